From an optimization exercise on the open Yosys and OpenROAD flow, aimed at small area and a short achievable clock period; shortcuts taken in it are not production practice.
At most, simulation tests tie the RTL to the original design; equivalence was not proved.
The runs stand in the order in which they began. Some may have run side by side, so a run need not build on the results above it, and the first need not be the original design.
Not every run is shown, and edits may drop behaviour that the tests do not exercise.
Function not checked in runs 5 to 18, 23, 24, 27 to 30, 33, 42, 45, 52, 53 and 59: the RTL went through the layout flow alone.
Power and IR drop assume default switching activity.

`flow/constraint.sdc`:
```
create_clock -name core_clock -period 11.0 [get_ports {clk}]
set_input_delay 2.2000 -clock core_clock [delete_from_list [all_inputs] [get_ports {clk}]]
set_output_delay 2.2000 -clock core_clock [all_outputs]
set_load 0.01 [all_outputs]
```
`flow/run.sh`:
```
#!/bin/bash
# synth_recipe.tcl (not shown) runs the flow's synth.tcl, then flattens the netlist and writes it again
# the make line also repeats each setting of config.mk as NAME=value (left out here)
make -C /OpenROAD-flow-scripts/flow DESIGN_CONFIG=/design/flow/config.mk WORK_HOME=/design/flow/orfs CLKGATE_MAP_FILE= SYNTH_SCRIPT=/design/flow/synth_recipe.tcl finish
```
`flow/config.mk`:
```
export PLATFORM = sky130hd
export DESIGN_NAME = alu
export DESIGN_NICKNAME = alu
export VERILOG_FILES = /design/flow/design.v
export SDC_FILE = /design/flow/constraint.sdc
export NUM_CORES = 4
export LEC_CHECK = 0
export CAP_MARGIN = 20
export CORE_MARGIN = 2
export CORE_UTILIZATION = 40
export SLEW_MARGIN = 20
```
`flow/design.v`:
```
`timescale 1ns/1ps
module alu_top(
			   src1,        
               src2,        
               less,        
               A_invert,    
               B_invert,    
               cin,         
               operation,   
               result,      
               cout         
               );
input         src1;
input         src2;
input         less;
input         A_invert;
input         B_invert;
input         cin;
input [3-1:0] operation;                                                     
output        result;
output        cout;
reg           result, cout;
parameter AND = 3'b001, 
          OR  = 3'b010,
          ADD = 3'b011,
		  SUB = 3'b100,
		  NOR = 3'b101,
		  SLT = 3'b110;
always@(*)																	 
begin
	case(operation)
		AND: 
			begin
				result = src1 & src2;
				cout = 1'b0;
			end
		OR: 
			begin
				result = src1 | src2;
				cout = 1'b0;
			end
		ADD: 
			begin
				result = src1 ^ src2 ^ cin;
				cout = (src1 & src2) | (cin & (src1 | src2));
			end
		SUB:  																 
			begin
				result = src1 ^ B_invert ^ cin;
				cout = (src1 & B_invert) | (cin & (src1 | B_invert));
			end
		NOR:																 
			begin
				result = A_invert & B_invert;
				cout = 1'b0;
			end
		SLT:																 
			begin
				result = less;
				cout = (src1 & B_invert) | (cin & (src1 | B_invert));
			end
		default:
			begin
				result = 1'b0;
				cout = 1'b0;
			end
	endcase
end
endmodule
`timescale 1ns/1ps
module alu_bottom(
			   src1,        
               src2,        
               less,        
               A_invert,    
               B_invert,    
               cin,         
               operation,   
               result,      
               cout,        
			   set,         
			   overflow     
               );
input         src1;
input         src2;
input         less;
input         A_invert;
input         B_invert;
input         cin;
input [3-1:0] operation;
output        result;
output        cout;
output        set;
output        overflow;
reg           result, cout, set, overflow;
parameter AND = 3'b001, 
          OR  = 3'b010,
          ADD = 3'b011,
		  SUB = 3'b100,
		  NOR = 3'b101,
		  SLT = 3'b110;
always@(*)
begin
	case(operation)
		AND: 
			begin
				result = src1 & src2;
				cout = 1'b0;
				set = 1'b0;
				overflow = 1'b0;
			end
		OR: 
			begin
				result = src1 | src2;
				cout = 1'b0;
				set = 1'b0;
				overflow = 1'b0;
			end
		ADD: 
			begin
				result = src1 ^ src2 ^ cin;
				cout = (src1 & src2) | (cin & (src1 | src2));
				set = 1'b0;
				overflow = (src1 ^ src2)? 1'b0:                             
				           (src1 ^ src2 ^ cin == src1)? 1'b0:               
						   1'b1;
			end
		SUB:                                                                
			begin
				result = src1 ^ B_invert ^ cin;
				cout = (src1 & B_invert) | (cin & (src1 | B_invert));
				set = 1'b0;
				overflow = (src1 ^ B_invert)? 1'b0:
				           (src1 ^ B_invert ^ cin == src1)? 1'b0:
						   1'b1;
			end
		NOR:
			begin
				result = A_invert & B_invert;
				cout = 1'b0;
				set = 1'b0;
				overflow = 1'b0;
			end
		SLT:
			begin
				result = less;
				cout = 1'b0;
				set = (src1 ^ src2)? ~(src1 < src2):                        
									 src1 ^ B_invert ^ cin;                 
				overflow = 1'b0;
			end
		default:
			begin
				result = 1'b0;
				cout = 1'b0;
				set = 1'b0;
				overflow = 1'b0;
			end
	endcase
end
endmodule
`timescale 1ns/1ps
module alu(
           clk,            
           rst_n,          
           src1,           
           src2,           
           ALU_control,    
           result,         
           zero,           
           cout,           
           overflow        
           );
input           clk;
input           rst_n;
input  [32-1:0] src1;
input  [32-1:0] src2;
input   [4-1:0] ALU_control;
output [32-1:0] result;
output          zero;
output          cout;
output          overflow;
wire    [32-1:0] result;
wire             zero;
wire             cout;
wire             overflow;
parameter And = 4'b0000, Or  = 4'b0001, Add = 4'b0010,
          Sub = 4'b0110, Nor = 4'b1100, Slt = 4'b0111;
wire [31-1:0] t_cout;                                  
wire [32-1:0] cin;									   
wire          set;									   
reg   [3-1:0] operation;
reg  [32-1:0] r_src1, r_src2;                          
reg           cin0;                                    
assign cin = t_cout << 1;							   
assign zero = ~(| result);							   
always@( posedge clk or negedge rst_n ) 
begin
	if(!rst_n) begin								   
		operation = 3'b000;
		r_src1 = 0;
		r_src2 = 0;
		cin0 = 0;
	end
	else begin
		case(ALU_control)
			And: 
			begin
				operation = 3'b001;
				cin0 = 0;
			end
			Or:  
			begin
				operation = 3'b010;
				cin0 = 0;
			end
			Add: 
			begin
				operation = 3'b011;
				cin0 = 0;
			end
			Sub: 
			begin
				operation = 3'b100;
				cin0 = 1;							   
			end
			Nor: 
			begin
				operation = 3'b101;
				cin0 = 0;
			end
			Slt: 
			begin
				operation = 3'b110;
				cin0 = 1;
			end
			default: operation = 3'b111;
		endcase
		r_src1 = src1;
		r_src2 = src2;
	end
end
genvar idx;
generate
	for (idx = 0; idx < 32; idx = idx + 1)
	begin: BLOCK
		if(idx == 0)								  
			begin
				alu_top alu_topI(				
					.src1(r_src1[idx]),
					.src2(r_src2[idx]),
					.less(set),
					.A_invert(~r_src1[idx]),
					.B_invert(~r_src2[idx]),
					.cin(cin0),
					.operation(operation),
					.result(result[idx]),
					.cout(t_cout[idx])
				);
			end
		else if(idx == 31)							  
			begin
				alu_bottom alu_bottomI(
					.src1(r_src1[idx]),
					.src2(r_src2[idx]),
					.less(1'b0),
					.A_invert(~r_src1[idx]),
					.B_invert(~r_src2[idx]),
					.cin(cin[idx]),
					.operation(operation),
					.result(result[idx]),
					.cout(cout),
					.set(set),
					.overflow(overflow)
				);
			end
		else										  
			begin
				alu_top alu_topI(
					.src1(r_src1[idx]),
					.src2(r_src2[idx]),
					.less(1'b0),
					.A_invert(~r_src1[idx]),
					.B_invert(~r_src2[idx]),
					.cin(cin[idx]),
					.operation(operation),
					.result(result[idx]),
					.cout(t_cout[idx])
				);
			end
	end
endgenerate
endmodule
```
==> results of run 1 <==
path summary, 6_finish.rpt:
kind / to / slack, ns / cells past startpoint
worst max-delay path: zero / 0.32 / 34
max in group asynchronous: operation[2]$_DFF_PN0_ / 8.51 / 1
worst min-delay path: cin0$_DFFE_PN0P_ / 0.66 / 2
worst min register to register: cin0$_DFFE_PN0P_ / 0.66 / 2
min in group asynchronous: r_src1[19]$_DFF_PN0_ / 1.95 / 1
worst max register to register: cin0$_DFFE_PN0P_ / 10.20 / 2
stage by stage:
stage	total power, W	cells
finish	0.0009144	1216
global placement	0.0005616	1195
CTS	0.0009103	1212
detailed placement	0.0005607	1195
floorplan	0.0004597	914
global route	0.0009608	1216
tightest hold or removal path, stage by stage, from the launching register on:
cell and delay [ns]:
dfrtp_1 0.45, nor2_1 0.13, nor3_1 0.05
logic make-up (layout without fill, tap and decap cells):
logic type	Yosys count	count (layout)	share of synthesized area (%)
AOI/OAI and AO/OA	356	356	35.95
xor gates and xnor gates	6	6	0.7616
adders and majority gates	25	25	4.242
buffers and inverters	136	213	9.500
DFF	68	68	24.66
muxes	32	32	4.659
and+or+nand+nor	291	291	20.23
power by group through the flow:
stage | Combinational [W] | Clock, W | Sequential (W)
3_3_place_gp | 0.000269 | 0 | 0.000293
4_1_cts | 0.000272 | 0.000349 | 0.000288
6_report | 0.000282 | 0.000343 | 0.000289
5_1_grt | 0.000305 | 0.000364 | 0.000292
3_5_place_dp | 0.000268 | 0 | 0.000293
2_1_floorplan | 0.000182 | 0 | 0.000278
cell usage after synthesis, drive strengths merged (9+ instances only):
cell type	n
nor2	91
nand2	85
o21ai	80
a21oi	77
dfrtp	68
buf	51
clkbuf	44
inv	40
mux2i	31
nand3	22
maj3	20
nor3	18
o211ai	15
o31ai	15
a211oi	14
o21a	14
and3	13
o221ai	13
a21o	12
a31oi	11
a221oi	10
o22ai	9
area by class of cell:
| type | instances | area share [%] |
|---|---|---|
| multi-input combinational | 710 | 54.27 |
| clock buffer | 10 | 2.791 |
| clock inverter | 6 | 1.301 |
| inverter | 41 | 1.797 |
| sequential | 68 | 19.87 |
| tap | 225 | 3.288 |
| timing repair buffer | 156 | 16.67 |
registers in the layout, summed over array words and instances, names as in the netlist:
signal     cells
operation      3
r_src2        32
cin0           1
r_src1        32
what timing repair did:
| action | in CTS | in global routing |
|---|---|---|
| gates resized for setup | 7 | 22 |
| pin swaps | 1 | 12 |
| setup endpoints to repair | 1 | 1 |
| setup buffers | 1 | 4 |
| gates cloned | 0 | 0 |
routing by layer:
metal | vias up | share of wire (%) | GRT usage [%]
li1 | 3533 | - | -
met1 | 3500 | 43 | 34.68
met2 | 376 | 45 | 41.23
met3 | 63 | 8.5 | 5.649
met4 | 0 | 3.4 | 10.42
met5 | - | 0 | 0
==> summary.txt, run 1 <==
Floorplan
  • Die width: 135.4 µm
  • Die ar.: 18320 µm²
  • Core box area: 17060 µm²
  • I/O pins: 105
  • Core Rows: 48
  • Initial core utilization: 40.46%
  • Die Ht: 135.4 µm

Global routing
  • First-pass GRT wire length: 37.15 mm
  • Largest net degree at the start of global routing: 69
  • Vias in the first global route: 6880
  • Gr usage total: 26.05%
  • Grt total ovfl: 0
  • Initial antenna violation count: 0

Power
  • Cell Pwr Density: 106.8 nW/µm²
  • Sw frac: 32.44%
  • Flop pwr share: 31.6%
  • Net Sw Power: 0.0002966 W
  • Combinational share of power: 30.9%
  • Clock Power Share: 37.5%
  • Leakage dissipation: 3.389 nW
  • Internal: 0.0006178 W
  • Maximum vdd drop: 95.54 µV

Place
  • Final HPWL DP: 16.67 mm
  • Post-DP Area: 8075 µm²
  • Port bufs: 104
  • GP Congestion: 0.9011
  • Dpl ws: -0.03879 ns

Worst setup path
  • Worst Setup End Kind: primary output
  • Worst setup path startpoint: operation[0]$_DFF_PN0_
  • CP max FO: 10
  • Buf/Inv on CP: 6
  • Delay-heaviest family, CP: simple AND/OR/NAND/NOR gates
  • Setup CP Type: reg2out
  • Worst Path Arrival: 8.48 ns
  • CP required: 8.80 ns
  • Most frequent CP cell: buf_4
  • Startpoint types: flop
  • Worst r2r src: cin0$_DFFE_PN0P_
  • Crit-path slowest cell: or4b_4
  • Critical Path Max Stage Delay: 0.51 ns

Status
  • Status: complete, no violations

STA
  • Final Hold Vio Count: 0
  • Worst-margin pin slew: 1.054 ns
  • Hold slack: 0.6588 ns
  • Setup WS post-layout: 0.3217 ns
  • Final Cycle Share: 97.08%
  • Setup violators final: 0
  • Relative slew slack: 29.46%
  • Final Slew Violations: 0
  • Clock skew: 0 ns
  • TNS Setup: 0 ns
  • Final min period: 10.68 ns
  • Max Clock Freq: 93.65 MHz

Run
  • Max-cap viol count: 0

Yosys
  • Synth area leader: dfrtp_1
  • Synthesized netlist cell count: 914
  • Post-Syn Nets: 989
  • Sequential area share after synthesis: 24.66%
  • Count of different cell masters after synthesis: 93
  • Post-synth top area share: 24.66%
  • Synth top area cells: dfrtp_1, a21oi_1, o21ai_0, nor2_1, nand2_1
  • Top_reg_cell synth: dfrtp_1
  • Syn Area/Cell: 7.551 µm²
  • EDFF count, synth: 0
  • Ys async rst share: 100.0%
  • Post-Syn Area: 6902 µm²
  • YS warnings: 3
  • Register bit total from synthesis: 68

Clocking
  • CTS clk-pin slew, worst paths: 0.05 ns
  • CTS tree: built
  • Num CTS Buffers: 9
  • Bufs on Longest Clock Path: 2
  • Root Driver: clkbuf_16
  • Hold buffers post-CTS: 0
  • # H-tree levels: 3
  • Worst-Skew Late Latency: 0.35 ns
  • Clock sink total: 68

Worst hold path
  • Hold path start: cin0$_DFFE_PN0P_
  • Class of the worst hold path: reg2reg

Routing
  • Wire length per cell: 19.69 µm
  • 1st-iter DRT viols: 647
  • Vias per cell: 6.145
  • Antenna Nets Post-Route: 0
  • Final WL: 23.94 mm
  • Pre-antenna DRT Iters: 5
  • Via Count: 7472
  • Residual DRC: 0

Finish
  • Post-layout util: 50.20%
  • Commonest non-fill, non-tap cells in the layout: clkdlybuf4s50_1, nor2_1, nand2_1, a21oi_1, o21ai_0
  • Final Cell Area: 8562 µm²
  • Fraction of layout cells with a size suffix above 1: 12.31%
  • Storage cell area: 1702 µm²
  • Area grow syn2layout: 24.06%
  • Most common cell after layout, fill and taps aside: clkdlybuf4s50_1
  • Final-layout fill cell count: 1676
  • Antenna cell count: 0
  • Fin nets: 1061
  • Multi-input logic area: 4647 µm²
==> run 2: changes to the inputs <==
==> flow/design.v (replaced) <==
`timescale 1ns/1ps
module alu(
           clk,
           rst_n,
           src1,
           src2,
           ALU_control,
           result,
           zero,
           cout,
           overflow
           );
input           clk;
input           rst_n;
input  [32-1:0] src1;
input  [32-1:0] src2;
input   [4-1:0] ALU_control;
output [32-1:0] result;
output          zero;
output          cout;
output          overflow;
wire is_and = (ALU_control == 4'b0000);
wire is_or  = (ALU_control == 4'b0001);
wire is_add = (ALU_control == 4'b0010);
wire is_sub = (ALU_control == 4'b0110);
wire is_slt = (ALU_control == 4'b0111);
wire is_nor = (ALU_control == 4'b1100);
wire        inv  = is_sub | is_slt;
wire [31:0] b    = src2 ^ {32{inv}};
wire [32:0] sum  = {1'b0, src1} + {1'b0, b} + {32'b0, inv};
wire        ovf  = (src1[31] == b[31]) & (sum[31] != src1[31]);
wire        lt   = sum[31] ^ ovf;
wire [31:0] orv  = src1 | src2;
wire [31:0] res  = ({32{is_and}} & (src1 & src2))
                 | ({32{is_or}}  & orv)
                 | ({32{is_nor}} & ~orv)
                 | ({32{is_add | is_sub}} & sum[31:0])
                 | {31'b0, is_slt & lt};
reg  [31:0] r_result;
reg         r_cout;
reg         r_ovf;
always @(posedge clk or negedge rst_n) begin
	if (!rst_n) begin
		r_result <= 32'b0;
		r_cout   <= 1'b0;
		r_ovf    <= 1'b0;
	end else begin
		r_result <= res;
		r_cout   <= (is_add | is_sub) & sum[32];
		r_ovf    <= (is_add | is_sub) & ovf;
	end
end
assign result   = r_result;
assign zero     = ~(|r_result);
assign cout     = r_cout;
assign overflow = r_ovf;
endmodule
==> run 2 against run 1 <==
  * Hold slack better by 1.7 ns
  * Flip-flop and latch count shrank 34
  * Synthesized cell count shrank 41%
  * Fmax up 76%
  * Critical path depth decreased by 21
  * Sequential power down about 50%
  * Via count is 39% lower
  * Global-route usage decreased by 1.7 points
  * Setup slack better by 4.6 ns
  * Utilization increased by 3.1 points
  * Critical path type is now in2reg
  * Critical endpoint is now r_result[28]$_DFF_PN0_
==> summary.txt, run 2 <==
Power
  • Cell Pwr Density: 99.63 nW/µm² (-6.7%)
  • Maximum vdd drop: 50.96 µV (-47%)
  • Tot Pwr: 0.0005526 W (-40%)

Yosys
  • Synth top area cells: dfrtp_1, ha_1, o211ai_1, xnor2_1, a21oi_1
  • Synth Area in XOR/XNOR: 10.56% (+9.8 points)
  • YS warnings: 1 (-2)
  • Synth area leader: dfrtp_1
  • EDFF count, synth: 0 (unchanged)
  • Top_reg_cell synth: dfrtp_1
  • Sequential area share after synthesis: 19.72% (-4.9 points)
  • Count of different cell masters after synthesis: 68 (-27%)
  • Post-synth top area share: 19.72% (-4.9 points)
  • Post-Syn Nets: 645 (-35%)
  • Main combinational cell family by area after synthesis: compound AO/OA/AOI/OAI gates
  • Post-Syn Area: 4314 µm² (-37%)
  • Most frequent cells after synthesis: o211ai_1, a21oi_1, xnor2_1
  • Ys async rst share: 100.0% (unchanged)
  • Synthesized netlist cell count: 540 (-41%)
  • Compound-Gate Fraction of Synth Area: 36.14% (+0.19 points)
  • Synth Area in Adders: 10.56% (+6.3 points)

Floorplan
  • Core Rows: 37 (-23%)
  • Die ar.: 11630 µm² (-37%)
  • Die Ht: 107.9 µm (-20%)
  • Core box area: 10420 µm² (-39%)
  • Initial core utilization: 41.42% (+0.95 points)

Global routing
  • Gr usage total: 24.32% (-1.7 points)
  • First-pass GRT wire length: 22.67 mm (-39%)
  • Grt total ovfl: 0 (unchanged)
  • Largest net degree at the start of global routing: 37 (-46%)
  • Initial antenna violation count: 0 (unchanged)

Status
  • Status: complete, no violations

Routing
  • Final WL: 13.99 mm (-42%)
  • 1st-iter DRT viols: 224 (-65%)
  • Wire length per cell: 18.34 µm (-6.9%)
  • Via Count: 4552 (-39%)

STA
  • Final Hold Vio Count: 0 (unchanged)
  • Max Clock Freq: 164.8 MHz (+76%)
  • Setup violators final: 0 (unchanged)
  • Worst-margin pin slew: 0.9985 ns (-0.05566 ns)
  • Final Slew Violations: 0 (unchanged)
  • Final Cycle Share: 55.15% (-42 points)
  • Final min period: 6.067 ns (-4.612 ns)
  • Relative slew slack: 33.20% (+3.7 points)

Worst setup path
  • Setup CP Type: in2reg
  • Worst Path Arrival: 6.25 ns (-2.23 ns)
  • Crit-path slowest cell: nand2_2
  • CP required: 11.18 ns (+2.38 ns)
  • Startpoint types: input pin
  • Delay-heaviest family, CP: simple AND/OR/NAND/NOR gates
  • Critical Path Max Stage Delay: 0.62 ns (+0.11 ns)
  • Buf/Inv on CP: 2 (-4)
  • CP max FO: 32 (+22)

Place
  • Post-DP Area: 5438 µm² (-33%)
  • Final HPWL DP: 10.42 mm (-37%)
  • Port bufs: 104 (unchanged)
  • Dpl ws: 4.604 ns (+4.643 ns)

Clocking
  • CTS tree: built
  • Hold buffers post-CTS: 0 (unchanged)
  • Bufs on Longest Clock Path: 2 (unchanged)
  • CTS clk-pin slew, worst paths: 0.09 ns (+0.04 ns)
  • Post-CTS sizing: 0 (-7)
  • Num CTS Buffers: 5 (-4)
  • Setup bufs post-CTS: 0 (-1)

Finish
  • Final Cell Area: 5547 µm² (-35%)
  • Fin nets: 731 (-31%)
  • Most flops, register: r_result
  • Commonest non-fill, non-tap cells in the layout: clkdlybuf4s50_1, o211ai_1, a21oi_1, xnor2_1, nand2_1
  • Most common cell after layout, fill and taps aside: clkdlybuf4s50_1
  • Fraction of layout cells with a size suffix above 1: 5.423% (-6.9 points)

Worst hold path
  • Class of the worst hold path: in2async

Run
  • Max-cap viol count: 0 (unchanged)
-- run 2: changes by cell type in the layout (fill, tap and decap cells not counted), sizes merged, moves of 30 or more --
cell,change
nand2,-47
buf,-48
mux2i,-30
nor2,-67
xnor2,+38
ha,+32
o211ai,+38
o21ai,-58
dfrtp,-34
-- run 2: area by class of cell --
type	count	area (µm²)	area share [%]
clock buffers	5	68.82	1.241
clock inverters	3	40.04	0.7219
inverters	18	67.56	1.218
multi-input cells	457	3263	58.83
flip-flops and latches	34	850.8	15.34
well taps	136	170.2	3.068
repair buffers	110	1086	19.58
-- run 2: cells by family after synthesis --
logic type | after synthesis
AOI/OAI and AO/OA | 214
and+or+nand+nor | 154
DFF | 34
buffers and inverters | 49
adders and majority gates | 36
muxes | 1
xor gates and xnor gates | 52
-- run 2: final timing paths --
check | slack [ns] | cells past startpoint | to | startpoint
min | 2.33 | 2 | r_result[14]$_DFF_PN0_ | rst_n
max in group asynchronous | 8.34 | 2 | r_result[20]$_DFF_PN0_ | rst_n
min in group core_clock | 2.59 | 3 | r_result[4]$_DFF_PN0_ | src2[4]
max | 4.93 | 13 | r_result[28]$_DFF_PN0_ | ALU_control[1]
-- run 2: metrics by stage --
| step | utilization, % | instances | hold WS (ns) |
|---|---|---|---|
| after CTS | 53.25 | 763 | 2.334 |
| after detailed placement | 52.20 | 755 | 2.658 |
| after floorplan | - | 540 | 1.904 |
| after global routing | 53.25 | 763 | 2.352 |
| final | 53.25 | 763 | 2.326 |
| after global placement | 52.20 | 755 | 2.662 |
-- run 2: per-layer routing --
layer | up-vias | global-route usage [%] | wire, µm
li1 | 2254 | - | -
met1 | 2159 | 33.43 | 6371
met2 | 134 | 42.14 | 6844
met3 | 5 | 2.179 | 708
met4 | 0 | 3.663 | 65
met5 | - | 0 | 0
-- run 2: power by group --
| part | total [W] | internal (W) | switching (W) |
|---|---|---|---|
| Combinational | 0.000288 | 0.000129 | 0.000160 |
| Sequential | 0.000144 | 0.000136 | 0.00000736 |
| Clock | 0.000121 | 0.0000668 | 0.0000538 |
| Total | 0.000553 | 0.000332 | 0.000221 |
==> run 3: changes to the inputs <==
==> flow/flow/run.sh (new file) <==
#!/bin/bash
set -euo pipefail
export BUFFER_PORTS_ARGS="-buffer_cell sky130_fd_sc_hd__buf_1"
bash standard.sh > standard_flow.log 2>&1
==> flow/standard.sh (new file) <==
#!/bin/bash
# synth_recipe.tcl (not shown) runs the flow's synth.tcl, then flattens the netlist and writes it again
# the make line also repeats each setting of config.mk as NAME=value (left out here)
make -C /OpenROAD-flow-scripts/flow DESIGN_CONFIG=/design/flow/config.mk WORK_HOME=/design/flow/orfs CLKGATE_MAP_FILE= SYNTH_SCRIPT=/design/flow/synth_recipe.tcl "${@:-finish}"
removed: flow/run.sh
==> run 3 against run 2 <==
  * Setup slack better by 0.35 ns
  * Routed wire length decreased by 3.7%
  * Utilization decreased by 6.3 points
  * Final area is 12% lower
  * Count of clock-buffer cells in the layout is the same
  * Synthesized cell count is the same
  * Final cell count is 0.13% lower
  * Largest cell class unchanged
  * Largest power group unchanged
  * Highest routed layer unchanged
==> summary.txt, run 3 <==
Place
  • Placed Cells: 754 (-0.13%)
  • Final HPWL DP: 10.17 mm (-2.4%)
  • Port bufs: 104 (unchanged)

Yosys
  • Synth area leader: dfrtp_1
  • Sequential area share after synthesis: 19.72% (unchanged)
  • EDFF count, synth: 0 (unchanged)
  • Most frequent cells after synthesis: o211ai_1, a21oi_1, xnor2_1
  • Register bit total from synthesis: 34
  • Count of different cell masters after synthesis: 68 (unchanged)
  • Top_reg_cell synth: dfrtp_1
  • Post-synth top area share: 19.72% (unchanged)
  • Synth top area cells: dfrtp_1, ha_1, o211ai_1, xnor2_1, a21oi_1
  • YS warnings: 1 (unchanged)
  • Synthesized netlist cell count: 540 (unchanged)

Power
  • Net Sw Power: 0.0002207 W (about the same)
  • Cell Pwr Density: 106.7 nW/µm² (+7.1%)
  • Internal: 0.0003008 W (-9.4%)
  • Maximum vdd drop: 47.58 µV (-6.6%)
  • Clock Power Share: 23.4% (+1.6 points)
  • Sw frac: 42.32% (+2.4 points)
  • Flop pwr share: 27.5% (+1.5 points)

Worst setup path
  • CP max FO: 32 (unchanged)
  • Startpoint types: input pin
  • Buf/Inv on CP: 1 (-1)
  • Critical Path Max Stage Delay: 0.64 ns (+0.02 ns)
  • Worst Path Arrival: 5.92 ns (-0.33 ns)
  • CP required: 11.21 ns (+0.03 ns)
  • Crit-path slowest cell: nand2_2

STA
  • Hold slack: 2.006 ns (-0.3198 ns)
  • Relative slew slack: 30.09% (-3.1 points)
  • Worst-margin pin slew: 1.045 ns (+0.04638 ns)
  • Final Hold Vio Count: 0 (unchanged)
  • Max Clock Freq: 175.0 MHz (+6.1%)
  • Final min period: 5.716 ns (-0.3510 ns)
  • Final Cycle Share: 51.96% (-3.2 points)
  • Final Slew Violations: 0 (unchanged)
  • Setup violators final: 0 (unchanged)

Clocking
  • Bufs on Longest Clock Path: 2 (unchanged)
  • CTS clk-pin slew, worst paths: 0.08 ns (about the same)
  • CTS tree: built
  • Setup bufs post-CTS: 0 (unchanged)
  • Num CTS Buffers: 5 (unchanged)
  • Hold buffers post-CTS: 0 (unchanged)
  • Post-CTS sizing: 0 (unchanged)

Floorplan
  • Die ar.: 11630 µm² (unchanged)
  • Core box area: 10420 µm² (unchanged)
  • Initial core utilization: 41.42% (unchanged)
  • Die Ht: 107.9 µm (unchanged)
  • Core Rows: 37 (unchanged)
  • I/O pins: 105

Routing
  • Via Count: 4576 (+0.53%)
  • Wire length per cell: 17.67 µm (-3.6%)
  • Final WL: 13.47 mm (-3.7%)
  • 1st-iter DRT viols: 191 (-15%)

Worst hold path
  • Class of the worst hold path: in2async

Global routing
  • Initial antenna violation count: 0 (unchanged)
  • Largest net degree at the start of global routing: 37 (unchanged)
  • First-pass GRT wire length: 21.74 mm (-4.1%)
  • Grt total ovfl: 0 (unchanged)
  • Gr usage total: 23.59% (-0.74 points)

Finish
  • Fraction of layout cells with a size suffix above 1: 5.431% (+0.0087 points)
  • Fin nets: 730 (-0.14%)
  • Most common cell after layout, fill and taps aside: buf_1
  • Multi-input logic area: 3263 µm² (unchanged)
  • Post-layout util: 46.94% (-6.3 points)
  • Storage cell area: 850.8 µm² (unchanged)
  • Most flops, register: r_result
  • Commonest non-fill, non-tap cells in the layout: buf_1, o211ai_1, a21oi_1, xnor2_1, nand2_1
  • Fin cells: 762 (-0.13%)

Status
  • Status: complete, no violations

Run
  • Max-cap viol count: 0 (unchanged)
## run 3: cell counts after synthesis
Identical to the previous run, type by type.
## run 3: power by group through the flow
stage	logic [W]	clock network, W	registers (W)
floorplan	0.000174	0	0.000150
global placement	0.000251	0	0.000146
detailed placement	0.000254	0	0.000146
CTS	0.000255	0.000123	0.000143
global route	0.000284	0.000130	0.000145
finish	0.000256	0.000122	0.000143
## run 3: worst paths after layout
kind,start,end,slack (ns),cells after the start
max,ALU_control[1],r_result[0]$_DFF_PN0_,5.28,12
min,rst_n,r_result[5]$_DFF_PN0_,2.01,1
max in group asynchronous,rst_n,r_result[29]$_DFF_PN0_,8.45,1
min in group core_clock,src2[25],r_result[25]$_DFF_PN0_,2.21,3
## run 3: final cells by class
class / instances / area share (%)
clock buffer: 5 / 1.407
clock inverter: 3 / 0.8188
inverter: 18 / 1.382
multi-input combinational: 457 / 66.73
sequential: 34 / 17.40
tap: 136 / 3.480
timing repair buffer: 109 / 8.777
## run 3: per-layer routing
layer | up-vias | part of all wire [%] | track usage (%) | routed length, µm
li1 | 2246 | - | - | -
met1 | 2176 | 44 | 30.50 | 5925
met2 | 143 | 50 | 40.70 | 6747
met3 | 11 | 4.9 | 3.632 | 664
met4 | 0 | 0.97 | 6.319 | 131
met5 | - | 0 | 0 | 0
## run 3: cell families (layout without fill, tap and decap cells)
logic type | Yosys count | in the layout | share of synthesized area (%)
compound gates | 214 | 214 | 36.14
xor+xnor | 52 | 52 | 10.56
fa+ha+maj | 36 | 36 | 10.56
buf+inv | 49 | 135 | 4.814
flops | 34 | 34 | 19.72
mux | 1 | 1 | 0.2320
simple gates | 154 | 154 | 17.98
## run 3: stage by stage
stage	setup WS, ns	area (µm²)	power [W]
global route	5.000	4890	0.0005588
finish	5.284	4890	0.0005215
CTS	5.307	4890	0.0005212
floorplan	6.000	4314	0.0003248
detailed placement	4.973	4781	0.0003996
global placement	5.150	4781	0.0003965
==> run 4: changes to the inputs <==
==> flow/flow/run.sh (replaced) <==
#!/bin/bash
set -euo pipefail
export BUFFER_PORTS_ARGS="-buffer_cell sky130_fd_sc_hd__buf_1"
export SETUP_SLACK_MARGIN=6
bash standard.sh > standard_flow.log 2>&1
==> run 4 against run 3 <==
  * Power rose by 1.6%
  * Via count rose by 0.94%
  * Synthesized cell count did not move
  * Combinational power rose by 4%
  * Final area rose by 2.6%
  * Flip-flop and latch count did not move
  * Utilization rose by 1.2 points
  * Routed wire length rose by 3.4%
  * Global-route usage rose by 0.51 points
  * Largest power group unchanged
==> summary.txt, run 4 <==
Routing
  • Final WL: 13.92 mm (+3.4%)
  • Via Count: 4619 (+0.94%)
  • Wire length per cell: 18.22 µm (+3.1%)
  • 1st-iter DRT viols: 245 (+28%)

Global routing
  • Initial antenna violation count: 0 (unchanged)
  • Gr usage total: 24.10% (+0.51 points)
  • Largest net degree at the start of global routing: 37 (unchanged)

Yosys
  • Sequential area share after synthesis: 19.72% (unchanged)
  • Synthesized netlist cell count: 540 (unchanged)
  • Top_reg_cell synth: dfrtp_1
  • Synth area leader: dfrtp_1
  • YS warnings: 1 (unchanged)
  • Post-synth top area share: 19.72% (unchanged)
  • Synth top area cells: dfrtp_1, ha_1, o211ai_1, xnor2_1, a21oi_1
  • EDFF count, synth: 0 (unchanged)
  • Count of different cell masters after synthesis: 68 (unchanged)
  • Register bit total from synthesis: 34 (unchanged)
  • Most frequent cells after synthesis: o211ai_1, a21oi_1, xnor2_1

STA
  • Setup violators final: 0 (unchanged)
  • Setup WS post-layout: 6.163 ns (+0.8793 ns)
  • Worst-margin pin slew: 0.9033 ns (-0.1416 ns)
  • Max Clock Freq: 206.8 MHz (+18%)
  • TNS Setup: 0 ns
  • Final min period: 4.837 ns (-0.8793 ns)
  • Final Cycle Share: 43.97% (-8.0 points)
  • Relative slew slack: 39.78% (+9.7 points)
  • Hold slack: 2.005 ns (-0.0008700 ns)
  • Final Hold Vio Count: 0 (unchanged)

Worst setup path
  • Startpoint types: input pin
  • Worst Path Arrival: 5.03 ns (-0.89 ns)
  • Crit-path slowest cell: or3_1
  • CP max FO: 16 (-50%)
  • Worst Setup End Kind: flop
  • Critical Path Max Stage Delay: 0.38 ns (-0.26 ns)
  • CP required: 11.19 ns (-0.02 ns)
  • Worst setup path startpoint: ALU_control[3]

Place
  • Dpl ws: 4.915 ns (-0.05771 ns)
  • Port bufs: 104 (unchanged)
  • Final HPWL DP: 10.19 mm (+0.21%)
  • Post-DP Area: 4781 µm² (unchanged)
  • Placed Cells: 754 (unchanged)

Floorplan
  • Die ar.: 11630 µm² (unchanged)
  • Core box area: 10420 µm² (unchanged)
  • Initial core utilization: 41.42% (unchanged)
  • Core Rows: 37 (unchanged)
  • I/O pins: 105 (unchanged)
  • Die Ht: 107.9 µm (unchanged)

Finish
  • Most common cell after layout, fill and taps aside: buf_1
  • Commonest non-fill, non-tap cells in the layout: buf_1, o211ai_1, a21oi_1, xnor2_1, nand2_1
  • Most flops, register: r_result
  • Post-layout util: 48.14% (+1.2 points)
  • Fin nets: 732 (+0.27%)
  • Final Cell Area: 5015 µm² (+2.6%)
  • Fin cells: 764 (+0.26%)
  • Fraction of layout cells with a size suffix above 1: 7.484% (+2.1 points)

Clocking
  • CTS tree: built
  • CTS clk-pin slew, worst paths: 0.09 ns (about the same)
  • Root Driver: clkbuf_8
  • Num CTS Buffers: 5 (unchanged)
  • Bufs on Longest Clock Path: 2 (unchanged)

Power
  • Cell Pwr Density: 105.7 nW/µm² (-0.93%)
  • Sw frac: 42.46% (+0.14 points)
  • Clock Power Share: 22.9% (-0.5 points)
  • Internal: 0.0003049 W (+1.4%)
  • Net Sw Power: 0.0002250 W (+1.9%)
  • Maximum vdd drop: 44.17 µV (-7.2%)
  • Flop pwr share: 27.1% (-0.4 points)
  • Tot Pwr: 0.0005299 W (+1.6%)

Worst hold path
  • Class of the worst hold path: in2async

Run
  • Max-cap viol count: 0 (unchanged)

Status
  • Status: complete, no violations
## run 4: cell families (layout without fill, tap and decap cells)
kind of cell | Yosys count | in the layout | share of synthesized area, %
AOI/OAI and AO/OA | 214 | 214 | 36.14
adders and majority gates | 36 | 36 | 10.56
buffers and inverters | 49 | 136 | 4.814
DFF | 34 | 34 | 19.72
muxes | 1 | 1 | 0.2320
xor gates and xnor gates | 52 | 52 | 10.56
and+or+nand+nor | 154 | 155 | 17.98
## run 4: what timing repair did
action                                  4_1_cts  5_1_grt
buffers inserted                              1        0
pin swaps                                     0        2
endpoints found under the setup margin       27       21
gates cloned                                  1        0
endpoints found under the hold margin         0        0
hold buffers                                  0        0
gates resized for setup                       7       14
## run 4: power by group through the flow
| stage | clock network, W | registers [W] | logic, W |
|---|---|---|---|
| 4_1_cts | 0.000124 | 0.000144 | 0.000258 |
| 6_report | 0.000121 | 0.000144 | 0.000265 |
| 2_1_floorplan | 0 | 0.000150 | 0.000174 |
| 3_3_place_gp | 0 | 0.000146 | 0.000251 |
| 3_5_place_dp | 0 | 0.000146 | 0.000253 |
| 5_1_grt | 0.000129 | 0.000145 | 0.000293 |
## run 4: layout make-up
| cell class | count | area (µm²) |
|---|---|---|
| fillers | 1056 | 5401 |
| multi-input cells | 458 | 3366 |
| flip-flops and latches | 34 | 850.8 |
| repair buffers | 110 | 451.7 |
| well taps | 136 | 170.2 |
| clock buffers | 5 | 68.82 |
| inverters | 18 | 67.56 |
| clock inverters | 3 | 40.04 |
## run 4: final timing paths
| check | to | slack [ns] | depth (start not counted) |
|---|---|---|---|
| worst max-delay path | r_ovf$_DFF_PN0_ | 6.16 | 12 |
| worst min-delay path | r_result[1]$_DFF_PN0_ | 2.01 | 1 |
| max in group asynchronous | r_result[24]$_DFF_PN0_ | 8.43 | 1 |
| min in group core_clock | r_result[15]$_DFF_PN0_ | 2.21 | 3 |
## run 4: per-layer routing
metal,global-route usage [%],wire length [µm],part of all wire (%),vias up
met5,0,0,0,-
met4,5.861,136,0.98,0
met3,2.966,620,4.5,8
met2,41.96,6967,50,123
met1,31.55,6200,45,2232
li1,-,-,-,2256
==> run 5: changes to the inputs <==
==> flow/design.v (replaced) <==
`timescale 1ns/1ps
module alu(
           clk,
           rst_n,
           src1,
           src2,
           ALU_control,
           result,
           zero,
           cout,
           overflow
           );
input           clk;
input           rst_n;
input  [32-1:0] src1;
input  [32-1:0] src2;
input   [4-1:0] ALU_control;
output [32-1:0] result;
output          zero;
output          cout;
output          overflow;
  wire is_and = (ALU_control == 4'b0000);
  wire is_or  = (ALU_control == 4'b0001);
  wire is_add = (ALU_control == 4'b0010);
  wire is_sub = (ALU_control == 4'b0110);
  wire is_slt = (ALU_control == 4'b0111);
  wire is_nor = (ALU_control == 4'b1100);
  wire arith  = is_add | is_sub;
  wire        inv = is_sub | is_slt;
  wire [31:0] b   = src2 ^ {32{inv}};
  wire [31:0] p   = src1 ^ b;
  wire [31:0] g   = src1 & b;
  wire [31:0] g0 = {g[31:1], g[0] | (p[0] & inv)};
  wire [31:0] p0 = p;
  wire G0_1 = g0[1] | (p0[1] & g0[0]);
  wire G0_3 = g0[3] | (p0[3] & g0[2]);
  wire P0_3 = p0[3] & p0[2];
  wire G0_5 = g0[5] | (p0[5] & g0[4]);
  wire P0_5 = p0[5] & p0[4];
  wire G0_7 = g0[7] | (p0[7] & g0[6]);
  wire P0_7 = p0[7] & p0[6];
  wire G0_9 = g0[9] | (p0[9] & g0[8]);
  wire P0_9 = p0[9] & p0[8];
  wire G0_11 = g0[11] | (p0[11] & g0[10]);
  wire P0_11 = p0[11] & p0[10];
  wire G0_13 = g0[13] | (p0[13] & g0[12]);
  wire P0_13 = p0[13] & p0[12];
  wire G0_15 = g0[15] | (p0[15] & g0[14]);
  wire P0_15 = p0[15] & p0[14];
  wire G0_17 = g0[17] | (p0[17] & g0[16]);
  wire P0_17 = p0[17] & p0[16];
  wire G0_19 = g0[19] | (p0[19] & g0[18]);
  wire P0_19 = p0[19] & p0[18];
  wire G0_21 = g0[21] | (p0[21] & g0[20]);
  wire P0_21 = p0[21] & p0[20];
  wire G0_23 = g0[23] | (p0[23] & g0[22]);
  wire P0_23 = p0[23] & p0[22];
  wire G0_25 = g0[25] | (p0[25] & g0[24]);
  wire P0_25 = p0[25] & p0[24];
  wire G0_27 = g0[27] | (p0[27] & g0[26]);
  wire P0_27 = p0[27] & p0[26];
  wire G0_29 = g0[29] | (p0[29] & g0[28]);
  wire P0_29 = p0[29] & p0[28];
  wire G0_31 = g0[31] | (p0[31] & g0[30]);
  wire P0_31 = p0[31] & p0[30];
  wire G1_2 = g0[2] | (p0[2] & G0_1);
  wire G1_3 = G0_3 | (P0_3 & G0_1);
  wire G1_6 = g0[6] | (p0[6] & G0_5);
  wire P1_6 = p0[6] & P0_5;
  wire G1_7 = G0_7 | (P0_7 & G0_5);
  wire P1_7 = P0_7 & P0_5;
  wire G1_10 = g0[10] | (p0[10] & G0_9);
  wire P1_10 = p0[10] & P0_9;
  wire G1_11 = G0_11 | (P0_11 & G0_9);
  wire P1_11 = P0_11 & P0_9;
  wire G1_14 = g0[14] | (p0[14] & G0_13);
  wire P1_14 = p0[14] & P0_13;
  wire G1_15 = G0_15 | (P0_15 & G0_13);
  wire P1_15 = P0_15 & P0_13;
  wire G1_18 = g0[18] | (p0[18] & G0_17);
  wire P1_18 = p0[18] & P0_17;
  wire G1_19 = G0_19 | (P0_19 & G0_17);
  wire P1_19 = P0_19 & P0_17;
  wire G1_22 = g0[22] | (p0[22] & G0_21);
  wire P1_22 = p0[22] & P0_21;
  wire G1_23 = G0_23 | (P0_23 & G0_21);
  wire P1_23 = P0_23 & P0_21;
  wire G1_26 = g0[26] | (p0[26] & G0_25);
  wire P1_26 = p0[26] & P0_25;
  wire G1_27 = G0_27 | (P0_27 & G0_25);
  wire P1_27 = P0_27 & P0_25;
  wire G1_30 = g0[30] | (p0[30] & G0_29);
  wire P1_30 = p0[30] & P0_29;
  wire G1_31 = G0_31 | (P0_31 & G0_29);
  wire P1_31 = P0_31 & P0_29;
  wire G2_4 = g0[4] | (p0[4] & G1_3);
  wire G2_5 = G0_5 | (P0_5 & G1_3);
  wire G2_6 = G1_6 | (P1_6 & G1_3);
  wire G2_7 = G1_7 | (P1_7 & G1_3);
  wire G2_12 = g0[12] | (p0[12] & G1_11);
  wire P2_12 = p0[12] & P1_11;
  wire G2_13 = G0_13 | (P0_13 & G1_11);
  wire P2_13 = P0_13 & P1_11;
  wire G2_14 = G1_14 | (P1_14 & G1_11);
  wire P2_14 = P1_14 & P1_11;
  wire G2_15 = G1_15 | (P1_15 & G1_11);
  wire P2_15 = P1_15 & P1_11;
  wire G2_20 = g0[20] | (p0[20] & G1_19);
  wire P2_20 = p0[20] & P1_19;
  wire G2_21 = G0_21 | (P0_21 & G1_19);
  wire P2_21 = P0_21 & P1_19;
  wire G2_22 = G1_22 | (P1_22 & G1_19);
  wire P2_22 = P1_22 & P1_19;
  wire G2_23 = G1_23 | (P1_23 & G1_19);
  wire P2_23 = P1_23 & P1_19;
  wire G2_28 = g0[28] | (p0[28] & G1_27);
  wire P2_28 = p0[28] & P1_27;
  wire G2_29 = G0_29 | (P0_29 & G1_27);
  wire P2_29 = P0_29 & P1_27;
  wire G2_30 = G1_30 | (P1_30 & G1_27);
  wire P2_30 = P1_30 & P1_27;
  wire G2_31 = G1_31 | (P1_31 & G1_27);
  wire P2_31 = P1_31 & P1_27;
  wire G3_8 = g0[8] | (p0[8] & G2_7);
  wire G3_9 = G0_9 | (P0_9 & G2_7);
  wire G3_10 = G1_10 | (P1_10 & G2_7);
  wire G3_11 = G1_11 | (P1_11 & G2_7);
  wire G3_12 = G2_12 | (P2_12 & G2_7);
  wire G3_13 = G2_13 | (P2_13 & G2_7);
  wire G3_14 = G2_14 | (P2_14 & G2_7);
  wire G3_15 = G2_15 | (P2_15 & G2_7);
  wire G3_24 = g0[24] | (p0[24] & G2_23);
  wire P3_24 = p0[24] & P2_23;
  wire G3_25 = G0_25 | (P0_25 & G2_23);
  wire P3_25 = P0_25 & P2_23;
  wire G3_26 = G1_26 | (P1_26 & G2_23);
  wire P3_26 = P1_26 & P2_23;
  wire G3_27 = G1_27 | (P1_27 & G2_23);
  wire P3_27 = P1_27 & P2_23;
  wire G3_28 = G2_28 | (P2_28 & G2_23);
  wire P3_28 = P2_28 & P2_23;
  wire G3_29 = G2_29 | (P2_29 & G2_23);
  wire P3_29 = P2_29 & P2_23;
  wire G3_30 = G2_30 | (P2_30 & G2_23);
  wire P3_30 = P2_30 & P2_23;
  wire G3_31 = G2_31 | (P2_31 & G2_23);
  wire P3_31 = P2_31 & P2_23;
  wire G4_16 = g0[16] | (p0[16] & G3_15);
  wire G4_17 = G0_17 | (P0_17 & G3_15);
  wire G4_18 = G1_18 | (P1_18 & G3_15);
  wire G4_19 = G1_19 | (P1_19 & G3_15);
  wire G4_20 = G2_20 | (P2_20 & G3_15);
  wire G4_21 = G2_21 | (P2_21 & G3_15);
  wire G4_22 = G2_22 | (P2_22 & G3_15);
  wire G4_23 = G2_23 | (P2_23 & G3_15);
  wire G4_24 = G3_24 | (P3_24 & G3_15);
  wire G4_25 = G3_25 | (P3_25 & G3_15);
  wire G4_26 = G3_26 | (P3_26 & G3_15);
  wire G4_27 = G3_27 | (P3_27 & G3_15);
  wire G4_28 = G3_28 | (P3_28 & G3_15);
  wire G4_29 = G3_29 | (P3_29 & G3_15);
  wire G4_30 = G3_30 | (P3_30 & G3_15);
  wire G4_31 = G3_31 | (P3_31 & G3_15);
  wire [32:0] c;
  assign c[0] = inv;
  assign c[1] = g0[0];
  assign c[2] = G0_1;
  assign c[3] = G1_2;
  assign c[4] = G1_3;
  assign c[5] = G2_4;
  assign c[6] = G2_5;
  assign c[7] = G2_6;
  assign c[8] = G2_7;
  assign c[9] = G3_8;
  assign c[10] = G3_9;
  assign c[11] = G3_10;
  assign c[12] = G3_11;
  assign c[13] = G3_12;
  assign c[14] = G3_13;
  assign c[15] = G3_14;
  assign c[16] = G3_15;
  assign c[17] = G4_16;
  assign c[18] = G4_17;
  assign c[19] = G4_18;
  assign c[20] = G4_19;
  assign c[21] = G4_20;
  assign c[22] = G4_21;
  assign c[23] = G4_22;
  assign c[24] = G4_23;
  assign c[25] = G4_24;
  assign c[26] = G4_25;
  assign c[27] = G4_26;
  assign c[28] = G4_27;
  assign c[29] = G4_28;
  assign c[30] = G4_29;
  assign c[31] = G4_30;
  assign c[32] = G4_31;
  wire [31:0] sum = p ^ c[31:0];
  wire        ovf = c[31] ^ c[32];
  wire        lt  = sum[31] ^ ovf;
  wire [31:0] orv = src1 | src2;
  wire [31:0] res = ({32{is_and}} & (src1 & src2))
                  | ({32{is_or}}  & orv)
                  | ({32{is_nor}} & ~orv)
                  | ({32{arith}}  & sum)
                  | {31'b0, is_slt & lt};
  reg  [31:0] r_result;
  reg         r_cout;
  reg         r_ovf;
  always @(posedge clk or negedge rst_n) begin
    if (!rst_n) begin
      r_result <= 32'b0;
      r_cout   <= 1'b0;
      r_ovf    <= 1'b0;
    end else begin
      r_result <= res;
      r_cout   <= arith & c[32];
      r_ovf    <= arith & ovf;
    end
  end
  assign result   = r_result;
  assign zero     = ~(|r_result);
  assign cout     = r_cout;
  assign overflow = r_ovf;
endmodule
==> run 5 against run 4 <==
  * Global-route usage fell by 1.8 points
  * Routed wire length fell by 21%
  * Count of clock-buffer cells in the layout rose by 2
  * Critical path depth rose by 1
  * Fmax fell by 1.1%
  * Critical endpoint is now r_result[26]$_DFF_PN0_
==> summary.txt, run 5 <==
Yosys
  • Top_reg_cell synth: dfrtp_1
  • Post-synth top area share: 23.34% (+3.6 points)
  • Register bit total from synthesis: 34 (unchanged)
  • Synthesized netlist cell count: 431 (-20%)
  • Count of different cell masters after synthesis: 52 (-24%)
  • YS warnings: 1 (unchanged)
  • EDFF count, synth: 0 (unchanged)

Worst setup path
  • Startpoint types: input pin
  • CP required: 11.14 ns (-0.05 ns)
  • Worst Setup End Kind: flop
  • Worst Path Arrival: 5.03 ns (about the same)
  • CP max FO: 17 (+1)
  • Worst setup path startpoint: ALU_control[3]
  • Setup crit end: r_result[26]$_DFF_PN0_

Finish
  • Most common cell after layout, fill and taps aside: buf_1
  • Fin cells: 645 (-16%)
  • Fin nets: 643 (-12%)
  • Post-layout util: 50.26% (+2.1 points)
  • Most flops, register: r_result
  • Final Cell Area: 4404 µm² (-12%)
  • Commonest non-fill, non-tap cells in the layout: buf_1, o211ai_1, xnor2_1, dfrtp_1, ha_1
  • Fraction of layout cells with a size suffix above 1: 10.43% (+2.9 points)

STA
  • Setup violators final: 0 (unchanged)
  • Relative slew slack: 33.21% (-6.6 points)
  • Max Clock Freq: 204.5 MHz (-1.1%)
  • Worst-margin pin slew: 1.001 ns (+0.09753 ns)
  • Final Hold Vio Count: 0 (unchanged)
  • TNS Setup: 0 ns (unchanged)
  • Final Cycle Share: 44.45% (+0.48 points)
  • Hold slack: 2.041 ns (+0.03624 ns)

Routing
  • Wire length per cell: 17.10 µm (-6.2%)
  • Metal3 WL: 516 µm (-17%)
  • Routed wl met2: 5.440 mm (-22%)
  • Final WL: 11.03 mm (-21%)
  • 1st-iter DRT viols: 157 (-36%)
  • WL met1: 4.948 mm (-20%)
  • Highest Signal Layer: met4
  • Via Count: 3729 (-19%)

Worst hold path
  • Class of the worst hold path: in2async

Floorplan
  • Die ar.: 9894 µm² (-15%)
  • I/O pins: 105 (unchanged)
  • Initial core utilization: 41.60% (+0.19 points)
  • Core box area: 8763 µm² (-16%)
  • Core Rows: 34 (-8.1%)

Power
  • Internal: 0.0002742 W (-10%)
  • Cell Pwr Density: 101.6 nW/µm² (-3.8%)
  • Sw frac: 38.73% (-3.7 points)
  • Maximum vdd drop: 40.17 µV (-9.1%)
  • Tot Pwr: 0.0004476 W (-16%)
  • Clock Power Share: 22.0% (-0.9 points)
  • Net Sw Power: 0.0001733 W (-23%)
  • Flop pwr share: 32.0% (+4.9 points)

Clocking
  • Bufs on Longest Clock Path: 2 (unchanged)
  • CTS clk-pin slew, worst paths: 0.07 ns (-0.02 ns)
  • Hold buffers post-CTS: 0 (unchanged)
  • Root Driver: clkbuf_8
  • CTS tree: built
  • Post-CTS sizing: 5 (-2)
  • Num CTS Buffers: 5 (unchanged)

Global routing
  • Gr usage total: 22.28% (-1.8 points)
  • Grt peak-use layer: met2
  • GRT met1 Usage: 28.66% (-2.9 points)
  • Met3 Resource Use GR: 2.670% (-0.30 points)
  • Grt met2 use: 39.45% (-2.5 points)
  • Largest net degree at the start of global routing: 36 (-2.7%)

Place
  • Dpl ws: 5.304 ns (+0.3888 ns)
  • Placed Cells: 627 (-17%)
  • Post-DP Area: 4151 µm² (-13%)
  • Port bufs: 104 (unchanged)

Status
  • Status: complete, no violations

Run
  • Max-cap viol count: 0 (unchanged)
-- run 5: cell types whose count changed after synthesis, sizes merged, moves of 7 or more --
cell | before | now
a221oi | 1 | 9
xor2 | 11 | 3
a21oi | 55 | 32
nand2 | 38 | 27
a21o | 15 | 4
nand4 | 13 | 6
buf | 10 | 2
nor3 | 34 | 27
o211ai | 53 | 45
-- run 5: final cells by class --
type                       count  area [µm²]
fill                         906        4359
multi-input combinational    356        2705
sequential                    34       850.8
timing repair buffer         120       550.5
tap                          108       135.1
clock buffer                   7       86.33
inverter                      19       71.32
clock inverter                 1       5.005
-- run 5: how the worst min path moves through the flow --
stage	startpoint	endpoint	cells past startpoint	slack (ns)
6_report	rst_n	r_result[3]$_DFF_PN0_	1	2.04
3_5_place_dp	rst_n	r_result[3]$_DFF_PN0_	1	2.38
3_3_place_gp	rst_n	r_result[4]$_DFF_PN0_	1	2.38
2_1_floorplan	rst_n	r_cout$_DFF_PN0_	0	1.90
5_1_grt	rst_n	r_result[7]$_DFF_PN0_	1	2.11
4_1_cts	rst_n	r_result[3]$_DFF_PN0_	1	2.07
-- run 5: power by group through the flow --
stage	clock (W)	sequential (W)	combinational, W
final	0.0000983	0.000143	0.000206
after floorplan	0	0.000150	0.000127
after CTS	0.000102	0.000143	0.000196
after global placement	0	0.000146	0.000187
after detailed placement	0	0.000146	0.000191
after global routing	0.000108	0.000145	0.000229
-- run 5: critical path: stages --
cell and delay, ns:
buf_2 0.14, nand3b_1 0.23, buf_12 0.21, xnor2_1 0.15
fa_2 0.39, a211oi_2 0.27, o211ai_2 0.19, a32o_2 0.30
a21boi_0 0.24, o21ai_1 0.18, o21ai_1 0.19, mux2i_1 0.19
o21ai_0 0.14
-- run 5: cells by family (layout without fill, tap and decap cells) --
family	Yosys count	count (layout)	share of synthesized area [%]
AO/OA/AOI/OAI	145	145	28.83
AND/OR/NAND/NOR	121	121	16.71
XOR/XNOR	44	44	10.57
buffers and inverters	41	147	4.221
adder cells (fa/ha/maj)	37	37	13.73
flip-flops	34	34	23.34
multiplexers	9	9	2.608
==> run 6: changes to the inputs <==
==> flow/flow/run.sh (replaced) <==
#!/bin/bash
set -euo pipefail
export BUFFER_PORTS_ARGS="-buffer_cell sky130_fd_sc_hd__buf_1"
export SETUP_SLACK_MARGIN=0
bash standard.sh > standard_flow.log 2>&1
==> run 6 against run 5 <==
  * Still clean
  * Area after synthesis unchanged
  * Die area is the same
  * Hold slack worse by 0.0012 ns
  * Via count hardly changed
  * Clock power grew 14%
  * First-iteration DRC count grew 11%
  * Sequential share of layout area grew 0.64 points
  * Routed wire length decreased by 3.2%
  * Count of clock-buffer cells in the layout is 1 higher
  * Final area is 3.2% lower
  * Global-route usage is 0.42 points lower
  * Power is 0.45% lower
  * Largest cell class unchanged
  * Largest power group unchanged
==> summary.txt, run 6 <==
Clocking
  • Num CTS Buffers: 5 (unchanged)
  • CTS clk-pin slew, worst paths: 0.07 ns (about the same)
  • Hold buffers post-CTS: 0 (unchanged)
  • CTS tree: built
  • Setup bufs post-CTS: 0
  • Bufs on Longest Clock Path: 2 (unchanged)
  • Post-CTS sizing: 0 (-5)

Status
  • Status: complete, no violations

Routing
  • Wire length per cell: 16.78 µm (-1.8%)
  • 1st-iter DRT viols: 174 (+11%)
  • Final WL: 10.67 mm (-3.2%)
  • Via Count: 3726 (-0.080%)

Worst setup path
  • Critical Path Max Stage Delay: 0.49 ns (+0.10 ns)
  • Crit-path slowest cell: buf_4
  • CP required: 11.17 ns (+0.03 ns)
  • Worst Setup End Kind: flop
  • CP max FO: 34 (+17)
  • Worst Path Arrival: 5.49 ns (+0.46 ns)
  • Delay-heaviest family, CP: compound AO/OA/AOI/OAI gates
  • Buf/Inv on CP: 2 (unchanged)
  • Startpoint types: input pin
  • Crit path cell chain: buf_1 -> nand3b_1 -> buf_4 -> o21ai_0 -> fa_1 -> a211oi_2 -> o21ai_0 -> a21oi_1 -> o21bai_1 -> fa_1 -> xnor2_1 -> o32ai_1 -> a21oi_1 -> nand2_1

Global routing
  • Gr usage total: 21.86% (-0.42 points)
  • Largest net degree at the start of global routing: 36 (unchanged)
  • First-pass GRT wire length: 17.66 mm

Finish
  • Fin cells: 636 (-1.4%)
  • Fraction of layout cells with a size suffix above 1: 7.386% (-3.0 points)
  • Antenna cell count: 0
  • Most common cell after layout, fill and taps aside: buf_1
  • Fin nets: 634 (-1.4%)
  • Most flops, register: r_result
  • Final-layout fill cell count: 871 (-3.9%)
  • Area grow syn2layout: 16.92%
  • Post-layout util: 48.64% (-1.6 points)
  • Commonest non-fill, non-tap cells in the layout: buf_1, o211ai_1, xnor2_1, dfrtp_1, ha_1

Yosys
  • Syn Area/Cell: 8.459 µm²
  • Most frequent cells after synthesis: o211ai_1, xnor2_1, dfrtp_1
  • Synthesized netlist cell count: 431 (unchanged)
  • Top_reg_cell synth: dfrtp_1
  • YS warnings: 1 (unchanged)
  • EDFF count, synth: 0 (unchanged)
  • Post-synth top area share: 23.34% (unchanged)
  • Register bit total from synthesis: 34 (unchanged)
  • Synth top area cells: dfrtp_1, ha_1, xnor2_1, o211ai_1, a21oi_1
  • Count of different cell masters after synthesis: 52 (unchanged)

Place
  • Placed Cells: 628 (+0.16%)
  • Port bufs: 104 (unchanged)
  • Dpl ws: 5.396 ns (+0.09205 ns)
  • GP Congestion: 0.8342

Run
  • Max-cap viol count: 0 (unchanged)

STA
  • Max Clock Freq: 188.1 MHz (-8.0%)
  • Worst-margin pin slew: 0.9213 ns (-0.07950 ns)
  • Hold slack: 2.040 ns (-0.001200 ns)
  • TNS Setup: 0 ns (unchanged)
  • Final Hold Vio Count: 0 (unchanged)
  • Final Cycle Share: 48.32% (+3.9 points)
  • Relative slew slack: 38.58% (+5.4 points)
  • Setup violators final: 0 (unchanged)

Worst hold path
  • Class of the worst hold path: in2async

Floorplan
  • Core box area: 8763 µm² (unchanged)
  • I/O pins: 105 (unchanged)
  • Die ar.: 9894 µm² (unchanged)
  • Core Rows: 34 (unchanged)
  • Initial core utilization: 41.60% (unchanged)

Power
  • Net Sw Power: 0.0001674 W (-3.4%)
  • Sw frac: 37.57% (-1.2 points)
  • Maximum vdd drop: 47.68 µV (+19%)
  • Internal: 0.0002782 W (+1.4%)
  • Flop pwr share: 32.1% (about the same)
  • Clock Power Share: 25.1% (+3.1 points)
  • Cell Pwr Density: 104.5 nW/µm² (+2.9%)
==> run 6: final cells by class <==
type,count,area (µm²),area share (%)
tap,108,135.1,3.170
timing repair buffer,111,444.2,10.42
multi-input combinational,356,2651,62.20
sequential,34,850.8,19.96
inverter,19,71.32,1.673
clock buffer,8,110.1,2.583
==> run 6: worst max path at each step <==
stage | startpoint | to | slack [ns] | depth (start not counted)
6_report | ALU_control[3] | r_result[9]$_DFF_PN0_ | 5.69 | 14
5_1_grt | ALU_control[3] | r_result[9]$_DFF_PN0_ | 5.40 | 14
4_1_cts | ALU_control[3] | r_result[9]$_DFF_PN0_ | 5.67 | 14
3_5_place_dp | ALU_control[3] | r_result[9]$_DFF_PN0_ | 5.40 | 14
3_3_place_gp | ALU_control[3] | r_result[9]$_DFF_PN0_ | 5.47 | 14
2_1_floorplan | ALU_control[3] | r_result[9]$_DFF_PN0_ | 5.70 | 14
==> run 6: layer usage <==
metal	vias up	part of all wire [%]	global-route usage, %
met5	-	0	0
met4	0	0.68	5.479
met3	4	5.1	2.389
met2	101	49	36.28
li1	1838	-	-
met1	1783	46	30.47
==> run 6: kinds of logic (layout without fill, tap and decap cells) <==
family | Yosys count | in the layout | share of synthesized area, %
AOI/OAI and AO/OA | 145 | 145 | 28.83
xor gates and xnor gates | 44 | 44 | 10.57
adders and majority gates | 37 | 37 | 13.73
buffers and inverters | 41 | 138 | 4.221
DFF | 34 | 34 | 23.34
muxes | 9 | 9 | 2.608
and+or+nand+nor | 121 | 121 | 16.71
==> run 6: through the flow <==
step                      total power, W  instance area [µm²]
after detailed placement       0.0003362                 4153
final                          0.0004455                 4263
after CTS                      0.0004510                 4263
after global placement         0.0003327                 4153
after floorplan                0.0002764                 3646
after global routing           0.0004813                 4263
==> run 6: power by group through the flow <==
stage / Combinational, W / Sequential (W) / Clock [W]
final: 0.000191 / 0.000143 / 0.000112
after detailed placement: 0.000190 / 0.000146 / 0
after global placement: 0.000187 / 0.000146 / 0
after floorplan: 0.000126 / 0.000150 / 0
after global routing: 0.000215 / 0.000145 / 0.000121
after CTS: 0.000192 / 0.000143 / 0.000116
==> run 7: changes to the inputs <==
==> flow/design.v (replaced) <==
`timescale 1ns/1ps
module alu(
           clk,
           rst_n,
           src1,
           src2,
           ALU_control,
           result,
           zero,
           cout,
           overflow
           );
input           clk;
input           rst_n;
input  [32-1:0] src1;
input  [32-1:0] src2;
input   [4-1:0] ALU_control;
output [32-1:0] result;
output          zero;
output          cout;
output          overflow;
  wire is_and = (ALU_control == 4'b0000);
  wire is_or  = (ALU_control == 4'b0001);
  wire is_add = (ALU_control == 4'b0010);
  wire is_sub = (ALU_control == 4'b0110);
  wire is_slt = (ALU_control == 4'b0111);
  wire is_nor = (ALU_control == 4'b1100);
  wire arith  = is_add | is_sub;
  wire        inv = is_sub | is_slt;
  wire [31:0] b   = src2 ^ {32{inv}};
  wire [31:0] p   = src1 ^ b;
  wire [31:0] g   = src1 & b;
  wire [31:0] g0 = {g[31:1], g[0] | (p[0] & inv)};
  wire [31:0] p0 = p;
  wire G0_1 = g0[1] | (p0[1] & g0[0]);
  wire G0_3 = g0[3] | (p0[3] & g0[2]);
  wire P0_3 = p0[3] & p0[2];
  wire G0_5 = g0[5] | (p0[5] & g0[4]);
  wire P0_5 = p0[5] & p0[4];
  wire G0_7 = g0[7] | (p0[7] & g0[6]);
  wire P0_7 = p0[7] & p0[6];
  wire G0_9 = g0[9] | (p0[9] & g0[8]);
  wire P0_9 = p0[9] & p0[8];
  wire G0_11 = g0[11] | (p0[11] & g0[10]);
  wire P0_11 = p0[11] & p0[10];
  wire G0_13 = g0[13] | (p0[13] & g0[12]);
  wire P0_13 = p0[13] & p0[12];
  wire G0_15 = g0[15] | (p0[15] & g0[14]);
  wire P0_15 = p0[15] & p0[14];
  wire G0_17 = g0[17] | (p0[17] & g0[16]);
  wire P0_17 = p0[17] & p0[16];
  wire G0_19 = g0[19] | (p0[19] & g0[18]);
  wire P0_19 = p0[19] & p0[18];
  wire G0_21 = g0[21] | (p0[21] & g0[20]);
  wire P0_21 = p0[21] & p0[20];
  wire G0_23 = g0[23] | (p0[23] & g0[22]);
  wire P0_23 = p0[23] & p0[22];
  wire G0_25 = g0[25] | (p0[25] & g0[24]);
  wire P0_25 = p0[25] & p0[24];
  wire G0_27 = g0[27] | (p0[27] & g0[26]);
  wire P0_27 = p0[27] & p0[26];
  wire G0_29 = g0[29] | (p0[29] & g0[28]);
  wire P0_29 = p0[29] & p0[28];
  wire G0_31 = g0[31] | (p0[31] & g0[30]);
  wire P0_31 = p0[31] & p0[30];
  wire G1_3 = G0_3 | (P0_3 & G0_1);
  wire G1_5 = G0_5 | (P0_5 & G0_3);
  wire P1_5 = P0_5 & P0_3;
  wire G1_7 = G0_7 | (P0_7 & G0_5);
  wire P1_7 = P0_7 & P0_5;
  wire G1_9 = G0_9 | (P0_9 & G0_7);
  wire P1_9 = P0_9 & P0_7;
  wire G1_11 = G0_11 | (P0_11 & G0_9);
  wire P1_11 = P0_11 & P0_9;
  wire G1_13 = G0_13 | (P0_13 & G0_11);
  wire P1_13 = P0_13 & P0_11;
  wire G1_15 = G0_15 | (P0_15 & G0_13);
  wire P1_15 = P0_15 & P0_13;
  wire G1_17 = G0_17 | (P0_17 & G0_15);
  wire P1_17 = P0_17 & P0_15;
  wire G1_19 = G0_19 | (P0_19 & G0_17);
  wire P1_19 = P0_19 & P0_17;
  wire G1_21 = G0_21 | (P0_21 & G0_19);
  wire P1_21 = P0_21 & P0_19;
  wire G1_23 = G0_23 | (P0_23 & G0_21);
  wire P1_23 = P0_23 & P0_21;
  wire G1_25 = G0_25 | (P0_25 & G0_23);
  wire P1_25 = P0_25 & P0_23;
  wire G1_27 = G0_27 | (P0_27 & G0_25);
  wire P1_27 = P0_27 & P0_25;
  wire G1_29 = G0_29 | (P0_29 & G0_27);
  wire P1_29 = P0_29 & P0_27;
  wire G1_31 = G0_31 | (P0_31 & G0_29);
  wire P1_31 = P0_31 & P0_29;
  wire G2_5 = G1_5 | (P1_5 & G0_1);
  wire G2_7 = G1_7 | (P1_7 & G1_3);
  wire G2_9 = G1_9 | (P1_9 & G1_5);
  wire P2_9 = P1_9 & P1_5;
  wire G2_11 = G1_11 | (P1_11 & G1_7);
  wire P2_11 = P1_11 & P1_7;
  wire G2_13 = G1_13 | (P1_13 & G1_9);
  wire P2_13 = P1_13 & P1_9;
  wire G2_15 = G1_15 | (P1_15 & G1_11);
  wire P2_15 = P1_15 & P1_11;
  wire G2_17 = G1_17 | (P1_17 & G1_13);
  wire P2_17 = P1_17 & P1_13;
  wire G2_19 = G1_19 | (P1_19 & G1_15);
  wire P2_19 = P1_19 & P1_15;
  wire G2_21 = G1_21 | (P1_21 & G1_17);
  wire P2_21 = P1_21 & P1_17;
  wire G2_23 = G1_23 | (P1_23 & G1_19);
  wire P2_23 = P1_23 & P1_19;
  wire G2_25 = G1_25 | (P1_25 & G1_21);
  wire P2_25 = P1_25 & P1_21;
  wire G2_27 = G1_27 | (P1_27 & G1_23);
  wire P2_27 = P1_27 & P1_23;
  wire G2_29 = G1_29 | (P1_29 & G1_25);
  wire P2_29 = P1_29 & P1_25;
  wire G2_31 = G1_31 | (P1_31 & G1_27);
  wire P2_31 = P1_31 & P1_27;
  wire G3_9 = G2_9 | (P2_9 & G0_1);
  wire G3_11 = G2_11 | (P2_11 & G1_3);
  wire G3_13 = G2_13 | (P2_13 & G2_5);
  wire G3_15 = G2_15 | (P2_15 & G2_7);
  wire G3_17 = G2_17 | (P2_17 & G2_9);
  wire P3_17 = P2_17 & P2_9;
  wire G3_19 = G2_19 | (P2_19 & G2_11);
  wire P3_19 = P2_19 & P2_11;
  wire G3_21 = G2_21 | (P2_21 & G2_13);
  wire P3_21 = P2_21 & P2_13;
  wire G3_23 = G2_23 | (P2_23 & G2_15);
  wire P3_23 = P2_23 & P2_15;
  wire G3_25 = G2_25 | (P2_25 & G2_17);
  wire P3_25 = P2_25 & P2_17;
  wire G3_27 = G2_27 | (P2_27 & G2_19);
  wire P3_27 = P2_27 & P2_19;
  wire G3_29 = G2_29 | (P2_29 & G2_21);
  wire P3_29 = P2_29 & P2_21;
  wire G3_31 = G2_31 | (P2_31 & G2_23);
  wire P3_31 = P2_31 & P2_23;
  wire G4_17 = G3_17 | (P3_17 & G0_1);
  wire G4_19 = G3_19 | (P3_19 & G1_3);
  wire G4_21 = G3_21 | (P3_21 & G2_5);
  wire G4_23 = G3_23 | (P3_23 & G2_7);
  wire G4_25 = G3_25 | (P3_25 & G3_9);
  wire G4_27 = G3_27 | (P3_27 & G3_11);
  wire G4_29 = G3_29 | (P3_29 & G3_13);
  wire G4_31 = G3_31 | (P3_31 & G3_15);
  wire G5_2 = g0[2] | (p0[2] & G0_1);
  wire G5_4 = g0[4] | (p0[4] & G1_3);
  wire G5_6 = g0[6] | (p0[6] & G2_5);
  wire G5_8 = g0[8] | (p0[8] & G2_7);
  wire G5_10 = g0[10] | (p0[10] & G3_9);
  wire G5_12 = g0[12] | (p0[12] & G3_11);
  wire G5_14 = g0[14] | (p0[14] & G3_13);
  wire G5_16 = g0[16] | (p0[16] & G3_15);
  wire G5_18 = g0[18] | (p0[18] & G4_17);
  wire G5_20 = g0[20] | (p0[20] & G4_19);
  wire G5_22 = g0[22] | (p0[22] & G4_21);
  wire G5_24 = g0[24] | (p0[24] & G4_23);
  wire G5_26 = g0[26] | (p0[26] & G4_25);
  wire G5_28 = g0[28] | (p0[28] & G4_27);
  wire G5_30 = g0[30] | (p0[30] & G4_29);
  wire [32:0] c;
  assign c[0] = inv;
  assign c[1] = g0[0];
  assign c[2] = G0_1;
  assign c[3] = G5_2;
  assign c[4] = G1_3;
  assign c[5] = G5_4;
  assign c[6] = G2_5;
  assign c[7] = G5_6;
  assign c[8] = G2_7;
  assign c[9] = G5_8;
  assign c[10] = G3_9;
  assign c[11] = G5_10;
  assign c[12] = G3_11;
  assign c[13] = G5_12;
  assign c[14] = G3_13;
  assign c[15] = G5_14;
  assign c[16] = G3_15;
  assign c[17] = G5_16;
  assign c[18] = G4_17;
  assign c[19] = G5_18;
  assign c[20] = G4_19;
  assign c[21] = G5_20;
  assign c[22] = G4_21;
  assign c[23] = G5_22;
  assign c[24] = G4_23;
  assign c[25] = G5_24;
  assign c[26] = G4_25;
  assign c[27] = G5_26;
  assign c[28] = G4_27;
  assign c[29] = G5_28;
  assign c[30] = G4_29;
  assign c[31] = G5_30;
  assign c[32] = G4_31;
  wire [31:0] sum = p ^ c[31:0];
  wire        ovf = c[31] ^ c[32];
  wire        lt  = sum[31] ^ ovf;
  wire [31:0] orv = src1 | src2;
  wire [31:0] res = ({32{is_and}} & (src1 & src2))
                  | ({32{is_or}}  & orv)
                  | ({32{is_nor}} & ~orv)
                  | ({32{arith}}  & sum)
                  | {31'b0, is_slt & lt};
  reg  [31:0] r_result;
  reg         r_cout;
  reg         r_ovf;
  always @(posedge clk or negedge rst_n) begin
    if (!rst_n) begin
      r_result <= 32'b0;
      r_cout   <= 1'b0;
      r_ovf    <= 1'b0;
    end else begin
      r_result <= res;
      r_cout   <= arith & c[32];
      r_ovf    <= arith & ovf;
    end
  end
  assign result   = r_result;
  assign zero     = ~(|r_result);
  assign cout     = r_cout;
  assign overflow = r_ovf;
endmodule
==> flow/flow/run.sh (replaced) <==
#!/bin/bash
set -euo pipefail
export BUFFER_PORTS_ARGS="-buffer_cell sky130_fd_sc_hd__buf_1"
export SETUP_SLACK_MARGIN=6
bash standard.sh > standard_flow.log 2>&1
==> run 7 against run 6 <==
  * Global-route usage increased by 1.1 points
  * Highest routed layer unchanged
  * Synthesized cell count down 5.6%
  * Power grew 9.2%
  * Setup slack better by 0.16 ns
  * Flip-flop and latch count unchanged
  * Area after synthesis down 1.7%
  * Final area rose by 15%
  * Clock power is 12% lower
  * Combinational power up 28%
  * Hold slack lost 0.022 ns
  * Sequential share of layout area shrank 2.6 points
  * Final cell count grew 2.2%
==> summary.txt, run 7 <==
Finish
  • Commonest non-fill, non-tap cells in the layout: buf_1, nand2_1, buf_4, dfrtp_1, o211ai_1
  • Antenna cell count: 0 (unchanged)
  • Fraction of layout cells with a size suffix above 1: 20.66% (+13 points)
  • Area grow syn2layout: 36.80%
  • Most flops, register: r_result
  • Fin nets: 659 (+3.9%)
  • Most common cell after layout, fill and taps aside: buf_1

Routing
  • 1st-iter DRT viols: 123 (-29%)
  • Pre-antenna DRT Iters: 4
  • Wire length per cell: 17.49 µm (+4.2%)
  • Via Count: 3751 (+0.67%)
  • Antenna Nets Post-Route: 0

Worst hold path
  • Class of the worst hold path: in2async

Worst setup path
  • Worst setup path startpoint: ALU_control[3]
  • CP max FO: 8 (-76%)
  • Worst Path Arrival: 5.34 ns (-0.15 ns)
  • Worst Setup End Kind: flop
  • Delay-heaviest family, CP: compound AO/OA/AOI/OAI gates
  • Startpoint types: input pin
  • Crit-path slowest cell: fa_2
  • Critical Path Max Stage Delay: 0.39 ns (-0.10 ns)
  • Crit path depth: 18 (+4)
  • Crit path cell chain: buf_8 -> nor2b_4 -> buf_12 -> nand2_8 -> buf_6 -> xnor2_4 -> ha_4 -> o211ai_1 -> a21oi_2 -> o2111ai_2 -> o2111ai_2 -> a31o_1 -> a221o_1 -> fa_2 -> xnor2_2 -> o32ai_2 -> a21oi_1 -> nand2_1
  • Buf/Inv on CP: 3 (+1)
  • CP required: 11.18 ns (about the same)
  • Setup crit end: r_result[27]$_DFF_PN0_

STA
  • Final Cycle Share: 46.88% (-1.4 points)
  • Setup violators final: 0 (unchanged)
  • TNS Setup: 0 ns (unchanged)
  • Worst-margin pin slew: 0.9462 ns (+0.02490 ns)
  • Setup WS post-layout: 5.843 ns
  • Final Hold Vio Count: 0 (unchanged)
  • Max Clock Freq: 193.9 MHz (+3.1%)

Yosys
  • Synth Area in XOR/XNOR: 11.24% (+0.67 points)
  • Synth Area in Adders: 20.11% (+6.4 points)
  • Most frequent cells after synthesis: nand2_1, xnor2_1, a21oi_1, dfrtp_1
  • Top_reg_cell synth: dfrtp_1
  • Syn Area/Cell: 8.805 µm² (+4.1%)
  • Post-synth top area share: 23.74% (+0.41 points)
  • Count of different cell masters after synthesis: 40 (-23%)
  • Synth top area cells: dfrtp_1, ha_1, xnor2_1, fa_1, o211ai_1
  • Ys async rst share: 100.0%
  • EDFF count, synth: 0 (unchanged)
  • Synthesized netlist cell count: 407 (-5.6%)
  • Main combinational cell family by area after synthesis: compound AO/OA/AOI/OAI gates
  • Compound-Gate Fraction of Synth Area: 26.78% (-2.0 points)
  • Multiplexer share of the synthesized area: 0% (-2.6 points)
  • Synth Area in Simple Gates: 14.32% (-2.4 points)
  • Register bit total from synthesis: 34 (unchanged)
  • YS warnings: 1 (unchanged)

Clocking
  • Bufs on Longest Clock Path: 2 (unchanged)
  • Num CTS Buffers: 5 (unchanged)
  • Root Driver: clkbuf_8
  • CTS tree: built
  • CTS clk-pin slew, worst paths: 0.07 ns (about the same)

Floorplan
  • Core box area: 8721 µm² (-0.49%)
  • Core Rows: 34 (unchanged)
  • Die ar.: 9732 µm² (-1.6%)
  • I/O pins: 105 (unchanged)

Power
  • Cell Pwr Density: 99.28 nW/µm² (-5.0%)
  • Maximum vdd drop: 47.89 µV (+0.43%)
  • Leakage dissipation: 2.077 nW

Global routing
  • Gr usage total: 22.92% (+1.1 points)
  • First-pass GRT wire length: 17.96 mm (+1.7%)
  • Initial antenna violation count: 0
  • Largest net degree at the start of global routing: 39 (+8.3%)

Place
  • GP Congestion: 0.8352 (+0.12%)
  • Port bufs: 104 (unchanged)
  • Dpl ws: 5.112 ns (-0.2839 ns)

Status
  • Status: complete, no violations

Run
  • Max-cap viol count: 0 (unchanged)
==> run 7: stage by stage <==
stage               utilization (%)  total power [W]  instance area, µm²  std cells  hold WS [ns]
detailed placement            47.12        0.0003370                4109        604         2.361
floorplan                         -        0.0002761                3642        407         1.904
global route                  56.21        0.0005214                4902        650         2.086
global placement              47.12        0.0003351                4109        604         2.350
CTS                           53.31        0.0004617                4649        641         2.046
finish                        56.21        0.0004867                4902        650         2.018
==> run 7: layer usage <==
metal / share of wire [%] / track usage (%) / up-vias
met5: 0 / 0 / -
met4: 1.3 / 5.479 / 0
met3: 4.8 / 2.624 / 11
met2: 50 / 38.83 / 113
met1: 44 / 31.52 / 1810
li1: - / - / 1817
==> run 7: logic make-up (layout without fill, tap and decap cells) <==
kind of cell / Yosys count / count (layout)
AOI/OAI and AO/OA: 135 / 135
xor gates and xnor gates: 46 / 46
adders and majority gates: 48 / 48
buffers and inverters: 34 / 166
DFF: 34 / 34
and+or+nand+nor: 110 / 113
==> run 7: what timing repair did <==
| action | 4_1_cts | 5_1_grt |
|---|---|---|
| endpoints found under the setup margin | 24 | 19 |
| pin swaps | 32 | 33 |
| endpoints found under the hold margin | 0 | 0 |
| cloned | 3 | 0 |
| hold buffers | 0 | 0 |
| setup buffers | 26 | 9 |
| gates resized for setup | 37 | 34 |
==> run 7: power breakdown <==
group / internal (W) / switching [W] / leakage [nW] / total [W]
combinational: 0.000112 / 0.000133 / 1.57 / 0.000245
clock: 0.0000506 / 0.0000483 / 0.0482 / 0.0000988
sequential: 0.000136 / 0.00000643 / 0.454 / 0.000143
total: 0.000299 / 0.000188 / 2.08 / 0.000487
==> run 7: layout make-up <==
cell class / instances / area [µm²]
Clock buffer: 7 / 86.33
Clock inverter: 1 / 5.005
Fill cell: 809 / 3819
Inverter: 14 / 52.55
Multi-Input combinational cell: 342 / 3005
Sequential cell: 34 / 850.8
Tap cell: 108 / 135.1
Timing Repair Buffer: 144 / 767.0
==> run 8: changes to the inputs <==
==> flow/design.v: back to that of run 5 <==
==> flow/flow/run.sh (replaced) <==
#!/bin/bash
set -euo pipefail
export BUFFER_PORTS_ARGS="-buffer_cell sky130_fd_sc_hd__buf_1"
export SETUP_SLACK_MARGIN=7
bash standard.sh > standard_flow.log 2>&1
==> run 8 against run 7 <==
  * Count of clock-buffer cells in the layout unchanged
  * Global-route usage increased by 1.1 points
  * Combinational power increased by 8.6%
  * Critical path type unchanged
  * Largest power group unchanged
  * Highest routed layer unchanged
==> summary.txt, run 8 <==
Worst setup path
  • Crit path cell chain: buf_8 -> nand3b_1 -> buf_6 -> buf_8 -> buf_16 -> xnor2_1 -> ha_1 -> nand3_2 -> nor2_2 -> and3_4 -> a211oi_4 -> a21oi_4 -> o21ai_4 -> a211oi_2 -> mux2_1
  • Startpoint types: input pin
  • Delay-heaviest family, CP: simple AND/OR/NAND/NOR gates
  • CP required: 11.18 ns (about the same)
  • CP max FO: 6 (-2)
  • Worst Setup End Kind: flop
  • Critical Path Max Stage Delay: 0.40 ns (about the same)
  • Crit-path slowest cell: ha_1
  • Worst Path Arrival: 4.87 ns (-0.47 ns)

STA
  • Setup WS post-layout: 6.308 ns (+0.4653 ns)
  • TNS Setup: 0 ns (unchanged)
  • Max Clock Freq: 213.1 MHz (+9.9%)
  • Hold slack: 2.033 ns (+0.01449 ns)
  • Final Hold Vio Count: 0 (unchanged)
  • Setup violators final: 0 (unchanged)
  • Worst-margin pin slew: 0.9545 ns (+0.008346 ns)
  • Final Cycle Share: 42.65% (-4.2 points)

Global routing
  • Gr usage total: 24.00% (+1.1 points)
  • First-pass GRT wire length: 19.27 mm (+7.3%)
  • Initial antenna violation count: 0 (unchanged)

Floorplan
  • I/O pins: 105 (unchanged)
  • Core box area: 8763 µm² (+0.49%)
  • Core Rows: 34 (unchanged)
  • Die ar.: 9894 µm² (+1.7%)

Finish
  • Storage cell area: 850.8 µm² (unchanged)
  • Area grow syn2layout: 40.63%
  • Fin nets: 671 (+1.8%)
  • Commonest non-fill, non-tap cells in the layout: buf_1, o211ai_1, buf_4, dfrtp_1
  • Final Cell Area: 5127 µm² (+4.6%)
  • Most common cell after layout, fill and taps aside: buf_1
  • Fraction of layout cells with a size suffix above 1: 25.13% (+4.5 points)
  • Antenna cell count: 0 (unchanged)
  • Fin cells: 673 (+3.5%)
  • Final-layout fill cell count: 807 (-0.25%)
  • Multi-input logic area: 3138 µm² (+4.4%)

Routing
  • Via Count: 4010 (+6.9%)
  • 1st-iter DRT viols: 147 (+20%)
  • Pre-antenna DRT Iters: 5 (+1)
  • Wire length per cell: 18.60 µm (+6.4%)

Yosys
  • Syn Area/Cell: 8.459 µm² (-3.9%)
  • Synth Area in Simple Gates: 16.71% (+2.4 points)
  • Ys async rst share: 100.0% (unchanged)
  • Top_reg_cell synth: dfrtp_1
  • Compound-Gate Fraction of Synth Area: 28.83% (+2.0 points)
  • Register bit total from synthesis: 34 (unchanged)
  • Main combinational cell family by area after synthesis: compound AO/OA/AOI/OAI gates
  • Count of different cell masters after synthesis: 52 (+30%)
  • Synth Area in XOR/XNOR: 10.57% (-0.67 points)
  • EDFF count, synth: 0 (unchanged)
  • Synthesized netlist cell count: 431 (+5.9%)
  • Post-synth top area share: 23.34% (-0.41 points)
  • Synth top area cells: dfrtp_1, ha_1, xnor2_1, o211ai_1, a21oi_1
  • Most frequent cells after synthesis: o211ai_1, xnor2_1, dfrtp_1
  • Synth Area in Adders: 13.73% (-6.4 points)

Worst hold path
  • Class of the worst hold path: in2async

Clocking
  • Num CTS Buffers: 5 (unchanged)
  • Bufs on Longest Clock Path: 2 (unchanged)
  • Hold buffers post-CTS: 0 (unchanged)
  • Root Driver: clkbuf_8
  • CTS tree: built
  • CTS clk-pin slew, worst paths: 0.08 ns (about the same)

Power
  • Cell Pwr Density: 99.86 nW/µm² (+0.58%)
  • Leakage dissipation: 2.067 nW (-0.47%)
  • Maximum vdd drop: 39.74 µV (-17%)

Place
  • Placed Cells: 628 (+4.0%)
  • GP Congestion: 0.7996 (-4.3%)
  • Port bufs: 104 (unchanged)
  • Post-DP Area: 4209 µm² (+2.4%)
  • Dpl ws: 5.538 ns (+0.4266 ns)

Status
  • Status: complete, no violations

Run
  • Max-cap viol count: 0 (unchanged)
run 8: cell types whose count changed after synthesis, sizes merged, moves of 6 or more:
cell,delta
nor3,+9
clkbuf,+7
o32ai,-12
nand2,-18
nor2,+6
o311ai,+7
fa,-11
nand3,+6
a221oi,-7
o21ai,+7
o211ai,+13
run 8: worst paths after layout:
check | from | endpoint | slack (ns) | depth (start not counted)
max | ALU_control[3] | r_ovf$_DFF_PN0_ | 6.31 | 15
min | rst_n | r_result[1]$_DFF_PN0_ | 2.03 | 1
max in group asynchronous | rst_n | r_result[13]$_DFF_PN0_ | 8.37 | 1
min in group core_clock | src2[3] | r_result[3]$_DFF_PN0_ | 2.22 | 3
run 8: layout make-up:
class                   instances  share of cell area [%]
clock buffers                   7                   1.684
inverters                      19                   1.391
repair buffers                148                   16.40
well taps                     108                   2.635
clock inverters                 1                 0.09761
multi-input cells             356                   61.20
flip-flops and latches         34                   16.59
run 8: timing repair:
action / 4_1_cts / 5_1_grt
setup buffers: 24 / 9
endpoints found under the setup margin: 34 / 32
gates cloned: 3 / 1
resized for setup: 49 / 39
pin swaps: 26 / 35
run 8: logic make-up after synthesis:
group,after synthesis
flops,34
fa+ha+maj,37
xor+xnor,44
simple gates,121
compound gates,145
buf+inv,41
mux,9
run 8: routing by layer:
layer / GRT usage (%) / share of wire [%] / routed length, µm
met1: 31.33 / 43 / 5421
met2: 41.11 / 49 / 6170
met3: 2.811 / 5.0 / 622
met4: 8.325 / 2.4 / 304
met5: 0 / 0 / 0
run 8: stage by stage:
step	util [%]	power (W)
after global routing	58.51	0.0005423
after detailed placement	48.03	0.0003411
after floorplan	-	0.0002825
final	58.51	0.0005120
after global placement	48.03	0.0003378
after CTS	54.43	0.0004760
run 8: power by group:
group	switching (W)	internal [W]
Combinational	0.000144	0.000123
Clock	0.0000516	0.0000506
Sequential	0.00000704	0.000136
Total	0.000202	0.000310
==> run 9: changes to the inputs <==
==> flow/design.v (replaced) <==
`timescale 1ns/1ps
module alu(
           clk,
           rst_n,
           src1,
           src2,
           ALU_control,
           result,
           zero,
           cout,
           overflow
           );
input           clk;
input           rst_n;
input  [32-1:0] src1;
input  [32-1:0] src2;
input   [4-1:0] ALU_control;
output [32-1:0] result;
output          zero;
output          cout;
output          overflow;
  wire is_and = (ALU_control == 4'b0000);
  wire is_or  = (ALU_control == 4'b0001);
  wire is_add = (ALU_control == 4'b0010);
  wire is_sub = (ALU_control == 4'b0110);
  wire is_slt = (ALU_control == 4'b0111);
  wire is_nor = (ALU_control == 4'b1100);
  wire arith  = is_add | is_sub;
  wire        inv = is_sub | is_slt;
  wire [31:0] b   = src2 ^ {32{inv}};
  wire [31:0] p   = src1 ^ b;
  wire [31:0] g   = src1 & b;
  wire [31:0] g0 = {g[31:1], g[0] | (p[0] & inv)};
  wire [31:0] p0 = p;
  wire G0_1 = g0[1] | (p0[1] & g0[0]);
  wire G0_3 = g0[3] | (p0[3] & g0[2]);
  wire P0_3 = p0[3] & p0[2];
  wire G0_5 = g0[5] | (p0[5] & g0[4]);
  wire P0_5 = p0[5] & p0[4];
  wire G0_7 = g0[7] | (p0[7] & g0[6]);
  wire P0_7 = p0[7] & p0[6];
  wire G0_9 = g0[9] | (p0[9] & g0[8]);
  wire P0_9 = p0[9] & p0[8];
  wire G0_11 = g0[11] | (p0[11] & g0[10]);
  wire P0_11 = p0[11] & p0[10];
  wire G0_13 = g0[13] | (p0[13] & g0[12]);
  wire P0_13 = p0[13] & p0[12];
  wire G0_15 = g0[15] | (p0[15] & g0[14]);
  wire P0_15 = p0[15] & p0[14];
  wire G0_17 = g0[17] | (p0[17] & g0[16]);
  wire P0_17 = p0[17] & p0[16];
  wire G0_19 = g0[19] | (p0[19] & g0[18]);
  wire P0_19 = p0[19] & p0[18];
  wire G0_21 = g0[21] | (p0[21] & g0[20]);
  wire P0_21 = p0[21] & p0[20];
  wire G0_23 = g0[23] | (p0[23] & g0[22]);
  wire P0_23 = p0[23] & p0[22];
  wire G0_25 = g0[25] | (p0[25] & g0[24]);
  wire P0_25 = p0[25] & p0[24];
  wire G0_27 = g0[27] | (p0[27] & g0[26]);
  wire P0_27 = p0[27] & p0[26];
  wire G0_29 = g0[29] | (p0[29] & g0[28]);
  wire P0_29 = p0[29] & p0[28];
  wire G0_31 = g0[31] | (p0[31] & g0[30]);
  wire P0_31 = p0[31] & p0[30];
  wire G1_3 = G0_3 | (P0_3 & G0_1);
  wire G1_7 = G0_7 | (P0_7 & G0_5);
  wire P1_7 = P0_7 & P0_5;
  wire G1_11 = G0_11 | (P0_11 & G0_9);
  wire P1_11 = P0_11 & P0_9;
  wire G1_15 = G0_15 | (P0_15 & G0_13);
  wire P1_15 = P0_15 & P0_13;
  wire G1_19 = G0_19 | (P0_19 & G0_17);
  wire P1_19 = P0_19 & P0_17;
  wire G1_23 = G0_23 | (P0_23 & G0_21);
  wire P1_23 = P0_23 & P0_21;
  wire G1_27 = G0_27 | (P0_27 & G0_25);
  wire P1_27 = P0_27 & P0_25;
  wire G1_31 = G0_31 | (P0_31 & G0_29);
  wire P1_31 = P0_31 & P0_29;
  wire G2_7 = G1_7 | (P1_7 & G1_3);
  wire G2_15 = G1_15 | (P1_15 & G1_11);
  wire P2_15 = P1_15 & P1_11;
  wire G2_23 = G1_23 | (P1_23 & G1_19);
  wire P2_23 = P1_23 & P1_19;
  wire G2_31 = G1_31 | (P1_31 & G1_27);
  wire P2_31 = P1_31 & P1_27;
  wire G3_15 = G2_15 | (P2_15 & G2_7);
  wire G3_31 = G2_31 | (P2_31 & G2_23);
  wire P3_31 = P2_31 & P2_23;
  wire G4_31 = G3_31 | (P3_31 & G3_15);
  wire G5_23 = G2_23 | (P2_23 & G3_15);
  wire G6_11 = G1_11 | (P1_11 & G2_7);
  wire G6_19 = G1_19 | (P1_19 & G3_15);
  wire G6_27 = G1_27 | (P1_27 & G5_23);
  wire G7_5 = G0_5 | (P0_5 & G1_3);
  wire G7_9 = G0_9 | (P0_9 & G2_7);
  wire G7_13 = G0_13 | (P0_13 & G6_11);
  wire G7_17 = G0_17 | (P0_17 & G3_15);
  wire G7_21 = G0_21 | (P0_21 & G6_19);
  wire G7_25 = G0_25 | (P0_25 & G5_23);
  wire G7_29 = G0_29 | (P0_29 & G6_27);
  wire G8_2 = g0[2] | (p0[2] & G0_1);
  wire G8_4 = g0[4] | (p0[4] & G1_3);
  wire G8_6 = g0[6] | (p0[6] & G7_5);
  wire G8_8 = g0[8] | (p0[8] & G2_7);
  wire G8_10 = g0[10] | (p0[10] & G7_9);
  wire G8_12 = g0[12] | (p0[12] & G6_11);
  wire G8_14 = g0[14] | (p0[14] & G7_13);
  wire G8_16 = g0[16] | (p0[16] & G3_15);
  wire G8_18 = g0[18] | (p0[18] & G7_17);
  wire G8_20 = g0[20] | (p0[20] & G6_19);
  wire G8_22 = g0[22] | (p0[22] & G7_21);
  wire G8_24 = g0[24] | (p0[24] & G5_23);
  wire G8_26 = g0[26] | (p0[26] & G7_25);
  wire G8_28 = g0[28] | (p0[28] & G6_27);
  wire G8_30 = g0[30] | (p0[30] & G7_29);
  wire [32:0] c;
  assign c[0] = inv;
  assign c[1] = g0[0];
  assign c[2] = G0_1;
  assign c[3] = G8_2;
  assign c[4] = G1_3;
  assign c[5] = G8_4;
  assign c[6] = G7_5;
  assign c[7] = G8_6;
  assign c[8] = G2_7;
  assign c[9] = G8_8;
  assign c[10] = G7_9;
  assign c[11] = G8_10;
  assign c[12] = G6_11;
  assign c[13] = G8_12;
  assign c[14] = G7_13;
  assign c[15] = G8_14;
  assign c[16] = G3_15;
  assign c[17] = G8_16;
  assign c[18] = G7_17;
  assign c[19] = G8_18;
  assign c[20] = G6_19;
  assign c[21] = G8_20;
  assign c[22] = G7_21;
  assign c[23] = G8_22;
  assign c[24] = G5_23;
  assign c[25] = G8_24;
  assign c[26] = G7_25;
  assign c[27] = G8_26;
  assign c[28] = G6_27;
  assign c[29] = G8_28;
  assign c[30] = G7_29;
  assign c[31] = G8_30;
  assign c[32] = G4_31;
  wire [31:0] sum = p ^ c[31:0];
  wire        ovf = c[31] ^ c[32];
  wire        lt  = sum[31] ^ ovf;
  wire [31:0] orv = src1 | src2;
  wire [31:0] res = ({32{is_and}} & (src1 & src2))
                  | ({32{is_or}}  & orv)
                  | ({32{is_nor}} & ~orv)
                  | ({32{arith}}  & sum)
                  | {31'b0, is_slt & lt};
  reg  [31:0] r_result;
  reg         r_cout;
  reg         r_ovf;
  always @(posedge clk or negedge rst_n) begin
    if (!rst_n) begin
      r_result <= 32'b0;
      r_cout   <= 1'b0;
      r_ovf    <= 1'b0;
    end else begin
      r_result <= res;
      r_cout   <= arith & c[32];
      r_ovf    <= arith & ovf;
    end
  end
  assign result   = r_result;
  assign zero     = ~(|r_result);
  assign cout     = r_cout;
  assign overflow = r_ovf;
endmodule
==> flow/flow/run.sh (replaced) <==
#!/bin/bash
set -euo pipefail
export BUFFER_PORTS_ARGS="-buffer_cell sky130_fd_sc_hd__buf_1"
export SETUP_SLACK_MARGIN=6
bash standard.sh > standard_flow.log 2>&1
==> run 9 against run 8 <==
  * Largest cell class unchanged
  * Via count down 11%
  * Fmax decreased by 7.8%
  * Critical path type unchanged
  * Highest routed layer unchanged
  * Final area is 7.7% lower
  * Routed wire length decreased by 12%
  * Still clean
  * Critical endpoint is now r_result[15]$_DFF_PN0_
  * Global-route usage fell by 1.2 points
  * Combinational power decreased by 13%
  * Clock power grew 14%
  * Final cell count down 8.6%
  * Critical path depth rose by 1
  * Synthesized cell count is 10% lower
==> summary.txt, run 9 <==
Finish
  • Area grow syn2layout: 32.92%
  • Commonest non-fill, non-tap cells in the layout: buf_1, nand2_1, dfrtp_1, ha_1, a21oi_1
  • Most flops, register: r_result
  • Fraction of layout cells with a size suffix above 1: 21.10% (-4.0 points)
  • Most common cell after layout, fill and taps aside: buf_1
  • Fin nets: 624 (-7.0%)
  • Max FFs per register: 32
  • Antenna cell count: 0 (unchanged)

Worst setup path
  • Worst Path Arrival: 5.27 ns (+0.40 ns)
  • CP required: 11.18 ns (about the same)
  • Setup crit end: r_result[15]$_DFF_PN0_
  • Crit path depth: 16 (+1)
  • Crit path cell chain: buf_8 -> nand3b_1 -> buf_12 -> xnor2_4 -> fa_2 -> a211oi_4 -> o21ai_4 -> o211ai_1 -> a31oi_2 -> a21o_1 -> a21o_1 -> fa_2 -> xnor2_2 -> o32ai_1 -> a21oi_1 -> nand2_1
  • Crit-path slowest cell: fa_2
  • CP max FO: 7 (+1)
  • Worst Setup End Kind: flop
  • Delay-heaviest family, CP: compound AO/OA/AOI/OAI gates
  • Startpoint types: input pin
  • Critical Path Max Stage Delay: 0.40 ns (about the same)
  • Worst setup path startpoint: ALU_control[3]

Floorplan
  • I/O pins: 105 (unchanged)
  • Initial core utilization: 41.03%
  • Core box area: 8678 µm² (-0.97%)
  • Core Rows: 34 (unchanged)
  • Die ar.: 9673 µm² (-2.2%)

Routing
  • Antenna Nets Post-Route: 0
  • Via Count: 3550 (-11%)
  • Pre-antenna DRT Iters: 6 (+1)
  • Wire length per cell: 17.83 µm (-4.1%)
  • 1st-iter DRT viols: 126 (-14%)

Yosys
  • Top_reg_cell synth: dfrtp_1
  • Most frequent cells after synthesis: xnor2_1, nand2_1, a21oi_1
  • Synth top area cells: dfrtp_1, ha_1, xnor2_1, fa_1, o211ai_1
  • EDFF count, synth: 0 (unchanged)
  • Register bit total from synthesis: 34 (unchanged)
  • Sequential area share after synthesis: 23.89%
  • Syn Area/Cell: 9.178 µm² (+8.5%)
  • Ys async rst share: 100.0% (unchanged)
  • Synthesized netlist cell count: 388 (-10%)
  • Count of different cell masters after synthesis: 45 (-13%)
  • Post-synth top area share: 23.89% (+0.56 points)

Power
  • Net Sw Power: 0.0001855 W (-8.3%)
  • Cell Pwr Density: 103.7 nW/µm² (+3.9%)
  • Sw frac: 37.79% (-1.7 points)
  • Maximum vdd drop: 41.73 µV (+5.0%)
  • Internal: 0.0003054 W (-1.4%)
  • Flop pwr share: 29.2% (+1.2 points)
  • Clock Power Share: 23.6% (+3.6 points)
  • Leakage dissipation: 1.994 nW (-3.6%)

Global routing
  • Initial antenna violation count: 0 (unchanged)
  • First-pass GRT wire length: 17.98 mm (-6.7%)
  • Gr usage total: 22.81% (-1.2 points)

Clocking
  • CTS tree: built
  • Num CTS Buffers: 5 (unchanged)
  • Clock sink total: 34
  • CTS clk-pin slew, worst paths: 0.08 ns (about the same)
  • Root Driver: clkbuf_8
  • Bufs on Longest Clock Path: 2 (unchanged)

STA
  • Final Hold Vio Count: 0 (unchanged)
  • TNS Setup: 0 ns (unchanged)
  • Worst-margin pin slew: 1.079 ns (+0.1244 ns)
  • Hold slack: 2.024 ns (-0.008910 ns)
  • Max Clock Freq: 196.6 MHz (-7.8%)
  • Setup violators final: 0 (unchanged)
  • Final Cycle Share: 46.25% (+3.6 points)

Run
  • Max-cap viol count: 0 (unchanged)

Place
  • Port bufs: 104 (unchanged)
  • Dpl ws: 5.047 ns (-0.4910 ns)
  • GP Congestion: 0.8199 (+2.5%)

Status
  • Status: complete, no violations

Worst hold path
  • Class of the worst hold path: in2async
[run 9: per-layer routing]
metal | share of wire, % | routed length [µm] | global-route usage (%)
met3 | 3.3 | 367 | 2.792
met5 | 0 | 0 | 0
met1 | 44 | 4803 | 29.33
met2 | 51 | 5593 | 39.93
met4 | 1.8 | 202 | 7.165
[run 9: how the worst min path moves through the flow]
| stage | endpoint | cells past startpoint | start |
|---|---|---|---|
| finish | r_result[2]$_DFF_PN0_ | 1 | rst_n |
| global route | r_result[2]$_DFF_PN0_ | 1 | rst_n |
| CTS | r_result[30]$_DFF_PN0_ | 1 | rst_n |
| detailed placement | r_result[2]$_DFF_PN0_ | 1 | rst_n |
| global placement | r_result[2]$_DFF_PN0_ | 1 | rst_n |
| floorplan | r_cout$_DFF_PN0_ | 0 | rst_n |
[run 9: power groups by stage]
stage,Sequential (W),Clock (W),Combinational (W)
after global routing,0.000144,0.000122,0.000256
after detailed placement,0.000146,0,0.000191
after CTS,0.000143,0.000118,0.000214
final,0.000143,0.000116,0.000232
after floorplan,0.000150,0,0.000127
after global placement,0.000145,0,0.000188
[run 9: through the flow]
stage	std cells	utilization [%]	area, µm²	power [W]
2_1_floorplan	388	-	3662	0.0002768
3_3_place_gp	585	47.53	4125	0.0003333
3_5_place_dp	585	47.53	4125	0.0003368
4_1_cts	611	52.49	4556	0.0004755
5_1_grt	615	54.54	4733	0.0005222
6_report	615	54.54	4733	0.0004909
[run 9: logic make-up after synthesis]
kind of cell / synth area share [%]
AOI/OAI and AO/OA: 28.36
and+or+nand+nor: 12.26
adders and majority gates: 20.24
xor gates and xnor gates: 11.31
buffers and inverters: 3.935
DFF: 23.89
[run 9: what timing repair did]
item                                    CTS  global route
endpoints found under the setup margin   25            21
hold buffers                              0             0
setup buffers                            16             4
gates cloned                              2             0
gates resized for setup                  34            29
pin swaps                                26            30
[run 9: final cells by class]
cell class	instances	area [µm²]
inverter	14	52.55
timing repair buffer	132	678.2
sequential	34	850.8
multi-input combinational	319	2907
fill	809	3945
clock buffer	8	110.1
tap	108	135.1
==> run 10: changes to the inputs <==
==> flow/design.v: back to that of run 5 <==
==> flow/flow/run.sh (replaced) <==
#!/bin/bash
set -euo pipefail
export BUFFER_PORTS_ARGS="-buffer_cell sky130_fd_sc_hd__buf_1"
export SETUP_SLACK_MARGIN=0
export ABC_AREA=1
bash standard.sh > standard_flow.log 2>&1
==> run 10 against run 9 <==
  * Still clean
  * Final cell count rose by 35%
  * Global-route usage fell by 0.50 points
  * Hold slack improved by 0.026 ns
  * Combinational power fell by 19%
  * Clock power fell by 9%
  * Die area rose by 10%
  * Power fell by 11%
  * Critical endpoint is now r_result[17]$_DFF_PN0_
  * Largest cell class unchanged
==> summary.txt, run 10 <==
Floorplan
  • Core Rows: 36 (+5.9%)
  • Initial core utilization: 40.82% (-0.21 points)
  • Die Ht: 103.2 µm
  • Die width: 103.2 µm
  • Die ar.: 10650 µm² (+10%)
  • Core box area: 9639 µm² (+11%)
  • I/O pins: 105 (unchanged)

Finish
  • Fraction of layout cells with a size suffix above 1: 3.309% (-18 points)
  • Max FFs per register: 32 (unchanged)
  • Final-layout fill cell count: 1017 (+26%)
  • Fin cells: 828 (+35%)
  • Most common cell after layout, fill and taps aside: nand2_1
  • Antenna cell count: 0 (unchanged)
  • Most flops, register: r_result
  • Area grow syn2layout: 16.34%
  • Fin nets: 801 (+28%)
  • Commonest non-fill, non-tap cells in the layout: nand2_1, buf_1, inv_1, nand3_1, nor2_1

STA
  • Final min period: 5.428 ns
  • Setup WS post-layout: 5.572 ns
  • Final Hold Vio Count: 0 (unchanged)
  • RSZ-0062 raised after global routing: false
  • Setup violators final: 0 (unchanged)
  • Worst-margin pin slew: 0.9788 ns (-0.1002 ns)
  • TNS Setup: 0 ns (unchanged)
  • Final Slew Violations: 0
  • Final Cycle Share: 49.35% (+3.1 points)
  • Hold slack: 2.050 ns (+0.02576 ns)
  • Relative slew slack: 34.75%
  • Max Clock Freq: 184.2 MHz (-6.3%)

Yosys
  • Sequential area share after synthesis: 21.62% (-2.3 points)
  • Most frequent cells after synthesis: nand2_1, inv_1, nand3_1
  • Top_reg_cell synth: dfrtp_1
  • EDFF count, synth: 0 (unchanged)
  • Syn Area/Cell: 6.602 µm² (-28%)
  • Count of different cell masters after synthesis: 34 (-24%)
  • Post-Syn Nets: 703
  • Synth top area cells: dfrtp_1, nand2_1, ha_1, nand3_1, inv_1
  • Post-synth top area share: 21.62% (-2.3 points)
  • YS warnings: 1
  • Count leader, synth: nand2_1
  • Synthesized netlist cell count: 596 (+54%)
  • Synth area leader: dfrtp_1
  • Post-Syn Area: 3935 µm²
  • Register bit total from synthesis: 34 (unchanged)
  • Ys async rst share: 100.0% (unchanged)

Clocking
  • Root Driver: clkbuf_8
  • Bufs on Longest Clock Path: 2 (unchanged)
  • CTS tree: built
  • # H-tree levels: 2
  • Hold buffers post-CTS: 0 (unchanged)
  • Num CTS Buffers: 5 (unchanged)
  • Clock sink total: 34 (unchanged)
  • CTS clk-pin slew, worst paths: 0.08 ns (about the same)
  • Setup bufs post-CTS: 0 (-16)
  • Post-CTS sizing: 0 (-100%)

Place
  • GP Congestion: 0.8783 (+7.1%)
  • Final HPWL DP: 8.533 mm
  • Placed Cells: 818 (+40%)
  • Dpl ws: 4.787 ns (-0.2607 ns)
  • Port bufs: 104 (unchanged)

Worst setup path
  • Setup CP Type: in2reg
  • Worst setup path startpoint: ALU_control[3]
  • Setup crit end: r_result[17]$_DFF_PN0_
  • Worst Path Arrival: 5.58 ns (+0.31 ns)
  • Worst Setup End Kind: flop
  • CP required: 11.15 ns (-0.03 ns)
  • Startpoint types: input pin
  • CP max FO: 19 (+12)

Routing
  • Via Count: 4283 (+21%)
  • Pre-antenna DRT Iters: 4 (-2)
  • Wire length per cell: 13.90 µm (-22%)
  • Antenna Nets Post-Route: 0 (unchanged)
  • Final WL: 11.51 mm
  • Vias per cell: 5.173
  • Residual DRC: 0
  • 1st-iter DRT viols: 138 (+9.5%)

Run
  • Max-cap viol count: 0 (unchanged)

Global routing
  • Initial antenna violation count: 0 (unchanged)
  • Largest net degree at the start of global routing: 35
  • Gr usage total: 22.31% (-0.50 points)
  • First-pass GRT wire length: 18.69 mm (+4.0%)
  • Grt total ovfl: 0
  • Vias in the first global route: 4032

Status
  • Status: complete, no violations

Worst hold path
  • Class of the worst hold path: in2async

Power
  • Maximum vdd drop: 39.44 µV (-5.5%)
  • Cell Pwr Density: 94.95 nW/µm² (-8.4%)
  • Leakage dissipation: 2.239 nW (+12%)
run 10: critical path: stages:
cell and delay (ns):
buf_1 0.13, inv_2 0.10, nand3_2 0.43, buf_16 0.37, o21ai_0 0.23, fa_1 0.27, nand2_1 0.06, nand2_1 0.11
nand3_1 0.09, nand2_1 0.17, nand2_1 0.09, nand2_2 0.25, inv_1 0.15, fa_1 0.42, or2_2 0.30, nand3_1 0.08
o2111ai_1 0.11
run 10: layer usage:
layer,GRT usage (%),part of all wire [%]
met1,28.89,46
met5,0,0
met4,5.162,1.2
met3,3.159,5.0
met2,39.41,47
run 10: logic make-up (layout without fill, tap and decap cells):
| group | Yosys count | count (layout) | share of synthesized area [%] |
|---|---|---|---|
| flip-flops | 34 | 34 | 21.62 |
| adder cells (fa/ha/maj) | 37 | 37 | 12.72 |
| buffers and inverters | 93 | 192 | 9.221 |
| AO/OA/AOI/OAI | 96 | 96 | 15.80 |
| AND/OR/NAND/NOR | 305 | 305 | 33.74 |
| XOR/XNOR | 31 | 31 | 6.900 |
run 10: final cells by class:
type | count | area (µm²) | share of cell area [%]
flip-flops and latches | 34 | 850.8 | 18.58
multi-input cells | 469 | 2726 | 59.55
clock inverters | 1 | 5.005 | 0.1093
inverters | 77 | 289.0 | 6.313
clock buffers | 7 | 86.33 | 1.886
well taps | 133 | 166.4 | 3.635
repair buffers | 107 | 454.2 | 9.921
run 10: where the power goes:
part           total (W)  leakage (nW)  switching, W  internal, W
Combinational   0.000189          1.73      0.000121    0.0000685
Clock           0.000105        0.0482     0.0000538    0.0000507
Sequential      0.000141         0.456    0.00000609     0.000135
Total           0.000435          2.24      0.000180     0.000254
run 10: stage by stage:
stage	cell area [µm²]	utilization, %	power, W
detailed placement	4432	45.98	0.0003297
floorplan	3935	-	0.0002722
global route	4578	47.49	0.0004721
finish	4578	47.49	0.0004347
CTS	4523	46.92	0.0004361
global placement	4432	45.98	0.0003256
==> run 11: changes to the inputs <==
==> flow/flow/run.sh (replaced) <==
#!/bin/bash
set -euo pipefail
export BUFFER_PORTS_ARGS="-buffer_cell sky130_fd_sc_hd__buf_1"
export SETUP_SLACK_MARGIN=6.5
export ABC_AREA=1
bash standard.sh > standard_flow.log 2>&1
==> run 11 against run 10 <==
  * Still clean on timing, DRC and antenna
  * Flip-flop and latch count unchanged
  * Clock power is 15% higher
  * Utilization is 2.8 points higher
  * Synthesized cell count stayed put
  * Routed wire length increased by 2.4%
  * Critical path depth fell by 2
  * Fmax rose by 22%
  * Combinational power increased by 11%
  * Hold slack worse by 0.025 ns
  * Critical path type unchanged
==> summary.txt, run 11 <==
Worst setup path
  • Worst setup path startpoint: ALU_control[3]
  • Crit path cell chain: buf_4 -> inv_8 -> nand3_4 -> clkbuf_16 -> xnor2_1 -> ha_1 -> nand2_2 -> inv_1 -> a21oi_2 -> nand2_2 -> buf_4 -> fa_2 -> or2_2 -> nand3_1 -> o2111ai_1
  • Critical Path Max Stage Delay: 0.34 ns (-0.09 ns)
  • Crit-path slowest cell: ha_1
  • CP required: 11.16 ns (about the same)
  • Worst Setup End Kind: flop
  • Delay-heaviest family, CP: simple AND/OR/NAND/NOR gates
  • Setup CP Type: in2reg
  • Worst Path Arrival: 4.62 ns (-0.96 ns)
  • Startpoint types: input pin
  • CP max FO: 8 (-11)

Clocking
  • CTS clk-pin slew, worst paths: 0.08 ns (about the same)
  • CTS tree: built
  • Clock sink total: 34 (unchanged)
  • Hold buffers post-CTS: 0 (unchanged)

Finish
  • Nonclk inv count: 77 (unchanged)
  • Fraction of area in registers: 17.55% (-1.0 points)
  • Layout non-clock buf frac: 11.66% (+1.7 points)
  • Top class by area: multi-input gates
  • Area grow syn2layout: 23.21%
  • Storage cell area: 850.8 µm² (unchanged)
  • Antenna cell count: 0 (unchanged)
  • Final-layout fill cell count: 1061 (+4.3%)
  • Most flops, register: r_result
  • Seq cells: 34 (unchanged)
  • Bufs w/o clock: 120 (+12%)
  • ClkCell Share: 2.194% (+0.20 points)
  • Commonest non-fill, non-tap cells in the layout: nand2_1, buf_1, inv_1, nand3_1, nor2_1
  • Fraction of area in multi-input gates: 58.99% (-0.56 points)
  • Fin nets: 815 (+1.7%)

Place
  • Final HPWL DP: 8.392 mm (-1.7%)
  • GP Congestion: 0.8360 (-4.8%)
  • Port bufs: 104 (unchanged)
  • Placed Cells: 818 (unchanged)

Floorplan
  • Tap cell count: 133 (unchanged)
  • Die Ht: 103.2 µm (unchanged)
  • Die width: 103.2 µm (unchanged)
  • Core box area: 9639 µm² (unchanged)
  • I/O pins: 105 (unchanged)

Yosys
  • Synth area leader: dfrtp_1
  • Count leader, synth: nand2_1
  • Most frequent cells after synthesis: nand2_1, inv_1, nand3_1
  • EDFF count, synth: 0 (unchanged)
  • Ys async rst share: 100.0% (unchanged)
  • Post-Syn Area: 3935 µm² (unchanged)
  • Post-Syn Nets: 703 (unchanged)
  • Synthesized netlist cell count: 596 (unchanged)
  • YS warnings: 1 (unchanged)
  • Top_reg_cell synth: dfrtp_1
  • Post-synth top area share: 21.62% (unchanged)
  • Count of different cell masters after synthesis: 34 (unchanged)

STA
  • Worst-margin pin slew: 0.9396 ns (-0.03914 ns)
  • Final Cycle Share: 40.55% (-8.8 points)
  • Final Hold Vio Count: 0 (unchanged)
  • Relative slew slack: 37.36% (+2.6 points)
  • RSZ-0062 raised after global routing: true
  • TNS Setup: 0 ns (unchanged)

Power
  • Maximum vdd drop: 53.74 µV (+36%)

Global routing
  • First-pass GRT wire length: 18.11 mm (-3.1%)
  • Grt total ovfl: 0 (unchanged)
  • Gr usage total: 21.87% (-0.44 points)
  • Largest net degree at the start of global routing: 35 (unchanged)
  • Initial antenna violation count: 0 (unchanged)

Routing
  • 1st-iter DRT viols: 149 (+8.0%)
  • Final WL: 11.78 mm (+2.4%)
  • Pre-antenna DRT Iters: 5 (+1)
  • Antenna Nets Post-Route: 0 (unchanged)
  • Vias per cell: 5.190 (+0.33%)

Worst hold path
  • Class of the worst hold path: in2async

Run
  • Max-cap viol count: 0 (unchanged)

Status
  • Status: complete, no violations
==> run 11: cell counts after synthesis <==
No cell type changed its count.
==> run 11: cell families (layout without fill, tap and decap cells) <==
| group | Yosys count | count (layout) | share of synthesized area [%] |
|---|---|---|---|
| buffers and inverters | 93 | 205 | 9.221 |
| and+or+nand+nor | 305 | 306 | 33.74 |
| xor gates and xnor gates | 31 | 31 | 6.900 |
| adders and majority gates | 37 | 37 | 12.72 |
| DFF | 34 | 34 | 21.62 |
| AOI/OAI and AO/OA | 96 | 96 | 15.80 |
==> run 11: through the flow <==
step | setup slack (ns) | hold slack (ns) | area (µm²) | total power, W | util (%)
after floorplan | 6.527 | 1.904 | 3971 | 0.0002737 | -
after global placement | 5.646 | 2.377 | 4447 | 0.0003251 | 46.13
after detailed placement | 5.515 | 2.386 | 4447 | 0.0003296 | 46.13
after CTS | 6.377 | 2.058 | 4606 | 0.0004547 | 47.78
after global routing | 6.455 | 2.106 | 4848 | 0.0005066 | 50.30
final | 6.539 | 2.025 | 4848 | 0.0004722 | 50.30
==> run 11: final timing paths <==
| check | end | slack, ns | depth (start not counted) |
|---|---|---|---|
| min in group core_clock | r_result[3]$_DFF_PN0_ | 2.23 | 3 |
| max in group asynchronous | r_result[21]$_DFF_PN0_ | 8.38 | 1 |
| worst max-delay path | r_result[9]$_DFF_PN0_ | 6.54 | 15 |
| worst min-delay path | r_result[2]$_DFF_PN0_ | 2.02 | 1 |
==> run 11: metal layers <==
metal  vias to the layer above  wire, µm  part of all wire, %  track usage [%]
met2                       110      5652                   48            38.26
met4                         0       122                  1.0            4.150
li1                       2229         -                    -                -
met3                        10       604                  5.1            2.554
met5                         -         0                    0                0
met1                      2021      5404                   46            29.33
==> run 11: timing repair <==
item	in CTS	in global routing
pin swaps	1	13
endpoints found under the setup margin	23	12
resized for setup	6	31
setup buffers	1	13
cloned	1	1
==> run 11: power breakdown <==
| group | switching [W] | leakage (nW) | internal (W) |
|---|---|---|---|
| combinational | 0.000129 | 1.87 | 0.0000814 |
| sequential | 0.00000594 | 0.456 | 0.000135 |
| clock | 0.0000533 | 0.0524 | 0.0000680 |
==> run 12: changes to the inputs <==
==> flow/flow/run.sh (replaced) <==
#!/bin/bash
set -euo pipefail
export BUFFER_PORTS_ARGS="-buffer_cell sky130_fd_sc_hd__buf_1"
export SETUP_SLACK_MARGIN=6.25

bash standard.sh > standard_flow.log 2>&1
==> run 12 against run 11 <==
  * Count of clock-buffer cells in the layout increased by 1
  * Final area decreased by 6.7%
  * Highest routed layer unchanged
  * Final cell count decreased by 23%
  * Die area decreased by 7.1%
  * Sequential power about the same
  * Utilization increased by 1.3 points
  * Largest power group unchanged
  * Synthesized cell count decreased by 28%
  * Sequential share of layout area increased by 1.3 points
  * Non-clock buffer count increased by 6
  * Power decreased by 0.61%
  * Combinational power about the same
  * Critical path depth decreased by 1
==> summary.txt, run 12 <==
Place
  • GP Congestion: 0.8521 (+1.9%)
  • Port bufs: 104 (unchanged)
  • Dpl ws: 5.586 ns (+0.07124 ns)
  • Placed Cells: 628 (-23%)
  • Final HPWL DP: 7.680 mm (-8.5%)

Power
  • Maximum vdd drop: 43.70 µV (-19%)
  • Tot Pwr: 0.0004693 W (-0.61%)

Finish
  • Storage cell area: 850.8 µm² (unchanged)
  • Multi-input logic area: 2751 µm²
  • Commonest non-fill, non-tap cells in the layout: buf_1, o211ai_1, xnor2_1, dfrtp_1, ha_1
  • Most flops, register: r_result
  • Post-layout util: 51.61% (+1.3 points)
  • Area grow syn2layout: 24.06%
  • Final Cell Area: 4523 µm² (-6.7%)
  • Final-layout fill cell count: 861 (-19%)
  • Antenna cell count: 0 (unchanged)
  • Fin nets: 649 (-20%)

Worst setup path
  • Startpoint types: input pin
  • CP max FO: 17 (+9)
  • Crit-path slowest cell: ha_2
  • CP required: 11.18 ns (+0.02 ns)
  • Worst setup path startpoint: ALU_control[3]
  • Setup CP Type: in2reg
  • Worst Setup End Kind: flop
  • Crit path cell chain: buf_2 -> nand3b_1 -> buf_4 -> buf_16 -> xnor2_2 -> ha_2 -> nand4_1 -> nor2_1 -> and3_1 -> a211oi_2 -> a21oi_2 -> o21ai_2 -> a211oi_2 -> mux2_1
  • Critical Path Max Stage Delay: 0.37 ns (+0.03 ns)
  • Worst Path Arrival: 4.97 ns (+0.35 ns)

Yosys
  • Post-Syn Area: 3646 µm² (-7.3%)
  • Synthesized netlist cell count: 431 (-28%)
  • Top_reg_cell synth: dfrtp_1
  • Post-synth top area share: 23.34% (+1.7 points)
  • Synth area leader: dfrtp_1
  • Post-Syn Nets: 538 (-23%)
  • YS warnings: 1 (unchanged)
  • Ys async rst share: 100.0% (unchanged)
  • Count of different cell masters after synthesis: 52 (+53%)
  • EDFF count, synth: 0 (unchanged)
  • Most frequent cells after synthesis: o211ai_1, xnor2_1, dfrtp_1
  • Count leader, synth: o211ai_1

Floorplan
  • Die width: 99.47 µm (-3.6%)
  • Core box area: 8763 µm² (-9.1%)
  • I/O pins: 105 (unchanged)
  • Die Ht: 99.47 µm (-3.6%)

Status
  • Status: complete, no violations

STA
  • Final Hold Vio Count: 0 (unchanged)
  • Final min period: 4.796 ns
  • RSZ-0062 raised after global routing: true
  • Worst-margin pin slew: 0.9481 ns (+0.008448 ns)
  • Setup WS post-layout: 6.204 ns (-0.3347 ns)
  • TNS Setup: 0 ns (unchanged)
  • Final Cycle Share: 43.60% (+3.0 points)
  • Setup violators final: 0
  • Hold slack: 2.036 ns (+0.01163 ns)

Clocking
  • CTS clk-pin slew, worst paths: 0.08 ns (about the same)
  • Clock sink total: 34 (unchanged)
  • Hold buffers post-CTS: 0 (unchanged)
  • CTS tree: built

Routing
  • Final WL: 11.16 mm (-5.3%)
  • Vias per cell: 5.869 (+13%)
  • Antenna Nets Post-Route: 0 (unchanged)
  • 1st-iter DRT viols: 153 (+2.7%)
  • Pre-antenna DRT Iters: 4 (-1)

Global routing
  • GRT met1 Usage: 29.56% (+0.23 points)
  • Largest net degree at the start of global routing: 36 (+2.9%)
  • Met3 Resource Use GR: 2.600% (+0.046 points)
  • Grt peak-use layer: met2
  • First-pass GRT wire length: 17.66 mm (-2.5%)
  • Gr usage total: 22.01% (+0.15 points)
  • Grt met2 use: 36.80% (-1.5 points)

Worst hold path
  • Class of the worst hold path: in2async

Run
  • Max-cap viol count: 0 (unchanged)
## run 12: cell count changes in the layout (fill, tap and decap cells not counted), sizes merged, moves of 13 or more
cell / change
nand2: -132
nor2: -25
inv: -58
xnor2: +26
xor2: -13
nor3: +16
o311a: -17
nand3: -56
o211ai: +45
## run 12: how the worst max path moves through the flow
stage                             endpoint  slack [ns]  cells after the start
floorplan           r_result[17]$_DFF_PN0_        6.25                     15
global placement    r_result[17]$_DFF_PN0_        5.69                     15
detailed placement  r_result[19]$_DFF_PN0_        5.59                     13
CTS                 r_result[19]$_DFF_PN0_        6.24                     13
global route        r_result[31]$_DFF_PN0_        6.03                     13
finish                     r_ovf$_DFF_PN0_        6.20                     14
## run 12: cell type report
cell class | count | area share, %
inverter | 19 | 1.577
tap | 108 | 2.988
sequential | 34 | 18.81
clock buffer | 8 | 2.434
multi-input combinational | 356 | 60.83
timing repair buffer | 126 | 13.36
## run 12: report_power, final
group / internal (W) / leakage (nW) / switching [W]
clock network: 0.0000633 / 0.0575 / 0.0000500
registers: 0.000136 / 0.454 / 0.00000694
logic: 0.0000918 / 1.30 / 0.000121
total: 0.000291 / 1.81 / 0.000178
## run 12: layer usage
metal	wire (µm)	share of wire, %
met1	4958	44
met4	198	1.8
met3	691	6.2
met2	5310	48
met5	0	0
## run 12: critical path: cells and delay by family
kind / cells / cell delay [ns]
and+or+nand+nor: 4 / 0.72
muxes: 1 / 0.36
AOI/OAI and AO/OA: 4 / 0.69
adders and majority gates: 1 / 0.37
buffers and inverters: 3 / 0.50
xor gates and xnor gates: 1 / 0.15
## run 12: kinds of logic (layout without fill, tap and decap cells)
group	after synthesis	count (layout)	share of synthesized area [%]
compound gates	145	145	28.83
simple gates	121	121	16.71
xor+xnor	44	44	10.57
buf+inv	41	153	4.221
fa+ha+maj	37	37	13.73
flops	34	34	23.34
mux	9	9	2.608
## run 12: repair_timing
item,4_1_cts,5_1_grt
pin swaps,8,14
gates cloned,1,0
resized for setup,12,13
endpoints found under the hold margin,0,0
endpoints found under the setup margin,22,20
setup buffers,6,8
==> run 13: changes to the inputs <==
==> flow/flow/run.sh (replaced) <==
#!/bin/bash
set -euo pipefail
export BUFFER_PORTS_ARGS="-buffer_cell sky130_fd_sc_hd__buf_1"
export SETUP_SLACK_MARGIN=6

bash standard.sh > standard_flow.log 2>&1
--- a/flow/config.mk
+++ b/flow/config.mk
@@ -8,4 +8,4 @@
 export CAP_MARGIN = 20
 export CORE_MARGIN = 2
-export CORE_UTILIZATION = 40
+export CORE_UTILIZATION = 60
 export SLEW_MARGIN = 20
==> run 13 against run 12 <==
  * Combinational power shrank 4%
  * Critical endpoint unchanged
  * Via count grew 0.52%
  * Still clean
  * Count of clock-buffer cells in the layout shrank 1
  * Critical path type unchanged
==> summary.txt, run 13 <==
Status
  • Status: complete, no violations

STA
  • Final Hold Vio Count: 0 (unchanged)
  • Final min period: 4.850 ns (+0.05410 ns)
  • RSZ-0062 raised after global routing: false
  • Setup violators final: 0 (unchanged)
  • Final Cycle Share: 44.09% (+0.49 points)
  • TNS Setup: 0 ns (unchanged)
  • Worst-margin pin slew: 0.9208 ns (-0.02725 ns)

Worst setup path
  • Delay-heaviest family, CP: compound AO/OA/AOI/OAI gates
  • Crit path cell chain: clkbuf_2 -> nand3b_1 -> buf_4 -> buf_16 -> xnor2_1 -> ha_1 -> nand2_1 -> o21a_1 -> o21ai_1 -> a211oi_2 -> a21oi_2 -> o21ai_2 -> a211oi_2 -> mux2_4
  • Worst Setup End Kind: flop
  • Buf/Inv on CP: 3 (unchanged)
  • CP max FO: 17 (unchanged)
  • Setup CP Type: in2reg
  • Worst Path Arrival: 5.03 ns (+0.06 ns)
  • CP required: 11.18 ns (about the same)
  • Crit-path slowest cell: ha_1
  • Startpoint types: input pin

Global routing
  • Grt peak-use layer: met2
  • GRT met1 Usage: 41.59% (+12 points)
  • First-pass GRT wire length: 16.48 mm (-6.6%)
  • Largest net degree at the start of global routing: 36 (unchanged)
  • Gr usage total: 31.88% (+9.9 points)
  • Grt met2 use: 53.82% (+17 points)

Yosys
  • Post-Syn Area: 3646 µm² (unchanged)
  • Syn Area/Cell: 8.459 µm²
  • Synth Area in XOR/XNOR: 10.57% (unchanged)
  • Most frequent cells after synthesis: o211ai_1, xnor2_1, dfrtp_1
  • Top_reg_cell synth: dfrtp_1
  • Synth area leader: dfrtp_1
  • Compound-Gate Fraction of Synth Area: 28.83% (unchanged)
  • Multiplexer share of the synthesized area: 2.608% (unchanged)
  • Count of different cell masters after synthesis: 52 (unchanged)
  • Synth Area in Simple Gates: 16.71% (unchanged)
  • EDFF count, synth: 0 (unchanged)
  • YS warnings: 1 (unchanged)
  • Main combinational cell family by area after synthesis: compound AO/OA/AOI/OAI gates
  • Post-synth top area share: 23.34% (unchanged)
  • Count leader, synth: o211ai_1
  • Synth Area in Adders: 13.73% (unchanged)
  • Synthesized netlist cell count: 431 (unchanged)
  • Post-Syn Nets: 538 (unchanged)
  • Ys async rst share: 100.0% (unchanged)

Floorplan
  • Die width: 81.95 µm (-18%)
  • Die ar.: 6716 µm²
  • Die Ht: 81.95 µm (-18%)
  • Core box area: 5886 µm² (-33%)
  • I/O pins: 105 (unchanged)
  • Core Rows: 28

Clocking
  • CTS tree: built
  • Hold buffers post-CTS: 0 (unchanged)
  • CTS clk-pin slew, worst paths: 0.08 ns (about the same)
  • Clock sink total: 34 (unchanged)

Run
  • Max-cap viol count: 0 (unchanged)

Power
  • Maximum vdd drop: 60.32 µV (+38%)
  • Cell Pwr Density: 102.8 nW/µm²

Finish
  • Final Cell Area: 4348 µm² (-3.9%)
  • Antenna cell count: 0 (unchanged)
  • Fin nets: 645 (-0.62%)
  • Most flops, register: r_result
  • Post-layout util: 73.87% (+22 points)
  • Commonest non-fill, non-tap cells in the layout: buf_1, o211ai_1, xnor2_1, dfrtp_1, ha_1
  • Area grow syn2layout: 19.25%

Routing
  • Vias per cell: 6.256 (+6.6%)
  • Pre-antenna DRT Iters: 4 (unchanged)
  • 1st-iter DRT viols: 175 (+14%)
  • Final WL: 10.71 mm (-4.0%)

Place
  • Placed Cells: 595 (-5.3%)
  • Final HPWL DP: 7.201 mm (-6.2%)
  • Port bufs: 104 (unchanged)

Worst hold path
  • Class of the worst hold path: in2async
[run 13: cell counts after synthesis]
No cell type changed its count.
[run 13: final timing paths]
kind | slack [ns] | startpoint | depth (start not counted) | to
worst max-delay path | 6.15 | ALU_control[3] | 14 | r_ovf$_DFF_PN0_
worst min-delay path | 2.03 | rst_n | 1 | r_result[3]$_DFF_PN0_
max in group asynchronous | 8.40 | rst_n | 1 | r_result[16]$_DFF_PN0_
min in group core_clock | 2.19 | src2[4] | 3 | r_result[4]$_DFF_PN0_
[run 13: what timing repair did]
action | CTS | global route
gates resized for setup | 3 | 15
pin swaps | 1 | 17
cloned | 1 | 0
hold endpoints to repair | 0 | 0
setup endpoints to repair | 19 | 15
setup buffers | 0 | 10
[run 13: metal layers]
metal | wire [µm] | vias up | share of wire [%]
met3 | 922 | 15 | 8.6
li1 | - | 1867 | -
met4 | 191 | 0 | 1.8
met5 | 0 | - | 0
met1 | 4358 | 1801 | 41
met2 | 5241 | 158 | 49
[run 13: layout make-up]
| type | instances | area, µm² |
|---|---|---|
| Clock buffer | 7 | 86.33 |
| Clock inverter | 1 | 5.005 |
| Fill cell | 485 | 1538 |
| Inverter | 19 | 71.32 |
| Multi-Input combinational cell | 356 | 2679 |
| Sequential cell | 34 | 850.8 |
| Tap cell | 75 | 93.84 |
| Timing Repair Buffer | 122 | 561.8 |
[run 13: metrics by stage]
stage / hold WS, ns / total power [W] / setup slack, ns
2_1_floorplan: 1.904 / 0.0002769 / 5.986
3_3_place_gp: 2.359 / 0.0003292 / 5.496
3_5_place_dp: 2.373 / 0.0003348 / 5.410
4_1_cts: 2.058 / 0.0004361 / 6.010
5_1_grt: 2.098 / 0.0004773 / 5.987
6_report: 2.030 / 0.0004471 / 6.150
[run 13: report_power, final]
part	switching, W	internal, W	total (W)
registers	0.00000692	0.000136	0.000143
clock network	0.0000494	0.0000506	0.000100
logic	0.000117	0.0000867	0.000204
total	0.000173	0.000274	0.000447
==> run 14: changes to the inputs <==
--- a/flow/config.mk
+++ b/flow/config.mk
@@ -8,4 +8,5 @@
 export CAP_MARGIN = 20
 export CORE_MARGIN = 2
-export CORE_UTILIZATION = 60
+export CORE_UTILIZATION = 75
+export PLACE_DENSITY = 0.8
 export SLEW_MARGIN = 20
==> run 14 against run 13 <==
  * Setup slack worse by 0.31 ns
  * Combinational power rose by about 20%
  * Final area is 2.4% higher
  * Hold slack improved by 0.0086 ns
  * Clock power about the same
  * Final cell count fell by 2.9%
  * Power is 9.9% higher
  * Via count up 27%
  * Non-clock buffer count rose by 3
  * Die area fell by 19%
  * Sequential share of layout area is 0.46 points lower
  * Critical path type unchanged
  * Largest cell class unchanged
==> summary.txt, run 14 <==
Status
  • Status: complete, no violations

Run
  • Max-cap viol count: 0 (unchanged)

Worst setup path
  • Worst setup path startpoint: ALU_control[3]
  • Setup CP Type: in2reg
  • Startpoint types: input pin
  • Worst Setup End Kind: flop
  • Worst Path Arrival: 5.33 ns (+0.30 ns)
  • CP required: 11.17 ns (about the same)
  • CP max FO: 17 (unchanged)

Yosys
  • Count leader, synth: o211ai_1
  • Register bit total from synthesis: 34
  • Synth top area cells: dfrtp_1, ha_1, xnor2_1, o211ai_1, a21oi_1
  • Synthesized netlist cell count: 431 (unchanged)
  • Top_reg_cell synth: dfrtp_1
  • YS warnings: 1 (unchanged)
  • Post-synth top area share: 23.34% (unchanged)
  • EDFF count, synth: 0 (unchanged)
  • Count of different cell masters after synthesis: 52 (unchanged)
  • Ys async rst share: 100.0% (unchanged)
  • Sequential area share after synthesis: 23.34%
  • Synth area leader: dfrtp_1
  • Most frequent cells after synthesis: o211ai_1, xnor2_1, dfrtp_1
  • Post-Syn Nets: 538 (unchanged)
  • Syn Area/Cell: 8.459 µm² (unchanged)
  • Post-Syn Area: 3646 µm² (unchanged)

Routing
  • Via Count: 4887
  • 1st-iter DRT viols: 1008 (+480%)
  • Antenna Nets Post-Route: 0
  • Wire length per cell: 26.37 µm
  • Final WL: 15.72 mm (+47%)
  • Residual DRC: 0
  • Pre-antenna DRT Iters: 12 (+8)
  • Vias per cell: 8.200 (+31%)

Place
  • Port bufs: 104 (unchanged)
  • Post-DP Area: 4078 µm²
  • GP Congestion: 0.8718
  • Final HPWL DP: 7.701 mm (+6.9%)

Global routing
  • Grt total ovfl: 0
  • Gr usage total: 45.25% (+13 points)
  • Vias in the first global route: 4041
  • Initial antenna violation count: 2
  • Largest net degree at the start of global routing: 36 (unchanged)
  • First-pass GRT wire length: 18.98 mm (+15%)

Floorplan
  • Core box area: 4692 µm² (-20%)
  • Core Rows: 25 (-11%)
  • Die Ht: 73.73 µm (-10%)
  • Die ar.: 5435 µm² (-19%)
  • Die width: 73.73 µm (-10%)
  • I/O pins: 105 (unchanged)
  • Initial core utilization: 77.71%

Finish
  • Fraction of layout cells with a size suffix above 1: 13.33%
  • Commonest non-fill, non-tap cells in the layout: buf_1, o211ai_1, xnor2_1, dfrtp_1, ha_1
  • Post-layout util: 94.88% (+21 points)
  • Final-layout fill cell count: 140 (-71%)
  • Storage cell area: 850.8 µm² (unchanged)
  • Fin nets: 648 (+0.47%)
  • Multi-input logic area: 2765 µm² (+3.2%)
  • Area grow syn2layout: 22.10%
  • Most common cell after layout, fill and taps aside: buf_1
  • Most flops, register: r_result
  • Max FFs per register: 32
  • Final Cell Area: 4452 µm² (+2.4%)

Clocking
  • Setup bufs post-CTS: 0 (unchanged)
  • Root Driver: clkbuf_8
  • Hold buffers post-CTS: 0 (unchanged)
  • Bufs on Longest Clock Path: 2
  • Clock sink total: 34 (unchanged)
  • CTS tree: built
  • Num CTS Buffers: 5
  • Post-CTS sizing: 5 (+2)
  • # H-tree levels: 2
  • CTS clk-pin slew, worst paths: 0.08 ns (about the same)

STA
  • Setup violators final: 0 (unchanged)
  • Worst-margin pin slew: 0.9798 ns (+0.05894 ns)
  • Final Cycle Share: 46.89% (+2.8 points)
  • Final Hold Vio Count: 0 (unchanged)
  • Max Clock Freq: 193.9 MHz
  • TNS Setup: 0 ns (unchanged)
  • RSZ-0062 raised after global routing: true
  • Final Slew Violations: 0
  • Hold slack: 2.038 ns (+0.008630 ns)
  • Relative slew slack: 34.68%
  • Final min period: 5.158 ns (+0.3085 ns)

Power
  • Maximum vdd drop: 78.89 µV (+31%)
  • Leakage dissipation: 1.794 nW
  • Tot Pwr: 0.0004913 W (+9.9%)
  • Cell Pwr Density: 110.4 nW/µm² (+7.3%)

Worst hold path
  • Class of the worst hold path: in2async
[run 14: cell families after synthesis]
family | Yosys count | share of synthesized area (%)
xor+xnor | 44 | 10.57
flops | 34 | 23.34
fa+ha+maj | 37 | 13.73
compound gates | 145 | 28.83
simple gates | 121 | 16.71
mux | 9 | 2.608
buf+inv | 41 | 4.221
[run 14: area by class of cell]
class	instances	area share (%)
tap	54	1.518
multi-input combinational	356	62.11
clock buffer	6	1.855
timing repair buffer	125	13.69
antenna	2	0.1124
inverter	19	1.602
sequential	34	19.11
[run 14: per-stage QoR]
step                      cells  worst slack, ns
after floorplan             431            5.986
after global placement      573            5.460
after detailed placement    573            5.318
after CTS                   580            6.028
after global routing        596            5.718
final                       596            5.842
[run 14: report_power, final]
part,switching (W),internal (W),total [W]
logic,0.000151,0.0000938,0.000245
registers,0.00000980,0.000136,0.000146
clock network,0.0000520,0.0000485,0.000101
total,0.000213,0.000279,0.000491
[run 14: metal layers]
layer | part of all wire [%] | global-route usage (%) | wire (µm) | vias to the layer above
met3 | 16 | 9.328 | 2548 | 271
li1 | - | - | - | 1864
met1 | 30 | 54.50 | 4751 | 2097
met5 | 0 | 0 | 0 | -
met4 | 11 | 22.42 | 1735 | 0
met2 | 43 | 76.19 | 6681 | 655
[run 14: how the worst max path moves through the flow]
| stage | endpoint | slack, ns |
|---|---|---|
| after floorplan | r_result[9]$_DFF_PN0_ | 5.99 |
| after global placement | r_result[9]$_DFF_PN0_ | 5.46 |
| after detailed placement | r_result[9]$_DFF_PN0_ | 5.32 |
| after CTS | r_result[9]$_DFF_PN0_ | 6.03 |
| after global routing | r_cout$_DFF_PN0_ | 5.72 |
| final | r_result[16]$_DFF_PN0_ | 5.84 |
[run 14: worst max-delay path, stage by stage]
cell,delay (ns)
clkbuf_2,0.14
nand3b_1,0.27
buf_6,0.20
buf_16,0.17
xnor2_1,0.15
ha_1,0.27
o21ai_0,0.15
nor2_1,0.25
a32oi_2,0.22
o21bai_1,0.29
inv_1,0.12
fa_1,0.54
o32ai_1,0.08
a21oi_1,0.13
o21ai_0,0.14
==> run 15: changes to the inputs <==
==> flow/flow/run.sh (replaced) <==
#!/bin/bash
# Layout flow: the standard layout, with two changes.
# 1. Synthesis is the standard synthesis (synth_recipe.tcl, so -nofsm -noshare,
#    flatten and the same renames) except that Yosys does not extract full and
#    half adder cells, and ABC maps the logic with flow/abc.script instead of
#    the ORFS speed script. The registers are the standard synthesis's.
# 2. The port buffers are the small plain buffer instead of the default
#    delay-buffer cell, and the resizer's setup repair aims for a slack margin.
# Each tool's output goes to a log of its own in the work folder.
set -euo pipefail
here=$(pwd)
{ head -n 1 synth_recipe.tcl
  cat <<'EOT'
# ABC with this flow's own script
proc abc {args} {
  set i [lsearch -exact $args -script]
  if {$i >= 0} { lset args [expr {$i + 1}] $::env(OWN_ABC_SCRIPT) }
  yosys abc {*}$args
}
EOT
  tail -n +2 synth_recipe.tcl
} > own_synth.tcl
sed -e "s#SYNTH_SCRIPT=[^ ]*#SYNTH_SCRIPT=$here/own_synth.tcl ADDER_MAP_FILE=#" standard.sh > own_synth.sh
export OWN_ABC_SCRIPT=$here/flow/abc.script
bash own_synth.sh synth > synth.log 2>&1
export BUFFER_PORTS_ARGS="-buffer_cell sky130_fd_sc_hd__buf_1"
export SETUP_SLACK_MARGIN=6
bash standard.sh > layout.log 2>&1
==> flow/flow/abc.script (new file) <==
strash
&get -n
&dch -f
&nf -R 1000
&put
topo
buffer -c
upsize -c
dnsize -c
stime -c
--- a/flow/config.mk
+++ b/flow/config.mk
@@ -8,5 +8,4 @@
 export CAP_MARGIN = 20
 export CORE_MARGIN = 2
-export CORE_UTILIZATION = 75
-export PLACE_DENSITY = 0.8
+export CORE_UTILIZATION = 40
 export SLEW_MARGIN = 20
==> run 15 against run 14 <==
  * Hold slack improved by 0.0063 ns
  * Setup slack improved by 0.16 ns
  * Fmax increased by 3.2%
  * Combinational power decreased by 13%
  * Sequential power decreased by 3%
  * First-iteration DRC count decreased by 83%
  * Critical endpoint is now r_result[22]$_DFF_PN0_
  * Largest cell class unchanged
  * Largest power group unchanged
==> summary.txt, run 15 <==
Finish
  • Commonest non-fill, non-tap cells in the layout: buf_1, o21ai_0, xnor2_1
  • Fraction of layout cells with a size suffix above 1: 12.01% (-1.3 points)
  • Area grow syn2layout: 24.89%
  • Fin nets: 627 (-3.2%)
  • Fin cells: 666 (+12%)
  • Most flops, register: r_result
  • Most common cell after layout, fill and taps aside: buf_1

Yosys
  • Syn Area/Cell: 8.008 µm² (-5.3%)
  • Register bit total from synthesis: 34 (unchanged)
  • Most frequent cells after synthesis: o21ai_0, xnor2_1, xor2_1
  • Post-Syn Nets: 515 (-4.3%)
  • Synth area leader: dfrtp_1
  • Ys async rst share: 100.0% (unchanged)
  • Synthesized netlist cell count: 445 (+3.2%)
  • Sequential area share after synthesis: 23.88% (+0.54 points)
  • Count leader, synth: o21ai_0

Floorplan
  • I/O pins: 105 (unchanged)
  • Core box area: 8678 µm² (+85%)
  • Core Rows: 34 (+36%)
  • Die ar.: 9680 µm² (+78%)
  • Die Ht: 98.39 µm (+33%)
  • Initial core utilization: 41.06% (-37 points)
  • Die width: 98.39 µm (+33%)

Routing
  • Antenna Nets Post-Route: 0 (unchanged)
  • Via Count: 3787 (-23%)
  • Final WL: 10.73 mm (-32%)
  • Residual DRC: 0 (unchanged)
  • 1st-iter DRT viols: 169 (-83%)
  • Vias per cell: 5.686 (-31%)
  • Wire length per cell: 16.11 µm (-39%)
  • Pre-antenna DRT Iters: 4 (-8)

Global routing
  • Largest net degree at the start of global routing: 35 (-2.8%)
  • Vias in the first global route: 3588 (-11%)
  • Grt total ovfl: 0 (unchanged)
  • Gr usage total: 21.50% (-24 points)
  • Grt met2 use: 37.31% (-39 points)
  • Grt peak-use layer: met2
  • Met3 Resource Use GR: 3.865% (-5.5 points)

Worst setup path
  • CP max FO: 7 (-10)
  • Worst setup path startpoint: ALU_control[3]
  • Critical Path Max Stage Delay: 0.51 ns (-0.03 ns)
  • Setup CP Type: in2reg
  • Worst Path Arrival: 5.14 ns (-0.19 ns)
  • Crit-path slowest cell: a2111o_4
  • Crit path cell chain: buf_12 -> nand3b_4 -> buf_6 -> xor2_2 -> xnor2_2 -> nor2b_4 -> a221o_1 -> a31oi_4 -> and3b_2 -> a2111o_4 -> a311oi_2 -> xnor2_1 -> o21ai_1
  • CP required: 11.15 ns (-0.02 ns)

STA
  • Worst-margin pin slew: 0.9431 ns (-0.03673 ns)
  • RSZ-0062 raised after global routing: true
  • Final Slew Violations: 0 (unchanged)
  • Setup WS post-layout: 6.001 ns (+0.1596 ns)
  • Max Clock Freq: 200.1 MHz (+3.2%)
  • Relative slew slack: 37.13% (+2.4 points)
  • Setup violators final: 0 (unchanged)
  • TNS Setup: 0 ns (unchanged)

Power
  • Combinational share of power: 45.4% (-4.4 points)
  • Flop pwr share: 30.4% (+0.6 points)
  • Net Sw Power: 0.0001801 W (-15%)
  • Leakage dissipation: 1.699 nW (-5.3%)
  • Maximum vdd drop: 47.72 µV (-40%)

Clocking
  • Clock sink total: 34 (unchanged)
  • Root Driver: clkbuf_8
  • Bufs on Longest Clock Path: 2 (unchanged)
  • CTS tree: built
  • # H-tree levels: 2 (unchanged)

Worst hold path
  • Class of the worst hold path: in2async

Status
  • Status: complete, no violations

Place
  • Port bufs: 104 (unchanged)
  • Dpl ws: 4.913 ns (-0.4053 ns)
  • Placed Cells: 642 (+12%)
  • GP Congestion: 0.7758 (-11%)

Run
  • Max-cap viol count: 0 (unchanged)
-- run 15: power by group through the flow --
| stage | Sequential [W] | Clock (W) | Combinational [W] |
|---|---|---|---|
| after floorplan | 0.000149 | 0 | 0.000128 |
| after global placement | 0.000144 | 0 | 0.000183 |
| after detailed placement | 0.000144 | 0 | 0.000187 |
| after CTS | 0.000142 | 0.000116 | 0.000197 |
| after global routing | 0.000143 | 0.000119 | 0.000233 |
| final | 0.000142 | 0.000113 | 0.000212 |
-- run 15: area by class of cell --
type                       instances  area [µm²]
clock buffer                       8       110.1
fill                             874        4228
inverter                          17       63.81
multi-input combinational        379        2731
sequential                        34       850.8
tap                              108       135.1
timing repair buffer             120       559.3
-- run 15: cells by family after synthesis --
family / after synthesis / share of synthesized area, %
XOR/XNOR: 90 / 23.38
buffers and inverters: 35 / 4.564
adder cells (fa/ha/maj): 9 / 2.563
flip-flops: 34 / 23.88
AND/OR/NAND/NOR: 110 / 15.13
AO/OA/AOI/OAI: 167 / 30.48
-- run 15: worst max-delay path by stage --
stage,to
detailed placement,r_result[23]$_DFF_PN0_
global route,r_result[23]$_DFF_PN0_
floorplan,r_result[29]$_DFF_PN0_
CTS,r_result[23]$_DFF_PN0_
global placement,r_result[23]$_DFF_PN0_
finish,r_result[22]$_DFF_PN0_
-- run 15: repair_timing --
item / in CTS / in global routing
gates resized for setup: 11 / 27
pin swaps: 3 / 11
setup buffers: 5 / 8
setup endpoints to repair: 25 / 18
gates cloned: 2 / 1
-- run 15: routing by layer --
metal	wire length [µm]	vias to the layer above
met1	4665	1790
met2	5285	113
met5	0	-
li1	-	1861
met4	233	0
met3	542	23
-- run 15: critical path: cells and delay by family --
family | cells | cell delay, ns
AO/OA/AOI/OAI | 5 | 1.50
AND/OR/NAND/NOR | 3 | 0.69
buffers and inverters | 2 | 0.28
XOR/XNOR | 3 | 0.47
-- run 15: per-stage QoR --
stage	area [µm²]	hold slack, ns
after floorplan	3563	1.904
after global placement	4026	2.367
after detailed placement	4026	2.377
after CTS	4265	2.065
after global routing	4451	2.118
final	4451	2.045
==> run 16: changes to the inputs <==
==> flow/flow/abc.script (replaced) <==
strash
&get -n
&dch -f
&nf -R 1000
&put
topo
upsize -c
dnsize -c
stime -c
==> run 16 against run 15 <==
  * Via count shrank 0.26%
  * Fmax grew 2.0%
  * Critical path type unchanged
  * Synthesized cell count shrank 4.0%
  * Area after synthesis shrank 2.8%
  * Count of clock-buffer cells in the layout shrank 1
  * Routed wire length grew 0.30%
  * Combinational power is essentially flat
  * Non-clock buffer count is the same
==> summary.txt, run 16 <==
Global routing
  • Largest net degree at the start of global routing: 35 (unchanged)
  • Gr usage total: 21.19% (-0.31 points)
  • Vias in the first global route: 3425 (-4.5%)
  • Grt total ovfl: 0 (unchanged)

Floorplan
  • Die ar.: 9422 µm² (-2.7%)
  • Die width: 97.07 µm (-1.3%)
  • Die Ht: 97.07 µm (-1.3%)
  • I/O pins: 105 (unchanged)
  • Initial core utilization: 41.75% (+0.68 points)
  • Core box area: 8299 µm² (-4.4%)

STA
  • Worst-margin pin slew: 0.9029 ns (-0.04018 ns)
  • Setup violators final: 0 (unchanged)
  • Relative slew slack: 39.81% (+2.7 points)
  • RSZ-0062 raised after global routing: true
  • Max Clock Freq: 204.0 MHz (+2.0%)
  • TNS Setup: 0 ns (unchanged)

Routing
  • WL met1: 4.763 mm (+2.1%)
  • Antenna Nets Post-Route: 0 (unchanged)
  • Final WL: 10.76 mm (+0.30%)
  • 1st-iter DRT viols: 162 (-4.1%)
  • Metal3 WL: 732 µm (+35%)
  • Wire length per cell: 16.20 µm (+0.60%)
  • Routed wl met2: 5.127 mm (-3.0%)
  • Vias per cell: 5.688 (about the same)
  • Residual DRC: 0 (unchanged)
  • Via Count: 3777 (-0.26%)

Run
  • Max-cap viol count: 0 (unchanged)

Yosys
  • EDFF count, synth: 0
  • Synth area leader: dfrtp_1
  • Syn Area/Cell: 8.114 µm² (+1.3%)
  • Count leader, synth: o21ai_0
  • Ys async rst share: 100.0% (unchanged)
  • Post-Syn Nets: 497 (-3.5%)
  • Sequential area share after synthesis: 24.56% (+0.68 points)
  • Most frequent cells after synthesis: o21ai_0, xnor2_1, a31oi_1
  • Synthesized netlist cell count: 427 (-4.0%)
  • Register bit total from synthesis: 34 (unchanged)

Worst setup path
  • Crit path cell chain: buf_12 -> nand3b_4 -> buf_12 -> xor2_4 -> xnor2_2 -> nor2b_4 -> a221o_1 -> a31oi_4 -> and3b_2 -> a2111o_4 -> a221oi_4 -> xor2_1 -> o21ai_1
  • Critical Path Max Stage Delay: 0.54 ns (+0.03 ns)
  • Worst Path Arrival: 5.04 ns (-0.10 ns)
  • CP required: 11.14 ns (about the same)
  • Worst setup path startpoint: ALU_control[3]
  • Crit path depth: 13 (unchanged)
  • CP max FO: 6 (-1)
  • Crit-path slowest cell: a2111o_4
  • Setup CP Type: in2reg
  • Delay-heaviest family, CP: compound AO/OA/AOI/OAI gates
  • Buf/Inv on CP: 2 (unchanged)
  • Setup crit end: r_result[21]$_DFF_PN0_

Power
  • Maximum vdd drop: 49.61 µV (+4.0%)
  • Leakage dissipation: 1.653 nW (-2.7%)
  • Flop pwr share: 31.6% (+1.2 points)
  • Net Sw Power: 0.0001770 W (-1.7%)
  • Combinational share of power: 46.7% (+1.3 points)

Status
  • Status: complete, no violations

Worst hold path
  • Class of the worst hold path: in2async

Finish
  • Most flops, register: r_result
  • Final Cell Area: 4484 µm² (+0.76%)
  • Commonest non-fill, non-tap cells in the layout: buf_1, o21ai_0, xnor2_1, a31oi_1
  • Area grow syn2layout: 29.43%
  • Most common cell after layout, fill and taps aside: buf_1
  • Fraction of layout cells with a size suffix above 1: 11.99% (-0.021 points)
  • Fin nets: 628 (+0.16%)

Place
  • Port bufs: 104 (unchanged)
  • GP Congestion: 0.8228 (+6.1%)
  • Post-DP Area: 4030 µm² (about the same)

Clocking
  • Root Driver: clkbuf_8
  • Clock sink total: 34 (unchanged)
  • CTS tree: built
  • # H-tree levels: 2 (unchanged)
  • Bufs on Longest Clock Path: 2 (unchanged)
==> run 16: cell count changes after synthesis, sizes merged <==
cell,delta
buf,-7
clkinv,+16
inv,-16
clkbuf,-11
nor2b,+1
and2b,-1
==> run 16: power by group through the flow <==
stage,logic [W],clock network (W),registers (W)
after floorplan,0.000124,0,0.000149
after global placement,0.000182,0,0.000145
after detailed placement,0.000185,0,0.000145
after CTS,0.000192,0.000100,0.000142
after global routing,0.000232,0.000106,0.000144
final,0.000210,0.0000978,0.000142
==> run 16: per-layer routing <==
metal / vias up / track usage (%)
met5: - / 0
met4: 0 / 4.009
met3: 16 / 4.245
met2: 140 / 35.74
met1: 1742 / 28.42
li1: 1879 / -
==> run 16: per-stage QoR <==
stage	hold WS [ns]	utilization [%]	setup WS, ns	instances	total power, W
final	2.028	54.03	6.097	664	0.0004507
after global routing	2.097	54.03	5.993	664	0.0004818
after CTS	2.053	51.09	5.967	652	0.0004345
after detailed placement	2.364	48.56	5.014	639	0.0003295
after global placement	2.357	48.56	5.117	639	0.0003267
after floorplan	1.904	-	5.778	427	0.0002732
==> run 16: layout make-up <==
cell class                      instances  area [µm²]
Inverter                               17       63.81
Tap cell                              105       131.4
Clock buffer                            7       86.33
Sequential cell                        34       850.8
Fill cell                             799        3815
Clock inverter                          1       5.005
Timing Repair Buffer                  120       568.0
Multi-Input combinational cell        380        2779
==> run 16: kinds of logic (layout without fill, tap and decap cells) <==
group | after synthesis | count (layout) | synth area share (%)
XOR/XNOR | 90 | 90 | 24.16
AO/OA/AOI/OAI | 167 | 169 | 31.13
adder cells (fa/ha/maj) | 9 | 9 | 2.709
flip-flops | 34 | 34 | 24.56
AND/OR/NAND/NOR | 110 | 112 | 15.60
buffers and inverters | 17 | 145 | 1.842
==> run 16: what timing repair did <==
| action | CTS | global route |
|---|---|---|
| pin swaps | 1 | 11 |
| gates cloned | 2 | 2 |
| setup endpoints to repair | 24 | 18 |
| resized for setup | 13 | 27 |
| buffers inserted | 3 | 10 |
==> run 17: changes to the inputs <==
--- a/flow/flow/run.sh
+++ b/flow/flow/run.sh
@@ -25,4 +25,4 @@
 bash own_synth.sh synth > synth.log 2>&1
 export BUFFER_PORTS_ARGS="-buffer_cell sky130_fd_sc_hd__buf_1"
-export SETUP_SLACK_MARGIN=6
+export SETUP_SLACK_MARGIN=0
 bash standard.sh > layout.log 2>&1
==> run 17 against run 16 <==
  * Final cell count fell by 2.6%
  * Flip-flop and latch count did not move
  * Highest routed layer unchanged
  * Power rose by 4.6%
  * Clock power rose by 46%
==> summary.txt, run 17 <==
Floorplan
  • Die Ht: 97.07 µm (unchanged)
  • Core box area: 8299 µm² (unchanged)
  • Die ar.: 9422 µm² (unchanged)
  • Core Rows: 33
  • Initial core utilization: 41.75% (unchanged)
  • Die width: 97.07 µm (unchanged)
  • I/O pins: 105 (unchanged)

STA
  • Worst-margin pin slew: 0.8777 ns (-0.02517 ns)
  • Final Hold Vio Count: 0
  • Final min period: 5.740 ns
  • Final Cycle Share: 52.18%
  • Setup violators final: 0 (unchanged)
  • Final Slew Violations: 0
  • RSZ-0062 raised after global routing: false
  • TNS Setup: 0 ns (unchanged)
  • Relative slew slack: 41.49% (+1.7 points)
  • Max Clock Freq: 174.2 MHz (-15%)

Finish
  • Most flops, register: r_result
  • Commonest non-fill, non-tap cells in the layout: buf_1, o21ai_0, xnor2_1, a31oi_1, xor2_1
  • Most common cell after layout, fill and taps aside: buf_1
  • Area grow syn2layout: 20.08%
  • Post-layout util: 50.13% (-3.9 points)
  • Max FFs per register: 32
  • Fin nets: 611 (-2.7%)
  • Fraction of layout cells with a size suffix above 1: 6.458% (-5.5 points)
  • Antenna cell count: 0

Global routing
  • First-pass GRT wire length: 16.10 mm
  • Vias in the first global route: 3496 (+2.1%)
  • Largest net degree at the start of global routing: 35 (unchanged)
  • Gr usage total: 20.36% (-0.83 points)
  • Initial antenna violation count: 0
  • Grt total ovfl: 0 (unchanged)

Place
  • GP Congestion: 0.8822 (+7.2%)
  • Port bufs: 104 (unchanged)
  • Final HPWL DP: 6.917 mm

Yosys
  • Post-Syn Area: 3465 µm²
  • Multiplexer share of the synthesized area: 0% (unchanged)
  • Sequential area share after synthesis: 24.56% (unchanged)
  • Synthesized netlist cell count: 427 (unchanged)
  • Syn Area/Cell: 8.114 µm² (unchanged)
  • Count of different cell masters after synthesis: 45
  • YS warnings: 1
  • Compound-Gate Fraction of Synth Area: 31.13% (unchanged)
  • Register bit total from synthesis: 34 (unchanged)
  • EDFF count, synth: 0 (unchanged)
  • Top_reg_cell synth: dfrtp_1
  • Synth Area in Adders: 2.709% (unchanged)
  • Post-Syn Nets: 497 (unchanged)
  • Synth top area cells: dfrtp_1, xnor2_1, o21ai_0, xor2_1, o31ai_1
  • Synth area leader: dfrtp_1
  • Count leader, synth: o21ai_0
  • Synth Area in XOR/XNOR: 24.16% (unchanged)
  • Ys async rst share: 100.0% (unchanged)
  • Main combinational cell family by area after synthesis: compound AO/OA/AOI/OAI gates
  • Synth Area in Simple Gates: 15.60% (unchanged)
  • Most frequent cells after synthesis: o21ai_0, xnor2_1, a31oi_1
  • Post-synth top area share: 24.56%

Routing
  • Final WL: 9.689 mm (-9.9%)
  • Antenna Nets Post-Route: 0 (unchanged)
  • Vias per cell: 5.564 (-2.2%)
  • Pre-antenna DRT Iters: 4
  • Residual DRC: 0 (unchanged)
  • Via Count: 3600 (-4.7%)
  • Wire length per cell: 14.98 µm (-7.6%)
  • 1st-iter DRT viols: 151 (-6.8%)

Worst setup path
  • CP required: 11.15 ns (about the same)
  • Startpoint types: input pin
  • Setup CP Type: in2reg
  • Worst Setup End Kind: flop
  • CP max FO: 32 (+26)
  • Worst Path Arrival: 5.89 ns (+0.85 ns)

Clocking
  • CTS tree: built
  • Post-CTS sizing: 0 (-13)
  • CTS clk-pin slew, worst paths: 0.08 ns
  • Hold buffers post-CTS: 0
  • Bufs on Longest Clock Path: 2 (unchanged)
  • # H-tree levels: 2 (unchanged)
  • Clock sink total: 34 (unchanged)
  • Root Driver: clkbuf_8
  • Setup bufs post-CTS: 0 (-3)
  • Num CTS Buffers: 5

Run
  • Max-cap viol count: 0 (unchanged)

Status
  • Status: complete, no violations

Power
  • Maximum vdd drop: 54.89 µV (+11%)
  • Leakage dissipation: 1.501 nW (-9.2%)
  • Cell Pwr Density: 113.3 nW/µm²

Worst hold path
  • Class of the worst hold path: in2async
[run 17: cell counts after synthesis]
No cell type changed its count.
[run 17: worst paths after layout]
check,to,cells after the start,startpoint
max in group asynchronous,r_result[3]$_DFF_PN0_,1,rst_n
max,r_result[21]$_DFF_PN0_,12,ALU_control[1]
min in group core_clock,r_result[16]$_DFF_PN0_,3,src1[16]
min,r_result[23]$_DFF_PN0_,1,rst_n
[run 17: through the flow]
stage | std cells | total power (W) | setup slack, ns | area (µm²) | hold slack [ns]
after floorplan | 427 | 0.0002730 | 5.667 | 3465 | 1.904
after global placement | 639 | 0.0003260 | 5.081 | 4023 | 2.354
after detailed placement | 639 | 0.0003295 | 4.926 | 4023 | 2.360
after CTS | 647 | 0.0004732 | 5.217 | 4160 | 2.040
after global routing | 647 | 0.0005026 | 4.882 | 4160 | 2.091
final | 647 | 0.0004713 | 5.260 | 4160 | 2.014
[run 17: kinds of logic after synthesis]
family | after synthesis
compound gates | 167
simple gates | 110
xor+xnor | 90
flops | 34
buf+inv | 17
fa+ha+maj | 9
[run 17: routing by layer]
metal,vias to the layer above,global-route usage [%],routed length [µm]
met5,-,0,0
met4,0,5.200,93
met3,11,4.748,630
met2,101,33.87,4557
met1,1666,26.73,4407
li1,1822,-,-
[run 17: area by class of cell]
type / count / area, µm²
clock inverters: 3 / 68.82
multi-input cells: 376 / 2562
fillers: 860 / 4139
flip-flops and latches: 34 / 850.8
well taps: 105 / 131.4
clock buffers: 5 / 68.82
repair buffers: 107 / 414.1
inverters: 17 / 63.81
[run 17: power by group]
part	internal, W	switching (W)
Combinational	0.0000747	0.000111
Clock	0.0000909	0.0000524
Sequential	0.000136	0.00000653
[run 17: critical path: stages]
cell and delay (ns):
buf_1 0.28, nand3b_4 0.55, xnor2_1 0.65, xnor2_4 0.20, nor2b_4 0.07, a221o_1 0.31, a31oi_2 0.30, and3b_1 0.23
a2111o_4 0.56, a221oi_2 0.28, xor2_1 0.16, o21ai_0 0.08
==> run 18: changes to the inputs <==
==> flow/flow/abc.script (replaced) <==
strash
&get -n
&st
&dch -f
&nf -R 1000
&dch -f
&nf -R 1000
&put
topo
buffer -c
upsize -c
dnsize -c
stime -c
==> run 18 against run 17 <==
  * Hold slack improved by 0.019 ns
  * Largest cell class unchanged
  * Still clean
  * Critical path type unchanged
  * Utilization decreased by 2.7 points
  * Final cell count increased by 7.7%
  * Count of clock-buffer cells in the layout increased by 2
  * Critical path depth increased by 2
  * Routed wire length increased by 4.4%
  * Synthesized cell count increased by 15%
  * First-iteration DRC count increased by 21%
  * Fmax decreased by 1.4%
  * Final area decreased by 1.0%
  * Via count increased by 7.0%
==> summary.txt, run 18 <==
Status
  • Status: complete, no violations

Place
  • Placed Cells: 690 (+8.0%)
  • GP Congestion: 0.8290 (-6.0%)
  • Dpl ws: 4.858 ns (-0.06780 ns)

STA
  • Final Hold Vio Count: 0 (unchanged)
  • Setup WS post-layout: 5.178 ns (-0.08181 ns)
  • Worst-margin pin slew: 0.9259 ns (+0.04817 ns)
  • Setup violators final: 0 (unchanged)
  • Max Clock Freq: 171.8 MHz (-1.4%)
  • TNS Setup: 0 ns (unchanged)
  • Final Slew Violations: 0 (unchanged)
  • Final Cycle Share: 52.92% (+0.74 points)

Yosys
  • Register bit total from synthesis: 34 (unchanged)
  • Post-synth top area share: 23.90% (-0.66 points)
  • EDFF count, synth: 0 (unchanged)
  • Post-Syn Nets: 561 (+13%)
  • Sequential area share after synthesis: 23.90% (-0.66 points)
  • Synth top area cells: dfrtp_1, xor2_1, o21ai_0, a31oi_1, xnor2_1
  • Ys async rst share: 100.0% (unchanged)
  • Count leader, synth: o21ai_0
  • Synth area leader: dfrtp_1
  • Syn Area/Cell: 7.250 µm² (-11%)
  • Most frequent cells after synthesis: o21ai_0, nand2_1, xor2_1
  • Synthesized netlist cell count: 491 (+15%)
  • YS warnings: 1 (unchanged)
  • Post-Syn Area: 3560 µm² (+2.7%)
  • Count of different cell masters after synthesis: 51 (+13%)

Clocking
  • Bufs on Longest Clock Path: 2 (unchanged)
  • CTS tree: built
  • Setup bufs post-CTS: 0 (unchanged)
  • Root Driver: clkbuf_8
  • Hold buffers post-CTS: 0 (unchanged)
  • Clock sink total: 34 (unchanged)
  • Num CTS Buffers: 5 (unchanged)

Finish
  • Most flops, register: r_result
  • Commonest non-fill, non-tap cells in the layout: buf_1, o21ai_0, xor2_1, nand2_1
  • Area grow syn2layout: 15.68%
  • Final-layout fill cell count: 948 (+10%)
  • Fraction of layout cells with a size suffix above 1: 5.433% (-1.0 points)
  • Multi-input logic area: 2502 µm² (-2.3%)
  • Fin nets: 659 (+7.9%)
  • Storage cell area: 850.8 µm² (unchanged)
  • Most common cell after layout, fill and taps aside: buf_1

Worst setup path
  • CP required: 11.18 ns (+0.03 ns)
  • Setup CP Type: in2reg
  • CP max FO: 33 (+3.1%)
  • Startpoint types: input pin
  • Worst Path Arrival: 6.00 ns (+0.11 ns)
  • Worst Setup End Kind: flop

Worst hold path
  • Class of the worst hold path: in2async

Global routing
  • Vias in the first global route: 3599 (+2.9%)
  • Initial antenna violation count: 0 (unchanged)
  • First-pass GRT wire length: 16.89 mm (+4.9%)
  • Gr usage total: 21.18% (+0.82 points)
  • Largest net degree at the start of global routing: 35 (unchanged)
  • Grt total ovfl: 0 (unchanged)

Routing
  • Vias per cell: 5.527 (-0.68%)
  • Pre-antenna DRT Iters: 4 (unchanged)
  • Antenna Nets Post-Route: 0 (unchanged)
  • Via Count: 3852 (+7.0%)
  • Wire length per cell: 14.52 µm (-3.0%)

Power
  • Cell Pwr Density: 96.95 nW/µm² (-14%)
  • Maximum vdd drop: 38.65 µV (-30%)
  • Tot Pwr: 0.0003992 W (-15%)
  • Leakage dissipation: 1.681 nW (+12%)

Floorplan
  • Core box area: 8678 µm² (+4.6%)
  • I/O pins: 105 (unchanged)
  • Core Rows: 34 (+3.0%)
  • Initial core utilization: 41.02% (-0.73 points)
  • Die ar.: 9670 µm² (+2.6%)

Run
  • Max-cap viol count: 0 (unchanged)
[run 18: cell type report]
cell class,count,share of cell area (%)
Tap cell,108,3.282
Multi-Input combinational cell,405,60.77
Inverter,35,3.191
Clock buffer,7,1.854
Timing Repair Buffer,108,10.24
Sequential cell,34,20.66
[run 18: cell families (layout without fill, tap and decap cells)]
family | Yosys count | in the layout | share of synthesized area (%)
AND/OR/NAND/NOR | 171 | 171 | 23.52
multiplexers | 1 | 1 | 0.2812
AO/OA/AOI/OAI | 159 | 159 | 26.50
buffers and inverters | 52 | 150 | 6.397
flip-flops | 34 | 34 | 23.90
XOR/XNOR | 64 | 64 | 16.38
adder cells (fa/ha/maj) | 10 | 10 | 3.023
[run 18: metrics by stage]
step	area, µm²	hold slack (ns)	utilization [%]
after CTS	4118	2.064	47.45
after global routing	4118	2.104	47.45
after detailed placement	4041	2.381	46.57
after floorplan	3560	1.904	-
final	4118	2.033	47.45
after global placement	4041	2.374	46.57
[run 18: worst paths after layout]
kind | endpoint | cells past startpoint | startpoint
worst max-delay path | r_result[0]$_DFF_PN0_ | 14 | ALU_control[1]
worst min-delay path | r_result[5]$_DFF_PN0_ | 1 | rst_n
max in group asynchronous | r_result[28]$_DFF_PN0_ | 1 | rst_n
min in group core_clock | r_result[13]$_DFF_PN0_ | 3 | src1[13]
[run 18: report_power, final]
group	total (W)	switching (W)	internal [W]
combinational	0.000165	0.000105	0.0000603
clock	0.0000930	0.0000493	0.0000437
sequential	0.000141	0.00000624	0.000135
total	0.000399	0.000160	0.000239
[run 18: critical path, stage by stage]
cell	delay [ns]
buf_1	0.31
nand3b_4	0.54
xor2_1	0.35
xnor2_1	0.20
nor2_1	0.13
o211ai_1	0.18
a31oi_1	0.29
a31oi_1	0.22
o221ai_2	0.68
inv_2	0.13
nor4b_2	0.40
o21ai_0	0.18
nand3_1	0.11
nand3_1	0.07
[run 18: routing by layer]
layer	routed length (µm)	vias to the layer above	part of all wire [%]	GRT usage [%]
li1	-	1956	-	-
met1	4756	1781	47	29.03
met2	4609	102	46	34.85
met3	522	13	5.2	2.434
met4	231	0	2.3	6.955
met5	0	-	0	0
==> run 19: changes to the inputs <==
--- a/flow/design.v
+++ b/flow/design.v
@@ -27,5 +27,5 @@
   wire is_nor = (ALU_control == 4'b1100);
   wire arith  = is_add | is_sub;
-  wire        inv = is_sub | is_slt;
+  wire        inv = ALU_control[2];
   wire [31:0] b   = src2 ^ {32{inv}};
   wire [31:0] p   = src1 ^ b;
==> flow/flow/run.sh (replaced) <==
#!/bin/bash
set -euo pipefail
export BUFFER_PORTS_ARGS="-buffer_cell sky130_fd_sc_hd__buf_1"
export SETUP_SLACK_MARGIN=6

bash standard.sh > standard_flow.log 2>&1
--- a/flow/config.mk
+++ b/flow/config.mk
@@ -8,4 +8,4 @@
 export CAP_MARGIN = 20
 export CORE_MARGIN = 2
-export CORE_UTILIZATION = 40
+export CORE_UTILIZATION = 60
 export SLEW_MARGIN = 20
removed: flow/flow/abc.script
==> run 19 against run 18 <==
  * Fmax increased by 21%
  * First-iteration DRC count decreased by 1.6%
  * Combinational power increased by 25%
  * Synthesized cell count decreased by 12%
  * Critical path type unchanged
  * Utilization increased by 25 points
  * Die area decreased by 29%
  * Critical endpoint is now r_result[27]$_DFF_PN0_
==> summary.txt, run 19 <==
Worst setup path
  • Setup CP Type: in2reg
  • Delay-heaviest family, CP: compound AO/OA/AOI/OAI gates
  • CP max FO: 36 (+9.1%)
  • Worst Path Arrival: 4.92 ns (-1.08 ns)
  • Crit path cell chain: clkbuf_2 -> buf_12 -> mux2_2 -> fa_1 -> a211oi_2 -> nor3_1 -> o21ba_2 -> o21bai_2 -> nand2_1 -> a311oi_1 -> xor2_1 -> o21ai_0
  • Startpoint types: input pin
  • CP required: 11.11 ns (-0.07 ns)
  • Worst Setup End Kind: flop
  • Critical Path Max Stage Delay: 0.46 ns (-0.22 ns)
  • Crit-path slowest cell: fa_1

Status
  • Status: complete, no violations

Finish
  • Storage cell area: 850.8 µm² (unchanged)
  • Fraction of layout cells with a size suffix above 1: 6.226% (+0.79 points)
  • Final Cell Area: 4288 µm² (+4.1%)
  • Area grow syn2layout: 15.43%
  • Post-layout util: 72.00% (+25 points)
  • Multi-input logic area: 2760 µm² (+10%)
  • Commonest non-fill, non-tap cells in the layout: buf_1, xor2_1, nor3_1, dfrtp_1, o21ai_0
  • Most common cell after layout, fill and taps aside: buf_1
  • Fin nets: 637 (-3.3%)
  • Most flops, register: r_result
  • Final-layout fill cell count: 501 (-47%)

Floorplan
  • Core Rows: 28 (-18%)
  • I/O pins: 105 (unchanged)
  • Die ar.: 6837 µm² (-29%)
  • Initial core utilization: 62.37% (+21 points)
  • Core box area: 5956 µm² (-31%)

STA
  • Setup WS post-layout: 6.196 ns (+1.018 ns)
  • Setup violators final: 0 (unchanged)
  • Hold slack: 2.037 ns (+0.003680 ns)
  • Max Clock Freq: 208.2 MHz (+21%)
  • Worst-margin pin slew: 1.117 ns (+0.1908 ns)
  • Final Hold Vio Count: 0 (unchanged)
  • Final min period: 4.804 ns
  • TNS Setup: 0 ns (unchanged)

Global routing
  • Largest net degree at the start of global routing: 37 (+5.7%)
  • Gr usage total: 30.18% (+9.0 points)
  • Vias in the first global route: 3387 (-5.9%)
  • Initial antenna violation count: 0 (unchanged)
  • First-pass GRT wire length: 15.87 mm (-6.0%)

Yosys
  • Post-Syn Nets: 541 (-3.6%)
  • Ys async rst share: 100.0% (unchanged)
  • Top_reg_cell synth: dfrtp_1
  • YS warnings: 1 (unchanged)
  • Register bit total from synthesis: 34 (unchanged)
  • Syn Area/Cell: 8.559 µm² (+18%)
  • Count of different cell masters after synthesis: 54 (+5.9%)
  • EDFF count, synth: 0 (unchanged)
  • Synth area leader: dfrtp_1
  • Count leader, synth: xor2_1
  • Sequential area share after synthesis: 22.90% (-1.0 points)
  • Synthesized netlist cell count: 434 (-12%)
  • Synth top area cells: dfrtp_1, ha_1, xor2_1, a221oi_1, a21o_1
  • Post-Syn Area: 3715 µm² (+4.4%)

Routing
  • Via Count: 3805 (-1.2%)
  • Pre-antenna DRT Iters: 5 (+1)
  • Antenna Nets Post-Route: 0 (unchanged)
  • Vias per cell: 6.289 (+14%)

Place
  • Placed Cells: 598 (-13%)
  • Post-DP Area: 4184 µm² (+3.5%)

Power
  • Maximum vdd drop: 65.23 µV (+69%)
  • Tot Pwr: 0.0004398 W (+10%)
  • Cell Pwr Density: 102.6 nW/µm² (+5.8%)
  • Leakage dissipation: 1.964 nW (+17%)

Clocking
  • Hold buffers post-CTS: 0 (unchanged)
  • Clock sink total: 34 (unchanged)
  • Num CTS Buffers: 5 (unchanged)
  • Bufs on Longest Clock Path: 2 (unchanged)
  • CTS tree: built

Worst hold path
  • Class of the worst hold path: in2async

Run
  • Max-cap viol count: 0 (unchanged)
[run 19: power by group]
group	total [W]	internal (W)	switching (W)	leakage (nW)
Combinational	0.000206	0.0000870	0.000119	1.47
Clock	0.0000890	0.0000436	0.0000454	0.0383
Sequential	0.000144	0.000137	0.00000741	0.454
Total	0.000440	0.000268	0.000172	1.96
[run 19: cell type report]
cell class                 instances  share of cell area (%)
inverter                          17                   1.488
multi-input combinational        363                   64.37
sequential                        34                   19.84
tap                               75                   2.189
clock buffer                       7                   1.780
timing repair buffer             109                   10.33
[run 19: logic make-up after synthesis]
| kind of cell | Yosys count | share of synthesized area, % |
|---|---|---|
| AOI/OAI and AO/OA | 154 | 29.10 |
| xor gates and xnor gates | 46 | 10.85 |
| adders and majority gates | 37 | 13.47 |
| buffers and inverters | 37 | 3.739 |
| DFF | 34 | 22.90 |
| muxes | 9 | 2.627 |
| and+or+nand+nor | 117 | 17.31 |
[run 19: worst max-delay path by stage]
stage	startpoint	endpoint	slack [ns]	depth (start not counted)
global placement	ALU_control[2]	r_result[23]$_DFF_PN0_	5.65	12
global route	ALU_control[2]	r_result[30]$_DFF_PN0_	6.05	12
finish	ALU_control[2]	r_result[27]$_DFF_PN0_	6.20	12
detailed placement	ALU_control[2]	r_result[23]$_DFF_PN0_	5.61	12
floorplan	ALU_control[2]	r_result[31]$_DFF_PN0_	5.98	12
CTS	ALU_control[2]	r_result[23]$_DFF_PN0_	6.00	12
[run 19: per-layer routing]
metal / vias to the layer above / GRT usage, % / share of wire (%)
li1: 1847 / - / -
met3: 18 / 3.804 / 5.9
met5: - / 0 / 0
met1: 1802 / 41.34 / 45
met2: 138 / 48.95 / 47
met4: 0 / 10.49 / 2.1
[run 19: repair_timing]
item | in CTS | in global routing
buffers inserted | 0 | 0
hold endpoints to repair | 0 | 0
setup endpoints to repair | 6 | 16
pin swaps | 0 | 1
resized for setup | 1 | 5
==> run 20: changes to the inputs <==
==> flow/flow/run.sh (replaced) <==
#!/bin/bash
set -euo pipefail
export BUFFER_PORTS_ARGS="-buffer_cell sky130_fd_sc_hd__buf_1"
export SETUP_SLACK_MARGIN=0

bash standard.sh > standard_flow.log 2>&1
==> run 20 against run 19 <==
  * Setup slack worse by 0.34 ns
  * Count of clock-buffer cells in the layout stayed put
  * Final area is 0.17% lower
  * First-iteration DRC count is 22% higher
  * Sequential share of layout area hardly changed
  * Via count is 0.21% lower
  * Die area stayed put
==> summary.txt, run 20 <==
Yosys
  • Ys async rst share: 100.0% (unchanged)
  • Sequential area share after synthesis: 22.90% (unchanged)
  • YS warnings: 1 (unchanged)
  • Synth area leader: dfrtp_1
  • Synth Area in XOR/XNOR: 10.85% (unchanged)
  • Post-Syn Area: 3715 µm² (unchanged)
  • EDFF count, synth: 0 (unchanged)
  • Register bit total from synthesis: 34 (unchanged)
  • Syn Area/Cell: 8.559 µm² (unchanged)
  • Synth Area in Adders: 13.47% (unchanged)
  • Synth top area cells: dfrtp_1, ha_1, xor2_1, a221oi_1, a21o_1
  • Count leader, synth: xor2_1
  • Count of different cell masters after synthesis: 54 (unchanged)
  • Synth Area in Simple Gates: 17.31% (unchanged)
  • Multiplexer share of the synthesized area: 2.627% (unchanged)
  • Synthesized netlist cell count: 434 (unchanged)
  • Top_reg_cell synth: dfrtp_1
  • Post-Syn Nets: 541 (unchanged)
  • Compound-Gate Fraction of Synth Area: 29.10% (unchanged)

Finish
  • Final-layout fill cell count: 535 (+6.8%)
  • Most common cell after layout, fill and taps aside: buf_1
  • Fin nets: 638 (+0.16%)
  • Final Cell Area: 4280 µm² (-0.17%)
  • Commonest non-fill, non-tap cells in the layout: buf_1, xor2_1, nor3_1, dfrtp_1, o21ai_0
  • Area grow syn2layout: 15.22%
  • Most flops, register: r_result
  • Fraction of layout cells with a size suffix above 1: 6.026% (-0.20 points)
  • Storage cell area: 850.8 µm² (unchanged)
  • Multi-input logic area: 2751 µm² (-0.32%)

Worst setup path
  • Delay-heaviest family, CP: compound AO/OA/AOI/OAI gates
  • Worst Setup End Kind: flop
  • CP max FO: 36 (unchanged)
  • Critical Path Max Stage Delay: 0.47 ns (about the same)
  • Worst Path Arrival: 5.31 ns (+0.39 ns)
  • CP required: 11.16 ns (+0.05 ns)
  • Startpoint types: input pin
  • Crit path cell chain: clkbuf_2 -> buf_4 -> mux2_2 -> fa_1 -> a211oi_1 -> o21ai_0 -> a21oi_1 -> o21bai_1 -> fa_1 -> a221oi_1 -> o21ai_0

Global routing
  • Gr usage total: 29.36% (-0.82 points)
  • First-pass GRT wire length: 15.28 mm (-3.7%)
  • Largest net degree at the start of global routing: 42 (+14%)
  • Initial antenna violation count: 0 (unchanged)
  • Vias in the first global route: 3269 (-3.5%)

Routing
  • Antenna Nets Post-Route: 0 (unchanged)
  • Pre-antenna DRT Iters: 4 (-1)
  • Vias per cell: 6.266 (-0.37%)
  • Via Count: 3797 (-0.21%)

Clocking
  • CTS tree: built
  • Bufs on Longest Clock Path: 2 (unchanged)
  • Setup bufs post-CTS: 0 (unchanged)
  • Clock sink total: 34 (unchanged)
  • Num CTS Buffers: 5 (unchanged)
  • Post-CTS sizing: 0 (-1)
  • # H-tree levels: 2
  • Hold buffers post-CTS: 0 (unchanged)

Floorplan
  • I/O pins: 105 (unchanged)
  • Initial core utilization: 62.37% (unchanged)
  • Die ar.: 6837 µm² (unchanged)
  • Core Rows: 28 (unchanged)
  • Core box area: 5956 µm² (unchanged)

STA
  • Worst-margin pin slew: 0.9001 ns (-0.2166 ns)
  • Final Hold Vio Count: 0 (unchanged)
  • TNS Setup: 0 ns (unchanged)
  • Final Slew Violations: 0
  • Max Clock Freq: 194.3 MHz (-6.7%)
  • Setup violators final: 0 (unchanged)

Worst hold path
  • Class of the worst hold path: in2async

Power
  • Maximum vdd drop: 55.76 µV (-15%)
  • Leakage dissipation: 1.970 nW (+0.31%)

Place
  • Port bufs: 104

Status
  • Status: complete, no violations

Run
  • Max-cap viol count: 0 (unchanged)
==> run 20: area by class of cell <==
class | count | share of cell area, %
multi-input cells | 363 | 64.28
inverters | 17 | 1.491
clock buffers | 7 | 1.783
well taps | 75 | 2.192
flip-flops and latches | 34 | 19.88
repair buffers | 110 | 10.38
==> run 20: stage by stage <==
stage	setup slack [ns]	utilization [%]	instances	hold WS, ns	total power, W
4_1_cts	5.934	71.53	605	2.056	0.0004356
6_report	5.853	71.87	606	2.028	0.0004366
3_3_place_gp	5.657	70.25	598	2.346	0.0003411
2_1_floorplan	5.817	-	434	1.904	0.0002867
5_1_grt	5.722	71.87	606	2.084	0.0004675
3_5_place_dp	5.631	70.25	598	2.363	0.0003471
==> run 20: routing by layer <==
metal / vias to the layer above / track usage [%] / wire length [µm]
li1: 1851 / - / -
met4: 0 / 8.197 / 144
met1: 1813 / 39.27 / 4516
met2: 123 / 49.52 / 4808
met3: 10 / 4.022 / 586
met5: - / 0 / 0
==> run 20: kinds of logic after synthesis <==
| family | Yosys count |
|---|---|
| AOI/OAI and AO/OA | 154 |
| xor gates and xnor gates | 46 |
| adders and majority gates | 37 |
| buffers and inverters | 37 |
| DFF | 34 |
| muxes | 9 |
| and+or+nand+nor | 117 |
==> run 20: worst max-delay path by stage <==
stage | depth (start not counted) | start | endpoint | slack [ns]
after floorplan | 12 | ALU_control[2] | r_result[31]$_DFF_PN0_ | 5.82
after global placement | 12 | ALU_control[2] | r_result[23]$_DFF_PN0_ | 5.66
after detailed placement | 12 | ALU_control[2] | r_result[23]$_DFF_PN0_ | 5.63
after CTS | 12 | ALU_control[2] | r_result[23]$_DFF_PN0_ | 5.93
after global routing | 12 | ALU_control[2] | r_result[23]$_DFF_PN0_ | 5.72
final | 11 | ALU_control[2] | r_result[8]$_DFF_PN0_ | 5.85
==> run 20: power by group <==
part,total [W],internal [W],switching [W]
Clock,0.0000884,0.0000436,0.0000448
Sequential,0.000144,0.000137,0.00000716
Combinational,0.000204,0.0000860,0.000118
Total,0.000437,0.000267,0.000170
==> run 21: changes to the inputs <==
==> flow/flow/run.sh (replaced) <==
#!/bin/bash
set -euo pipefail
export BUFFER_PORTS_ARGS="-buffer_cell sky130_fd_sc_hd__buf_1"
export SETUP_SLACK_MARGIN=5.5

bash standard.sh > standard_flow.log 2>&1
==> run 21 against run 20 <==
  * Still clean
  * Synthesized cell count is the same
  * Count of clock-buffer cells in the layout unchanged
  * Final area stayed put
  * Combinational power hardly changed
  * Global-route usage did not move
  * Hold slack did not move
  * Sequential share of layout area unchanged
  * Utilization did not move
  * Clock power about the same
  * Largest cell class unchanged
==> summary.txt, run 21 <==
Status
  • Status: complete, no violations

Power
  • Flop pwr share: 33.0% (about the same)
  • Net Sw Power: 0.0001700 W (unchanged)
  • Sw frac: 38.93% (unchanged)
  • Maximum vdd drop: 55.76 µV (unchanged)
  • Clock Power Share: 20.2% (about the same)
  • Combinational share of power: 46.7% (about the same)
  • Internal: 0.0002666 W (unchanged)

Place
  • Port bufs: 104 (unchanged)

Worst setup path
  • CP max FO: 36 (unchanged)
  • Worst Path Arrival: 5.31 ns (about the same)
  • CP required: 11.16 ns (about the same)
  • Worst Setup End Kind: flop
  • Crit path cell chain: clkbuf_2 -> buf_4 -> mux2_2 -> fa_1 -> a211oi_1 -> o21ai_0 -> a21oi_1 -> o21bai_1 -> fa_1 -> a221oi_1 -> o21ai_0
  • Startpoint types: input pin
  • Critical Path Max Stage Delay: 0.47 ns (about the same)

Yosys
  • Ys async rst share: 100.0% (unchanged)
  • Count of different cell masters after synthesis: 54 (unchanged)
  • Post-Syn Nets: 541 (unchanged)
  • Synthesized netlist cell count: 434 (unchanged)
  • Syn Area/Cell: 8.559 µm² (unchanged)
  • Register bit total from synthesis: 34 (unchanged)
  • Synth area leader: dfrtp_1
  • EDFF count, synth: 0 (unchanged)
  • Top_reg_cell synth: dfrtp_1
  • Post-Syn Area: 3715 µm² (unchanged)
  • Count leader, synth: xor2_1
  • Sequential area share after synthesis: 22.90% (unchanged)
  • Synth top area cells: dfrtp_1, ha_1, xor2_1, a221oi_1, a21o_1

Routing
  • Antenna Nets Post-Route: 0 (unchanged)
  • Routed wl met2: 4.808 mm (unchanged)
  • Pre-antenna DRT Iters: 4 (unchanged)
  • WL met1: 4.516 mm (unchanged)
  • Residual DRC: 0
  • Highest Signal Layer: met4
  • Wire length per cell: 16.59 µm
  • Via Count: 3797 (unchanged)

Finish
  • Antenna cell count: 0
  • Final Cell Area: 4280 µm² (unchanged)
  • Area grow syn2layout: 15.22% (unchanged)
  • Most flops, register: r_result
  • Fraction of layout cells with a size suffix above 1: 6.026% (unchanged)
  • Post-layout util: 71.87% (unchanged)
  • Commonest non-fill, non-tap cells in the layout: buf_1, xor2_1, nor3_1, dfrtp_1, o21ai_0
  • Fin nets: 638 (unchanged)

Global routing
  • Vias in the first global route: 3269 (unchanged)
  • First-pass GRT wire length: 15.28 mm (unchanged)
  • Gr usage total: 29.36% (unchanged)
  • Grt total ovfl: 0
  • Largest net degree at the start of global routing: 42 (unchanged)
  • Initial antenna violation count: 0 (unchanged)

Floorplan
  • I/O pins: 105 (unchanged)
  • Core box area: 5956 µm² (unchanged)
  • Initial core utilization: 62.37% (unchanged)

Clocking
  • Hold buffers post-CTS: 0 (unchanged)
  • Post-CTS sizing: 0 (unchanged)
  • Clock sink total: 34 (unchanged)
  • CTS tree: built
  • # H-tree levels: 2 (unchanged)
  • Bufs on Longest Clock Path: 2 (unchanged)
  • Setup bufs post-CTS: 0 (unchanged)
  • Num CTS Buffers: 5 (unchanged)

STA
  • Setup violators final: 0 (unchanged)
  • Final Cycle Share: 46.79%
  • TNS Setup: 0 ns (unchanged)
  • Final Hold Vio Count: 0 (unchanged)
  • Max Clock Freq: 194.3 MHz (unchanged)
  • Final Slew Violations: 0 (unchanged)
  • Worst-margin pin slew: 0.9001 ns (unchanged)

Run
  • Max-cap viol count: 0 (unchanged)

Worst hold path
  • Class of the worst hold path: in2async
[run 21: cell counts after synthesis]
No cell type changed its count.
[run 21: power groups by stage]
stage               registers [W]  logic, W  clock network [W]
global placement         0.000146  0.000195                  0
CTS                      0.000144  0.000202          0.0000897
global route             0.000146  0.000226          0.0000955
floorplan                0.000151  0.000135                  0
finish                   0.000144  0.000204          0.0000884
detailed placement       0.000147  0.000201                  0
[run 21: layer usage]
metal	up-vias	GRT usage, %
li1	1851	-
met1	1813	39.27
met2	123	49.52
met3	10	4.022
met4	0	8.197
met5	-	0
[run 21: final timing paths]
kind	depth (start not counted)	from	slack, ns	end
setup / recovery	11	ALU_control[2]	5.85	r_result[8]$_DFF_PN0_
hold / removal	1	rst_n	2.03	r_result[27]$_DFF_PN0_
max in group asynchronous	1	rst_n	8.41	r_result[6]$_DFF_PN0_
min in group core_clock	3	src2[4]	2.19	r_result[4]$_DFF_PN0_
[run 21: kinds of logic after synthesis]
family	count (synthesis)	synth area share, %
flip-flops	34	22.90
adder cells (fa/ha/maj)	37	13.47
buffers and inverters	37	3.739
XOR/XNOR	46	10.85
AO/OA/AOI/OAI	154	29.10
AND/OR/NAND/NOR	117	17.31
multiplexers	9	2.627
[run 21: final cells by class]
type	count	area (µm²)
multi-input combinational	363	2751
fill	535	1675
sequential	34	850.8
timing repair buffer	110	444.2
tap	75	93.84
clock buffer	7	76.32
inverter	17	63.81
[run 21: critical path, delay by kind of cell]
kind,cells,cell delay (ns)
mux,1,0.35
fa+ha+maj,2,0.92
compound gates,6,1.43
buf+inv,2,0.38
[run 21: metrics by stage]
stage | std cells | worst slack (ns) | total power, W | hold WS (ns)
final | 606 | 5.853 | 0.0004366 | 2.028
after global routing | 606 | 5.722 | 0.0004675 | 2.084
after CTS | 605 | 5.934 | 0.0004356 | 2.056
after detailed placement | 598 | 5.631 | 0.0003471 | 2.363
after global placement | 598 | 5.657 | 0.0003411 | 2.346
after floorplan | 434 | 5.817 | 0.0002867 | 1.904
==> run 22: changes to the inputs <==
==> flow/flow/run.sh (replaced) <==
#!/bin/bash
# Layout flow: the standard layout, with two changes.
# 1. Synthesis is the standard synthesis (synth_recipe.tcl, so -nofsm -noshare,
#    flatten and the same renames) except that Yosys does not extract full and
#    half adder cells, and ABC maps the logic with flow/abc.script instead of
#    the ORFS speed script. The registers are the standard synthesis's.
# 2. The port buffers are the small plain buffer instead of the default
#    delay-buffer cell, and the resizer's setup repair aims for a slack margin.
# Each tool's output goes to a log of its own in the work folder.
set -euo pipefail
here=$(pwd)
{ head -n 1 synth_recipe.tcl
  cat <<'EOT'
# ABC with this flow's own script
proc abc {args} {
  set i [lsearch -exact $args -script]
  if {$i >= 0} { lset args [expr {$i + 1}] $::env(OWN_ABC_SCRIPT) }
  yosys abc {*}$args
}
EOT
  tail -n +2 synth_recipe.tcl
} > own_synth.tcl
sed -e "s#SYNTH_SCRIPT=[^ ]*#SYNTH_SCRIPT=$here/own_synth.tcl ADDER_MAP_FILE=#" standard.sh > own_synth.sh
export OWN_ABC_SCRIPT=$here/flow/abc.script
bash own_synth.sh synth > synth.log 2>&1
export BUFFER_PORTS_ARGS="-buffer_cell sky130_fd_sc_hd__buf_1"
export SETUP_SLACK_MARGIN=6
bash standard.sh > layout.log 2>&1
==> flow/flow/abc.script (new file) <==
strash
&get -n
&dch -f
&nf -R 1000
&put
topo
buffer -c
upsize -c
dnsize -c
stime -c
==> run 22 against run 21 <==
  * Hold slack got worse by 0.0033 ns
  * Power increased by 1.1%
  * Final area decreased by 2.0%
  * Clock power increased by 1%
  * Critical path depth grew 3
  * Flip-flop and latch count stayed put
  * Count of clock-buffer cells in the layout is the same
==> summary.txt, run 22 <==
Yosys
  • EDFF count, synth: 0 (unchanged)
  • Count leader, synth: o21ai_0
  • Syn Area/Cell: 7.994 µm² (-6.6%)
  • Synthesized netlist cell count: 445 (+2.5%)
  • Top_reg_cell synth: dfrtp_1
  • Register bit total from synthesis: 34 (unchanged)
  • Sequential area share after synthesis: 23.92% (+1.0 points)
  • Synth area leader: dfrtp_1
  • Post-Syn Area: 3557 µm² (-4.2%)
  • Post-Syn Nets: 515 (-4.8%)
  • Ys async rst share: 100.0% (unchanged)
  • Synth top area cells: dfrtp_1, xor2_1, o21ai_0, xnor2_1, a31oi_1

Global routing
  • GRT met1 Usage: 34.69% (-4.6 points)
  • Grt peak-use layer: met2
  • Largest net degree at the start of global routing: 37 (-12%)
  • Grt met2 use: 50.91% (+1.4 points)
  • Initial antenna violation count: 0 (unchanged)
  • Grt total ovfl: 0 (unchanged)
  • Met3 Resource Use GR: 5.667% (+1.6 points)
  • First-pass GRT wire length: 14.79 mm (-3.2%)
  • Vias in the first global route: 3273 (+0.12%)
  • Gr usage total: 28.85% (-0.51 points)

Floorplan
  • Core box area: 5816 µm² (-2.4%)
  • Initial core utilization: 61.17% (-1.2 points)
  • I/O pins: 105 (unchanged)

Power
  • Comb group: 0.000209 W (+2%)
  • Sw frac: 40.21% (+1.3 points)
  • Seq group: 0.000143 W (about the same)
  • Net Sw Power: 0.0001775 W (+4.4%)
  • Combinational share of power: 47.4% (+0.7 points)
  • Internal: 0.0002639 W (-1.0%)
  • Max power group: combinational cells
  • Tot Pwr: 0.0004414 W (+1.1%)
  • Clock Power Share: 20.2% (about the same)
  • Clock-net power: 0.0000893 W (+1%)

STA
  • Max Clock Freq: 206.0 MHz (+6.0%)
  • Worst-margin pin slew: 0.9018 ns (+0.001693 ns)
  • Setup violators final: 0 (unchanged)
  • Final Slew Violations: 0 (unchanged)
  • TNS Setup: 0 ns (unchanged)
  • Final Cycle Share: 44.13% (-2.7 points)
  • Final Hold Vio Count: 0 (unchanged)

Finish
  • Multi-input logic area: 2609 µm² (-5.2%)
  • Fraction of layout cells with a size suffix above 1: 8.696% (+2.7 points)
  • Post-layout util: 72.14% (+0.27 points)
  • Fin nets: 622 (-2.5%)
  • Final-layout fill cell count: 495 (-7.5%)
  • Area grow syn2layout: 17.94%
  • Storage cell area: 850.8 µm² (unchanged)
  • Commonest non-fill, non-tap cells in the layout: buf_1, o21ai_0, xor2_1, a31oi_1, nand2_1
  • Antenna cell count: 0 (unchanged)

Worst setup path
  • Worst Path Arrival: 5.00 ns (-0.31 ns)
  • CP max FO: 16 (-56%)
  • Startpoint types: input pin
  • CP required: 11.14 ns (-0.02 ns)
  • Worst Setup End Kind: flop

Routing
  • Residual DRC: 0 (unchanged)
  • Pre-antenna DRT Iters: 4 (unchanged)
  • Wire length per cell: 15.59 µm (-6.0%)
  • Vias per cell: 6.049
  • Antenna Nets Post-Route: 0 (unchanged)
  • Via Count: 3793 (-0.11%)

Clocking
  • CTS tree: built
  • # H-tree levels: 2 (unchanged)
  • Num CTS Buffers: 5 (unchanged)
  • Bufs on Longest Clock Path: 2 (unchanged)
  • Clock sink total: 34 (unchanged)

Place
  • Port bufs: 104 (unchanged)

Worst hold path
  • Class of the worst hold path: in2async

Run
  • Max-cap viol count: 0 (unchanged)

Status
  • Status: complete, no violations
## run 22: worst paths after layout
kind | start | endpoint | slack [ns] | depth (start not counted)
min in group core_clock | src2[20] | r_result[20]$_DFF_PN0_ | 2.24 | 3
setup / recovery | ALU_control[2] | r_result[29]$_DFF_PN0_ | 6.15 | 14
hold / removal | rst_n | r_result[4]$_DFF_PN0_ | 2.02 | 1
max in group asynchronous | rst_n | r_result[12]$_DFF_PN0_ | 8.41 | 1
## run 22: what timing repair did
item	in CTS	in global routing
buffers inserted	0	10
pin swaps	0	1
gates cloned	0	2
endpoints found under the setup margin	18	10
resized for setup	3	2
## run 22: critical path: stages
cell       delay, ns
clkbuf_2        0.16
buf_12          0.21
xor2_4          0.19
xor2_2          0.23
nand2_1         0.13
o211ai_4        0.26
nand3_2         0.11
and4_4          0.20
or4_4           0.57
o211ai_4        0.18
nand4_1         0.15
o2111ai_1       0.15
xor2_1          0.17
o21ai_0         0.08
## run 22: per-stage QoR
step           instance area [µm²]  hold WS [ns]  setup WS, ns  instances
2_1_floorplan                 3557         1.904         6.298        445
6_report                      4195         2.025         6.146        627
3_5_place_dp                  3970         2.363         5.422        608
4_1_cts                       4059         2.053         6.025        615
3_3_place_gp                  3970         2.358         5.544        608
5_1_grt                       4195         2.085         5.982        627
## run 22: logic make-up after synthesis
| family | share of synthesized area, % |
|---|---|
| buffers and inverters | 4.115 |
| XOR/XNOR | 24.06 |
| AND/OR/NAND/NOR | 16.46 |
| adder cells (fa/ha/maj) | 1.161 |
| AO/OA/AOI/OAI | 29.97 |
| multiplexers | 0.3165 |
| flip-flops | 23.92 |
## run 22: layout make-up
type	count	share of cell area [%]
repair buffers	120	12.94
clock buffers	7	1.819
flip-flops and latches	34	20.28
multi-input cells	385	62.18
inverters	6	0.5368
well taps	75	2.237
## run 22: routing by layer
metal,vias up,part of all wire (%)
li1,1869,-
met1,1768,41
met2,135,50
met3,21,6.3
met4,0,2.1
met5,-,0
==> run 23: too many edits to list; what changed since run 22 <==
flow/design.v: 225 -> 323 lines; modules unchanged: 0
  alu: edited, 224 -> 322 lines, shown in part
==> module alu, changes in run 23, first 49 of 302 lines <==
@@ -33,131 +33,229 @@
   wire [31:0] p0 = p;
   wire G0_1 = g0[1] | (p0[1] & g0[0]);
+  wire G0_2 = g0[2] | (p0[2] & g0[1]);
+  wire P0_2 = p0[2] & p0[1];
   wire G0_3 = g0[3] | (p0[3] & g0[2]);
   wire P0_3 = p0[3] & p0[2];
+  wire G0_4 = g0[4] | (p0[4] & g0[3]);
+  wire P0_4 = p0[4] & p0[3];
   wire G0_5 = g0[5] | (p0[5] & g0[4]);
   wire P0_5 = p0[5] & p0[4];
+  wire G0_6 = g0[6] | (p0[6] & g0[5]);
+  wire P0_6 = p0[6] & p0[5];
   wire G0_7 = g0[7] | (p0[7] & g0[6]);
   wire P0_7 = p0[7] & p0[6];
+  wire G0_8 = g0[8] | (p0[8] & g0[7]);
+  wire P0_8 = p0[8] & p0[7];
   wire G0_9 = g0[9] | (p0[9] & g0[8]);
   wire P0_9 = p0[9] & p0[8];
+  wire G0_10 = g0[10] | (p0[10] & g0[9]);
+  wire P0_10 = p0[10] & p0[9];
   wire G0_11 = g0[11] | (p0[11] & g0[10]);
   wire P0_11 = p0[11] & p0[10];
+  wire G0_12 = g0[12] | (p0[12] & g0[11]);
+  wire P0_12 = p0[12] & p0[11];
   wire G0_13 = g0[13] | (p0[13] & g0[12]);
   wire P0_13 = p0[13] & p0[12];
+  wire G0_14 = g0[14] | (p0[14] & g0[13]);
+  wire P0_14 = p0[14] & p0[13];
   wire G0_15 = g0[15] | (p0[15] & g0[14]);
   wire P0_15 = p0[15] & p0[14];
+  wire G0_16 = g0[16] | (p0[16] & g0[15]);
+  wire P0_16 = p0[16] & p0[15];
   wire G0_17 = g0[17] | (p0[17] & g0[16]);
   wire P0_17 = p0[17] & p0[16];
+  wire G0_18 = g0[18] | (p0[18] & g0[17]);
+  wire P0_18 = p0[18] & p0[17];
   wire G0_19 = g0[19] | (p0[19] & g0[18]);
   wire P0_19 = p0[19] & p0[18];
+  wire G0_20 = g0[20] | (p0[20] & g0[19]);
+  wire P0_20 = p0[20] & p0[19];
   wire G0_21 = g0[21] | (p0[21] & g0[20]);
   wire P0_21 = p0[21] & p0[20];
+  wire G0_22 = g0[22] | (p0[22] & g0[21]);
+  wire P0_22 = p0[22] & p0[21];
   wire G0_23 = g0[23] | (p0[23] & g0[22]);
   wire P0_23 = p0[23] & p0[22];
+  wire G0_24 = g0[24] | (p0[24] & g0[23]);
+  wire P0_24 = p0[24] & p0[23];
removed: flow/flow/abc.script
==> flow/flow/run.sh (replaced) <==
#!/bin/bash
set -euo pipefail
export BUFFER_PORTS_ARGS="-buffer_cell sky130_fd_sc_hd__buf_1"
export SETUP_SLACK_MARGIN=6

bash standard.sh > standard_flow.log 2>&1
==> run 23 against run 22 <==
  * Still clean on timing, DRC and antenna
  * Setup slack improved by 0.035 ns
  * Routed wire length grew 16%
  * First-iteration DRC count decreased by 8.6%
  * Final area grew 5.7%
  * Critical path type unchanged
  * Largest power group unchanged
  * Highest routed layer unchanged
==> summary.txt, run 23 <==
Yosys
  • Ys async rst share: 100.0% (unchanged)
  • Multiplexer share of the synthesized area: 0.6163% (+0.30 points)
  • Synth Area in Adders: 11.55% (+10 points)
  • Synth Area in XOR/XNOR: 13.40% (-11 points)
  • Count leader, synth: a21oi_1
  • Synth Area in Simple Gates: 16.74% (+0.28 points)
  • Main combinational cell family by area after synthesis: compound AO/OA/AOI/OAI gates
  • Post-Syn Area: 3857 µm² (+8.4%)
  • Synth top area cells: dfrtp_1, xor2_1, o211ai_1, ha_1, a21oi_1
  • Syn Area/Cell: 7.970 µm² (-0.30%)
  • Synthesized netlist cell count: 484 (+8.8%)
  • Sequential area share after synthesis: 22.06% (-1.9 points)
  • Synth area leader: dfrtp_1
  • Top_reg_cell synth: dfrtp_1
  • Post-Syn Nets: 589 (+14%)
  • Compound-Gate Fraction of Synth Area: 32.01% (+2.0 points)

Finish
  • Final-layout fill cell count: 536 (+8.3%)
  • Top class by area: multi-input gates
  • ClkCell Share: 2.060% (+0.24 points)
  • Final Cell Area: 4433 µm² (+5.7%)
  • Storage cell area: 850.8 µm² (unchanged)
  • Multi-input logic area: 2893 µm² (+11%)
  • Antenna cell count: 0 (unchanged)
  • Fraction of area in multi-input gates: 65.26% (+3.1 points)
  • Seq cells: 34 (unchanged)
  • Fin nets: 678 (+9.0%)
  • Nonclk inv count: 7 (+1)
  • Fin cells: 651 (+3.8%)
  • Bufs w/o clock: 111 (-7.5%)
  • Post-layout util: 70.62% (-1.5 points)
  • Area grow syn2layout: 14.92%
  • #MultiIn Comb: 414 (+7.5%)

Place
  • Dpl ws: 5.596 ns (+0.1738 ns)
  • Post-DP Area: 4283 µm² (+7.9%)
  • Placed Cells: 642 (+5.6%)

Worst setup path
  • Worst Path Arrival: 4.97 ns (-0.03 ns)
  • Buf/Inv on CP: 3 (+1)
  • Critical Path Max Stage Delay: 0.40 ns (-0.17 ns)
  • Most frequent CP cell: o21ai_1
  • Crit path cell chain: clkbuf_2 -> buf_12 -> xor2_1 -> inv_1 -> fa_1 -> nand3b_1 -> a21oi_1 -> o21ai_1 -> a211o_1 -> a31oi_1 -> o31ai_1 -> o21ai_1 -> xnor2_1 -> o211ai_1
  • CP required: 11.15 ns (about the same)
  • Crit-path slowest cell: fa_1
  • Setup crit end: r_result[30]$_DFF_PN0_
  • Worst setup path startpoint: ALU_control[2]

STA
  • Max Clock Freq: 207.5 MHz (+0.72%)
  • Final Cycle Share: 43.81% (-0.32 points)
  • Hold slack: 2.038 ns (+0.01357 ns)
  • Final Hold Vio Count: 0 (unchanged)
  • Worst-margin pin slew: 0.9077 ns (+0.005911 ns)
  • Setup WS post-layout: 6.181 ns (+0.03469 ns)
  • TNS Setup: 0 ns (unchanged)
  • Setup violators final: 0 (unchanged)

Floorplan
  • Core box area: 6277 µm² (+7.9%)
  • Initial core utilization: 61.45% (+0.28 points)
  • I/O pins: 105 (unchanged)

Clocking
  • Bufs on Longest Clock Path: 2 (unchanged)
  • Clock sink total: 34 (unchanged)
  • Num CTS Buffers: 5 (unchanged)

Run
  • Max-cap viol count: 0 (unchanged)

Routing
  • Pre-antenna DRT Iters: 4 (unchanged)
  • Wire length per cell: 17.40 µm (+12%)
  • Antenna Nets Post-Route: 0 (unchanged)
  • Via Count: 4204 (+11%)

Power
  • Sw frac: 41.29% (+1.1 points)
  • Internal: 0.0002826 W (+7.1%)
  • Net Sw Power: 0.0001988 W (+12%)
  • Clock Power Share: 20.2% (about the same)

Global routing
  • Initial antenna violation count: 0 (unchanged)
  • Largest net degree at the start of global routing: 38 (+2.7%)
  • First-pass GRT wire length: 18.02 mm (+22%)

Status
  • Status: complete, no violations
[run 23: changes by cell type in the layout (fill, tap and decap cells not counted), moves of 5 or more]
cell      delta
a21o_1      +15
a21oi_1     +52
a31oi_1     -28
buf_4        -9
ha_1        +34
nand2_1      -7
nand4_1      +5
nor2_1      -14
nor2b_1      +5
nor3_1      +24
o211ai_1    +56
o21ai_0     -54
o31ai_1     -29
xnor2_1     -25
[run 23: cell families after synthesis]
kind of cell	after synthesis
AO/OA/AOI/OAI	192
adder cells (fa/ha/maj)	35
XOR/XNOR	59
buffers and inverters	36
multiplexers	2
AND/OR/NAND/NOR	126
flip-flops	34
[run 23: metal layers]
layer | wire length [µm] | track usage, % | vias up | share of wire (%)
met5 | 0 | 0 | - | 0
met3 | 663 | 3.147 | 8 | 5.9
met1 | 5170 | 43.73 | 2021 | 46
li1 | - | - | 2019 | -
met4 | 89 | 7.771 | 0 | 0.79
met2 | 5406 | 50.22 | 156 | 48
[run 23: power groups by stage]
stage | sequential (W) | clock [W] | combinational (W)
5_1_grt | 0.000146 | 0.000106 | 0.000263
2_1_floorplan | 0.000151 | 0 | 0.000158
3_3_place_gp | 0.000147 | 0 | 0.000227
3_5_place_dp | 0.000147 | 0 | 0.000230
4_1_cts | 0.000145 | 0.0000987 | 0.000232
6_report | 0.000145 | 0.0000971 | 0.000239
[run 23: how the worst min path moves through the flow]
stage	slack (ns)	end	cells after the start	from
5_1_grt	2.09	r_result[3]$_DFF_PN0_	1	rst_n
2_1_floorplan	1.90	r_cout$_DFF_PN0_	0	rst_n
6_report	2.04	r_result[3]$_DFF_PN0_	1	rst_n
3_3_place_gp	2.35	r_result[2]$_DFF_PN0_	1	rst_n
3_5_place_dp	2.36	r_result[3]$_DFF_PN0_	1	rst_n
4_1_cts	2.06	r_result[3]$_DFF_PN0_	1	rst_n
[run 23: what timing repair did]
item / in CTS / in global routing
endpoints found under the setup margin: 5 / 11
hold buffers: 0 / 0
resized for setup: 1 / 10
cloned: 0 / 1
endpoints found under the hold margin: 0 / 0
==> run 24: changes to the inputs <==
==> flow/design.v (replaced) <==
`timescale 1ns/1ps
module alu(
           clk,
           rst_n,
           src1,
           src2,
           ALU_control,
           result,
           zero,
           cout,
           overflow
           );
input           clk;
input           rst_n;
input  [32-1:0] src1;
input  [32-1:0] src2;
input   [4-1:0] ALU_control;
output [32-1:0] result;
output          zero;
output          cout;
output          overflow;
  wire is_and = (ALU_control == 4'b0000);
  wire is_or  = (ALU_control == 4'b0001);
  wire is_add = (ALU_control == 4'b0010);
  wire is_sub = (ALU_control == 4'b0110);
  wire is_slt = (ALU_control == 4'b0111);
  wire is_nor = (ALU_control == 4'b1100);
  wire arith  = is_add | is_sub;
  wire        inv = ALU_control[2];
  wire [31:0] b   = src2 ^ {32{inv}};
  wire [31:0] p   = src1 ^ b;
  wire [31:0] g   = src1 & b;
  wire [31:0] g0 = {g[31:1], g[0] | (p[0] & inv)};
  wire [31:0] p0 = p;
  wire G0_1 = g0[1] | (p0[1] & g0[0]);
  wire G0_3 = g0[3] | (p0[3] & g0[2]);
  wire P0_3 = p0[3] & p0[2];
  wire G0_5 = g0[5] | (p0[5] & g0[4]);
  wire P0_5 = p0[5] & p0[4];
  wire G0_7 = g0[7] | (p0[7] & g0[6]);
  wire P0_7 = p0[7] & p0[6];
  wire G0_9 = g0[9] | (p0[9] & g0[8]);
  wire P0_9 = p0[9] & p0[8];
  wire G0_11 = g0[11] | (p0[11] & g0[10]);
  wire P0_11 = p0[11] & p0[10];
  wire G0_13 = g0[13] | (p0[13] & g0[12]);
  wire P0_13 = p0[13] & p0[12];
  wire G0_15 = g0[15] | (p0[15] & g0[14]);
  wire P0_15 = p0[15] & p0[14];
  wire G0_17 = g0[17] | (p0[17] & g0[16]);
  wire P0_17 = p0[17] & p0[16];
  wire G0_19 = g0[19] | (p0[19] & g0[18]);
  wire P0_19 = p0[19] & p0[18];
  wire G0_21 = g0[21] | (p0[21] & g0[20]);
  wire P0_21 = p0[21] & p0[20];
  wire G0_23 = g0[23] | (p0[23] & g0[22]);
  wire P0_23 = p0[23] & p0[22];
  wire G0_25 = g0[25] | (p0[25] & g0[24]);
  wire P0_25 = p0[25] & p0[24];
  wire G0_27 = g0[27] | (p0[27] & g0[26]);
  wire P0_27 = p0[27] & p0[26];
  wire G0_29 = g0[29] | (p0[29] & g0[28]);
  wire P0_29 = p0[29] & p0[28];
  wire G0_31 = g0[31] | (p0[31] & g0[30]);
  wire P0_31 = p0[31] & p0[30];
  wire G1_3 = G0_3 | (P0_3 & G0_1);
  wire G1_5 = G0_5 | (P0_5 & G0_3);
  wire P1_5 = P0_5 & P0_3;
  wire G1_7 = G0_7 | (P0_7 & G0_5);
  wire P1_7 = P0_7 & P0_5;
  wire G1_9 = G0_9 | (P0_9 & G0_7);
  wire P1_9 = P0_9 & P0_7;
  wire G1_11 = G0_11 | (P0_11 & G0_9);
  wire P1_11 = P0_11 & P0_9;
  wire G1_13 = G0_13 | (P0_13 & G0_11);
  wire P1_13 = P0_13 & P0_11;
  wire G1_15 = G0_15 | (P0_15 & G0_13);
  wire P1_15 = P0_15 & P0_13;
  wire G1_17 = G0_17 | (P0_17 & G0_15);
  wire P1_17 = P0_17 & P0_15;
  wire G1_19 = G0_19 | (P0_19 & G0_17);
  wire P1_19 = P0_19 & P0_17;
  wire G1_21 = G0_21 | (P0_21 & G0_19);
  wire P1_21 = P0_21 & P0_19;
  wire G1_23 = G0_23 | (P0_23 & G0_21);
  wire P1_23 = P0_23 & P0_21;
  wire G1_25 = G0_25 | (P0_25 & G0_23);
  wire P1_25 = P0_25 & P0_23;
  wire G1_27 = G0_27 | (P0_27 & G0_25);
  wire P1_27 = P0_27 & P0_25;
  wire G1_29 = G0_29 | (P0_29 & G0_27);
  wire P1_29 = P0_29 & P0_27;
  wire G1_31 = G0_31 | (P0_31 & G0_29);
  wire P1_31 = P0_31 & P0_29;
  wire G2_5 = G1_5 | (P1_5 & G0_1);
  wire G2_7 = G1_7 | (P1_7 & G1_3);
  wire G2_9 = G1_9 | (P1_9 & G1_5);
  wire P2_9 = P1_9 & P1_5;
  wire G2_11 = G1_11 | (P1_11 & G1_7);
  wire P2_11 = P1_11 & P1_7;
  wire G2_13 = G1_13 | (P1_13 & G1_9);
  wire P2_13 = P1_13 & P1_9;
  wire G2_15 = G1_15 | (P1_15 & G1_11);
  wire P2_15 = P1_15 & P1_11;
  wire G2_17 = G1_17 | (P1_17 & G1_13);
  wire P2_17 = P1_17 & P1_13;
  wire G2_19 = G1_19 | (P1_19 & G1_15);
  wire P2_19 = P1_19 & P1_15;
  wire G2_21 = G1_21 | (P1_21 & G1_17);
  wire P2_21 = P1_21 & P1_17;
  wire G2_23 = G1_23 | (P1_23 & G1_19);
  wire P2_23 = P1_23 & P1_19;
  wire G2_25 = G1_25 | (P1_25 & G1_21);
  wire P2_25 = P1_25 & P1_21;
  wire G2_27 = G1_27 | (P1_27 & G1_23);
  wire P2_27 = P1_27 & P1_23;
  wire G2_29 = G1_29 | (P1_29 & G1_25);
  wire P2_29 = P1_29 & P1_25;
  wire G2_31 = G1_31 | (P1_31 & G1_27);
  wire P2_31 = P1_31 & P1_27;
  wire G3_9 = G2_9 | (P2_9 & G0_1);
  wire G3_11 = G2_11 | (P2_11 & G1_3);
  wire G3_13 = G2_13 | (P2_13 & G2_5);
  wire G3_15 = G2_15 | (P2_15 & G2_7);
  wire G3_17 = G2_17 | (P2_17 & G2_9);
  wire P3_17 = P2_17 & P2_9;
  wire G3_19 = G2_19 | (P2_19 & G2_11);
  wire P3_19 = P2_19 & P2_11;
  wire G3_21 = G2_21 | (P2_21 & G2_13);
  wire P3_21 = P2_21 & P2_13;
  wire G3_23 = G2_23 | (P2_23 & G2_15);
  wire P3_23 = P2_23 & P2_15;
  wire G3_25 = G2_25 | (P2_25 & G2_17);
  wire P3_25 = P2_25 & P2_17;
  wire G3_27 = G2_27 | (P2_27 & G2_19);
  wire P3_27 = P2_27 & P2_19;
  wire G3_29 = G2_29 | (P2_29 & G2_21);
  wire P3_29 = P2_29 & P2_21;
  wire G3_31 = G2_31 | (P2_31 & G2_23);
  wire P3_31 = P2_31 & P2_23;
  wire G4_17 = G3_17 | (P3_17 & G0_1);
  wire G4_19 = G3_19 | (P3_19 & G1_3);
  wire G4_21 = G3_21 | (P3_21 & G2_5);
  wire G4_23 = G3_23 | (P3_23 & G2_7);
  wire G4_25 = G3_25 | (P3_25 & G3_9);
  wire G4_27 = G3_27 | (P3_27 & G3_11);
  wire G4_29 = G3_29 | (P3_29 & G3_13);
  wire G4_31 = G3_31 | (P3_31 & G3_15);
  wire G5_2 = g0[2] | (p0[2] & G0_1);
  wire G5_4 = g0[4] | (p0[4] & G1_3);
  wire G5_6 = g0[6] | (p0[6] & G2_5);
  wire G5_8 = g0[8] | (p0[8] & G2_7);
  wire G5_10 = g0[10] | (p0[10] & G3_9);
  wire G5_12 = g0[12] | (p0[12] & G3_11);
  wire G5_14 = g0[14] | (p0[14] & G3_13);
  wire G5_16 = g0[16] | (p0[16] & G3_15);
  wire G5_18 = g0[18] | (p0[18] & G4_17);
  wire G5_20 = g0[20] | (p0[20] & G4_19);
  wire G5_22 = g0[22] | (p0[22] & G4_21);
  wire G5_24 = g0[24] | (p0[24] & G4_23);
  wire G5_26 = g0[26] | (p0[26] & G4_25);
  wire G5_28 = g0[28] | (p0[28] & G4_27);
  wire G5_30 = g0[30] | (p0[30] & G4_29);
  wire [32:0] c;
  assign c[0] = inv;
  assign c[1] = g0[0];
  assign c[2] = G0_1;
  assign c[3] = G5_2;
  assign c[4] = G1_3;
  assign c[5] = G5_4;
  assign c[6] = G2_5;
  assign c[7] = G5_6;
  assign c[8] = G2_7;
  assign c[9] = G5_8;
  assign c[10] = G3_9;
  assign c[11] = G5_10;
  assign c[12] = G3_11;
  assign c[13] = G5_12;
  assign c[14] = G3_13;
  assign c[15] = G5_14;
  assign c[16] = G3_15;
  assign c[17] = G5_16;
  assign c[18] = G4_17;
  assign c[19] = G5_18;
  assign c[20] = G4_19;
  assign c[21] = G5_20;
  assign c[22] = G4_21;
  assign c[23] = G5_22;
  assign c[24] = G4_23;
  assign c[25] = G5_24;
  assign c[26] = G4_25;
  assign c[27] = G5_26;
  assign c[28] = G4_27;
  assign c[29] = G5_28;
  assign c[30] = G4_29;
  assign c[31] = G5_30;
  assign c[32] = G4_31;
  wire [31:0] sum = p ^ c[31:0];
  wire        ovf = c[31] ^ c[32];
  wire        lt  = sum[31] ^ ovf;
  wire [31:0] orv = src1 | src2;
  wire [31:0] res = ({32{is_and}} & (src1 & src2))
                  | ({32{is_or}}  & orv)
                  | ({32{is_nor}} & ~orv)
                  | ({32{arith}}  & sum)
                  | {31'b0, is_slt & lt};
  reg  [31:0] r_result;
  reg         r_cout;
  reg         r_ovf;
  always @(posedge clk or negedge rst_n) begin
    if (!rst_n) begin
      r_result <= 32'b0;
      r_cout   <= 1'b0;
      r_ovf    <= 1'b0;
    end else begin
      r_result <= res;
      r_cout   <= arith & c[32];
      r_ovf    <= arith & ovf;
    end
  end
  assign result   = r_result;
  assign zero     = ~(|r_result);
  assign cout     = r_cout;
  assign overflow = r_ovf;
endmodule
==> run 24 against run 23 <==
  * Flip-flop and latch count stayed put
  * Sequential power hardly changed
  * Final cell count is 8.0% lower
  * Critical endpoint is now r_result[24]$_DFF_PN0_
  * Area after synthesis is 3.8% lower
  * Power is 6.5% higher
  * Routed wire length is 6.7% lower
  * Clock power is 48% higher
  * Via count is 11% lower
==> summary.txt, run 24 <==
Place
  • Final HPWL DP: 7.412 mm
  • Port bufs: 104
  • Placed Cells: 577 (-10%)
  • GP Congestion: 0.8617

Finish
  • Fraction of layout cells with a size suffix above 1: 11.07%
  • Most flops, register: r_result
  • Antenna cell count: 0 (unchanged)
  • Post-layout util: 76.62% (+6.0 points)
  • Most common cell after layout, fill and taps aside: buf_1
  • Commonest non-fill, non-tap cells in the layout: buf_1, dfrtp_1, nor3_1, ha_1
  • Max FFs per register: 32
  • Fin nets: 641 (-5.5%)
  • Fin cells: 599 (-8.0%)
  • Area grow syn2layout: 22.96%

Power
  • Cell Pwr Density: 112.3 nW/µm²
  • Maximum vdd drop: 63.62 µV
  • Tot Pwr: 0.0005125 W
  • Leakage dissipation: 1.982 nW

Yosys
  • Register bit total from synthesis: 34
  • Synth area leader: dfrtp_1
  • Post-synth top area share: 22.93%
  • Synth top area cells: dfrtp_1, ha_1, fa_1, xor2_1, a221oi_1
  • Post-Syn Area: 3711 µm² (-3.8%)
  • EDFF count, synth: 0
  • Count leader, synth: dfrtp_1
  • Count of different cell masters after synthesis: 51
  • Ys async rst share: 100.0% (unchanged)
  • Most frequent cells after synthesis: dfrtp_1, nor3_1, ha_1
  • Sequential area share after synthesis: 22.93% (+0.87 points)
  • Post-Syn Nets: 531 (-9.8%)
  • YS warnings: 1
  • Top_reg_cell synth: dfrtp_1
  • Synthesized netlist cell count: 413 (-15%)
  • Syn Area/Cell: 8.986 µm² (+13%)

Floorplan
  • Die ar.: 6830 µm²
  • Die width: 82.65 µm
  • I/O pins: 105 (unchanged)
  • Die Ht: 82.65 µm
  • Core box area: 5956 µm² (-5.1%)
  • Core Rows: 28
  • Initial core utilization: 62.31% (+0.86 points)

Worst setup path
  • Startpoint types: input pin
  • Buf/Inv on CP: 4 (+1)
  • Crit-path slowest cell: fa_1
  • Critical Path Max Stage Delay: 0.49 ns (+0.09 ns)
  • Most frequent CP cell: buf_12
  • Delay-heaviest family, CP: adder cells
  • CP required: 11.17 ns (+0.02 ns)
  • Worst Path Arrival: 5.17 ns (+0.20 ns)
  • Setup CP Type: in2reg
  • Crit path cell chain: buf_12 -> buf_12 -> xor2_2 -> ha_1 -> nor3_2 -> or3_4 -> a21oi_2 -> nor2_2 -> clkinv_2 -> a311oi_4 -> buf_6 -> o21ai_4 -> fa_1 -> a221oi_2 -> o21ai_1
  • CP max FO: 5
  • Worst Setup End Kind: flop

Run
  • Max-cap viol count: 0 (unchanged)

Clocking
  • Clock sink total: 34 (unchanged)
  • Num CTS Buffers: 5 (unchanged)
  • # H-tree levels: 2
  • Root Driver: clkbuf_8
  • Bufs on Longest Clock Path: 2 (unchanged)
  • CTS clk-pin slew, worst paths: 0.08 ns
  • CTS tree: built

Routing
  • Via Count: 3744 (-11%)
  • Wire length per cell: 17.65 µm (+1.4%)
  • Residual DRC: 0
  • Final WL: 10.57 mm
  • 1st-iter DRT viols: 249
  • Vias per cell: 6.250
  • Antenna Nets Post-Route: 0 (unchanged)
  • Pre-antenna DRT Iters: 4 (unchanged)

Global routing
  • Grt total ovfl: 0
  • First-pass GRT wire length: 15.81 mm (-12%)
  • Gr usage total: 30.54%
  • Largest net degree at the start of global routing: 41 (+7.9%)
  • Initial antenna violation count: 0 (unchanged)
  • Vias in the first global route: 3303

STA
  • Hold slack: 1.992 ns (-0.04627 ns)
  • Final Hold Vio Count: 0 (unchanged)
  • Final Slew Violations: 0
  • RSZ-0062 raised after global routing: true
  • Worst-margin pin slew: 0.8793 ns (-0.02837 ns)
  • Max Clock Freq: 200.0 MHz (-3.6%)
  • Final min period: 5.000 ns
  • TNS Setup: 0 ns (unchanged)
  • Final Cycle Share: 45.46% (+1.6 points)
  • Relative slew slack: 41.38%
  • Setup violators final: 0 (unchanged)

Worst hold path
  • Class of the worst hold path: in2async

Status
  • Status: complete, no violations
-- run 24: what timing repair did --
| item | in CTS | in global routing |
|---|---|---|
| resized for setup | 5 | 24 |
| hold endpoints to repair | 0 | 0 |
| setup buffers | 0 | 10 |
| endpoints found under the setup margin | 18 | 16 |
| gates cloned | 1 | 2 |
| pin swaps | 0 | 13 |
| hold buffers | 0 | 0 |
-- run 24: final cells by class --
class | instances | area [µm²]
Clock buffer | 5 | 68.82
Clock inverter | 3 | 68.82
Fill cell | 448 | 1393
Inverter | 22 | 83.83
Multi-Input combinational cell | 338 | 2771
Sequential cell | 34 | 850.8
Tap cell | 75 | 93.84
Timing Repair Buffer | 122 | 625.6
-- run 24: report_power, final --
group / internal, W / leakage, nW / switching [W]
clock: 0.0000909 / 0.0683 / 0.0000533
combinational: 0.0000969 / 1.46 / 0.000128
sequential: 0.000137 / 0.454 / 0.00000680
-- run 24: cell families after synthesis --
kind of cell | count (synthesis) | share of synthesized area (%)
AOI/OAI and AO/OA | 146 | 27.11
xor gates and xnor gates | 47 | 11.09
adders and majority gates | 48 | 19.42
buffers and inverters | 41 | 4.754
DFF | 34 | 22.93
muxes | 1 | 0.2697
and+or+nand+nor | 96 | 14.43
-- run 24: stage by stage --
step	cell area [µm²]	worst slack, ns
final	4563	6.000
after global placement	4141	5.507
after global routing	4563	5.881
after CTS	4324	6.000
after floorplan	3735	5.989
after detailed placement	4141	5.374
-- run 24: routing by layer --
metal / GRT usage, % / share of wire, %
met5: 0 / 0
met4: 6.885 / 1.4
met3: 4.565 / 8.3
met2: 50.24 / 48
met1: 42.49 / 42
-- run 24: worst paths after layout --
kind                                           to  slack [ns]  depth (start not counted)           start
max                        r_result[24]$_DFF_PN0_        6.00                         15  ALU_control[2]
max in group asynchronous   r_result[4]$_DFF_PN0_        8.47                          1           rst_n
min                        r_result[19]$_DFF_PN0_        1.99                          1           rst_n
min in group core_clock    r_result[18]$_DFF_PN0_        2.16                          3        src2[18]
==> run 25: changes to the inputs <==
==> flow/design.v: back to that of run 19 <==
==> flow/flow/run.sh (replaced) <==
#!/bin/bash
# Layout flow: the standard layout, with two changes.
# 1. Synthesis is the standard synthesis (synth_recipe.tcl, so -nofsm -noshare,
#    flatten and the same renames) except that Yosys does not extract full and
#    half adder cells, and ABC maps the logic with flow/abc.script instead of
#    the ORFS speed script. The registers are the standard synthesis's.
# 2. The port buffers are the small plain buffer instead of the default
#    delay-buffer cell, and the resizer's setup repair aims for a slack margin.
# Each tool's output goes to a log of its own in the work folder.
set -euo pipefail
here=$(pwd)
{ head -n 1 synth_recipe.tcl
  cat <<'EOT'
# ABC with this flow's own script
proc abc {args} {
  set i [lsearch -exact $args -script]
  if {$i >= 0} { lset args [expr {$i + 1}] $::env(OWN_ABC_SCRIPT) }
  yosys abc {*}$args
}
EOT
  tail -n +2 synth_recipe.tcl
} > own_synth.tcl
sed -e "s#SYNTH_SCRIPT=[^ ]*#SYNTH_SCRIPT=$here/own_synth.tcl ADDER_MAP_FILE=#" standard.sh > own_synth.sh
export OWN_ABC_SCRIPT=$here/flow/abc.script
bash own_synth.sh synth > synth.log 2>&1
export BUFFER_PORTS_ARGS="-buffer_cell sky130_fd_sc_hd__buf_1"
export SETUP_SLACK_MARGIN=6
bash standard.sh > layout.log 2>&1
==> flow/flow/abc.script (new file) <==
strash
&get -n
&dch -f
&nf -R 1000
&put
topo
upsize -c
dnsize -c
stime -c
==> run 25 against run 24 <==
  * Still clean
  * Synthesized cell count up 2.7%
  * Power is 15% lower
  * Critical path depth increased by 1
  * Setup slack improved by 0.16 ns
  * Fmax is 3.2% higher
  * First-iteration DRC count is 27% lower
  * Routed wire length shrank 12%
  * Utilization down 1.2 points
  * Die area decreased by 8.7%
  * Combinational power down 8.9%
  * Sequential power hardly changed
  * Critical path type unchanged
  * Largest cell class unchanged
==> summary.txt, run 25 <==
Clocking
  • Setup bufs post-CTS: 3 (+3)
  • CTS tree: built
  • Clock sink total: 34 (unchanged)
  • Post-CTS sizing: 3 (-2)
  • Num CTS Buffers: 5 (unchanged)
  • # H-tree levels: 2 (unchanged)
  • CTS clk-pin slew, worst paths: 0.07 ns (about the same)
  • Root Driver: clkbuf_8

Worst setup path
  • Worst setup path startpoint: ALU_control[2]
  • Setup CP Type: in2reg
  • CP required: 11.14 ns (-0.03 ns)
  • Crit-path slowest cell: or4_4
  • Crit path cell chain: clkbuf_2 -> buf_12 -> xor2_1 -> and2_1 -> nor2_2 -> a21oi_2 -> o211ai_2 -> nand3_2 -> and4_4 -> or4_4 -> o211ai_4 -> buf_4 -> nand3_1 -> nand3_1 -> xnor2_1 -> o21ai_1
  • Worst Setup End Kind: flop
  • CP max FO: 18 (+13)
  • Most frequent CP cell: nand3_1
  • Delay-heaviest family, CP: simple AND/OR/NAND/NOR gates
  • Buf/Inv on CP: 3 (-1)

Place
  • Final HPWL DP: 6.624 mm (-11%)
  • Port bufs: 104 (unchanged)
  • Placed Cells: 604 (+4.7%)
  • Post-DP Area: 3905 µm² (-5.7%)

Finish
  • Fin cells: 615 (+2.7%)
  • Area grow syn2layout: 22.46%
  • Final Cell Area: 4128 µm² (-9.5%)
  • Most common cell after layout, fill and taps aside: buf_1
  • Fraction of layout cells with a size suffix above 1: 6.630% (-4.4 points)
  • Max FFs per register: 32 (unchanged)
  • Fin nets: 614 (-4.2%)
  • Most flops, register: r_result

Routing
  • Via Count: 3723 (-0.56%)
  • Antenna Nets Post-Route: 0 (unchanged)
  • Final WL: 9.263 mm (-12%)
  • Pre-antenna DRT Iters: 5 (+1)
  • Wire length per cell: 15.06 µm (-15%)
  • 1st-iter DRT viols: 181 (-27%)

Yosys
  • Sequential area share after synthesis: 25.24% (+2.3 points)
  • Synth top area cells: dfrtp_1, xor2_1, o21ai_0, xnor2_1, a31oi_1
  • Most frequent cells after synthesis: o21ai_0, xor2_1, a31oi_1
  • Top_reg_cell synth: dfrtp_1
  • EDFF count, synth: 0 (unchanged)
  • Synthesized netlist cell count: 424 (+2.7%)
  • Post-Syn Area: 3371 µm² (-9.2%)
  • Syn Area/Cell: 7.950 µm² (-12%)
  • Ys async rst share: 100.0% (unchanged)
  • Post-synth top area share: 25.24% (+2.3 points)

Global routing
  • First-pass GRT wire length: 14.78 mm (-6.5%)
  • Vias in the first global route: 3359 (+1.7%)
  • Initial antenna violation count: 0 (unchanged)

STA
  • Setup violators final: 0 (unchanged)
  • Final Hold Vio Count: 0 (unchanged)
  • Final min period: 4.844 ns (-0.1566 ns)
  • RSZ-0062 raised after global routing: false
  • Relative slew slack: 29.69% (-12 points)
  • TNS Setup: 0 ns (unchanged)
  • Worst-margin pin slew: 1.055 ns (+0.1754 ns)
  • Final Cycle Share: 44.03% (-1.4 points)

Power
  • Flop pwr share: 32.7% (+4.7 points)
  • Maximum vdd drop: 52.08 µV (-18%)
  • Net Sw Power: 0.0001714 W (-8.7%)
  • Sw frac: 39.13% (+2.5 points)
  • Cell Pwr Density: 106.1 nW/µm² (-5.5%)
  • Combinational share of power: 46.7% (+2.9 points)
  • Leakage dissipation: 1.520 nW (-23%)

Floorplan
  • Core box area: 5473 µm² (-8.1%)
  • Initial core utilization: 61.59% (-0.72 points)
  • I/O pins: 105 (unchanged)
  • Die Ht: 78.95 µm (-4.5%)

Worst hold path
  • Class of the worst hold path: in2async

Status
  • Status: complete, no violations

Run
  • Max-cap viol count: 0 (unchanged)
## run 25: logic make-up (layout without fill, tap and decap cells)
logic type | count (synthesis) | in the layout | share of synthesized area (%)
muxes | 1 | 1 | 0.3341
adders and majority gates | 4 | 4 | 1.188
xor gates and xnor gates | 90 | 90 | 24.05
AOI/OAI and AO/OA | 174 | 174 | 31.52
and+or+nand+nor | 115 | 115 | 17.00
DFF | 34 | 34 | 25.24
buffers and inverters | 6 | 125 | 0.6681
## run 25: power groups by stage
| stage | logic, W | clock network (W) | registers, W |
|---|---|---|---|
| 3_5_place_dp | 0.000189 | 0 | 0.000145 |
| 6_report | 0.000205 | 0.0000904 | 0.000143 |
| 2_1_floorplan | 0.000124 | 0 | 0.000150 |
| 5_1_grt | 0.000227 | 0.0000959 | 0.000144 |
| 4_1_cts | 0.000195 | 0.0000910 | 0.000143 |
| 3_3_place_gp | 0.000183 | 0 | 0.000145 |
## run 25: final cells by class
class	instances	area (µm²)
multi-input combinational	384	2575
fill	443	1345
sequential	34	850.8
timing repair buffer	113	506.7
tap	72	90.09
clock buffer	6	82.58
inverter	6	22.52
## run 25: path summary, 6_finish.rpt
path	endpoint	depth (start not counted)
worst max-delay path	r_result[25]$_DFF_PN0_	16
worst min-delay path	r_result[17]$_DFF_PN0_	1
max in group asynchronous	r_result[24]$_DFF_PN0_	1
min in group core_clock	r_result[26]$_DFF_PN0_	3
## run 25: metrics by stage
stage          worst slack [ns]  power (W)  util, %  hold slack, ns
3_5_place_dp              5.398  0.0003342    71.35           2.350
4_1_cts                   6.034  0.0004291    73.73           2.051
6_report                  6.156  0.0004380    75.42           2.020
5_1_grt                   5.978  0.0004668    75.42           2.094
3_3_place_gp              5.527  0.0003281    71.35           2.350
2_1_floorplan             6.323  0.0002741        -           1.904
## run 25: per-layer routing
metal  GRT usage, %  wire (µm)
met1          35.57       3924
met2          55.73       4778
met3          4.091        469
met4          5.345         90
met5              0          0
==> run 26: changes to the inputs <==
==> flow/flow/abc.script (replaced) <==
strash
dch -f
map -D 1500
topo
buffer -c
upsize -c
dnsize -c
stime -c
==> run 26 against run 25 <==
  * Power is 2.5% lower
  * Clock power is 2.5% higher
  * Sequential power hardly changed
  * Non-clock buffer count is 6 lower
  * Synthesized cell count is 44% higher
  * Flip-flop and latch count stayed put
  * Global-route usage is 1.1 points higher
  * Sequential share of layout area is 1.2 points lower
  * Highest routed layer unchanged
==> summary.txt, run 26 <==
Status
  • Status: complete, no violations

Yosys
  • Top_reg_cell synth: dfrtp_1
  • Post-Syn Area: 3865 µm² (+15%)
  • Sequential area share after synthesis: 22.01% (-3.2 points)
  • Syn Area/Cell: 6.336 µm² (-20%)
  • Synth top area cells: dfrtp_1, nand2_1, nor2_1, inv_1, xnor2_1
  • Synth Area in Simple Gates: 32.37% (+15 points)
  • Post-synth top area share: 22.01% (-3.2 points)
  • Synth Area in Adders: 0% (-1.2 points)
  • Multiplexer share of the synthesized area: 0% (-0.33 points)
  • Synthesized netlist cell count: 610 (+44%)
  • Ys async rst share: 100.0% (unchanged)
  • Most frequent cells after synthesis: nand2_1, nor2_1, inv_1
  • EDFF count, synth: 0 (unchanged)
  • Main combinational cell family by area after synthesis: simple AND/OR/NAND/NOR gates
  • Synth Area in XOR/XNOR: 9.518% (-15 points)

Routing
  • Via Count: 4439 (+19%)
  • Wire length per cell: 13.78 µm (-8.5%)
  • Metal3 WL: 630 µm (+34%)
  • Antenna Nets Post-Route: 0 (unchanged)
  • 1st-iter DRT viols: 241 (+33%)
  • WL met1: 4.801 mm (+22%)
  • Final WL: 10.82 mm (+17%)
  • Routed wl met2: 5.191 mm (+8.6%)
  • Highest Signal Layer: met4

Finish
  • Fraction of layout cells with a size suffix above 1: 6.073% (-0.56 points)
  • Fin nets: 778 (+27%)
  • Most common cell after layout, fill and taps aside: nand2_1
  • Area grow syn2layout: 13.27%
  • Most flops, register: r_result

Clocking
  • CTS clk-pin slew, worst paths: 0.08 ns (about the same)
  • Setup bufs post-CTS: 0 (-3)
  • Root Driver: clkbuf_8
  • CTS tree: built
  • Clock sink total: 34 (unchanged)
  • # H-tree levels: 2 (unchanged)
  • Hold buffers post-CTS: 0

Floorplan
  • Core box area: 6277 µm² (+15%)
  • Initial core utilization: 61.57% (about the same)
  • Die Ht: 84.26 µm (+6.7%)
  • I/O pins: 105 (unchanged)

Global routing
  • First-pass GRT wire length: 17.78 mm (+20%)
  • Initial antenna violation count: 0 (unchanged)
  • Grt met2 use: 52.24% (-3.5 points)
  • Grt peak-use layer: met2
  • GRT met1 Usage: 40.05% (+4.5 points)
  • Met3 Resource Use GR: 4.130% (+0.039 points)
  • Gr usage total: 30.48%
  • Vias in the first global route: 3996 (+19%)

Place
  • Final HPWL DP: 8.057 mm (+22%)
  • GP Congestion: 0.8771
  • Port bufs: 104 (unchanged)

Run
  • Max-cap viol count: 0 (unchanged)

STA
  • Relative slew slack: 34.90% (+5.2 points)
  • Setup violators final: 0 (unchanged)
  • Final Slew Violations: 0
  • Final Cycle Share: 42.70% (-1.3 points)
  • Worst-margin pin slew: 0.9738 ns (-0.08092 ns)
  • RSZ-0062 raised after global routing: false
  • Final Hold Vio Count: 0 (unchanged)
  • Final min period: 4.697 ns (-0.1461 ns)

Worst setup path
  • CP max FO: 37 (+19)
  • Worst Setup End Kind: flop
  • Setup CP Type: in2reg

Power
  • Flop pwr share: 33.0% (+0.3 points)
  • Tot Pwr: 0.0004271 W (-2.5%)
  • Cell Pwr Density: 97.55 nW/µm² (-8.1%)
  • Sw frac: 42.88% (+3.7 points)
  • Combinational share of power: 45.3% (-1.4 points)
  • Net Sw Power: 0.0001831 W (+6.8%)
  • Maximum vdd drop: 72.93 µV (+40%)
## run 26: cell count changes in the layout (fill, tap and decap cells not counted), sizes merged, moves of 13 or more
cell and change:
inv +73, nand2 +70, nor2 +66, xor2 -46, nand3 +33, a21oi +21
a31oi -18, o31ai -15, o21ai -13
## run 26: layout make-up
type	count	area, µm²
clock inverters	2	10.01
well taps	77	96.34
repair buffers	107	435.4
clock buffers	5	68.82
inverters	75	281.5
multi-input cells	485	2635
flip-flops and latches	34	850.8
fillers	574	1899
## run 26: what timing repair did
action | CTS | global route
gates resized for setup | 0 | 1
endpoints found under the setup margin | 0 | 18
endpoints found under the hold margin | 0 | 0
## run 26: critical path: stages
cell	delay [ns]
clkbuf_2	0.07
buf_4	0.52
xnor2_1	0.19
or2_1	0.25
and2_1	0.15
nand2_1	0.08
nor2_1	0.04
a211oi_1	0.32
a21boi_2	0.31
o21bai_4	0.22
a21oi_2	0.29
nand3_1	0.10
nand2_1	0.07
nor2_1	0.04
## run 26: final timing paths
| kind | slack, ns | from | cells past startpoint | end |
|---|---|---|---|---|
| max | 6.30 | ALU_control[2] | 14 | r_ovf$_DFF_PN0_ |
| min | 2.03 | rst_n | 1 | r_result[19]$_DFF_PN0_ |
| max in group asynchronous | 8.40 | rst_n | 1 | r_result[8]$_DFF_PN0_ |
| min in group core_clock | 2.22 | ALU_control[0] | 3 | r_result[0]$_DFF_PN0_ |
## run 26: power groups by stage
stage	Combinational, W	Clock, W	Sequential [W]
after global routing	0.000218	0.0000956	0.000142
final	0.000193	0.0000927	0.000141
after CTS	0.000190	0.0000926	0.000141
after global placement	0.000183	0	0.000143
after floorplan	0.000133	0	0.000147
after detailed placement	0.000189	0	0.000143
## run 26: stage by stage
stage	util, %	hold slack (ns)	cell area, µm²	worst slack, ns	std cells
3_3_place_gp	67.93	2.369	4264	5.819	777
6_report	69.74	2.035	4378	6.303	785
5_1_grt	69.74	2.105	4378	6.014	785
4_1_cts	69.18	2.059	4343	6.034	784
2_1_floorplan	-	1.904	3865	6.896	610
3_5_place_dp	67.93	2.372	4264	5.731	777
==> run 27: changes to the inputs <==
==> flow/design.v: back to that of run 23 <==
==> flow/flow/abc.script (replaced) <==
strash
&get -n
&st
&dch -f
&nf -R 1000
&dch -f
&nf -R 1000
&put
topo
buffer -c
upsize -c
dnsize -c
stime -c
==> run 27 against run 26 <==
  * Still clean
  * Critical path depth decreased by 2
  * Sequential share of layout area decreased by 0.89 points
  * Die area increased by 4.4%
  * Final area increased by 4.8%
  * Non-clock buffer count increased by 2
  * Flip-flop and latch count unchanged
  * Final cell count decreased by 7.1%
  * Synthesized cell count decreased by 9.3%
  * Via count increased by 2.1%
  * Count of clock-buffer cells in the layout increased by 1
  * Largest power group unchanged
  * Highest routed layer unchanged
==> summary.txt, run 27 <==
Yosys
  • Most frequent cells after synthesis: nor2_1, o21ai_0, nand2_1
  • Post-Syn Area: 4044 µm² (+4.6%)
  • Syn Area/Cell: 7.313 µm² (+15%)
  • Synth Area in Adders: 0% (unchanged)
  • Sequential area share after synthesis: 21.04% (-0.97 points)
  • Top_reg_cell synth: dfrtp_1
  • Synthesized netlist cell count: 553 (-9.3%)
  • EDFF count, synth: 0 (unchanged)
  • Multiplexer share of the synthesized area: 0.2475% (+0.25 points)
  • Post-synth top area share: 21.04% (-0.97 points)
  • Main combinational cell family by area after synthesis: compound AO/OA/AOI/OAI gates
  • Ys async rst share: 100.0% (unchanged)
  • Synth Area in XOR/XNOR: 21.16% (+12 points)

Clocking
  • Root Driver: clkbuf_8
  • CTS tree: built
  • CTS clk-pin slew, worst paths: 0.08 ns (about the same)
  • Clock sink total: 34 (unchanged)
  • # H-tree levels: 2 (unchanged)
  • Setup bufs post-CTS: 0 (unchanged)

Finish
  • Commonest non-fill, non-tap cells in the layout: buf_1, nor2_1, o21ai_0, nand2_1
  • Most common cell after layout, fill and taps aside: buf_1
  • Fin nets: 721 (-7.3%)
  • Area grow syn2layout: 13.43%
  • Fraction of layout cells with a size suffix above 1: 7.055% (+0.98 points)
  • Most flops, register: r_result

Routing
  • Metal3 WL: 903 µm (+43%)
  • Routed wl met2: 5.787 mm (+11%)
  • WL met1: 5.444 mm (+13%)
  • 1st-iter DRT viols: 340 (+41%)
  • Antenna Nets Post-Route: 0 (unchanged)
  • Wire length per cell: 17.00 µm (+23%)
  • Final WL: 12.39 mm (+15%)
  • Highest Signal Layer: met4
  • Via Count: 4533 (+2.1%)

Global routing
  • Initial antenna violation count: 0 (unchanged)
  • Gr usage total: 33.51% (+3.0 points)
  • First-pass GRT wire length: 19.89 mm (+12%)
  • Vias in the first global route: 4279 (+7.1%)

STA
  • Final min period: 4.828 ns (+0.1305 ns)
  • Setup WS post-layout: 6.172 ns (-0.1305 ns)
  • Final Cycle Share: 43.89% (+1.2 points)
  • Relative slew slack: 37.30% (+2.4 points)
  • Setup violators final: 0 (unchanged)
  • RSZ-0062 raised after global routing: false
  • Final Hold Vio Count: 0 (unchanged)
  • Hold slack: 2.034 ns (-0.0009800 ns)
  • Worst-margin pin slew: 0.9404 ns (-0.03331 ns)
  • Final Slew Violations: 0 (unchanged)

Floorplan
  • Initial core utilization: 62.97% (+1.4 points)
  • I/O pins: 105 (unchanged)
  • Die Ht: 86.10 µm (+2.2%)
  • Core box area: 6422 µm² (+2.3%)

Worst setup path
  • Worst Setup End Kind: flop
  • Critical Path Max Stage Delay: 0.41 ns (-0.11 ns)
  • Delay-heaviest family, CP: compound AO/OA/AOI/OAI gates
  • Setup CP Type: in2reg
  • Crit-path slowest cell: or3_4
  • Worst Path Arrival: 5.00 ns
  • Buf/Inv on CP: 2 (unchanged)
  • CP max FO: 36 (-2.7%)
  • Crit path cell chain: clkbuf_2 -> clkbuf_8 -> xor2_1 -> and2_4 -> or3_4 -> a31oi_4 -> a31oi_2 -> o31ai_2 -> nor3b_2 -> a21oi_2 -> o211ai_1 -> nand3_1
  • CP required: 11.18 ns

Power
  • Tot Pwr: 0.0004987 W (+17%)
  • Cell Pwr Density: 108.7 nW/µm² (+11%)
  • Maximum vdd drop: 57.97 µV (-21%)

Place
  • Port bufs: 104 (unchanged)
  • Dpl ws: 5.713 ns (-0.01859 ns)
  • Final HPWL DP: 9.633 mm (+20%)
  • GP Congestion: 0.9627 (+9.8%)

Status
  • Status: complete, no violations

Run
  • Max-cap viol count: 0 (unchanged)
[run 27: cell count changes after synthesis, moves of 8 or more]
cell       delta
inv_1        -62
nand2_1      -47
xor2_1       +46
nand3_1      -34
a21oi_1      +24
o21ai_0      +22
nor2_1       -19
a31oi_1      +14
o31ai_1      +13
o2111ai_1     -9
xor2_2        +9
nor2_2        -8
[run 27: area by class of cell]
| cell class | instances | area, µm² |
|---|---|---|
| well taps | 77 | 96.34 |
| multi-input cells | 496 | 3089 |
| inverters | 5 | 18.77 |
| repair buffers | 109 | 436.7 |
| flip-flops and latches | 34 | 850.8 |
| fillers | 584 | 1836 |
| clock inverters | 2 | 12.51 |
| clock buffers | 6 | 82.58 |
[run 27: routing by layer]
metal	up-vias	track usage [%]
li1	2213	-
met1	2073	44.24
met2	219	55.88
met3	28	5.679
met4	0	10.53
met5	-	0
[run 27: worst paths after layout]
| path | from | end | depth (start not counted) |
|---|---|---|---|
| min in group core_clock | src2[2] | r_result[2]$_DFF_PN0_ | 3 |
| max in group asynchronous | rst_n | r_result[25]$_DFF_PN0_ | 1 |
| setup / recovery | ALU_control[2] | r_result[0]$_DFF_PN0_ | 12 |
| hold / removal | rst_n | r_result[2]$_DFF_PN0_ | 1 |
[run 27: report_power, final]
part / leakage [nW] / internal, W / switching, W
clock: 0.0472 / 0.0000504 / 0.0000531
combinational: 1.18 / 0.0000869 / 0.000165
sequential: 0.456 / 0.000136 / 0.00000701
[run 27: through the flow]
step | std cells | area (µm²)
floorplan | 553 | 4044
global placement | 721 | 4486
detailed placement | 721 | 4486
CTS | 729 | 4581
global route | 729 | 4587
finish | 729 | 4587
[run 27: timing repair]
action,in CTS,in global routing
endpoints found under the setup margin,0,13
resized for setup,0,2
hold buffers,0,0
[run 27: logic make-up after synthesis]
kind of cell / after synthesis
AO/OA/AOI/OAI: 218
flip-flops: 34
buffers and inverters: 23
AND/OR/NAND/NOR: 187
XOR/XNOR: 90
multiplexers: 1
==> run 28: changes to the inputs <==
==> flow/design.v (replaced) <==
`timescale 1ns/1ps
module alu(
           clk,
           rst_n,
           src1,
           src2,
           ALU_control,
           result,
           zero,
           cout,
           overflow
           );
input           clk;
input           rst_n;
input  [32-1:0] src1;
input  [32-1:0] src2;
input   [4-1:0] ALU_control;
output [32-1:0] result;
output          zero;
output          cout;
output          overflow;
  wire is_and = (ALU_control == 4'b0000);
  wire is_or  = (ALU_control == 4'b0001);
  wire is_add = (ALU_control == 4'b0010);
  wire is_sub = (ALU_control == 4'b0110);
  wire is_slt = (ALU_control == 4'b0111);
  wire is_nor = (ALU_control == 4'b1100);
  wire arith  = is_add | is_sub;
  wire        inv = ALU_control[2];
  wire [31:0] b   = src2 ^ {32{inv}};
  wire [31:0] p   = src1 ^ b;
  wire [31:0] g   = src1 & b;
  wire [31:0] g0 = {g[31:1], g[0] | (p[0] & inv)};
  wire [31:0] p0 = p;
  wire G0_1 = g0[1] | (p0[1] & g0[0]);
  wire G0_3 = g0[3] | (p0[3] & g0[2]);
  wire P0_3 = p0[3] & p0[2];
  wire G0_5 = g0[5] | (p0[5] & g0[4]);
  wire P0_5 = p0[5] & p0[4];
  wire G0_7 = g0[7] | (p0[7] & g0[6]);
  wire P0_7 = p0[7] & p0[6];
  wire G0_9 = g0[9] | (p0[9] & g0[8]);
  wire P0_9 = p0[9] & p0[8];
  wire G0_11 = g0[11] | (p0[11] & g0[10]);
  wire P0_11 = p0[11] & p0[10];
  wire G0_13 = g0[13] | (p0[13] & g0[12]);
  wire P0_13 = p0[13] & p0[12];
  wire G0_15 = g0[15] | (p0[15] & g0[14]);
  wire P0_15 = p0[15] & p0[14];
  wire G0_17 = g0[17] | (p0[17] & g0[16]);
  wire P0_17 = p0[17] & p0[16];
  wire G0_19 = g0[19] | (p0[19] & g0[18]);
  wire P0_19 = p0[19] & p0[18];
  wire G0_21 = g0[21] | (p0[21] & g0[20]);
  wire P0_21 = p0[21] & p0[20];
  wire G0_23 = g0[23] | (p0[23] & g0[22]);
  wire P0_23 = p0[23] & p0[22];
  wire G0_25 = g0[25] | (p0[25] & g0[24]);
  wire P0_25 = p0[25] & p0[24];
  wire G0_27 = g0[27] | (p0[27] & g0[26]);
  wire P0_27 = p0[27] & p0[26];
  wire G0_29 = g0[29] | (p0[29] & g0[28]);
  wire P0_29 = p0[29] & p0[28];
  wire G0_31 = g0[31] | (p0[31] & g0[30]);
  wire P0_31 = p0[31] & p0[30];
  wire G1_3 = G0_3 | (P0_3 & G0_1);
  wire G1_7 = G0_7 | (P0_7 & G0_5);
  wire P1_7 = P0_7 & P0_5;
  wire G1_11 = G0_11 | (P0_11 & G0_9);
  wire P1_11 = P0_11 & P0_9;
  wire G1_15 = G0_15 | (P0_15 & G0_13);
  wire P1_15 = P0_15 & P0_13;
  wire G1_19 = G0_19 | (P0_19 & G0_17);
  wire P1_19 = P0_19 & P0_17;
  wire G1_23 = G0_23 | (P0_23 & G0_21);
  wire P1_23 = P0_23 & P0_21;
  wire G1_27 = G0_27 | (P0_27 & G0_25);
  wire P1_27 = P0_27 & P0_25;
  wire G1_31 = G0_31 | (P0_31 & G0_29);
  wire P1_31 = P0_31 & P0_29;
  wire G2_7 = G1_7 | (P1_7 & G1_3);
  wire G2_15 = G1_15 | (P1_15 & G1_11);
  wire P2_15 = P1_15 & P1_11;
  wire G2_23 = G1_23 | (P1_23 & G1_19);
  wire P2_23 = P1_23 & P1_19;
  wire G2_31 = G1_31 | (P1_31 & G1_27);
  wire P2_31 = P1_31 & P1_27;
  wire G3_15 = G2_15 | (P2_15 & G2_7);
  wire G3_31 = G2_31 | (P2_31 & G2_23);
  wire P3_31 = P2_31 & P2_23;
  wire G4_31 = G3_31 | (P3_31 & G3_15);
  wire G5_23 = G2_23 | (P2_23 & G3_15);
  wire G6_11 = G1_11 | (P1_11 & G2_7);
  wire G6_19 = G1_19 | (P1_19 & G3_15);
  wire G6_27 = G1_27 | (P1_27 & G5_23);
  wire G7_5 = G0_5 | (P0_5 & G1_3);
  wire G7_9 = G0_9 | (P0_9 & G2_7);
  wire G7_13 = G0_13 | (P0_13 & G6_11);
  wire G7_17 = G0_17 | (P0_17 & G3_15);
  wire G7_21 = G0_21 | (P0_21 & G6_19);
  wire G7_25 = G0_25 | (P0_25 & G5_23);
  wire G7_29 = G0_29 | (P0_29 & G6_27);
  wire G8_2 = g0[2] | (p0[2] & G0_1);
  wire G8_4 = g0[4] | (p0[4] & G1_3);
  wire G8_6 = g0[6] | (p0[6] & G7_5);
  wire G8_8 = g0[8] | (p0[8] & G2_7);
  wire G8_10 = g0[10] | (p0[10] & G7_9);
  wire G8_12 = g0[12] | (p0[12] & G6_11);
  wire G8_14 = g0[14] | (p0[14] & G7_13);
  wire G8_16 = g0[16] | (p0[16] & G3_15);
  wire G8_18 = g0[18] | (p0[18] & G7_17);
  wire G8_20 = g0[20] | (p0[20] & G6_19);
  wire G8_22 = g0[22] | (p0[22] & G7_21);
  wire G8_24 = g0[24] | (p0[24] & G5_23);
  wire G8_26 = g0[26] | (p0[26] & G7_25);
  wire G8_28 = g0[28] | (p0[28] & G6_27);
  wire G8_30 = g0[30] | (p0[30] & G7_29);
  wire [32:0] c;
  assign c[0] = inv;
  assign c[1] = g0[0];
  assign c[2] = G0_1;
  assign c[3] = G8_2;
  assign c[4] = G1_3;
  assign c[5] = G8_4;
  assign c[6] = G7_5;
  assign c[7] = G8_6;
  assign c[8] = G2_7;
  assign c[9] = G8_8;
  assign c[10] = G7_9;
  assign c[11] = G8_10;
  assign c[12] = G6_11;
  assign c[13] = G8_12;
  assign c[14] = G7_13;
  assign c[15] = G8_14;
  assign c[16] = G3_15;
  assign c[17] = G8_16;
  assign c[18] = G7_17;
  assign c[19] = G8_18;
  assign c[20] = G6_19;
  assign c[21] = G8_20;
  assign c[22] = G7_21;
  assign c[23] = G8_22;
  assign c[24] = G5_23;
  assign c[25] = G8_24;
  assign c[26] = G7_25;
  assign c[27] = G8_26;
  assign c[28] = G6_27;
  assign c[29] = G8_28;
  assign c[30] = G7_29;
  assign c[31] = G8_30;
  assign c[32] = G4_31;
  wire [31:0] sum = p ^ c[31:0];
  wire        ovf = c[31] ^ c[32];
  wire        lt  = sum[31] ^ ovf;
  wire [31:0] orv = src1 | src2;
  wire [31:0] res = ({32{is_and}} & (src1 & src2))
                  | ({32{is_or}}  & orv)
                  | ({32{is_nor}} & ~orv)
                  | ({32{arith}}  & sum)
                  | {31'b0, is_slt & lt};
  reg  [31:0] r_result;
  reg         r_cout;
  reg         r_ovf;
  always @(posedge clk or negedge rst_n) begin
    if (!rst_n) begin
      r_result <= 32'b0;
      r_cout   <= 1'b0;
      r_ovf    <= 1'b0;
    end else begin
      r_result <= res;
      r_cout   <= arith & c[32];
      r_ovf    <= arith & ovf;
    end
  end
  assign result   = r_result;
  assign zero     = ~(|r_result);
  assign cout     = r_cout;
  assign overflow = r_ovf;
endmodule
==> run 28 against run 27 <==
  * Final area decreased by 10%
  * Clock power increased by 6%
  * Still clean
  * Utilization increased by 4.4 points
  * Sequential power about the same
  * Power decreased by 10%
  * Critical path type unchanged
  * Combinational power decreased by 23%
  * Flip-flop and latch count unchanged
  * Largest cell class unchanged
  * Synthesized cell count decreased by 26%
  * Via count decreased by 22%
==> summary.txt, run 28 <==
STA
  • Setup violators final: 0 (unchanged)
  • Final Hold Vio Count: 0 (unchanged)
  • Final min period: 4.886 ns (+0.05830 ns)
  • Worst-margin pin slew: 0.8772 ns (-0.06326 ns)
  • Final Slew Violations: 0 (unchanged)
  • RSZ-0062 raised after global routing: false
  • Final Cycle Share: 44.42% (+0.53 points)
  • Relative slew slack: 41.03% (+3.7 points)

Worst setup path
  • Worst Path Arrival: 5.05 ns (+0.05 ns)
  • CP max FO: 12 (-67%)
  • CP required: 11.17 ns (about the same)
  • Critical Path Max Stage Delay: 0.35 ns (-0.06 ns)
  • Crit-path slowest cell: maj3_1
  • Delay-heaviest family, CP: compound AO/OA/AOI/OAI gates
  • Crit path cell chain: clkbuf_2 -> buf_12 -> buf_4 -> buf_4 -> xor2_1 -> and2_1 -> maj3_1 -> a31o_2 -> a21oi_1 -> nand3_4 -> a31oi_4 -> nor3_2 -> nor2_1 -> o21a_1 -> o21ai_0 -> nand3_1 -> nand3_1
  • Buf/Inv on CP: 4 (+2)
  • Setup CP Type: in2reg
  • Worst Setup End Kind: flop

Place
  • Post-DP Area: 3760 µm² (-16%)
  • Port bufs: 104 (unchanged)
  • Final HPWL DP: 6.425 mm (-33%)
  • Placed Cells: 574 (-20%)
  • GP Congestion: 0.9021 (-6.3%)

Finish
  • Final Cell Area: 4123 µm² (-10%)
  • Storage cell area: 850.8 µm² (unchanged)
  • Commonest non-fill, non-tap cells in the layout: buf_1, o21ai_0, xor2_1, nand2_1, dfrtp_1
  • Most common cell after layout, fill and taps aside: buf_1
  • Area grow syn2layout: 24.06%
  • Fin nets: 590 (-18%)
  • Fin cells: 593 (-19%)
  • Most flops, register: r_result
  • Multi-input logic area: 2509 µm² (-19%)
  • Final-layout fill cell count: 466 (-20%)
  • Fraction of layout cells with a size suffix above 1: 11.32% (+4.3 points)

Yosys
  • Sequential area share after synthesis: 25.60% (+4.6 points)
  • Post-Syn Area: 3323 µm² (-18%)
  • Count of different cell masters after synthesis: 46
  • Synthesized netlist cell count: 410 (-26%)
  • YS warnings: 1
  • Ys async rst share: 100.0% (unchanged)
  • Most frequent cells after synthesis: o21ai_0, xor2_1, nand2_1
  • Count leader, synth: o21ai_0
  • Post-synth top area share: 25.60% (+4.6 points)
  • EDFF count, synth: 0 (unchanged)
  • Top_reg_cell synth: dfrtp_1
  • Syn Area/Cell: 8.105 µm² (+11%)

Power
  • Cell Pwr Density: 108.4 nW/µm² (-0.26%)
  • Tot Pwr: 0.0004470 W (-10%)
  • Maximum vdd drop: 58.96 µV (+1.7%)

Floorplan
  • Die width: 78.42 µm
  • I/O pins: 105 (unchanged)
  • Die Ht: 78.42 µm (-8.9%)
  • Core box area: 5439 µm² (-15%)
  • Initial core utilization: 61.10% (-1.9 points)

Routing
  • Via Count: 3555 (-22%)
  • Wire length per cell: 15.35 µm (-9.7%)
  • 1st-iter DRT viols: 258 (-24%)
  • Final WL: 9.100 mm (-27%)
  • Antenna Nets Post-Route: 0 (unchanged)

Global routing
  • Initial antenna violation count: 0 (unchanged)
  • First-pass GRT wire length: 14.52 mm (-27%)
  • Vias in the first global route: 3280 (-23%)
  • Gr usage total: 29.24% (-4.3 points)

Status
  • Status: complete, no violations

Clocking
  • # H-tree levels: 2 (unchanged)
  • Num CTS Buffers: 5
  • Clock sink total: 34 (unchanged)
  • CTS tree: built
  • Root Driver: clkbuf_8
  • CTS clk-pin slew, worst paths: 0.07 ns (about the same)

Run
  • Max-cap viol count: 0 (unchanged)
## run 28: cell types whose count changed after synthesis, moves of 8 or more
| cell | delta |
|---|---|
| a21oi_1 | -45 |
| nor2_1 | -39 |
| xor2_2 | -8 |
| o21ai_1 | -16 |
| nand2_1 | -23 |
## run 28: cell type report
type / instances / share of cell area [%]
multi-input cells: 358 / 60.85
clock buffers: 8 / 2.671
flip-flops and latches: 34 / 20.64
repair buffers: 119 / 13.47
well taps: 72 / 2.185
inverters: 2 / 0.1821
## run 28: cell families (layout without fill, tap and decap cells)
kind of cell | count (synthesis) | after routing | share of synthesized area, %
buffers and inverters | 18 | 129 | 2.899
adder cells (fa/ha/maj) | 6 | 6 | 1.807
AO/OA/AOI/OAI | 159 | 159 | 29.86
multiplexers | 1 | 1 | 0.3388
AND/OR/NAND/NOR | 107 | 107 | 15.74
flip-flops | 34 | 34 | 25.60
XOR/XNOR | 85 | 85 | 23.76
## run 28: where the power goes
part	total (W)	internal, W	leakage (nW)	switching [W]
Sequential	0.000142	0.000136	0.456	0.00000619
Clock	0.000110	0.0000632	0.0575	0.0000464
Combinational	0.000195	0.0000793	1.05	0.000116
Total	0.000447	0.000278	1.56	0.000169
## run 28: worst paths after layout
check,cells past startpoint,slack [ns],from,end
max,17,6.11,ALU_control[2],r_result[31]$_DFF_PN0_
min,1,2.02,rst_n,r_result[3]$_DFF_PN0_
max in group asynchronous,1,8.44,rst_n,r_result[23]$_DFF_PN0_
min in group core_clock,3,2.25,src2[23],r_result[23]$_DFF_PN0_
## run 28: metal layers
layer,global-route usage (%),share of wire (%)
met5,0,0
met4,7.193,0.65
met3,3.908,5.2
met2,54.40,52
met1,35.52,42
## run 28: what timing repair did
action / CTS / global route
resized for setup: 7 / 14
hold buffers: 0 / 0
endpoints found under the setup margin: 12 / 6
cloned: 1 / 0
endpoints found under the hold margin: 0 / 0
setup buffers: 3 / 7
pin swaps: 1 / 10
## run 28: metrics by stage
step / setup slack, ns / hold WS (ns)
floorplan: 6.164 / 1.904
global placement: 5.504 / 2.349
detailed placement: 5.289 / 2.355
CTS: 6.028 / 2.047
global route: 5.986 / 2.096
finish: 6.114 / 2.017
==> run 29: changes to the inputs <==
==> flow/design.v: back to that of run 24 <==
==> run 29 against run 28 <==
  * Final cell count is 7.1% higher
  * Fmax is 2.8% higher
  * Routed wire length is 7.5% higher
  * First-iteration DRC count is 12% lower
  * Sequential power hardly changed
  * Still clean on timing, DRC and antenna
  * Critical path depth is 3 lower
==> summary.txt, run 29 <==
Routing
  • Routed wl met2: 4.735 mm (+0.19%)
  • Antenna Nets Post-Route: 0 (unchanged)
  • Wire length per cell: 15.41 µm (+0.44%)
  • Metal3 WL: 635 µm (+34%)
  • Highest Signal Layer: met4
  • Final WL: 9.787 mm (+7.5%)
  • WL met1: 4.309 mm (+12%)
  • Via Count: 3858 (+8.5%)
  • 1st-iter DRT viols: 228 (-12%)

Global routing
  • Gr usage total: 31.10% (+1.9 points)
  • Initial antenna violation count: 0 (unchanged)
  • First-pass GRT wire length: 15.77 mm (+8.6%)
  • Vias in the first global route: 3460 (+5.5%)

Place
  • Placed Cells: 627 (+9.2%)
  • Dpl ws: 5.832 ns (+0.5425 ns)
  • Final HPWL DP: 7.357 mm (+15%)
  • Port bufs: 104 (unchanged)
  • GP Congestion: 0.8910 (-1.2%)

Floorplan
  • Initial core utilization: 63.01% (+1.9 points)
  • Core box area: 5608 µm² (+3.1%)
  • I/O pins: 105 (unchanged)
  • Die width: 80.74 µm (+3.0%)
  • Die Ht: 80.74 µm (+3.0%)

Clocking
  • CTS clk-pin slew, worst paths: 0.08 ns (about the same)
  • # H-tree levels: 2 (unchanged)
  • CTS tree: built
  • Hold buffers post-CTS: 0 (unchanged)
  • Root Driver: clkbuf_8
  • Clock sink total: 34 (unchanged)

Worst setup path
  • Worst setup path startpoint: ALU_control[2]
  • Setup CP Type: in2reg
  • CP required: 11.15 ns (-0.02 ns)
  • Worst Setup End Kind: flop
  • Crit-path slowest cell: buf_6
  • Crit path cell chain: clkbuf_2 -> buf_6 -> xor2_1 -> and2_1 -> nor2_1 -> and3_4 -> or2_4 -> nand3_2 -> and3_1 -> a21oi_1 -> a31oi_1 -> o21ai_1 -> xor2_1 -> o21ai_0
  • Critical Path Max Stage Delay: 0.37 ns (+0.02 ns)
  • Worst Path Arrival: 4.90 ns (-0.15 ns)
  • Buf/Inv on CP: 2 (-2)
  • CP max FO: 36 (+24)

STA
  • Setup WS post-layout: 6.249 ns (+0.1352 ns)
  • Setup violators final: 0 (unchanged)
  • Worst-margin pin slew: 0.9120 ns (+0.03486 ns)
  • Final Slew Violations: 0 (unchanged)
  • RSZ-0062 raised after global routing: false
  • Final Hold Vio Count: 0 (unchanged)
  • Final Cycle Share: 43.19% (-1.2 points)
  • Relative slew slack: 39.20% (-1.8 points)

Yosys
  • Count leader, synth: o21ai_0
  • EDFF count, synth: 0 (unchanged)
  • Post-synth top area share: 24.08% (-1.5 points)
  • Synthesized netlist cell count: 463 (+13%)
  • Top_reg_cell synth: dfrtp_1
  • Sequential area share after synthesis: 24.08% (-1.5 points)
  • Ys async rst share: 100.0% (unchanged)
  • Syn Area/Cell: 7.632 µm² (-5.8%)
  • Post-Syn Area: 3533 µm² (+6.3%)
  • Most frequent cells after synthesis: o21ai_0, nand2_1, xor2_1

Finish
  • Most flops, register: r_result
  • Fin nets: 632 (+7.1%)
  • Commonest non-fill, non-tap cells in the layout: buf_1, o21ai_0, xor2_1, nand2_1, dfrtp_1
  • Post-layout util: 72.51%
  • Fraction of layout cells with a size suffix above 1: 6.394% (-4.9 points)
  • Storage cell area: 850.8 µm² (unchanged)
  • Most common cell after layout, fill and taps aside: buf_1
  • Multi-input logic area: 2589 µm² (+3.2%)
  • Area grow syn2layout: 15.08%

Power
  • Maximum vdd drop: 61.03 µV (+3.5%)
  • Cell Pwr Density: 108.9 nW/µm² (+0.44%)
  • Tot Pwr: 0.0004429 W (-0.94%)

Run
  • Max-cap viol count: 0 (unchanged)

Status
  • Status: complete, no violations
[run 29: cell types whose count changed after synthesis, sizes merged, moves of 3 or more]
cell	delta
nand2	+18
a21oi	+15
o21ai	+7
nor2b	+5
o211ai	+5
inv	+3
nand3	-3
or2	+3
or3	+3
[run 29: kinds of logic after synthesis]
family,synth area share [%]
AOI/OAI and AO/OA,30.49
xor gates and xnor gates,21.99
adders and majority gates,1.771
buffers and inverters,3.258
DFF,24.08
muxes,0.3187
and+or+nand+nor,18.09
[run 29: layout make-up]
class,instances,area share [%]
multi-input combinational,408,63.66
sequential,34,20.92
timing repair buffer,108,10.49
tap,72,2.215
clock buffer,7,2.123
inverter,5,0.4615
clock inverter,1,0.1231
[run 29: final timing paths]
| kind | endpoint | slack (ns) | cells after the start |
|---|---|---|---|
| min | r_result[2]$_DFF_PN0_ | 2.03 | 1 |
| min in group core_clock | r_result[16]$_DFF_PN0_ | 2.24 | 3 |
| max | r_result[29]$_DFF_PN0_ | 6.25 | 14 |
| max in group asynchronous | r_result[24]$_DFF_PN0_ | 8.41 | 1 |
[run 29: routing by layer]
layer,track usage [%],vias up
met5,0,-
met2,55.00,130
met3,5.222,10
met4,7.627,0
met1,39.60,1818
li1,-,1900
[run 29: repair_timing]
item | CTS | global route
gates resized for setup | 0 | 1
setup buffers | 0 | 0
endpoints found under the hold margin | 0 | 0
setup endpoints to repair | 0 | 5
[run 29: through the flow]
stage | hold slack (ns) | cell area, µm²
final | 2.025 | 4066
after global routing | 2.102 | 4066
after CTS | 2.060 | 4063
after detailed placement | 2.378 | 3971
after global placement | 2.369 | 3963
after floorplan | 1.904 | 3533
[run 29: power breakdown]
part,switching (W),internal (W)
clock,0.0000489,0.0000506
sequential,0.00000654,0.000136
combinational,0.000125,0.0000759
==> run 30: changes to the inputs <==
==> flow/design.v (replaced) <==
`timescale 1ns/1ps
module alu(
           clk,
           rst_n,
           src1,
           src2,
           ALU_control,
           result,
           zero,
           cout,
           overflow
           );
input           clk;
input           rst_n;
input  [32-1:0] src1;
input  [32-1:0] src2;
input   [4-1:0] ALU_control;
output [32-1:0] result;
output          zero;
output          cout;
output          overflow;
  wire is_and = (ALU_control == 4'b0000);
  wire is_or  = (ALU_control == 4'b0001);
  wire is_add = (ALU_control == 4'b0010);
  wire is_sub = (ALU_control == 4'b0110);
  wire is_slt = (ALU_control == 4'b0111);
  wire is_nor = (ALU_control == 4'b1100);
  wire arith  = is_add | is_sub;
  wire        inv = ALU_control[2];
  wire [31:0] b   = src2 ^ {32{inv}};
  wire [31:0] p   = src1 ^ b;
  wire [31:0] g   = src1 & b;
  wire [31:0] g0 = {g[31:1], g[0] | (p[0] & inv)};
  wire [31:0] p0 = p;
  wire G0_1 = g0[1] | (p0[1] & g0[0]);
  wire G0_3 = g0[3] | (p0[3] & g0[2]);
  wire P0_3 = p0[3] & p0[2];
  wire G0_5 = g0[5] | (p0[5] & g0[4]);
  wire P0_5 = p0[5] & p0[4];
  wire G0_7 = g0[7] | (p0[7] & g0[6]);
  wire P0_7 = p0[7] & p0[6];
  wire G0_9 = g0[9] | (p0[9] & g0[8]);
  wire P0_9 = p0[9] & p0[8];
  wire G0_11 = g0[11] | (p0[11] & g0[10]);
  wire P0_11 = p0[11] & p0[10];
  wire G0_13 = g0[13] | (p0[13] & g0[12]);
  wire P0_13 = p0[13] & p0[12];
  wire G0_15 = g0[15] | (p0[15] & g0[14]);
  wire P0_15 = p0[15] & p0[14];
  wire G0_17 = g0[17] | (p0[17] & g0[16]);
  wire P0_17 = p0[17] & p0[16];
  wire G0_19 = g0[19] | (p0[19] & g0[18]);
  wire P0_19 = p0[19] & p0[18];
  wire G0_21 = g0[21] | (p0[21] & g0[20]);
  wire P0_21 = p0[21] & p0[20];
  wire G0_23 = g0[23] | (p0[23] & g0[22]);
  wire P0_23 = p0[23] & p0[22];
  wire G0_25 = g0[25] | (p0[25] & g0[24]);
  wire P0_25 = p0[25] & p0[24];
  wire G0_27 = g0[27] | (p0[27] & g0[26]);
  wire P0_27 = p0[27] & p0[26];
  wire G0_29 = g0[29] | (p0[29] & g0[28]);
  wire P0_29 = p0[29] & p0[28];
  wire G0_31 = g0[31] | (p0[31] & g0[30]);
  wire P0_31 = p0[31] & p0[30];
  wire G1_2 = g0[2] | (p0[2] & G0_1);
  wire G1_3 = G0_3 | (P0_3 & G0_1);
  wire G1_6 = g0[6] | (p0[6] & G0_5);
  wire P1_6 = p0[6] & P0_5;
  wire G1_7 = G0_7 | (P0_7 & G0_5);
  wire P1_7 = P0_7 & P0_5;
  wire G1_10 = g0[10] | (p0[10] & G0_9);
  wire P1_10 = p0[10] & P0_9;
  wire G1_11 = G0_11 | (P0_11 & G0_9);
  wire P1_11 = P0_11 & P0_9;
  wire G1_14 = g0[14] | (p0[14] & G0_13);
  wire P1_14 = p0[14] & P0_13;
  wire G1_15 = G0_15 | (P0_15 & G0_13);
  wire P1_15 = P0_15 & P0_13;
  wire G1_18 = g0[18] | (p0[18] & G0_17);
  wire P1_18 = p0[18] & P0_17;
  wire G1_19 = G0_19 | (P0_19 & G0_17);
  wire P1_19 = P0_19 & P0_17;
  wire G1_22 = g0[22] | (p0[22] & G0_21);
  wire P1_22 = p0[22] & P0_21;
  wire G1_23 = G0_23 | (P0_23 & G0_21);
  wire P1_23 = P0_23 & P0_21;
  wire G1_26 = g0[26] | (p0[26] & G0_25);
  wire P1_26 = p0[26] & P0_25;
  wire G1_27 = G0_27 | (P0_27 & G0_25);
  wire P1_27 = P0_27 & P0_25;
  wire G1_30 = g0[30] | (p0[30] & G0_29);
  wire P1_30 = p0[30] & P0_29;
  wire G1_31 = G0_31 | (P0_31 & G0_29);
  wire P1_31 = P0_31 & P0_29;
  wire G2_4 = g0[4] | (p0[4] & G1_3);
  wire G2_5 = G0_5 | (P0_5 & G1_3);
  wire G2_6 = G1_6 | (P1_6 & G1_3);
  wire G2_7 = G1_7 | (P1_7 & G1_3);
  wire G2_12 = g0[12] | (p0[12] & G1_11);
  wire P2_12 = p0[12] & P1_11;
  wire G2_13 = G0_13 | (P0_13 & G1_11);
  wire P2_13 = P0_13 & P1_11;
  wire G2_14 = G1_14 | (P1_14 & G1_11);
  wire P2_14 = P1_14 & P1_11;
  wire G2_15 = G1_15 | (P1_15 & G1_11);
  wire P2_15 = P1_15 & P1_11;
  wire G2_20 = g0[20] | (p0[20] & G1_19);
  wire P2_20 = p0[20] & P1_19;
  wire G2_21 = G0_21 | (P0_21 & G1_19);
  wire P2_21 = P0_21 & P1_19;
  wire G2_22 = G1_22 | (P1_22 & G1_19);
  wire P2_22 = P1_22 & P1_19;
  wire G2_23 = G1_23 | (P1_23 & G1_19);
  wire P2_23 = P1_23 & P1_19;
  wire G2_28 = g0[28] | (p0[28] & G1_27);
  wire P2_28 = p0[28] & P1_27;
  wire G2_29 = G0_29 | (P0_29 & G1_27);
  wire P2_29 = P0_29 & P1_27;
  wire G2_30 = G1_30 | (P1_30 & G1_27);
  wire P2_30 = P1_30 & P1_27;
  wire G2_31 = G1_31 | (P1_31 & G1_27);
  wire P2_31 = P1_31 & P1_27;
  wire G3_8 = g0[8] | (p0[8] & G2_7);
  wire G3_9 = G0_9 | (P0_9 & G2_7);
  wire G3_10 = G1_10 | (P1_10 & G2_7);
  wire G3_11 = G1_11 | (P1_11 & G2_7);
  wire G3_12 = G2_12 | (P2_12 & G2_7);
  wire G3_13 = G2_13 | (P2_13 & G2_7);
  wire G3_14 = G2_14 | (P2_14 & G2_7);
  wire G3_15 = G2_15 | (P2_15 & G2_7);
  wire G3_24 = g0[24] | (p0[24] & G2_23);
  wire P3_24 = p0[24] & P2_23;
  wire G3_25 = G0_25 | (P0_25 & G2_23);
  wire P3_25 = P0_25 & P2_23;
  wire G3_26 = G1_26 | (P1_26 & G2_23);
  wire P3_26 = P1_26 & P2_23;
  wire G3_27 = G1_27 | (P1_27 & G2_23);
  wire P3_27 = P1_27 & P2_23;
  wire G3_28 = G2_28 | (P2_28 & G2_23);
  wire P3_28 = P2_28 & P2_23;
  wire G3_29 = G2_29 | (P2_29 & G2_23);
  wire P3_29 = P2_29 & P2_23;
  wire G3_30 = G2_30 | (P2_30 & G2_23);
  wire P3_30 = P2_30 & P2_23;
  wire G3_31 = G2_31 | (P2_31 & G2_23);
  wire P3_31 = P2_31 & P2_23;
  wire G4_16 = g0[16] | (p0[16] & G3_15);
  wire G4_17 = G0_17 | (P0_17 & G3_15);
  wire G4_18 = G1_18 | (P1_18 & G3_15);
  wire G4_19 = G1_19 | (P1_19 & G3_15);
  wire G4_20 = G2_20 | (P2_20 & G3_15);
  wire G4_21 = G2_21 | (P2_21 & G3_15);
  wire G4_22 = G2_22 | (P2_22 & G3_15);
  wire G4_23 = G2_23 | (P2_23 & G3_15);
  wire G4_24 = G3_24 | (P3_24 & G3_15);
  wire G4_25 = G3_25 | (P3_25 & G3_15);
  wire G4_26 = G3_26 | (P3_26 & G3_15);
  wire G4_27 = G3_27 | (P3_27 & G3_15);
  wire G4_28 = G3_28 | (P3_28 & G3_15);
  wire G4_29 = G3_29 | (P3_29 & G3_15);
  wire G4_30 = G3_30 | (P3_30 & G3_15);
  wire G4_31 = G3_31 | (P3_31 & G3_15);
  wire [32:0] c;
  assign c[0] = inv;
  assign c[1] = g0[0];
  assign c[2] = G0_1;
  assign c[3] = G1_2;
  assign c[4] = G1_3;
  assign c[5] = G2_4;
  assign c[6] = G2_5;
  assign c[7] = G2_6;
  assign c[8] = G2_7;
  assign c[9] = G3_8;
  assign c[10] = G3_9;
  assign c[11] = G3_10;
  assign c[12] = G3_11;
  assign c[13] = G3_12;
  assign c[14] = G3_13;
  assign c[15] = G3_14;
  assign c[16] = G3_15;
  assign c[17] = G4_16;
  assign c[18] = G4_17;
  assign c[19] = G4_18;
  assign c[20] = G4_19;
  assign c[21] = G4_20;
  assign c[22] = G4_21;
  assign c[23] = G4_22;
  assign c[24] = G4_23;
  assign c[25] = G4_24;
  assign c[26] = G4_25;
  assign c[27] = G4_26;
  assign c[28] = G4_27;
  assign c[29] = G4_28;
  assign c[30] = G4_29;
  assign c[31] = G4_30;
  assign c[32] = G4_31;
  wire [31:0] sum = p ^ c[31:0];
  wire        ovf = c[31] ^ c[32];
  wire        lt  = sum[31] ^ ovf;
  wire [31:0] res = ({32{is_and}} & g)
                  | ({32{is_or}}  & (p | g))
                  | ({32{is_nor}} & ~(src1 | src2))
                  | ({32{arith}}  & sum)
                  | {31'b0, is_slt & lt};
  reg  [31:0] r_result;
  reg         r_cout;
  reg         r_ovf;
  always @(posedge clk or negedge rst_n) begin
    if (!rst_n) begin
      r_result <= 32'b0;
      r_cout   <= 1'b0;
      r_ovf    <= 1'b0;
    end else begin
      r_result <= res;
      r_cout   <= arith & c[32];
      r_ovf    <= arith & ovf;
    end
  end
  assign result   = r_result;
  assign zero     = ~(|r_result);
  assign cout     = r_cout;
  assign overflow = r_ovf;
endmodule
--- a/flow/flow/run.sh
+++ b/flow/flow/run.sh
@@ -25,4 +25,4 @@
 bash own_synth.sh synth > synth.log 2>&1
 export BUFFER_PORTS_ARGS="-buffer_cell sky130_fd_sc_hd__buf_1"
-export SETUP_SLACK_MARGIN=6
+export SETUP_SLACK_MARGIN=6.25
 bash standard.sh > layout.log 2>&1
==> run 30 against run 29 <==
  * Still clean
  * Synthesized cell count grew 2.2%
  * Sequential power is essentially flat
  * Combinational power grew 9%
  * Power grew 4.2%
  * Critical endpoint is now r_result[26]$_DFF_PN0_
  * Largest power group unchanged
==> summary.txt, run 30 <==
STA
  • Final Hold Vio Count: 0 (unchanged)
  • Final Cycle Share: 43.34% (+0.14 points)
  • Setup violators final: 0 (unchanged)
  • Worst-margin pin slew: 1.055 ns (+0.1430 ns)
  • RSZ-0062 raised after global routing: true
  • Final min period: 4.767 ns
  • Relative slew slack: 29.08% (-10 points)

Power
  • Seq group: 0.000142 W (about the same)
  • Clock-net power: 0.000101 W (about the same)
  • Sw frac: 39.86% (-0.86 points)
  • Internal: 0.0002775 W (+5.7%)
  • Flop pwr share: 30.8% (-1.4 points)
  • Net Sw Power: 0.0001839 W (+2.0%)
  • Max power group: combinational cells
  • Cell Pwr Density: 105.8 nW/µm² (-2.9%)
  • Comb group: 0.000219 W (+9%)
  • Combinational share of power: 47.4% (+2.0 points)

Finish
  • Most common cell after layout, fill and taps aside: buf_1
  • Final Cell Area: 4363 µm² (+7.3%)
  • Fin nets: 666 (+5.4%)
  • Area grow syn2layout: 26.39%
  • Most flops, register: r_result
  • Fraction of layout cells with a size suffix above 1: 12.90% (+6.5 points)
  • Commonest non-fill, non-tap cells in the layout: buf_1, nand2_1, nor2_1, a21oi_1, dfrtp_1
  • Max FFs per register: 32

Yosys
  • Synthesized netlist cell count: 473 (+2.2%)
  • Post-Syn Area: 3452 µm² (-2.3%)
  • EDFF count, synth: 0 (unchanged)
  • Post-synth top area share: 24.65% (+0.57 points)
  • YS warnings: 1
  • Count leader, synth: nand2_1
  • Sequential area share after synthesis: 24.65% (+0.57 points)
  • Top_reg_cell synth: dfrtp_1
  • Syn Area/Cell: 7.298 µm² (-4.4%)
  • Ys async rst share: 100.0% (unchanged)

Clocking
  • Hold buffers post-CTS: 0 (unchanged)
  • # H-tree levels: 2 (unchanged)
  • CTS clk-pin slew, worst paths: 0.07 ns (about the same)
  • Setup bufs post-CTS: 12 (+12)
  • Clock sink total: 34 (unchanged)
  • Post-CTS sizing: 5 (+5)
  • CTS tree: built

Place
  • GP Congestion: 0.8910 (unchanged)
  • Post-DP Area: 3880 µm² (-2.3%)
  • Final HPWL DP: 7.015 mm (-4.7%)
  • Port bufs: 104 (unchanged)

Worst setup path
  • CP max FO: 5 (-86%)
  • CP required: 11.17 ns (+0.02 ns)
  • Worst setup path startpoint: ALU_control[2]
  • Setup CP Type: in2reg
  • Setup crit end: r_result[26]$_DFF_PN0_
  • Worst Setup End Kind: flop
  • Startpoint types: input pin

Routing
  • Antenna Nets Post-Route: 0 (unchanged)
  • Final WL: 10.73 mm (+9.6%)
  • Via Count: 4069 (+5.5%)
  • 1st-iter DRT viols: 360 (+58%)
  • Vias per cell: 6.082

Global routing
  • Vias in the first global route: 3631 (+4.9%)
  • GRT met1 Usage: 41.36% (+1.8 points)
  • Initial antenna violation count: 0 (unchanged)
  • Met3 Resource Use GR: 3.620% (-1.6 points)
  • Grt total ovfl: 0
  • Gr usage total: 32.80% (+1.7 points)
  • First-pass GRT wire length: 16.52 mm (+4.8%)
  • Grt peak-use layer: met2

Run
  • Max-cap viol count: 0 (unchanged)

Floorplan
  • Die Ht: 79.85 µm (-1.1%)
  • Initial core utilization: 62.31% (-0.70 points)
  • I/O pins: 105 (unchanged)

Status
  • Status: complete, no violations
-- run 30: cell count changes after synthesis, moves of 10 or more --
cell     change
nor2_1      +20
o31ai_1     -25
o21ai_0     -23
a31oi_1     -27
xnor2_1     -10
nor3_1      +13
o22ai_1     +12
a21oi_1     +19
xor2_1      -19
-- run 30: cell families (layout without fill, tap and decap cells) --
logic type                 count (synthesis)  count (layout)  share of synthesized area, %
and+or+nand+nor                          206             206                         28.71
AOI/OAI and AO/OA                        144             144                         26.50
xor gates and xnor gates                  57              57                         15.01
DFF                                       34              34                         24.65
buffers and inverters                     28             152                         3.950
adders and majority gates                  3               3                        0.8699
muxes                                      1               1                        0.3262
-- run 30: final cells by class --
type | instances | area [µm²]
multi-input cells | 411 | 2570
well taps | 72 | 90.09
fillers | 437 | 1177
inverters | 12 | 45.04
clock inverters | 1 | 5.005
clock buffers | 7 | 86.33
repair buffers | 132 | 715.7
flip-flops and latches | 34 | 850.8
-- run 30: layer usage --
metal / wire length (µm) / up-vias
met4: 275 / 0
met1: 4341 / 1871
li1: - / 1961
met5: 0 / -
met3: 829 / 29
met2: 5284 / 208
-- run 30: worst max-delay path: stages --
cell and delay [ns]:
buf_8 0.11, buf_12 0.13, buf_4 0.13, xor2_2 0.20, nand2_1 0.15, a21oi_1 0.23
nor2_2 0.08, nor4_2 0.30, a211oi_2 0.05, buf_4 0.15, o311ai_4 0.32, buf_6 0.17
buf_16 0.11, inv_1 0.07, o21ai_2 0.17, a21oi_1 0.13, o21ai_1 0.14, nand4_1 0.09
-- run 30: stage by stage --
| step | util (%) | setup WS, ns | cells | power (W) | hold slack (ns) |
|---|---|---|---|---|---|
| 2_1_floorplan | - | 6.295 | 473 | 0.0002731 | 1.904 |
| 3_3_place_gp | 70.03 | 5.401 | 637 | 0.0003172 | 2.358 |
| 3_5_place_dp | 70.03 | 5.307 | 637 | 0.0003222 | 2.366 |
| 4_1_cts | 74.98 | 6.260 | 659 | 0.0004391 | 2.044 |
| 5_1_grt | 78.75 | 6.105 | 669 | 0.0004867 | 2.118 |
| 6_report | 78.75 | 6.233 | 669 | 0.0004614 | 2.033 |
==> run 31: changes to the inputs <==
--- a/flow/design.v
+++ b/flow/design.v
@@ -199,7 +199,8 @@
   wire        ovf = c[31] ^ c[32];
   wire        lt  = sum[31] ^ ovf;
-  wire [31:0] res = ({32{is_and}} & g)
-                  | ({32{is_or}}  & (p | g))
-                  | ({32{is_nor}} & ~(src1 | src2))
+  wire [31:0] orv = src1 | src2;
+  wire [31:0] res = ({32{is_and}} & (src1 & src2))
+                  | ({32{is_or}}  & orv)
+                  | ({32{is_nor}} & ~orv)
                   | ({32{arith}}  & sum)
                   | {31'b0, is_slt & lt};
--- a/flow/flow/run.sh
+++ b/flow/flow/run.sh
@@ -25,4 +25,4 @@
 bash own_synth.sh synth > synth.log 2>&1
 export BUFFER_PORTS_ARGS="-buffer_cell sky130_fd_sc_hd__buf_1"
-export SETUP_SLACK_MARGIN=6.25
+export SETUP_SLACK_MARGIN=6.5
 bash standard.sh > layout.log 2>&1
==> run 31 against run 30 <==
  * Still clean on timing, DRC and antenna
  * Flip-flop and latch count unchanged
  * Highest routed layer unchanged
  * Sequential share of layout area down 0.64 points
  * Via count down 3.8%
  * Fmax up 7.5%
  * Sequential power about the same
  * Synthesized cell count down 7.4%
  * Largest cell class unchanged
  * Routed wire length about the same
==> summary.txt, run 31 <==
Status
  • Status: complete, no violations

Place
  • Final HPWL DP: 7.055 mm (+0.58%)
  • Port bufs: 104 (unchanged)
  • Post-DP Area: 3988 µm² (+2.8%)
  • GP Congestion: 0.8262 (-7.3%)

Global routing
  • First-pass GRT wire length: 15.97 mm (-3.3%)
  • Vias in the first global route: 3505 (-3.5%)
  • Grt total ovfl: 0 (unchanged)
  • Gr usage total: 31.31% (-1.5 points)

Worst setup path
  • CP required: 11.15 ns (-0.02 ns)
  • Startpoint types: input pin
  • Delay-heaviest family, CP: simple AND/OR/NAND/NOR gates
  • Crit path cell chain: buf_12 -> buf_12 -> buf_8 -> xor2_4 -> xnor2_1 -> inv_1 -> nand2_2 -> or2_1 -> or3_4 -> o221ai_4 -> nand4_1 -> nor3b_4 -> xnor2_2 -> o21ai_1
  • Critical Path Max Stage Delay: 0.38 ns (+0.06 ns)
  • Worst Setup End Kind: flop
  • Buf/Inv on CP: 4 (-3)
  • Crit-path slowest cell: or3_4
  • Setup CP Type: in2reg
  • CP max FO: 5 (unchanged)
  • Most frequent CP cell: buf_12

STA
  • Hold slack: 2.019 ns (-0.01417 ns)
  • Final Hold Vio Count: 0 (unchanged)
  • Setup violators final: 0 (unchanged)
  • Relative slew slack: 41.15% (+12 points)
  • Final min period: 4.435 ns (-0.3319 ns)
  • Final Cycle Share: 40.32% (-3.0 points)
  • RSZ-0062 raised after global routing: true
  • Worst-margin pin slew: 0.8828 ns (-0.1723 ns)

Clocking
  • Clock sink total: 34 (unchanged)
  • CTS clk-pin slew, worst paths: 0.08 ns (about the same)
  • # H-tree levels: 2 (unchanged)

Finish
  • Commonest non-fill, non-tap cells in the layout: buf_1, o21ai_0, xor2_1, dfrtp_1, nor2_1
  • #MultiIn Comb: 381 (-7.3%)
  • Fraction of area in multi-input gates: 62.51% (+3.6 points)
  • # clk buffers: 7 (unchanged)
  • Area grow syn2layout: 26.70%
  • Multi-input logic area: 2820 µm² (+9.7%)
  • Most common cell after layout, fill and taps aside: buf_1
  • Most flops, register: r_result
  • Bufs w/o clock: 126 (-4.5%)
  • Post-layout util: 77.58% (-1.2 points)
  • Fraction of area in registers: 18.86% (-0.64 points)
  • Top class by area: multi-input gates
  • Seq cells: 34 (unchanged)
  • Max FFs per register: 32 (unchanged)
  • Nonclk inv count: 5 (-7)
  • ClkCell Share: 1.692% (-0.40 points)
  • Final Cell Area: 4512 µm² (+3.4%)
  • Layout non-clock buf frac: 14.45% (-2.0 points)
  • Fraction of layout cells with a size suffix above 1: 16.27% (+3.4 points)

Power
  • Combinational share of power: 50.1% (+2.7 points)
  • Net Sw Power: 0.0001910 W (+3.9%)
  • Tot Pwr: 0.0004674 W (+1.3%)
  • Cell Pwr Density: 103.6 nW/µm² (-2.0%)
  • Internal: 0.0002764 W (-0.39%)
  • Sw frac: 40.87% (+1.0 points)

Floorplan
  • Initial core utilization: 61.23% (-1.1 points)
  • I/O pins: 105 (unchanged)
  • Tap cell count: 75 (+4.2%)

Yosys
  • YS warnings: 1 (unchanged)
  • Sequential area share after synthesis: 23.89% (-0.75 points)
  • Synthesized netlist cell count: 438 (-7.4%)
  • Top_reg_cell synth: dfrtp_1
  • EDFF count, synth: 0 (unchanged)
  • Post-Syn Area: 3561 µm² (+3.2%)
  • Count leader, synth: o21ai_0

Routing
  • Antenna Nets Post-Route: 0 (unchanged)
  • Via Count: 3914 (-3.8%)
  • Final WL: 10.73 mm (about the same)
  • Vias per cell: 6.232 (+2.5%)

Run
  • Max-cap viol count: 0 (unchanged)
## run 31: changes by cell type after synthesis, moves of 10 or more
cell / delta
nor3_1: -10
a21oi_1: -30
nor2_1: -18
o21ai_0: +21
xnor2_1: +15
a31oi_1: +30
o22ai_1: -12
o31ai_1: +26
xor2_1: +12
nand2_1: -32
## run 31: kinds of logic (layout without fill, tap and decap cells)
| kind of cell | after synthesis | after routing | synth area share, % |
|---|---|---|---|
| compound gates | 169 | 169 | 30.46 |
| mux | 1 | 1 | 0.3162 |
| fa+ha+maj | 11 | 11 | 3.303 |
| simple gates | 111 | 111 | 15.25 |
| buf+inv | 23 | 138 | 3.619 |
| flops | 34 | 34 | 23.89 |
| xor+xnor | 89 | 89 | 23.16 |
## run 31: timing repair
action,in CTS,in global routing
gates cloned,1,2
gates resized for setup,8,45
pin swaps,3,14
hold buffers,0,0
setup endpoints to repair,23,22
setup buffers,5,9
## run 31: power by group through the flow
stage	logic (W)	registers [W]	clock network, W
2_1_floorplan	0.000135	0.000149	0
3_3_place_gp	0.000191	0.000145	0
3_5_place_dp	0.000196	0.000145	0
4_1_cts	0.000206	0.000143	0.0000903
5_1_grt	0.000255	0.000144	0.0000933
6_report	0.000234	0.000143	0.0000903
## run 31: worst max path at each step
stage                     cells after the start                      to            from  slack (ns)
after global routing                         14  r_result[31]$_DFF_PN0_  ALU_control[2]        6.41
after detailed placement                     12  r_result[31]$_DFF_PN0_  ALU_control[2]        5.77
after floorplan                              13         r_ovf$_DFF_PN0_  ALU_control[2]        6.50
final                                        14  r_result[31]$_DFF_PN0_  ALU_control[2]        6.56
after CTS                                    11  r_result[31]$_DFF_PN0_  ALU_control[2]        6.50
after global placement                       12   r_result[0]$_DFF_PN0_  ALU_control[2]        5.88
## run 31: routing by layer
metal  vias to the layer above  track usage, %  routed length (µm)
met4                         0           10.85                 208
met3                        18           5.000                 745
met2                       194           54.88                5422
met1                      1852           38.96                4358
li1                       1850               -                   -
met5                         -               0                   0
## run 31: metrics by stage
stage	setup WS (ns)	instances
floorplan	6.503	438
CTS	6.502	617
global route	6.412	628
global placement	5.878	604
finish	6.565	628
detailed placement	5.765	604
==> run 32: changes to the inputs <==
--- a/flow/flow/run.sh
+++ b/flow/flow/run.sh
@@ -25,4 +25,4 @@
 bash own_synth.sh synth > synth.log 2>&1
 export BUFFER_PORTS_ARGS="-buffer_cell sky130_fd_sc_hd__buf_1"
-export SETUP_SLACK_MARGIN=6.5
+export SETUP_SLACK_MARGIN=6.75
 bash standard.sh > layout.log 2>&1
==> run 32 against run 31 <==
  * Still clean
  * Sequential power about the same
  * Combinational power up 6%
  * Power up 3.1%
  * Count of clock-buffer cells in the layout down 1
  * Critical path type unchanged
  * Critical endpoint is now r_result[20]$_DFF_PN0_
  * Largest cell class unchanged
  * Highest routed layer unchanged
==> summary.txt, run 32 <==
Status
  • Status: complete, no violations

Place
  • Final HPWL DP: 6.945 mm (-1.6%)
  • Placed Cells: 604 (unchanged)
  • GP Congestion: 0.8666 (+4.9%)
  • Port bufs: 104 (unchanged)
  • Post-DP Area: 4011 µm² (+0.60%)

Yosys
  • YS warnings: 1 (unchanged)
  • Top_reg_cell synth: dfrtp_1
  • Count leader, synth: o21ai_0
  • Post-Syn Area: 3561 µm² (unchanged)
  • Synth Area in Simple Gates: 15.25% (unchanged)
  • EDFF count, synth: 0 (unchanged)
  • Synth Area in Adders: 3.303% (unchanged)
  • Synth Area in XOR/XNOR: 23.16% (unchanged)
  • Sequential area share after synthesis: 23.89% (unchanged)
  • Main combinational cell family by area after synthesis: compound AO/OA/AOI/OAI gates
  • Compound-Gate Fraction of Synth Area: 30.46% (unchanged)
  • Synthesized netlist cell count: 438 (unchanged)
  • Multiplexer share of the synthesized area: 0.3162% (unchanged)

Finish
  • Max FFs per register: 32 (unchanged)
  • Area grow syn2layout: 29.62%
  • Fraction of layout cells with a size suffix above 1: 18.62% (+2.3 points)
  • Commonest non-fill, non-tap cells in the layout: buf_1, o21ai_0, xor2_1, dfrtp_1
  • Most common cell after layout, fill and taps aside: buf_1
  • Fin cells: 639 (+1.8%)
  • Final Cell Area: 4616 µm² (+2.3%)
  • Most flops, register: r_result
  • Multi-input logic area: 2838 µm² (+0.62%)
  • Storage cell area: 850.8 µm²

Clocking
  • # H-tree levels: 2 (unchanged)
  • CTS clk-pin slew, worst paths: 0.07 ns (about the same)
  • Hold buffers post-CTS: 0 (unchanged)
  • Clock sink total: 34 (unchanged)

STA
  • Setup violators final: 0 (unchanged)
  • Hold slack: 2.031 ns (+0.01168 ns)
  • RSZ-0062 raised after global routing: true
  • TNS Setup: 0 ns
  • Final min period: 4.517 ns (+0.08150 ns)
  • Relative slew slack: 33.11% (-8.0 points)
  • Final Hold Vio Count: 0 (unchanged)
  • Final Cycle Share: 41.06% (+0.74 points)

Power
  • Net Sw Power: 0.0001920 W (+0.52%)
  • Sw frac: 39.83% (-1.0 points)
  • Combinational share of power: 51.5% (+1.4 points)
  • Leakage dissipation: 1.736 nW
  • Internal: 0.0002901 W (+4.9%)

Worst setup path
  • Crit path cell chain: clkbuf_16 -> buf_12 -> buf_4 -> xor2_2 -> xnor2_1 -> inv_1 -> nand2_2 -> or2_1 -> or3_4 -> o221ai_4 -> buf_4 -> buf_6 -> a21oi_2 -> xor2_1 -> o21ai_0
  • Buf/Inv on CP: 6 (+2)
  • Crit-path slowest cell: or3_4
  • Worst setup path startpoint: ALU_control[2]
  • Delay-heaviest family, CP: buffers and inverters
  • Critical Path Max Stage Delay: 0.35 ns (-0.03 ns)
  • CP max FO: 8 (+3)
  • Worst Setup End Kind: flop
  • CP required: 11.19 ns (+0.04 ns)
  • Setup CP Type: in2reg
  • Most frequent CP cell: buf_4
  • Startpoint types: input pin

Global routing
  • Grt total ovfl: 0 (unchanged)
  • Initial antenna violation count: 0
  • Vias in the first global route: 3565 (+1.7%)
  • First-pass GRT wire length: 16.55 mm (+3.7%)

Floorplan
  • I/O pins: 105 (unchanged)
  • Initial core utilization: 61.23% (unchanged)

Routing
  • Vias per cell: 6.110 (-2.0%)
  • Residual DRC: 0
  • Final WL: 10.71 mm (-0.25%)
  • Via Count: 3904 (-0.26%)
  • Antenna Nets Post-Route: 0 (unchanged)
  • Wire length per cell: 16.76 µm

Run
  • Max-cap viol count: 0 (unchanged)
[run 32: routing by layer]
layer	share of wire, %	track usage (%)	vias to the layer above	wire, µm
met5	0	0	-	0
met4	2.9	14.07	0	307
met3	6.3	4.889	27	678
met2	47	54.55	168	5076
met1	43	41.78	1826	4644
li1	-	-	1883	-
[run 32: worst max-delay path by stage]
stage               cells past startpoint                endpoint  slack, ns
floorplan                              13         r_ovf$_DFF_PN0_       6.56
global placement                       12   r_result[0]$_DFF_PN0_       5.86
detailed placement                     12   r_result[0]$_DFF_PN0_       5.76
CTS                                    12  r_result[31]$_DFF_PN0_       6.57
global route                           14  r_result[31]$_DFF_PN0_       6.37
finish                                 15  r_result[20]$_DFF_PN0_       6.48
[run 32: power groups by stage]
stage / Sequential, W / Clock, W / Combinational, W
floorplan: 0.000149 / 0 / 0.000137
global placement: 0.000145 / 0 / 0.000192
detailed placement: 0.000145 / 0 / 0.000198
CTS: 0.000143 / 0.0000933 / 0.000230
global route: 0.000144 / 0.0000972 / 0.000270
finish: 0.000143 / 0.0000911 / 0.000248
[run 32: layout make-up]
type,count,area share (%)
clock buffer,6,1.789
inverter,5,0.4066
multi-input combinational,381,61.48
sequential,34,18.43
tap,75,2.033
timing repair buffer,138,15.86
[run 32: cells by family after synthesis]
group / Yosys count
xor gates and xnor gates: 89
muxes: 1
buffers and inverters: 23
AOI/OAI and AO/OA: 169
adders and majority gates: 11
DFF: 34
and+or+nand+nor: 111
[run 32: through the flow]
step	worst slack [ns]	total power (W)	util, %
2_1_floorplan	6.559	0.0002865	-
3_3_place_gp	5.863	0.0003368	68.98
3_5_place_dp	5.758	0.0003427	68.98
4_1_cts	6.567	0.0004660	77.04
5_1_grt	6.374	0.0005107	79.37
6_report	6.483	0.0004821	79.37
[run 32: repair_timing]
| action | 4_1_cts | 5_1_grt |
|---|---|---|
| gates cloned | 2 | 0 |
| resized for setup | 35 | 15 |
| setup buffers | 21 | 6 |
| setup endpoints to repair | 26 | 26 |
| pin swaps | 19 | 4 |
| endpoints found under the hold margin | 0 | 0 |
==> run 33: changes to the inputs <==
==> flow/design.v: back to that of run 24 <==
--- a/flow/flow/run.sh
+++ b/flow/flow/run.sh
@@ -25,4 +25,4 @@
 bash own_synth.sh synth > synth.log 2>&1
 export BUFFER_PORTS_ARGS="-buffer_cell sky130_fd_sc_hd__buf_1"
-export SETUP_SLACK_MARGIN=6.75
+export SETUP_SLACK_MARGIN=6.25
 bash standard.sh > layout.log 2>&1
==> run 33 against run 32 <==
  * Critical endpoint is now r_result[31]$_DFF_PN0_
  * Sequential share of layout area increased by 2.2 points
  * Flip-flop and latch count unchanged
  * Count of clock-buffer cells in the layout increased by 1
  * Die area decreased by 0.74%
  * Still clean on timing, DRC and antenna
  * Clock power increased by 9.7%
  * Fmax decreased by 2.4%
  * Utilization decreased by 6.0 points
  * Largest cell class unchanged
  * Global-route usage decreased by 1.4 points
==> summary.txt, run 33 <==
Yosys
  • Synth Area in XOR/XNOR: 21.99% (-1.2 points)
  • EDFF count, synth: 0 (unchanged)
  • YS warnings: 1 (unchanged)
  • Post-Syn Area: 3533 µm² (-0.77%)
  • Main combinational cell family by area after synthesis: compound AO/OA/AOI/OAI gates
  • Synth Area in Adders: 1.771% (-1.5 points)
  • Sequential area share after synthesis: 24.08% (+0.19 points)
  • Register bit total from synthesis: 34
  • Synth Area in Simple Gates: 18.09% (+2.8 points)
  • Synth area leader: dfrtp_1
  • Multiplexer share of the synthesized area: 0.3187% (+0.0025 points)
  • Compound-Gate Fraction of Synth Area: 30.49% (about the same)
  • Top_reg_cell synth: dfrtp_1
  • Synthesized netlist cell count: 463 (+5.7%)
  • Post-Syn Nets: 533
  • Count leader, synth: o21ai_0

Worst setup path
  • CP required: 11.20 ns (about the same)
  • Critical Path Max Stage Delay: 0.36 ns (about the same)
  • Crit path depth: 13 (-2)
  • CP max FO: 18 (+10)
  • Delay-heaviest family, CP: compound AO/OA/AOI/OAI gates
  • Buf/Inv on CP: 2 (-4)
  • Worst Setup End Kind: flop
  • Crit path cell chain: clkbuf_2 -> buf_12 -> mux2_2 -> maj3_2 -> and3_4 -> or3_1 -> o21ai_2 -> or3_1 -> o211ai_2 -> a21oi_2 -> o21ai_2 -> xor2_1 -> o21ai_1
  • Setup CP Type: in2reg
  • Startpoint types: input pin
  • Crit-path slowest cell: or3_1

Floorplan
  • I/O pins: 105 (unchanged)
  • Initial core utilization: 63.01% (+1.8 points)

Routing
  • Wire length per cell: 15.90 µm (-5.1%)
  • Residual DRC: 0 (unchanged)
  • Final WL: 10.11 mm (-5.6%)
  • Antenna Nets Post-Route: 0 (unchanged)
  • 1st-iter DRT viols: 304
  • Via Count: 3938 (+0.87%)
  • Vias per cell: 6.192 (+1.3%)
  • Pre-antenna DRT Iters: 5

Clocking
  • Clock sink total: 34 (unchanged)
  • Setup bufs post-CTS: 0 (-100%)
  • # H-tree levels: 2 (unchanged)
  • Post-CTS sizing: 1 (-97%)
  • Hold buffers post-CTS: 0 (unchanged)
  • CTS clk-pin slew, worst paths: 0.08 ns (about the same)

Place
  • GP Congestion: 0.8910 (+2.8%)
  • Port bufs: 104 (unchanged)
  • Dpl ws: 5.832 ns (+0.07382 ns)
  • Final HPWL DP: 7.357 mm (+5.9%)

STA
  • Setup WS post-layout: 6.374 ns (-0.1099 ns)
  • Final Hold Vio Count: 0 (unchanged)
  • RSZ-0062 raised after global routing: false
  • Setup violators final: 0 (unchanged)
  • Worst-margin pin slew: 0.9108 ns
  • Final min period: 4.627 ns (+0.1099 ns)
  • Final Cycle Share: 42.06% (+1.0 points)
  • Relative slew slack: 38.78% (+5.7 points)
  • TNS Setup: 0 ns (unchanged)

Finish
  • Most flops, register: r_result
  • Max FFs per register: 32 (unchanged)
  • Fraction of layout cells with a size suffix above 1: 7.270% (-11 points)
  • Area grow syn2layout: 16.50%
  • Commonest non-fill, non-tap cells in the layout: buf_1, o21ai_0, xor2_1, nand2_1, dfrtp_1
  • Post-layout util: 73.40% (-6.0 points)
  • Most common cell after layout, fill and taps aside: buf_1

Global routing
  • Grt total ovfl: 0 (unchanged)
  • Vias in the first global route: 3459 (-3.0%)
  • First-pass GRT wire length: 15.79 mm (-4.6%)
  • Initial antenna violation count: 0 (unchanged)

Power
  • Leakage dissipation: 1.546 nW (-11%)

Worst hold path
  • Class of the worst hold path: in2async

Run
  • Max-cap viol count: 0 (unchanged)

Status
  • Status: complete, no violations
## run 33: cell types whose count changed in the layout (fill, tap and decap cells not counted), sizes merged, moves of 6 or more
cell,delta
o21ai,+6
xnor2,-6
nand2,+25
a21oi,+9
buf,-30
## run 33: power by group
group          leakage, nW  switching, W  internal (W)   total, W
Clock               0.0482     0.0000493     0.0000506  0.0000999
Sequential           0.456    0.00000652      0.000136   0.000143
Combinational         1.04      0.000127     0.0000779   0.000205
Total                 1.55      0.000183      0.000264   0.000448
## run 33: final cells by class
cell class	count	area, µm²	share of cell area [%]
Tap cell	72	90.09	2.188
Sequential cell	34	850.8	20.67
Clock buffer	7	86.33	2.097
Inverter	5	18.77	0.4559
Timing Repair Buffer	109	460.4	11.19
Multi-Input combinational cell	408	2605	63.28
Clock inverter	1	5.005	0.1216
## run 33: per-stage QoR
step                std cells  area (µm²)  total power, W  hold slack (ns)
global route              636        4116       0.0004748            2.102
finish                    636        4116       0.0004476            2.026
floorplan                 463        3533       0.0002815            1.904
CTS                       635        4066       0.0004430            2.060
global placement          627        3963       0.0003380            2.369
detailed placement        627        3971       0.0003434            2.378
## run 33: worst max-delay path by stage
stage	startpoint	endpoint	slack, ns
floorplan	ALU_control[2]	r_result[25]$_DFF_PN0_	6.52
global placement	ALU_control[2]	r_result[29]$_DFF_PN0_	5.95
detailed placement	ALU_control[2]	r_result[29]$_DFF_PN0_	5.83
CTS	ALU_control[2]	r_result[29]$_DFF_PN0_	6.28
global route	ALU_control[2]	r_result[23]$_DFF_PN0_	6.26
finish	ALU_control[2]	r_result[31]$_DFF_PN0_	6.37
## run 33: metal layers
layer / routed length (µm) / vias up / global-route usage [%]
li1: - / 1907 / -
met5: 0 / - / 0
met1: 4414 / 1870 / 39.67
met4: 101 / 0 / 7.627
met3: 684 / 8 / 5.222
met2: 4913 / 153 / 55.08
## run 33: cell families after synthesis
family,after synthesis
fa+ha+maj,6
xor+xnor,87
buf+inv,21
compound gates,179
simple gates,135
flops,34
mux,1
==> run 34: changes to the inputs <==
==> flow/design.v: back to that of run 19 <==
==> run 34 against run 33 <==
  * Fmax rose by 0.62%
  * Hold slack better by 0.00054 ns
  * Utilization decreased by 2.5 points
  * Final cell count fell by 3.3%
  * Routed wire length is 5.5% lower
  * Clock power down about 10%
  * Die area grew 0.74%
  * Via count shrank 6.0%
  * Setup slack better by 0.029 ns
  * Non-clock buffer count up 4
  * Global-route usage shrank 1.2 points
  * Sequential power about the same
  * Critical path type unchanged
  * Largest power group unchanged
==> summary.txt, run 34 <==
Routing
  • 1st-iter DRT viols: 193 (-37%)
  • Metal3 WL: 537 µm (-21%)
  • Residual DRC: 0 (unchanged)
  • Vias per cell: 6.020 (-2.8%)
  • WL met1: 4.152 mm (-5.9%)
  • Pre-antenna DRT Iters: 4 (-1)
  • Antenna Nets Post-Route: 0 (unchanged)
  • Highest Signal Layer: met4
  • Routed wl met2: 4.745 mm (-3.4%)
  • Via Count: 3702 (-6.0%)
  • Final WL: 9.551 mm (-5.5%)
  • Wire length per cell: 15.53 µm (-2.3%)

Worst setup path
  • CP max FO: 36 (+18)
  • Worst Setup End Kind: flop
  • CP required: 11.15 ns (-0.05 ns)
  • Startpoint types: input pin
  • Setup CP Type: in2reg

Yosys
  • Most frequent cells after synthesis: o21ai_0, xor2_1, xnor2_1
  • Sequential area share after synthesis: 23.89% (-0.19 points)
  • Synthesized netlist cell count: 438 (-5.4%)
  • Top_reg_cell synth: dfrtp_1
  • YS warnings: 1 (unchanged)
  • Count leader, synth: o21ai_0
  • Post-Syn Area: 3561 µm² (+0.78%)
  • EDFF count, synth: 0 (unchanged)
  • Register bit total from synthesis: 34 (unchanged)
  • Post-Syn Nets: 508 (-4.7%)
  • Synth area leader: dfrtp_1

Floorplan
  • Core box area: 5816 µm²
  • I/O pins: 105 (unchanged)
  • Die Ht: 81.04 µm
  • Initial core utilization: 61.23% (-1.8 points)

Worst hold path
  • Class of the worst hold path: in2async

Global routing
  • Initial antenna violation count: 0 (unchanged)
  • Grt peak-use layer: met2
  • Grt met2 use: 51.98% (-3.1 points)
  • GRT met1 Usage: 38.54% (-1.1 points)
  • Vias in the first global route: 3366 (-2.7%)
  • Grt total ovfl: 0 (unchanged)
  • First-pass GRT wire length: 15.38 mm (-2.6%)
  • Met3 Resource Use GR: 3.778% (-1.4 points)

Place
  • Port bufs: 104 (unchanged)
  • Dpl ws: 5.765 ns (-0.06677 ns)
  • Final HPWL DP: 7.055 mm (-4.1%)
  • GP Congestion: 0.8262 (-7.3%)
  • Placed Cells: 604 (-3.7%)

Finish
  • Commonest non-fill, non-tap cells in the layout: buf_1, o21ai_0, xor2_1, xnor2_1, a31oi_1
  • Area grow syn2layout: 15.74%
  • Fraction of layout cells with a size suffix above 1: 8.889% (+1.6 points)
  • Max FFs per register: 32 (unchanged)
  • Fin cells: 615 (-3.3%)
  • Most flops, register: r_result
  • Post-layout util: 70.87% (-2.5 points)
  • Most common cell after layout, fill and taps aside: buf_1

STA
  • Setup violators final: 0 (unchanged)
  • Final min period: 4.598 ns (-0.02861 ns)
  • Final Slew Violations: 0
  • RSZ-0062 raised after global routing: false
  • Setup WS post-layout: 6.402 ns (+0.02861 ns)
  • TNS Setup: 0 ns (unchanged)
  • Relative slew slack: 40.61% (+1.8 points)
  • Final Cycle Share: 41.80% (-0.26 points)

Clocking
  • Clock sink total: 34 (unchanged)
  • Hold buffers post-CTS: 0 (unchanged)
  • # H-tree levels: 2 (unchanged)
  • CTS clk-pin slew, worst paths: 0.07 ns (about the same)
  • Setup bufs post-CTS: 0 (unchanged)
  • Post-CTS sizing: 2 (+1)

Power
  • Leakage dissipation: 1.520 nW (-1.7%)

Status
  • Status: complete, no violations

Run
  • Max-cap viol count: 0 (unchanged)
==> run 34: changes by cell type in the layout (fill, tap and decap cells not counted), sizes merged, moves of 5 or more <==
cell	delta
nand2	-25
maj3	+5
buf	+5
a31oi	+5
a21oi	-9
o21ai	-6
o211ai	-5
xnor2	+6
==> run 34: cell type report <==
cell class / count / area [µm²]
repair buffers: 113 / 473.0
inverters: 5 / 18.77
fillers: 522 / 1694
multi-input cells: 381 / 2609
clock buffers: 7 / 76.32
flip-flops and latches: 34 / 850.8
well taps: 75 / 93.84
==> run 34: final timing paths <==
kind / from / endpoint / cells past startpoint
worst max-delay path: ALU_control[2] / r_result[27]$_DFF_PN0_ / 13
worst min-delay path: rst_n / r_result[6]$_DFF_PN0_ / 1
max in group asynchronous: rst_n / r_result[11]$_DFF_PN0_ / 1
min in group core_clock: src2[20] / r_result[20]$_DFF_PN0_ / 3
==> run 34: report_power, final <==
| part | switching, W | internal (W) |
|---|---|---|
| Clock | 0.0000461 | 0.0000436 |
| Sequential | 0.00000673 | 0.000136 |
| Combinational | 0.000123 | 0.0000809 |
| Total | 0.000175 | 0.000261 |
==> run 34: critical path: stages <==
cell and delay, ns:
clkbuf_2 0.10, buf_12 0.27, xor2_1 0.30, xnor2_1 0.20, nor2_1 0.12, a221o_1 0.34, a31oi_4 0.27, o221ai_4 0.17
buf_4 0.18, buf_4 0.13, a31oi_1 0.23, xor2_1 0.16, o21ai_1 0.07
==> run 34: cells by family (layout without fill, tap and decap cells) <==
group / count (synthesis) / in the layout / share of synthesized area [%]
XOR/XNOR: 89 / 89 / 23.16
AND/OR/NAND/NOR: 111 / 111 / 15.25
buffers and inverters: 23 / 125 / 3.619
flip-flops: 34 / 34 / 23.89
adder cells (fa/ha/maj): 11 / 11 / 3.303
multiplexers: 1 / 1 / 0.3162
AO/OA/AOI/OAI: 169 / 169 / 30.46
==> run 34: metrics by stage <==
stage	cell area (µm²)	hold slack [ns]	total power, W
finish	4121	2.027	0.0004361
global route	4121	2.098	0.0004633
CTS	4071	2.056	0.0004306
detailed placement	3988	2.364	0.0003414
global placement	3988	2.348	0.0003353
floorplan	3561	1.904	0.0002848
==> run 35: changes to the inputs <==
--- a/flow/config.mk
+++ b/flow/config.mk
@@ -9,3 +9,4 @@
 export CORE_MARGIN = 2
 export CORE_UTILIZATION = 60
+export CTS_BUF_LIST = sky130_fd_sc_hd__clkbuf_4
 export SLEW_MARGIN = 20
==> run 35 against run 34 <==
  * Final area shrank 1.0%
  * Area after synthesis is the same
  * Hold slack lost 0.062 ns
  * Highest routed layer unchanged
  * First-iteration DRC count grew 9.3%
  * Global-route usage shrank 0.28 points
==> summary.txt, run 35 <==
Status
  • Status: complete, no violations

Yosys
  • Register bit total from synthesis: 34 (unchanged)
  • Count leader, synth: o21ai_0
  • Synth area leader: dfrtp_1
  • Post-Syn Area: 3561 µm² (unchanged)
  • Post-Syn Nets: 508 (unchanged)
  • EDFF count, synth: 0 (unchanged)
  • Most frequent cells after synthesis: o21ai_0, xor2_1, xnor2_1
  • YS warnings: 1 (unchanged)
  • Sequential area share after synthesis: 23.89% (unchanged)
  • Top_reg_cell synth: dfrtp_1

Finish
  • Layout non-clock buf frac: 11.47% (about the same)
  • Fraction of layout cells with a size suffix above 1: 8.889% (unchanged)
  • Nonclk inv count: 5 (unchanged)
  • Fin cells: 615 (unchanged)
  • Top class by area: multi-input gates
  • Most flops, register: r_result
  • Fraction of area in registers: 20.85% (+0.21 points)
  • # clk buffers: 7 (unchanged)
  • #MultiIn Comb: 381 (unchanged)
  • Final-layout fill cell count: 528 (+1.1%)
  • Seq cells: 34 (unchanged)
  • ClkCell Share: 1.288% (-0.56 points)
  • Bufs w/o clock: 113 (unchanged)
  • Most common cell after layout, fill and taps aside: buf_1
  • Commonest non-fill, non-tap cells in the layout: buf_1, o21ai_0, xor2_1, xnor2_1, a31oi_1

Power
  • Leakage dissipation: 1.505 nW (-0.97%)
  • Maximum vdd drop: 54.85 µV
  • Tot Pwr: 0.0004160 W (-4.6%)

Routing
  • Final WL: 9.412 mm (-1.5%)
  • Antenna Nets Post-Route: 0 (unchanged)
  • Wire length per cell: 15.30 µm (-1.5%)
  • Residual DRC: 0 (unchanged)
  • Vias per cell: 5.974 (-0.76%)
  • 1st-iter DRT viols: 211 (+9.3%)
  • Via Count: 3674 (-0.76%)

STA
  • TNS Setup: 0 ns (unchanged)
  • Final Cycle Share: 41.91% (+0.11 points)
  • Setup violators final: 0 (unchanged)
  • Setup WS post-layout: 6.390 ns (-0.01232 ns)
  • RSZ-0062 raised after global routing: false
  • Final Slew Violations: 0 (unchanged)
  • Relative slew slack: 41.52% (+0.91 points)

Global routing
  • Initial antenna violation count: 0 (unchanged)
  • Grt total ovfl: 0 (unchanged)
  • First-pass GRT wire length: 15.32 mm (-0.40%)
  • Vias in the first global route: 3404 (+1.1%)

Place
  • Final HPWL DP: 7.055 mm (unchanged)
  • Dpl ws: 5.765 ns (unchanged)
  • Placed Cells: 604 (unchanged)
  • GP Congestion: 0.8262 (unchanged)

Worst setup path
  • Critical Path Max Stage Delay: 0.34 ns (about the same)
  • Buf/Inv on CP: 4 (unchanged)
  • Crit path cell chain: clkbuf_2 -> buf_8 -> xor2_1 -> xnor2_1 -> nor2_1 -> a221o_1 -> a31oi_4 -> o221ai_4 -> buf_4 -> buf_4 -> a31oi_1 -> xor2_1 -> o21ai_1
  • CP required: 11.21 ns (+0.06 ns)
  • Startpoint types: input pin
  • Crit-path slowest cell: a221o_1
  • Delay-heaviest family, CP: compound AO/OA/AOI/OAI gates
  • CP max FO: 36 (unchanged)
  • Worst Setup End Kind: flop

Floorplan
  • Tap cell count: 75 (unchanged)
  • Die Ht: 81.04 µm (unchanged)
  • Initial core utilization: 61.23% (unchanged)
  • Core box area: 5816 µm² (unchanged)
  • I/O pins: 105 (unchanged)

Clocking
  • Hold buffers post-CTS: 0 (unchanged)
  • Clock sink total: 34 (unchanged)
  • CTS clk-pin slew, worst paths: 0.11 ns (+0.04 ns)
  • # H-tree levels: 2 (unchanged)

Worst hold path
  • Class of the worst hold path: in2async

Run
  • Max-cap viol count: 0 (unchanged)
## run 35: cell counts after synthesis
Identical to the previous run, type by type.
## run 35: routing by layer
metal / share of wire [%] / GRT usage (%) / wire (µm) / vias to the layer above
li1: - / - / - / 1837
met1: 44 / 38.06 / 4116 / 1711
met2: 51 / 52.89 / 4761 / 116
met3: 4.7 / 2.778 / 444 / 10
met4: 0.96 / 8.305 / 90 / 0
met5: 0 / 0 / 0 / -
## run 35: cells by family (layout without fill, tap and decap cells)
kind of cell               count (synthesis)  in the layout  share of synthesized area [%]
AOI/OAI and AO/OA                        169            169                          30.46
xor gates and xnor gates                  89             89                          23.16
adders and majority gates                 11             11                          3.303
buffers and inverters                     23            125                          3.619
DFF                                       34             34                          23.89
muxes                                      1              1                         0.3162
and+or+nand+nor                          111            111                          15.25
## run 35: worst max-delay path by stage
stage | startpoint | to | slack, ns | cells past startpoint
global placement | ALU_control[2] | r_result[0]$_DFF_PN0_ | 5.88 | 12
CTS | ALU_control[2] | r_result[31]$_DFF_PN0_ | 6.28 | 12
finish | ALU_control[2] | r_result[27]$_DFF_PN0_ | 6.39 | 13
floorplan | ALU_control[2] | r_ovf$_DFF_PN0_ | 6.50 | 13
global route | ALU_control[2] | r_result[31]$_DFF_PN0_ | 6.27 | 15
detailed placement | ALU_control[2] | r_result[31]$_DFF_PN0_ | 5.77 | 12
## run 35: metrics by stage
stage | util, % | cell area (µm²)
after floorplan | - | 3561
after global placement | 68.57 | 3988
after detailed placement | 68.57 | 3988
after CTS | 69.54 | 4044
after global routing | 70.16 | 4080
final | 70.16 | 4080
## run 35: power breakdown
part / internal (W) / total (W) / switching [W] / leakage, nW
Sequential: 0.000136 / 0.000143 / 0.00000690 / 0.456
Combinational: 0.0000802 / 0.000202 / 0.000122 / 1.02
Clock: 0.0000291 / 0.0000712 / 0.0000421 / 0.0322
## run 35: repair_timing
action                                  CTS  global route
pin swaps                                 0             1
setup buffers                             0             4
endpoints found under the setup margin    8            12
cloned                                    0             0
gates resized for setup                   1             3
==> run 36: changes to the inputs <==
--- a/flow/flow/run.sh
+++ b/flow/flow/run.sh
@@ -25,4 +25,4 @@
 bash own_synth.sh synth > synth.log 2>&1
 export BUFFER_PORTS_ARGS="-buffer_cell sky130_fd_sc_hd__buf_1"
-export SETUP_SLACK_MARGIN=6.25
+export SETUP_SLACK_MARGIN=6.35
 bash standard.sh > layout.log 2>&1
--- a/flow/config.mk
+++ b/flow/config.mk
@@ -9,4 +9,3 @@
 export CORE_MARGIN = 2
 export CORE_UTILIZATION = 60
-export CTS_BUF_LIST = sky130_fd_sc_hd__clkbuf_4
 export SLEW_MARGIN = 20
==> run 36 against run 35 <==
  * Hold slack better by 0.056 ns
  * Count of clock-buffer cells in the layout stayed put
  * Critical endpoint is now r_ovf$_DFF_PN0_
  * Setup slack better by 0.045 ns
  * Utilization is 2.7 points higher
  * Die area stayed put
  * Area after synthesis stayed put
  * Via count is 2.3% higher
  * Routed wire length is 7.5% higher
  * Global-route usage is 0.49 points higher
  * Highest routed layer unchanged
  * Combinational power is 5% higher
  * Non-clock buffer count is 4 higher
==> summary.txt, run 36 <==
Status
  • Status: complete, no violations

STA
  • Setup WS post-layout: 6.435 ns (+0.04480 ns)
  • Final Slew Violations: 0 (unchanged)
  • Max Clock Freq: 219.0 MHz
  • Relative slew slack: 41.30% (-0.22 points)
  • Setup violators final: 0 (unchanged)
  • RSZ-0062 raised after global routing: true
  • TNS Setup: 0 ns (unchanged)
  • Final Cycle Share: 41.50% (-0.41 points)

Worst setup path
  • CP required: 11.14 ns (-0.07 ns)
  • Crit-path slowest cell: maj3_2
  • Startpoint types: input pin
  • Buf/Inv on CP: 3 (-1)
  • Delay-heaviest family, CP: XOR/XNOR gates
  • Worst Path Arrival: 4.71 ns
  • Critical Path Max Stage Delay: 0.34 ns (about the same)
  • CP max FO: 9 (-75%)
  • Worst Setup End Kind: flop
  • Crit path cell chain: buf_2 -> buf_12 -> buf_4 -> xor2_1 -> xnor2_1 -> nand2b_1 -> o221ai_2 -> maj3_2 -> maj3_2 -> a21oi_2 -> o21ai_1 -> xor2_1 -> nor2_1

Yosys
  • Synth area leader: dfrtp_1
  • EDFF count, synth: 0 (unchanged)
  • Count of different cell masters after synthesis: 57
  • YS warnings: 1 (unchanged)
  • Post-Syn Nets: 508 (unchanged)
  • Top_reg_cell synth: dfrtp_1
  • Sequential area share after synthesis: 23.89% (unchanged)
  • Register bit total from synthesis: 34 (unchanged)
  • Post-Syn Area: 3561 µm² (unchanged)
  • Count leader, synth: o21ai_0
  • Most frequent cells after synthesis: o21ai_0, xor2_1, xnor2_1
  • Post-synth top area share: 23.89%

Routing
  • Vias per cell: 6.074 (+1.7%)
  • Antenna Nets Post-Route: 0 (unchanged)
  • Wire length per cell: 16.35 µm (+6.8%)
  • Residual DRC: 0 (unchanged)
  • Final WL: 10.12 mm (+7.5%)
  • Pre-antenna DRT Iters: 5
  • 1st-iter DRT viols: 244 (+16%)
  • Via Count: 3760 (+2.3%)

Global routing
  • Initial antenna violation count: 0 (unchanged)
  • Grt total ovfl: 0 (unchanged)
  • Vias in the first global route: 3388 (-0.47%)
  • First-pass GRT wire length: 15.46 mm (+0.90%)

Power
  • Maximum vdd drop: 63.53 µV (+16%)
  • Leakage dissipation: 1.563 nW (+3.8%)

Floorplan
  • Initial core utilization: 61.23% (unchanged)
  • Die Ht: 81.04 µm (unchanged)
  • I/O pins: 105 (unchanged)
  • Core box area: 5816 µm² (unchanged)
  • Core Rows: 28

Finish
  • Most common cell after layout, fill and taps aside: buf_1
  • Post-layout util: 72.85% (+2.7 points)
  • Antenna cell count: 0
  • Fin cells: 619 (+0.65%)
  • Most flops, register: r_result
  • Commonest non-fill, non-tap cells in the layout: buf_1, o21ai_0, xor2_1, xnor2_1
  • Fin nets: 614
  • Fraction of layout cells with a size suffix above 1: 10.85% (+2.0 points)

Place
  • Port bufs: 104
  • GP Congestion: 0.8262 (unchanged)
  • Final HPWL DP: 7.055 mm (unchanged)
  • Dpl ws: 5.765 ns (unchanged)
  • Placed Cells: 604 (unchanged)

Clocking
  • CTS tree: built
  • Hold buffers post-CTS: 0 (unchanged)
  • # H-tree levels: 2 (unchanged)
  • Clock sink total: 34 (unchanged)
  • Root Driver: clkbuf_8
  • CTS clk-pin slew, worst paths: 0.06 ns (-0.05 ns)

Worst hold path
  • Class of the worst hold path: in2async

Run
  • Max-cap viol count: 0 (unchanged)
[run 36: cell count changes in the layout (fill, tap and decap cells not counted), sizes merged]
cell | previous run | this run
clkbuf | 9 | 10
buf | 111 | 114
[run 36: logic make-up after synthesis]
kind of cell,synth area share (%)
compound gates,30.46
xor+xnor,23.16
fa+ha+maj,3.303
buf+inv,3.619
flops,23.89
mux,0.3162
simple gates,15.25
[run 36: per-stage QoR]
| step | instance area [µm²] | total power (W) |
|---|---|---|
| floorplan | 3561 | 0.0002848 |
| global placement | 3988 | 0.0003353 |
| detailed placement | 3988 | 0.0003414 |
| CTS | 4089 | 0.0004326 |
| global route | 4237 | 0.0004710 |
| finish | 4237 | 0.0004437 |
[run 36: what timing repair did]
action	CTS	global route
endpoints found under the setup margin	21	19
pin swaps	1	4
endpoints found under the hold margin	0	0
gates resized for setup	3	14
gates cloned	0	2
setup buffers	2	4
[run 36: final timing paths]
check	from	to	slack [ns]	cells after the start
worst min-delay path	rst_n	r_result[6]$_DFF_PN0_	2.02	1
worst max-delay path	ALU_control[2]	r_ovf$_DFF_PN0_	6.43	13
min in group core_clock	src2[20]	r_result[20]$_DFF_PN0_	2.25	3
max in group asynchronous	rst_n	r_result[9]$_DFF_PN0_	8.43	1
[run 36: cell type report]
type,instances,area [µm²]
Fill cell,493,1579
Clock buffer,7,76.32
Multi-Input combinational cell,381,2655
Sequential cell,34,850.8
Inverter,5,18.77
Timing Repair Buffer,117,541.8
Tap cell,75,93.84
[run 36: where the power goes]
group          leakage [nW]  total (W)  internal (W)  switching (W)
sequential            0.456   0.000143      0.000136     0.00000676
clock                0.0383  0.0000891     0.0000436      0.0000455
combinational          1.07   0.000212     0.0000840       0.000128
total                  1.56   0.000444      0.000264       0.000180
[run 36: layer usage]
metal,GRT usage [%],up-vias,routed length [µm]
met4,9.322,0,200
met2,52.56,150,5013
met1,38.75,1757,4269
met5,0,-,0
li1,-,1833,-
met3,3.778,20,636
==> run 37: changes to the inputs <==
--- a/flow/flow/run.sh
+++ b/flow/flow/run.sh
@@ -25,4 +25,4 @@
 bash own_synth.sh synth > synth.log 2>&1
 export BUFFER_PORTS_ARGS="-buffer_cell sky130_fd_sc_hd__buf_1"
-export SETUP_SLACK_MARGIN=6.35
+export SETUP_SLACK_MARGIN=6.15
 bash standard.sh > layout.log 2>&1
==> run 37 against run 36 <==
  * Critical path depth is the same
  * Sequential share of layout area grew 0.62 points
  * Sequential power is essentially flat
  * Die area is the same
==> summary.txt, run 37 <==
Status
  • Status: complete, no violations

Routing
  • Residual DRC: 0 (unchanged)
  • Final WL: 9.526 mm (-5.9%)
  • Vias per cell: 6.037 (-0.61%)
  • 1st-iter DRT viols: 199 (-18%)
  • Via Count: 3713 (-1.3%)
  • Antenna Nets Post-Route: 0 (unchanged)
  • Pre-antenna DRT Iters: 4 (-1)

Floorplan
  • I/O pins: 105 (unchanged)
  • Initial core utilization: 61.23% (unchanged)
  • Core Rows: 28 (unchanged)
  • Die Ht: 81.04 µm (unchanged)

Worst setup path
  • Worst Path Arrival: 4.82 ns (+0.11 ns)
  • Startpoint types: input pin
  • Worst Setup End Kind: flop
  • CP max FO: 36 (+27)
  • CP required: 11.15 ns (about the same)
  • Setup crit end: r_result[27]$_DFF_PN0_

Power
  • Clock Power Share: 20.6% (+0.5 points)
  • Maximum vdd drop: 73.24 µV (+15%)
  • Leakage dissipation: 1.513 nW (-3.2%)
  • Combinational share of power: 46.6% (-1.1 points)
  • Tot Pwr: 0.0004357 W (-1.8%)
  • Flop pwr share: 32.8% (+0.6 points)
  • Sw frac: 40.31% (-0.24 points)

Yosys
  • EDFF count, synth: 0 (unchanged)
  • Synth Area in XOR/XNOR: 23.16% (unchanged)
  • Synth area leader: dfrtp_1
  • Post-synth top area share: 23.89% (unchanged)
  • YS warnings: 1 (unchanged)
  • Post-Syn Nets: 508 (unchanged)
  • Main combinational cell family by area after synthesis: compound AO/OA/AOI/OAI gates
  • Most frequent cells after synthesis: o21ai_0, xor2_1, xnor2_1
  • Count of different cell masters after synthesis: 57 (unchanged)
  • Compound-Gate Fraction of Synth Area: 30.46% (unchanged)
  • Sequential area share after synthesis: 23.89% (unchanged)
  • Register bit total from synthesis: 34 (unchanged)

Place
  • Post-DP Area: 3988 µm² (unchanged)
  • Placed Cells: 604 (unchanged)
  • GP Congestion: 0.8262 (unchanged)
  • Final HPWL DP: 7.055 mm (unchanged)
  • Dpl ws: 5.765 ns (unchanged)
  • Port bufs: 104 (unchanged)

Finish
  • Most flops, register: r_result
  • Fin cells: 615 (-0.65%)
  • Final Cell Area: 4109 µm² (-3.0%)
  • Most common cell after layout, fill and taps aside: buf_1
  • Commonest non-fill, non-tap cells in the layout: buf_1, o21ai_0, xor2_1, xnor2_1, a31oi_1
  • Fraction of layout cells with a size suffix above 1: 8.704% (-2.1 points)
  • Antenna cell count: 0 (unchanged)
  • Final-layout fill cell count: 524 (+6.3%)

Clocking
  • Post-CTS sizing: 1 (-2)
  • CTS clk-pin slew, worst paths: 0.07 ns (about the same)
  • Clock sink total: 34 (unchanged)
  • Setup bufs post-CTS: 0 (-2)
  • CTS tree: built
  • # H-tree levels: 2 (unchanged)
  • Root Driver: clkbuf_8
  • Hold buffers post-CTS: 0 (unchanged)

STA
  • Setup violators final: 0 (unchanged)
  • Final Cycle Share: 42.38% (+0.88 points)
  • RSZ-0062 raised after global routing: false
  • Final Slew Violations: 0 (unchanged)
  • Setup WS post-layout: 6.338 ns (-0.09654 ns)
  • Relative slew slack: 40.76% (-0.54 points)

Global routing
  • Initial antenna violation count: 0 (unchanged)
  • Grt total ovfl: 0 (unchanged)
  • First-pass GRT wire length: 15.38 mm (-0.49%)
  • Vias in the first global route: 3366 (-0.65%)

Worst hold path
  • Class of the worst hold path: in2async

Run
  • Max-cap viol count: 0 (unchanged)
==> run 37: cell counts after synthesis <==
Identical to the previous run, type by type.
==> run 37: layer usage <==
| metal | GRT usage, % | part of all wire (%) | vias to the layer above |
|---|---|---|---|
| met4 | 9.492 | 1.2 | 0 |
| met2 | 51.98 | 50 | 105 |
| met5 | 0 | 0 | - |
| met3 | 3.778 | 4.3 | 11 |
| li1 | - | - | 1835 |
| met1 | 38.54 | 45 | 1762 |
==> run 37: worst max-delay path: stages <==
cell and delay [ns]:
clkbuf_2 0.09, buf_8 0.33, xor2_1 0.30, xnor2_1 0.20, nor2_1 0.12, a221o_1 0.34
a31oi_4 0.27, o221ai_4 0.17, buf_4 0.18, buf_4 0.13, a31oi_1 0.23, xor2_1 0.16
o21ai_1 0.07
==> run 37: final cells by class <==
type	instances	area (µm²)	share of cell area [%]
multi-input cells	381	2601	63.31
flip-flops and latches	34	850.8	20.71
repair buffers	113	467.9	11.39
well taps	75	93.84	2.284
clock buffers	7	76.32	1.857
inverters	5	18.77	0.4568
==> run 37: worst min path at each step <==
stage | startpoint | to | slack [ns] | depth (start not counted)
global route | rst_n | r_result[31]$_DFF_PN0_ | 2.10 | 1
global placement | rst_n | r_result[5]$_DFF_PN0_ | 2.35 | 1
floorplan | rst_n | r_cout$_DFF_PN0_ | 1.90 | 0
CTS | rst_n | r_result[31]$_DFF_PN0_ | 2.06 | 1
detailed placement | rst_n | r_result[6]$_DFF_PN0_ | 2.36 | 1
finish | rst_n | r_result[6]$_DFF_PN0_ | 2.02 | 1
==> run 37: power groups by stage <==
stage | Clock, W | Combinational, W | Sequential (W)
after floorplan | 0 | 0.000135 | 0.000149
after global placement | 0 | 0.000191 | 0.000145
after detailed placement | 0 | 0.000196 | 0.000145
after CTS | 0.0000903 | 0.000197 | 0.000143
after global routing | 0.0000937 | 0.000225 | 0.000144
final | 0.0000900 | 0.000203 | 0.000143
==> run 37: logic make-up after synthesis <==
group | after synthesis
buf+inv | 23
simple gates | 111
compound gates | 169
mux | 1
xor+xnor | 89
flops | 34
fa+ha+maj | 11
==> run 38: changes to the inputs <==
--- a/flow/design.v
+++ b/flow/design.v
@@ -29,5 +29,6 @@
   wire        inv = ALU_control[2];
   wire [31:0] b   = src2 ^ {32{inv}};
-  wire [31:0] p   = src1 ^ b;
+  wire [31:0] x   = src1 ^ src2;
+  wire [31:0] p   = x ^ {32{inv}};
   wire [31:0] g   = src1 & b;
   wire [31:0] g0 = {g[31:1], g[0] | (p[0] & inv)};
--- a/flow/flow/run.sh
+++ b/flow/flow/run.sh
@@ -25,4 +25,4 @@
 bash own_synth.sh synth > synth.log 2>&1
 export BUFFER_PORTS_ARGS="-buffer_cell sky130_fd_sc_hd__buf_1"
-export SETUP_SLACK_MARGIN=6.15
+export SETUP_SLACK_MARGIN=6.25
 bash standard.sh > layout.log 2>&1
==> flow/flow/abc.script (replaced) <==
strash
&get -n
&st
&dch -f
&nf -R 1000
&dch -f
&nf -R 1000
&put
topo
upsize -c
dnsize -c
stime -c
--- a/flow/config.mk
+++ b/flow/config.mk
@@ -9,3 +9,4 @@
 export CORE_MARGIN = 2
 export CORE_UTILIZATION = 60
+export CTS_BUF_LIST = sky130_fd_sc_hd__clkbuf_4
 export SLEW_MARGIN = 20
==> run 38 against run 37 <==
  * Setup slack improved by 0.012 ns
  * Still clean on timing, DRC and antenna
  * Largest power group unchanged
  * Sequential power barely moved
  * Highest routed layer unchanged
  * First-iteration DRC count rose by 4.5%
  * Via count rose by 1.7%
  * Hold slack got worse by 0.088 ns
  * Fmax rose by 0.25%
  * Flip-flop and latch count did not move
  * Global-route usage fell by 0.46 points
  * Area after synthesis fell by 4.7%
==> summary.txt, run 38 <==
Worst setup path
  • Worst Path Arrival: 4.87 ns (+0.05 ns)
  • CP max FO: 16 (-56%)
  • CP required: 11.22 ns (+0.07 ns)
  • Buf/Inv on CP: 3 (-1)
  • Critical Path Max Stage Delay: 0.44 ns (+0.10 ns)
  • Crit-path slowest cell: maj3_1
  • Startpoint types: input pin
  • Worst Setup End Kind: flop
  • Crit path cell chain: clkbuf_2 -> buf_12 -> mux2_1 -> maj3_1 -> nand3_1 -> o21ai_2 -> a31oi_4 -> o211ai_4 -> buf_12 -> maj3_1 -> xnor2_1 -> nand2_1 -> nand3_1

Routing
  • Residual DRC: 0 (unchanged)
  • 1st-iter DRT viols: 208 (+4.5%)
  • Final WL: 9.685 mm (+1.7%)
  • Vias per cell: 6.108 (+1.2%)
  • Via Count: 3775 (+1.7%)
  • Pre-antenna DRT Iters: 5 (+1)
  • Antenna Nets Post-Route: 0 (unchanged)
  • Wire length per cell: 15.67 µm

Finish
  • Final Cell Area: 4128 µm² (+0.46%)
  • Fin cells: 618 (+0.49%)
  • Fin nets: 615
  • Antenna cell count: 0 (unchanged)
  • Most flops, register: r_result
  • Commonest non-fill, non-tap cells in the layout: buf_1, o21ai_0, xor2_1, xnor2_1, dfrtp_1
  • Fraction of layout cells with a size suffix above 1: 6.777% (-1.9 points)
  • Most common cell after layout, fill and taps aside: buf_1

STA
  • RSZ-0062 raised after global routing: true
  • Setup violators final: 0 (unchanged)
  • Hold slack: 1.937 ns
  • Setup WS post-layout: 6.350 ns (+0.01179 ns)
  • Final Slew Violations: 0 (unchanged)
  • Relative slew slack: 32.94% (-7.8 points)
  • Final Cycle Share: 42.27% (-0.11 points)

Clocking
  • CTS tree: built
  • Num CTS Buffers: 5
  • CTS clk-pin slew, worst paths: 0.12 ns (+0.05 ns)
  • Hold buffers post-CTS: 0 (unchanged)
  • # H-tree levels: 2 (unchanged)
  • Root Driver: clkbuf_4
  • Clock sink total: 34 (unchanged)

Power
  • Tot Pwr: 0.0004164 W (-4.4%)
  • Maximum vdd drop: 52.23 µV (-29%)
  • Leakage dissipation: 1.537 nW (+1.6%)

Floorplan
  • Die Ht: 79.20 µm (-2.3%)
  • I/O pins: 105 (unchanged)
  • Core Rows: 27 (-3.6%)
  • Core box area: 5473 µm²
  • Initial core utilization: 62.00% (+0.77 points)

Place
  • Dpl ws: 5.490 ns (-0.2749 ns)
  • Placed Cells: 604 (unchanged)
  • GP Congestion: 0.9236 (+12%)
  • Post-DP Area: 3928 µm² (-1.5%)
  • Port bufs: 104 (unchanged)
  • Final HPWL DP: 6.729 mm (-4.6%)

Run
  • Max-cap viol count: 0 (unchanged)

Worst hold path
  • Class of the worst hold path: in2async

Status
  • Status: complete, no violations

Global routing
  • Initial antenna violation count: 0 (unchanged)
  • Vias in the first global route: 3332 (-1.0%)
  • Grt total ovfl: 0 (unchanged)
  • Gr usage total: 29.45%
  • First-pass GRT wire length: 14.72 mm (-4.3%)

Yosys
  • Count of different cell masters after synthesis: 49 (-14%)
  • Synth area leader: dfrtp_1
  • Post-Syn Nets: 494 (-2.8%)
  • Post-synth top area share: 25.07% (+1.2 points)
  • Most frequent cells after synthesis: o21ai_0, xor2_1, xnor2_1
  • Synth top area cells: dfrtp_1, xor2_1, o21ai_0, xnor2_1, o31ai_1
  • Sequential area share after synthesis: 25.07% (+1.2 points)
  • EDFF count, synth: 0 (unchanged)
  • YS warnings: 1 (unchanged)
  • Register bit total from synthesis: 34 (unchanged)
==> run 38: changes by cell type after synthesis, moves of 5 or more <==
cell	before	now
xor2_2	5	0
o21ai_0	59	65
maj3_2	6	0
maj3_1	5	10
clkbuf_1	11	0
==> run 38: where the power goes <==
group          total (W)  switching [W]  internal [W]  leakage, nW
logic           0.000203       0.000122     0.0000808         1.05
registers       0.000143     0.00000719      0.000136        0.456
clock network  0.0000706      0.0000441     0.0000265       0.0331
==> run 38: timing repair <==
| item | CTS | global route |
|---|---|---|
| setup buffers | 0 | 5 |
| pin swaps | 0 | 3 |
| gates resized for setup | 5 | 7 |
| gates cloned | 0 | 1 |
| setup endpoints to repair | 15 | 9 |
==> run 38: kinds of logic after synthesis <==
kind of cell	share of synthesized area, %
mux	0.3318
fa+ha+maj	2.950
simple gates	18.33
compound gates	30.42
flops	25.07
buf+inv	0.4423
xor+xnor	22.46
==> run 38: layer usage <==
layer	share of wire [%]	GRT usage, %	wire (µm)	vias to the layer above
met5	0	0	0	-
met4	0.86	5.862	83	0
met3	6.5	4.886	631	13
met2	49	51.36	4748	148
met1	44	38.55	4221	1763
li1	-	-	-	1851
==> run 38: final cells by class <==
type                       count  area, µm²
clock buffer                   6      45.04
multi-input combinational    386       2595
fill                         459       1345
timing repair buffer         114      523.0
clock inverter                 2      8.758
inverter                       4      15.01
sequential                    34      850.8
tap                           72      90.09
==> run 38: final timing paths <==
check / from / end / slack (ns) / cells after the start
worst max-delay path: ALU_control[2] / r_result[17]$_DFF_PN0_ / 6.35 / 13
worst min-delay path: rst_n / r_result[31]$_DFF_PN0_ / 1.94 / 1
max in group asynchronous: rst_n / r_result[19]$_DFF_PN0_ / 8.53 / 1
min in group core_clock: src2[27] / r_result[27]$_DFF_PN0_ / 2.19 / 3
==> run 39: changes to the inputs <==
==> flow/flow/abc.script (replaced) <==
strash
&get -n
&st
&dch -f
&nf -R 1000
&dch -f
&nf -R 1000
&dch -f
&nf -R 1000
&put
topo
buffer -c
upsize -c
dnsize -c
stime -c
==> run 39 against run 38 <==
  * Combinational power grew 2%
  * Count of clock-buffer cells in the layout is the same
  * Setup slack gained 0.050 ns
  * Final area grew 1.2%
  * Sequential power is essentially flat
  * Largest power group unchanged
  * Utilization shrank 4.0 points
  * Area after synthesis grew 5.9%
  * Sequential share of layout area shrank 0.24 points
  * Routed wire length grew 0.33%
  * Die area grew 5.6%
  * Largest cell class unchanged
  * Via count grew 1.1%
==> summary.txt, run 39 <==
Routing
  • Vias per cell: 6.104 (about the same)
  • Final WL: 9.717 mm (+0.33%)
  • Residual DRC: 0 (unchanged)
  • Pre-antenna DRT Iters: 5 (unchanged)
  • Wire length per cell: 15.55 µm (-0.79%)
  • Antenna Nets Post-Route: 0 (unchanged)
  • Via Count: 3815 (+1.1%)

Power
  • Leakage dissipation: 1.552 nW (+0.97%)
  • Tot Pwr: 0.0004219 W (+1.3%)
  • Maximum vdd drop: 51.99 µV (-0.45%)

Clocking
  • Clock sink total: 34 (unchanged)
  • Root Driver: clkbuf_4
  • Num CTS Buffers: 5 (unchanged)
  • CTS clk-pin slew, worst paths: 0.12 ns (about the same)
  • CTS tree: built
  • # H-tree levels: 2 (unchanged)

Place
  • Port bufs: 104 (unchanged)
  • Final HPWL DP: 6.788 mm (+0.87%)
  • GP Congestion: 0.8935 (-3.3%)
  • Placed Cells: 609 (+0.83%)
  • Post-DP Area: 4006 µm² (+2.0%)

Finish
  • Fraction of layout cells with a size suffix above 1: 10.36% (+3.6 points)
  • Most flops, register: r_result
  • Most common cell after layout, fill and taps aside: buf_1
  • Commonest non-fill, non-tap cells in the layout: buf_1, o21ai_0, xor2_1, xnor2_1, nor2_1
  • Final Cell Area: 4177 µm² (+1.2%)
  • Antenna cell count: 0 (unchanged)
  • Fin nets: 619 (+0.65%)
  • Fin cells: 625 (+1.1%)

Run
  • Max-cap viol count: 0 (unchanged)

Worst setup path
  • Startpoint types: input pin
  • Crit path depth: 14 (+1)
  • Crit-path slowest cell: a211o_2
  • Setup crit end: r_result[22]$_DFF_PN0_
  • Worst Setup End Kind: flop
  • Critical Path Max Stage Delay: 0.37 ns (-0.07 ns)
  • Buf/Inv on CP: 4 (+1)
  • Worst Path Arrival: 4.82 ns (-0.05 ns)
  • CP required: 11.22 ns (about the same)
  • CP max FO: 14 (-2)
  • Worst setup path startpoint: ALU_control[2]

Floorplan
  • I/O pins: 105 (unchanged)
  • Core box area: 5851 µm² (+6.9%)
  • Initial core utilization: 61.42% (-0.58 points)
  • Die Ht: 81.39 µm (+2.8%)
  • Core Rows: 28 (+3.7%)

Yosys
  • Synth top area cells: dfrtp_1, xor2_1, o21ai_0, xnor2_1, o31ai_1
  • Count of different cell masters after synthesis: 55 (+12%)
  • Post-Syn Nets: 514 (+4.0%)
  • Sequential area share after synthesis: 23.68% (-1.4 points)
  • EDFF count, synth: 0 (unchanged)
  • Register bit total from synthesis: 34 (unchanged)
  • YS warnings: 1 (unchanged)
  • Most frequent cells after synthesis: o21ai_0, xor2_1, nor2_1, xnor2_1, dfrtp_1
  • Synth area leader: dfrtp_1
  • Post-synth top area share: 23.68% (-1.4 points)

STA
  • TNS Setup: 0 ns
  • Final Slew Violations: 0 (unchanged)
  • Worst-margin pin slew: 0.9542 ns
  • Final Cycle Share: 41.82% (-0.45 points)
  • Relative slew slack: 36.22% (+3.3 points)
  • Setup violators final: 0 (unchanged)
  • RSZ-0062 raised after global routing: false
  • Final min period: 4.600 ns

Global routing
  • First-pass GRT wire length: 14.77 mm (+0.37%)
  • Initial antenna violation count: 0 (unchanged)
  • Gr usage total: 28.39% (-1.1 points)
  • Grt total ovfl: 0 (unchanged)
  • Vias in the first global route: 3251 (-2.4%)

Worst hold path
  • Class of the worst hold path: in2async

Status
  • Status: complete, no violations
==> run 39: worst min path at each step <==
stage                                         to  slack, ns
final                     r_result[26]$_DFF_PN0_       1.96
after global routing      r_result[26]$_DFF_PN0_       2.00
after CTS                 r_result[26]$_DFF_PN0_       1.98
after detailed placement   r_result[6]$_DFF_PN0_       2.36
after global placement     r_result[6]$_DFF_PN0_       2.35
after floorplan                 r_cout$_DFF_PN0_       1.90
==> run 39: power by group <==
group | internal [W] | total, W | leakage, nW | switching [W]
Clock | 0.0000265 | 0.0000722 | 0.0331 | 0.0000457
Sequential | 0.000136 | 0.000143 | 0.456 | 0.00000686
Combinational | 0.0000823 | 0.000207 | 1.06 | 0.000125
==> run 39: per-layer routing <==
metal	vias to the layer above	GRT usage (%)	wire length (µm)
li1	1850	-	-
met1	1801	38.38	4349
met2	151	47.87	4541
met3	13	4.444	708
met4	0	5.932	119
met5	-	0	0
==> run 39: what timing repair did <==
item,CTS,global route
endpoints found under the setup margin,19,17
pin swaps,1,1
setup buffers,3,4
gates cloned,0,1
resized for setup,3,4
hold buffers,0,0
==> run 39: per-stage QoR <==
| stage | setup slack, ns | util [%] | hold WS (ns) |
|---|---|---|---|
| 2_1_floorplan | 6.461 | - | 1.904 |
| 3_3_place_gp | 5.645 | 68.48 | 2.353 |
| 3_5_place_dp | 5.503 | 68.48 | 2.363 |
| 4_1_cts | 6.254 | 70.00 | 1.981 |
| 5_1_grt | 6.236 | 71.39 | 2.004 |
| 6_report | 6.400 | 71.39 | 1.956 |
==> run 39: layout make-up <==
class	instances	area, µm²
fillers	516	1674
clock inverters	2	8.758
clock buffers	6	45.04
well taps	75	93.84
multi-input cells	384	2635
repair buffers	116	513.0
flip-flops and latches	34	850.8
inverters	8	30.03
==> run 39: cells by family after synthesis <==
logic type | after synthesis | synth area share, %
AO/OA/AOI/OAI | 178 | 32.45
XOR/XNOR | 86 | 22.84
adder cells (fa/ha/maj) | 7 | 2.054
buffers and inverters | 26 | 4.074
flip-flops | 34 | 23.68
AND/OR/NAND/NOR | 113 | 14.90
==> run 40: changes to the inputs <==
--- a/flow/flow/run.sh
+++ b/flow/flow/run.sh
@@ -25,4 +25,4 @@
 bash own_synth.sh synth > synth.log 2>&1
 export BUFFER_PORTS_ARGS="-buffer_cell sky130_fd_sc_hd__buf_1"
-export SETUP_SLACK_MARGIN=6.25
+export SETUP_SLACK_MARGIN=6.4
 bash standard.sh > layout.log 2>&1
==> flow/flow/abc.script (replaced) <==
strash
&get -n
&st
&dch -f
&nf -R 1000
&dch -f
&nf -R 1000
&put
topo
buffer -c
upsize -c
dnsize -c
stime -c
==> run 40 against run 39 <==
  * Count of clock-buffer cells in the layout increased by 1
  * Global-route usage rose by 0.59 points
  * Final cell count shrank 0.48%
  * Area after synthesis fell by 0.59%
  * Combinational power hardly changed
  * Sequential share of layout area fell by 0.10 points
  * Sequential power barely moved
  * Clock power up 0.8%
  * Final area is 0.51% higher
  * First-iteration DRC count up 20%
  * Critical path depth shrank 2
  * Power increased by 0.39%
  * Highest routed layer unchanged
==> summary.txt, run 40 <==
Status
  • Status: complete, no violations

Finish
  • Fraction of area in multi-input gates: 63.67% (+0.57 points)
  • Commonest non-fill, non-tap cells in the layout: buf_1, o21ai_0, xor2_1, dfrtp_1, xnor2_1
  • Top class by area: multi-input gates
  • Nonclk inv count: 4 (-4)
  • Storage cell area: 850.8 µm² (unchanged)
  • Multi-input logic area: 2673 µm² (+1.4%)
  • Most common cell after layout, fill and taps aside: buf_1
  • Fraction of area in registers: 20.27% (-0.10 points)
  • Bufs w/o clock: 116 (unchanged)
  • Antenna cell count: 0 (unchanged)
  • Final Cell Area: 4198 µm² (+0.51%)
  • Most flops, register: r_result
  • # clk buffers: 7 (+1)
  • Final-layout fill cell count: 533 (+3.3%)
  • Fraction of layout cells with a size suffix above 1: 10.05% (-0.31 points)

Floorplan
  • I/O pins: 105 (unchanged)
  • Core Rows: 28 (unchanged)
  • Tap cell count: 75 (unchanged)
  • Core box area: 5851 µm² (unchanged)

Run
  • Max-cap viol count: 0 (unchanged)

Yosys
  • Synth Area in Simple Gates: 17.30% (+2.4 points)
  • Sequential area share after synthesis: 23.82% (+0.14 points)
  • Post-synth top area share: 23.82% (+0.14 points)
  • Post-Syn Nets: 513 (-0.19%)
  • Compound-Gate Fraction of Synth Area: 29.70% (-2.7 points)
  • Multiplexer share of the synthesized area: 0.3152% (+0.32 points)
  • Synth Area in XOR/XNOR: 22.59% (-0.25 points)
  • Count of different cell masters after synthesis: 61 (+11%)
  • Main combinational cell family by area after synthesis: compound AO/OA/AOI/OAI gates
  • Synth Area in Adders: 2.942% (+0.89 points)
  • Register bit total from synthesis: 34 (unchanged)

Power
  • Combinational share of power: 49.2% (+0.2 points)
  • Net Sw Power: 0.0001749 W (-1.2%)
  • Maximum vdd drop: 55.89 µV (+7.5%)
  • Internal: 0.0002487 W (+1.6%)
  • Sw frac: 41.29% (-0.68 points)
  • Clock Power Share: 17.2% (about the same)

Worst setup path
  • Startpoint types: input pin
  • CP required: 11.21 ns (about the same)
  • Worst Setup End Kind: flop
  • Worst Path Arrival: 4.65 ns (-0.17 ns)
  • CP max FO: 19 (+5)
  • Crit-path slowest cell: o211ai_4
  • Critical Path Max Stage Delay: 0.38 ns (about the same)

Global routing
  • Vias in the first global route: 3398 (+4.5%)
  • First-pass GRT wire length: 14.99 mm (+1.4%)
  • Gr usage total: 28.98% (+0.59 points)
  • Grt total ovfl: 0 (unchanged)

Clocking
  • Hold buffers post-CTS: 0 (unchanged)
  • Num CTS Buffers: 5 (unchanged)
  • CTS clk-pin slew, worst paths: 0.11 ns (about the same)
  • Clock sink total: 34 (unchanged)
  • CTS tree: built
  • Root Driver: clkbuf_4

Place
  • GP Congestion: 0.8570 (-4.1%)
  • Final HPWL DP: 7.149 mm (+5.3%)
  • Port bufs: 104 (unchanged)
  • Post-DP Area: 4013 µm² (+0.16%)

Routing
  • Vias per cell: 6.087 (-0.28%)
  • Residual DRC: 0 (unchanged)
  • Via Count: 3786 (-0.76%)
  • Pre-antenna DRT Iters: 5 (unchanged)

STA
  • Relative slew slack: 38.52% (+2.3 points)
  • Final Slew Violations: 0 (unchanged)
  • Final min period: 4.434 ns (-0.1661 ns)
  • Setup WS post-layout: 6.566 ns (+0.1661 ns)
  • RSZ-0062 raised after global routing: true
  • TNS Setup: 0 ns (unchanged)
  • Setup violators final: 0 (unchanged)

Worst hold path
  • Class of the worst hold path: in2async
run 40: changes by cell type in the layout (fill, tap and decap cells not counted), moves of 3 or more:
cell,previous run,this run
nand3_1,5,12
o21ai_0,68,61
xor2_2,11,4
a21oi_2,5,0
o21ai_1,6,11
xor2_1,39,44
and2_1,2,6
nor2_1,35,31
nor3_1,10,6
inv_1,6,3
xnor2_2,1,4
run 40: routing by layer:
metal | share of wire [%] | global-route usage, % | up-vias
met5 | 0 | 0 | -
met4 | 2.7 | 10.00 | 0
met2 | 50 | 52.07 | 107
met1 | 44 | 35.70 | 1815
met3 | 3.8 | 3.333 | 20
li1 | - | - | 1844
run 40: worst paths after layout:
| path | startpoint | endpoint | slack [ns] | depth (start not counted) |
|---|---|---|---|---|
| setup / recovery | ALU_control[2] | r_result[31]$_DFF_PN0_ | 6.57 | 12 |
| hold / removal | rst_n | r_result[17]$_DFF_PN0_ | 1.98 | 1 |
| max in group asynchronous | rst_n | r_cout$_DFF_PN0_ | 8.44 | 1 |
| min in group core_clock | src2[22] | r_result[22]$_DFF_PN0_ | 2.19 | 3 |
run 40: through the flow:
step | instances | hold WS [ns] | total power, W | utilization [%]
finish | 622 | 1.976 | 0.0004236 | 71.75
global route | 622 | 2.038 | 0.0004543 | 71.75
CTS | 616 | 2.003 | 0.0004137 | 69.70
detailed placement | 609 | 2.376 | 0.0003411 | 68.58
global placement | 609 | 2.361 | 0.0003358 | 68.58
floorplan | 443 | 1.904 | 0.0002844 | -
run 40: what timing repair did:
item                                    4_1_cts  5_1_grt
gates resized for setup                       3        7
pin swaps                                     0        3
cloned                                        0        1
endpoints found under the setup margin       21       15
buffers inserted                              0        5
run 40: worst max-delay path, delay by kind of cell:
kind | cells | cell delay (ns)
simple gates | 3 | 0.50
xor+xnor | 3 | 0.67
buf+inv | 2 | 0.38
compound gates | 4 | 0.89
run 40: power groups by stage:
stage	Clock [W]	Sequential (W)	Combinational, W
after CTS	0.0000735	0.000142	0.000198
after floorplan	0	0.000149	0.000135
after detailed placement	0	0.000145	0.000196
final	0.0000728	0.000142	0.000208
after global routing	0.0000807	0.000144	0.000230
after global placement	0	0.000144	0.000191
==> run 41: changes to the inputs <==
--- a/flow/flow/run.sh
+++ b/flow/flow/run.sh
@@ -25,4 +25,4 @@
 bash own_synth.sh synth > synth.log 2>&1
 export BUFFER_PORTS_ARGS="-buffer_cell sky130_fd_sc_hd__buf_1"
-export SETUP_SLACK_MARGIN=6.4
+export SETUP_SLACK_MARGIN=6.25
 bash standard.sh > layout.log 2>&1
==> run 41 against run 40 <==
  * Combinational power shrank 2%
  * Flip-flop and latch count unchanged
  * Critical path depth stayed put
  * Final area down 2.0%
  * Clock power fell by 0.8%
==> summary.txt, run 41 <==
Status
  • Status: complete, no violations

Finish
  • Most flops, register: r_result
  • Max FFs per register: 32
  • Area grow syn2layout: 15.20%
  • Fin nets: 615
  • Most common cell after layout, fill and taps aside: buf_1
  • Fraction of layout cells with a size suffix above 1: 8.991% (-1.1 points)
  • Fin cells: 620 (-0.32%)
  • Commonest non-fill, non-tap cells in the layout: buf_1, o21ai_0, xor2_1, xnor2_1, dfrtp_1
  • Antenna cell count: 0 (unchanged)

Clocking
  • # H-tree levels: 2
  • CTS tree: built
  • Num CTS Buffers: 5 (unchanged)
  • Hold buffers post-CTS: 0 (unchanged)
  • Clock sink total: 34 (unchanged)
  • Bufs on Longest Clock Path: 2
  • Root Driver: clkbuf_4
  • CTS clk-pin slew, worst paths: 0.11 ns (about the same)

Worst setup path
  • Worst Setup End Kind: flop
  • Setup crit end: r_result[25]$_DFF_PN0_
  • CP required: 11.21 ns (about the same)
  • Worst setup path startpoint: ALU_control[2]
  • Startpoint types: input pin
  • Setup CP Type: in2reg
  • CP max FO: 38 (+19)
  • Worst Path Arrival: 4.69 ns (+0.04 ns)

Routing
  • Residual DRC: 0 (unchanged)
  • 1st-iter DRT viols: 184
  • Via Count: 3697 (-2.4%)
  • Wire length per cell: 15.49 µm
  • Antenna Nets Post-Route: 0
  • Pre-antenna DRT Iters: 5 (unchanged)
  • Vias per cell: 5.963 (-2.0%)
  • Final WL: 9.606 mm

STA
  • Relative slew slack: 38.94% (+0.41 points)
  • Setup violators final: 0 (unchanged)
  • Worst-margin pin slew: 0.9160 ns
  • Final Cycle Share: 40.74%
  • Final min period: 4.482 ns (+0.04735 ns)
  • Final Hold Vio Count: 0
  • RSZ-0062 raised after global routing: false
  • Final Slew Violations: 0 (unchanged)
  • TNS Setup: 0 ns (unchanged)
  • Max Clock Freq: 223.1 MHz

Power
  • Sw frac: 41.14% (-0.15 points)
  • Flop pwr share: 34.1%
  • Clock Power Share: 17.3% (about the same)
  • Internal: 0.0002457 W (-1.2%)
  • Leakage dissipation: 1.545 nW
  • Combinational share of power: 48.6% (-0.6 points)
  • Net Sw Power: 0.0001718 W (-1.8%)
  • Maximum vdd drop: 55.77 µV (-0.22%)
  • Cell Pwr Density: 101.5 nW/µm²

Yosys
  • Post-synth top area share: 23.82% (unchanged)
  • Syn Area/Cell: 8.064 µm²
  • Synth top area cells: dfrtp_1, xor2_1, xnor2_1, o21ai_0, o31ai_1
  • Count of different cell masters after synthesis: 61 (unchanged)
  • Top_reg_cell synth: dfrtp_1
  • Sequential area share after synthesis: 23.82% (unchanged)
  • Post-Syn Nets: 513 (unchanged)
  • EDFF count, synth: 0
  • YS warnings: 1
  • Most frequent cells after synthesis: o21ai_0, xor2_1, xnor2_1
  • Post-Syn Area: 3572 µm²
  • Synthesized netlist cell count: 443
  • Ys async rst share: 100.0%
  • Synth area leader: dfrtp_1
  • Register bit total from synthesis: 34 (unchanged)
  • Count leader, synth: o21ai_0

Place
  • GP Congestion: 0.8570 (unchanged)
  • Final HPWL DP: 7.149 mm (unchanged)
  • Placed Cells: 609 (unchanged)
  • Port bufs: 104 (unchanged)

Floorplan
  • Initial core utilization: 61.06%
  • Die ar.: 6587 µm²
  • Die width: 81.16 µm
  • I/O pins: 105 (unchanged)
  • Core box area: 5851 µm² (unchanged)
  • Die Ht: 81.16 µm
  • Core Rows: 28 (unchanged)

Global routing
  • First-pass GRT wire length: 14.93 mm (-0.37%)
  • Initial antenna violation count: 0
  • Gr usage total: 28.89% (-0.093 points)
  • Grt total ovfl: 0 (unchanged)
  • Vias in the first global route: 3386 (-0.35%)
  • Largest net degree at the start of global routing: 39

Run
  • Max-cap viol count: 0 (unchanged)

Worst hold path
  • Class of the worst hold path: in2async
-- run 41: cell type report --
cell class	count	area (µm²)
Timing Repair Buffer	114	480.5
Fill cell	540	1735
Tap cell	75	93.84
Clock buffer	7	52.55
Inverter	4	15.01
Multi-Input combinational cell	386	2623
Sequential cell	34	850.8
-- run 41: timing repair --
item	in CTS	in global routing
pin swaps	0	1
resized for setup	1	4
endpoints found under the setup margin	5	13
buffers inserted	0	4
-- run 41: cells by family after synthesis --
kind of cell             Yosys count  synth area share, %
AO/OA/AOI/OAI                    167                29.70
XOR/XNOR                          87                22.59
adder cells (fa/ha/maj)           10                2.942
buffers and inverters             23                3.327
flip-flops                        34                23.82
multiplexers                       1               0.3152
AND/OR/NAND/NOR                  121                17.30
-- run 41: critical path, cell delays in order --
cell,delay [ns]
clkbuf_2,0.10
buf_12,0.26
xor2_1,0.26
xnor2_1,0.22
nor2_1,0.14
a221o_1,0.34
a31oi_4,0.26
o211ai_4,0.19
buf_4,0.19
a221oi_1,0.29
xnor2_1,0.16
o21ai_1,0.07
-- run 41: metal layers --
layer  global-route usage [%]  vias up  part of all wire, %
met5                        0        -                    0
met4                    10.00        0                  1.7
met3                    3.333       10                  3.5
met2                    51.82       95                   51
met1                    35.64     1752                   44
li1                         -     1840                    -
-- run 41: stage by stage --
stage | utilization, % | hold slack, ns | cell area [µm²] | setup WS [ns] | total power (W)
2_1_floorplan | - | 1.904 | 3572 | 6.645 | 0.0002844
3_3_place_gp | 68.58 | 2.361 | 4013 | 5.960 | 0.0003358
3_5_place_dp | 68.58 | 2.376 | 4013 | 5.798 | 0.0003411
4_1_cts | 69.55 | 2.003 | 4069 | 6.293 | 0.0004132
5_1_grt | 70.34 | 2.039 | 4115 | 6.334 | 0.0004489
6_report | 70.34 | 1.973 | 4115 | 6.518 | 0.0004175
-- run 41: power by group through the flow --
stage	logic [W]	registers, W	clock network (W)
final	0.000203	0.000142	0.0000722
after global placement	0.000191	0.000144	0
after global routing	0.000224	0.000144	0.0000808
after CTS	0.000198	0.000142	0.0000735
after detailed placement	0.000196	0.000145	0
after floorplan	0.000135	0.000149	0
==> run 42: changes to the inputs <==
--- a/flow/design.v
+++ b/flow/design.v
@@ -28,5 +28,6 @@
   wire arith  = is_add | is_sub;
   wire        inv = ALU_control[2];
-  wire [31:0] b   = src2 ^ {32{inv}};
+  wire        invg = ALU_control[2] & ALU_control[1];
+  wire [31:0] b   = src2 ^ {32{invg}};
   wire [31:0] x   = src1 ^ src2;
   wire [31:0] p   = x ^ {32{inv}};
==> run 42 against run 41 <==
  * Critical path depth is 4 higher
  * Clock power is 6.8% lower
  * Area after synthesis is 7.3% higher
  * First-iteration DRC count increased by 69%
  * Final area increased by 8.3%
  * Die area grew 6.9%
  * Still clean
  * Routed wire length grew 18%
  * Sequential share of layout area shrank 1.6 points
  * Critical endpoint is now r_result[21]$_DFF_PN0_
  * Synthesized cell count rose by 16%
  * Flip-flop and latch count did not move
  * Global-route usage is 3.4 points higher
==> summary.txt, run 42 <==
Status
  • Status: complete, no violations

STA
  • Worst-margin pin slew: 1.044 ns (+0.1277 ns)
  • Final min period: 4.616 ns (+0.1346 ns)
  • RSZ-0062 raised after global routing: true
  • Max Clock Freq: 216.6 MHz (-2.9%)
  • TNS Setup: 0 ns (unchanged)
  • Final Cycle Share: 41.97% (+1.2 points)
  • Final Slew Violations: 0 (unchanged)
  • Setup violators final: 0 (unchanged)
  • Hold slack: 1.986 ns (+0.01371 ns)

Global routing
  • Grt met2 use: 54.11% (+2.3 points)
  • Largest net degree at the start of global routing: 35 (-10%)
  • Initial antenna violation count: 0 (unchanged)
  • GRT met1 Usage: 44.22% (+8.6 points)
  • Grt total ovfl: 0 (unchanged)
  • Gr usage total: 32.33% (+3.4 points)
  • Met3 Resource Use GR: 4.253% (+0.92 points)
  • First-pass GRT wire length: 18.49 mm (+24%)
  • Grt peak-use layer: met2

Yosys
  • Register bit total from synthesis: 34 (unchanged)
  • Compound-Gate Fraction of Synth Area: 26.44% (-3.3 points)
  • Synth Area in Adders: 0% (-2.9 points)
  • EDFF count, synth: 0 (unchanged)
  • YS warnings: 1 (unchanged)
  • Post-synth top area share: 22.20% (-1.6 points)
  • Count of different cell masters after synthesis: 62 (+1.6%)
  • Syn Area/Cell: 7.471 µm² (-7.4%)
  • Synth area leader: dfrtp_1
  • Ys async rst share: 100.0% (unchanged)
  • Synthesized netlist cell count: 513 (+16%)
  • Multiplexer share of the synthesized area: 0% (-0.32 points)
  • Count leader, synth: xnor2_1
  • Top_reg_cell synth: dfrtp_1
  • Post-Syn Nets: 583 (+14%)

Finish
  • Commonest non-fill, non-tap cells in the layout: buf_1, xnor2_1, nand2_1, nor2_1, nand3_1
  • Fraction of layout cells with a size suffix above 1: 8.632% (-0.36 points)
  • Max FFs per register: 32 (unchanged)
  • Area grow syn2layout: 16.29%
  • Fin nets: 685 (+11%)
  • Antenna cell count: 0 (unchanged)
  • Fin cells: 691 (+11%)
  • Most common cell after layout, fill and taps aside: buf_1

Power
  • Sw frac: 43.43% (+2.3 points)
  • Clock Power Share: 15.8% (-1.5 points)
  • Tot Pwr: 0.0004252 W (+1.8%)
  • Maximum vdd drop: 52.96 µV (-5.0%)
  • Combinational share of power: 50.6% (+2.0 points)

Routing
  • Antenna Nets Post-Route: 0 (unchanged)
  • Pre-antenna DRT Iters: 5 (unchanged)
  • Residual DRC: 0 (unchanged)
  • 1st-iter DRT viols: 311 (+69%)
  • Routed wl met2: 5.326 mm (+8.6%)
  • Wire length per cell: 16.37 µm (+5.7%)
  • Vias per cell: 6.203 (+4.0%)

Worst setup path
  • CP max FO: 19 (-50%)
  • Worst Setup End Kind: flop
  • Setup CP Type: in2reg
  • CP required: 11.23 ns (+0.02 ns)
  • Worst Path Arrival: 4.84 ns (+0.15 ns)
  • Startpoint types: input pin

Place
  • Placed Cells: 677 (+11%)
  • GP Congestion: 0.8923 (+4.1%)
  • Port bufs: 104 (unchanged)
  • Final HPWL DP: 7.651 mm (+7.0%)

Clocking
  • CTS tree: built
  • Bufs on Longest Clock Path: 2 (unchanged)
  • Clock sink total: 34 (unchanged)

Floorplan
  • Die width: 83.92 µm (+3.4%)
  • Initial core utilization: 61.05% (about the same)

Run
  • Max-cap viol count: 0 (unchanged)

Worst hold path
  • Class of the worst hold path: in2async
-- run 42: changes by cell type in the layout (fill, tap and decap cells not counted), moves of 18 or more --
cell,delta
o31ai_1,-25
o21ai_0,-21
a21oi_1,+18
nand3_1,+29
xnor2_1,+29
xor2_1,-26
-- run 42: layout make-up --
| cell class | count | area (µm²) |
|---|---|---|
| clock buffer | 5 | 37.54 |
| clock inverter | 1 | 3.754 |
| fill | 552 | 1821 |
| inverter | 5 | 18.77 |
| multi-input combinational | 452 | 2900 |
| sequential | 34 | 850.8 |
| tap | 77 | 96.34 |
| timing repair buffer | 117 | 549.3 |
-- run 42: logic make-up after synthesis --
kind of cell	count (synthesis)
AO/OA/AOI/OAI	160
XOR/XNOR	85
flip-flops	34
AND/OR/NAND/NOR	206
buffers and inverters	28
-- run 42: timing repair --
action / 4_1_cts / 5_1_grt
endpoints found under the setup margin: 27 / 21
resized for setup: 6 / 9
pin swaps: 0 / 1
setup buffers: 1 / 5
hold buffers: 0 / 0
gates cloned: 2 / 0
-- run 42: worst max-delay path, cell delays in order --
cell	delay, ns
clkbuf_2	0.15
buf_12	0.14
and2_4	0.16
buf_8	0.16
o21ai_1	0.07
a21o_1	0.18
a21oi_2	0.20
a221oi_2	0.07
a21oi_4	0.18
a41oi_4	0.15
or3_4	0.46
o211ai_4	0.20
nand3_1	0.16
nand3_1	0.13
xor2_1	0.15
o21ai_1	0.07
-- run 42: final timing paths --
kind | startpoint | end | slack (ns)
max | ALU_control[2] | r_result[21]$_DFF_PN0_ | 6.38
min | rst_n | r_result[15]$_DFF_PN0_ | 1.99
max in group asynchronous | rst_n | r_result[0]$_DFF_PN0_ | 8.42
min in group core_clock | src1[22] | r_result[22]$_DFF_PN0_ | 2.17
-- run 42: power by group through the flow --
stage / logic, W / registers [W] / clock network [W]
finish: 0.000215 / 0.000143 / 0.0000673
global route: 0.000237 / 0.000144 / 0.0000727
CTS: 0.000206 / 0.000143 / 0.0000704
detailed placement: 0.000200 / 0.000145 / 0
global placement: 0.000196 / 0.000145 / 0
floorplan: 0.000138 / 0.000150 / 0
==> run 43: changes to the inputs <==
--- a/flow/design.v
+++ b/flow/design.v
@@ -28,6 +28,5 @@
   wire arith  = is_add | is_sub;
   wire        inv = ALU_control[2];
-  wire        invg = ALU_control[2] & ALU_control[1];
-  wire [31:0] b   = src2 ^ {32{invg}};
+  wire [31:0] b   = src2 ^ {32{inv}};
   wire [31:0] x   = src1 ^ src2;
   wire [31:0] p   = x ^ {32{inv}};
--- a/flow/config.mk
+++ b/flow/config.mk
@@ -9,4 +9,4 @@
 export CORE_MARGIN = 2
 export CORE_UTILIZATION = 60
-export CTS_BUF_LIST = sky130_fd_sc_hd__clkbuf_4
+export CTS_BUF_LIST = sky130_fd_sc_hd__clkbuf_4 sky130_fd_sc_hd__clkbuf_8
 export SLEW_MARGIN = 20
==> run 43 against run 42 <==
  * Still clean on timing, DRC and antenna
  * Fmax up 1.8%
  * Count of clock-buffer cells in the layout up 2
  * Largest cell class unchanged
  * Clock power up 41%
  * Critical path type unchanged
  * Power up 3.5%
  * Non-clock buffer count down 3
==> summary.txt, run 43 <==
Status
  • Status: complete, no violations

Yosys
  • Syn Area/Cell: 8.064 µm² (+7.9%)
  • EDFF count, synth: 0 (unchanged)
  • YS warnings: 1 (unchanged)
  • Post-Syn Nets: 513 (-12%)
  • Post-synth top area share: 23.82% (+1.6 points)
  • Count leader, synth: o21ai_0
  • Register bit total from synthesis: 34 (unchanged)
  • Ys async rst share: 100.0% (unchanged)
  • Synth area leader: dfrtp_1
  • Count of different cell masters after synthesis: 61 (-1.6%)
  • Top_reg_cell synth: dfrtp_1
  • Synthesized netlist cell count: 443 (-14%)

STA
  • Worst-margin pin slew: 0.9273 ns (-0.1164 ns)
  • Final min period: 4.534 ns (-0.08238 ns)
  • Final Cycle Share: 41.22% (-0.75 points)
  • Setup violators final: 0 (unchanged)
  • Setup WS post-layout: 6.466 ns
  • Final Slew Violations: 0 (unchanged)

Worst setup path
  • Worst Path Arrival: 4.68 ns (-0.16 ns)
  • Most frequent CP cell: xnor2_1
  • CP required: 11.15 ns (-0.08 ns)
  • Critical Path Max Stage Delay: 0.34 ns (-0.12 ns)
  • Startpoint types: input pin
  • Setup CP Type: in2reg
  • Worst Setup End Kind: flop
  • Buf/Inv on CP: 3 (unchanged)
  • Crit path cell chain: clkbuf_2 -> buf_12 -> xor2_1 -> xnor2_1 -> nor2_1 -> a221o_1 -> a31oi_4 -> o211ai_4 -> buf_4 -> a221oi_1 -> xnor2_1 -> o21ai_1
  • Delay-heaviest family, CP: compound AO/OA/AOI/OAI gates
  • CP max FO: 38 (+19)
  • Crit-path slowest cell: a221o_1

Place
  • Final HPWL DP: 7.149 mm (-6.6%)
  • Placed Cells: 609 (-10%)
  • Port bufs: 104 (unchanged)
  • GP Congestion: 0.8570 (-4.0%)

Finish
  • Antenna cell count: 0 (unchanged)
  • Area grow syn2layout: 16.08%
  • Storage cell area: 850.8 µm² (unchanged)
  • Multi-input logic area: 2623 µm² (-9.6%)
  • Fin nets: 615 (-10%)
  • Max FFs per register: 32 (unchanged)
  • Commonest non-fill, non-tap cells in the layout: buf_1, o21ai_0, xor2_1, xnor2_1, dfrtp_1
  • Most common cell after layout, fill and taps aside: buf_1
  • Final-layout fill cell count: 536 (-2.9%)
  • Fin cells: 620 (-10%)
  • Fraction of layout cells with a size suffix above 1: 8.991% (+0.36 points)

Clocking
  • CTS tree: built
  • Clock sink total: 34 (unchanged)
  • Bufs on Longest Clock Path: 2 (unchanged)

Global routing
  • Grt total ovfl: 0 (unchanged)
  • Initial antenna violation count: 0 (unchanged)
  • First-pass GRT wire length: 15.06 mm (-19%)
  • Largest net degree at the start of global routing: 39 (+11%)
  • Gr usage total: 29.03% (-3.3 points)

Run
  • Max-cap viol count: 0 (unchanged)

Power
  • Maximum vdd drop: 59.65 µV (+13%)
  • Sw frac: 39.73% (-3.7 points)
  • Tot Pwr: 0.0004403 W (+3.5%)
  • Flop pwr share: 32.3%
  • Combinational share of power: 46.1% (-4.5 points)
  • Clock Power Share: 21.6% (+5.8 points)

Floorplan
  • Initial core utilization: 61.06% (about the same)
  • Die width: 81.16 µm (-3.3%)
  • Core Rows: 28

Routing
  • Wire length per cell: 15.62 µm (-4.6%)
  • Pre-antenna DRT Iters: 5 (unchanged)
  • Vias per cell: 6.039 (-2.6%)
  • Residual DRC: 0 (unchanged)
  • Antenna Nets Post-Route: 0 (unchanged)
  • 1st-iter DRT viols: 193 (-38%)

Worst hold path
  • Class of the worst hold path: in2async
## run 43: routing by layer
metal,routed length (µm),GRT usage (%)
met3,430,3.000
met4,121,8.644
met2,4880,52.64
met5,0,0
met1,4249,36.11
## run 43: final cells by class
| class | instances | area share [%] |
|---|---|---|
| well taps | 75 | 2.263 |
| inverters | 4 | 0.3621 |
| flip-flops and latches | 34 | 20.52 |
| repair buffers | 114 | 11.59 |
| multi-input cells | 386 | 63.25 |
| clock buffers | 7 | 2.022 |
## run 43: repair_timing
item	CTS	global route
endpoints found under the setup margin	10	14
hold buffers	0	0
pin swaps	0	1
resized for setup	2	2
buffers inserted	0	4
## run 43: final timing paths
check | start | end | slack (ns) | cells past startpoint
max in group asynchronous | rst_n | r_cout$_DFF_PN0_ | 8.38 | 1
max | ALU_control[2] | r_result[25]$_DFF_PN0_ | 6.47 | 12
min in group core_clock | src2[22] | r_result[22]$_DFF_PN0_ | 2.25 | 3
min | rst_n | r_result[17]$_DFF_PN0_ | 2.04 | 1
## run 43: cell families after synthesis
logic type      count (synthesis)  synth area share (%)
compound gates                167                 29.70
simple gates                  121                 17.30
xor+xnor                       87                 22.59
flops                          34                 23.82
buf+inv                        23                 3.327
fa+ha+maj                      10                 2.942
mux                             1                0.3152
## run 43: stage by stage
step / utilization [%] / hold slack, ns
after global placement: 68.58 / 2.361
after global routing: 70.87 / 2.119
final: 70.87 / 2.036
after floorplan: - / 1.904
after detailed placement: 68.58 / 2.376
after CTS: 70.15 / 2.069
## run 43: power by group through the flow
stage / registers, W / clock network, W / logic (W)
2_1_floorplan: 0.000149 / 0 / 0.000135
3_3_place_gp: 0.000144 / 0 / 0.000191
3_5_place_dp: 0.000145 / 0 / 0.000196
4_1_cts: 0.000142 / 0.0000952 / 0.000198
5_1_grt: 0.000144 / 0.000103 / 0.000225
6_report: 0.000142 / 0.0000950 / 0.000203
==> run 44: changes to the inputs <==
--- a/flow/config.mk
+++ b/flow/config.mk
@@ -9,4 +9,3 @@
 export CORE_MARGIN = 2
 export CORE_UTILIZATION = 60
-export CTS_BUF_LIST = sky130_fd_sc_hd__clkbuf_4 sky130_fd_sc_hd__clkbuf_8
 export SLEW_MARGIN = 20
==> run 44 against run 43 <==
  * Still clean
  * Final cell count unchanged
  * Area after synthesis unchanged
  * Sequential share of layout area about the same
  * Flip-flop and latch count stayed put
  * First-iteration DRC count fell by 5.7%
  * Routed wire length is essentially flat
  * Combinational power is essentially flat
  * Synthesized cell count unchanged
  * Die area did not move
  * Global-route usage did not move
  * Critical path type unchanged
  * Critical endpoint unchanged
  * Largest power group unchanged
==> summary.txt, run 44 <==
Worst setup path
  • Startpoint types: input pin
  • Buf/Inv on CP: 3 (unchanged)
  • CP max FO: 38 (unchanged)
  • Setup CP Type: in2reg
  • Crit-path slowest cell: a221o_1
  • CP required: 11.15 ns (about the same)
  • Worst Setup End Kind: flop
  • Crit path cell chain: clkbuf_2 -> buf_12 -> xor2_1 -> xnor2_1 -> nor2_1 -> a221o_1 -> a31oi_4 -> o211ai_4 -> buf_4 -> a221oi_1 -> xnor2_1 -> o21ai_1
  • Critical Path Max Stage Delay: 0.34 ns (about the same)
  • Worst Path Arrival: 4.68 ns (about the same)
  • Delay-heaviest family, CP: compound AO/OA/AOI/OAI gates
  • Most frequent CP cell: xnor2_1

Place
  • Dpl ws: 5.798 ns
  • Port bufs: 104 (unchanged)
  • Final HPWL DP: 7.149 mm (unchanged)
  • GP Congestion: 0.8570 (unchanged)

STA
  • Worst-margin pin slew: 0.9272 ns (-0.0001012 ns)
  • Final Cycle Share: 41.24% (about the same)
  • RSZ-0062 raised after global routing: false
  • Setup WS post-layout: 6.463 ns (-0.002760 ns)
  • Final Slew Violations: 0 (unchanged)
  • Setup violators final: 0 (unchanged)
  • Final min period: 4.537 ns (+0.002760 ns)
  • Hold slack: 2.036 ns (+0.0002600 ns)

Finish
  • Commonest non-fill, non-tap cells in the layout: buf_1, o21ai_0, xor2_1, xnor2_1, dfrtp_1
  • Max FFs per register: 32 (unchanged)
  • Fraction of layout cells with a size suffix above 1: 8.624% (-0.37 points)
  • Final-layout fill cell count: 540 (+0.75%)
  • Most common cell after layout, fill and taps aside: buf_1
  • Antenna cell count: 0 (unchanged)
  • Area grow syn2layout: 15.87%
  • Fin nets: 615 (unchanged)

Yosys
  • Post-Syn Nets: 513 (unchanged)
  • Register bit total from synthesis: 34 (unchanged)
  • Synth area leader: dfrtp_1
  • Count leader, synth: o21ai_0
  • Count of different cell masters after synthesis: 61 (unchanged)
  • Most frequent cells after synthesis: o21ai_0, xor2_1, xnor2_1
  • EDFF count, synth: 0 (unchanged)
  • Post-synth top area share: 23.82% (unchanged)
  • Top_reg_cell synth: dfrtp_1
  • Syn Area/Cell: 8.064 µm² (unchanged)
  • YS warnings: 1 (unchanged)
  • Synthesized netlist cell count: 443 (unchanged)
  • Ys async rst share: 100.0% (unchanged)

Power
  • Cell Pwr Density: 105.2 nW/µm²
  • Maximum vdd drop: 59.65 µV (about the same)

Global routing
  • Largest net degree at the start of global routing: 39 (unchanged)
  • Grt total ovfl: 0 (unchanged)
  • Gr usage total: 29.03% (unchanged)
  • First-pass GRT wire length: 15.06 mm (unchanged)
  • Initial antenna violation count: 0 (unchanged)

Clocking
  • CTS tree: built
  • Clock sink total: 34 (unchanged)
  • Bufs on Longest Clock Path: 2 (unchanged)
  • Hold buffers post-CTS: 0 (unchanged)
  • CTS clk-pin slew, worst paths: 0.08 ns

Floorplan
  • Die width: 81.16 µm (unchanged)
  • Initial core utilization: 61.06% (unchanged)
  • Core Rows: 28 (unchanged)

Routing
  • Wire length per cell: 15.60 µm (about the same)
  • 1st-iter DRT viols: 182 (-5.7%)
  • Via Count: 3749
  • Residual DRC: 0 (unchanged)
  • Antenna Nets Post-Route: 0 (unchanged)
  • Final WL: 9.673 mm
  • Pre-antenna DRT Iters: 5 (unchanged)
  • Vias per cell: 6.047 (+0.13%)

Worst hold path
  • Class of the worst hold path: in2async

Status
  • Status: complete, no violations

Run
  • Max-cap viol count: 0 (unchanged)
-- run 44: cell counts after synthesis --
Identical to the previous run, type by type.
-- run 44: path summary, 6_finish.rpt --
kind,start,to,slack [ns],cells past startpoint
max in group asynchronous,rst_n,r_cout$_DFF_PN0_,8.38,1
setup / recovery,ALU_control[2],r_result[25]$_DFF_PN0_,6.46,12
min in group core_clock,src2[22],r_result[22]$_DFF_PN0_,2.25,3
hold / removal,rst_n,r_result[17]$_DFF_PN0_,2.04,1
-- run 44: layout make-up --
type | count | area (µm²) | area share (%)
Multi-Input combinational cell | 386 | 2623 | 63.36
Inverter | 4 | 15.01 | 0.3628
Clock buffer | 7 | 76.32 | 1.844
Sequential cell | 34 | 850.8 | 20.56
Timing Repair Buffer | 114 | 480.5 | 11.61
Tap cell | 75 | 93.84 | 2.267
-- run 44: timing repair --
action                     4_1_cts  5_1_grt
pin swaps                        0        1
gates resized for setup          2        2
setup endpoints to repair       10       14
gates cloned                     0        0
buffers inserted                 0        4
-- run 44: layer usage --
layer	up-vias	part of all wire (%)	global-route usage [%]	wire length (µm)
met4	0	1.5	8.644	141
met3	14	4.5	3.000	436
met1	1778	44	36.11	4250
li1	1847	-	-	-
met2	110	50	52.64	4845
met5	-	0	0	0
-- run 44: report_power, final --
group / switching, W / internal (W) / total, W
combinational: 0.000122 / 0.0000808 / 0.000203
sequential: 0.00000638 / 0.000136 / 0.000142
clock: 0.0000463 / 0.0000436 / 0.0000900
-- run 44: logic make-up after synthesis --
logic type | after synthesis | synth area share [%]
AOI/OAI and AO/OA | 167 | 29.70
xor gates and xnor gates | 87 | 22.59
adders and majority gates | 10 | 2.942
buffers and inverters | 23 | 3.327
DFF | 34 | 23.82
muxes | 1 | 0.3152
and+or+nand+nor | 121 | 17.30
-- run 44: through the flow --
step	cell area [µm²]	instances	util, %	power, W
floorplan	3572	443	-	0.0002844
global placement	4013	609	68.58	0.0003358
detailed placement	4013	609	68.58	0.0003411
CTS	4096	616	70.02	0.0004304
global route	4139	620	70.74	0.0004658
finish	4139	620	70.74	0.0004353
==> run 45: changes to the inputs <==
--- a/flow/design.v
+++ b/flow/design.v
@@ -201,9 +201,10 @@
   wire        lt  = sum[31] ^ ovf;
   wire [31:0] orv = src1 | src2;
-  wire [31:0] res = ({32{is_and}} & (src1 & src2))
+  wire [31:0] lg  = ({32{is_and}} & (src1 & src2))
                   | ({32{is_or}}  & orv)
-                  | ({32{is_nor}} & ~orv)
-                  | ({32{arith}}  & sum)
-                  | {31'b0, is_slt & lt};
+                  | ({32{is_nor}} & ~orv);
+  wire [31:0] r0  = ({32{arith}} & p)  | lg;
+  wire [31:0] r1  = ({32{arith}} & ~p) | lg;
+  wire [31:0] res = ((c[31:0] & r1) | (~c[31:0] & r0)) | {31'b0, is_slt & lt};
   reg  [31:0] r_result;
   reg         r_cout;
--- a/flow/config.mk
+++ b/flow/config.mk
@@ -9,3 +9,4 @@
 export CORE_MARGIN = 2
 export CORE_UTILIZATION = 60
+export CTS_BUF_LIST = sky130_fd_sc_hd__clkbuf_4 sky130_fd_sc_hd__clkbuf_8
 export SLEW_MARGIN = 20
==> run 45 against run 44 <==
  * Global-route usage shrank 0.24 points
  * Fmax grew 0.36%
  * Via count grew 5.4%
  * Synthesized cell count grew 8.1%
  * Routed wire length grew 3.0%
  * Setup slack gained 0.016 ns
  * Combinational power is essentially flat
  * Hold slack lost 0.0075 ns
  * Still clean on timing, DRC and antenna
  * Utilization grew 0.90 points
  * Area after synthesis grew 0.53%
  * First-iteration DRC count grew 6.6%
  * Critical path depth is the same
==> summary.txt, run 45 <==
Status
  • Status: complete, no violations

Place
  • Dpl ws: 5.802 ns (+0.003700 ns)
  • GP Congestion: 0.8384 (-2.2%)

Clocking
  • Clock sink total: 34 (unchanged)
  • CTS tree: built
  • CTS clk-pin slew, worst paths: 0.07 ns (about the same)

Finish
  • #MultiIn Comb: 420 (+8.8%)
  • Storage cell area: 850.8 µm² (unchanged)
  • Layout non-clock buf frac: 11.76% (+0.15 points)
  • Seq cells: 34 (unchanged)
  • Commonest non-fill, non-tap cells in the layout: buf_1, o21ai_0, nor2_1, nand2_1, a21oi_1
  • Fraction of area in multi-input gates: 63.25% (-0.11 points)
  • Area grow syn2layout: 16.72%
  • Most common cell after layout, fill and taps aside: buf_1
  • Fraction of layout cells with a size suffix above 1: 8.839% (+0.21 points)
  • Nonclk inv count: 5 (+1)
  • Antenna cell count: 0 (unchanged)
  • Max FFs per register: 32 (unchanged)
  • Final-layout fill cell count: 507 (-6.1%)
  • Multi-input logic area: 2651 µm² (+1.1%)
  • ClkCell Share: 2.000% (+0.16 points)
  • Bufs w/o clock: 111 (-2.6%)

Yosys
  • Register bit total from synthesis: 34 (unchanged)
  • Count leader, synth: o21ai_0
  • EDFF count, synth: 0 (unchanged)
  • YS warnings: 1 (unchanged)
  • Syn Area/Cell: 7.497 µm² (-7.0%)
  • Top_reg_cell synth: dfrtp_1
  • Count of different cell masters after synthesis: 59 (-3.3%)
  • Post-synth top area share: 23.69% (-0.12 points)
  • Synth area leader: dfrtp_1
  • Post-Syn Nets: 549 (+7.0%)
  • Ys async rst share: 100.0% (unchanged)

Power
  • Internal: 0.0002646 W (+1.6%)
  • Seq group: 0.000150 W (+6%)
  • Net Sw Power: 0.0001792 W (+2.5%)
  • Flop pwr share: 33.9% (+1.2 points)
  • Cell Pwr Density: 105.9 nW/µm² (+0.67%)
  • Combinational share of power: 45.1% (-1.5 points)
  • Max power group: combinational cells
  • Maximum vdd drop: 65.27 µV (+9.4%)
  • Comb group: 0.000200 W (about the same)
  • Sw frac: 40.39% (+0.22 points)
  • Clock Power Share: 21.0% (+0.3 points)

Routing
  • Final WL: 9.966 mm (+3.0%)
  • Pre-antenna DRT Iters: 4 (-1)
  • Via Count: 3951 (+5.4%)
  • Antenna Nets Post-Route: 0 (unchanged)
  • 1st-iter DRT viols: 194 (+6.6%)
  • Residual DRC: 0 (unchanged)

STA
  • Final min period: 4.520 ns (-0.01617 ns)
  • Worst-margin pin slew: 1.001 ns (+0.07404 ns)
  • Final Cycle Share: 41.10% (-0.15 points)
  • Final Slew Violations: 0 (unchanged)
  • Setup WS post-layout: 6.480 ns (+0.01617 ns)
  • Setup violators final: 0 (unchanged)

Worst setup path
  • Worst setup path startpoint: ALU_control[2]
  • Startpoint types: input pin
  • Worst Path Arrival: 4.68 ns (about the same)
  • CP required: 11.16 ns (about the same)
  • CP max FO: 13 (-66%)
  • Setup CP Type: in2reg
  • Setup crit end: r_result[0]$_DFF_PN0_

Global routing
  • Grt peak-use layer: met2
  • Gr usage total: 28.79% (-0.24 points)
  • First-pass GRT wire length: 14.91 mm (-1.0%)
  • Grt total ovfl: 0 (unchanged)
  • Largest net degree at the start of global routing: 52 (+33%)
  • Met3 Resource Use GR: 3.222% (+0.22 points)

Floorplan
  • Core Rows: 28 (unchanged)
  • Tap cell count: 75 (unchanged)
==> run 45: per-stage QoR <==
stage	utilization (%)	hold WS (ns)	cell area, µm²	std cells	power (W)
final	71.64	2.029	4192	652	0.0004438
after floorplan	-	1.904	3591	479	0.0002859
after CTS	70.21	2.059	4108	650	0.0004381
after detailed placement	68.65	2.355	4016	643	0.0003456
after global routing	71.64	2.102	4192	652	0.0004740
after global placement	68.65	2.356	4016	643	0.0003404
==> run 45: what timing repair did <==
action / in CTS / in global routing
endpoints found under the setup margin: 17 / 15
gates cloned: 0 / 2
setup buffers: 0 / 0
resized for setup: 2 / 4
hold buffers: 0 / 0
==> run 45: worst max-delay path, cell delays in order <==
cell and delay [ns]:
clkbuf_2 0.20, buf_12 0.19, xor2_1 0.25, xnor2_1 0.17
o31ai_4 0.36, a31oi_2 0.19, inv_2 0.11, a311o_4 0.25
nand3_4 0.10, o31ai_2 0.39, a211o_1 0.20, nand3_1 0.06
==> run 45: per-layer routing <==
| metal | wire length, µm | vias up |
|---|---|---|
| li1 | - | 1950 |
| met1 | 4526 | 1864 |
| met2 | 4778 | 118 |
| met3 | 489 | 19 |
| met4 | 171 | 0 |
| met5 | 0 | - |
==> run 45: how the worst min path moves through the flow <==
stage           from  slack, ns  cells past startpoint                      to
2_1_floorplan  rst_n       1.90                      0        r_cout$_DFF_PN0_
3_3_place_gp   rst_n       2.36                      1  r_result[11]$_DFF_PN0_
3_5_place_dp   rst_n       2.35                      1  r_result[11]$_DFF_PN0_
4_1_cts        rst_n       2.06                      1  r_result[11]$_DFF_PN0_
5_1_grt        rst_n       2.10                      1  r_result[11]$_DFF_PN0_
6_report       rst_n       2.03                      1  r_result[11]$_DFF_PN0_
==> run 45: cells by family (layout without fill, tap and decap cells) <==
group,Yosys count,after routing,synth area share (%)
AOI/OAI and AO/OA,176,176,30.56
and+or+nand+nor,173,173,23.31
xor gates and xnor gates,69,69,18.08
adders and majority gates,2,2,0.5923
buffers and inverters,25,123,3.763
DFF,34,34,23.69
==> run 46: changes to the inputs <==
--- a/flow/design.v
+++ b/flow/design.v
@@ -201,10 +201,9 @@
   wire        lt  = sum[31] ^ ovf;
   wire [31:0] orv = src1 | src2;
-  wire [31:0] lg  = ({32{is_and}} & (src1 & src2))
+  wire [31:0] res = ({32{is_and}} & (src1 & src2))
                   | ({32{is_or}}  & orv)
-                  | ({32{is_nor}} & ~orv);
-  wire [31:0] r0  = ({32{arith}} & p)  | lg;
-  wire [31:0] r1  = ({32{arith}} & ~p) | lg;
-  wire [31:0] res = ((c[31:0] & r1) | (~c[31:0] & r0)) | {31'b0, is_slt & lt};
+                  | ({32{is_nor}} & ~orv)
+                  | ({32{arith}}  & sum)
+                  | {31'b0, is_slt & lt};
   reg  [31:0] r_result;
   reg         r_cout;
--- a/flow/config.mk
+++ b/flow/config.mk
@@ -9,4 +9,5 @@
 export CORE_MARGIN = 2
 export CORE_UTILIZATION = 60
-export CTS_BUF_LIST = sky130_fd_sc_hd__clkbuf_4 sky130_fd_sc_hd__clkbuf_8
+export CTS_BUF_LIST = sky130_fd_sc_hd__clkbuf_4
+export GPL_ROUTABILITY_DRIVEN = 0
 export SLEW_MARGIN = 20
==> run 46 against run 45 <==
  * Final area fell by 2.2%
  * Via count fell by 3.9%
  * Hold slack got worse by 0.062 ns
  * First-iteration DRC count fell by 5.7%
  * Largest power group unchanged
  * Critical path depth did not move
  * Sequential power fell by 5%
  * Combinational power barely moved
  * Die area fell by 0.49%
  * Global-route usage rose by 0.28 points
  * Area after synthesis fell by 0.52%
  * Clock power fell by 22%
  * Utilization fell by 1.6 points
==> summary.txt, run 46 <==
Power
  • Clock-net power: 0.0000729 W
  • Max power group: combinational cells
  • Flop pwr share: 34.1% (+0.2 points)
  • Combinational share of power: 48.4% (+3.3 points)
  • Tot Pwr: 0.0004165 W (-6.2%)
  • Internal: 0.0002447 W (-7.5%)
  • Maximum vdd drop: 60.94 µV (-6.6%)
  • Clock Power Share: 17.5% (-3.5 points)
  • Sw frac: 41.24% (+0.85 points)
  • Comb group: 0.000201 W (about the same)
  • Net Sw Power: 0.0001717 W (-4.2%)
  • Cell Pwr Density: 101.6 nW/µm² (-4.1%)
  • Seq group: 0.000142 W (-5%)

Finish
  • Area grow syn2layout: 14.78%
  • Multi-input logic area: 2620 µm² (-1.2%)
  • Max FFs per register: 32 (unchanged)
  • Most common cell after layout, fill and taps aside: buf_1
  • Final-layout fill cell count: 525 (+3.6%)
  • Storage cell area: 850.8 µm² (unchanged)
  • Final Cell Area: 4100 µm² (-2.2%)
  • Post-layout util: 70.08% (-1.6 points)
  • Fraction of layout cells with a size suffix above 1: 8.824% (-0.015 points)
  • Fin cells: 619 (-5.1%)
  • Commonest non-fill, non-tap cells in the layout: buf_1, o21ai_0, xor2_1, xnor2_1, dfrtp_1
  • Antenna cell count: 0 (unchanged)

STA
  • Hold slack: 1.966 ns (-0.06248 ns)
  • Setup WS post-layout: 6.431 ns (-0.04859 ns)
  • Final Cycle Share: 41.54% (+0.44 points)
  • Setup violators final: 0 (unchanged)
  • Worst-margin pin slew: 0.9292 ns (-0.07199 ns)
  • Final Slew Violations: 0 (unchanged)
  • Final min period: 4.569 ns (+0.04859 ns)

Routing
  • Residual DRC: 0 (unchanged)
  • Pre-antenna DRT Iters: 5 (+1)
  • Final WL: 9.423 mm (-5.4%)
  • Via Count: 3798 (-3.9%)
  • Antenna Nets Post-Route: 0 (unchanged)
  • 1st-iter DRT viols: 183 (-5.7%)

Clocking
  • Root Driver: clkbuf_4
  • Hold buffers post-CTS: 0 (unchanged)
  • Clock sink total: 34 (unchanged)
  • CTS clk-pin slew, worst paths: 0.11 ns (+0.04 ns)
  • CTS tree: built

Worst setup path
  • Worst Path Arrival: 4.78 ns (+0.10 ns)
  • CP max FO: 38 (+25)
  • Setup CP Type: in2reg
  • Startpoint types: input pin
  • CP required: 11.21 ns (+0.05 ns)

Yosys
  • EDFF count, synth: 0 (unchanged)
  • Ys async rst share: 100.0% (unchanged)
  • Post-Syn Nets: 513 (-6.6%)
  • Top_reg_cell synth: dfrtp_1
  • Register bit total from synthesis: 34 (unchanged)
  • Synth area leader: dfrtp_1
  • Post-synth top area share: 23.82% (+0.12 points)
  • Synth top area cells: dfrtp_1, xor2_1, xnor2_1, o21ai_0, o31ai_1
  • Syn Area/Cell: 8.064 µm² (+7.6%)
  • Count leader, synth: o21ai_0
  • YS warnings: 1 (unchanged)
  • Count of different cell masters after synthesis: 61 (+3.4%)

Global routing
  • First-pass GRT wire length: 14.92 mm (about the same)
  • Gr usage total: 29.07% (+0.28 points)
  • Grt total ovfl: 0 (unchanged)
  • Largest net degree at the start of global routing: 39 (-25%)

Place
  • Placed Cells: 609 (-5.3%)
  • Post-DP Area: 4013 µm² (about the same)
  • Dpl ws: 5.821 ns (+0.01926 ns)

Status
  • Status: complete, no violations

Worst hold path
  • Class of the worst hold path: in2async

Floorplan
  • Die Ht: 81.16 µm
  • Core Rows: 28 (unchanged)
==> run 46: cell count changes after synthesis, moves of 5 or more <==
| cell | previous run | this run |
|---|---|---|
| maj3_1 | 1 | 6 |
| nand3_1 | 19 | 12 |
| xor2_1 | 33 | 46 |
| o31ai_1 | 12 | 28 |
| xnor2_1 | 30 | 35 |
| o21ai_1 | 5 | 11 |
| nor2_1 | 53 | 31 |
| o311ai_0 | 12 | 1 |
| a21oi_1 | 47 | 14 |
| o21ai_0 | 55 | 61 |
| a31oi_1 | 22 | 32 |
| nand2_1 | 47 | 32 |
==> run 46: cell families after synthesis <==
family	synth area share (%)
fa+ha+maj	2.942
xor+xnor	22.59
simple gates	17.30
buf+inv	3.327
mux	0.3152
flops	23.82
compound gates	29.70
==> run 46: worst max-delay path: stages <==
cell      delay [ns]
clkbuf_2        0.09
buf_8           0.32
xor2_1          0.31
xnor2_1         0.21
nor2_1          0.14
a221o_1         0.35
a31oi_4         0.26
o211ai_4        0.19
nand4_1         0.15
nor3b_2         0.29
xor2_1          0.17
nor2_1          0.05
==> run 46: repair_timing <==
action | CTS | global route
buffers inserted | 0 | 3
gates resized for setup | 1 | 3
endpoints found under the hold margin | 0 | 0
pin swaps | 0 | 1
endpoints found under the setup margin | 4 | 9
==> run 46: final timing paths <==
check / startpoint / endpoint / slack [ns] / cells past startpoint
max: ALU_control[2] / r_ovf$_DFF_PN0_ / 6.43 / 12
max in group asynchronous: rst_n / r_result[26]$_DFF_PN0_ / 8.45 / 1
min: rst_n / r_result[18]$_DFF_PN0_ / 1.97 / 1
min in group core_clock: src2[22] / r_result[22]$_DFF_PN0_ / 2.18 / 3
==> run 46: layout make-up <==
class                   count  area share (%)
well taps                  75           2.289
flip-flops and latches     34           20.75
multi-input cells         386           63.90
repair buffers            113           11.41
inverters                   4          0.3662
clock buffers               7           1.282
==> run 46: layer usage <==
metal  track usage [%]  part of all wire, %  up-vias
met5                 0                    0        -
met4             8.814                  1.7        0
met3             4.000                  4.6       17
met2             52.31                   51      112
met1             35.82                   43     1829
li1                  -                    -     1840
==> run 47: changes to the inputs <==
--- a/flow/config.mk
+++ b/flow/config.mk
@@ -10,4 +10,4 @@
 export CORE_UTILIZATION = 60
 export CTS_BUF_LIST = sky130_fd_sc_hd__clkbuf_4
-export GPL_ROUTABILITY_DRIVEN = 0
+export PLACE_DENSITY = 0.75
 export SLEW_MARGIN = 20
==> run 47 against run 46 <==
  * Utilization increased by 1.0 points
  * Count of clock-buffer cells in the layout unchanged
  * Setup slack worse by 0.016 ns
  * Final cell count grew 0.65%
  * Critical path depth increased by 1
  * Largest cell class unchanged
==> summary.txt, run 47 <==
Clocking
  • Bufs on Longest Clock Path: 2
  • Root Driver: clkbuf_4
  • CTS tree: built
  • Hold buffers post-CTS: 0 (unchanged)
  • Num CTS Buffers: 5
  • Clock sink total: 34 (unchanged)
  • CTS clk-pin slew, worst paths: 0.11 ns (about the same)
  • # H-tree levels: 2

Routing
  • 1st-iter DRT viols: 179 (-2.2%)
  • Antenna Nets Post-Route: 0 (unchanged)
  • Pre-antenna DRT Iters: 5 (unchanged)
  • Via Count: 3748 (-1.3%)
  • Vias per cell: 6.016
  • Wire length per cell: 15.57 µm
  • Final WL: 9.703 mm (+3.0%)
  • Residual DRC: 0 (unchanged)

Yosys
  • Count of different cell masters after synthesis: 61 (unchanged)
  • Ys async rst share: 100.0% (unchanged)
  • Syn Area/Cell: 8.064 µm² (unchanged)
  • Synthesized netlist cell count: 443
  • YS warnings: 1 (unchanged)
  • Synth area leader: dfrtp_1
  • Post-synth top area share: 23.82% (unchanged)
  • EDFF count, synth: 0 (unchanged)
  • Sequential area share after synthesis: 23.82%
  • Top_reg_cell synth: dfrtp_1
  • Synth top area cells: dfrtp_1, xor2_1, xnor2_1, o21ai_0, o31ai_1
  • Count leader, synth: o21ai_0
  • Most frequent cells after synthesis: o21ai_0, xor2_1, xnor2_1
  • Register bit total from synthesis: 34 (unchanged)
  • Post-Syn Area: 3572 µm²
  • Post-Syn Nets: 513 (unchanged)

STA
  • RSZ-0062 raised after global routing: false
  • Worst-margin pin slew: 0.9296 ns (+0.0003365 ns)
  • TNS Setup: 0 ns
  • Final Slew Violations: 0 (unchanged)
  • Relative slew slack: 38.03%
  • Final Hold Vio Count: 0
  • Final min period: 4.585 ns (+0.01593 ns)
  • Setup violators final: 0 (unchanged)
  • Max Clock Freq: 218.1 MHz
  • Final Cycle Share: 41.68% (+0.14 points)

Worst setup path
  • Worst Path Arrival: 4.83 ns (+0.05 ns)
  • Startpoint types: input pin
  • Critical Path Max Stage Delay: 0.38 ns (+0.03 ns)
  • Worst setup path startpoint: ALU_control[2]
  • CP required: 11.24 ns (+0.03 ns)
  • Crit-path slowest cell: a21oi_1
  • Delay-heaviest family, CP: compound AO/OA/AOI/OAI gates
  • Worst Setup End Kind: flop
  • Crit path depth: 13 (+1)
  • Crit path cell chain: clkbuf_2 -> buf_12 -> xor2_1 -> and2_1 -> maj3_1 -> a21o_1 -> a21oi_1 -> o211ai_4 -> buf_4 -> maj3_1 -> xnor2_1 -> nand2_1 -> nand3_1
  • Most frequent CP cell: maj3_1
  • CP max FO: 38 (unchanged)
  • Buf/Inv on CP: 3 (+1)
  • Setup CP Type: in2reg

Run
  • Max-cap viol count: 0

Floorplan
  • Core Rows: 28 (unchanged)
  • Core box area: 5851 µm²
  • Die Ht: 81.16 µm (unchanged)
  • I/O pins: 105
  • Die ar.: 6587 µm²
  • Die width: 81.16 µm
  • Initial core utilization: 61.06%

Global routing
  • Vias in the first global route: 3301
  • Initial antenna violation count: 0
  • Largest net degree at the start of global routing: 39 (unchanged)
  • Grt total ovfl: 0 (unchanged)
  • Gr usage total: 29.43% (+0.37 points)
  • First-pass GRT wire length: 15.10 mm (+1.2%)

Worst hold path
  • Class of the worst hold path: in2async

Finish
  • Final-layout fill cell count: 501 (-4.6%)
  • Commonest non-fill, non-tap cells in the layout: buf_1, o21ai_0, xor2_1, xnor2_1, dfrtp_1
  • Fraction of layout cells with a size suffix above 1: 9.489% (+0.67 points)
  • Most common cell after layout, fill and taps aside: buf_1
  • Antenna cell count: 0 (unchanged)
  • Fin nets: 618
  • Area grow syn2layout: 16.46%
  • Max FFs per register: 32 (unchanged)
  • Fin cells: 623 (+0.65%)
  • Most flops, register: r_result

Power
  • Maximum vdd drop: 53.22 µV (-13%)
  • Leakage dissipation: 1.566 nW
  • Tot Pwr: 0.0004236 W (+1.7%)
  • Cell Pwr Density: 101.8 nW/µm² (+0.24%)

Place
  • Placed Cells: 608 (-0.16%)
  • Port bufs: 104
  • Final HPWL DP: 7.022 mm
  • GP Congestion: 0.8862

Status
  • Status: complete, no violations
run 47: cell counts after synthesis:
No cell type changed its count.
run 47: path summary, 6_finish.rpt:
| kind | end | slack, ns |
|---|---|---|
| setup / recovery | r_result[17]$_DFF_PN0_ | 6.42 |
| max in group asynchronous | r_result[23]$_DFF_PN0_ | 8.46 |
| hold / removal | r_result[19]$_DFF_PN0_ | 1.97 |
| min in group core_clock | r_result[2]$_DFF_PN0_ | 2.19 |
run 47: cell type report:
class                      count  area [µm²]  share of cell area, %
clock buffer                   7       52.55                  1.263
inverter                       4       15.01                 0.3609
multi-input combinational    387        2653                  63.76
sequential                    34       850.8                  20.45
tap                           75       93.84                  2.256
timing repair buffer         116       495.5                  11.91
run 47: logic make-up (layout without fill, tap and decap cells):
family | Yosys count | after routing | share of synthesized area [%]
AOI/OAI and AO/OA | 167 | 168 | 29.70
buffers and inverters | 23 | 127 | 3.327
DFF | 34 | 34 | 23.82
adders and majority gates | 10 | 10 | 2.942
xor gates and xnor gates | 87 | 87 | 22.59
muxes | 1 | 1 | 0.3152
and+or+nand+nor | 121 | 121 | 17.30
run 47: what timing repair did:
item                                    CTS  global route
resized for setup                         1             4
pin swaps                                 1             1
cloned                                    0             1
buffers inserted                          0             7
endpoints found under the setup margin    6            22
run 47: metal layers:
metal | vias up | part of all wire (%) | GRT usage (%)
li1 | 1848 | - | -
met1 | 1756 | 43 | 37.44
met2 | 129 | 49 | 50.50
met3 | 15 | 5.8 | 4.000
met4 | 0 | 1.8 | 11.19
met5 | - | 0 | 0
run 47: where the power goes:
group          switching [W]  internal, W
registers         0.00000635     0.000136
clock network      0.0000450    0.0000291
logic               0.000124    0.0000835
total               0.000175     0.000248
run 47: through the flow:
stage | cell area, µm² | worst slack (ns) | utilization [%] | hold slack (ns)
floorplan | 3572 | 6.645 | - | 1.904
global placement | 4005 | 5.950 | 68.46 | 2.357
detailed placement | 4005 | 5.760 | 68.46 | 2.371
CTS | 4061 | 6.269 | 69.42 | 1.997
global route | 4160 | 6.250 | 71.11 | 2.029
finish | 4160 | 6.415 | 71.11 | 1.973
==> run 48: changes to the inputs <==
--- a/flow/config.mk
+++ b/flow/config.mk
@@ -8,6 +8,5 @@
 export CAP_MARGIN = 20
 export CORE_MARGIN = 2
-export CORE_UTILIZATION = 60
+export CORE_UTILIZATION = 50
 export CTS_BUF_LIST = sky130_fd_sc_hd__clkbuf_4
-export PLACE_DENSITY = 0.75
 export SLEW_MARGIN = 20
==> run 48 against run 47 <==
  * Global-route usage shrank 3.8 points
  * Via count down 0.40%
  * Combinational power down 2%
  * Setup slack improved by 0.086 ns
  * Power fell by 0.59%
  * Critical path type unchanged
==> summary.txt, run 48 <==
Global routing
  • Grt peak-use layer: met2
  • Met3 Resource Use GR: 2.705% (-1.3 points)
  • Initial antenna violation count: 0 (unchanged)
  • GRT met1 Usage: 34.10% (-3.3 points)
  • Grt total ovfl: 0 (unchanged)
  • Gr usage total: 25.67% (-3.8 points)
  • Largest net degree at the start of global routing: 39 (unchanged)
  • First-pass GRT wire length: 15.89 mm (+5.3%)

Floorplan
  • Core box area: 6869 µm² (+17%)
  • I/O pins: 105 (unchanged)
  • Die ar.: 7837 µm² (+19%)
  • Die Ht: 88.53 µm (+9.1%)
  • Die width: 88.53 µm (+9.1%)
  • Initial core utilization: 52.00% (-9.1 points)
  • Core Rows: 30 (+7.1%)

Worst setup path
  • Worst Setup End Kind: flop
  • Setup CP Type: in2reg
  • Startpoint types: input pin

Yosys
  • Most frequent cells after synthesis: o21ai_0, xor2_1, xnor2_1
  • Count leader, synth: o21ai_0
  • Post-synth top area share: 23.82% (unchanged)
  • Ys async rst share: 100.0% (unchanged)
  • Syn Area/Cell: 8.064 µm² (unchanged)
  • YS warnings: 1 (unchanged)
  • Register bit total from synthesis: 34 (unchanged)
  • Sequential area share after synthesis: 23.82% (unchanged)
  • Synth area leader: dfrtp_1
  • Post-Syn Nets: 513 (unchanged)

Clocking
  • # H-tree levels: 2 (unchanged)
  • CTS tree: built
  • Num CTS Buffers: 5 (unchanged)
  • Bufs on Longest Clock Path: 2 (unchanged)
  • Clock sink total: 34 (unchanged)
  • Root Driver: clkbuf_4
  • Hold buffers post-CTS: 0 (unchanged)

STA
  • Relative slew slack: 32.60% (-5.4 points)
  • Setup violators final: 0 (unchanged)
  • Final Hold Vio Count: 0 (unchanged)
  • Final min period: 4.499 ns (-0.08557 ns)
  • Max Clock Freq: 222.3 MHz (+1.9%)
  • Final Cycle Share: 40.90% (-0.78 points)
  • RSZ-0062 raised after global routing: false
  • Final Slew Violations: 0 (unchanged)

Routing
  • 1st-iter DRT viols: 162 (-9.5%)
  • Via Count: 3733 (-0.40%)
  • Wire length per cell: 15.46 µm (-0.76%)
  • Pre-antenna DRT Iters: 5 (unchanged)
  • WL met1: 4.670 mm (+12%)
  • Residual DRC: 0 (unchanged)
  • Metal3 WL: 463 µm (-18%)
  • Final WL: 9.892 mm (+1.9%)
  • Antenna Nets Post-Route: 0 (unchanged)
  • Highest Signal Layer: met4

Worst hold path
  • Class of the worst hold path: in2async

Finish
  • Most common cell after layout, fill and taps aside: buf_1
  • Commonest non-fill, non-tap cells in the layout: buf_1, o21ai_0, xor2_1, xnor2_1, dfrtp_1
  • Multi-input logic area: 2631 µm² (-0.80%)
  • Max FFs per register: 32 (unchanged)
  • Most flops, register: r_result
  • Fraction of layout cells with a size suffix above 1: 8.824% (-0.67 points)
  • Final Cell Area: 4143 µm² (-0.42%)
  • Storage cell area: 850.8 µm² (unchanged)

Power
  • Leakage dissipation: 1.544 nW (-1.4%)
  • Tot Pwr: 0.0004211 W (-0.59%)
  • Maximum vdd drop: 47.42 µV (-11%)

Status
  • Status: complete, no violations

Place
  • GP Congestion: 0.8233 (-7.1%)
  • Final HPWL DP: 7.002 mm (-0.28%)
  • Post-DP Area: 4040 µm² (+0.87%)
  • Port bufs: 104 (unchanged)

Run
  • Max-cap viol count: 0 (unchanged)
[run 48: cell counts after synthesis]
No cell type changed its count.
[run 48: final cells by class]
type	instances	area share (%)
repair buffers	113	11.42
clock buffers	7	1.268
flip-flops and latches	34	20.54
inverters	4	0.3624
multi-input cells	386	63.52
well taps	96	2.899
[run 48: timing repair]
action	in CTS	in global routing
buffers inserted	0	4
pin swaps	1	1
endpoints found under the setup margin	6	18
gates resized for setup	1	4
[run 48: power breakdown]
group          switching, W  internal [W]
Clock             0.0000463     0.0000291
Sequential       0.00000645      0.000136
Combinational      0.000122     0.0000808
Total              0.000175      0.000246
[run 48: stage by stage]
step	std cells	util (%)	setup WS, ns
finish	640	60.31	6.501
floorplan	443	-	6.645
global route	640	60.31	6.280
CTS	636	59.64	6.259
detailed placement	629	58.82	5.710
global placement	629	58.82	5.875
[run 48: worst max-delay path, stage by stage]
cell and delay (ns):
clkbuf_2 0.10, buf_12 0.28, xor2_1 0.24, xnor2_1 0.20, nor2_1 0.13, a221o_1 0.35, a31oi_4 0.26, o211ai_4 0.18
buf_4 0.19, a311oi_1 0.29, xor2_1 0.17, o21ai_0 0.08
[run 48: logic make-up after synthesis]
| logic type | count (synthesis) | share of synthesized area, % |
|---|---|---|
| AO/OA/AOI/OAI | 167 | 29.70 |
| adder cells (fa/ha/maj) | 10 | 2.942 |
| buffers and inverters | 23 | 3.327 |
| flip-flops | 34 | 23.82 |
| multiplexers | 1 | 0.3152 |
| XOR/XNOR | 87 | 22.59 |
| AND/OR/NAND/NOR | 121 | 17.30 |
[run 48: final timing paths]
check                          startpoint                     end  slack [ns]  cells past startpoint
max in group asynchronous           rst_n   r_result[5]$_DFF_PN0_        8.42                      1
worst min-delay path                rst_n   r_result[4]$_DFF_PN0_        1.99                      1
min in group core_clock          src2[28]  r_result[28]$_DFF_PN0_        2.18                      3
worst max-delay path       ALU_control[2]  r_result[22]$_DFF_PN0_        6.50                     12
==> run 49: changes to the inputs <==
--- a/flow/flow/run.sh
+++ b/flow/flow/run.sh
@@ -25,4 +25,9 @@
 bash own_synth.sh synth > synth.log 2>&1
 export BUFFER_PORTS_ARGS="-buffer_cell sky130_fd_sc_hd__buf_1"
-export SETUP_SLACK_MARGIN=6.25
+MARGINS=(0 6.25 6.25)
+export SETUP_SLACK_MARGIN=${MARGINS[0]}
+bash standard.sh place > layout_place.log 2>&1
+export SETUP_SLACK_MARGIN=${MARGINS[1]}
+bash standard.sh cts > layout_cts.log 2>&1
+export SETUP_SLACK_MARGIN=${MARGINS[2]}
 bash standard.sh > layout.log 2>&1
--- a/flow/config.mk
+++ b/flow/config.mk
@@ -8,5 +8,5 @@
 export CAP_MARGIN = 20
 export CORE_MARGIN = 2
-export CORE_UTILIZATION = 50
+export CORE_UTILIZATION = 60
 export CTS_BUF_LIST = sky130_fd_sc_hd__clkbuf_4
 export SLEW_MARGIN = 20
==> run 49 against run 48 <==
  * Final cell count fell by 3.1%
  * Count of clock-buffer cells in the layout did not move
  * Hold slack got worse by 0.016 ns
  * Sequential power barely moved
  * Clock power fell by 4.2%
  * Critical path type unchanged
  * Power fell by 0.84%
  * Via count fell by 0.96%
  * Flip-flop and latch count did not move
  * Still clean
  * Setup slack improved by 0.018 ns
  * Largest cell class unchanged
  * Utilization rose by 10 points
==> summary.txt, run 49 <==
Worst hold path
  • Class of the worst hold path: in2async

Power
  • Maximum vdd drop: 55.77 µV (+18%)
  • Flop pwr share: 34.1% (+0.3 points)
  • Internal: 0.0002457 W (about the same)
  • Leakage dissipation: 1.545 nW (about the same)
  • Clock Power Share: 17.3% (-0.6 points)
  • Tot Pwr: 0.0004175 W (-0.84%)
  • Net Sw Power: 0.0001718 W (-2.0%)
  • Combinational share of power: 48.6% (+0.3 points)

Finish
  • Most common cell after layout, fill and taps aside: buf_1
  • Final-layout fill cell count: 540
  • Final Cell Area: 4115 µm² (-0.66%)
  • Post-layout util: 70.34% (+10 points)
  • Fraction of layout cells with a size suffix above 1: 8.991% (+0.17 points)
  • Commonest non-fill, non-tap cells in the layout: buf_1, o21ai_0, xor2_1, xnor2_1, dfrtp_1
  • Fin cells: 620 (-3.1%)

Clocking
  • CTS tree: built
  • Bufs on Longest Clock Path: 2 (unchanged)
  • Clock sink total: 34 (unchanged)
  • Root Driver: clkbuf_4
  • Num CTS Buffers: 5 (unchanged)
  • # H-tree levels: 2 (unchanged)

STA
  • TNS Setup: 0 ns
  • Max Clock Freq: 223.1 MHz (+0.40%)
  • Relative slew slack: 38.94% (+6.3 points)
  • Final Hold Vio Count: 0 (unchanged)
  • Setup WS post-layout: 6.518 ns (+0.01775 ns)
  • Final min period: 4.482 ns (-0.01775 ns)
  • Setup violators final: 0 (unchanged)
  • Final Slew Violations: 0 (unchanged)
  • Final Cycle Share: 40.74% (-0.16 points)
  • RSZ-0062 raised after global routing: false

Routing
  • 1st-iter DRT viols: 184 (+14%)
  • Pre-antenna DRT Iters: 5 (unchanged)
  • Via Count: 3697 (-0.96%)
  • Antenna Nets Post-Route: 0 (unchanged)
  • Wire length per cell: 15.49 µm (+0.24%)
  • Final WL: 9.606 mm (-2.9%)
  • Residual DRC: 0 (unchanged)

Global routing
  • Largest net degree at the start of global routing: 39 (unchanged)
  • Grt total ovfl: 0 (unchanged)
  • Initial antenna violation count: 0 (unchanged)
  • Vias in the first global route: 3386
  • First-pass GRT wire length: 14.93 mm (-6.0%)
  • Gr usage total: 28.89% (+3.2 points)

Place
  • Post-DP Area: 4013 µm² (-0.68%)
  • Dpl ws: 5.798 ns (+0.08765 ns)
  • Final HPWL DP: 7.149 mm (+2.1%)
  • Placed Cells: 609 (-3.2%)
  • Port bufs: 104 (unchanged)

Floorplan
  • Initial core utilization: 61.06% (+9.1 points)
  • Die Ht: 81.16 µm (-8.3%)
  • Die ar.: 6587 µm² (-16%)
  • Die width: 81.16 µm (-8.3%)
  • Core box area: 5851 µm² (-15%)

Status
  • Status: complete, no violations

Yosys
  • Syn Area/Cell: 8.064 µm² (unchanged)
  • Count leader, synth: o21ai_0
  • Synth area leader: dfrtp_1
  • YS warnings: 1 (unchanged)
  • Ys async rst share: 100.0% (unchanged)
  • Register bit total from synthesis: 34 (unchanged)
  • Sequential area share after synthesis: 23.82% (unchanged)
  • Most frequent cells after synthesis: o21ai_0, xor2_1, xnor2_1
  • Post-synth top area share: 23.82% (unchanged)
  • Post-Syn Nets: 513 (unchanged)

Worst setup path
  • Worst setup path startpoint: ALU_control[2]
  • Startpoint types: input pin
  • Worst Setup End Kind: flop
  • Setup CP Type: in2reg

Run
  • Max-cap viol count: 0 (unchanged)
[run 49: cell count changes in the layout (fill, tap and decap cells not counted)]
| cell | delta |
|---|---|
| nor4b_4 | -1 |
| buf_4 | +1 |
| nor4b_2 | +1 |
[run 49: power by group through the flow]
stage,clock network [W],registers [W],logic (W)
final,0.0000722,0.000142,0.000203
after global routing,0.0000808,0.000144,0.000224
after CTS,0.0000735,0.000142,0.000198
after detailed placement,0,0.000145,0.000196
after global placement,0,0.000144,0.000191
after floorplan,0,0.000149,0.000135
[run 49: what timing repair did]
action,CTS,global route
setup endpoints to repair,5,13
pin swaps,0,1
gates cloned,0,0
gates resized for setup,1,4
buffers inserted,0,4
hold buffers,0,0
[run 49: critical path: stages]
cell and delay [ns]:
clkbuf_2 0.10, buf_12 0.26, xor2_1 0.26, xnor2_1 0.22, nor2_1 0.14, a221o_1 0.34
a31oi_4 0.26, o211ai_4 0.19, buf_4 0.19, a221oi_1 0.29, xnor2_1 0.16, o21ai_1 0.07
[run 49: cell families after synthesis]
group                    Yosys count  share of synthesized area, %
multiplexers                       1                        0.3152
buffers and inverters             23                         3.327
AND/OR/NAND/NOR                  121                         17.30
AO/OA/AOI/OAI                    167                         29.70
flip-flops                        34                         23.82
XOR/XNOR                          87                         22.59
adder cells (fa/ha/maj)           10                         2.942
[run 49: metal layers]
metal | routed length (µm) | global-route usage (%)
met1 | 4206 | 35.64
met2 | 4904 | 51.82
met3 | 337 | 3.333
met4 | 159 | 10.00
met5 | 0 | 0
[run 49: worst paths after layout]
path | slack (ns) | depth (start not counted) | to
min | 1.97 | 1 | r_result[17]$_DFF_PN0_
max in group asynchronous | 8.44 | 1 | r_cout$_DFF_PN0_
min in group core_clock | 2.19 | 3 | r_result[22]$_DFF_PN0_
max | 6.52 | 12 | r_result[25]$_DFF_PN0_
[run 49: final cells by class]
class                      count  area (µm²)  area share [%]
tap                           75       93.84           2.280
timing repair buffer         114       480.5           11.68
sequential                    34       850.8           20.67
inverter                       4       15.01          0.3649
clock buffer                   7       52.55           1.277
multi-input combinational    386        2623           63.73
==> run 50: changes to the inputs <==
--- a/flow/flow/run.sh
+++ b/flow/flow/run.sh
@@ -25,5 +25,5 @@
 bash own_synth.sh synth > synth.log 2>&1
 export BUFFER_PORTS_ARGS="-buffer_cell sky130_fd_sc_hd__buf_1"
-MARGINS=(0 6.25 6.25)
+MARGINS=(6.25 6.25 6.5)
 export SETUP_SLACK_MARGIN=${MARGINS[0]}
 bash standard.sh place > layout_place.log 2>&1
==> run 50 against run 49 <==
  * Still clean
  * Non-clock buffer count grew 9
  * Utilization grew 4.2 points
  * Synthesized cell count is the same
  * Critical path type unchanged
  * Largest power group unchanged
==> summary.txt, run 50 <==
Finish
  • Final-layout fill cell count: 503 (-6.9%)
  • Most common cell after layout, fill and taps aside: buf_1
  • Fin cells: 630 (+1.6%)
  • Commonest non-fill, non-tap cells in the layout: buf_1, o21ai_0, xor2_1, dfrtp_1, xnor2_1
  • Fraction of layout cells with a size suffix above 1: 12.25% (+3.3 points)
  • Final Cell Area: 4360 µm² (+6.0%)

Floorplan
  • Initial core utilization: 61.06% (unchanged)
  • Die ar.: 6587 µm² (unchanged)
  • Die Ht: 81.16 µm (unchanged)
  • Die width: 81.16 µm (unchanged)
  • Core box area: 5851 µm² (unchanged)

Yosys
  • Sequential area share after synthesis: 23.82% (unchanged)
  • Post-Syn Nets: 513 (unchanged)
  • Syn Area/Cell: 8.064 µm² (unchanged)
  • Synth Area in Adders: 2.942% (unchanged)
  • Post-synth top area share: 23.82% (unchanged)
  • Most frequent cells after synthesis: o21ai_0, xor2_1, xnor2_1
  • Ys async rst share: 100.0% (unchanged)
  • YS warnings: 1 (unchanged)
  • Multiplexer share of the synthesized area: 0.3152% (unchanged)
  • Synth area leader: dfrtp_1
  • Compound-Gate Fraction of Synth Area: 29.70% (unchanged)
  • Synth Area in XOR/XNOR: 22.59% (unchanged)
  • Main combinational cell family by area after synthesis: compound AO/OA/AOI/OAI gates
  • Synth Area in Simple Gates: 17.30% (unchanged)
  • Register bit total from synthesis: 34 (unchanged)

STA
  • RSZ-0062 raised after global routing: true
  • TNS Setup: 0 ns (unchanged)
  • Final min period: 4.414 ns (-0.06811 ns)
  • Setup WS post-layout: 6.586 ns (+0.06811 ns)
  • Max Clock Freq: 226.6 MHz (+1.5%)
  • Setup violators final: 0 (unchanged)
  • Final Cycle Share: 40.12% (-0.62 points)
  • Relative slew slack: 39.15% (+0.22 points)
  • Final Hold Vio Count: 0 (unchanged)
  • Final Slew Violations: 0 (unchanged)

Clocking
  • Root Driver: clkbuf_4
  • Bufs on Longest Clock Path: 2 (unchanged)
  • CTS tree: built
  • # H-tree levels: 2 (unchanged)
  • Post-CTS sizing: 1 (unchanged)
  • Clock sink total: 34 (unchanged)
  • Hold buffers post-CTS: 0 (unchanged)
  • Num CTS Buffers: 5 (unchanged)
  • Setup bufs post-CTS: 0 (unchanged)

Worst setup path
  • Setup CP Type: in2reg
  • Startpoint types: input pin
  • Worst Setup End Kind: flop

Global routing
  • Vias in the first global route: 3386 (unchanged)
  • Grt peak-use layer: met2
  • Largest net degree at the start of global routing: 39 (unchanged)
  • Initial antenna violation count: 0 (unchanged)
  • First-pass GRT wire length: 14.93 mm (unchanged)
  • Gr usage total: 28.89% (unchanged)
  • Grt met2 use: 51.82% (unchanged)
  • GRT met1 Usage: 35.64% (unchanged)
  • Met3 Resource Use GR: 3.333% (unchanged)

Power
  • Tot Pwr: 0.0004374 W (+4.8%)
  • Maximum vdd drop: 56.74 µV (+1.7%)

Routing
  • Wire length per cell: 16.62 µm (+7.3%)
  • Antenna Nets Post-Route: 0 (unchanged)
  • Pre-antenna DRT Iters: 5 (unchanged)
  • Via Count: 3879 (+4.9%)
  • 1st-iter DRT viols: 236 (+28%)

Status
  • Status: complete, no violations

Place
  • Port bufs: 104 (unchanged)
  • Final HPWL DP: 7.149 mm (unchanged)
  • Placed Cells: 609 (unchanged)
  • Post-DP Area: 4013 µm² (unchanged)

Run
  • Max-cap viol count: 0 (unchanged)

Worst hold path
  • Class of the worst hold path: in2async
==> run 50: cell counts after synthesis <==
Identical to the previous run, type by type.
==> run 50: power by group <==
group / internal [W] / switching [W]
sequential: 0.000136 / 0.00000644
clock: 0.0000291 / 0.0000443
combinational: 0.0000899 / 0.000132
total: 0.000255 / 0.000183
==> run 50: routing by layer <==
layer | share of wire, % | up-vias | routed length (µm)
li1 | - | 1870 | -
met1 | 43 | 1842 | 4505
met2 | 49 | 153 | 5140
met3 | 5.9 | 14 | 614
met4 | 2.0 | 0 | 209
met5 | 0 | - | 0
==> run 50: layout make-up <==
type / count / area [µm²] / share of cell area (%)
Timing Repair Buffer: 123 / 600.6 / 13.77
Clock buffer: 7 / 52.55 / 1.205
Inverter: 4 / 15.01 / 0.3443
Multi-Input combinational cell: 387 / 2748 / 63.01
Sequential cell: 34 / 850.8 / 19.51
Tap cell: 75 / 93.84 / 2.152
==> run 50: cell families (layout without fill, tap and decap cells) <==
| kind of cell | after synthesis | count (layout) |
|---|---|---|
| AOI/OAI and AO/OA | 167 | 168 |
| and+or+nand+nor | 121 | 121 |
| xor gates and xnor gates | 87 | 87 |
| DFF | 34 | 34 |
| buffers and inverters | 23 | 134 |
| adders and majority gates | 10 | 10 |
| muxes | 1 | 1 |
==> run 50: worst max-delay path, stage by stage <==
cell	delay, ns
buf_2	0.20
buf_12	0.18
xor2_2	0.20
xnor2_2	0.17
nor2_1	0.13
a221o_1	0.34
a31oi_4	0.31
o211ai_4	0.16
buf_4	0.17
a211oi_1	0.27
xor2_1	0.19
o21ai_0	0.10
==> run 50: worst paths after layout <==
| path | startpoint | to | slack [ns] | cells past startpoint |
|---|---|---|---|---|
| max in group asynchronous | rst_n | r_cout$_DFF_PN0_ | 8.45 | 1 |
| min in group core_clock | src2[22] | r_result[22]$_DFF_PN0_ | 2.18 | 3 |
| worst min-delay path | rst_n | r_result[17]$_DFF_PN0_ | 1.96 | 1 |
| worst max-delay path | ALU_control[2] | r_result[23]$_DFF_PN0_ | 6.59 | 12 |
==> run 51: changes to the inputs <==
--- a/flow/flow/run.sh
+++ b/flow/flow/run.sh
@@ -25,5 +25,5 @@
 bash own_synth.sh synth > synth.log 2>&1
 export BUFFER_PORTS_ARGS="-buffer_cell sky130_fd_sc_hd__buf_1"
-MARGINS=(6.25 6.25 6.5)
+MARGINS=(6.25 6.5 6.25)
 export SETUP_SLACK_MARGIN=${MARGINS[0]}
 bash standard.sh place > layout_place.log 2>&1
==> run 51 against run 50 <==
  * Still clean on timing, DRC and antenna
  * Combinational power fell by 9%
  * Synthesized cell count unchanged
  * Non-clock buffer count is 9 lower
  * Area after synthesis is the same
  * Final cell count fell by 1.6%
  * Global-route usage up 0.33 points
  * Highest routed layer unchanged
==> summary.txt, run 51 <==
Worst setup path
  • Buf/Inv on CP: 2 (-1)
  • Most frequent CP cell: xor2_1
  • Crit path cell chain: clkbuf_2 -> buf_12 -> xor2_1 -> xnor2_1 -> nor2_1 -> a221o_1 -> a31oi_4 -> o21bai_1 -> maj3_1 -> xor2_1 -> o21ai_1
  • Crit-path slowest cell: maj3_1
  • CP max FO: 38
  • Worst Path Arrival: 4.72 ns
  • Setup CP Type: in2reg
  • Startpoint types: input pin
  • Worst Setup End Kind: flop
  • Critical Path Max Stage Delay: 0.41 ns (+0.07 ns)
  • Delay-heaviest family, CP: compound AO/OA/AOI/OAI gates
  • CP required: 11.25 ns

Finish
  • Commonest non-fill, non-tap cells in the layout: buf_1, o21ai_0, xor2_1, xnor2_1, dfrtp_1
  • Max FFs per register: 32
  • Most flops, register: r_result
  • Fin cells: 620 (-1.6%)
  • Fin nets: 615
  • Fraction of layout cells with a size suffix above 1: 8.991% (-3.3 points)
  • Final Cell Area: 4115 µm² (-5.6%)
  • Most common cell after layout, fill and taps aside: buf_1
  • Post-layout util: 70.34%
  • Area grow syn2layout: 15.20%
  • Antenna cell count: 0

Yosys
  • Ys async rst share: 100.0% (unchanged)
  • Sequential area share after synthesis: 23.82% (unchanged)
  • Register bit total from synthesis: 34 (unchanged)
  • Top_reg_cell synth: dfrtp_1
  • YS warnings: 1 (unchanged)
  • Synth top area cells: dfrtp_1, xor2_1, xnor2_1, o21ai_0, o31ai_1
  • Post-Syn Area: 3572 µm²
  • Post-Syn Nets: 513 (unchanged)
  • Syn Area/Cell: 8.064 µm² (unchanged)
  • EDFF count, synth: 0
  • Count of different cell masters after synthesis: 61
  • Post-synth top area share: 23.82% (unchanged)
  • Synthesized netlist cell count: 443
  • Count leader, synth: o21ai_0
  • Synth area leader: dfrtp_1
  • Most frequent cells after synthesis: o21ai_0, xor2_1, xnor2_1

Clocking
  • CTS tree: built
  • CTS clk-pin slew, worst paths: 0.11 ns
  • # H-tree levels: 2 (unchanged)
  • Num CTS Buffers: 5 (unchanged)
  • Root Driver: clkbuf_4
  • Clock sink total: 34 (unchanged)
  • Bufs on Longest Clock Path: 2 (unchanged)

STA
  • Final Slew Violations: 0 (unchanged)
  • RSZ-0062 raised after global routing: false
  • Final Hold Vio Count: 0 (unchanged)
  • Setup violators final: 0 (unchanged)
  • Final min period: 4.467 ns (+0.05388 ns)
  • Worst-margin pin slew: 0.9329 ns
  • TNS Setup: 0 ns (unchanged)
  • Relative slew slack: 37.81% (-1.3 points)
  • Max Clock Freq: 223.8 MHz (-1.2%)
  • Final Cycle Share: 40.61% (+0.49 points)

Floorplan
  • Die Ht: 81.16 µm (unchanged)
  • Die ar.: 6587 µm² (unchanged)
  • Core box area: 5851 µm² (unchanged)
  • Die width: 81.16 µm (unchanged)
  • Initial core utilization: 61.06% (unchanged)
  • Core Rows: 28
  • I/O pins: 105

Place
  • Final HPWL DP: 7.149 mm (unchanged)
  • Post-DP Area: 4013 µm² (unchanged)
  • Placed Cells: 609 (unchanged)
  • Port bufs: 104 (unchanged)
  • GP Congestion: 0.8570

Routing
  • Final WL: 9.608 mm
  • Vias per cell: 6.032
  • Via Count: 3740 (-3.6%)
  • Residual DRC: 0
  • Pre-antenna DRT Iters: 4 (-1)
  • Wire length per cell: 15.50 µm (-6.7%)
  • 1st-iter DRT viols: 239 (+1.3%)
  • Antenna Nets Post-Route: 0 (unchanged)

Power
  • Leakage dissipation: 1.545 nW
  • Cell Pwr Density: 101.5 nW/µm²
  • Maximum vdd drop: 55.29 µV (-2.6%)

Status
  • Status: complete, no violations

Global routing
  • First-pass GRT wire length: 15.10 mm (+1.2%)
  • Grt total ovfl: 0
  • Largest net degree at the start of global routing: 39 (unchanged)
  • Gr usage total: 29.22% (+0.33 points)
  • Vias in the first global route: 3402 (+0.47%)
  • Initial antenna violation count: 0 (unchanged)

Worst hold path
  • Class of the worst hold path: in2async

Run
  • Max-cap viol count: 0 (unchanged)
run 51: cell counts after synthesis:
No cell type changed its count.
run 51: layer usage:
layer | wire length (µm) | global-route usage, % | part of all wire [%]
met4 | 164 | 9.492 | 1.7
met3 | 407 | 3.333 | 4.2
met5 | 0 | 0 | 0
met1 | 4215 | 36.00 | 44
met2 | 4821 | 52.81 | 50
run 51: final timing paths:
| kind | startpoint | depth (start not counted) | end |
|---|---|---|---|
| min in group core_clock | src2[22] | 3 | r_result[22]$_DFF_PN0_ |
| setup / recovery | ALU_control[2] | 11 | r_result[13]$_DFF_PN0_ |
| max in group asynchronous | rst_n | 1 | r_cout$_DFF_PN0_ |
| hold / removal | rst_n | 1 | r_result[5]$_DFF_PN0_ |
run 51: cell type report:
class	count	area, µm²
inverter	4	15.01
sequential	34	850.8
timing repair buffer	114	480.5
tap	75	93.84
multi-input combinational	386	2623
clock buffer	7	52.55
fill	540	1735
run 51: timing repair:
action                                  in CTS  in global routing
buffers inserted                             4                  0
resized for setup                            4                  0
hold buffers                                 0                  0
endpoints found under the setup margin      22                  0
run 51: through the flow:
step	total power [W]	setup slack, ns	hold WS [ns]
after floorplan	0.0002844	6.645	1.904
after global placement	0.0003358	5.960	2.361
after detailed placement	0.0003411	5.798	2.376
after CTS	0.0004176	6.536	2.003
after global routing	0.0004490	6.363	2.039
final	0.0004179	6.533	1.979
run 51: power breakdown:
part / internal, W / switching, W / leakage [nW]
combinational: 0.0000808 / 0.000122 / 1.06
sequential: 0.000136 / 0.00000641 / 0.456
clock: 0.0000291 / 0.0000437 / 0.0322
total: 0.000246 / 0.000172 / 1.54
run 51: logic make-up after synthesis:
family	count (synthesis)	synth area share [%]
XOR/XNOR	87	22.59
AND/OR/NAND/NOR	121	17.30
adder cells (fa/ha/maj)	10	2.942
flip-flops	34	23.82
multiplexers	1	0.3152
buffers and inverters	23	3.327
AO/OA/AOI/OAI	167	29.70
==> run 52: changes to the inputs <==
==> flow/design.v (replaced) <==
`timescale 1ns/1ps
module alu(
           clk,
           rst_n,
           src1,
           src2,
           ALU_control,
           result,
           zero,
           cout,
           overflow
           );
input           clk;
input           rst_n;
input  [32-1:0] src1;
input  [32-1:0] src2;
input   [4-1:0] ALU_control;
output [32-1:0] result;
output          zero;
output          cout;
output          overflow;
  wire is_and = (ALU_control == 4'b0000);
  wire is_or  = (ALU_control == 4'b0001);
  wire is_add = (ALU_control == 4'b0010);
  wire is_sub = (ALU_control == 4'b0110);
  wire is_slt = (ALU_control == 4'b0111);
  wire is_nor = (ALU_control == 4'b1100);
  wire arith  = is_add | is_sub;
  wire        inv = ALU_control[2];
  wire [31:0] b   = src2 ^ {32{inv}};
  wire [31:0] x   = src1 ^ src2;
  wire [31:0] p   = x ^ {32{inv}};
  wire [31:0] g   = src1 & b;
  wire [31:0] g0 = {g[31:1], g[0] | (p[0] & inv)};
  wire [31:0] p0 = p;
  wire G0_1 = g0[1] | (p0[1] & g0[0]);
  wire G0_3 = g0[3] | (p0[3] & g0[2]);
  wire P0_3 = p0[3] & p0[2];
  wire G0_5 = g0[5] | (p0[5] & g0[4]);
  wire P0_5 = p0[5] & p0[4];
  wire G0_7 = g0[7] | (p0[7] & g0[6]);
  wire P0_7 = p0[7] & p0[6];
  wire G0_9 = g0[9] | (p0[9] & g0[8]);
  wire P0_9 = p0[9] & p0[8];
  wire G0_11 = g0[11] | (p0[11] & g0[10]);
  wire P0_11 = p0[11] & p0[10];
  wire G0_13 = g0[13] | (p0[13] & g0[12]);
  wire P0_13 = p0[13] & p0[12];
  wire G0_15 = g0[15] | (p0[15] & g0[14]);
  wire P0_15 = p0[15] & p0[14];
  wire G0_17 = g0[17] | (p0[17] & g0[16]);
  wire P0_17 = p0[17] & p0[16];
  wire G0_19 = g0[19] | (p0[19] & g0[18]);
  wire P0_19 = p0[19] & p0[18];
  wire G0_21 = g0[21] | (p0[21] & g0[20]);
  wire P0_21 = p0[21] & p0[20];
  wire G0_23 = g0[23] | (p0[23] & g0[22]);
  wire P0_23 = p0[23] & p0[22];
  wire G0_25 = g0[25] | (p0[25] & g0[24]);
  wire P0_25 = p0[25] & p0[24];
  wire G0_27 = g0[27] | (p0[27] & g0[26]);
  wire P0_27 = p0[27] & p0[26];
  wire G0_29 = g0[29] | (p0[29] & g0[28]);
  wire P0_29 = p0[29] & p0[28];
  wire G0_31 = g0[31] | (p0[31] & g0[30]);
  wire P0_31 = p0[31] & p0[30];
  wire G1_3 = G0_3 | (P0_3 & G0_1);
  wire G1_5 = G0_5 | (P0_5 & G0_3);
  wire P1_5 = P0_5 & P0_3;
  wire G1_7 = G0_7 | (P0_7 & G0_5);
  wire P1_7 = P0_7 & P0_5;
  wire G1_9 = G0_9 | (P0_9 & G0_7);
  wire P1_9 = P0_9 & P0_7;
  wire G1_11 = G0_11 | (P0_11 & G0_9);
  wire P1_11 = P0_11 & P0_9;
  wire G1_13 = G0_13 | (P0_13 & G0_11);
  wire P1_13 = P0_13 & P0_11;
  wire G1_15 = G0_15 | (P0_15 & G0_13);
  wire P1_15 = P0_15 & P0_13;
  wire G1_17 = G0_17 | (P0_17 & G0_15);
  wire P1_17 = P0_17 & P0_15;
  wire G1_19 = G0_19 | (P0_19 & G0_17);
  wire P1_19 = P0_19 & P0_17;
  wire G1_21 = G0_21 | (P0_21 & G0_19);
  wire P1_21 = P0_21 & P0_19;
  wire G1_23 = G0_23 | (P0_23 & G0_21);
  wire P1_23 = P0_23 & P0_21;
  wire G1_25 = G0_25 | (P0_25 & G0_23);
  wire P1_25 = P0_25 & P0_23;
  wire G1_27 = G0_27 | (P0_27 & G0_25);
  wire P1_27 = P0_27 & P0_25;
  wire G1_29 = G0_29 | (P0_29 & G0_27);
  wire P1_29 = P0_29 & P0_27;
  wire G1_31 = G0_31 | (P0_31 & G0_29);
  wire P1_31 = P0_31 & P0_29;
  wire G2_5 = G1_5 | (P1_5 & G0_1);
  wire G2_7 = G1_7 | (P1_7 & G1_3);
  wire G2_9 = G1_9 | (P1_9 & G1_5);
  wire P2_9 = P1_9 & P1_5;
  wire G2_11 = G1_11 | (P1_11 & G1_7);
  wire P2_11 = P1_11 & P1_7;
  wire G2_13 = G1_13 | (P1_13 & G1_9);
  wire P2_13 = P1_13 & P1_9;
  wire G2_15 = G1_15 | (P1_15 & G1_11);
  wire P2_15 = P1_15 & P1_11;
  wire G2_17 = G1_17 | (P1_17 & G1_13);
  wire P2_17 = P1_17 & P1_13;
  wire G2_19 = G1_19 | (P1_19 & G1_15);
  wire P2_19 = P1_19 & P1_15;
  wire G2_21 = G1_21 | (P1_21 & G1_17);
  wire P2_21 = P1_21 & P1_17;
  wire G2_23 = G1_23 | (P1_23 & G1_19);
  wire P2_23 = P1_23 & P1_19;
  wire G2_25 = G1_25 | (P1_25 & G1_21);
  wire P2_25 = P1_25 & P1_21;
  wire G2_27 = G1_27 | (P1_27 & G1_23);
  wire P2_27 = P1_27 & P1_23;
  wire G2_29 = G1_29 | (P1_29 & G1_25);
  wire P2_29 = P1_29 & P1_25;
  wire G2_31 = G1_31 | (P1_31 & G1_27);
  wire P2_31 = P1_31 & P1_27;
  wire G3_9 = G2_9 | (P2_9 & G0_1);
  wire G3_11 = G2_11 | (P2_11 & G1_3);
  wire G3_13 = G2_13 | (P2_13 & G2_5);
  wire G3_15 = G2_15 | (P2_15 & G2_7);
  wire G3_17 = G2_17 | (P2_17 & G2_9);
  wire P3_17 = P2_17 & P2_9;
  wire G3_19 = G2_19 | (P2_19 & G2_11);
  wire P3_19 = P2_19 & P2_11;
  wire G3_21 = G2_21 | (P2_21 & G2_13);
  wire P3_21 = P2_21 & P2_13;
  wire G3_23 = G2_23 | (P2_23 & G2_15);
  wire P3_23 = P2_23 & P2_15;
  wire G3_25 = G2_25 | (P2_25 & G2_17);
  wire P3_25 = P2_25 & P2_17;
  wire G3_27 = G2_27 | (P2_27 & G2_19);
  wire P3_27 = P2_27 & P2_19;
  wire G3_29 = G2_29 | (P2_29 & G2_21);
  wire P3_29 = P2_29 & P2_21;
  wire G3_31 = G2_31 | (P2_31 & G2_23);
  wire P3_31 = P2_31 & P2_23;
  wire G4_17 = G3_17 | (P3_17 & G0_1);
  wire G4_19 = G3_19 | (P3_19 & G1_3);
  wire G4_21 = G3_21 | (P3_21 & G2_5);
  wire G4_23 = G3_23 | (P3_23 & G2_7);
  wire G4_25 = G3_25 | (P3_25 & G3_9);
  wire G4_27 = G3_27 | (P3_27 & G3_11);
  wire G4_29 = G3_29 | (P3_29 & G3_13);
  wire G4_31 = G3_31 | (P3_31 & G3_15);
  wire G5_2 = g0[2] | (p0[2] & G0_1);
  wire G5_4 = g0[4] | (p0[4] & G1_3);
  wire G5_6 = g0[6] | (p0[6] & G2_5);
  wire G5_8 = g0[8] | (p0[8] & G2_7);
  wire G5_10 = g0[10] | (p0[10] & G3_9);
  wire G5_12 = g0[12] | (p0[12] & G3_11);
  wire G5_14 = g0[14] | (p0[14] & G3_13);
  wire G5_16 = g0[16] | (p0[16] & G3_15);
  wire G5_18 = g0[18] | (p0[18] & G4_17);
  wire G5_20 = g0[20] | (p0[20] & G4_19);
  wire G5_22 = g0[22] | (p0[22] & G4_21);
  wire G5_24 = g0[24] | (p0[24] & G4_23);
  wire G5_26 = g0[26] | (p0[26] & G4_25);
  wire G5_28 = g0[28] | (p0[28] & G4_27);
  wire G5_30 = g0[30] | (p0[30] & G4_29);
  wire [32:0] c;
  assign c[0] = inv;
  assign c[1] = g0[0];
  assign c[2] = G0_1;
  assign c[3] = G5_2;
  assign c[4] = G1_3;
  assign c[5] = G5_4;
  assign c[6] = G2_5;
  assign c[7] = G5_6;
  assign c[8] = G2_7;
  assign c[9] = G5_8;
  assign c[10] = G3_9;
  assign c[11] = G5_10;
  assign c[12] = G3_11;
  assign c[13] = G5_12;
  assign c[14] = G3_13;
  assign c[15] = G5_14;
  assign c[16] = G3_15;
  assign c[17] = G5_16;
  assign c[18] = G4_17;
  assign c[19] = G5_18;
  assign c[20] = G4_19;
  assign c[21] = G5_20;
  assign c[22] = G4_21;
  assign c[23] = G5_22;
  assign c[24] = G4_23;
  assign c[25] = G5_24;
  assign c[26] = G4_25;
  assign c[27] = G5_26;
  assign c[28] = G4_27;
  assign c[29] = G5_28;
  assign c[30] = G4_29;
  assign c[31] = G5_30;
  assign c[32] = G4_31;
  wire [31:0] sum = p ^ c[31:0];
  wire        ovf = c[31] ^ c[32];
  wire        lt  = sum[31] ^ ovf;
  wire [31:0] orv = src1 | src2;
  wire [31:0] res = ({32{is_and}} & (src1 & src2))
                  | ({32{is_or}}  & orv)
                  | ({32{is_nor}} & ~orv)
                  | ({32{arith}}  & sum)
                  | {31'b0, is_slt & lt};
  reg  [31:0] r_result;
  reg         r_cout;
  reg         r_ovf;
  always @(posedge clk or negedge rst_n) begin
    if (!rst_n) begin
      r_result <= 32'b0;
      r_cout   <= 1'b0;
      r_ovf    <= 1'b0;
    end else begin
      r_result <= res;
      r_cout   <= arith & c[32];
      r_ovf    <= arith & ovf;
    end
  end
  assign result   = r_result;
  assign zero     = ~(|r_result);
  assign cout     = r_cout;
  assign overflow = r_ovf;
endmodule
--- a/flow/flow/run.sh
+++ b/flow/flow/run.sh
@@ -25,9 +25,4 @@
 bash own_synth.sh synth > synth.log 2>&1
 export BUFFER_PORTS_ARGS="-buffer_cell sky130_fd_sc_hd__buf_1"
-MARGINS=(6.25 6.5 6.25)
-export SETUP_SLACK_MARGIN=${MARGINS[0]}
-bash standard.sh place > layout_place.log 2>&1
-export SETUP_SLACK_MARGIN=${MARGINS[1]}
-bash standard.sh cts > layout_cts.log 2>&1
-export SETUP_SLACK_MARGIN=${MARGINS[2]}
+export SETUP_SLACK_MARGIN=6.25
 bash standard.sh > layout.log 2>&1
--- a/flow/config.mk
+++ b/flow/config.mk
@@ -9,4 +9,3 @@
 export CORE_MARGIN = 2
 export CORE_UTILIZATION = 60
-export CTS_BUF_LIST = sky130_fd_sc_hd__clkbuf_4
 export SLEW_MARGIN = 20
==> run 52 against run 51 <==
  * Still clean on timing, DRC and antenna
  * Largest cell class unchanged
  * Count of clock-buffer cells in the layout decreased by 2
  * Fmax shrank 4.0%
  * Setup slack lost 0.19 ns
  * Sequential power barely moved
  * Combinational power up 7%
==> summary.txt, run 52 <==
Clocking
  • Bufs on Longest Clock Path: 2 (unchanged)
  • Clock sink total: 34 (unchanged)
  • Hold buffers post-CTS: 0 (unchanged)
  • Post-CTS sizing: 3 (-1)
  • Setup bufs post-CTS: 0 (-4)
  • # H-tree levels: 2 (unchanged)
  • Num CTS Buffers: 5 (unchanged)

Routing
  • Antenna Nets Post-Route: 0 (unchanged)
  • 1st-iter DRT viols: 280 (+17%)
  • Wire length per cell: 16.09 µm (+3.8%)
  • Via Count: 3940 (+5.3%)
  • Vias per cell: 6.015 (-0.28%)
  • Pre-antenna DRT Iters: 5 (+1)
  • Residual DRC: 0 (unchanged)

Yosys
  • Compound-Gate Fraction of Synth Area: 29.24% (-0.46 points)
  • Syn Area/Cell: 7.751 µm² (-3.9%)
  • Synth Area in Adders: 1.694% (-1.2 points)
  • Sequential area share after synthesis: 23.51% (-0.31 points)
  • Ys async rst share: 100.0% (unchanged)
  • Synth top area cells: dfrtp_1, xor2_1, o21ai_0, xnor2_1, a31oi_1
  • Register bit total from synthesis: 34 (unchanged)
  • Post-Syn Area: 3620 µm² (+1.3%)
  • EDFF count, synth: 0 (unchanged)
  • Most frequent cells after synthesis: o21ai_0, nand2_1, xor2_1
  • Synthesized netlist cell count: 467 (+5.4%)
  • YS warnings: 1 (unchanged)
  • Top_reg_cell synth: dfrtp_1
  • Count of different cell masters after synthesis: 51 (-16%)
  • Post-Syn Nets: 537 (+4.7%)

STA
  • Max Clock Freq: 214.9 MHz (-4.0%)
  • Hold slack: 2.030 ns (+0.05120 ns)
  • Final Cycle Share: 42.30% (+1.7 points)
  • Relative slew slack: 37.65% (-0.15 points)
  • RSZ-0062 raised after global routing: true
  • Final Hold Vio Count: 0 (unchanged)

Power
  • Maximum vdd drop: 74.08 µV (+34%)
  • Clock Power Share: 25.1% (+7.7 points)
  • Clock-net power: 0.000121 W (+66%)
  • Flop pwr share: 29.6% (-4.5 points)
  • Combinational share of power: 45.3% (-3.2 points)
  • Net Sw Power: 0.0001916 W (+11%)
  • Cell Pwr Density: 109.4 nW/µm² (+7.7%)
  • Seq group: 0.000142 W (about the same)
  • Internal: 0.0002890 W (+18%)
  • Comb group: 0.000218 W (+7%)
  • Leakage dissipation: 1.687 nW (+9.2%)

Worst hold path
  • Class of the worst hold path: in2async

Worst setup path
  • Worst Setup End Kind: flop
  • CP required: 11.15 ns (-0.10 ns)
  • Setup CP Type: in2reg

Place
  • GP Congestion: 0.9044 (+5.5%)
  • Port bufs: 104 (unchanged)
  • Post-DP Area: 4055 µm² (+1.1%)
  • Final HPWL DP: 7.430 mm (+3.9%)
  • Placed Cells: 634 (+4.1%)

Global routing
  • Vias in the first global route: 3550 (+4.4%)
  • Gr usage total: 31.37% (+2.2 points)
  • Largest net degree at the start of global routing: 35 (-10%)
  • First-pass GRT wire length: 16.39 mm (+8.5%)
  • Initial antenna violation count: 0 (unchanged)

Finish
  • Max FFs per register: 32 (unchanged)
  • Final Cell Area: 4393 µm² (+6.7%)
  • Fin nets: 649 (+5.5%)
  • Fin cells: 655 (+5.6%)
  • Commonest non-fill, non-tap cells in the layout: buf_1, o21ai_0, nand2_1, xor2_1, a31oi_1

Status
  • Status: complete, no violations

Floorplan
  • Die Ht: 81.67 µm (+0.63%)
  • Die ar.: 6670 µm² (+1.3%)
  • Initial core utilization: 61.50% (+0.44 points)
  • Core box area: 5886 µm² (+0.60%)
  • Die width: 81.67 µm (+0.63%)
==> run 52: cell count changes after synthesis, moves of 5 or more <==
cell	change
nand2_1	+16
o21ai_0	+12
a21oi_1	+9
xor2_2	+7
nand3_1	-6
o21ai_1	-6
or3_1	+5
==> run 52: worst max path at each step <==
stage                                         to            from  depth (start not counted)
after floorplan           r_result[31]$_DFF_PN0_  ALU_control[2]                         15
after global placement    r_result[31]$_DFF_PN0_  ALU_control[2]                         16
after detailed placement  r_result[31]$_DFF_PN0_  ALU_control[2]                         16
after CTS                 r_result[31]$_DFF_PN0_  ALU_control[2]                         16
after global routing      r_result[29]$_DFF_PN0_  ALU_control[2]                         15
final                     r_result[31]$_DFF_PN0_  ALU_control[2]                         15
==> run 52: per-stage QoR <==
step                      utilization, %  worst slack (ns)
after floorplan                        -             6.382
after global placement             68.90             5.735
after global routing               74.64             6.194
final                              74.64             6.347
after CTS                          71.51             6.251
after detailed placement           68.90             5.613
==> run 52: critical path, stage by stage <==
cell and delay, ns:
buf_4 0.15, buf_12 0.15, mux2_4 0.28, maj3_2 0.31, and3_4 0.16, or3_4 0.37, o21ai_4 0.08, or3_1 0.13
o211ai_2 0.10, nor3b_2 0.18, a211oi_2 0.21, or2_1 0.16, nand2_2 0.08, xor2_1 0.15, o21ai_1 0.07
==> run 52: logic make-up (layout without fill, tap and decap cells) <==
group | Yosys count | count (layout)
fa+ha+maj | 6 | 6
buf+inv | 23 | 136
simple gates | 138 | 138
mux | 1 | 1
flops | 34 | 34
compound gates | 179 | 179
xor+xnor | 86 | 86
==> run 52: final cells by class <==
type,instances,area [µm²]
fill,488,1493
timing repair buffer,122,598.1
clock inverter,3,40.04
tap,75,93.84
clock buffer,5,68.82
multi-input combinational,410,2719
sequential,34,850.8
inverter,6,22.52
==> run 52: routing by layer <==
| metal | track usage, % | vias to the layer above | wire length [µm] |
|---|---|---|---|
| li1 | - | 1923 | - |
| met1 | 42.60 | 1848 | 4606 |
| met2 | 52.70 | 154 | 5171 |
| met3 | 4.835 | 15 | 638 |
| met4 | 7.333 | 0 | 125 |
| met5 | 0 | - | 0 |
==> run 53: changes to the inputs <==
==> flow/design.v (replaced) <==
`timescale 1ns/1ps
module alu(
           clk,
           rst_n,
           src1,
           src2,
           ALU_control,
           result,
           zero,
           cout,
           overflow
           );
input           clk;
input           rst_n;
input  [32-1:0] src1;
input  [32-1:0] src2;
input   [4-1:0] ALU_control;
output [32-1:0] result;
output          zero;
output          cout;
output          overflow;
  wire is_and = (ALU_control == 4'b0000);
  wire is_or  = (ALU_control == 4'b0001);
  wire is_add = (ALU_control == 4'b0010);
  wire is_sub = (ALU_control == 4'b0110);
  wire is_slt = (ALU_control == 4'b0111);
  wire is_nor = (ALU_control == 4'b1100);
  wire arith  = is_add | is_sub;
  wire        inv = ALU_control[2];
  wire [31:0] b   = src2 ^ {32{inv}};
  wire [31:0] x   = src1 ^ src2;
  wire [31:0] p   = x ^ {32{inv}};
  wire [31:0] g   = src1 & b;
  wire [31:0] g0 = {g[31:1], g[0] | (p[0] & inv)};
  wire [31:0] p0 = p;
  wire G0_1 = g0[1] | (p0[1] & g0[0]);
  wire G0_3 = g0[3] | (p0[3] & g0[2]);
  wire P0_3 = p0[3] & p0[2];
  wire G0_5 = g0[5] | (p0[5] & g0[4]);
  wire P0_5 = p0[5] & p0[4];
  wire G0_7 = g0[7] | (p0[7] & g0[6]);
  wire P0_7 = p0[7] & p0[6];
  wire G0_9 = g0[9] | (p0[9] & g0[8]);
  wire P0_9 = p0[9] & p0[8];
  wire G0_11 = g0[11] | (p0[11] & g0[10]);
  wire P0_11 = p0[11] & p0[10];
  wire G0_13 = g0[13] | (p0[13] & g0[12]);
  wire P0_13 = p0[13] & p0[12];
  wire G0_15 = g0[15] | (p0[15] & g0[14]);
  wire P0_15 = p0[15] & p0[14];
  wire G0_17 = g0[17] | (p0[17] & g0[16]);
  wire P0_17 = p0[17] & p0[16];
  wire G0_19 = g0[19] | (p0[19] & g0[18]);
  wire P0_19 = p0[19] & p0[18];
  wire G0_21 = g0[21] | (p0[21] & g0[20]);
  wire P0_21 = p0[21] & p0[20];
  wire G0_23 = g0[23] | (p0[23] & g0[22]);
  wire P0_23 = p0[23] & p0[22];
  wire G0_25 = g0[25] | (p0[25] & g0[24]);
  wire P0_25 = p0[25] & p0[24];
  wire G0_27 = g0[27] | (p0[27] & g0[26]);
  wire P0_27 = p0[27] & p0[26];
  wire G0_29 = g0[29] | (p0[29] & g0[28]);
  wire P0_29 = p0[29] & p0[28];
  wire G0_31 = g0[31] | (p0[31] & g0[30]);
  wire P0_31 = p0[31] & p0[30];
  wire G1_2 = g0[2] | (p0[2] & G0_1);
  wire G1_3 = G0_3 | (P0_3 & G0_1);
  wire G1_6 = g0[6] | (p0[6] & G0_5);
  wire P1_6 = p0[6] & P0_5;
  wire G1_7 = G0_7 | (P0_7 & G0_5);
  wire P1_7 = P0_7 & P0_5;
  wire G1_10 = g0[10] | (p0[10] & G0_9);
  wire P1_10 = p0[10] & P0_9;
  wire G1_11 = G0_11 | (P0_11 & G0_9);
  wire P1_11 = P0_11 & P0_9;
  wire G1_14 = g0[14] | (p0[14] & G0_13);
  wire P1_14 = p0[14] & P0_13;
  wire G1_15 = G0_15 | (P0_15 & G0_13);
  wire P1_15 = P0_15 & P0_13;
  wire G1_18 = g0[18] | (p0[18] & G0_17);
  wire P1_18 = p0[18] & P0_17;
  wire G1_19 = G0_19 | (P0_19 & G0_17);
  wire P1_19 = P0_19 & P0_17;
  wire G1_22 = g0[22] | (p0[22] & G0_21);
  wire P1_22 = p0[22] & P0_21;
  wire G1_23 = G0_23 | (P0_23 & G0_21);
  wire P1_23 = P0_23 & P0_21;
  wire G1_26 = g0[26] | (p0[26] & G0_25);
  wire P1_26 = p0[26] & P0_25;
  wire G1_27 = G0_27 | (P0_27 & G0_25);
  wire P1_27 = P0_27 & P0_25;
  wire G1_30 = g0[30] | (p0[30] & G0_29);
  wire P1_30 = p0[30] & P0_29;
  wire G1_31 = G0_31 | (P0_31 & G0_29);
  wire P1_31 = P0_31 & P0_29;
  wire G2_4 = g0[4] | (p0[4] & G1_3);
  wire G2_5 = G0_5 | (P0_5 & G1_3);
  wire G2_6 = G1_6 | (P1_6 & G1_3);
  wire G2_7 = G1_7 | (P1_7 & G1_3);
  wire G2_12 = g0[12] | (p0[12] & G1_11);
  wire P2_12 = p0[12] & P1_11;
  wire G2_13 = G0_13 | (P0_13 & G1_11);
  wire P2_13 = P0_13 & P1_11;
  wire G2_14 = G1_14 | (P1_14 & G1_11);
  wire P2_14 = P1_14 & P1_11;
  wire G2_15 = G1_15 | (P1_15 & G1_11);
  wire P2_15 = P1_15 & P1_11;
  wire G2_20 = g0[20] | (p0[20] & G1_19);
  wire P2_20 = p0[20] & P1_19;
  wire G2_21 = G0_21 | (P0_21 & G1_19);
  wire P2_21 = P0_21 & P1_19;
  wire G2_22 = G1_22 | (P1_22 & G1_19);
  wire P2_22 = P1_22 & P1_19;
  wire G2_23 = G1_23 | (P1_23 & G1_19);
  wire P2_23 = P1_23 & P1_19;
  wire G2_28 = g0[28] | (p0[28] & G1_27);
  wire P2_28 = p0[28] & P1_27;
  wire G2_29 = G0_29 | (P0_29 & G1_27);
  wire P2_29 = P0_29 & P1_27;
  wire G2_30 = G1_30 | (P1_30 & G1_27);
  wire P2_30 = P1_30 & P1_27;
  wire G2_31 = G1_31 | (P1_31 & G1_27);
  wire P2_31 = P1_31 & P1_27;
  wire G3_8 = g0[8] | (p0[8] & G2_7);
  wire G3_9 = G0_9 | (P0_9 & G2_7);
  wire G3_10 = G1_10 | (P1_10 & G2_7);
  wire G3_11 = G1_11 | (P1_11 & G2_7);
  wire G3_12 = G2_12 | (P2_12 & G2_7);
  wire G3_13 = G2_13 | (P2_13 & G2_7);
  wire G3_14 = G2_14 | (P2_14 & G2_7);
  wire G3_15 = G2_15 | (P2_15 & G2_7);
  wire G3_24 = g0[24] | (p0[24] & G2_23);
  wire P3_24 = p0[24] & P2_23;
  wire G3_25 = G0_25 | (P0_25 & G2_23);
  wire P3_25 = P0_25 & P2_23;
  wire G3_26 = G1_26 | (P1_26 & G2_23);
  wire P3_26 = P1_26 & P2_23;
  wire G3_27 = G1_27 | (P1_27 & G2_23);
  wire P3_27 = P1_27 & P2_23;
  wire G3_28 = G2_28 | (P2_28 & G2_23);
  wire P3_28 = P2_28 & P2_23;
  wire G3_29 = G2_29 | (P2_29 & G2_23);
  wire P3_29 = P2_29 & P2_23;
  wire G3_30 = G2_30 | (P2_30 & G2_23);
  wire P3_30 = P2_30 & P2_23;
  wire G3_31 = G2_31 | (P2_31 & G2_23);
  wire P3_31 = P2_31 & P2_23;
  wire G4_16 = g0[16] | (p0[16] & G3_15);
  wire G4_17 = G0_17 | (P0_17 & G3_15);
  wire G4_18 = G1_18 | (P1_18 & G3_15);
  wire G4_19 = G1_19 | (P1_19 & G3_15);
  wire G4_20 = G2_20 | (P2_20 & G3_15);
  wire G4_21 = G2_21 | (P2_21 & G3_15);
  wire G4_22 = G2_22 | (P2_22 & G3_15);
  wire G4_23 = G2_23 | (P2_23 & G3_15);
  wire G4_24 = G3_24 | (P3_24 & G3_15);
  wire G4_25 = G3_25 | (P3_25 & G3_15);
  wire G4_26 = G3_26 | (P3_26 & G3_15);
  wire G4_27 = G3_27 | (P3_27 & G3_15);
  wire G4_28 = G3_28 | (P3_28 & G3_15);
  wire G4_29 = G3_29 | (P3_29 & G3_15);
  wire G4_30 = G3_30 | (P3_30 & G3_15);
  wire G4_31 = G3_31 | (P3_31 & G3_15);
  wire [32:0] c;
  assign c[0] = inv;
  assign c[1] = g0[0];
  assign c[2] = G0_1;
  assign c[3] = G1_2;
  assign c[4] = G1_3;
  assign c[5] = G2_4;
  assign c[6] = G2_5;
  assign c[7] = G2_6;
  assign c[8] = G2_7;
  assign c[9] = G3_8;
  assign c[10] = G3_9;
  assign c[11] = G3_10;
  assign c[12] = G3_11;
  assign c[13] = G3_12;
  assign c[14] = G3_13;
  assign c[15] = G3_14;
  assign c[16] = G3_15;
  assign c[17] = G4_16;
  assign c[18] = G4_17;
  assign c[19] = G4_18;
  assign c[20] = G4_19;
  assign c[21] = G4_20;
  assign c[22] = G4_21;
  assign c[23] = G4_22;
  assign c[24] = G4_23;
  assign c[25] = G4_24;
  assign c[26] = G4_25;
  assign c[27] = G4_26;
  assign c[28] = G4_27;
  assign c[29] = G4_28;
  assign c[30] = G4_29;
  assign c[31] = G4_30;
  assign c[32] = G4_31;
  wire [31:0] sum = p ^ c[31:0];
  wire        ovf = c[31] ^ c[32];
  wire        lt  = sum[31] ^ ovf;
  wire [31:0] res = ({32{is_and}} & g)
                  | ({32{is_or}}  & (p | g))
                  | ({32{is_nor}} & ~(src1 | src2))
                  | ({32{arith}}  & sum)
                  | {31'b0, is_slt & lt};
  reg  [31:0] r_result;
  reg         r_cout;
  reg         r_ovf;
  always @(posedge clk or negedge rst_n) begin
    if (!rst_n) begin
      r_result <= 32'b0;
      r_cout   <= 1'b0;
      r_ovf    <= 1'b0;
    end else begin
      r_result <= res;
      r_cout   <= arith & c[32];
      r_ovf    <= arith & ovf;
    end
  end
  assign result   = r_result;
  assign zero     = ~(|r_result);
  assign cout     = r_cout;
  assign overflow = r_ovf;
endmodule
--- a/flow/config.mk
+++ b/flow/config.mk
@@ -9,3 +9,4 @@
 export CORE_MARGIN = 2
 export CORE_UTILIZATION = 60
+export CTS_BUF_LIST = sky130_fd_sc_hd__clkbuf_4
 export SLEW_MARGIN = 20
==> run 53 against run 52 <==
  * Still clean on timing, DRC and antenna
  * Synthesized cell count increased by 0.86%
  * Critical path depth is 3 lower
  * Area after synthesis shrank 2.9%
  * Setup slack improved by 0.031 ns
  * Routed wire length rose by 1.5%
  * Sequential share of layout area grew 0.87 points
  * Fmax increased by 0.68%
  * Final area is 4.3% lower
  * Hold slack lost 0.065 ns
  * Largest cell class unchanged
==> summary.txt, run 53 <==
Status
  • Status: complete, no violations

Yosys
  • EDFF count, synth: 0 (unchanged)
  • Most frequent cells after synthesis: nor2_1, nand2_1, o21ai_0
  • YS warnings: 1 (unchanged)
  • Count of different cell masters after synthesis: 60 (+18%)
  • Register bit total from synthesis: 34 (unchanged)
  • Post-Syn Area: 3513 µm² (-2.9%)
  • Synthesized netlist cell count: 471 (+0.86%)
  • Synth top area cells: dfrtp_1, xor2_1, nor2_1, nand2_1, xnor2_1
  • Sequential area share after synthesis: 24.22% (+0.71 points)
  • Syn Area/Cell: 7.459 µm² (-3.8%)
  • Top_reg_cell synth: dfrtp_1
  • Ys async rst share: 100.0% (unchanged)
  • Post-Syn Nets: 541 (+0.74%)

Power
  • Flop pwr share: 33.9% (+4.3 points)
  • Net Sw Power: 0.0001811 W (-5.5%)
  • Cell Pwr Density: 99.90 nW/µm² (-8.7%)
  • Internal: 0.0002389 W (-17%)
  • Maximum vdd drop: 52.45 µV (-29%)
  • Combinational share of power: 49.5% (+4.2 points)
  • Clock Power Share: 16.7% (-8.4 points)
  • Leakage dissipation: 1.688 nW (about the same)

Floorplan
  • Core box area: 5574 µm² (-5.3%)
  • Die width: 80.52 µm (-1.4%)
  • Die ar.: 6483 µm² (-2.8%)
  • Die Ht: 80.52 µm (-1.4%)
  • Initial core utilization: 63.03% (+1.5 points)

Place
  • Final HPWL DP: 7.204 mm (-3.0%)
  • Post-DP Area: 3920 µm² (-3.3%)
  • GP Congestion: 0.9189 (+1.6%)
  • Port bufs: 104 (unchanged)

Global routing
  • First-pass GRT wire length: 16.08 mm (-1.9%)
  • Initial antenna violation count: 0 (unchanged)
  • Gr usage total: 31.49% (+0.11 points)
  • Largest net degree at the start of global routing: 38 (+8.6%)
  • Vias in the first global route: 3581 (+0.87%)

Clocking
  • # H-tree levels: 2 (unchanged)
  • Clock sink total: 34 (unchanged)
  • Num CTS Buffers: 5 (unchanged)
  • Bufs on Longest Clock Path: 2 (unchanged)

Finish
  • Commonest non-fill, non-tap cells in the layout: buf_1, nor2_1, nand2_1, o21ai_0, dfrtp_1
  • Final Cell Area: 4204 µm² (-4.3%)
  • Fin nets: 655 (+0.92%)
  • Max FFs per register: 32 (unchanged)
  • Final-layout fill cell count: 450 (-7.8%)
  • Most common cell after layout, fill and taps aside: buf_1

Worst setup path
  • Crit-path slowest cell: or3_4
  • Delay-heaviest family, CP: simple AND/OR/NAND/NOR gates
  • Buf/Inv on CP: 3 (+1)
  • Setup CP Type: in2reg
  • Critical Path Max Stage Delay: 0.44 ns (+0.07 ns)
  • CP required: 11.24 ns (+0.09 ns)
  • Crit path cell chain: clkbuf_2 -> buf_12 -> buf_4 -> xor2_4 -> xnor2_1 -> or3_4 -> or3_4 -> nor3_4 -> a31oi_1 -> o21ai_1 -> a21oi_1 -> or3_1
  • Most frequent CP cell: or3_4
  • Worst Setup End Kind: flop

Routing
  • Routed wl met2: 5.340 mm (+3.3%)
  • Vias per cell: 6.132 (+1.9%)
  • Via Count: 4035 (+2.4%)
  • Wire length per cell: 16.26 µm (+1.0%)
  • Antenna Nets Post-Route: 0 (unchanged)
  • Highest Signal Layer: met4
  • 1st-iter DRT viols: 270 (-3.6%)
  • WL met1: 4.325 mm (-6.1%)
  • Residual DRC: 0 (unchanged)
  • Pre-antenna DRT Iters: 5 (unchanged)

STA
  • Relative slew slack: 28.05% (-9.6 points)
  • RSZ-0062 raised after global routing: false
  • Final Cycle Share: 42.01% (-0.29 points)
  • Max Clock Freq: 216.4 MHz (+0.68%)
  • TNS Setup: 0 ns

Worst hold path
  • Class of the worst hold path: in2async
run 53: worst paths after layout:
path	start	end	slack, ns	depth (start not counted)
setup / recovery	ALU_control[2]	r_result[28]$_DFF_PN0_	6.38	12
hold / removal	rst_n	r_result[4]$_DFF_PN0_	1.97	1
max in group asynchronous	rst_n	r_result[24]$_DFF_PN0_	8.47	1
min in group core_clock	src1[24]	r_result[24]$_DFF_PN0_	2.19	2
run 53: cells by family (layout without fill, tap and decap cells):
kind of cell,count (synthesis),in the layout,share of synthesized area (%)
simple gates,213,213,28.38
compound gates,133,133,25.18
xor+xnor,66,66,17.84
flops,34,34,24.22
buf+inv,23,138,3.775
fa+ha+maj,1,1,0.2849
mux,1,1,0.3205
run 53: layout make-up:
cell class / count / area [µm²] / area share (%)
well taps: 72 / 90.09 / 2.143
clock inverters: 3 / 11.26 / 0.2679
multi-input cells: 414 / 2623 / 62.38
clock buffers: 5 / 37.54 / 0.8929
inverters: 7 / 26.28 / 0.6250
flip-flops and latches: 34 / 850.8 / 20.24
repair buffers: 123 / 565.5 / 13.45
run 53: power groups by stage:
stage	clock [W]	sequential (W)	combinational, W
finish	0.0000700	0.000142	0.000208
global route	0.0000762	0.000143	0.000228
CTS	0.0000697	0.000142	0.000191
detailed placement	0	0.000145	0.000186
global placement	0	0.000144	0.000181
floorplan	0	0.000149	0.000130
run 53: per-stage QoR:
stage	utilization (%)	total power, W	hold slack, ns	cells	setup slack (ns)
detailed placement	70.33	0.0003303	2.368	635	5.212
global placement	70.33	0.0003256	2.355	635	5.380
CTS	72.01	0.0004030	1.987	645	6.258
global route	75.42	0.0004478	2.020	658	6.228
floorplan	-	0.0002793	1.904	471	6.421
finish	75.42	0.0004200	1.965	658	6.379
run 53: metal layers:
metal  up-vias  track usage (%)
li1       1928                -
met1      1873            39.40
met2       206            56.17
met3        28            4.831
met4         0            8.136
met5         -                0
run 53: what timing repair did:
item	CTS	global route
pin swaps	1	5
buffers inserted	2	11
endpoints found under the setup margin	21	14
gates resized for setup	5	12
cloned	0	1
==> run 54: changes to the inputs <==
--- a/flow/design.v
+++ b/flow/design.v
@@ -200,7 +200,8 @@
   wire        ovf = c[31] ^ c[32];
   wire        lt  = sum[31] ^ ovf;
-  wire [31:0] res = ({32{is_and}} & g)
-                  | ({32{is_or}}  & (p | g))
-                  | ({32{is_nor}} & ~(src1 | src2))
+  wire [31:0] orv = src1 | src2;
+  wire [31:0] res = ({32{is_and}} & (src1 & src2))
+                  | ({32{is_or}}  & orv)
+                  | ({32{is_nor}} & ~orv)
                   | ({32{arith}}  & sum)
                   | {31'b0, is_slt & lt};
==> flow/flow/abc.script (replaced) <==
strash
&get -n
&dch -f
&nf -R 1000
&put
topo
buffer -c
upsize -c
dnsize -c
stime -c
==> run 54 against run 53 <==
  * Still clean on timing, DRC and antenna
  * Final cell count decreased by 3.6%
  * Die area decreased by 0.94%
  * Sequential share of layout area decreased by 0.072 points
  * Routed wire length decreased by 7.6%
  * Largest cell class unchanged
  * Highest routed layer unchanged
==> summary.txt, run 54 <==
Floorplan
  • Die width: 80.14 µm (-0.47%)
  • Die ar.: 6422 µm² (-0.94%)
  • Initial core utilization: 62.78% (-0.25 points)
  • Core box area: 5540 µm² (-0.61%)
  • Die Ht: 80.14 µm (-0.47%)

Finish
  • Most common cell after layout, fill and taps aside: buf_1
  • Fin nets: 631 (-3.7%)
  • Commonest non-fill, non-tap cells in the layout: buf_1, o21ai_0, xor2_1, nand2_1, a31oi_1
  • Fin cells: 634 (-3.6%)
  • Final-layout fill cell count: 463 (+2.9%)
  • Max FFs per register: 32 (unchanged)
  • Post-layout util: 76.15% (+0.73 points)

Clocking
  • Hold buffers post-CTS: 0
  • Num CTS Buffers: 5 (unchanged)
  • Setup bufs post-CTS: 4 (+2)
  • Clock sink total: 34 (unchanged)
  • Post-CTS sizing: 4 (-1)
  • Bufs on Longest Clock Path: 2 (unchanged)

Yosys
  • Register bit total from synthesis: 34 (unchanged)
  • Post-Syn Area: 3478 µm² (-1.0%)
  • Top_reg_cell synth: dfrtp_1
  • Syn Area/Cell: 7.712 µm² (+3.4%)
  • YS warnings: 1 (unchanged)
  • Synth top area cells: dfrtp_1, xor2_1, o21ai_0, xnor2_1, o31ai_1
  • Synthesized netlist cell count: 451 (-4.2%)
  • Count of different cell masters after synthesis: 51 (-15%)
  • Ys async rst share: 100.0% (unchanged)
  • EDFF count, synth: 0 (unchanged)
  • Sequential area share after synthesis: 24.46% (+0.24 points)
  • Most frequent cells after synthesis: o21ai_0, xor2_1, nand2_1
  • Count leader, synth: o21ai_0

STA
  • TNS Setup: 0 ns (unchanged)
  • Final min period: 4.643 ns
  • Max Clock Freq: 215.4 MHz (-0.46%)
  • Final Slew Violations: 0
  • Relative slew slack: 40.20% (+12 points)
  • Final Cycle Share: 42.21% (+0.20 points)
  • Setup WS post-layout: 6.357 ns (-0.02158 ns)
  • RSZ-0062 raised after global routing: true
  • Hold slack: 1.954 ns (-0.01114 ns)

Place
  • GP Congestion: 0.8704 (-5.3%)
  • Placed Cells: 612 (-3.6%)
  • Post-DP Area: 3913 µm² (-0.19%)
  • Dpl ws: 5.233 ns (+0.02078 ns)
  • Final HPWL DP: 6.576 mm (-8.7%)

Routing
  • Antenna Nets Post-Route: 0 (unchanged)
  • Wire length per cell: 15.59 µm (-4.1%)
  • Vias per cell: 6.148 (+0.26%)
  • 1st-iter DRT viols: 217 (-20%)
  • Residual DRC: 0 (unchanged)
  • Pre-antenna DRT Iters: 7 (+2)

Worst setup path
  • CP required: 11.29 ns (+0.05 ns)
  • Worst Path Arrival: 4.94 ns
  • Setup CP Type: in2reg

Power
  • Comb group: 0.000213 W (+2%)
  • Max power group: combinational cells
  • Combinational share of power: 49.8% (+0.3 points)
  • Clock Power Share: 16.8% (about the same)
  • Maximum vdd drop: 53.30 µV (+1.6%)
  • Clock-net power: 0.0000721 W (+3.0%)
  • Internal: 0.0002488 W (+4.2%)
  • Tot Pwr: 0.0004284 W (+2.0%)
  • Flop pwr share: 33.4% (-0.5 points)
  • Cell Pwr Density: 101.5 nW/µm² (+1.6%)
  • Leakage dissipation: 1.583 nW (-6.2%)
  • Net Sw Power: 0.0001796 W (-0.82%)

Global routing
  • Largest net degree at the start of global routing: 38 (unchanged)
  • First-pass GRT wire length: 14.88 mm (-7.5%)
  • Gr usage total: 29.31% (-2.2 points)
  • Vias in the first global route: 3360 (-6.2%)

Status
  • Status: complete, no violations
run 54: cell count changes in the layout (fill, tap and decap cells not counted), moves of 19 or more:
| cell | before | now |
|---|---|---|
| o21ai_0 | 41 | 65 |
| nor2_1 | 66 | 32 |
| a31oi_1 | 5 | 35 |
| o31ai_1 | 1 | 31 |
| a21oi_1 | 28 | 9 |
run 54: per-layer routing:
metal | part of all wire, % | GRT usage [%] | vias to the layer above
met3 | 5.4 | 3.034 | 22
met5 | 0 | 0 | -
met2 | 51 | 51.83 | 151
li1 | - | - | 1890
met1 | 42 | 36.57 | 1835
met4 | 1.9 | 11.02 | 0
run 54: cell families (layout without fill, tap and decap cells):
logic type      count (synthesis)  after routing  synth area share, %
compound gates                169            169                30.94
flops                          34             34                24.46
fa+ha+maj                       2              2               0.5756
xor+xnor                       89             89                22.84
simple gates                  133            133                18.02
buf+inv                        24            135                3.165
run 54: worst max-delay path by stage:
stage,start,end,slack (ns),cells past startpoint
after floorplan,ALU_control[2],r_result[0]$_DFF_PN0_,6.33,14
after global placement,ALU_control[2],r_result[0]$_DFF_PN0_,5.36,15
after detailed placement,ALU_control[2],r_result[0]$_DFF_PN0_,5.23,15
after CTS,ALU_control[2],r_result[29]$_DFF_PN0_,6.27,14
after global routing,ALU_control[2],r_result[19]$_DFF_PN0_,6.16,15
final,ALU_control[2],r_result[0]$_DFF_PN0_,6.36,15
run 54: layout make-up:
| type | instances | area, µm² | area share, % |
|---|---|---|---|
| clock buffers | 6 | 45.04 | 1.068 |
| clock inverters | 2 | 8.758 | 0.2076 |
| inverters | 5 | 18.77 | 0.4448 |
| multi-input cells | 393 | 2626 | 62.25 |
| flip-flops and latches | 34 | 850.8 | 20.17 |
| well taps | 72 | 90.09 | 2.135 |
| repair buffers | 122 | 579.3 | 13.73 |
run 54: worst max-delay path: stages:
cell       delay (ns)
clkbuf_2         0.17
buf_12           0.20
xor2_4           0.20
xnor2_2          0.20
a21oi_2          0.07
a21oi_2          0.19
o211ai_2         0.14
nand3_2          0.10
o2111ai_4        0.17
a221oi_4         0.47
nor4_2           0.12
a211oi_2         0.22
nor2_1           0.06
or3_1            0.35
nand3_1          0.07
==> run 55: changes to the inputs <==
--- a/flow/flow/run.sh
+++ b/flow/flow/run.sh
@@ -6,5 +6,6 @@
 #    the ORFS speed script. The registers are the standard synthesis's.
 # 2. The port buffers are the small plain buffer instead of the default
-#    delay-buffer cell, and the resizer's setup repair aims for a slack margin.
+#    delay-buffer cell, and the resizer's setup repair aims for a slack margin,
+#    set per stage (up to placement, clock tree, the rest).
 # Each tool's output goes to a log of its own in the work folder.
 set -euo pipefail
@@ -25,4 +26,9 @@
 bash own_synth.sh synth > synth.log 2>&1
 export BUFFER_PORTS_ARGS="-buffer_cell sky130_fd_sc_hd__buf_1"
-export SETUP_SLACK_MARGIN=6.25
+MARGINS=(6.25 6.5 6.25)
+export SETUP_SLACK_MARGIN=${MARGINS[0]}
+bash standard.sh place > layout_place.log 2>&1
+export SETUP_SLACK_MARGIN=${MARGINS[1]}
+bash standard.sh cts > layout_cts.log 2>&1
+export SETUP_SLACK_MARGIN=${MARGINS[2]}
 bash standard.sh > layout.log 2>&1
==> flow/flow/abc.script (replaced) <==
strash
&get -n
&st
&dch -f
&nf -R 1000
&dch -f
&nf -R 1000
&put
topo
buffer -c
upsize -c
dnsize -c
stime -c
==> run 55 against run 54 <==
  * Combinational power is 5% lower
  * Non-clock buffer count is 8 lower
  * Sequential share of layout area is 0.51 points higher
  * Count of clock-buffer cells in the layout is 1 higher
  * Critical endpoint is now r_result[13]$_DFF_PN0_
  * Sequential power hardly changed
  * Utilization is 5.8 points lower
  * Largest cell class unchanged
  * Final cell count is 2.2% lower
  * Fmax is 3.9% higher
  * Synthesized cell count is 1.8% lower
  * Via count is 4.1% lower
  * Setup slack better by 0.18 ns
  * Flip-flop and latch count stayed put
  * Largest power group unchanged
==> summary.txt, run 55 <==
Global routing
  • GRT met1 Usage: 36.00% (-0.57 points)
  • Met3 Resource Use GR: 3.333% (+0.30 points)
  • Gr usage total: 29.22% (-0.091 points)
  • First-pass GRT wire length: 15.10 mm (+1.5%)
  • Grt peak-use layer: met2
  • Vias in the first global route: 3402 (+1.3%)
  • Grt met2 use: 52.81% (+0.98 points)
  • Largest net degree at the start of global routing: 39 (+2.6%)

Yosys
  • Synthesized netlist cell count: 443 (-1.8%)
  • Count leader, synth: o21ai_0
  • Count of different cell masters after synthesis: 61 (+20%)
  • Sequential area share after synthesis: 23.82% (-0.64 points)
  • Most frequent cells after synthesis: o21ai_0, xor2_1, xnor2_1
  • Post-Syn Area: 3572 µm² (+2.7%)
  • YS warnings: 1 (unchanged)
  • Syn Area/Cell: 8.064 µm² (+4.6%)
  • Register bit total from synthesis: 34 (unchanged)
  • Synth top area cells: dfrtp_1, xor2_1, xnor2_1, o21ai_0, o31ai_1
  • Ys async rst share: 100.0% (unchanged)
  • Top_reg_cell synth: dfrtp_1
  • EDFF count, synth: 0 (unchanged)

Routing
  • Via Count: 3740
  • Wire length per cell: 15.50 µm (-0.60%)
  • Residual DRC: 0 (unchanged)
  • Metal3 WL: 407 µm (-23%)
  • Routed wl met2: 4.821 mm (-3.8%)
  • Vias per cell: 6.032 (-1.9%)
  • Antenna Nets Post-Route: 0 (unchanged)
  • 1st-iter DRT viols: 239 (+10%)
  • WL met1: 4.215 mm (+1.4%)
  • Highest Signal Layer: met4
  • Pre-antenna DRT Iters: 4 (-3)

STA
  • RSZ-0062 raised after global routing: false
  • Max Clock Freq: 223.8 MHz (+3.9%)
  • Final min period: 4.467 ns (-0.1756 ns)
  • TNS Setup: 0 ns (unchanged)
  • Hold slack: 1.979 ns (+0.02472 ns)
  • Relative slew slack: 37.81% (-2.4 points)
  • Final Cycle Share: 40.61% (-1.6 points)
  • Final Slew Violations: 0 (unchanged)

Finish
  • Fin cells: 620 (-2.2%)
  • Max FFs per register: 32 (unchanged)
  • Most common cell after layout, fill and taps aside: buf_1
  • Fin nets: 615 (-2.5%)
  • Commonest non-fill, non-tap cells in the layout: buf_1, o21ai_0, xor2_1, xnor2_1, dfrtp_1

Floorplan
  • Die ar.: 6587 µm² (+2.6%)
  • Initial core utilization: 61.06% (-1.7 points)
  • Die width: 81.16 µm (+1.3%)
  • Die Ht: 81.16 µm (+1.3%)
  • Core box area: 5851 µm² (+5.6%)

Place
  • Final HPWL DP: 7.149 mm (+8.7%)
  • Post-DP Area: 4013 µm² (+2.6%)
  • Port bufs: 104
  • GP Congestion: 0.8570 (-1.5%)
  • Placed Cells: 609 (-0.49%)

Worst setup path
  • Worst Path Arrival: 4.72 ns (-0.22 ns)
  • CP max FO: 38
  • Critical Path Max Stage Delay: 0.41 ns (-0.06 ns)
  • Crit-path slowest cell: maj3_1
  • Setup CP Type: in2reg
  • Most frequent CP cell: xor2_1
  • CP required: 11.25 ns (-0.04 ns)
  • Crit path cell chain: clkbuf_2 -> buf_12 -> xor2_1 -> xnor2_1 -> nor2_1 -> a221o_1 -> a31oi_4 -> o21bai_1 -> maj3_1 -> xor2_1 -> o21ai_1

Clocking
  • Clock sink total: 34 (unchanged)
  • Bufs on Longest Clock Path: 2 (unchanged)
  • Num CTS Buffers: 5 (unchanged)

Power
  • Cell Pwr Density: 101.5 nW/µm² (about the same)
  • Leakage dissipation: 1.545 nW (-2.4%)
  • Tot Pwr: 0.0004179 W (-2.5%)
  • Maximum vdd drop: 55.29 µV (+3.7%)

Status
  • Status: complete, no violations
==> run 55: cell types whose count changed after synthesis, sizes merged, moves of 3 or more <==
| cell | delta |
|---|---|
| o31ai | -3 |
| a21oi | +3 |
| a31oi | -3 |
| xor2 | -6 |
| buf | +5 |
| clkbuf | -5 |
| o211ai | -3 |
| nand2 | -14 |
| maj3 | +8 |
| a22oi | +3 |
| xnor2 | +4 |
| nand3 | +3 |
| and2 | +3 |
==> run 55: cell type report <==
class,count,area (µm²)
clock buffer,7,52.55
fill,540,1735
inverter,4,15.01
sequential,34,850.8
multi-input combinational,386,2623
timing repair buffer,114,480.5
tap,75,93.84
==> run 55: cells by family (layout without fill, tap and decap cells) <==
kind of cell	Yosys count	after routing	share of synthesized area, %
compound gates	167	167	29.70
xor+xnor	87	87	22.59
mux	1	1	0.3152
flops	34	34	23.82
buf+inv	23	125	3.327
simple gates	121	121	17.30
fa+ha+maj	10	10	2.942
==> run 55: what timing repair did <==
action                     CTS  global route
setup endpoints to repair   22             0
resized for setup            4             0
hold buffers                 0             0
buffers inserted             4             0
==> run 55: through the flow <==
| stage | worst slack (ns) | utilization (%) |
|---|---|---|
| floorplan | 6.645 | - |
| global placement | 5.960 | 68.58 |
| detailed placement | 5.798 | 68.58 |
| CTS | 6.536 | 70.34 |
| global route | 6.363 | 70.34 |
| finish | 6.533 | 70.34 |
==> run 55: worst max-delay path: cells and delay by family <==
kind | cells | cell delay (ns)
xor+xnor | 3 | 0.63
simple gates | 1 | 0.14
compound gates | 4 | 0.97
buf+inv | 2 | 0.36
fa+ha+maj | 1 | 0.41
==> run 55: final timing paths <==
path | from | to | slack, ns | cells after the start
max in group asynchronous | rst_n | r_cout$_DFF_PN0_ | 8.43 | 1
setup / recovery | ALU_control[2] | r_result[13]$_DFF_PN0_ | 6.53 | 11
min in group core_clock | src2[22] | r_result[22]$_DFF_PN0_ | 2.18 | 3
hold / removal | rst_n | r_result[5]$_DFF_PN0_ | 1.98 | 1
==> run 55: power breakdown <==
part	internal (W)	switching, W
registers	0.000136	0.00000641
clock network	0.0000291	0.0000437
logic	0.0000808	0.000122
total	0.000246	0.000172
==> run 56: changes to the inputs <==
--- a/flow/flow/run.sh
+++ b/flow/flow/run.sh
@@ -6,6 +6,5 @@
 #    the ORFS speed script. The registers are the standard synthesis's.
 # 2. The port buffers are the small plain buffer instead of the default
-#    delay-buffer cell, and the resizer's setup repair aims for a slack margin,
-#    set per stage (up to placement, clock tree, the rest).
+#    delay-buffer cell, and the resizer's setup repair aims for a slack margin.
 # Each tool's output goes to a log of its own in the work folder.
 set -euo pipefail
@@ -26,9 +25,4 @@
 bash own_synth.sh synth > synth.log 2>&1
 export BUFFER_PORTS_ARGS="-buffer_cell sky130_fd_sc_hd__buf_1"
-MARGINS=(6.25 6.5 6.25)
-export SETUP_SLACK_MARGIN=${MARGINS[0]}
-bash standard.sh place > layout_place.log 2>&1
-export SETUP_SLACK_MARGIN=${MARGINS[1]}
-bash standard.sh cts > layout_cts.log 2>&1
-export SETUP_SLACK_MARGIN=${MARGINS[2]}
+export SETUP_SLACK_MARGIN=6.25
 bash standard.sh > layout.log 2>&1
--- a/flow/flow/abc.script
+++ b/flow/flow/abc.script
@@ -2,4 +2,5 @@
 &get -n
 &st
+&dc2
 &dch -f
 &nf -R 1000
==> run 56 against run 55 <==
  * Still clean on timing, DRC and antenna
  * Die area down 6.3%
  * Flip-flop and latch count did not move
  * Clock power fell by 2%
  * Power up 1.1%
  * Critical path depth grew 10
  * Critical endpoint is now r_result[31]$_DFF_PN0_
==> summary.txt, run 56 <==
Status
  • Status: complete, no violations

Yosys
  • Register bit total from synthesis: 34 (unchanged)
  • Count of different cell masters after synthesis: 54 (-11%)
  • EDFF count, synth: 0 (unchanged)
  • Top_reg_cell synth: dfrtp_1
  • YS warnings: 1 (unchanged)
  • Synthesized netlist cell count: 420 (-5.2%)
  • Most frequent cells after synthesis: o21ai_0, xor2_1, nand2_1
  • Synth top area cells: dfrtp_1, xor2_1, o21ai_0, xnor2_1, a31oi_1
  • Syn Area/Cell: 7.942 µm² (-1.5%)
  • Ys async rst share: 100.0% (unchanged)
  • Count leader, synth: o21ai_0
  • Sequential area share after synthesis: 25.51% (+1.7 points)
  • Post-Syn Area: 3336 µm² (-6.6%)

Power
  • Clock-net power: 0.0000714 W (-2%)
  • Leakage dissipation: 1.653 nW (+7.0%)
  • Internal: 0.0002556 W (+4.0%)
  • Flop pwr share: 33.7% (-0.4 points)
  • Max power group: combinational cells
  • Comb group: 0.000209 W (+3%)
  • Cell Pwr Density: 101.5 nW/µm² (about the same)
  • Sw frac: 39.46% (-1.7 points)
  • Clock Power Share: 16.9% (-0.5 points)
  • Tot Pwr: 0.0004223 W (+1.1%)
  • Seq group: 0.000142 W (about the same)
  • Combinational share of power: 49.4% (+0.9 points)

Global routing
  • Met3 Resource Use GR: 3.678% (+0.34 points)
  • First-pass GRT wire length: 14.98 mm (-0.83%)
  • Gr usage total: 30.36% (+1.1 points)
  • Largest net degree at the start of global routing: 35 (-10%)
  • Vias in the first global route: 3289 (-3.3%)
  • Grt met2 use: 54.19% (+1.4 points)
  • Grt peak-use layer: met2
  • GRT met1 Usage: 37.49% (+1.5 points)

STA
  • Final Slew Violations: 0 (unchanged)
  • Final Cycle Share: 47.82% (+7.2 points)
  • RSZ-0062 raised after global routing: true
  • Relative slew slack: 31.54% (-6.3 points)
  • TNS Setup: 0 ns (unchanged)
  • Max Clock Freq: 190.1 MHz (-15%)
  • Final min period: 5.261 ns (+0.7932 ns)

Worst setup path
  • Worst Path Arrival: 5.53 ns (+0.81 ns)
  • Worst setup path startpoint: ALU_control[2]
  • Setup CP Type: in2reg
  • Buf/Inv on CP: 2 (unchanged)
  • Crit path cell chain: buf_8 -> buf_12 -> mux2_4 -> maj3_2 -> maj3_2 -> maj3_2 -> nand2_2 -> nor2_4 -> nand3_2 -> a21oi_2 -> o21ai_2 -> nand2_4 -> a31oi_4 -> o21ai_4 -> a41oi_4 -> or3_1 -> and3_4 -> nor2_4 -> nand2_2 -> nand3_2 -> nand3_2
  • Crit-path slowest cell: maj3_2
  • Crit path depth: 21 (+10)
  • CP max FO: 5 (-87%)
  • Setup crit end: r_result[31]$_DFF_PN0_
  • Delay-heaviest family, CP: adder cells

Routing
  • Residual DRC: 0 (unchanged)
  • Vias per cell: 5.912 (-2.0%)
  • Pre-antenna DRT Iters: 4 (unchanged)
  • Highest Signal Layer: met4
  • Routed wl met2: 4.725 mm (-2.0%)
  • WL met1: 3.967 mm (-5.9%)
  • Wire length per cell: 15.28 µm (-1.4%)

Clocking
  • # H-tree levels: 2
  • Bufs on Longest Clock Path: 2 (unchanged)
  • Clock sink total: 34 (unchanged)
  • Hold buffers post-CTS: 0 (unchanged)

Floorplan
  • Die width: 78.56 µm (-3.2%)
  • Die Ht: 78.56 µm (-3.2%)
  • Die ar.: 6172 µm² (-6.3%)
  • Core box area: 5439 µm² (-7.0%)

Finish
  • Fin nets: 614 (-0.16%)
  • Most common cell after layout, fill and taps aside: buf_1
  • Max FFs per register: 32 (unchanged)

Place
  • Dpl ws: 5.027 ns (-0.7713 ns)
  • GP Congestion: 0.8590 (+0.23%)
## run 56: changes by cell type after synthesis, sizes merged, moves of 3 or more
cell,change
maj3,-5
or3,+3
o31ai,-6
xnor2,-3
or2,+5
nand3,+3
nand2,+5
and2,-3
xor2,-3
o21ai,-11
a22oi,-3
buf,-5
nor2,-6
nor3,+4
## run 56: how the worst min path moves through the flow
| stage | to | slack (ns) | depth (start not counted) |
|---|---|---|---|
| finish | r_result[7]$_DFF_PN0_ | 1.97 | 1 |
| global route | r_result[7]$_DFF_PN0_ | 2.03 | 1 |
| CTS | r_result[0]$_DFF_PN0_ | 1.99 | 1 |
| detailed placement | r_result[3]$_DFF_PN0_ | 2.36 | 1 |
| global placement | r_result[3]$_DFF_PN0_ | 2.35 | 1 |
| floorplan | r_cout$_DFF_PN0_ | 1.90 | 0 |
## run 56: logic make-up after synthesis
| kind of cell | count (synthesis) | share of synthesized area [%] |
|---|---|---|
| xor gates and xnor gates | 81 | 21.49 |
| buffers and inverters | 22 | 2.926 |
| adders and majority gates | 5 | 1.613 |
| muxes | 1 | 0.4500 |
| AOI/OAI and AO/OA | 147 | 27.95 |
| DFF | 34 | 25.51 |
| and+or+nand+nor | 130 | 20.07 |
## run 56: metrics by stage
step | instance area (µm²) | hold WS, ns | cells
2_1_floorplan | 3344 | 1.904 | 420
3_3_place_gp | 3794 | 2.348 | 585
3_5_place_dp | 3794 | 2.361 | 585
4_1_cts | 4064 | 1.992 | 609
5_1_grt | 4159 | 2.025 | 616
6_report | 4159 | 1.971 | 616
## run 56: timing repair
item	CTS	global route
buffers inserted	16	7
endpoints found under the setup margin	24	22
resized for setup	20	18
pin swaps	20	22
cloned	1	0
## run 56: area by class of cell
cell class                      instances  area (µm²)
Sequential cell                        34       850.8
Inverter                                6       22.52
Clock buffer                            7       52.55
Multi-Input combinational cell        364        2469
Fill cell                             430        1280
Timing Repair Buffer                  133       674.4
Tap cell                               72       90.09
==> run 57: changes to the inputs <==
--- a/flow/flow/run.sh
+++ b/flow/flow/run.sh
@@ -25,4 +25,4 @@
 bash own_synth.sh synth > synth.log 2>&1
 export BUFFER_PORTS_ARGS="-buffer_cell sky130_fd_sc_hd__buf_1"
-export SETUP_SLACK_MARGIN=6.25
+export SETUP_SLACK_MARGIN=6.5
 bash standard.sh > layout.log 2>&1
==> run 57 against run 56 <==
  * Still clean on timing, DRC and antenna
  * Via count up 0.93%
  * Sequential power about the same
  * Combinational power about the same
  * Final cell count down 0.65%
  * Non-clock buffer count down 3
  * Die area unchanged
  * Critical endpoint unchanged
==> summary.txt, run 57 <==
Routing
  • Final WL: 9.457 mm
  • Residual DRC: 0 (unchanged)
  • Highest Signal Layer: met4
  • WL met1: 4.046 mm (+2.0%)
  • Pre-antenna DRT Iters: 5 (+1)
  • Routed wl met2: 4.624 mm (-2.1%)
  • Vias per cell: 6.007 (+1.6%)
  • Wire length per cell: 15.45 µm (+1.2%)

Global routing
  • First-pass GRT wire length: 14.64 mm (-2.3%)
  • Largest net degree at the start of global routing: 35 (unchanged)
  • Vias in the first global route: 3145 (-4.4%)
  • Grt total ovfl: 0
  • Gr usage total: 29.80% (-0.56 points)

Place
  • Placed Cells: 584 (-0.17%)
  • GP Congestion: 0.8424 (-1.9%)
  • Dpl ws: 4.983 ns (-0.04381 ns)
  • Post-DP Area: 3786 µm² (-0.20%)

Power
  • Flop pwr share: 34.2% (+0.5 points)
  • Clock Power Share: 15.7% (-1.2 points)
  • Internal: 0.0002475 W (-3.2%)
  • Tot Pwr: 0.0004157 W (-1.6%)
  • Maximum vdd drop: 49.54 µV
  • Net Sw Power: 0.0001682 W
  • Cell Pwr Density: 100.3 nW/µm² (-1.2%)
  • Sw frac: 40.46% (+1.0 points)
  • Leakage dissipation: 1.638 nW (-0.86%)

Yosys
  • Count leader, synth: o21ai_0
  • Syn Area/Cell: 7.942 µm² (unchanged)
  • YS warnings: 1 (unchanged)
  • Register bit total from synthesis: 34 (unchanged)
  • Post-Syn Area: 3336 µm² (unchanged)
  • Count of different cell masters after synthesis: 54 (unchanged)
  • Ys async rst share: 100.0% (unchanged)
  • Synth top area cells: dfrtp_1, xor2_1, o21ai_0, xnor2_1, a31oi_1
  • Post-Syn Nets: 490
  • EDFF count, synth: 0 (unchanged)
  • Top_reg_cell synth: dfrtp_1
  • Most frequent cells after synthesis: o21ai_0, xor2_1, nand2_1
  • Sequential area share after synthesis: 25.51% (unchanged)

Floorplan
  • Die width: 78.56 µm (unchanged)
  • Core Rows: 27
  • Die ar.: 6172 µm² (unchanged)
  • Core box area: 5439 µm² (unchanged)
  • Die Ht: 78.56 µm (unchanged)

Status
  • Status: complete, no violations

STA
  • Relative slew slack: 40.13% (+8.6 points)
  • RSZ-0062 raised after global routing: true
  • Final Slew Violations: 0 (unchanged)
  • Final Cycle Share: 47.33% (-0.49 points)
  • Final min period: 5.206 ns (-0.05436 ns)
  • Max Clock Freq: 192.1 MHz (+1.0%)
  • Hold slack: 1.954 ns (-0.01695 ns)
  • TNS Setup: 0 ns (unchanged)
  • Setup WS post-layout: 5.794 ns

Finish
  • Max FFs per register: 32 (unchanged)
  • Fin nets: 611 (-0.49%)
  • Final Cell Area: 4143 µm² (-0.39%)
  • Most common cell after layout, fill and taps aside: buf_1
  • Final-layout fill cell count: 407 (-5.3%)
  • Fin cells: 612 (-0.65%)

Worst setup path
  • Worst Path Arrival: 5.45 ns (-0.08 ns)
  • Crit path cell chain: buf_8 -> buf_12 -> mux2_4 -> maj3_2 -> maj3_2 -> maj3_2 -> nand2_2 -> nor2_4 -> nand3_2 -> a21oi_4 -> o21ai_4 -> nand2_4 -> a31oi_4 -> o21ai_4 -> a41oi_4 -> or3_4 -> and3_4 -> o21ai_0 -> nand3_2 -> nand3_2
  • Delay-heaviest family, CP: adder cells
  • CP max FO: 4 (-1)
  • Setup CP Type: in2reg
  • Crit-path slowest cell: maj3_2
  • Startpoint types: input pin
  • Critical Path Max Stage Delay: 0.33 ns

Clocking
  • Clock sink total: 34 (unchanged)
  • # H-tree levels: 2 (unchanged)
  • Bufs on Longest Clock Path: 2 (unchanged)
## run 57: worst max path at each step
| stage | startpoint | to | slack [ns] | cells past startpoint |
|---|---|---|---|---|
| after global placement | ALU_control[2] | r_result[31]$_DFF_PN0_ | 5.08 | 21 |
| after CTS | ALU_control[2] | r_result[31]$_DFF_PN0_ | 5.74 | 21 |
| after detailed placement | ALU_control[2] | r_result[31]$_DFF_PN0_ | 4.98 | 21 |
| final | ALU_control[2] | r_result[31]$_DFF_PN0_ | 5.79 | 20 |
| after floorplan | ALU_control[2] | r_result[31]$_DFF_PN0_ | 5.81 | 20 |
| after global routing | ALU_control[2] | r_result[31]$_DFF_PN0_ | 5.68 | 20 |
## run 57: final cells by class
type	instances	area, µm²	area share, %
inverters	6	22.52	0.5436
flip-flops and latches	34	850.8	20.54
clock buffers	5	37.54	0.9061
clock inverters	1	3.754	0.09061
multi-input cells	364	2489	60.07
well taps	72	90.09	2.175
repair buffers	130	649.4	15.68
## run 57: layer usage
metal  track usage, %  up-vias
li1                 -     1793
met1            38.37     1721
met2            51.97      152
met3            4.138       10
met4            8.421        0
met5                0        -
## run 57: power groups by stage
stage	combinational (W)	clock [W]	sequential [W]
after CTS	0.000193	0.0000650	0.000142
after global routing	0.000227	0.0000711	0.000143
after global placement	0.000171	0	0.000144
after floorplan	0.000119	0	0.000149
after detailed placement	0.000175	0	0.000145
final	0.000208	0.0000652	0.000142
## run 57: kinds of logic (layout without fill, tap and decap cells)
| logic type | Yosys count | after routing | share of synthesized area [%] |
|---|---|---|---|
| buffers and inverters | 22 | 142 | 2.926 |
| flip-flops | 34 | 34 | 25.51 |
| multiplexers | 1 | 1 | 0.4500 |
| XOR/XNOR | 81 | 81 | 21.49 |
| AND/OR/NAND/NOR | 130 | 130 | 20.07 |
| AO/OA/AOI/OAI | 147 | 147 | 27.95 |
| adder cells (fa/ha/maj) | 5 | 5 | 1.613 |
## run 57: repair_timing
action | CTS | global route
setup buffers | 14 | 7
hold buffers | 0 | 0
setup endpoints to repair | 27 | 24
gates cloned | 1 | 0
endpoints found under the hold margin | 0 | 0
resized for setup | 16 | 18
pin swaps | 18 | 16
==> run 58: changes to the inputs <==
--- a/flow/flow/run.sh
+++ b/flow/flow/run.sh
@@ -25,4 +25,9 @@
 bash own_synth.sh synth > synth.log 2>&1
 export BUFFER_PORTS_ARGS="-buffer_cell sky130_fd_sc_hd__buf_1"
-export SETUP_SLACK_MARGIN=6.5
+MARGINS=(6.25 6.4 6.25)
+export SETUP_SLACK_MARGIN=${MARGINS[0]}
+bash standard.sh place > layout_place.log 2>&1
+export SETUP_SLACK_MARGIN=${MARGINS[1]}
+bash standard.sh cts > layout_cts.log 2>&1
+export SETUP_SLACK_MARGIN=${MARGINS[2]}
 bash standard.sh > layout.log 2>&1
==> flow/flow/abc.script (replaced) <==
strash
&get -n
&st
&dch -f
&nf -R 1000
&dch -f
&nf -R 1000
&put
topo
buffer -c
upsize -c
dnsize -c
stime -c
==> run 58 against run 57 <==
  * Routed wire length grew 1.6%
  * Sequential share of layout area up 0.14 points
  * Sequential power is essentially flat
  * Fmax is 16% higher
  * Non-clock buffer count fell by 16
  * Final area shrank 0.66%
  * Global-route usage is 0.82 points lower
  * Critical path type unchanged
  * Largest power group unchanged
==> summary.txt, run 58 <==
Worst setup path
  • Setup CP Type: in2reg
  • Delay-heaviest family, CP: compound AO/OA/AOI/OAI gates
  • Crit-path slowest cell: a221o_1
  • Crit path cell chain: clkbuf_2 -> buf_12 -> xor2_1 -> xnor2_1 -> nor2_1 -> a221o_1 -> a31oi_4 -> o211ai_4 -> buf_4 -> a221oi_1 -> xnor2_1 -> o21ai_1
  • Worst Path Arrival: 4.69 ns (-0.76 ns)
  • Critical Path Max Stage Delay: 0.34 ns (about the same)
  • Startpoint types: input pin
  • CP max FO: 38 (+34)

Power
  • Maximum vdd drop: 55.77 µV (+13%)
  • Flop pwr share: 34.1% (about the same)
  • Internal: 0.0002457 W (-0.70%)
  • Cell Pwr Density: 101.5 nW/µm² (+1.1%)
  • Clock Power Share: 17.3% (+1.6 points)
  • Leakage dissipation: 1.545 nW (-5.7%)
  • Sw frac: 41.14% (+0.68 points)
  • Net Sw Power: 0.0001718 W (+2.1%)

STA
  • Final Cycle Share: 40.74% (-6.6 points)
  • Relative slew slack: 38.94% (-1.2 points)
  • TNS Setup: 0 ns (unchanged)
  • Setup violators final: 0
  • Max Clock Freq: 223.1 MHz (+16%)
  • RSZ-0062 raised after global routing: false
  • Final Slew Violations: 0 (unchanged)

Clocking
  • Hold buffers post-CTS: 0 (unchanged)
  • Num CTS Buffers: 5
  • Clock sink total: 34 (unchanged)
  • Setup bufs post-CTS: 0 (-14)
  • # H-tree levels: 2 (unchanged)
  • Post-CTS sizing: 3 (-13)
  • Bufs on Longest Clock Path: 2 (unchanged)

Yosys
  • Top_reg_cell synth: dfrtp_1
  • Multiplexer share of the synthesized area: 0.3152% (-0.13 points)
  • Synth top area cells: dfrtp_1, xor2_1, xnor2_1, o21ai_0, o31ai_1
  • Most frequent cells after synthesis: o21ai_0, xor2_1, xnor2_1
  • Count of different cell masters after synthesis: 61 (+13%)
  • Post-Syn Nets: 513 (+4.7%)
  • Count leader, synth: o21ai_0
  • Main combinational cell family by area after synthesis: compound AO/OA/AOI/OAI gates
  • YS warnings: 1 (unchanged)
  • Compound-Gate Fraction of Synth Area: 29.70% (+1.8 points)
  • Synth Area in Simple Gates: 17.30% (-2.8 points)
  • Register bit total from synthesis: 34 (unchanged)
  • Syn Area/Cell: 8.064 µm² (+1.5%)
  • Ys async rst share: 100.0% (unchanged)
  • EDFF count, synth: 0 (unchanged)
  • Synth Area in Adders: 2.942% (+1.3 points)
  • Sequential area share after synthesis: 23.82% (-1.7 points)
  • Post-Syn Area: 3572 µm² (+7.1%)
  • Synth Area in XOR/XNOR: 22.59% (+1.1 points)

Place
  • Placed Cells: 609 (+4.3%)
  • GP Congestion: 0.8570 (+1.7%)

Global routing
  • Grt total ovfl: 0 (unchanged)
  • Vias in the first global route: 3398 (+8.0%)
  • First-pass GRT wire length: 14.99 mm (+2.4%)
  • Largest net degree at the start of global routing: 39 (+11%)
  • Gr usage total: 28.98% (-0.82 points)

Floorplan
  • Die width: 81.16 µm (+3.3%)
  • Core Rows: 28 (+3.7%)
  • Die ar.: 6587 µm² (+6.7%)
  • Core box area: 5851 µm² (+7.6%)
  • Die Ht: 81.16 µm (+3.3%)

Status
  • Status: complete, no violations

Routing
  • Pre-antenna DRT Iters: 5 (unchanged)
  • Wire length per cell: 15.49 µm (+0.26%)
  • Final WL: 9.606 mm (+1.6%)
  • Vias per cell: 5.963 (-0.73%)

Finish
  • Fin nets: 615 (+0.65%)
  • Max FFs per register: 32 (unchanged)
  • Fin cells: 620 (+1.3%)
  • Commonest non-fill, non-tap cells in the layout: buf_1, o21ai_0, xor2_1, xnor2_1, dfrtp_1
  • Most common cell after layout, fill and taps aside: buf_1
## run 58: changes by cell type after synthesis, sizes merged, moves of 4 or more
cell	delta
nor3	-4
o31ai	+6
or2	-5
o21ai	+11
maj3	+5
nand2	-5
nor2	+6
buf	+5
## run 58: metrics by stage
step | util [%] | setup WS [ns] | hold WS [ns] | total power, W | cell area (µm²)
global route | 70.34 | 6.334 | 2.039 | 0.0004489 | 4115
global placement | 68.58 | 5.960 | 2.361 | 0.0003358 | 4013
CTS | 69.70 | 6.410 | 2.003 | 0.0004137 | 4078
detailed placement | 68.58 | 5.798 | 2.376 | 0.0003411 | 4013
floorplan | - | 6.645 | 1.904 | 0.0002844 | 3572
finish | 70.34 | 6.518 | 1.973 | 0.0004175 | 4115
## run 58: final timing paths
check                                    endpoint  slack (ns)  cells after the start      startpoint
setup / recovery           r_result[25]$_DFF_PN0_        6.52                     12  ALU_control[2]
hold / removal             r_result[17]$_DFF_PN0_        1.97                      1           rst_n
max in group asynchronous        r_cout$_DFF_PN0_        8.44                      1           rst_n
min in group core_clock    r_result[22]$_DFF_PN0_        2.19                      3        src2[22]
## run 58: layout make-up
type / instances / area, µm²
multi-input cells: 386 / 2623
fillers: 540 / 1735
flip-flops and latches: 34 / 850.8
repair buffers: 114 / 480.5
well taps: 75 / 93.84
clock buffers: 7 / 52.55
inverters: 4 / 15.01
## run 58: metal layers
metal / up-vias / share of wire, % / wire [µm] / global-route usage (%)
met5: - / 0 / 0 / 0
met4: 0 / 1.7 / 159 / 10.00
met3: 10 / 3.5 / 337 / 3.333
met2: 95 / 51 / 4904 / 52.07
met1: 1752 / 44 / 4206 / 35.70
li1: 1840 / - / - / -
## run 58: power groups by stage
stage / Sequential, W / Clock, W / Combinational (W)
5_1_grt: 0.000144 / 0.0000808 / 0.000224
6_report: 0.000142 / 0.0000722 / 0.000203
3_5_place_dp: 0.000145 / 0 / 0.000196
3_3_place_gp: 0.000144 / 0 / 0.000191
2_1_floorplan: 0.000149 / 0 / 0.000135
4_1_cts: 0.000142 / 0.0000735 / 0.000198
==> run 59: changes to the inputs <==
==> flow/design.v (replaced) <==
`timescale 1ns/1ps
module alu(
           clk,
           rst_n,
           src1,
           src2,
           ALU_control,
           result,
           zero,
           cout,
           overflow
           );
input           clk;
input           rst_n;
input  [32-1:0] src1;
input  [32-1:0] src2;
input   [4-1:0] ALU_control;
output [32-1:0] result;
output          zero;
output          cout;
output          overflow;
  wire is_and = (ALU_control == 4'b0000);
  wire is_or  = (ALU_control == 4'b0001);
  wire is_add = (ALU_control == 4'b0010);
  wire is_sub = (ALU_control == 4'b0110);
  wire is_slt = (ALU_control == 4'b0111);
  wire is_nor = (ALU_control == 4'b1100);
  wire arith  = is_add | is_sub;
  wire        inv = ALU_control[2];
  wire [31:0] b   = src2 ^ {32{inv}};
  wire [31:0] x   = src1 ^ src2;
  wire [31:0] p   = x ^ {32{inv}};
  wire [31:0] g   = src1 & b;
  wire [31:0] g0 = {g[31:1], g[0] | (p[0] & inv)};
  wire [31:0] p0 = p;
  wire G0_1 = g0[1] | (p0[1] & g0[0]);
  wire G0_3 = g0[3] | (p0[3] & g0[2]);
  wire P0_3 = p0[3] & p0[2];
  wire G0_5 = g0[5] | (p0[5] & g0[4]);
  wire P0_5 = p0[5] & p0[4];
  wire G0_7 = g0[7] | (p0[7] & g0[6]);
  wire P0_7 = p0[7] & p0[6];
  wire G0_9 = g0[9] | (p0[9] & g0[8]);
  wire P0_9 = p0[9] & p0[8];
  wire G0_11 = g0[11] | (p0[11] & g0[10]);
  wire P0_11 = p0[11] & p0[10];
  wire G0_13 = g0[13] | (p0[13] & g0[12]);
  wire P0_13 = p0[13] & p0[12];
  wire G0_15 = g0[15] | (p0[15] & g0[14]);
  wire P0_15 = p0[15] & p0[14];
  wire G0_17 = g0[17] | (p0[17] & g0[16]);
  wire P0_17 = p0[17] & p0[16];
  wire G0_19 = g0[19] | (p0[19] & g0[18]);
  wire P0_19 = p0[19] & p0[18];
  wire G0_21 = g0[21] | (p0[21] & g0[20]);
  wire P0_21 = p0[21] & p0[20];
  wire G0_23 = g0[23] | (p0[23] & g0[22]);
  wire P0_23 = p0[23] & p0[22];
  wire G0_25 = g0[25] | (p0[25] & g0[24]);
  wire P0_25 = p0[25] & p0[24];
  wire G0_27 = g0[27] | (p0[27] & g0[26]);
  wire P0_27 = p0[27] & p0[26];
  wire G0_29 = g0[29] | (p0[29] & g0[28]);
  wire P0_29 = p0[29] & p0[28];
  wire G0_31 = g0[31] | (p0[31] & g0[30]);
  wire P0_31 = p0[31] & p0[30];
  wire G1_3 = G0_3 | (P0_3 & G0_1);
  wire G1_7 = G0_7 | (P0_7 & G0_5);
  wire P1_7 = P0_7 & P0_5;
  wire G1_11 = G0_11 | (P0_11 & G0_9);
  wire P1_11 = P0_11 & P0_9;
  wire G1_15 = G0_15 | (P0_15 & G0_13);
  wire P1_15 = P0_15 & P0_13;
  wire G1_19 = G0_19 | (P0_19 & G0_17);
  wire P1_19 = P0_19 & P0_17;
  wire G1_23 = G0_23 | (P0_23 & G0_21);
  wire P1_23 = P0_23 & P0_21;
  wire G1_27 = G0_27 | (P0_27 & G0_25);
  wire P1_27 = P0_27 & P0_25;
  wire G1_31 = G0_31 | (P0_31 & G0_29);
  wire P1_31 = P0_31 & P0_29;
  wire G2_7 = G1_7 | (P1_7 & G1_3);
  wire G2_15 = G1_15 | (P1_15 & G1_11);
  wire P2_15 = P1_15 & P1_11;
  wire G2_23 = G1_23 | (P1_23 & G1_19);
  wire P2_23 = P1_23 & P1_19;
  wire G2_31 = G1_31 | (P1_31 & G1_27);
  wire P2_31 = P1_31 & P1_27;
  wire G3_15 = G2_15 | (P2_15 & G2_7);
  wire G3_31 = G2_31 | (P2_31 & G2_23);
  wire P3_31 = P2_31 & P2_23;
  wire G4_31 = G3_31 | (P3_31 & G3_15);
  wire G5_23 = G2_23 | (P2_23 & G3_15);
  wire G6_11 = G1_11 | (P1_11 & G2_7);
  wire G6_19 = G1_19 | (P1_19 & G3_15);
  wire G6_27 = G1_27 | (P1_27 & G5_23);
  wire G7_5 = G0_5 | (P0_5 & G1_3);
  wire G7_9 = G0_9 | (P0_9 & G2_7);
  wire G7_13 = G0_13 | (P0_13 & G6_11);
  wire G7_17 = G0_17 | (P0_17 & G3_15);
  wire G7_21 = G0_21 | (P0_21 & G6_19);
  wire G7_25 = G0_25 | (P0_25 & G5_23);
  wire G7_29 = G0_29 | (P0_29 & G6_27);
  wire G8_2 = g0[2] | (p0[2] & G0_1);
  wire G8_4 = g0[4] | (p0[4] & G1_3);
  wire G8_6 = g0[6] | (p0[6] & G7_5);
  wire G8_8 = g0[8] | (p0[8] & G2_7);
  wire G8_10 = g0[10] | (p0[10] & G7_9);
  wire G8_12 = g0[12] | (p0[12] & G6_11);
  wire G8_14 = g0[14] | (p0[14] & G7_13);
  wire G8_16 = g0[16] | (p0[16] & G3_15);
  wire G8_18 = g0[18] | (p0[18] & G7_17);
  wire G8_20 = g0[20] | (p0[20] & G6_19);
  wire G8_22 = g0[22] | (p0[22] & G7_21);
  wire G8_24 = g0[24] | (p0[24] & G5_23);
  wire G8_26 = g0[26] | (p0[26] & G7_25);
  wire G8_28 = g0[28] | (p0[28] & G6_27);
  wire G8_30 = g0[30] | (p0[30] & G7_29);
  wire [32:0] c;
  assign c[0] = inv;
  assign c[1] = g0[0];
  assign c[2] = G0_1;
  assign c[3] = G8_2;
  assign c[4] = G1_3;
  assign c[5] = G8_4;
  assign c[6] = G7_5;
  assign c[7] = G8_6;
  assign c[8] = G2_7;
  assign c[9] = G8_8;
  assign c[10] = G7_9;
  assign c[11] = G8_10;
  assign c[12] = G6_11;
  assign c[13] = G8_12;
  assign c[14] = G7_13;
  assign c[15] = G8_14;
  assign c[16] = G3_15;
  assign c[17] = G8_16;
  assign c[18] = G7_17;
  assign c[19] = G8_18;
  assign c[20] = G6_19;
  assign c[21] = G8_20;
  assign c[22] = G7_21;
  assign c[23] = G8_22;
  assign c[24] = G5_23;
  assign c[25] = G8_24;
  assign c[26] = G7_25;
  assign c[27] = G8_26;
  assign c[28] = G6_27;
  assign c[29] = G8_28;
  assign c[30] = G7_29;
  assign c[31] = G8_30;
  assign c[32] = G4_31;
  wire [31:0] sum = p ^ c[31:0];
  wire        ovf = c[31] ^ c[32];
  wire        lt  = sum[31] ^ ovf;
  wire [31:0] orv = src1 | src2;
  wire [31:0] res = ({32{is_and}} & (src1 & src2))
                  | ({32{is_or}}  & orv)
                  | ({32{is_nor}} & ~orv)
                  | ({32{arith}}  & sum)
                  | {31'b0, is_slt & lt};
  reg  [31:0] r_result;
  reg         r_cout;
  reg         r_ovf;
  always @(posedge clk or negedge rst_n) begin
    if (!rst_n) begin
      r_result <= 32'b0;
      r_cout   <= 1'b0;
      r_ovf    <= 1'b0;
    end else begin
      r_result <= res;
      r_cout   <= arith & c[32];
      r_ovf    <= arith & ovf;
    end
  end
  assign result   = r_result;
  assign zero     = ~(|r_result);
  assign cout     = r_cout;
  assign overflow = r_ovf;
endmodule
--- a/flow/flow/run.sh
+++ b/flow/flow/run.sh
@@ -25,5 +25,5 @@
 bash own_synth.sh synth > synth.log 2>&1
 export BUFFER_PORTS_ARGS="-buffer_cell sky130_fd_sc_hd__buf_1"
-MARGINS=(6.25 6.4 6.25)
+MARGINS=(6.25 6.5 6.25)
 export SETUP_SLACK_MARGIN=${MARGINS[0]}
 bash standard.sh place > layout_place.log 2>&1
==> run 59 against run 58 <==
  * Routed wire length grew 2.0%
  * Area after synthesis shrank 6.0%
  * Count of clock-buffer cells in the layout decreased by 1
  * Critical path depth grew 7
  * Still clean
  * Clock power decreased by 2%
  * Fmax fell by 6.2%
  * Die area down 5.7%
==> summary.txt, run 59 <==
Place
  • Placed Cells: 585 (-3.9%)
  • Dpl ws: 5.413 ns (-0.3853 ns)
  • GP Congestion: 0.9251 (+7.9%)

Clocking
  • Num CTS Buffers: 5 (unchanged)
  • # H-tree levels: 2 (unchanged)
  • Post-CTS sizing: 36 (+33)
  • Root Driver: clkbuf_4
  • Bufs on Longest Clock Path: 2 (unchanged)
  • Setup bufs post-CTS: 18 (+18)
  • Clock sink total: 34 (unchanged)
  • Hold buffers post-CTS: 0 (unchanged)
  • CTS tree: built

Finish
  • Fin cells: 617 (-0.48%)
  • Antenna cell count: 0
  • Most common cell after layout, fill and taps aside: buf_1
  • Max FFs per register: 32 (unchanged)
  • Commonest non-fill, non-tap cells in the layout: buf_1, o21ai_0, xor2_1, nand2_1, dfrtp_1
  • Fin nets: 614 (-0.16%)

Worst setup path
  • Crit path depth: 19 (+7)
  • CP max FO: 7 (-82%)
  • Worst setup path startpoint: ALU_control[2]
  • Worst Path Arrival: 5.08 ns (+0.39 ns)
  • Crit-path slowest cell: a211o_4
  • Critical Path Max Stage Delay: 0.37 ns (+0.03 ns)
  • Most frequent CP cell: nand3_2
  • Crit path cell chain: clkbuf_16 -> buf_12 -> buf_12 -> xor2_4 -> xnor2_2 -> nor2b_4 -> a221o_1 -> or2b_4 -> o311ai_4 -> nand3_2 -> o2111ai_4 -> a211o_4 -> nand3_4 -> nand3_4 -> a21oi_4 -> nor2_4 -> nand2_2 -> nand3_2 -> nand3_2
  • Setup crit end: r_result[31]$_DFF_PN0_
  • Setup CP Type: in2reg
  • Delay-heaviest family, CP: compound AO/OA/AOI/OAI gates
  • Startpoint types: input pin

Routing
  • Pre-antenna DRT Iters: 5 (unchanged)
  • Wire length per cell: 15.88 µm (+2.5%)
  • Vias per cell: 6.096 (+2.2%)
  • Final WL: 9.796 mm (+2.0%)
  • Via Count: 3761

Yosys
  • Post-synth top area share: 25.34%
  • Top_reg_cell synth: dfrtp_1
  • Most frequent cells after synthesis: o21ai_0, xor2_1, nand2_1
  • EDFF count, synth: 0 (unchanged)
  • Count leader, synth: o21ai_0
  • Ys async rst share: 100.0% (unchanged)
  • Sequential area share after synthesis: 25.34% (+1.5 points)
  • Post-Syn Area: 3357 µm² (-6.0%)
  • Register bit total from synthesis: 34 (unchanged)
  • Synthesized netlist cell count: 420
  • Synth top area cells: dfrtp_1, xor2_1, o21ai_0, a31oi_1, o31ai_1
  • Count of different cell masters after synthesis: 51 (-16%)
  • YS warnings: 1 (unchanged)
  • Syn Area/Cell: 7.993 µm² (-0.88%)

Floorplan
  • Core box area: 5439 µm² (-7.0%)
  • Die ar.: 6209 µm² (-5.7%)
  • Core Rows: 27 (-3.6%)
  • Die Ht: 78.80 µm (-2.9%)
  • Die width: 78.80 µm (-2.9%)

Status
  • Status: complete, no violations

Power
  • Maximum vdd drop: 55.05 µV (-1.3%)
  • Tot Pwr: 0.0004306 W (+3.1%)
  • Leakage dissipation: 1.701 nW (+10%)
  • Cell Pwr Density: 99.21 nW/µm² (-2.2%)

STA
  • Setup violators final: 0 (unchanged)
  • Final Cycle Share: 43.44% (+2.7 points)
  • Relative slew slack: 42.10% (+3.2 points)
  • Setup WS post-layout: 6.221 ns (-0.2973 ns)
  • Final Slew Violations: 0 (unchanged)
  • TNS Setup: 0 ns (unchanged)
  • RSZ-0062 raised after global routing: true

Global routing
  • Grt total ovfl: 0 (unchanged)
  • Vias in the first global route: 3391 (-0.21%)
  • First-pass GRT wire length: 15.13 mm (+0.97%)
  • Largest net degree at the start of global routing: 35 (-10%)
  • Gr usage total: 30.86% (+1.9 points)
==> run 59: cells by family after synthesis <==
| family | count (synthesis) | share of synthesized area (%) |
|---|---|---|
| AOI/OAI and AO/OA | 156 | 29.26 |
| xor gates and xnor gates | 82 | 21.39 |
| adders and majority gates | 5 | 1.528 |
| buffers and inverters | 18 | 3.205 |
| DFF | 34 | 25.34 |
| muxes | 1 | 0.4471 |
| and+or+nand+nor | 124 | 18.82 |
==> run 59: final cells by class <==
class                   count  area [µm²]
clock inverters             2       8.758
well taps                  72       90.09
multi-input cells         368        2628
repair buffers            133       710.7
flip-flops and latches     34       850.8
clock buffers               6       45.04
inverters                   2       7.507
fillers                   386        1099
==> run 59: stage by stage <==
| stage | area, µm² | hold WS, ns | utilization [%] |
|---|---|---|---|
| finish | 4340 | 1.940 | 79.80 |
| global route | 4340 | 2.004 | 79.80 |
| CTS | 4228 | 1.971 | 77.73 |
| detailed placement | 3795 | 2.354 | 69.77 |
| global placement | 3795 | 2.345 | 69.77 |
| floorplan | 3362 | 1.904 | - |
==> run 59: worst min path at each step <==
stage          cells after the start  slack, ns   from                     end
6_report                           1       1.94  rst_n  r_result[23]$_DFF_PN0_
5_1_grt                            1       2.00  rst_n         r_ovf$_DFF_PN0_
4_1_cts                            1       1.97  rst_n  r_result[15]$_DFF_PN0_
3_5_place_dp                       1       2.35  rst_n  r_result[19]$_DFF_PN0_
3_3_place_gp                       1       2.35  rst_n  r_result[18]$_DFF_PN0_
2_1_floorplan                      0       1.90  rst_n        r_cout$_DFF_PN0_
==> run 59: power breakdown <==
| group | total [W] | internal [W] | switching, W | leakage, nW |
|---|---|---|---|---|
| combinational | 0.000218 | 0.0000932 | 0.000124 | 1.21 |
| clock | 0.0000710 | 0.0000265 | 0.0000446 | 0.0331 |
| sequential | 0.000142 | 0.000136 | 0.00000625 | 0.456 |
| total | 0.000431 | 0.000255 | 0.000175 | 1.70 |
==> run 59: routing by layer <==
layer	up-vias	global-route usage (%)	wire, µm
li1	1801	-	-
met1	1791	36.54	3977
met2	142	55.73	5052
met3	27	5.114	526
met4	0	11.75	240
met5	-	0	0

## re-timing with driven ports
No port has a modelled driver above. Below, the same layouts with a new extraction and two added sets of constraints. Step 1 (the two cells are an assumption about what drives the block):
set clk [get_ports {clk}]
set_driving_cell -lib_cell sky130_fd_sc_hd__clkbuf_16 $clk
set_driving_cell -lib_cell sky130_fd_sc_hd__buf_2 [delete_from_list [all_inputs] $clk]
Step 2 times the ports against the registers' clock, not the clock port: input delays grow and output delays shrink by t, the midpoint of the rising clock arrivals with the driver on. a / b / c = ideal / step 1 / step 2; a / b = the first two.
run	shift t [ns]	slack for setup (ns)	worst register clock-pin slew, ns
run 1	0.391	0.322 / 0.281 / 0.672	0.06 / 0.06
run 2	0.326	4.933 / 4.941 / 4.615	0.09 / 0.09
run 3	0.339	5.284 / 5.297 / 4.958	0.08 / 0.08
run 4	0.340	6.163 / 6.175 / 5.835	0.09 / 0.09
run 5	0.320	6.111 / 6.122 / 5.802	0.07 / 0.07
run 6	0.309	5.685 / 5.689 / 5.380	0.07 / 0.07
run 7	0.320	5.843 / 5.826 / 5.507	0.07 / 0.07
run 8	0.326	6.308 / 6.297 / 5.971	0.08 / 0.08
run 9	0.327	5.912 / 5.905 / 5.579	0.08 / 0.08
run 10	0.326	5.572 / 5.577 / 5.251	0.08 / 0.08
run 11	0.331	6.539 / 6.551 / 6.220	0.08 / 0.08
run 12	0.319	6.204 / 6.213 / 5.894	0.08 / 0.08
run 13	0.319	6.150 / 6.160 / 5.841	0.08 / 0.08
run 14	0.326	5.842 / 5.847 / 5.521	0.08 / 0.08
run 15	0.314	6.001 / 5.976 / 5.662	0.08 / 0.08
run 16	0.310	6.097 / 6.075 / 5.765	0.08 / 0.08
run 17	0.320	5.260 / 5.266 / 4.946	0.08 / 0.08
run 18	0.321	5.178 / 5.182 / 4.861	0.08 / 0.08
run 19	0.312	6.196 / 6.200 / 5.887	0.07 / 0.07
run 20	0.315	5.853 / 5.855 / 5.540	0.07 / 0.07
run 21	0.315	5.853 / 5.855 / 5.540	0.07 / 0.07
run 22	0.316	6.146 / 6.151 / 5.836	0.07 / 0.07
run 23	0.309	6.181 / 6.177 / 5.867	0.08 / 0.08
run 24	0.324	6.000 / 5.982 / 5.659	0.08 / 0.08
run 25	0.309	6.156 / 6.163 / 5.853	0.07 / 0.07
run 26	0.318	6.303 / 6.306 / 5.988	0.08 / 0.08
run 27	0.324	6.172 / 6.175 / 5.852	0.08 / 0.08
run 28	0.316	6.114 / 6.122 / 5.806	0.07 / 0.07
run 29	0.321	6.249 / 6.253 / 5.932	0.08 / 0.08
run 30	0.322	6.233 / 6.222 / 5.901	0.08 / 0.08
run 31	0.315	6.565 / 6.549 / 6.234	0.08 / 0.08
run 32	0.311	6.483 / 6.473 / 6.162	0.07 / 0.07
run 33	0.322	6.373 / 6.380 / 6.058	0.08 / 0.08
run 34	0.316	6.402 / 6.409 / 6.093	0.07 / 0.07
run 35	0.357	6.390 / 6.391 / 6.034	0.11 / 0.11
run 36	0.318	6.435 / 6.443 / 6.126	0.07 / 0.07
run 37	0.318	6.338 / 6.345 / 6.028	0.07 / 0.07
run 38	0.363	6.350 / 6.352 / 5.988	0.12 / 0.12
run 39	0.368	6.400 / 6.399 / 6.030	0.12 / 0.12
run 40	0.358	6.566 / 6.567 / 6.209	0.11 / 0.11
run 41	0.358	6.518 / 6.520 / 6.161	0.11 / 0.11
run 42	0.376	6.384 / 6.390 / 6.015	0.11 / 0.11
run 43	0.312	6.466 / 6.470 / 6.157	0.08 / 0.08
run 44	0.312	6.463 / 6.467 / 6.155	0.08 / 0.08
run 45	0.308	6.480 / 6.488 / 6.180	0.07 / 0.07
run 46	0.372	6.431 / 6.433 / 6.061	0.11 / 0.11
run 47	0.372	6.415 / 6.421 / 6.048	0.11 / 0.11
run 48	0.364	6.501 / 6.504 / 6.139	0.12 / 0.12
run 49	0.358	6.518 / 6.520 / 6.161	0.11 / 0.11
run 50	0.363	6.586 / 6.587 / 6.223	0.12 / 0.12
run 51	0.361	6.533 / 6.534 / 6.173	0.11 / 0.11
run 52	0.320	6.347 / 6.351 / 6.031	0.08 / 0.08
run 53	0.379	6.379 / 6.385 / 6.007	0.12 / 0.12
run 54	0.374	6.357 / 6.365 / 5.991	0.11 / 0.11
run 55	0.361	6.533 / 6.534 / 6.173	0.11 / 0.11
run 56	0.355	5.739 / 5.722 / 5.367	0.11 / 0.11
run 57	0.371	5.794 / 5.781 / 5.410	0.11 / 0.11
run 58	0.358	6.518 / 6.520 / 6.161	0.11 / 0.11
run 59	0.376	6.221 / 6.208 / 5.832	0.11 / 0.11
After both steps setup and hold are still met in every run listed. The setup slack of run 59, which loses most, moves by -0.013 ns with the drivers and by -0.389 ns with both steps.
